Context: an optimization exercise on an open-source flow, tuned for small area. The choices shown serve that exercise and are no tape-out recipe. At most, simulation tests tie the RTL to the original design; equivalence was not proved. Order is by start time. A run may have started before the one above it ended, and the first run may already hold edits. Some runs may be left out. An edit can pass the tests and still lose a function that they never use. Function not checked in runs 1 and 3 to 5: the RTL went through the layout flow alone. No activity file was given, so power comes from the tool's default toggle rates.

File: design/flow/design.v
`timescale 1ns / 1ps
module svo_axis_pipe #(
	parameter TDATA_WIDTH = 8,
	parameter TUSER_WIDTH = 1
) (
	input clk, resetn,
	input in_axis_tvalid,
	output in_axis_tready,
	input [TDATA_WIDTH-1:0] in_axis_tdata,
	input [TUSER_WIDTH-1:0] in_axis_tuser,
	output out_axis_tvalid,
	input out_axis_tready,
	output [TDATA_WIDTH-1:0] out_axis_tdata,
	output [TUSER_WIDTH-1:0] out_axis_tuser,
	output [TDATA_WIDTH-1:0] pipe_in_tdata,
	input [TDATA_WIDTH-1:0] pipe_out_tdata,
	output [TUSER_WIDTH-1:0] pipe_in_tuser,
	input [TUSER_WIDTH-1:0] pipe_out_tuser,
	output pipe_in_tvalid,
	input pipe_out_tvalid,
	output pipe_enable
);
	reg tvalid_q0, tvalid_q1;
	reg [TDATA_WIDTH-1:0] tdata_q0, tdata_q1;
	reg [TUSER_WIDTH-1:0] tuser_q0, tuser_q1;
	assign in_axis_tready = !tvalid_q1;
	assign out_axis_tvalid = tvalid_q0 || tvalid_q1;
	assign out_axis_tdata = tvalid_q1 ? tdata_q1 : tdata_q0;
	assign out_axis_tuser = tvalid_q1 ? tuser_q1 : tuser_q0;
	assign pipe_enable = in_axis_tvalid && in_axis_tready;
	assign pipe_in_tdata = in_axis_tdata;
	assign pipe_in_tuser = in_axis_tuser;
	assign pipe_in_tvalid = in_axis_tvalid;
	always @(posedge clk) begin
		if (!resetn) begin
			tvalid_q0 <= 0;
			tvalid_q1 <= 0;
		end else begin
			if (pipe_enable) begin
				tdata_q0 <= pipe_out_tdata;
				tdata_q1 <= tdata_q0;
				tuser_q0 <= pipe_out_tuser;
				tuser_q1 <= tuser_q0;
				tvalid_q0 <= pipe_out_tvalid;
				tvalid_q1 <= tvalid_q0 && !out_axis_tready;
			end else if (out_axis_tready) begin
				if (tvalid_q1)
					tvalid_q1 <= 0;
				else
					tvalid_q0 <= 0;
			end
		end
	end
endmodule
module svo_buf #(
	parameter TUSER_WIDTH = 1,
	parameter 
    SVO_MODE             =  "640x480", 
    SVO_FRAMERATE        =  60, 
    SVO_BITS_PER_PIXEL   =  24, 
    SVO_BITS_PER_RED     =   8, 
    SVO_BITS_PER_GREEN   =   8, 
    SVO_BITS_PER_BLUE    =   8, 
    SVO_BITS_PER_ALPHA   =   0
) (
	input clk, resetn,
	input in_axis_tvalid,
	output in_axis_tready,
	input [SVO_BITS_PER_PIXEL-1:0] in_axis_tdata,
	input [TUSER_WIDTH-1:0] in_axis_tuser,
	output out_axis_tvalid,
	input out_axis_tready,
	output [SVO_BITS_PER_PIXEL-1:0] out_axis_tdata,
	output [TUSER_WIDTH-1:0] out_axis_tuser
);
localparam SVO_HOR_PIXELS = 
  SVO_MODE == "640x480V" ? 640 : 
  SVO_MODE == "960x540" ? 960 : 
  SVO_MODE == "768x576" ? 768 : 
  SVO_MODE == "1280x854R" ? 1280 : 
  SVO_MODE == "2560x2048R" ? 2560 : 
  SVO_MODE == "1920x1200" ? 1920 : 
  SVO_MODE == "480x320R" ? 480 : 
  SVO_MODE == "1280x768R" ? 1280 : 
  SVO_MODE == "2560x1440R" ? 2560 : 
  SVO_MODE == "2048x1536" ? 2048 : 
  SVO_MODE == "1024x576" ? 1024 : 
  SVO_MODE == "320x200" ? 320 : 
  SVO_MODE == "384x288R" ? 384 : 
  SVO_MODE == "1280x1024R" ? 1280 : 
  SVO_MODE == "768x576R" ? 768 : 
  SVO_MODE == "2048x1536R" ? 2048 : 
  SVO_MODE == "1024x576R" ? 1024 : 
  SVO_MODE == "1680x1050R" ? 1680 : 
  SVO_MODE == "1280x854" ? 1280 : 
  SVO_MODE == "2560x2048" ? 2560 : 
  SVO_MODE == "1440x900R" ? 1440 : 
  SVO_MODE == "2048x1080" ? 2048 : 
  SVO_MODE == "1152x768R" ? 1152 : 
  SVO_MODE == "4096x2160" ? 4096 : 
  SVO_MODE == "4096x2160R" ? 4096 : 
  SVO_MODE == "800x480" ? 800 : 
  SVO_MODE == "2560x1080R" ? 2560 : 
  SVO_MODE == "1440x1080R" ? 1440 : 
  SVO_MODE == "854x480" ? 854 : 
  SVO_MODE == "640x480" ? 640 : 
  SVO_MODE == "480x320" ? 480 : 
  SVO_MODE == "1920x1200R" ? 1920 : 
  SVO_MODE == "3840x2160" ? 3840 : 
  SVO_MODE == "1400x1050" ? 1400 : 
  SVO_MODE == "854x480R" ? 854 : 
  SVO_MODE == "1680x1050" ? 1680 : 
  SVO_MODE == "320x200R" ? 320 : 
  SVO_MODE == "1920x1080R" ? 1920 : 
  SVO_MODE == "1920x1080" ? 1920 : 
  SVO_MODE == "2560x1440" ? 2560 : 
  SVO_MODE == "1440x900" ? 1440 : 
  SVO_MODE == "1024x600" ? 1024 : 
  SVO_MODE == "1400x1050R" ? 1400 : 
  SVO_MODE == "1366x768" ? 1366 : 
  SVO_MODE == "1440x1080" ? 1440 : 
  SVO_MODE == "1600x900" ? 1600 : 
  SVO_MODE == "64x48T" ? 64 : 
  SVO_MODE == "640x480R" ? 640 : 
  SVO_MODE == "352x288R" ? 352 : 
  SVO_MODE == "1024x768" ? 1024 : 
  SVO_MODE == "800x600" ? 800 : 
  SVO_MODE == "1280x960" ? 1280 : 
  SVO_MODE == "1024x768R" ? 1024 : 
  SVO_MODE == "1280x960R" ? 1280 : 
  SVO_MODE == "1600x900R" ? 1600 : 
  SVO_MODE == "800x600R" ? 800 : 
  SVO_MODE == "1280x800" ? 1280 : 
  SVO_MODE == "384x288" ? 384 : 
  SVO_MODE == "352x288" ? 352 : 
  SVO_MODE == "800x480R" ? 800 : 
  SVO_MODE == "1440x960" ? 1440 : 
  SVO_MODE == "3840x2160R" ? 3840 : 
  SVO_MODE == "2048x1080R" ? 2048 : 
  SVO_MODE == "1280x800R" ? 1280 : 
  SVO_MODE == "1366x768R" ? 1366 : 
  SVO_MODE == "1600x1200R" ? 1600 : 
  SVO_MODE == "2560x1600" ? 2560 : 
  SVO_MODE == "1600x1200" ? 1600 : 
  SVO_MODE == "320x240" ? 320 : 
  SVO_MODE == "1152x864" ? 1152 : 
  SVO_MODE == "1440x960R" ? 1440 : 
  SVO_MODE == "2560x1080" ? 2560 : 
  SVO_MODE == "1152x768" ? 1152 : 
  SVO_MODE == "1280x720" ? 1280 : 
  SVO_MODE == "1152x864R" ? 1152 : 
  SVO_MODE == "1024x600R" ? 1024 : 
  SVO_MODE == "1280x1024" ? 1280 : 
  SVO_MODE == "1280x768" ? 1280 : 
  SVO_MODE == "1280x720R" ? 1280 : 
  SVO_MODE == "2560x1600R" ? 2560 : 
  SVO_MODE == "320x240R" ? 320 : 
  'bx; 
localparam SVO_VER_PIXELS = 
  SVO_MODE == "640x480V" ? 480 : 
  SVO_MODE == "960x540" ? 540 : 
  SVO_MODE == "768x576" ? 576 : 
  SVO_MODE == "1280x854R" ? 854 : 
  SVO_MODE == "2560x2048R" ? 2048 : 
  SVO_MODE == "1920x1200" ? 1200 : 
  SVO_MODE == "480x320R" ? 320 : 
  SVO_MODE == "1280x768R" ? 768 : 
  SVO_MODE == "2560x1440R" ? 1440 : 
  SVO_MODE == "2048x1536" ? 1536 : 
  SVO_MODE == "1024x576" ? 576 : 
  SVO_MODE == "320x200" ? 200 : 
  SVO_MODE == "384x288R" ? 288 : 
  SVO_MODE == "1280x1024R" ? 1024 : 
  SVO_MODE == "768x576R" ? 576 : 
  SVO_MODE == "2048x1536R" ? 1536 : 
  SVO_MODE == "1024x576R" ? 576 : 
  SVO_MODE == "1680x1050R" ? 1050 : 
  SVO_MODE == "1280x854" ? 854 : 
  SVO_MODE == "2560x2048" ? 2048 : 
  SVO_MODE == "1440x900R" ? 900 : 
  SVO_MODE == "2048x1080" ? 1080 : 
  SVO_MODE == "1152x768R" ? 768 : 
  SVO_MODE == "4096x2160" ? 2160 : 
  SVO_MODE == "4096x2160R" ? 2160 : 
  SVO_MODE == "800x480" ? 480 : 
  SVO_MODE == "2560x1080R" ? 1080 : 
  SVO_MODE == "1440x1080R" ? 1080 : 
  SVO_MODE == "854x480" ? 480 : 
  SVO_MODE == "640x480" ? 480 : 
  SVO_MODE == "480x320" ? 320 : 
  SVO_MODE == "1920x1200R" ? 1200 : 
  SVO_MODE == "3840x2160" ? 2160 : 
  SVO_MODE == "1400x1050" ? 1050 : 
  SVO_MODE == "854x480R" ? 480 : 
  SVO_MODE == "1680x1050" ? 1050 : 
  SVO_MODE == "320x200R" ? 200 : 
  SVO_MODE == "1920x1080R" ? 1080 : 
  SVO_MODE == "1920x1080" ? 1080 : 
  SVO_MODE == "2560x1440" ? 1440 : 
  SVO_MODE == "1440x900" ? 900 : 
  SVO_MODE == "1024x600" ? 600 : 
  SVO_MODE == "1400x1050R" ? 1050 : 
  SVO_MODE == "1366x768" ? 768 : 
  SVO_MODE == "1440x1080" ? 1080 : 
  SVO_MODE == "1600x900" ? 900 : 
  SVO_MODE == "64x48T" ? 48 : 
  SVO_MODE == "640x480R" ? 480 : 
  SVO_MODE == "352x288R" ? 288 : 
  SVO_MODE == "1024x768" ? 768 : 
  SVO_MODE == "800x600" ? 600 : 
  SVO_MODE == "1280x960" ? 960 : 
  SVO_MODE == "1024x768R" ? 768 : 
  SVO_MODE == "1280x960R" ? 960 : 
  SVO_MODE == "1600x900R" ? 900 : 
  SVO_MODE == "800x600R" ? 600 : 
  SVO_MODE == "1280x800" ? 800 : 
  SVO_MODE == "384x288" ? 288 : 
  SVO_MODE == "352x288" ? 288 : 
  SVO_MODE == "800x480R" ? 480 : 
  SVO_MODE == "1440x960" ? 960 : 
  SVO_MODE == "3840x2160R" ? 2160 : 
  SVO_MODE == "2048x1080R" ? 1080 : 
  SVO_MODE == "1280x800R" ? 800 : 
  SVO_MODE == "1366x768R" ? 768 : 
  SVO_MODE == "1600x1200R" ? 1200 : 
  SVO_MODE == "2560x1600" ? 1600 : 
  SVO_MODE == "1600x1200" ? 1200 : 
  SVO_MODE == "320x240" ? 240 : 
  SVO_MODE == "1152x864" ? 864 : 
  SVO_MODE == "1440x960R" ? 960 : 
  SVO_MODE == "2560x1080" ? 1080 : 
  SVO_MODE == "1152x768" ? 768 : 
  SVO_MODE == "1280x720" ? 720 : 
  SVO_MODE == "1152x864R" ? 864 : 
  SVO_MODE == "1024x600R" ? 600 : 
  SVO_MODE == "1280x1024" ? 1024 : 
  SVO_MODE == "1280x768" ? 768 : 
  SVO_MODE == "1280x720R" ? 720 : 
  SVO_MODE == "2560x1600R" ? 1600 : 
  SVO_MODE == "320x240R" ? 240 : 
  'bx; 
localparam SVO_HOR_FRONT_PORCH = 
  SVO_MODE == "640x480V" ? 16 : 
  SVO_MODE == "960x540" ? 128 : 
  SVO_MODE == "768x576" ? 32 : 
  SVO_MODE == "1280x854R" ? 48 : 
  SVO_MODE == "2560x2048R" ? 48 : 
  SVO_MODE == "1920x1200" ? 136 : 
  SVO_MODE == "480x320R" ? 48 : 
  SVO_MODE == "1280x768R" ? 48 : 
  SVO_MODE == "2560x1440R" ? 48 : 
  SVO_MODE == "2048x1536" ? 160 : 
  SVO_MODE == "1024x576" ? 40 : 
  SVO_MODE == "320x200" ? 16 : 
  SVO_MODE == "384x288R" ? 48 : 
  SVO_MODE == "1280x1024R" ? 48 : 
  SVO_MODE == "768x576R" ? 48 : 
  SVO_MODE == "2048x1536R" ? 48 : 
  SVO_MODE == "1024x576R" ? 48 : 
  SVO_MODE == "1680x1050R" ? 48 : 
  SVO_MODE == "1280x854" ? 72 : 
  SVO_MODE == "2560x2048" ? 208 : 
  SVO_MODE == "1440x900R" ? 48 : 
  SVO_MODE == "2048x1080" ? 128 : 
  SVO_MODE == "1152x768R" ? 48 : 
  SVO_MODE == "4096x2160" ? 336 : 
  SVO_MODE == "4096x2160R" ? 48 : 
  SVO_MODE == "800x480" ? 24 : 
  SVO_MODE == "2560x1080R" ? 48 : 
  SVO_MODE == "1440x1080R" ? 48 : 
  SVO_MODE == "854x480" ? 24 : 
  SVO_MODE == "640x480" ? 24 : 
  SVO_MODE == "480x320" ? 16 : 
  SVO_MODE == "1920x1200R" ? 48 : 
  SVO_MODE == "3840x2160" ? 320 : 
  SVO_MODE == "1400x1050" ? 88 : 
  SVO_MODE == "854x480R" ? 48 : 
  SVO_MODE == "1680x1050" ? 104 : 
  SVO_MODE == "320x200R" ? 48 : 
  SVO_MODE == "1920x1080R" ? 48 : 
  SVO_MODE == "1920x1080" ? 128 : 
  SVO_MODE == "2560x1440" ? 192 : 
  SVO_MODE == "1440x900" ? 88 : 
  SVO_MODE == "1024x600" ? 48 : 
  SVO_MODE == "1400x1050R" ? 48 : 
  SVO_MODE == "1366x768" ? 72 : 
  SVO_MODE == "1440x1080" ? 88 : 
  SVO_MODE == "1600x900" ? 96 : 
  SVO_MODE == "64x48T" ? 2 : 
  SVO_MODE == "640x480R" ? 48 : 
  SVO_MODE == "352x288R" ? 48 : 
  SVO_MODE == "1024x768" ? 48 : 
  SVO_MODE == "800x600" ? 32 : 
  SVO_MODE == "1280x960" ? 80 : 
  SVO_MODE == "1024x768R" ? 48 : 
  SVO_MODE == "1280x960R" ? 48 : 
  SVO_MODE == "1600x900R" ? 48 : 
  SVO_MODE == "800x600R" ? 48 : 
  SVO_MODE == "1280x800" ? 72 : 
  SVO_MODE == "384x288" ? 16 : 
  SVO_MODE == "352x288" ? 8 : 
  SVO_MODE == "800x480R" ? 48 : 
  SVO_MODE == "1440x960" ? 88 : 
  SVO_MODE == "3840x2160R" ? 48 : 
  SVO_MODE == "2048x1080R" ? 48 : 
  SVO_MODE == "1280x800R" ? 48 : 
  SVO_MODE == "1366x768R" ? 48 : 
  SVO_MODE == "1600x1200R" ? 48 : 
  SVO_MODE == "2560x1600" ? 200 : 
  SVO_MODE == "1600x1200" ? 112 : 
  SVO_MODE == "320x240" ? 16 : 
  SVO_MODE == "1152x864" ? 64 : 
  SVO_MODE == "1440x960R" ? 48 : 
  SVO_MODE == "2560x1080" ? 160 : 
  SVO_MODE == "1152x768" ? 64 : 
  SVO_MODE == "1280x720" ? 64 : 
  SVO_MODE == "1152x864R" ? 48 : 
  SVO_MODE == "1024x600R" ? 48 : 
  SVO_MODE == "1280x1024" ? 88 : 
  SVO_MODE == "1280x768" ? 64 : 
  SVO_MODE == "1280x720R" ? 48 : 
  SVO_MODE == "2560x1600R" ? 48 : 
  SVO_MODE == "320x240R" ? 48 : 
  'bx; 
localparam SVO_HOR_SYNC = 
  SVO_MODE == "640x480V" ? 96 : 
  SVO_MODE == "960x540" ? 112 : 
  SVO_MODE == "768x576" ? 72 : 
  SVO_MODE == "1280x854R" ? 32 : 
  SVO_MODE == "2560x2048R" ? 32 : 
  SVO_MODE == "1920x1200" ? 200 : 
  SVO_MODE == "480x320R" ? 32 : 
  SVO_MODE == "1280x768R" ? 32 : 
  SVO_MODE == "2560x1440R" ? 32 : 
  SVO_MODE == "2048x1536" ? 216 : 
  SVO_MODE == "1024x576" ? 96 : 
  SVO_MODE == "320x200" ? 24 : 
  SVO_MODE == "384x288R" ? 32 : 
  SVO_MODE == "1280x1024R" ? 32 : 
  SVO_MODE == "768x576R" ? 32 : 
  SVO_MODE == "2048x1536R" ? 32 : 
  SVO_MODE == "1024x576R" ? 32 : 
  SVO_MODE == "1680x1050R" ? 32 : 
  SVO_MODE == "1280x854" ? 128 : 
  SVO_MODE == "2560x2048" ? 280 : 
  SVO_MODE == "1440x900R" ? 32 : 
  SVO_MODE == "2048x1080" ? 216 : 
  SVO_MODE == "1152x768R" ? 32 : 
  SVO_MODE == "4096x2160" ? 448 : 
  SVO_MODE == "4096x2160R" ? 32 : 
  SVO_MODE == "800x480" ? 72 : 
  SVO_MODE == "2560x1080R" ? 32 : 
  SVO_MODE == "1440x1080R" ? 32 : 
  SVO_MODE == "854x480" ? 80 : 
  SVO_MODE == "640x480" ? 56 : 
  SVO_MODE == "480x320" ? 40 : 
  SVO_MODE == "1920x1200R" ? 32 : 
  SVO_MODE == "3840x2160" ? 416 : 
  SVO_MODE == "1400x1050" ? 144 : 
  SVO_MODE == "854x480R" ? 32 : 
  SVO_MODE == "1680x1050" ? 176 : 
  SVO_MODE == "320x200R" ? 32 : 
  SVO_MODE == "1920x1080R" ? 32 : 
  SVO_MODE == "1920x1080" ? 200 : 
  SVO_MODE == "2560x1440" ? 272 : 
  SVO_MODE == "1440x900" ? 144 : 
  SVO_MODE == "1024x600" ? 96 : 
  SVO_MODE == "1400x1050R" ? 32 : 
  SVO_MODE == "1366x768" ? 136 : 
  SVO_MODE == "1440x1080" ? 152 : 
  SVO_MODE == "1600x900" ? 160 : 
  SVO_MODE == "64x48T" ? 4 : 
  SVO_MODE == "640x480R" ? 32 : 
  SVO_MODE == "352x288R" ? 32 : 
  SVO_MODE == "1024x768" ? 104 : 
  SVO_MODE == "800x600" ? 80 : 
  SVO_MODE == "1280x960" ? 128 : 
  SVO_MODE == "1024x768R" ? 32 : 
  SVO_MODE == "1280x960R" ? 32 : 
  SVO_MODE == "1600x900R" ? 32 : 
  SVO_MODE == "800x600R" ? 32 : 
  SVO_MODE == "1280x800" ? 128 : 
  SVO_MODE == "384x288" ? 32 : 
  SVO_MODE == "352x288" ? 32 : 
  SVO_MODE == "800x480R" ? 32 : 
  SVO_MODE == "1440x960" ? 144 : 
  SVO_MODE == "3840x2160R" ? 32 : 
  SVO_MODE == "2048x1080R" ? 32 : 
  SVO_MODE == "1280x800R" ? 32 : 
  SVO_MODE == "1366x768R" ? 32 : 
  SVO_MODE == "1600x1200R" ? 32 : 
  SVO_MODE == "2560x1600" ? 272 : 
  SVO_MODE == "1600x1200" ? 168 : 
  SVO_MODE == "320x240" ? 24 : 
  SVO_MODE == "1152x864" ? 120 : 
  SVO_MODE == "1440x960R" ? 32 : 
  SVO_MODE == "2560x1080" ? 272 : 
  SVO_MODE == "1152x768" ? 112 : 
  SVO_MODE == "1280x720" ? 128 : 
  SVO_MODE == "1152x864R" ? 32 : 
  SVO_MODE == "1024x600R" ? 32 : 
  SVO_MODE == "1280x1024" ? 128 : 
  SVO_MODE == "1280x768" ? 128 : 
  SVO_MODE == "1280x720R" ? 32 : 
  SVO_MODE == "2560x1600R" ? 32 : 
  SVO_MODE == "320x240R" ? 32 : 
  'bx; 
localparam SVO_HOR_BACK_PORCH = 
  SVO_MODE == "640x480V" ? 48 : 
  SVO_MODE == "960x540" ? 240 : 
  SVO_MODE == "768x576" ? 104 : 
  SVO_MODE == "1280x854R" ? 80 : 
  SVO_MODE == "2560x2048R" ? 80 : 
  SVO_MODE == "1920x1200" ? 336 : 
  SVO_MODE == "480x320R" ? 80 : 
  SVO_MODE == "1280x768R" ? 80 : 
  SVO_MODE == "2560x1440R" ? 80 : 
  SVO_MODE == "2048x1536" ? 376 : 
  SVO_MODE == "1024x576" ? 136 : 
  SVO_MODE == "320x200" ? 40 : 
  SVO_MODE == "384x288R" ? 80 : 
  SVO_MODE == "1280x1024R" ? 80 : 
  SVO_MODE == "768x576R" ? 80 : 
  SVO_MODE == "2048x1536R" ? 80 : 
  SVO_MODE == "1024x576R" ? 80 : 
  SVO_MODE == "1680x1050R" ? 80 : 
  SVO_MODE == "1280x854" ? 200 : 
  SVO_MODE == "2560x2048" ? 488 : 
  SVO_MODE == "1440x900R" ? 80 : 
  SVO_MODE == "2048x1080" ? 344 : 
  SVO_MODE == "1152x768R" ? 80 : 
  SVO_MODE == "4096x2160" ? 784 : 
  SVO_MODE == "4096x2160R" ? 80 : 
  SVO_MODE == "800x480" ? 96 : 
  SVO_MODE == "2560x1080R" ? 80 : 
  SVO_MODE == "1440x1080R" ? 80 : 
  SVO_MODE == "854x480" ? 104 : 
  SVO_MODE == "640x480" ? 80 : 
  SVO_MODE == "480x320" ? 56 : 
  SVO_MODE == "1920x1200R" ? 80 : 
  SVO_MODE == "3840x2160" ? 736 : 
  SVO_MODE == "1400x1050" ? 232 : 
  SVO_MODE == "854x480R" ? 80 : 
  SVO_MODE == "1680x1050" ? 280 : 
  SVO_MODE == "320x200R" ? 80 : 
  SVO_MODE == "1920x1080R" ? 80 : 
  SVO_MODE == "1920x1080" ? 328 : 
  SVO_MODE == "2560x1440" ? 464 : 
  SVO_MODE == "1440x900" ? 232 : 
  SVO_MODE == "1024x600" ? 144 : 
  SVO_MODE == "1400x1050R" ? 80 : 
  SVO_MODE == "1366x768" ? 208 : 
  SVO_MODE == "1440x1080" ? 240 : 
  SVO_MODE == "1600x900" ? 256 : 
  SVO_MODE == "64x48T" ? 2 : 
  SVO_MODE == "640x480R" ? 80 : 
  SVO_MODE == "352x288R" ? 80 : 
  SVO_MODE == "1024x768" ? 152 : 
  SVO_MODE == "800x600" ? 112 : 
  SVO_MODE == "1280x960" ? 208 : 
  SVO_MODE == "1024x768R" ? 80 : 
  SVO_MODE == "1280x960R" ? 80 : 
  SVO_MODE == "1600x900R" ? 80 : 
  SVO_MODE == "800x600R" ? 80 : 
  SVO_MODE == "1280x800" ? 200 : 
  SVO_MODE == "384x288" ? 48 : 
  SVO_MODE == "352x288" ? 40 : 
  SVO_MODE == "800x480R" ? 80 : 
  SVO_MODE == "1440x960" ? 232 : 
  SVO_MODE == "3840x2160R" ? 80 : 
  SVO_MODE == "2048x1080R" ? 80 : 
  SVO_MODE == "1280x800R" ? 80 : 
  SVO_MODE == "1366x768R" ? 80 : 
  SVO_MODE == "1600x1200R" ? 80 : 
  SVO_MODE == "2560x1600" ? 472 : 
  SVO_MODE == "1600x1200" ? 280 : 
  SVO_MODE == "320x240" ? 40 : 
  SVO_MODE == "1152x864" ? 184 : 
  SVO_MODE == "1440x960R" ? 80 : 
  SVO_MODE == "2560x1080" ? 432 : 
  SVO_MODE == "1152x768" ? 176 : 
  SVO_MODE == "1280x720" ? 192 : 
  SVO_MODE == "1152x864R" ? 80 : 
  SVO_MODE == "1024x600R" ? 80 : 
  SVO_MODE == "1280x1024" ? 216 : 
  SVO_MODE == "1280x768" ? 192 : 
  SVO_MODE == "1280x720R" ? 80 : 
  SVO_MODE == "2560x1600R" ? 80 : 
  SVO_MODE == "320x240R" ? 80 : 
  'bx; 
localparam SVO_VER_FRONT_PORCH = 
  SVO_MODE == "640x480V" ? 10 : 
  SVO_MODE == "960x540" ? 3 : 
  SVO_MODE == "768x576" ? 3 : 
  SVO_MODE == "1280x854R" ? 3 : 
  SVO_MODE == "2560x2048R" ? 3 : 
  SVO_MODE == "1920x1200" ? 3 : 
  SVO_MODE == "480x320R" ? 3 : 
  SVO_MODE == "1280x768R" ? 3 : 
  SVO_MODE == "2560x1440R" ? 3 : 
  SVO_MODE == "2048x1536" ? 3 : 
  SVO_MODE == "1024x576" ? 3 : 
  SVO_MODE == "320x200" ? 3 : 
  SVO_MODE == "384x288R" ? 3 : 
  SVO_MODE == "1280x1024R" ? 3 : 
  SVO_MODE == "768x576R" ? 3 : 
  SVO_MODE == "2048x1536R" ? 3 : 
  SVO_MODE == "1024x576R" ? 3 : 
  SVO_MODE == "1680x1050R" ? 3 : 
  SVO_MODE == "1280x854" ? 3 : 
  SVO_MODE == "2560x2048" ? 3 : 
  SVO_MODE == "1440x900R" ? 3 : 
  SVO_MODE == "2048x1080" ? 3 : 
  SVO_MODE == "1152x768R" ? 3 : 
  SVO_MODE == "4096x2160" ? 3 : 
  SVO_MODE == "4096x2160R" ? 3 : 
  SVO_MODE == "800x480" ? 3 : 
  SVO_MODE == "2560x1080R" ? 3 : 
  SVO_MODE == "1440x1080R" ? 3 : 
  SVO_MODE == "854x480" ? 3 : 
  SVO_MODE == "640x480" ? 3 : 
  SVO_MODE == "480x320" ? 3 : 
  SVO_MODE == "1920x1200R" ? 3 : 
  SVO_MODE == "3840x2160" ? 3 : 
  SVO_MODE == "1400x1050" ? 3 : 
  SVO_MODE == "854x480R" ? 3 : 
  SVO_MODE == "1680x1050" ? 3 : 
  SVO_MODE == "320x200R" ? 3 : 
  SVO_MODE == "1920x1080R" ? 3 : 
  SVO_MODE == "1920x1080" ? 3 : 
  SVO_MODE == "2560x1440" ? 3 : 
  SVO_MODE == "1440x900" ? 3 : 
  SVO_MODE == "1024x600" ? 3 : 
  SVO_MODE == "1400x1050R" ? 3 : 
  SVO_MODE == "1366x768" ? 3 : 
  SVO_MODE == "1440x1080" ? 3 : 
  SVO_MODE == "1600x900" ? 3 : 
  SVO_MODE == "64x48T" ? 1 : 
  SVO_MODE == "640x480R" ? 3 : 
  SVO_MODE == "352x288R" ? 3 : 
  SVO_MODE == "1024x768" ? 3 : 
  SVO_MODE == "800x600" ? 3 : 
  SVO_MODE == "1280x960" ? 3 : 
  SVO_MODE == "1024x768R" ? 3 : 
  SVO_MODE == "1280x960R" ? 3 : 
  SVO_MODE == "1600x900R" ? 3 : 
  SVO_MODE == "800x600R" ? 3 : 
  SVO_MODE == "1280x800" ? 3 : 
  SVO_MODE == "384x288" ? 3 : 
  SVO_MODE == "352x288" ? 3 : 
  SVO_MODE == "800x480R" ? 3 : 
  SVO_MODE == "1440x960" ? 3 : 
  SVO_MODE == "3840x2160R" ? 3 : 
  SVO_MODE == "2048x1080R" ? 3 : 
  SVO_MODE == "1280x800R" ? 3 : 
  SVO_MODE == "1366x768R" ? 3 : 
  SVO_MODE == "1600x1200R" ? 3 : 
  SVO_MODE == "2560x1600" ? 3 : 
  SVO_MODE == "1600x1200" ? 3 : 
  SVO_MODE == "320x240" ? 3 : 
  SVO_MODE == "1152x864" ? 3 : 
  SVO_MODE == "1440x960R" ? 3 : 
  SVO_MODE == "2560x1080" ? 3 : 
  SVO_MODE == "1152x768" ? 3 : 
  SVO_MODE == "1280x720" ? 3 : 
  SVO_MODE == "1152x864R" ? 3 : 
  SVO_MODE == "1024x600R" ? 3 : 
  SVO_MODE == "1280x1024" ? 3 : 
  SVO_MODE == "1280x768" ? 3 : 
  SVO_MODE == "1280x720R" ? 3 : 
  SVO_MODE == "2560x1600R" ? 3 : 
  SVO_MODE == "320x240R" ? 3 : 
  'bx; 
localparam SVO_VER_SYNC = 
  SVO_MODE == "640x480V" ? 2 : 
  SVO_MODE == "960x540" ? 5 : 
  SVO_MODE == "768x576" ? 4 : 
  SVO_MODE == "1280x854R" ? 10 : 
  SVO_MODE == "2560x2048R" ? 7 : 
  SVO_MODE == "1920x1200" ? 6 : 
  SVO_MODE == "480x320R" ? 10 : 
  SVO_MODE == "1280x768R" ? 10 : 
  SVO_MODE == "2560x1440R" ? 5 : 
  SVO_MODE == "2048x1536" ? 4 : 
  SVO_MODE == "1024x576" ? 5 : 
  SVO_MODE == "320x200" ? 6 : 
  SVO_MODE == "384x288R" ? 4 : 
  SVO_MODE == "1280x1024R" ? 7 : 
  SVO_MODE == "768x576R" ? 4 : 
  SVO_MODE == "2048x1536R" ? 4 : 
  SVO_MODE == "1024x576R" ? 5 : 
  SVO_MODE == "1680x1050R" ? 6 : 
  SVO_MODE == "1280x854" ? 10 : 
  SVO_MODE == "2560x2048" ? 7 : 
  SVO_MODE == "1440x900R" ? 6 : 
  SVO_MODE == "2048x1080" ? 10 : 
  SVO_MODE == "1152x768R" ? 10 : 
  SVO_MODE == "4096x2160" ? 10 : 
  SVO_MODE == "4096x2160R" ? 10 : 
  SVO_MODE == "800x480" ? 10 : 
  SVO_MODE == "2560x1080R" ? 10 : 
  SVO_MODE == "1440x1080R" ? 4 : 
  SVO_MODE == "854x480" ? 10 : 
  SVO_MODE == "640x480" ? 4 : 
  SVO_MODE == "480x320" ? 10 : 
  SVO_MODE == "1920x1200R" ? 6 : 
  SVO_MODE == "3840x2160" ? 5 : 
  SVO_MODE == "1400x1050" ? 4 : 
  SVO_MODE == "854x480R" ? 10 : 
  SVO_MODE == "1680x1050" ? 6 : 
  SVO_MODE == "320x200R" ? 6 : 
  SVO_MODE == "1920x1080R" ? 5 : 
  SVO_MODE == "1920x1080" ? 5 : 
  SVO_MODE == "2560x1440" ? 5 : 
  SVO_MODE == "1440x900" ? 6 : 
  SVO_MODE == "1024x600" ? 10 : 
  SVO_MODE == "1400x1050R" ? 4 : 
  SVO_MODE == "1366x768" ? 10 : 
  SVO_MODE == "1440x1080" ? 4 : 
  SVO_MODE == "1600x900" ? 5 : 
  SVO_MODE == "64x48T" ? 2 : 
  SVO_MODE == "640x480R" ? 4 : 
  SVO_MODE == "352x288R" ? 10 : 
  SVO_MODE == "1024x768" ? 4 : 
  SVO_MODE == "800x600" ? 4 : 
  SVO_MODE == "1280x960" ? 4 : 
  SVO_MODE == "1024x768R" ? 4 : 
  SVO_MODE == "1280x960R" ? 4 : 
  SVO_MODE == "1600x900R" ? 5 : 
  SVO_MODE == "800x600R" ? 4 : 
  SVO_MODE == "1280x800" ? 6 : 
  SVO_MODE == "384x288" ? 4 : 
  SVO_MODE == "352x288" ? 10 : 
  SVO_MODE == "800x480R" ? 10 : 
  SVO_MODE == "1440x960" ? 10 : 
  SVO_MODE == "3840x2160R" ? 5 : 
  SVO_MODE == "2048x1080R" ? 10 : 
  SVO_MODE == "1280x800R" ? 6 : 
  SVO_MODE == "1366x768R" ? 10 : 
  SVO_MODE == "1600x1200R" ? 4 : 
  SVO_MODE == "2560x1600" ? 6 : 
  SVO_MODE == "1600x1200" ? 4 : 
  SVO_MODE == "320x240" ? 4 : 
  SVO_MODE == "1152x864" ? 4 : 
  SVO_MODE == "1440x960R" ? 10 : 
  SVO_MODE == "2560x1080" ? 10 : 
  SVO_MODE == "1152x768" ? 10 : 
  SVO_MODE == "1280x720" ? 5 : 
  SVO_MODE == "1152x864R" ? 4 : 
  SVO_MODE == "1024x600R" ? 10 : 
  SVO_MODE == "1280x1024" ? 7 : 
  SVO_MODE == "1280x768" ? 10 : 
  SVO_MODE == "1280x720R" ? 5 : 
  SVO_MODE == "2560x1600R" ? 6 : 
  SVO_MODE == "320x240R" ? 4 : 
  'bx; 
localparam SVO_VER_BACK_PORCH = 
  SVO_MODE == "640x480V" ? 33 : 
  SVO_MODE == "960x540" ? 77 : 
  SVO_MODE == "768x576" ? 16 : 
  SVO_MODE == "1280x854R" ? 12 : 
  SVO_MODE == "2560x2048R" ? 49 : 
  SVO_MODE == "1920x1200" ? 36 : 
  SVO_MODE == "480x320R" ? 6 : 
  SVO_MODE == "1280x768R" ? 9 : 
  SVO_MODE == "2560x1440R" ? 33 : 
  SVO_MODE == "2048x1536" ? 49 : 
  SVO_MODE == "1024x576" ? 15 : 
  SVO_MODE == "320x200" ? 3 : 
  SVO_MODE == "384x288R" ? 6 : 
  SVO_MODE == "1280x1024R" ? 20 : 
  SVO_MODE == "768x576R" ? 10 : 
  SVO_MODE == "2048x1536R" ? 37 : 
  SVO_MODE == "1024x576R" ? 9 : 
  SVO_MODE == "1680x1050R" ? 21 : 
  SVO_MODE == "1280x854" ? 20 : 
  SVO_MODE == "2560x2048" ? 63 : 
  SVO_MODE == "1440x900R" ? 17 : 
  SVO_MODE == "2048x1080" ? 27 : 
  SVO_MODE == "1152x768R" ? 9 : 
  SVO_MODE == "4096x2160" ? 64 : 
  SVO_MODE == "4096x2160R" ? 49 : 
  SVO_MODE == "800x480" ? 7 : 
  SVO_MODE == "2560x1080R" ? 18 : 
  SVO_MODE == "1440x1080R" ? 24 : 
  SVO_MODE == "854x480" ? 7 : 
  SVO_MODE == "640x480" ? 13 : 
  SVO_MODE == "480x320" ? 3 : 
  SVO_MODE == "1920x1200R" ? 26 : 
  SVO_MODE == "3840x2160" ? 69 : 
  SVO_MODE == "1400x1050" ? 32 : 
  SVO_MODE == "854x480R" ? 6 : 
  SVO_MODE == "1680x1050" ? 30 : 
  SVO_MODE == "320x200R" ? 6 : 
  SVO_MODE == "1920x1080R" ? 23 : 
  SVO_MODE == "1920x1080" ? 32 : 
  SVO_MODE == "2560x1440" ? 45 : 
  SVO_MODE == "1440x900" ? 25 : 
  SVO_MODE == "1024x600" ? 11 : 
  SVO_MODE == "1400x1050R" ? 23 : 
  SVO_MODE == "1366x768" ? 17 : 
  SVO_MODE == "1440x1080" ? 33 : 
  SVO_MODE == "1600x900" ? 26 : 
  SVO_MODE == "64x48T" ? 1 : 
  SVO_MODE == "640x480R" ? 7 : 
  SVO_MODE == "352x288R" ? 6 : 
  SVO_MODE == "1024x768" ? 23 : 
  SVO_MODE == "800x600" ? 17 : 
  SVO_MODE == "1280x960" ? 29 : 
  SVO_MODE == "1024x768R" ? 15 : 
  SVO_MODE == "1280x960R" ? 21 : 
  SVO_MODE == "1600x900R" ? 18 : 
  SVO_MODE == "800x600R" ? 11 : 
  SVO_MODE == "1280x800" ? 22 : 
  SVO_MODE == "384x288" ? 6 : 
  SVO_MODE == "352x288" ? 3 : 
  SVO_MODE == "800x480R" ? 6 : 
  SVO_MODE == "1440x960" ? 23 : 
  SVO_MODE == "3840x2160R" ? 54 : 
  SVO_MODE == "2048x1080R" ? 18 : 
  SVO_MODE == "1280x800R" ? 14 : 
  SVO_MODE == "1366x768R" ? 9 : 
  SVO_MODE == "1600x1200R" ? 28 : 
  SVO_MODE == "2560x1600" ? 49 : 
  SVO_MODE == "1600x1200" ? 38 : 
  SVO_MODE == "320x240" ? 5 : 
  SVO_MODE == "1152x864" ? 26 : 
  SVO_MODE == "1440x960R" ? 15 : 
  SVO_MODE == "2560x1080" ? 27 : 
  SVO_MODE == "1152x768" ? 17 : 
  SVO_MODE == "1280x720" ? 20 : 
  SVO_MODE == "1152x864R" ? 18 : 
  SVO_MODE == "1024x600R" ? 6 : 
  SVO_MODE == "1280x1024" ? 29 : 
  SVO_MODE == "1280x768" ? 17 : 
  SVO_MODE == "1280x720R" ? 13 : 
  SVO_MODE == "2560x1600R" ? 37 : 
  SVO_MODE == "320x240R" ? 6 : 
  'bx; 
function integer svo_clog2; 
  input integer v; 
  begin 
    if (v > 0) 
      v = v - 1; 
    svo_clog2 = 0; 
    while (v != 0) begin 
      v = v >> 1; 
      svo_clog2 = svo_clog2 + 1; 
    end 
  end 
endfunction 
function integer svo_max; 
  input integer a, b; 
  begin 
    svo_max = a > b ? a : b; 
  end 
endfunction 
function [SVO_BITS_PER_RED-1:0] svo_r; 
  input [SVO_BITS_PER_PIXEL-1:0] rgba; 
  svo_r = rgba[0 +: SVO_BITS_PER_RED]; 
endfunction 
function [SVO_BITS_PER_RED-1:0] svo_g; 
  input [SVO_BITS_PER_PIXEL-1:0] rgba; 
  svo_g = rgba[SVO_BITS_PER_RED +: SVO_BITS_PER_GREEN]; 
endfunction 
function [SVO_BITS_PER_RED-1:0] svo_b; 
  input [SVO_BITS_PER_PIXEL-1:0] rgba; 
  svo_b = rgba[SVO_BITS_PER_RED + SVO_BITS_PER_GREEN +: SVO_BITS_PER_BLUE]; 
endfunction 
function [SVO_BITS_PER_RED-1:0] svo_a; 
  input [SVO_BITS_PER_PIXEL-1:0] rgba; 
  svo_a = rgba[SVO_BITS_PER_ALPHA ? SVO_BITS_PER_RED + SVO_BITS_PER_GREEN + SVO_BITS_PER_BLUE : 0 +: svo_max(SVO_BITS_PER_ALPHA, 1)]; 
endfunction 
function [SVO_BITS_PER_PIXEL-1:0] svo_rgba; 
  input [SVO_BITS_PER_RED-1:0] r; 
  input [SVO_BITS_PER_GREEN-1:0] g; 
  input [SVO_BITS_PER_BLUE-1:0] b; 
  input [SVO_BITS_PER_ALPHA-1:0] a; 
  svo_rgba = {a, b, g, r}; 
endfunction 
localparam SVO_HOR_TOTAL = SVO_HOR_FRONT_PORCH + SVO_HOR_SYNC + SVO_HOR_BACK_PORCH + SVO_HOR_PIXELS; 
localparam SVO_VER_TOTAL = SVO_VER_FRONT_PORCH + SVO_VER_SYNC + SVO_VER_BACK_PORCH + SVO_VER_PIXELS;
	wire [SVO_BITS_PER_PIXEL-1:0] pipe_in_tdata;
	reg [SVO_BITS_PER_PIXEL-1:0] pipe_out_tdata;
	wire [TUSER_WIDTH-1:0] pipe_in_tuser;
	reg [TUSER_WIDTH-1:0] pipe_out_tuser;
	wire pipe_in_tvalid;
	reg pipe_out_tvalid;
	wire pipe_enable;
	always @(posedge clk) begin
		if (!resetn) begin
			pipe_out_tvalid <= 0;
		end else
		if (pipe_enable) begin
			pipe_out_tdata <= pipe_in_tdata;
			pipe_out_tuser <= pipe_in_tuser;
			pipe_out_tvalid <= pipe_in_tvalid;
		end
	end
	svo_axis_pipe #(
		.TDATA_WIDTH(SVO_BITS_PER_PIXEL),
		.TUSER_WIDTH(TUSER_WIDTH)
	) svo_axis_pipe (
		.clk(clk),
		.resetn(resetn),
		.in_axis_tvalid(in_axis_tvalid),
		.in_axis_tready(in_axis_tready),
		.in_axis_tdata(in_axis_tdata),
		.in_axis_tuser(in_axis_tuser),
		.out_axis_tvalid(out_axis_tvalid),
		.out_axis_tready(out_axis_tready),
		.out_axis_tdata(out_axis_tdata),
		.out_axis_tuser(out_axis_tuser),
		.pipe_in_tdata(pipe_in_tdata),
		.pipe_out_tdata(pipe_out_tdata),
		.pipe_in_tuser(pipe_in_tuser),
		.pipe_out_tuser(pipe_out_tuser),
		.pipe_in_tvalid(pipe_in_tvalid),
		.pipe_out_tvalid(pipe_out_tvalid),
		.pipe_enable(pipe_enable)
	);
endmodule
module svo_dim #( parameter 
    SVO_MODE             =  "640x480", 
    SVO_FRAMERATE        =  60, 
    SVO_BITS_PER_PIXEL   =  24, 
    SVO_BITS_PER_RED     =   8, 
    SVO_BITS_PER_GREEN   =   8, 
    SVO_BITS_PER_BLUE    =   8, 
    SVO_BITS_PER_ALPHA   =   0 ) (
	input clk, resetn, enable,
	input in_axis_tvalid,
	output in_axis_tready,
	input [SVO_BITS_PER_PIXEL-1:0] in_axis_tdata,
	input [0:0] in_axis_tuser,
	output out_axis_tvalid,
	input out_axis_tready,
	output [SVO_BITS_PER_PIXEL-1:0] out_axis_tdata,
	output [0:0] out_axis_tuser
);
localparam SVO_HOR_PIXELS = 
  SVO_MODE == "640x480V" ? 640 : 
  SVO_MODE == "960x540" ? 960 : 
  SVO_MODE == "768x576" ? 768 : 
  SVO_MODE == "1280x854R" ? 1280 : 
  SVO_MODE == "2560x2048R" ? 2560 : 
  SVO_MODE == "1920x1200" ? 1920 : 
  SVO_MODE == "480x320R" ? 480 : 
  SVO_MODE == "1280x768R" ? 1280 : 
  SVO_MODE == "2560x1440R" ? 2560 : 
  SVO_MODE == "2048x1536" ? 2048 : 
  SVO_MODE == "1024x576" ? 1024 : 
  SVO_MODE == "320x200" ? 320 : 
  SVO_MODE == "384x288R" ? 384 : 
  SVO_MODE == "1280x1024R" ? 1280 : 
  SVO_MODE == "768x576R" ? 768 : 
  SVO_MODE == "2048x1536R" ? 2048 : 
  SVO_MODE == "1024x576R" ? 1024 : 
  SVO_MODE == "1680x1050R" ? 1680 : 
  SVO_MODE == "1280x854" ? 1280 : 
  SVO_MODE == "2560x2048" ? 2560 : 
  SVO_MODE == "1440x900R" ? 1440 : 
  SVO_MODE == "2048x1080" ? 2048 : 
  SVO_MODE == "1152x768R" ? 1152 : 
  SVO_MODE == "4096x2160" ? 4096 : 
  SVO_MODE == "4096x2160R" ? 4096 : 
  SVO_MODE == "800x480" ? 800 : 
  SVO_MODE == "2560x1080R" ? 2560 : 
  SVO_MODE == "1440x1080R" ? 1440 : 
  SVO_MODE == "854x480" ? 854 : 
  SVO_MODE == "640x480" ? 640 : 
  SVO_MODE == "480x320" ? 480 : 
  SVO_MODE == "1920x1200R" ? 1920 : 
  SVO_MODE == "3840x2160" ? 3840 : 
  SVO_MODE == "1400x1050" ? 1400 : 
  SVO_MODE == "854x480R" ? 854 : 
  SVO_MODE == "1680x1050" ? 1680 : 
  SVO_MODE == "320x200R" ? 320 : 
  SVO_MODE == "1920x1080R" ? 1920 : 
  SVO_MODE == "1920x1080" ? 1920 : 
  SVO_MODE == "2560x1440" ? 2560 : 
  SVO_MODE == "1440x900" ? 1440 : 
  SVO_MODE == "1024x600" ? 1024 : 
  SVO_MODE == "1400x1050R" ? 1400 : 
  SVO_MODE == "1366x768" ? 1366 : 
  SVO_MODE == "1440x1080" ? 1440 : 
  SVO_MODE == "1600x900" ? 1600 : 
  SVO_MODE == "64x48T" ? 64 : 
  SVO_MODE == "640x480R" ? 640 : 
  SVO_MODE == "352x288R" ? 352 : 
  SVO_MODE == "1024x768" ? 1024 : 
  SVO_MODE == "800x600" ? 800 : 
  SVO_MODE == "1280x960" ? 1280 : 
  SVO_MODE == "1024x768R" ? 1024 : 
  SVO_MODE == "1280x960R" ? 1280 : 
  SVO_MODE == "1600x900R" ? 1600 : 
  SVO_MODE == "800x600R" ? 800 : 
  SVO_MODE == "1280x800" ? 1280 : 
  SVO_MODE == "384x288" ? 384 : 
  SVO_MODE == "352x288" ? 352 : 
  SVO_MODE == "800x480R" ? 800 : 
  SVO_MODE == "1440x960" ? 1440 : 
  SVO_MODE == "3840x2160R" ? 3840 : 
  SVO_MODE == "2048x1080R" ? 2048 : 
  SVO_MODE == "1280x800R" ? 1280 : 
  SVO_MODE == "1366x768R" ? 1366 : 
  SVO_MODE == "1600x1200R" ? 1600 : 
  SVO_MODE == "2560x1600" ? 2560 : 
  SVO_MODE == "1600x1200" ? 1600 : 
  SVO_MODE == "320x240" ? 320 : 
  SVO_MODE == "1152x864" ? 1152 : 
  SVO_MODE == "1440x960R" ? 1440 : 
  SVO_MODE == "2560x1080" ? 2560 : 
  SVO_MODE == "1152x768" ? 1152 : 
  SVO_MODE == "1280x720" ? 1280 : 
  SVO_MODE == "1152x864R" ? 1152 : 
  SVO_MODE == "1024x600R" ? 1024 : 
  SVO_MODE == "1280x1024" ? 1280 : 
  SVO_MODE == "1280x768" ? 1280 : 
  SVO_MODE == "1280x720R" ? 1280 : 
  SVO_MODE == "2560x1600R" ? 2560 : 
  SVO_MODE == "320x240R" ? 320 : 
  'bx; 
localparam SVO_VER_PIXELS = 
  SVO_MODE == "640x480V" ? 480 : 
  SVO_MODE == "960x540" ? 540 : 
  SVO_MODE == "768x576" ? 576 : 
  SVO_MODE == "1280x854R" ? 854 : 
  SVO_MODE == "2560x2048R" ? 2048 : 
  SVO_MODE == "1920x1200" ? 1200 : 
  SVO_MODE == "480x320R" ? 320 : 
  SVO_MODE == "1280x768R" ? 768 : 
  SVO_MODE == "2560x1440R" ? 1440 : 
  SVO_MODE == "2048x1536" ? 1536 : 
  SVO_MODE == "1024x576" ? 576 : 
  SVO_MODE == "320x200" ? 200 : 
  SVO_MODE == "384x288R" ? 288 : 
  SVO_MODE == "1280x1024R" ? 1024 : 
  SVO_MODE == "768x576R" ? 576 : 
  SVO_MODE == "2048x1536R" ? 1536 : 
  SVO_MODE == "1024x576R" ? 576 : 
  SVO_MODE == "1680x1050R" ? 1050 : 
  SVO_MODE == "1280x854" ? 854 : 
  SVO_MODE == "2560x2048" ? 2048 : 
  SVO_MODE == "1440x900R" ? 900 : 
  SVO_MODE == "2048x1080" ? 1080 : 
  SVO_MODE == "1152x768R" ? 768 : 
  SVO_MODE == "4096x2160" ? 2160 : 
  SVO_MODE == "4096x2160R" ? 2160 : 
  SVO_MODE == "800x480" ? 480 : 
  SVO_MODE == "2560x1080R" ? 1080 : 
  SVO_MODE == "1440x1080R" ? 1080 : 
  SVO_MODE == "854x480" ? 480 : 
  SVO_MODE == "640x480" ? 480 : 
  SVO_MODE == "480x320" ? 320 : 
  SVO_MODE == "1920x1200R" ? 1200 : 
  SVO_MODE == "3840x2160" ? 2160 : 
  SVO_MODE == "1400x1050" ? 1050 : 
  SVO_MODE == "854x480R" ? 480 : 
  SVO_MODE == "1680x1050" ? 1050 : 
  SVO_MODE == "320x200R" ? 200 : 
  SVO_MODE == "1920x1080R" ? 1080 : 
  SVO_MODE == "1920x1080" ? 1080 : 
  SVO_MODE == "2560x1440" ? 1440 : 
  SVO_MODE == "1440x900" ? 900 : 
  SVO_MODE == "1024x600" ? 600 : 
  SVO_MODE == "1400x1050R" ? 1050 : 
  SVO_MODE == "1366x768" ? 768 : 
  SVO_MODE == "1440x1080" ? 1080 : 
  SVO_MODE == "1600x900" ? 900 : 
  SVO_MODE == "64x48T" ? 48 : 
  SVO_MODE == "640x480R" ? 480 : 
  SVO_MODE == "352x288R" ? 288 : 
  SVO_MODE == "1024x768" ? 768 : 
  SVO_MODE == "800x600" ? 600 : 
  SVO_MODE == "1280x960" ? 960 : 
  SVO_MODE == "1024x768R" ? 768 : 
  SVO_MODE == "1280x960R" ? 960 : 
  SVO_MODE == "1600x900R" ? 900 : 
  SVO_MODE == "800x600R" ? 600 : 
  SVO_MODE == "1280x800" ? 800 : 
  SVO_MODE == "384x288" ? 288 : 
  SVO_MODE == "352x288" ? 288 : 
  SVO_MODE == "800x480R" ? 480 : 
  SVO_MODE == "1440x960" ? 960 : 
  SVO_MODE == "3840x2160R" ? 2160 : 
  SVO_MODE == "2048x1080R" ? 1080 : 
  SVO_MODE == "1280x800R" ? 800 : 
  SVO_MODE == "1366x768R" ? 768 : 
  SVO_MODE == "1600x1200R" ? 1200 : 
  SVO_MODE == "2560x1600" ? 1600 : 
  SVO_MODE == "1600x1200" ? 1200 : 
  SVO_MODE == "320x240" ? 240 : 
  SVO_MODE == "1152x864" ? 864 : 
  SVO_MODE == "1440x960R" ? 960 : 
  SVO_MODE == "2560x1080" ? 1080 : 
  SVO_MODE == "1152x768" ? 768 : 
  SVO_MODE == "1280x720" ? 720 : 
  SVO_MODE == "1152x864R" ? 864 : 
  SVO_MODE == "1024x600R" ? 600 : 
  SVO_MODE == "1280x1024" ? 1024 : 
  SVO_MODE == "1280x768" ? 768 : 
  SVO_MODE == "1280x720R" ? 720 : 
  SVO_MODE == "2560x1600R" ? 1600 : 
  SVO_MODE == "320x240R" ? 240 : 
  'bx; 
localparam SVO_HOR_FRONT_PORCH = 
  SVO_MODE == "640x480V" ? 16 : 
  SVO_MODE == "960x540" ? 128 : 
  SVO_MODE == "768x576" ? 32 : 
  SVO_MODE == "1280x854R" ? 48 : 
  SVO_MODE == "2560x2048R" ? 48 : 
  SVO_MODE == "1920x1200" ? 136 : 
  SVO_MODE == "480x320R" ? 48 : 
  SVO_MODE == "1280x768R" ? 48 : 
  SVO_MODE == "2560x1440R" ? 48 : 
  SVO_MODE == "2048x1536" ? 160 : 
  SVO_MODE == "1024x576" ? 40 : 
  SVO_MODE == "320x200" ? 16 : 
  SVO_MODE == "384x288R" ? 48 : 
  SVO_MODE == "1280x1024R" ? 48 : 
  SVO_MODE == "768x576R" ? 48 : 
  SVO_MODE == "2048x1536R" ? 48 : 
  SVO_MODE == "1024x576R" ? 48 : 
  SVO_MODE == "1680x1050R" ? 48 : 
  SVO_MODE == "1280x854" ? 72 : 
  SVO_MODE == "2560x2048" ? 208 : 
  SVO_MODE == "1440x900R" ? 48 : 
  SVO_MODE == "2048x1080" ? 128 : 
  SVO_MODE == "1152x768R" ? 48 : 
  SVO_MODE == "4096x2160" ? 336 : 
  SVO_MODE == "4096x2160R" ? 48 : 
  SVO_MODE == "800x480" ? 24 : 
  SVO_MODE == "2560x1080R" ? 48 : 
  SVO_MODE == "1440x1080R" ? 48 : 
  SVO_MODE == "854x480" ? 24 : 
  SVO_MODE == "640x480" ? 24 : 
  SVO_MODE == "480x320" ? 16 : 
  SVO_MODE == "1920x1200R" ? 48 : 
  SVO_MODE == "3840x2160" ? 320 : 
  SVO_MODE == "1400x1050" ? 88 : 
  SVO_MODE == "854x480R" ? 48 : 
  SVO_MODE == "1680x1050" ? 104 : 
  SVO_MODE == "320x200R" ? 48 : 
  SVO_MODE == "1920x1080R" ? 48 : 
  SVO_MODE == "1920x1080" ? 128 : 
  SVO_MODE == "2560x1440" ? 192 : 
  SVO_MODE == "1440x900" ? 88 : 
  SVO_MODE == "1024x600" ? 48 : 
  SVO_MODE == "1400x1050R" ? 48 : 
  SVO_MODE == "1366x768" ? 72 : 
  SVO_MODE == "1440x1080" ? 88 : 
  SVO_MODE == "1600x900" ? 96 : 
  SVO_MODE == "64x48T" ? 2 : 
  SVO_MODE == "640x480R" ? 48 : 
  SVO_MODE == "352x288R" ? 48 : 
  SVO_MODE == "1024x768" ? 48 : 
  SVO_MODE == "800x600" ? 32 : 
  SVO_MODE == "1280x960" ? 80 : 
  SVO_MODE == "1024x768R" ? 48 : 
  SVO_MODE == "1280x960R" ? 48 : 
  SVO_MODE == "1600x900R" ? 48 : 
  SVO_MODE == "800x600R" ? 48 : 
  SVO_MODE == "1280x800" ? 72 : 
  SVO_MODE == "384x288" ? 16 : 
  SVO_MODE == "352x288" ? 8 : 
  SVO_MODE == "800x480R" ? 48 : 
  SVO_MODE == "1440x960" ? 88 : 
  SVO_MODE == "3840x2160R" ? 48 : 
  SVO_MODE == "2048x1080R" ? 48 : 
  SVO_MODE == "1280x800R" ? 48 : 
  SVO_MODE == "1366x768R" ? 48 : 
  SVO_MODE == "1600x1200R" ? 48 : 
  SVO_MODE == "2560x1600" ? 200 : 
  SVO_MODE == "1600x1200" ? 112 : 
  SVO_MODE == "320x240" ? 16 : 
  SVO_MODE == "1152x864" ? 64 : 
  SVO_MODE == "1440x960R" ? 48 : 
  SVO_MODE == "2560x1080" ? 160 : 
  SVO_MODE == "1152x768" ? 64 : 
  SVO_MODE == "1280x720" ? 64 : 
  SVO_MODE == "1152x864R" ? 48 : 
  SVO_MODE == "1024x600R" ? 48 : 
  SVO_MODE == "1280x1024" ? 88 : 
  SVO_MODE == "1280x768" ? 64 : 
  SVO_MODE == "1280x720R" ? 48 : 
  SVO_MODE == "2560x1600R" ? 48 : 
  SVO_MODE == "320x240R" ? 48 : 
  'bx; 
localparam SVO_HOR_SYNC = 
  SVO_MODE == "640x480V" ? 96 : 
  SVO_MODE == "960x540" ? 112 : 
  SVO_MODE == "768x576" ? 72 : 
  SVO_MODE == "1280x854R" ? 32 : 
  SVO_MODE == "2560x2048R" ? 32 : 
  SVO_MODE == "1920x1200" ? 200 : 
  SVO_MODE == "480x320R" ? 32 : 
  SVO_MODE == "1280x768R" ? 32 : 
  SVO_MODE == "2560x1440R" ? 32 : 
  SVO_MODE == "2048x1536" ? 216 : 
  SVO_MODE == "1024x576" ? 96 : 
  SVO_MODE == "320x200" ? 24 : 
  SVO_MODE == "384x288R" ? 32 : 
  SVO_MODE == "1280x1024R" ? 32 : 
  SVO_MODE == "768x576R" ? 32 : 
  SVO_MODE == "2048x1536R" ? 32 : 
  SVO_MODE == "1024x576R" ? 32 : 
  SVO_MODE == "1680x1050R" ? 32 : 
  SVO_MODE == "1280x854" ? 128 : 
  SVO_MODE == "2560x2048" ? 280 : 
  SVO_MODE == "1440x900R" ? 32 : 
  SVO_MODE == "2048x1080" ? 216 : 
  SVO_MODE == "1152x768R" ? 32 : 
  SVO_MODE == "4096x2160" ? 448 : 
  SVO_MODE == "4096x2160R" ? 32 : 
  SVO_MODE == "800x480" ? 72 : 
  SVO_MODE == "2560x1080R" ? 32 : 
  SVO_MODE == "1440x1080R" ? 32 : 
  SVO_MODE == "854x480" ? 80 : 
  SVO_MODE == "640x480" ? 56 : 
  SVO_MODE == "480x320" ? 40 : 
  SVO_MODE == "1920x1200R" ? 32 : 
  SVO_MODE == "3840x2160" ? 416 : 
  SVO_MODE == "1400x1050" ? 144 : 
  SVO_MODE == "854x480R" ? 32 : 
  SVO_MODE == "1680x1050" ? 176 : 
  SVO_MODE == "320x200R" ? 32 : 
  SVO_MODE == "1920x1080R" ? 32 : 
  SVO_MODE == "1920x1080" ? 200 : 
  SVO_MODE == "2560x1440" ? 272 : 
  SVO_MODE == "1440x900" ? 144 : 
  SVO_MODE == "1024x600" ? 96 : 
  SVO_MODE == "1400x1050R" ? 32 : 
  SVO_MODE == "1366x768" ? 136 : 
  SVO_MODE == "1440x1080" ? 152 : 
  SVO_MODE == "1600x900" ? 160 : 
  SVO_MODE == "64x48T" ? 4 : 
  SVO_MODE == "640x480R" ? 32 : 
  SVO_MODE == "352x288R" ? 32 : 
  SVO_MODE == "1024x768" ? 104 : 
  SVO_MODE == "800x600" ? 80 : 
  SVO_MODE == "1280x960" ? 128 : 
  SVO_MODE == "1024x768R" ? 32 : 
  SVO_MODE == "1280x960R" ? 32 : 
  SVO_MODE == "1600x900R" ? 32 : 
  SVO_MODE == "800x600R" ? 32 : 
  SVO_MODE == "1280x800" ? 128 : 
  SVO_MODE == "384x288" ? 32 : 
  SVO_MODE == "352x288" ? 32 : 
  SVO_MODE == "800x480R" ? 32 : 
  SVO_MODE == "1440x960" ? 144 : 
  SVO_MODE == "3840x2160R" ? 32 : 
  SVO_MODE == "2048x1080R" ? 32 : 
  SVO_MODE == "1280x800R" ? 32 : 
  SVO_MODE == "1366x768R" ? 32 : 
  SVO_MODE == "1600x1200R" ? 32 : 
  SVO_MODE == "2560x1600" ? 272 : 
  SVO_MODE == "1600x1200" ? 168 : 
  SVO_MODE == "320x240" ? 24 : 
  SVO_MODE == "1152x864" ? 120 : 
  SVO_MODE == "1440x960R" ? 32 : 
  SVO_MODE == "2560x1080" ? 272 : 
  SVO_MODE == "1152x768" ? 112 : 
  SVO_MODE == "1280x720" ? 128 : 
  SVO_MODE == "1152x864R" ? 32 : 
  SVO_MODE == "1024x600R" ? 32 : 
  SVO_MODE == "1280x1024" ? 128 : 
  SVO_MODE == "1280x768" ? 128 : 
  SVO_MODE == "1280x720R" ? 32 : 
  SVO_MODE == "2560x1600R" ? 32 : 
  SVO_MODE == "320x240R" ? 32 : 
  'bx; 
localparam SVO_HOR_BACK_PORCH = 
  SVO_MODE == "640x480V" ? 48 : 
  SVO_MODE == "960x540" ? 240 : 
  SVO_MODE == "768x576" ? 104 : 
  SVO_MODE == "1280x854R" ? 80 : 
  SVO_MODE == "2560x2048R" ? 80 : 
  SVO_MODE == "1920x1200" ? 336 : 
  SVO_MODE == "480x320R" ? 80 : 
  SVO_MODE == "1280x768R" ? 80 : 
  SVO_MODE == "2560x1440R" ? 80 : 
  SVO_MODE == "2048x1536" ? 376 : 
  SVO_MODE == "1024x576" ? 136 : 
  SVO_MODE == "320x200" ? 40 : 
  SVO_MODE == "384x288R" ? 80 : 
  SVO_MODE == "1280x1024R" ? 80 : 
  SVO_MODE == "768x576R" ? 80 : 
  SVO_MODE == "2048x1536R" ? 80 : 
  SVO_MODE == "1024x576R" ? 80 : 
  SVO_MODE == "1680x1050R" ? 80 : 
  SVO_MODE == "1280x854" ? 200 : 
  SVO_MODE == "2560x2048" ? 488 : 
  SVO_MODE == "1440x900R" ? 80 : 
  SVO_MODE == "2048x1080" ? 344 : 
  SVO_MODE == "1152x768R" ? 80 : 
  SVO_MODE == "4096x2160" ? 784 : 
  SVO_MODE == "4096x2160R" ? 80 : 
  SVO_MODE == "800x480" ? 96 : 
  SVO_MODE == "2560x1080R" ? 80 : 
  SVO_MODE == "1440x1080R" ? 80 : 
  SVO_MODE == "854x480" ? 104 : 
  SVO_MODE == "640x480" ? 80 : 
  SVO_MODE == "480x320" ? 56 : 
  SVO_MODE == "1920x1200R" ? 80 : 
  SVO_MODE == "3840x2160" ? 736 : 
  SVO_MODE == "1400x1050" ? 232 : 
  SVO_MODE == "854x480R" ? 80 : 
  SVO_MODE == "1680x1050" ? 280 : 
  SVO_MODE == "320x200R" ? 80 : 
  SVO_MODE == "1920x1080R" ? 80 : 
  SVO_MODE == "1920x1080" ? 328 : 
  SVO_MODE == "2560x1440" ? 464 : 
  SVO_MODE == "1440x900" ? 232 : 
  SVO_MODE == "1024x600" ? 144 : 
  SVO_MODE == "1400x1050R" ? 80 : 
  SVO_MODE == "1366x768" ? 208 : 
  SVO_MODE == "1440x1080" ? 240 : 
  SVO_MODE == "1600x900" ? 256 : 
  SVO_MODE == "64x48T" ? 2 : 
  SVO_MODE == "640x480R" ? 80 : 
  SVO_MODE == "352x288R" ? 80 : 
  SVO_MODE == "1024x768" ? 152 : 
  SVO_MODE == "800x600" ? 112 : 
  SVO_MODE == "1280x960" ? 208 : 
  SVO_MODE == "1024x768R" ? 80 : 
  SVO_MODE == "1280x960R" ? 80 : 
  SVO_MODE == "1600x900R" ? 80 : 
  SVO_MODE == "800x600R" ? 80 : 
  SVO_MODE == "1280x800" ? 200 : 
  SVO_MODE == "384x288" ? 48 : 
  SVO_MODE == "352x288" ? 40 : 
  SVO_MODE == "800x480R" ? 80 : 
  SVO_MODE == "1440x960" ? 232 : 
  SVO_MODE == "3840x2160R" ? 80 : 
  SVO_MODE == "2048x1080R" ? 80 : 
  SVO_MODE == "1280x800R" ? 80 : 
  SVO_MODE == "1366x768R" ? 80 : 
  SVO_MODE == "1600x1200R" ? 80 : 
  SVO_MODE == "2560x1600" ? 472 : 
  SVO_MODE == "1600x1200" ? 280 : 
  SVO_MODE == "320x240" ? 40 : 
  SVO_MODE == "1152x864" ? 184 : 
  SVO_MODE == "1440x960R" ? 80 : 
  SVO_MODE == "2560x1080" ? 432 : 
  SVO_MODE == "1152x768" ? 176 : 
  SVO_MODE == "1280x720" ? 192 : 
  SVO_MODE == "1152x864R" ? 80 : 
  SVO_MODE == "1024x600R" ? 80 : 
  SVO_MODE == "1280x1024" ? 216 : 
  SVO_MODE == "1280x768" ? 192 : 
  SVO_MODE == "1280x720R" ? 80 : 
  SVO_MODE == "2560x1600R" ? 80 : 
  SVO_MODE == "320x240R" ? 80 : 
  'bx; 
localparam SVO_VER_FRONT_PORCH = 
  SVO_MODE == "640x480V" ? 10 : 
  SVO_MODE == "960x540" ? 3 : 
  SVO_MODE == "768x576" ? 3 : 
  SVO_MODE == "1280x854R" ? 3 : 
  SVO_MODE == "2560x2048R" ? 3 : 
  SVO_MODE == "1920x1200" ? 3 : 
  SVO_MODE == "480x320R" ? 3 : 
  SVO_MODE == "1280x768R" ? 3 : 
  SVO_MODE == "2560x1440R" ? 3 : 
  SVO_MODE == "2048x1536" ? 3 : 
  SVO_MODE == "1024x576" ? 3 : 
  SVO_MODE == "320x200" ? 3 : 
  SVO_MODE == "384x288R" ? 3 : 
  SVO_MODE == "1280x1024R" ? 3 : 
  SVO_MODE == "768x576R" ? 3 : 
  SVO_MODE == "2048x1536R" ? 3 : 
  SVO_MODE == "1024x576R" ? 3 : 
  SVO_MODE == "1680x1050R" ? 3 : 
  SVO_MODE == "1280x854" ? 3 : 
  SVO_MODE == "2560x2048" ? 3 : 
  SVO_MODE == "1440x900R" ? 3 : 
  SVO_MODE == "2048x1080" ? 3 : 
  SVO_MODE == "1152x768R" ? 3 : 
  SVO_MODE == "4096x2160" ? 3 : 
  SVO_MODE == "4096x2160R" ? 3 : 
  SVO_MODE == "800x480" ? 3 : 
  SVO_MODE == "2560x1080R" ? 3 : 
  SVO_MODE == "1440x1080R" ? 3 : 
  SVO_MODE == "854x480" ? 3 : 
  SVO_MODE == "640x480" ? 3 : 
  SVO_MODE == "480x320" ? 3 : 
  SVO_MODE == "1920x1200R" ? 3 : 
  SVO_MODE == "3840x2160" ? 3 : 
  SVO_MODE == "1400x1050" ? 3 : 
  SVO_MODE == "854x480R" ? 3 : 
  SVO_MODE == "1680x1050" ? 3 : 
  SVO_MODE == "320x200R" ? 3 : 
  SVO_MODE == "1920x1080R" ? 3 : 
  SVO_MODE == "1920x1080" ? 3 : 
  SVO_MODE == "2560x1440" ? 3 : 
  SVO_MODE == "1440x900" ? 3 : 
  SVO_MODE == "1024x600" ? 3 : 
  SVO_MODE == "1400x1050R" ? 3 : 
  SVO_MODE == "1366x768" ? 3 : 
  SVO_MODE == "1440x1080" ? 3 : 
  SVO_MODE == "1600x900" ? 3 : 
  SVO_MODE == "64x48T" ? 1 : 
  SVO_MODE == "640x480R" ? 3 : 
  SVO_MODE == "352x288R" ? 3 : 
  SVO_MODE == "1024x768" ? 3 : 
  SVO_MODE == "800x600" ? 3 : 
  SVO_MODE == "1280x960" ? 3 : 
  SVO_MODE == "1024x768R" ? 3 : 
  SVO_MODE == "1280x960R" ? 3 : 
  SVO_MODE == "1600x900R" ? 3 : 
  SVO_MODE == "800x600R" ? 3 : 
  SVO_MODE == "1280x800" ? 3 : 
  SVO_MODE == "384x288" ? 3 : 
  SVO_MODE == "352x288" ? 3 : 
  SVO_MODE == "800x480R" ? 3 : 
  SVO_MODE == "1440x960" ? 3 : 
  SVO_MODE == "3840x2160R" ? 3 : 
  SVO_MODE == "2048x1080R" ? 3 : 
  SVO_MODE == "1280x800R" ? 3 : 
  SVO_MODE == "1366x768R" ? 3 : 
  SVO_MODE == "1600x1200R" ? 3 : 
  SVO_MODE == "2560x1600" ? 3 : 
  SVO_MODE == "1600x1200" ? 3 : 
  SVO_MODE == "320x240" ? 3 : 
  SVO_MODE == "1152x864" ? 3 : 
  SVO_MODE == "1440x960R" ? 3 : 
  SVO_MODE == "2560x1080" ? 3 : 
  SVO_MODE == "1152x768" ? 3 : 
  SVO_MODE == "1280x720" ? 3 : 
  SVO_MODE == "1152x864R" ? 3 : 
  SVO_MODE == "1024x600R" ? 3 : 
  SVO_MODE == "1280x1024" ? 3 : 
  SVO_MODE == "1280x768" ? 3 : 
  SVO_MODE == "1280x720R" ? 3 : 
  SVO_MODE == "2560x1600R" ? 3 : 
  SVO_MODE == "320x240R" ? 3 : 
  'bx; 
localparam SVO_VER_SYNC = 
  SVO_MODE == "640x480V" ? 2 : 
  SVO_MODE == "960x540" ? 5 : 
  SVO_MODE == "768x576" ? 4 : 
  SVO_MODE == "1280x854R" ? 10 : 
  SVO_MODE == "2560x2048R" ? 7 : 
  SVO_MODE == "1920x1200" ? 6 : 
  SVO_MODE == "480x320R" ? 10 : 
  SVO_MODE == "1280x768R" ? 10 : 
  SVO_MODE == "2560x1440R" ? 5 : 
  SVO_MODE == "2048x1536" ? 4 : 
  SVO_MODE == "1024x576" ? 5 : 
  SVO_MODE == "320x200" ? 6 : 
  SVO_MODE == "384x288R" ? 4 : 
  SVO_MODE == "1280x1024R" ? 7 : 
  SVO_MODE == "768x576R" ? 4 : 
  SVO_MODE == "2048x1536R" ? 4 : 
  SVO_MODE == "1024x576R" ? 5 : 
  SVO_MODE == "1680x1050R" ? 6 : 
  SVO_MODE == "1280x854" ? 10 : 
  SVO_MODE == "2560x2048" ? 7 : 
  SVO_MODE == "1440x900R" ? 6 : 
  SVO_MODE == "2048x1080" ? 10 : 
  SVO_MODE == "1152x768R" ? 10 : 
  SVO_MODE == "4096x2160" ? 10 : 
  SVO_MODE == "4096x2160R" ? 10 : 
  SVO_MODE == "800x480" ? 10 : 
  SVO_MODE == "2560x1080R" ? 10 : 
  SVO_MODE == "1440x1080R" ? 4 : 
  SVO_MODE == "854x480" ? 10 : 
  SVO_MODE == "640x480" ? 4 : 
  SVO_MODE == "480x320" ? 10 : 
  SVO_MODE == "1920x1200R" ? 6 : 
  SVO_MODE == "3840x2160" ? 5 : 
  SVO_MODE == "1400x1050" ? 4 : 
  SVO_MODE == "854x480R" ? 10 : 
  SVO_MODE == "1680x1050" ? 6 : 
  SVO_MODE == "320x200R" ? 6 : 
  SVO_MODE == "1920x1080R" ? 5 : 
  SVO_MODE == "1920x1080" ? 5 : 
  SVO_MODE == "2560x1440" ? 5 : 
  SVO_MODE == "1440x900" ? 6 : 
  SVO_MODE == "1024x600" ? 10 : 
  SVO_MODE == "1400x1050R" ? 4 : 
  SVO_MODE == "1366x768" ? 10 : 
  SVO_MODE == "1440x1080" ? 4 : 
  SVO_MODE == "1600x900" ? 5 : 
  SVO_MODE == "64x48T" ? 2 : 
  SVO_MODE == "640x480R" ? 4 : 
  SVO_MODE == "352x288R" ? 10 : 
  SVO_MODE == "1024x768" ? 4 : 
  SVO_MODE == "800x600" ? 4 : 
  SVO_MODE == "1280x960" ? 4 : 
  SVO_MODE == "1024x768R" ? 4 : 
  SVO_MODE == "1280x960R" ? 4 : 
  SVO_MODE == "1600x900R" ? 5 : 
  SVO_MODE == "800x600R" ? 4 : 
  SVO_MODE == "1280x800" ? 6 : 
  SVO_MODE == "384x288" ? 4 : 
  SVO_MODE == "352x288" ? 10 : 
  SVO_MODE == "800x480R" ? 10 : 
  SVO_MODE == "1440x960" ? 10 : 
  SVO_MODE == "3840x2160R" ? 5 : 
  SVO_MODE == "2048x1080R" ? 10 : 
  SVO_MODE == "1280x800R" ? 6 : 
  SVO_MODE == "1366x768R" ? 10 : 
  SVO_MODE == "1600x1200R" ? 4 : 
  SVO_MODE == "2560x1600" ? 6 : 
  SVO_MODE == "1600x1200" ? 4 : 
  SVO_MODE == "320x240" ? 4 : 
  SVO_MODE == "1152x864" ? 4 : 
  SVO_MODE == "1440x960R" ? 10 : 
  SVO_MODE == "2560x1080" ? 10 : 
  SVO_MODE == "1152x768" ? 10 : 
  SVO_MODE == "1280x720" ? 5 : 
  SVO_MODE == "1152x864R" ? 4 : 
  SVO_MODE == "1024x600R" ? 10 : 
  SVO_MODE == "1280x1024" ? 7 : 
  SVO_MODE == "1280x768" ? 10 : 
  SVO_MODE == "1280x720R" ? 5 : 
  SVO_MODE == "2560x1600R" ? 6 : 
  SVO_MODE == "320x240R" ? 4 : 
  'bx; 
localparam SVO_VER_BACK_PORCH = 
  SVO_MODE == "640x480V" ? 33 : 
  SVO_MODE == "960x540" ? 77 : 
  SVO_MODE == "768x576" ? 16 : 
  SVO_MODE == "1280x854R" ? 12 : 
  SVO_MODE == "2560x2048R" ? 49 : 
  SVO_MODE == "1920x1200" ? 36 : 
  SVO_MODE == "480x320R" ? 6 : 
  SVO_MODE == "1280x768R" ? 9 : 
  SVO_MODE == "2560x1440R" ? 33 : 
  SVO_MODE == "2048x1536" ? 49 : 
  SVO_MODE == "1024x576" ? 15 : 
  SVO_MODE == "320x200" ? 3 : 
  SVO_MODE == "384x288R" ? 6 : 
  SVO_MODE == "1280x1024R" ? 20 : 
  SVO_MODE == "768x576R" ? 10 : 
  SVO_MODE == "2048x1536R" ? 37 : 
  SVO_MODE == "1024x576R" ? 9 : 
  SVO_MODE == "1680x1050R" ? 21 : 
  SVO_MODE == "1280x854" ? 20 : 
  SVO_MODE == "2560x2048" ? 63 : 
  SVO_MODE == "1440x900R" ? 17 : 
  SVO_MODE == "2048x1080" ? 27 : 
  SVO_MODE == "1152x768R" ? 9 : 
  SVO_MODE == "4096x2160" ? 64 : 
  SVO_MODE == "4096x2160R" ? 49 : 
  SVO_MODE == "800x480" ? 7 : 
  SVO_MODE == "2560x1080R" ? 18 : 
  SVO_MODE == "1440x1080R" ? 24 : 
  SVO_MODE == "854x480" ? 7 : 
  SVO_MODE == "640x480" ? 13 : 
  SVO_MODE == "480x320" ? 3 : 
  SVO_MODE == "1920x1200R" ? 26 : 
  SVO_MODE == "3840x2160" ? 69 : 
  SVO_MODE == "1400x1050" ? 32 : 
  SVO_MODE == "854x480R" ? 6 : 
  SVO_MODE == "1680x1050" ? 30 : 
  SVO_MODE == "320x200R" ? 6 : 
  SVO_MODE == "1920x1080R" ? 23 : 
  SVO_MODE == "1920x1080" ? 32 : 
  SVO_MODE == "2560x1440" ? 45 : 
  SVO_MODE == "1440x900" ? 25 : 
  SVO_MODE == "1024x600" ? 11 : 
  SVO_MODE == "1400x1050R" ? 23 : 
  SVO_MODE == "1366x768" ? 17 : 
  SVO_MODE == "1440x1080" ? 33 : 
  SVO_MODE == "1600x900" ? 26 : 
  SVO_MODE == "64x48T" ? 1 : 
  SVO_MODE == "640x480R" ? 7 : 
  SVO_MODE == "352x288R" ? 6 : 
  SVO_MODE == "1024x768" ? 23 : 
  SVO_MODE == "800x600" ? 17 : 
  SVO_MODE == "1280x960" ? 29 : 
  SVO_MODE == "1024x768R" ? 15 : 
  SVO_MODE == "1280x960R" ? 21 : 
  SVO_MODE == "1600x900R" ? 18 : 
  SVO_MODE == "800x600R" ? 11 : 
  SVO_MODE == "1280x800" ? 22 : 
  SVO_MODE == "384x288" ? 6 : 
  SVO_MODE == "352x288" ? 3 : 
  SVO_MODE == "800x480R" ? 6 : 
  SVO_MODE == "1440x960" ? 23 : 
  SVO_MODE == "3840x2160R" ? 54 : 
  SVO_MODE == "2048x1080R" ? 18 : 
  SVO_MODE == "1280x800R" ? 14 : 
  SVO_MODE == "1366x768R" ? 9 : 
  SVO_MODE == "1600x1200R" ? 28 : 
  SVO_MODE == "2560x1600" ? 49 : 
  SVO_MODE == "1600x1200" ? 38 : 
  SVO_MODE == "320x240" ? 5 : 
  SVO_MODE == "1152x864" ? 26 : 
  SVO_MODE == "1440x960R" ? 15 : 
  SVO_MODE == "2560x1080" ? 27 : 
  SVO_MODE == "1152x768" ? 17 : 
  SVO_MODE == "1280x720" ? 20 : 
  SVO_MODE == "1152x864R" ? 18 : 
  SVO_MODE == "1024x600R" ? 6 : 
  SVO_MODE == "1280x1024" ? 29 : 
  SVO_MODE == "1280x768" ? 17 : 
  SVO_MODE == "1280x720R" ? 13 : 
  SVO_MODE == "2560x1600R" ? 37 : 
  SVO_MODE == "320x240R" ? 6 : 
  'bx; 
function integer svo_clog2; 
  input integer v; 
  begin 
    if (v > 0) 
      v = v - 1; 
    svo_clog2 = 0; 
    while (v != 0) begin 
      v = v >> 1; 
      svo_clog2 = svo_clog2 + 1; 
    end 
  end 
endfunction 
function integer svo_max; 
  input integer a, b; 
  begin 
    svo_max = a > b ? a : b; 
  end 
endfunction 
function [SVO_BITS_PER_RED-1:0] svo_r; 
  input [SVO_BITS_PER_PIXEL-1:0] rgba; 
  svo_r = rgba[0 +: SVO_BITS_PER_RED]; 
endfunction 
function [SVO_BITS_PER_RED-1:0] svo_g; 
  input [SVO_BITS_PER_PIXEL-1:0] rgba; 
  svo_g = rgba[SVO_BITS_PER_RED +: SVO_BITS_PER_GREEN]; 
endfunction 
function [SVO_BITS_PER_RED-1:0] svo_b; 
  input [SVO_BITS_PER_PIXEL-1:0] rgba; 
  svo_b = rgba[SVO_BITS_PER_RED + SVO_BITS_PER_GREEN +: SVO_BITS_PER_BLUE]; 
endfunction 
function [SVO_BITS_PER_RED-1:0] svo_a; 
  input [SVO_BITS_PER_PIXEL-1:0] rgba; 
  svo_a = rgba[SVO_BITS_PER_ALPHA ? SVO_BITS_PER_RED + SVO_BITS_PER_GREEN + SVO_BITS_PER_BLUE : 0 +: svo_max(SVO_BITS_PER_ALPHA, 1)]; 
endfunction 
function [SVO_BITS_PER_PIXEL-1:0] svo_rgba; 
  input [SVO_BITS_PER_RED-1:0] r; 
  input [SVO_BITS_PER_GREEN-1:0] g; 
  input [SVO_BITS_PER_BLUE-1:0] b; 
  input [SVO_BITS_PER_ALPHA-1:0] a; 
  svo_rgba = {a, b, g, r}; 
endfunction 
localparam SVO_HOR_TOTAL = SVO_HOR_FRONT_PORCH + SVO_HOR_SYNC + SVO_HOR_BACK_PORCH + SVO_HOR_PIXELS; 
localparam SVO_VER_TOTAL = SVO_VER_FRONT_PORCH + SVO_VER_SYNC + SVO_VER_BACK_PORCH + SVO_VER_PIXELS;
	wire [SVO_BITS_PER_PIXEL-1:0] pipe_in_tdata;
	reg [SVO_BITS_PER_PIXEL-1:0] pipe_out_tdata;
	wire pipe_in_tuser;
	reg pipe_out_tuser;
	wire pipe_in_tvalid;
	reg pipe_out_tvalid;
	wire pipe_enable;
	always @(posedge clk) begin
		if (!resetn) begin
			pipe_out_tvalid <= 0;
		end else
		if (pipe_enable) begin
			pipe_out_tdata <= enable ? svo_rgba(svo_r(pipe_in_tdata) >> 1, svo_g(pipe_in_tdata) >> 1, svo_b(pipe_in_tdata) >> 1, svo_a(pipe_in_tdata)) : pipe_in_tdata;
			pipe_out_tuser <= pipe_in_tuser;
			pipe_out_tvalid <= pipe_in_tvalid;
		end
	end
	svo_axis_pipe #(
		.TDATA_WIDTH(SVO_BITS_PER_PIXEL),
		.TUSER_WIDTH(1)
	) svo_axis_pipe (
		.clk(clk),
		.resetn(resetn),
		.in_axis_tvalid(in_axis_tvalid),
		.in_axis_tready(in_axis_tready),
		.in_axis_tdata(in_axis_tdata),
		.in_axis_tuser(in_axis_tuser),
		.out_axis_tvalid(out_axis_tvalid),
		.out_axis_tready(out_axis_tready),
		.out_axis_tdata(out_axis_tdata),
		.out_axis_tuser(out_axis_tuser),
		.pipe_in_tdata(pipe_in_tdata),
		.pipe_out_tdata(pipe_out_tdata),
		.pipe_in_tuser(pipe_in_tuser),
		.pipe_out_tuser(pipe_out_tuser),
		.pipe_in_tvalid(pipe_in_tvalid),
		.pipe_out_tvalid(pipe_out_tvalid),
		.pipe_enable(pipe_enable)
	);
endmodule
module svo_overlay #( parameter 
    SVO_MODE             =  "640x480", 
    SVO_FRAMERATE        =  60, 
    SVO_BITS_PER_PIXEL   =  24, 
    SVO_BITS_PER_RED     =   8, 
    SVO_BITS_PER_GREEN   =   8, 
    SVO_BITS_PER_BLUE    =   8, 
    SVO_BITS_PER_ALPHA   =   0 ) (
	input clk, resetn, enable,
	input in_axis_tvalid,
	output in_axis_tready,
	input [SVO_BITS_PER_PIXEL-1:0] in_axis_tdata,
	input [0:0] in_axis_tuser,
	input over_axis_tvalid,
	output over_axis_tready,
	input [SVO_BITS_PER_PIXEL-1:0] over_axis_tdata,
	input [1:0] over_axis_tuser,
	output out_axis_tvalid,
	input out_axis_tready,
	output [SVO_BITS_PER_PIXEL-1:0] out_axis_tdata,
	output [0:0] out_axis_tuser
);
localparam SVO_HOR_PIXELS = 
  SVO_MODE == "640x480V" ? 640 : 
  SVO_MODE == "960x540" ? 960 : 
  SVO_MODE == "768x576" ? 768 : 
  SVO_MODE == "1280x854R" ? 1280 : 
  SVO_MODE == "2560x2048R" ? 2560 : 
  SVO_MODE == "1920x1200" ? 1920 : 
  SVO_MODE == "480x320R" ? 480 : 
  SVO_MODE == "1280x768R" ? 1280 : 
  SVO_MODE == "2560x1440R" ? 2560 : 
  SVO_MODE == "2048x1536" ? 2048 : 
  SVO_MODE == "1024x576" ? 1024 : 
  SVO_MODE == "320x200" ? 320 : 
  SVO_MODE == "384x288R" ? 384 : 
  SVO_MODE == "1280x1024R" ? 1280 : 
  SVO_MODE == "768x576R" ? 768 : 
  SVO_MODE == "2048x1536R" ? 2048 : 
  SVO_MODE == "1024x576R" ? 1024 : 
  SVO_MODE == "1680x1050R" ? 1680 : 
  SVO_MODE == "1280x854" ? 1280 : 
  SVO_MODE == "2560x2048" ? 2560 : 
  SVO_MODE == "1440x900R" ? 1440 : 
  SVO_MODE == "2048x1080" ? 2048 : 
  SVO_MODE == "1152x768R" ? 1152 : 
  SVO_MODE == "4096x2160" ? 4096 : 
  SVO_MODE == "4096x2160R" ? 4096 : 
  SVO_MODE == "800x480" ? 800 : 
  SVO_MODE == "2560x1080R" ? 2560 : 
  SVO_MODE == "1440x1080R" ? 1440 : 
  SVO_MODE == "854x480" ? 854 : 
  SVO_MODE == "640x480" ? 640 : 
  SVO_MODE == "480x320" ? 480 : 
  SVO_MODE == "1920x1200R" ? 1920 : 
  SVO_MODE == "3840x2160" ? 3840 : 
  SVO_MODE == "1400x1050" ? 1400 : 
  SVO_MODE == "854x480R" ? 854 : 
  SVO_MODE == "1680x1050" ? 1680 : 
  SVO_MODE == "320x200R" ? 320 : 
  SVO_MODE == "1920x1080R" ? 1920 : 
  SVO_MODE == "1920x1080" ? 1920 : 
  SVO_MODE == "2560x1440" ? 2560 : 
  SVO_MODE == "1440x900" ? 1440 : 
  SVO_MODE == "1024x600" ? 1024 : 
  SVO_MODE == "1400x1050R" ? 1400 : 
  SVO_MODE == "1366x768" ? 1366 : 
  SVO_MODE == "1440x1080" ? 1440 : 
  SVO_MODE == "1600x900" ? 1600 : 
  SVO_MODE == "64x48T" ? 64 : 
  SVO_MODE == "640x480R" ? 640 : 
  SVO_MODE == "352x288R" ? 352 : 
  SVO_MODE == "1024x768" ? 1024 : 
  SVO_MODE == "800x600" ? 800 : 
  SVO_MODE == "1280x960" ? 1280 : 
  SVO_MODE == "1024x768R" ? 1024 : 
  SVO_MODE == "1280x960R" ? 1280 : 
  SVO_MODE == "1600x900R" ? 1600 : 
  SVO_MODE == "800x600R" ? 800 : 
  SVO_MODE == "1280x800" ? 1280 : 
  SVO_MODE == "384x288" ? 384 : 
  SVO_MODE == "352x288" ? 352 : 
  SVO_MODE == "800x480R" ? 800 : 
  SVO_MODE == "1440x960" ? 1440 : 
  SVO_MODE == "3840x2160R" ? 3840 : 
  SVO_MODE == "2048x1080R" ? 2048 : 
  SVO_MODE == "1280x800R" ? 1280 : 
  SVO_MODE == "1366x768R" ? 1366 : 
  SVO_MODE == "1600x1200R" ? 1600 : 
  SVO_MODE == "2560x1600" ? 2560 : 
  SVO_MODE == "1600x1200" ? 1600 : 
  SVO_MODE == "320x240" ? 320 : 
  SVO_MODE == "1152x864" ? 1152 : 
  SVO_MODE == "1440x960R" ? 1440 : 
  SVO_MODE == "2560x1080" ? 2560 : 
  SVO_MODE == "1152x768" ? 1152 : 
  SVO_MODE == "1280x720" ? 1280 : 
  SVO_MODE == "1152x864R" ? 1152 : 
  SVO_MODE == "1024x600R" ? 1024 : 
  SVO_MODE == "1280x1024" ? 1280 : 
  SVO_MODE == "1280x768" ? 1280 : 
  SVO_MODE == "1280x720R" ? 1280 : 
  SVO_MODE == "2560x1600R" ? 2560 : 
  SVO_MODE == "320x240R" ? 320 : 
  'bx; 
localparam SVO_VER_PIXELS = 
  SVO_MODE == "640x480V" ? 480 : 
  SVO_MODE == "960x540" ? 540 : 
  SVO_MODE == "768x576" ? 576 : 
  SVO_MODE == "1280x854R" ? 854 : 
  SVO_MODE == "2560x2048R" ? 2048 : 
  SVO_MODE == "1920x1200" ? 1200 : 
  SVO_MODE == "480x320R" ? 320 : 
  SVO_MODE == "1280x768R" ? 768 : 
  SVO_MODE == "2560x1440R" ? 1440 : 
  SVO_MODE == "2048x1536" ? 1536 : 
  SVO_MODE == "1024x576" ? 576 : 
  SVO_MODE == "320x200" ? 200 : 
  SVO_MODE == "384x288R" ? 288 : 
  SVO_MODE == "1280x1024R" ? 1024 : 
  SVO_MODE == "768x576R" ? 576 : 
  SVO_MODE == "2048x1536R" ? 1536 : 
  SVO_MODE == "1024x576R" ? 576 : 
  SVO_MODE == "1680x1050R" ? 1050 : 
  SVO_MODE == "1280x854" ? 854 : 
  SVO_MODE == "2560x2048" ? 2048 : 
  SVO_MODE == "1440x900R" ? 900 : 
  SVO_MODE == "2048x1080" ? 1080 : 
  SVO_MODE == "1152x768R" ? 768 : 
  SVO_MODE == "4096x2160" ? 2160 : 
  SVO_MODE == "4096x2160R" ? 2160 : 
  SVO_MODE == "800x480" ? 480 : 
  SVO_MODE == "2560x1080R" ? 1080 : 
  SVO_MODE == "1440x1080R" ? 1080 : 
  SVO_MODE == "854x480" ? 480 : 
  SVO_MODE == "640x480" ? 480 : 
  SVO_MODE == "480x320" ? 320 : 
  SVO_MODE == "1920x1200R" ? 1200 : 
  SVO_MODE == "3840x2160" ? 2160 : 
  SVO_MODE == "1400x1050" ? 1050 : 
  SVO_MODE == "854x480R" ? 480 : 
  SVO_MODE == "1680x1050" ? 1050 : 
  SVO_MODE == "320x200R" ? 200 : 
  SVO_MODE == "1920x1080R" ? 1080 : 
  SVO_MODE == "1920x1080" ? 1080 : 
  SVO_MODE == "2560x1440" ? 1440 : 
  SVO_MODE == "1440x900" ? 900 : 
  SVO_MODE == "1024x600" ? 600 : 
  SVO_MODE == "1400x1050R" ? 1050 : 
  SVO_MODE == "1366x768" ? 768 : 
  SVO_MODE == "1440x1080" ? 1080 : 
  SVO_MODE == "1600x900" ? 900 : 
  SVO_MODE == "64x48T" ? 48 : 
  SVO_MODE == "640x480R" ? 480 : 
  SVO_MODE == "352x288R" ? 288 : 
  SVO_MODE == "1024x768" ? 768 : 
  SVO_MODE == "800x600" ? 600 : 
  SVO_MODE == "1280x960" ? 960 : 
  SVO_MODE == "1024x768R" ? 768 : 
  SVO_MODE == "1280x960R" ? 960 : 
  SVO_MODE == "1600x900R" ? 900 : 
  SVO_MODE == "800x600R" ? 600 : 
  SVO_MODE == "1280x800" ? 800 : 
  SVO_MODE == "384x288" ? 288 : 
  SVO_MODE == "352x288" ? 288 : 
  SVO_MODE == "800x480R" ? 480 : 
  SVO_MODE == "1440x960" ? 960 : 
  SVO_MODE == "3840x2160R" ? 2160 : 
  SVO_MODE == "2048x1080R" ? 1080 : 
  SVO_MODE == "1280x800R" ? 800 : 
  SVO_MODE == "1366x768R" ? 768 : 
  SVO_MODE == "1600x1200R" ? 1200 : 
  SVO_MODE == "2560x1600" ? 1600 : 
  SVO_MODE == "1600x1200" ? 1200 : 
  SVO_MODE == "320x240" ? 240 : 
  SVO_MODE == "1152x864" ? 864 : 
  SVO_MODE == "1440x960R" ? 960 : 
  SVO_MODE == "2560x1080" ? 1080 : 
  SVO_MODE == "1152x768" ? 768 : 
  SVO_MODE == "1280x720" ? 720 : 
  SVO_MODE == "1152x864R" ? 864 : 
  SVO_MODE == "1024x600R" ? 600 : 
  SVO_MODE == "1280x1024" ? 1024 : 
  SVO_MODE == "1280x768" ? 768 : 
  SVO_MODE == "1280x720R" ? 720 : 
  SVO_MODE == "2560x1600R" ? 1600 : 
  SVO_MODE == "320x240R" ? 240 : 
  'bx; 
localparam SVO_HOR_FRONT_PORCH = 
  SVO_MODE == "640x480V" ? 16 : 
  SVO_MODE == "960x540" ? 128 : 
  SVO_MODE == "768x576" ? 32 : 
  SVO_MODE == "1280x854R" ? 48 : 
  SVO_MODE == "2560x2048R" ? 48 : 
  SVO_MODE == "1920x1200" ? 136 : 
  SVO_MODE == "480x320R" ? 48 : 
  SVO_MODE == "1280x768R" ? 48 : 
  SVO_MODE == "2560x1440R" ? 48 : 
  SVO_MODE == "2048x1536" ? 160 : 
  SVO_MODE == "1024x576" ? 40 : 
  SVO_MODE == "320x200" ? 16 : 
  SVO_MODE == "384x288R" ? 48 : 
  SVO_MODE == "1280x1024R" ? 48 : 
  SVO_MODE == "768x576R" ? 48 : 
  SVO_MODE == "2048x1536R" ? 48 : 
  SVO_MODE == "1024x576R" ? 48 : 
  SVO_MODE == "1680x1050R" ? 48 : 
  SVO_MODE == "1280x854" ? 72 : 
  SVO_MODE == "2560x2048" ? 208 : 
  SVO_MODE == "1440x900R" ? 48 : 
  SVO_MODE == "2048x1080" ? 128 : 
  SVO_MODE == "1152x768R" ? 48 : 
  SVO_MODE == "4096x2160" ? 336 : 
  SVO_MODE == "4096x2160R" ? 48 : 
  SVO_MODE == "800x480" ? 24 : 
  SVO_MODE == "2560x1080R" ? 48 : 
  SVO_MODE == "1440x1080R" ? 48 : 
  SVO_MODE == "854x480" ? 24 : 
  SVO_MODE == "640x480" ? 24 : 
  SVO_MODE == "480x320" ? 16 : 
  SVO_MODE == "1920x1200R" ? 48 : 
  SVO_MODE == "3840x2160" ? 320 : 
  SVO_MODE == "1400x1050" ? 88 : 
  SVO_MODE == "854x480R" ? 48 : 
  SVO_MODE == "1680x1050" ? 104 : 
  SVO_MODE == "320x200R" ? 48 : 
  SVO_MODE == "1920x1080R" ? 48 : 
  SVO_MODE == "1920x1080" ? 128 : 
  SVO_MODE == "2560x1440" ? 192 : 
  SVO_MODE == "1440x900" ? 88 : 
  SVO_MODE == "1024x600" ? 48 : 
  SVO_MODE == "1400x1050R" ? 48 : 
  SVO_MODE == "1366x768" ? 72 : 
  SVO_MODE == "1440x1080" ? 88 : 
  SVO_MODE == "1600x900" ? 96 : 
  SVO_MODE == "64x48T" ? 2 : 
  SVO_MODE == "640x480R" ? 48 : 
  SVO_MODE == "352x288R" ? 48 : 
  SVO_MODE == "1024x768" ? 48 : 
  SVO_MODE == "800x600" ? 32 : 
  SVO_MODE == "1280x960" ? 80 : 
  SVO_MODE == "1024x768R" ? 48 : 
  SVO_MODE == "1280x960R" ? 48 : 
  SVO_MODE == "1600x900R" ? 48 : 
  SVO_MODE == "800x600R" ? 48 : 
  SVO_MODE == "1280x800" ? 72 : 
  SVO_MODE == "384x288" ? 16 : 
  SVO_MODE == "352x288" ? 8 : 
  SVO_MODE == "800x480R" ? 48 : 
  SVO_MODE == "1440x960" ? 88 : 
  SVO_MODE == "3840x2160R" ? 48 : 
  SVO_MODE == "2048x1080R" ? 48 : 
  SVO_MODE == "1280x800R" ? 48 : 
  SVO_MODE == "1366x768R" ? 48 : 
  SVO_MODE == "1600x1200R" ? 48 : 
  SVO_MODE == "2560x1600" ? 200 : 
  SVO_MODE == "1600x1200" ? 112 : 
  SVO_MODE == "320x240" ? 16 : 
  SVO_MODE == "1152x864" ? 64 : 
  SVO_MODE == "1440x960R" ? 48 : 
  SVO_MODE == "2560x1080" ? 160 : 
  SVO_MODE == "1152x768" ? 64 : 
  SVO_MODE == "1280x720" ? 64 : 
  SVO_MODE == "1152x864R" ? 48 : 
  SVO_MODE == "1024x600R" ? 48 : 
  SVO_MODE == "1280x1024" ? 88 : 
  SVO_MODE == "1280x768" ? 64 : 
  SVO_MODE == "1280x720R" ? 48 : 
  SVO_MODE == "2560x1600R" ? 48 : 
  SVO_MODE == "320x240R" ? 48 : 
  'bx; 
localparam SVO_HOR_SYNC = 
  SVO_MODE == "640x480V" ? 96 : 
  SVO_MODE == "960x540" ? 112 : 
  SVO_MODE == "768x576" ? 72 : 
  SVO_MODE == "1280x854R" ? 32 : 
  SVO_MODE == "2560x2048R" ? 32 : 
  SVO_MODE == "1920x1200" ? 200 : 
  SVO_MODE == "480x320R" ? 32 : 
  SVO_MODE == "1280x768R" ? 32 : 
  SVO_MODE == "2560x1440R" ? 32 : 
  SVO_MODE == "2048x1536" ? 216 : 
  SVO_MODE == "1024x576" ? 96 : 
  SVO_MODE == "320x200" ? 24 : 
  SVO_MODE == "384x288R" ? 32 : 
  SVO_MODE == "1280x1024R" ? 32 : 
  SVO_MODE == "768x576R" ? 32 : 
  SVO_MODE == "2048x1536R" ? 32 : 
  SVO_MODE == "1024x576R" ? 32 : 
  SVO_MODE == "1680x1050R" ? 32 : 
  SVO_MODE == "1280x854" ? 128 : 
  SVO_MODE == "2560x2048" ? 280 : 
  SVO_MODE == "1440x900R" ? 32 : 
  SVO_MODE == "2048x1080" ? 216 : 
  SVO_MODE == "1152x768R" ? 32 : 
  SVO_MODE == "4096x2160" ? 448 : 
  SVO_MODE == "4096x2160R" ? 32 : 
  SVO_MODE == "800x480" ? 72 : 
  SVO_MODE == "2560x1080R" ? 32 : 
  SVO_MODE == "1440x1080R" ? 32 : 
  SVO_MODE == "854x480" ? 80 : 
  SVO_MODE == "640x480" ? 56 : 
  SVO_MODE == "480x320" ? 40 : 
  SVO_MODE == "1920x1200R" ? 32 : 
  SVO_MODE == "3840x2160" ? 416 : 
  SVO_MODE == "1400x1050" ? 144 : 
  SVO_MODE == "854x480R" ? 32 : 
  SVO_MODE == "1680x1050" ? 176 : 
  SVO_MODE == "320x200R" ? 32 : 
  SVO_MODE == "1920x1080R" ? 32 : 
  SVO_MODE == "1920x1080" ? 200 : 
  SVO_MODE == "2560x1440" ? 272 : 
  SVO_MODE == "1440x900" ? 144 : 
  SVO_MODE == "1024x600" ? 96 : 
  SVO_MODE == "1400x1050R" ? 32 : 
  SVO_MODE == "1366x768" ? 136 : 
  SVO_MODE == "1440x1080" ? 152 : 
  SVO_MODE == "1600x900" ? 160 : 
  SVO_MODE == "64x48T" ? 4 : 
  SVO_MODE == "640x480R" ? 32 : 
  SVO_MODE == "352x288R" ? 32 : 
  SVO_MODE == "1024x768" ? 104 : 
  SVO_MODE == "800x600" ? 80 : 
  SVO_MODE == "1280x960" ? 128 : 
  SVO_MODE == "1024x768R" ? 32 : 
  SVO_MODE == "1280x960R" ? 32 : 
  SVO_MODE == "1600x900R" ? 32 : 
  SVO_MODE == "800x600R" ? 32 : 
  SVO_MODE == "1280x800" ? 128 : 
  SVO_MODE == "384x288" ? 32 : 
  SVO_MODE == "352x288" ? 32 : 
  SVO_MODE == "800x480R" ? 32 : 
  SVO_MODE == "1440x960" ? 144 : 
  SVO_MODE == "3840x2160R" ? 32 : 
  SVO_MODE == "2048x1080R" ? 32 : 
  SVO_MODE == "1280x800R" ? 32 : 
  SVO_MODE == "1366x768R" ? 32 : 
  SVO_MODE == "1600x1200R" ? 32 : 
  SVO_MODE == "2560x1600" ? 272 : 
  SVO_MODE == "1600x1200" ? 168 : 
  SVO_MODE == "320x240" ? 24 : 
  SVO_MODE == "1152x864" ? 120 : 
  SVO_MODE == "1440x960R" ? 32 : 
  SVO_MODE == "2560x1080" ? 272 : 
  SVO_MODE == "1152x768" ? 112 : 
  SVO_MODE == "1280x720" ? 128 : 
  SVO_MODE == "1152x864R" ? 32 : 
  SVO_MODE == "1024x600R" ? 32 : 
  SVO_MODE == "1280x1024" ? 128 : 
  SVO_MODE == "1280x768" ? 128 : 
  SVO_MODE == "1280x720R" ? 32 : 
  SVO_MODE == "2560x1600R" ? 32 : 
  SVO_MODE == "320x240R" ? 32 : 
  'bx; 
localparam SVO_HOR_BACK_PORCH = 
  SVO_MODE == "640x480V" ? 48 : 
  SVO_MODE == "960x540" ? 240 : 
  SVO_MODE == "768x576" ? 104 : 
  SVO_MODE == "1280x854R" ? 80 : 
  SVO_MODE == "2560x2048R" ? 80 : 
  SVO_MODE == "1920x1200" ? 336 : 
  SVO_MODE == "480x320R" ? 80 : 
  SVO_MODE == "1280x768R" ? 80 : 
  SVO_MODE == "2560x1440R" ? 80 : 
  SVO_MODE == "2048x1536" ? 376 : 
  SVO_MODE == "1024x576" ? 136 : 
  SVO_MODE == "320x200" ? 40 : 
  SVO_MODE == "384x288R" ? 80 : 
  SVO_MODE == "1280x1024R" ? 80 : 
  SVO_MODE == "768x576R" ? 80 : 
  SVO_MODE == "2048x1536R" ? 80 : 
  SVO_MODE == "1024x576R" ? 80 : 
  SVO_MODE == "1680x1050R" ? 80 : 
  SVO_MODE == "1280x854" ? 200 : 
  SVO_MODE == "2560x2048" ? 488 : 
  SVO_MODE == "1440x900R" ? 80 : 
  SVO_MODE == "2048x1080" ? 344 : 
  SVO_MODE == "1152x768R" ? 80 : 
  SVO_MODE == "4096x2160" ? 784 : 
  SVO_MODE == "4096x2160R" ? 80 : 
  SVO_MODE == "800x480" ? 96 : 
  SVO_MODE == "2560x1080R" ? 80 : 
  SVO_MODE == "1440x1080R" ? 80 : 
  SVO_MODE == "854x480" ? 104 : 
  SVO_MODE == "640x480" ? 80 : 
  SVO_MODE == "480x320" ? 56 : 
  SVO_MODE == "1920x1200R" ? 80 : 
  SVO_MODE == "3840x2160" ? 736 : 
  SVO_MODE == "1400x1050" ? 232 : 
  SVO_MODE == "854x480R" ? 80 : 
  SVO_MODE == "1680x1050" ? 280 : 
  SVO_MODE == "320x200R" ? 80 : 
  SVO_MODE == "1920x1080R" ? 80 : 
  SVO_MODE == "1920x1080" ? 328 : 
  SVO_MODE == "2560x1440" ? 464 : 
  SVO_MODE == "1440x900" ? 232 : 
  SVO_MODE == "1024x600" ? 144 : 
  SVO_MODE == "1400x1050R" ? 80 : 
  SVO_MODE == "1366x768" ? 208 : 
  SVO_MODE == "1440x1080" ? 240 : 
  SVO_MODE == "1600x900" ? 256 : 
  SVO_MODE == "64x48T" ? 2 : 
  SVO_MODE == "640x480R" ? 80 : 
  SVO_MODE == "352x288R" ? 80 : 
  SVO_MODE == "1024x768" ? 152 : 
  SVO_MODE == "800x600" ? 112 : 
  SVO_MODE == "1280x960" ? 208 : 
  SVO_MODE == "1024x768R" ? 80 : 
  SVO_MODE == "1280x960R" ? 80 : 
  SVO_MODE == "1600x900R" ? 80 : 
  SVO_MODE == "800x600R" ? 80 : 
  SVO_MODE == "1280x800" ? 200 : 
  SVO_MODE == "384x288" ? 48 : 
  SVO_MODE == "352x288" ? 40 : 
  SVO_MODE == "800x480R" ? 80 : 
  SVO_MODE == "1440x960" ? 232 : 
  SVO_MODE == "3840x2160R" ? 80 : 
  SVO_MODE == "2048x1080R" ? 80 : 
  SVO_MODE == "1280x800R" ? 80 : 
  SVO_MODE == "1366x768R" ? 80 : 
  SVO_MODE == "1600x1200R" ? 80 : 
  SVO_MODE == "2560x1600" ? 472 : 
  SVO_MODE == "1600x1200" ? 280 : 
  SVO_MODE == "320x240" ? 40 : 
  SVO_MODE == "1152x864" ? 184 : 
  SVO_MODE == "1440x960R" ? 80 : 
  SVO_MODE == "2560x1080" ? 432 : 
  SVO_MODE == "1152x768" ? 176 : 
  SVO_MODE == "1280x720" ? 192 : 
  SVO_MODE == "1152x864R" ? 80 : 
  SVO_MODE == "1024x600R" ? 80 : 
  SVO_MODE == "1280x1024" ? 216 : 
  SVO_MODE == "1280x768" ? 192 : 
  SVO_MODE == "1280x720R" ? 80 : 
  SVO_MODE == "2560x1600R" ? 80 : 
  SVO_MODE == "320x240R" ? 80 : 
  'bx; 
localparam SVO_VER_FRONT_PORCH = 
  SVO_MODE == "640x480V" ? 10 : 
  SVO_MODE == "960x540" ? 3 : 
  SVO_MODE == "768x576" ? 3 : 
  SVO_MODE == "1280x854R" ? 3 : 
  SVO_MODE == "2560x2048R" ? 3 : 
  SVO_MODE == "1920x1200" ? 3 : 
  SVO_MODE == "480x320R" ? 3 : 
  SVO_MODE == "1280x768R" ? 3 : 
  SVO_MODE == "2560x1440R" ? 3 : 
  SVO_MODE == "2048x1536" ? 3 : 
  SVO_MODE == "1024x576" ? 3 : 
  SVO_MODE == "320x200" ? 3 : 
  SVO_MODE == "384x288R" ? 3 : 
  SVO_MODE == "1280x1024R" ? 3 : 
  SVO_MODE == "768x576R" ? 3 : 
  SVO_MODE == "2048x1536R" ? 3 : 
  SVO_MODE == "1024x576R" ? 3 : 
  SVO_MODE == "1680x1050R" ? 3 : 
  SVO_MODE == "1280x854" ? 3 : 
  SVO_MODE == "2560x2048" ? 3 : 
  SVO_MODE == "1440x900R" ? 3 : 
  SVO_MODE == "2048x1080" ? 3 : 
  SVO_MODE == "1152x768R" ? 3 : 
  SVO_MODE == "4096x2160" ? 3 : 
  SVO_MODE == "4096x2160R" ? 3 : 
  SVO_MODE == "800x480" ? 3 : 
  SVO_MODE == "2560x1080R" ? 3 : 
  SVO_MODE == "1440x1080R" ? 3 : 
  SVO_MODE == "854x480" ? 3 : 
  SVO_MODE == "640x480" ? 3 : 
  SVO_MODE == "480x320" ? 3 : 
  SVO_MODE == "1920x1200R" ? 3 : 
  SVO_MODE == "3840x2160" ? 3 : 
  SVO_MODE == "1400x1050" ? 3 : 
  SVO_MODE == "854x480R" ? 3 : 
  SVO_MODE == "1680x1050" ? 3 : 
  SVO_MODE == "320x200R" ? 3 : 
  SVO_MODE == "1920x1080R" ? 3 : 
  SVO_MODE == "1920x1080" ? 3 : 
  SVO_MODE == "2560x1440" ? 3 : 
  SVO_MODE == "1440x900" ? 3 : 
  SVO_MODE == "1024x600" ? 3 : 
  SVO_MODE == "1400x1050R" ? 3 : 
  SVO_MODE == "1366x768" ? 3 : 
  SVO_MODE == "1440x1080" ? 3 : 
  SVO_MODE == "1600x900" ? 3 : 
  SVO_MODE == "64x48T" ? 1 : 
  SVO_MODE == "640x480R" ? 3 : 
  SVO_MODE == "352x288R" ? 3 : 
  SVO_MODE == "1024x768" ? 3 : 
  SVO_MODE == "800x600" ? 3 : 
  SVO_MODE == "1280x960" ? 3 : 
  SVO_MODE == "1024x768R" ? 3 : 
  SVO_MODE == "1280x960R" ? 3 : 
  SVO_MODE == "1600x900R" ? 3 : 
  SVO_MODE == "800x600R" ? 3 : 
  SVO_MODE == "1280x800" ? 3 : 
  SVO_MODE == "384x288" ? 3 : 
  SVO_MODE == "352x288" ? 3 : 
  SVO_MODE == "800x480R" ? 3 : 
  SVO_MODE == "1440x960" ? 3 : 
  SVO_MODE == "3840x2160R" ? 3 : 
  SVO_MODE == "2048x1080R" ? 3 : 
  SVO_MODE == "1280x800R" ? 3 : 
  SVO_MODE == "1366x768R" ? 3 : 
  SVO_MODE == "1600x1200R" ? 3 : 
  SVO_MODE == "2560x1600" ? 3 : 
  SVO_MODE == "1600x1200" ? 3 : 
  SVO_MODE == "320x240" ? 3 : 
  SVO_MODE == "1152x864" ? 3 : 
  SVO_MODE == "1440x960R" ? 3 : 
  SVO_MODE == "2560x1080" ? 3 : 
  SVO_MODE == "1152x768" ? 3 : 
  SVO_MODE == "1280x720" ? 3 : 
  SVO_MODE == "1152x864R" ? 3 : 
  SVO_MODE == "1024x600R" ? 3 : 
  SVO_MODE == "1280x1024" ? 3 : 
  SVO_MODE == "1280x768" ? 3 : 
  SVO_MODE == "1280x720R" ? 3 : 
  SVO_MODE == "2560x1600R" ? 3 : 
  SVO_MODE == "320x240R" ? 3 : 
  'bx; 
localparam SVO_VER_SYNC = 
  SVO_MODE == "640x480V" ? 2 : 
  SVO_MODE == "960x540" ? 5 : 
  SVO_MODE == "768x576" ? 4 : 
  SVO_MODE == "1280x854R" ? 10 : 
  SVO_MODE == "2560x2048R" ? 7 : 
  SVO_MODE == "1920x1200" ? 6 : 
  SVO_MODE == "480x320R" ? 10 : 
  SVO_MODE == "1280x768R" ? 10 : 
  SVO_MODE == "2560x1440R" ? 5 : 
  SVO_MODE == "2048x1536" ? 4 : 
  SVO_MODE == "1024x576" ? 5 : 
  SVO_MODE == "320x200" ? 6 : 
  SVO_MODE == "384x288R" ? 4 : 
  SVO_MODE == "1280x1024R" ? 7 : 
  SVO_MODE == "768x576R" ? 4 : 
  SVO_MODE == "2048x1536R" ? 4 : 
  SVO_MODE == "1024x576R" ? 5 : 
  SVO_MODE == "1680x1050R" ? 6 : 
  SVO_MODE == "1280x854" ? 10 : 
  SVO_MODE == "2560x2048" ? 7 : 
  SVO_MODE == "1440x900R" ? 6 : 
  SVO_MODE == "2048x1080" ? 10 : 
  SVO_MODE == "1152x768R" ? 10 : 
  SVO_MODE == "4096x2160" ? 10 : 
  SVO_MODE == "4096x2160R" ? 10 : 
  SVO_MODE == "800x480" ? 10 : 
  SVO_MODE == "2560x1080R" ? 10 : 
  SVO_MODE == "1440x1080R" ? 4 : 
  SVO_MODE == "854x480" ? 10 : 
  SVO_MODE == "640x480" ? 4 : 
  SVO_MODE == "480x320" ? 10 : 
  SVO_MODE == "1920x1200R" ? 6 : 
  SVO_MODE == "3840x2160" ? 5 : 
  SVO_MODE == "1400x1050" ? 4 : 
  SVO_MODE == "854x480R" ? 10 : 
  SVO_MODE == "1680x1050" ? 6 : 
  SVO_MODE == "320x200R" ? 6 : 
  SVO_MODE == "1920x1080R" ? 5 : 
  SVO_MODE == "1920x1080" ? 5 : 
  SVO_MODE == "2560x1440" ? 5 : 
  SVO_MODE == "1440x900" ? 6 : 
  SVO_MODE == "1024x600" ? 10 : 
  SVO_MODE == "1400x1050R" ? 4 : 
  SVO_MODE == "1366x768" ? 10 : 
  SVO_MODE == "1440x1080" ? 4 : 
  SVO_MODE == "1600x900" ? 5 : 
  SVO_MODE == "64x48T" ? 2 : 
  SVO_MODE == "640x480R" ? 4 : 
  SVO_MODE == "352x288R" ? 10 : 
  SVO_MODE == "1024x768" ? 4 : 
  SVO_MODE == "800x600" ? 4 : 
  SVO_MODE == "1280x960" ? 4 : 
  SVO_MODE == "1024x768R" ? 4 : 
  SVO_MODE == "1280x960R" ? 4 : 
  SVO_MODE == "1600x900R" ? 5 : 
  SVO_MODE == "800x600R" ? 4 : 
  SVO_MODE == "1280x800" ? 6 : 
  SVO_MODE == "384x288" ? 4 : 
  SVO_MODE == "352x288" ? 10 : 
  SVO_MODE == "800x480R" ? 10 : 
  SVO_MODE == "1440x960" ? 10 : 
  SVO_MODE == "3840x2160R" ? 5 : 
  SVO_MODE == "2048x1080R" ? 10 : 
  SVO_MODE == "1280x800R" ? 6 : 
  SVO_MODE == "1366x768R" ? 10 : 
  SVO_MODE == "1600x1200R" ? 4 : 
  SVO_MODE == "2560x1600" ? 6 : 
  SVO_MODE == "1600x1200" ? 4 : 
  SVO_MODE == "320x240" ? 4 : 
  SVO_MODE == "1152x864" ? 4 : 
  SVO_MODE == "1440x960R" ? 10 : 
  SVO_MODE == "2560x1080" ? 10 : 
  SVO_MODE == "1152x768" ? 10 : 
  SVO_MODE == "1280x720" ? 5 : 
  SVO_MODE == "1152x864R" ? 4 : 
  SVO_MODE == "1024x600R" ? 10 : 
  SVO_MODE == "1280x1024" ? 7 : 
  SVO_MODE == "1280x768" ? 10 : 
  SVO_MODE == "1280x720R" ? 5 : 
  SVO_MODE == "2560x1600R" ? 6 : 
  SVO_MODE == "320x240R" ? 4 : 
  'bx; 
localparam SVO_VER_BACK_PORCH = 
  SVO_MODE == "640x480V" ? 33 : 
  SVO_MODE == "960x540" ? 77 : 
  SVO_MODE == "768x576" ? 16 : 
  SVO_MODE == "1280x854R" ? 12 : 
  SVO_MODE == "2560x2048R" ? 49 : 
  SVO_MODE == "1920x1200" ? 36 : 
  SVO_MODE == "480x320R" ? 6 : 
  SVO_MODE == "1280x768R" ? 9 : 
  SVO_MODE == "2560x1440R" ? 33 : 
  SVO_MODE == "2048x1536" ? 49 : 
  SVO_MODE == "1024x576" ? 15 : 
  SVO_MODE == "320x200" ? 3 : 
  SVO_MODE == "384x288R" ? 6 : 
  SVO_MODE == "1280x1024R" ? 20 : 
  SVO_MODE == "768x576R" ? 10 : 
  SVO_MODE == "2048x1536R" ? 37 : 
  SVO_MODE == "1024x576R" ? 9 : 
  SVO_MODE == "1680x1050R" ? 21 : 
  SVO_MODE == "1280x854" ? 20 : 
  SVO_MODE == "2560x2048" ? 63 : 
  SVO_MODE == "1440x900R" ? 17 : 
  SVO_MODE == "2048x1080" ? 27 : 
  SVO_MODE == "1152x768R" ? 9 : 
  SVO_MODE == "4096x2160" ? 64 : 
  SVO_MODE == "4096x2160R" ? 49 : 
  SVO_MODE == "800x480" ? 7 : 
  SVO_MODE == "2560x1080R" ? 18 : 
  SVO_MODE == "1440x1080R" ? 24 : 
  SVO_MODE == "854x480" ? 7 : 
  SVO_MODE == "640x480" ? 13 : 
  SVO_MODE == "480x320" ? 3 : 
  SVO_MODE == "1920x1200R" ? 26 : 
  SVO_MODE == "3840x2160" ? 69 : 
  SVO_MODE == "1400x1050" ? 32 : 
  SVO_MODE == "854x480R" ? 6 : 
  SVO_MODE == "1680x1050" ? 30 : 
  SVO_MODE == "320x200R" ? 6 : 
  SVO_MODE == "1920x1080R" ? 23 : 
  SVO_MODE == "1920x1080" ? 32 : 
  SVO_MODE == "2560x1440" ? 45 : 
  SVO_MODE == "1440x900" ? 25 : 
  SVO_MODE == "1024x600" ? 11 : 
  SVO_MODE == "1400x1050R" ? 23 : 
  SVO_MODE == "1366x768" ? 17 : 
  SVO_MODE == "1440x1080" ? 33 : 
  SVO_MODE == "1600x900" ? 26 : 
  SVO_MODE == "64x48T" ? 1 : 
  SVO_MODE == "640x480R" ? 7 : 
  SVO_MODE == "352x288R" ? 6 : 
  SVO_MODE == "1024x768" ? 23 : 
  SVO_MODE == "800x600" ? 17 : 
  SVO_MODE == "1280x960" ? 29 : 
  SVO_MODE == "1024x768R" ? 15 : 
  SVO_MODE == "1280x960R" ? 21 : 
  SVO_MODE == "1600x900R" ? 18 : 
  SVO_MODE == "800x600R" ? 11 : 
  SVO_MODE == "1280x800" ? 22 : 
  SVO_MODE == "384x288" ? 6 : 
  SVO_MODE == "352x288" ? 3 : 
  SVO_MODE == "800x480R" ? 6 : 
  SVO_MODE == "1440x960" ? 23 : 
  SVO_MODE == "3840x2160R" ? 54 : 
  SVO_MODE == "2048x1080R" ? 18 : 
  SVO_MODE == "1280x800R" ? 14 : 
  SVO_MODE == "1366x768R" ? 9 : 
  SVO_MODE == "1600x1200R" ? 28 : 
  SVO_MODE == "2560x1600" ? 49 : 
  SVO_MODE == "1600x1200" ? 38 : 
  SVO_MODE == "320x240" ? 5 : 
  SVO_MODE == "1152x864" ? 26 : 
  SVO_MODE == "1440x960R" ? 15 : 
  SVO_MODE == "2560x1080" ? 27 : 
  SVO_MODE == "1152x768" ? 17 : 
  SVO_MODE == "1280x720" ? 20 : 
  SVO_MODE == "1152x864R" ? 18 : 
  SVO_MODE == "1024x600R" ? 6 : 
  SVO_MODE == "1280x1024" ? 29 : 
  SVO_MODE == "1280x768" ? 17 : 
  SVO_MODE == "1280x720R" ? 13 : 
  SVO_MODE == "2560x1600R" ? 37 : 
  SVO_MODE == "320x240R" ? 6 : 
  'bx; 
function integer svo_clog2; 
  input integer v; 
  begin 
    if (v > 0) 
      v = v - 1; 
    svo_clog2 = 0; 
    while (v != 0) begin 
      v = v >> 1; 
      svo_clog2 = svo_clog2 + 1; 
    end 
  end 
endfunction 
function integer svo_max; 
  input integer a, b; 
  begin 
    svo_max = a > b ? a : b; 
  end 
endfunction 
function [SVO_BITS_PER_RED-1:0] svo_r; 
  input [SVO_BITS_PER_PIXEL-1:0] rgba; 
  svo_r = rgba[0 +: SVO_BITS_PER_RED]; 
endfunction 
function [SVO_BITS_PER_RED-1:0] svo_g; 
  input [SVO_BITS_PER_PIXEL-1:0] rgba; 
  svo_g = rgba[SVO_BITS_PER_RED +: SVO_BITS_PER_GREEN]; 
endfunction 
function [SVO_BITS_PER_RED-1:0] svo_b; 
  input [SVO_BITS_PER_PIXEL-1:0] rgba; 
  svo_b = rgba[SVO_BITS_PER_RED + SVO_BITS_PER_GREEN +: SVO_BITS_PER_BLUE]; 
endfunction 
function [SVO_BITS_PER_RED-1:0] svo_a; 
  input [SVO_BITS_PER_PIXEL-1:0] rgba; 
  svo_a = rgba[SVO_BITS_PER_ALPHA ? SVO_BITS_PER_RED + SVO_BITS_PER_GREEN + SVO_BITS_PER_BLUE : 0 +: svo_max(SVO_BITS_PER_ALPHA, 1)]; 
endfunction 
function [SVO_BITS_PER_PIXEL-1:0] svo_rgba; 
  input [SVO_BITS_PER_RED-1:0] r; 
  input [SVO_BITS_PER_GREEN-1:0] g; 
  input [SVO_BITS_PER_BLUE-1:0] b; 
  input [SVO_BITS_PER_ALPHA-1:0] a; 
  svo_rgba = {a, b, g, r}; 
endfunction 
localparam SVO_HOR_TOTAL = SVO_HOR_FRONT_PORCH + SVO_HOR_SYNC + SVO_HOR_BACK_PORCH + SVO_HOR_PIXELS; 
localparam SVO_VER_TOTAL = SVO_VER_FRONT_PORCH + SVO_VER_SYNC + SVO_VER_BACK_PORCH + SVO_VER_PIXELS;
	wire buf_in_axis_tvalid;
	wire buf_in_axis_tready;
	wire [SVO_BITS_PER_PIXEL-1:0] buf_in_axis_tdata;
	wire [0:0] buf_in_axis_tuser;
	wire buf_over_axis_tvalid;
	wire buf_over_axis_tready;
	wire [SVO_BITS_PER_PIXEL-1:0] buf_over_axis_tdata;
	wire [1:0] buf_over_axis_tuser;
	wire buf_out_axis_tvalid;
	wire buf_out_axis_tready;
	wire [SVO_BITS_PER_PIXEL-1:0] buf_out_axis_tdata;
	wire [0:0] buf_out_axis_tuser;
	wire active = buf_in_axis_tvalid && buf_over_axis_tvalid;
	wire skip_in = !buf_in_axis_tuser[0] && buf_over_axis_tuser[0];
	wire skip_over = buf_in_axis_tuser[0] && !buf_over_axis_tuser[0];
	assign buf_in_axis_tready = active && (skip_in || (!skip_over && buf_out_axis_tready));
	assign buf_over_axis_tready = active && (skip_over || (!skip_in && buf_out_axis_tready));
	assign buf_out_axis_tvalid = active && !skip_in && !skip_over;
	assign buf_out_axis_tdata = enable && buf_over_axis_tuser[1] ? buf_over_axis_tdata : buf_in_axis_tdata;
	assign buf_out_axis_tuser = enable && buf_over_axis_tuser[1] ? buf_over_axis_tuser : buf_in_axis_tuser;
	svo_buf #( 
    .SVO_MODE             (SVO_MODE),           
    .SVO_FRAMERATE        (SVO_FRAMERATE),      
    .SVO_BITS_PER_PIXEL   (SVO_BITS_PER_PIXEL), 
    .SVO_BITS_PER_RED     (SVO_BITS_PER_RED),   
    .SVO_BITS_PER_GREEN   (SVO_BITS_PER_GREEN), 
    .SVO_BITS_PER_BLUE    (SVO_BITS_PER_BLUE),  
    .SVO_BITS_PER_ALPHA   (SVO_BITS_PER_ALPHA) ) svo_buf_in (
		.clk(clk), .resetn(resetn),
		.in_axis_tvalid(in_axis_tvalid),
		.in_axis_tready(in_axis_tready),
		.in_axis_tdata(in_axis_tdata),
		.in_axis_tuser(in_axis_tuser),
		.out_axis_tvalid(buf_in_axis_tvalid),
		.out_axis_tready(buf_in_axis_tready),
		.out_axis_tdata(buf_in_axis_tdata),
		.out_axis_tuser(buf_in_axis_tuser)
	);
	svo_buf #( .TUSER_WIDTH(2), 
    .SVO_MODE             (SVO_MODE),           
    .SVO_FRAMERATE        (SVO_FRAMERATE),      
    .SVO_BITS_PER_PIXEL   (SVO_BITS_PER_PIXEL), 
    .SVO_BITS_PER_RED     (SVO_BITS_PER_RED),   
    .SVO_BITS_PER_GREEN   (SVO_BITS_PER_GREEN), 
    .SVO_BITS_PER_BLUE    (SVO_BITS_PER_BLUE),  
    .SVO_BITS_PER_ALPHA   (SVO_BITS_PER_ALPHA) ) svo_buf_over (
		.clk(clk), .resetn(resetn),
		.in_axis_tvalid(over_axis_tvalid),
		.in_axis_tready(over_axis_tready),
		.in_axis_tdata(over_axis_tdata),
		.in_axis_tuser(over_axis_tuser),
		.out_axis_tvalid(buf_over_axis_tvalid),
		.out_axis_tready(buf_over_axis_tready),
		.out_axis_tdata(buf_over_axis_tdata),
		.out_axis_tuser(buf_over_axis_tuser)
	);
	svo_buf #( 
    .SVO_MODE             (SVO_MODE),           
    .SVO_FRAMERATE        (SVO_FRAMERATE),      
    .SVO_BITS_PER_PIXEL   (SVO_BITS_PER_PIXEL), 
    .SVO_BITS_PER_RED     (SVO_BITS_PER_RED),   
    .SVO_BITS_PER_GREEN   (SVO_BITS_PER_GREEN), 
    .SVO_BITS_PER_BLUE    (SVO_BITS_PER_BLUE),  
    .SVO_BITS_PER_ALPHA   (SVO_BITS_PER_ALPHA) ) svo_buf_out (
		.clk(clk), .resetn(resetn),
		.in_axis_tvalid(buf_out_axis_tvalid),
		.in_axis_tready(buf_out_axis_tready),
		.in_axis_tdata(buf_out_axis_tdata),
		.in_axis_tuser(buf_out_axis_tuser),
		.out_axis_tvalid(out_axis_tvalid),
		.out_axis_tready(out_axis_tready),
		.out_axis_tdata(out_axis_tdata),
		.out_axis_tuser(out_axis_tuser)
	);
endmodule
module svo_rect #( parameter 
    SVO_MODE             =  "640x480", 
    SVO_FRAMERATE        =  60, 
    SVO_BITS_PER_PIXEL   =  24, 
    SVO_BITS_PER_RED     =   8, 
    SVO_BITS_PER_GREEN   =   8, 
    SVO_BITS_PER_BLUE    =   8, 
    SVO_BITS_PER_ALPHA   =   0 ) (
	input clk, resetn,
	input [11:0] x1, y1, x2, y2,
	output reg out_axis_tvalid,
	input out_axis_tready,
	output reg [SVO_BITS_PER_PIXEL-1:0] out_axis_tdata,
	output reg [2:0] out_axis_tuser
);
localparam SVO_HOR_PIXELS = 
  SVO_MODE == "640x480V" ? 640 : 
  SVO_MODE == "960x540" ? 960 : 
  SVO_MODE == "768x576" ? 768 : 
  SVO_MODE == "1280x854R" ? 1280 : 
  SVO_MODE == "2560x2048R" ? 2560 : 
  SVO_MODE == "1920x1200" ? 1920 : 
  SVO_MODE == "480x320R" ? 480 : 
  SVO_MODE == "1280x768R" ? 1280 : 
  SVO_MODE == "2560x1440R" ? 2560 : 
  SVO_MODE == "2048x1536" ? 2048 : 
  SVO_MODE == "1024x576" ? 1024 : 
  SVO_MODE == "320x200" ? 320 : 
  SVO_MODE == "384x288R" ? 384 : 
  SVO_MODE == "1280x1024R" ? 1280 : 
  SVO_MODE == "768x576R" ? 768 : 
  SVO_MODE == "2048x1536R" ? 2048 : 
  SVO_MODE == "1024x576R" ? 1024 : 
  SVO_MODE == "1680x1050R" ? 1680 : 
  SVO_MODE == "1280x854" ? 1280 : 
  SVO_MODE == "2560x2048" ? 2560 : 
  SVO_MODE == "1440x900R" ? 1440 : 
  SVO_MODE == "2048x1080" ? 2048 : 
  SVO_MODE == "1152x768R" ? 1152 : 
  SVO_MODE == "4096x2160" ? 4096 : 
  SVO_MODE == "4096x2160R" ? 4096 : 
  SVO_MODE == "800x480" ? 800 : 
  SVO_MODE == "2560x1080R" ? 2560 : 
  SVO_MODE == "1440x1080R" ? 1440 : 
  SVO_MODE == "854x480" ? 854 : 
  SVO_MODE == "640x480" ? 640 : 
  SVO_MODE == "480x320" ? 480 : 
  SVO_MODE == "1920x1200R" ? 1920 : 
  SVO_MODE == "3840x2160" ? 3840 : 
  SVO_MODE == "1400x1050" ? 1400 : 
  SVO_MODE == "854x480R" ? 854 : 
  SVO_MODE == "1680x1050" ? 1680 : 
  SVO_MODE == "320x200R" ? 320 : 
  SVO_MODE == "1920x1080R" ? 1920 : 
  SVO_MODE == "1920x1080" ? 1920 : 
  SVO_MODE == "2560x1440" ? 2560 : 
  SVO_MODE == "1440x900" ? 1440 : 
  SVO_MODE == "1024x600" ? 1024 : 
  SVO_MODE == "1400x1050R" ? 1400 : 
  SVO_MODE == "1366x768" ? 1366 : 
  SVO_MODE == "1440x1080" ? 1440 : 
  SVO_MODE == "1600x900" ? 1600 : 
  SVO_MODE == "64x48T" ? 64 : 
  SVO_MODE == "640x480R" ? 640 : 
  SVO_MODE == "352x288R" ? 352 : 
  SVO_MODE == "1024x768" ? 1024 : 
  SVO_MODE == "800x600" ? 800 : 
  SVO_MODE == "1280x960" ? 1280 : 
  SVO_MODE == "1024x768R" ? 1024 : 
  SVO_MODE == "1280x960R" ? 1280 : 
  SVO_MODE == "1600x900R" ? 1600 : 
  SVO_MODE == "800x600R" ? 800 : 
  SVO_MODE == "1280x800" ? 1280 : 
  SVO_MODE == "384x288" ? 384 : 
  SVO_MODE == "352x288" ? 352 : 
  SVO_MODE == "800x480R" ? 800 : 
  SVO_MODE == "1440x960" ? 1440 : 
  SVO_MODE == "3840x2160R" ? 3840 : 
  SVO_MODE == "2048x1080R" ? 2048 : 
  SVO_MODE == "1280x800R" ? 1280 : 
  SVO_MODE == "1366x768R" ? 1366 : 
  SVO_MODE == "1600x1200R" ? 1600 : 
  SVO_MODE == "2560x1600" ? 2560 : 
  SVO_MODE == "1600x1200" ? 1600 : 
  SVO_MODE == "320x240" ? 320 : 
  SVO_MODE == "1152x864" ? 1152 : 
  SVO_MODE == "1440x960R" ? 1440 : 
  SVO_MODE == "2560x1080" ? 2560 : 
  SVO_MODE == "1152x768" ? 1152 : 
  SVO_MODE == "1280x720" ? 1280 : 
  SVO_MODE == "1152x864R" ? 1152 : 
  SVO_MODE == "1024x600R" ? 1024 : 
  SVO_MODE == "1280x1024" ? 1280 : 
  SVO_MODE == "1280x768" ? 1280 : 
  SVO_MODE == "1280x720R" ? 1280 : 
  SVO_MODE == "2560x1600R" ? 2560 : 
  SVO_MODE == "320x240R" ? 320 : 
  'bx; 
localparam SVO_VER_PIXELS = 
  SVO_MODE == "640x480V" ? 480 : 
  SVO_MODE == "960x540" ? 540 : 
  SVO_MODE == "768x576" ? 576 : 
  SVO_MODE == "1280x854R" ? 854 : 
  SVO_MODE == "2560x2048R" ? 2048 : 
  SVO_MODE == "1920x1200" ? 1200 : 
  SVO_MODE == "480x320R" ? 320 : 
  SVO_MODE == "1280x768R" ? 768 : 
  SVO_MODE == "2560x1440R" ? 1440 : 
  SVO_MODE == "2048x1536" ? 1536 : 
  SVO_MODE == "1024x576" ? 576 : 
  SVO_MODE == "320x200" ? 200 : 
  SVO_MODE == "384x288R" ? 288 : 
  SVO_MODE == "1280x1024R" ? 1024 : 
  SVO_MODE == "768x576R" ? 576 : 
  SVO_MODE == "2048x1536R" ? 1536 : 
  SVO_MODE == "1024x576R" ? 576 : 
  SVO_MODE == "1680x1050R" ? 1050 : 
  SVO_MODE == "1280x854" ? 854 : 
  SVO_MODE == "2560x2048" ? 2048 : 
  SVO_MODE == "1440x900R" ? 900 : 
  SVO_MODE == "2048x1080" ? 1080 : 
  SVO_MODE == "1152x768R" ? 768 : 
  SVO_MODE == "4096x2160" ? 2160 : 
  SVO_MODE == "4096x2160R" ? 2160 : 
  SVO_MODE == "800x480" ? 480 : 
  SVO_MODE == "2560x1080R" ? 1080 : 
  SVO_MODE == "1440x1080R" ? 1080 : 
  SVO_MODE == "854x480" ? 480 : 
  SVO_MODE == "640x480" ? 480 : 
  SVO_MODE == "480x320" ? 320 : 
  SVO_MODE == "1920x1200R" ? 1200 : 
  SVO_MODE == "3840x2160" ? 2160 : 
  SVO_MODE == "1400x1050" ? 1050 : 
  SVO_MODE == "854x480R" ? 480 : 
  SVO_MODE == "1680x1050" ? 1050 : 
  SVO_MODE == "320x200R" ? 200 : 
  SVO_MODE == "1920x1080R" ? 1080 : 
  SVO_MODE == "1920x1080" ? 1080 : 
  SVO_MODE == "2560x1440" ? 1440 : 
  SVO_MODE == "1440x900" ? 900 : 
  SVO_MODE == "1024x600" ? 600 : 
  SVO_MODE == "1400x1050R" ? 1050 : 
  SVO_MODE == "1366x768" ? 768 : 
  SVO_MODE == "1440x1080" ? 1080 : 
  SVO_MODE == "1600x900" ? 900 : 
  SVO_MODE == "64x48T" ? 48 : 
  SVO_MODE == "640x480R" ? 480 : 
  SVO_MODE == "352x288R" ? 288 : 
  SVO_MODE == "1024x768" ? 768 : 
  SVO_MODE == "800x600" ? 600 : 
  SVO_MODE == "1280x960" ? 960 : 
  SVO_MODE == "1024x768R" ? 768 : 
  SVO_MODE == "1280x960R" ? 960 : 
  SVO_MODE == "1600x900R" ? 900 : 
  SVO_MODE == "800x600R" ? 600 : 
  SVO_MODE == "1280x800" ? 800 : 
  SVO_MODE == "384x288" ? 288 : 
  SVO_MODE == "352x288" ? 288 : 
  SVO_MODE == "800x480R" ? 480 : 
  SVO_MODE == "1440x960" ? 960 : 
  SVO_MODE == "3840x2160R" ? 2160 : 
  SVO_MODE == "2048x1080R" ? 1080 : 
  SVO_MODE == "1280x800R" ? 800 : 
  SVO_MODE == "1366x768R" ? 768 : 
  SVO_MODE == "1600x1200R" ? 1200 : 
  SVO_MODE == "2560x1600" ? 1600 : 
  SVO_MODE == "1600x1200" ? 1200 : 
  SVO_MODE == "320x240" ? 240 : 
  SVO_MODE == "1152x864" ? 864 : 
  SVO_MODE == "1440x960R" ? 960 : 
  SVO_MODE == "2560x1080" ? 1080 : 
  SVO_MODE == "1152x768" ? 768 : 
  SVO_MODE == "1280x720" ? 720 : 
  SVO_MODE == "1152x864R" ? 864 : 
  SVO_MODE == "1024x600R" ? 600 : 
  SVO_MODE == "1280x1024" ? 1024 : 
  SVO_MODE == "1280x768" ? 768 : 
  SVO_MODE == "1280x720R" ? 720 : 
  SVO_MODE == "2560x1600R" ? 1600 : 
  SVO_MODE == "320x240R" ? 240 : 
  'bx; 
localparam SVO_HOR_FRONT_PORCH = 
  SVO_MODE == "640x480V" ? 16 : 
  SVO_MODE == "960x540" ? 128 : 
  SVO_MODE == "768x576" ? 32 : 
  SVO_MODE == "1280x854R" ? 48 : 
  SVO_MODE == "2560x2048R" ? 48 : 
  SVO_MODE == "1920x1200" ? 136 : 
  SVO_MODE == "480x320R" ? 48 : 
  SVO_MODE == "1280x768R" ? 48 : 
  SVO_MODE == "2560x1440R" ? 48 : 
  SVO_MODE == "2048x1536" ? 160 : 
  SVO_MODE == "1024x576" ? 40 : 
  SVO_MODE == "320x200" ? 16 : 
  SVO_MODE == "384x288R" ? 48 : 
  SVO_MODE == "1280x1024R" ? 48 : 
  SVO_MODE == "768x576R" ? 48 : 
  SVO_MODE == "2048x1536R" ? 48 : 
  SVO_MODE == "1024x576R" ? 48 : 
  SVO_MODE == "1680x1050R" ? 48 : 
  SVO_MODE == "1280x854" ? 72 : 
  SVO_MODE == "2560x2048" ? 208 : 
  SVO_MODE == "1440x900R" ? 48 : 
  SVO_MODE == "2048x1080" ? 128 : 
  SVO_MODE == "1152x768R" ? 48 : 
  SVO_MODE == "4096x2160" ? 336 : 
  SVO_MODE == "4096x2160R" ? 48 : 
  SVO_MODE == "800x480" ? 24 : 
  SVO_MODE == "2560x1080R" ? 48 : 
  SVO_MODE == "1440x1080R" ? 48 : 
  SVO_MODE == "854x480" ? 24 : 
  SVO_MODE == "640x480" ? 24 : 
  SVO_MODE == "480x320" ? 16 : 
  SVO_MODE == "1920x1200R" ? 48 : 
  SVO_MODE == "3840x2160" ? 320 : 
  SVO_MODE == "1400x1050" ? 88 : 
  SVO_MODE == "854x480R" ? 48 : 
  SVO_MODE == "1680x1050" ? 104 : 
  SVO_MODE == "320x200R" ? 48 : 
  SVO_MODE == "1920x1080R" ? 48 : 
  SVO_MODE == "1920x1080" ? 128 : 
  SVO_MODE == "2560x1440" ? 192 : 
  SVO_MODE == "1440x900" ? 88 : 
  SVO_MODE == "1024x600" ? 48 : 
  SVO_MODE == "1400x1050R" ? 48 : 
  SVO_MODE == "1366x768" ? 72 : 
  SVO_MODE == "1440x1080" ? 88 : 
  SVO_MODE == "1600x900" ? 96 : 
  SVO_MODE == "64x48T" ? 2 : 
  SVO_MODE == "640x480R" ? 48 : 
  SVO_MODE == "352x288R" ? 48 : 
  SVO_MODE == "1024x768" ? 48 : 
  SVO_MODE == "800x600" ? 32 : 
  SVO_MODE == "1280x960" ? 80 : 
  SVO_MODE == "1024x768R" ? 48 : 
  SVO_MODE == "1280x960R" ? 48 : 
  SVO_MODE == "1600x900R" ? 48 : 
  SVO_MODE == "800x600R" ? 48 : 
  SVO_MODE == "1280x800" ? 72 : 
  SVO_MODE == "384x288" ? 16 : 
  SVO_MODE == "352x288" ? 8 : 
  SVO_MODE == "800x480R" ? 48 : 
  SVO_MODE == "1440x960" ? 88 : 
  SVO_MODE == "3840x2160R" ? 48 : 
  SVO_MODE == "2048x1080R" ? 48 : 
  SVO_MODE == "1280x800R" ? 48 : 
  SVO_MODE == "1366x768R" ? 48 : 
  SVO_MODE == "1600x1200R" ? 48 : 
  SVO_MODE == "2560x1600" ? 200 : 
  SVO_MODE == "1600x1200" ? 112 : 
  SVO_MODE == "320x240" ? 16 : 
  SVO_MODE == "1152x864" ? 64 : 
  SVO_MODE == "1440x960R" ? 48 : 
  SVO_MODE == "2560x1080" ? 160 : 
  SVO_MODE == "1152x768" ? 64 : 
  SVO_MODE == "1280x720" ? 64 : 
  SVO_MODE == "1152x864R" ? 48 : 
  SVO_MODE == "1024x600R" ? 48 : 
  SVO_MODE == "1280x1024" ? 88 : 
  SVO_MODE == "1280x768" ? 64 : 
  SVO_MODE == "1280x720R" ? 48 : 
  SVO_MODE == "2560x1600R" ? 48 : 
  SVO_MODE == "320x240R" ? 48 : 
  'bx; 
localparam SVO_HOR_SYNC = 
  SVO_MODE == "640x480V" ? 96 : 
  SVO_MODE == "960x540" ? 112 : 
  SVO_MODE == "768x576" ? 72 : 
  SVO_MODE == "1280x854R" ? 32 : 
  SVO_MODE == "2560x2048R" ? 32 : 
  SVO_MODE == "1920x1200" ? 200 : 
  SVO_MODE == "480x320R" ? 32 : 
  SVO_MODE == "1280x768R" ? 32 : 
  SVO_MODE == "2560x1440R" ? 32 : 
  SVO_MODE == "2048x1536" ? 216 : 
  SVO_MODE == "1024x576" ? 96 : 
  SVO_MODE == "320x200" ? 24 : 
  SVO_MODE == "384x288R" ? 32 : 
  SVO_MODE == "1280x1024R" ? 32 : 
  SVO_MODE == "768x576R" ? 32 : 
  SVO_MODE == "2048x1536R" ? 32 : 
  SVO_MODE == "1024x576R" ? 32 : 
  SVO_MODE == "1680x1050R" ? 32 : 
  SVO_MODE == "1280x854" ? 128 : 
  SVO_MODE == "2560x2048" ? 280 : 
  SVO_MODE == "1440x900R" ? 32 : 
  SVO_MODE == "2048x1080" ? 216 : 
  SVO_MODE == "1152x768R" ? 32 : 
  SVO_MODE == "4096x2160" ? 448 : 
  SVO_MODE == "4096x2160R" ? 32 : 
  SVO_MODE == "800x480" ? 72 : 
  SVO_MODE == "2560x1080R" ? 32 : 
  SVO_MODE == "1440x1080R" ? 32 : 
  SVO_MODE == "854x480" ? 80 : 
  SVO_MODE == "640x480" ? 56 : 
  SVO_MODE == "480x320" ? 40 : 
  SVO_MODE == "1920x1200R" ? 32 : 
  SVO_MODE == "3840x2160" ? 416 : 
  SVO_MODE == "1400x1050" ? 144 : 
  SVO_MODE == "854x480R" ? 32 : 
  SVO_MODE == "1680x1050" ? 176 : 
  SVO_MODE == "320x200R" ? 32 : 
  SVO_MODE == "1920x1080R" ? 32 : 
  SVO_MODE == "1920x1080" ? 200 : 
  SVO_MODE == "2560x1440" ? 272 : 
  SVO_MODE == "1440x900" ? 144 : 
  SVO_MODE == "1024x600" ? 96 : 
  SVO_MODE == "1400x1050R" ? 32 : 
  SVO_MODE == "1366x768" ? 136 : 
  SVO_MODE == "1440x1080" ? 152 : 
  SVO_MODE == "1600x900" ? 160 : 
  SVO_MODE == "64x48T" ? 4 : 
  SVO_MODE == "640x480R" ? 32 : 
  SVO_MODE == "352x288R" ? 32 : 
  SVO_MODE == "1024x768" ? 104 : 
  SVO_MODE == "800x600" ? 80 : 
  SVO_MODE == "1280x960" ? 128 : 
  SVO_MODE == "1024x768R" ? 32 : 
  SVO_MODE == "1280x960R" ? 32 : 
  SVO_MODE == "1600x900R" ? 32 : 
  SVO_MODE == "800x600R" ? 32 : 
  SVO_MODE == "1280x800" ? 128 : 
  SVO_MODE == "384x288" ? 32 : 
  SVO_MODE == "352x288" ? 32 : 
  SVO_MODE == "800x480R" ? 32 : 
  SVO_MODE == "1440x960" ? 144 : 
  SVO_MODE == "3840x2160R" ? 32 : 
  SVO_MODE == "2048x1080R" ? 32 : 
  SVO_MODE == "1280x800R" ? 32 : 
  SVO_MODE == "1366x768R" ? 32 : 
  SVO_MODE == "1600x1200R" ? 32 : 
  SVO_MODE == "2560x1600" ? 272 : 
  SVO_MODE == "1600x1200" ? 168 : 
  SVO_MODE == "320x240" ? 24 : 
  SVO_MODE == "1152x864" ? 120 : 
  SVO_MODE == "1440x960R" ? 32 : 
  SVO_MODE == "2560x1080" ? 272 : 
  SVO_MODE == "1152x768" ? 112 : 
  SVO_MODE == "1280x720" ? 128 : 
  SVO_MODE == "1152x864R" ? 32 : 
  SVO_MODE == "1024x600R" ? 32 : 
  SVO_MODE == "1280x1024" ? 128 : 
  SVO_MODE == "1280x768" ? 128 : 
  SVO_MODE == "1280x720R" ? 32 : 
  SVO_MODE == "2560x1600R" ? 32 : 
  SVO_MODE == "320x240R" ? 32 : 
  'bx; 
localparam SVO_HOR_BACK_PORCH = 
  SVO_MODE == "640x480V" ? 48 : 
  SVO_MODE == "960x540" ? 240 : 
  SVO_MODE == "768x576" ? 104 : 
  SVO_MODE == "1280x854R" ? 80 : 
  SVO_MODE == "2560x2048R" ? 80 : 
  SVO_MODE == "1920x1200" ? 336 : 
  SVO_MODE == "480x320R" ? 80 : 
  SVO_MODE == "1280x768R" ? 80 : 
  SVO_MODE == "2560x1440R" ? 80 : 
  SVO_MODE == "2048x1536" ? 376 : 
  SVO_MODE == "1024x576" ? 136 : 
  SVO_MODE == "320x200" ? 40 : 
  SVO_MODE == "384x288R" ? 80 : 
  SVO_MODE == "1280x1024R" ? 80 : 
  SVO_MODE == "768x576R" ? 80 : 
  SVO_MODE == "2048x1536R" ? 80 : 
  SVO_MODE == "1024x576R" ? 80 : 
  SVO_MODE == "1680x1050R" ? 80 : 
  SVO_MODE == "1280x854" ? 200 : 
  SVO_MODE == "2560x2048" ? 488 : 
  SVO_MODE == "1440x900R" ? 80 : 
  SVO_MODE == "2048x1080" ? 344 : 
  SVO_MODE == "1152x768R" ? 80 : 
  SVO_MODE == "4096x2160" ? 784 : 
  SVO_MODE == "4096x2160R" ? 80 : 
  SVO_MODE == "800x480" ? 96 : 
  SVO_MODE == "2560x1080R" ? 80 : 
  SVO_MODE == "1440x1080R" ? 80 : 
  SVO_MODE == "854x480" ? 104 : 
  SVO_MODE == "640x480" ? 80 : 
  SVO_MODE == "480x320" ? 56 : 
  SVO_MODE == "1920x1200R" ? 80 : 
  SVO_MODE == "3840x2160" ? 736 : 
  SVO_MODE == "1400x1050" ? 232 : 
  SVO_MODE == "854x480R" ? 80 : 
  SVO_MODE == "1680x1050" ? 280 : 
  SVO_MODE == "320x200R" ? 80 : 
  SVO_MODE == "1920x1080R" ? 80 : 
  SVO_MODE == "1920x1080" ? 328 : 
  SVO_MODE == "2560x1440" ? 464 : 
  SVO_MODE == "1440x900" ? 232 : 
  SVO_MODE == "1024x600" ? 144 : 
  SVO_MODE == "1400x1050R" ? 80 : 
  SVO_MODE == "1366x768" ? 208 : 
  SVO_MODE == "1440x1080" ? 240 : 
  SVO_MODE == "1600x900" ? 256 : 
  SVO_MODE == "64x48T" ? 2 : 
  SVO_MODE == "640x480R" ? 80 : 
  SVO_MODE == "352x288R" ? 80 : 
  SVO_MODE == "1024x768" ? 152 : 
  SVO_MODE == "800x600" ? 112 : 
  SVO_MODE == "1280x960" ? 208 : 
  SVO_MODE == "1024x768R" ? 80 : 
  SVO_MODE == "1280x960R" ? 80 : 
  SVO_MODE == "1600x900R" ? 80 : 
  SVO_MODE == "800x600R" ? 80 : 
  SVO_MODE == "1280x800" ? 200 : 
  SVO_MODE == "384x288" ? 48 : 
  SVO_MODE == "352x288" ? 40 : 
  SVO_MODE == "800x480R" ? 80 : 
  SVO_MODE == "1440x960" ? 232 : 
  SVO_MODE == "3840x2160R" ? 80 : 
  SVO_MODE == "2048x1080R" ? 80 : 
  SVO_MODE == "1280x800R" ? 80 : 
  SVO_MODE == "1366x768R" ? 80 : 
  SVO_MODE == "1600x1200R" ? 80 : 
  SVO_MODE == "2560x1600" ? 472 : 
  SVO_MODE == "1600x1200" ? 280 : 
  SVO_MODE == "320x240" ? 40 : 
  SVO_MODE == "1152x864" ? 184 : 
  SVO_MODE == "1440x960R" ? 80 : 
  SVO_MODE == "2560x1080" ? 432 : 
  SVO_MODE == "1152x768" ? 176 : 
  SVO_MODE == "1280x720" ? 192 : 
  SVO_MODE == "1152x864R" ? 80 : 
  SVO_MODE == "1024x600R" ? 80 : 
  SVO_MODE == "1280x1024" ? 216 : 
  SVO_MODE == "1280x768" ? 192 : 
  SVO_MODE == "1280x720R" ? 80 : 
  SVO_MODE == "2560x1600R" ? 80 : 
  SVO_MODE == "320x240R" ? 80 : 
  'bx; 
localparam SVO_VER_FRONT_PORCH = 
  SVO_MODE == "640x480V" ? 10 : 
  SVO_MODE == "960x540" ? 3 : 
  SVO_MODE == "768x576" ? 3 : 
  SVO_MODE == "1280x854R" ? 3 : 
  SVO_MODE == "2560x2048R" ? 3 : 
  SVO_MODE == "1920x1200" ? 3 : 
  SVO_MODE == "480x320R" ? 3 : 
  SVO_MODE == "1280x768R" ? 3 : 
  SVO_MODE == "2560x1440R" ? 3 : 
  SVO_MODE == "2048x1536" ? 3 : 
  SVO_MODE == "1024x576" ? 3 : 
  SVO_MODE == "320x200" ? 3 : 
  SVO_MODE == "384x288R" ? 3 : 
  SVO_MODE == "1280x1024R" ? 3 : 
  SVO_MODE == "768x576R" ? 3 : 
  SVO_MODE == "2048x1536R" ? 3 : 
  SVO_MODE == "1024x576R" ? 3 : 
  SVO_MODE == "1680x1050R" ? 3 : 
  SVO_MODE == "1280x854" ? 3 : 
  SVO_MODE == "2560x2048" ? 3 : 
  SVO_MODE == "1440x900R" ? 3 : 
  SVO_MODE == "2048x1080" ? 3 : 
  SVO_MODE == "1152x768R" ? 3 : 
  SVO_MODE == "4096x2160" ? 3 : 
  SVO_MODE == "4096x2160R" ? 3 : 
  SVO_MODE == "800x480" ? 3 : 
  SVO_MODE == "2560x1080R" ? 3 : 
  SVO_MODE == "1440x1080R" ? 3 : 
  SVO_MODE == "854x480" ? 3 : 
  SVO_MODE == "640x480" ? 3 : 
  SVO_MODE == "480x320" ? 3 : 
  SVO_MODE == "1920x1200R" ? 3 : 
  SVO_MODE == "3840x2160" ? 3 : 
  SVO_MODE == "1400x1050" ? 3 : 
  SVO_MODE == "854x480R" ? 3 : 
  SVO_MODE == "1680x1050" ? 3 : 
  SVO_MODE == "320x200R" ? 3 : 
  SVO_MODE == "1920x1080R" ? 3 : 
  SVO_MODE == "1920x1080" ? 3 : 
  SVO_MODE == "2560x1440" ? 3 : 
  SVO_MODE == "1440x900" ? 3 : 
  SVO_MODE == "1024x600" ? 3 : 
  SVO_MODE == "1400x1050R" ? 3 : 
  SVO_MODE == "1366x768" ? 3 : 
  SVO_MODE == "1440x1080" ? 3 : 
  SVO_MODE == "1600x900" ? 3 : 
  SVO_MODE == "64x48T" ? 1 : 
  SVO_MODE == "640x480R" ? 3 : 
  SVO_MODE == "352x288R" ? 3 : 
  SVO_MODE == "1024x768" ? 3 : 
  SVO_MODE == "800x600" ? 3 : 
  SVO_MODE == "1280x960" ? 3 : 
  SVO_MODE == "1024x768R" ? 3 : 
  SVO_MODE == "1280x960R" ? 3 : 
  SVO_MODE == "1600x900R" ? 3 : 
  SVO_MODE == "800x600R" ? 3 : 
  SVO_MODE == "1280x800" ? 3 : 
  SVO_MODE == "384x288" ? 3 : 
  SVO_MODE == "352x288" ? 3 : 
  SVO_MODE == "800x480R" ? 3 : 
  SVO_MODE == "1440x960" ? 3 : 
  SVO_MODE == "3840x2160R" ? 3 : 
  SVO_MODE == "2048x1080R" ? 3 : 
  SVO_MODE == "1280x800R" ? 3 : 
  SVO_MODE == "1366x768R" ? 3 : 
  SVO_MODE == "1600x1200R" ? 3 : 
  SVO_MODE == "2560x1600" ? 3 : 
  SVO_MODE == "1600x1200" ? 3 : 
  SVO_MODE == "320x240" ? 3 : 
  SVO_MODE == "1152x864" ? 3 : 
  SVO_MODE == "1440x960R" ? 3 : 
  SVO_MODE == "2560x1080" ? 3 : 
  SVO_MODE == "1152x768" ? 3 : 
  SVO_MODE == "1280x720" ? 3 : 
  SVO_MODE == "1152x864R" ? 3 : 
  SVO_MODE == "1024x600R" ? 3 : 
  SVO_MODE == "1280x1024" ? 3 : 
  SVO_MODE == "1280x768" ? 3 : 
  SVO_MODE == "1280x720R" ? 3 : 
  SVO_MODE == "2560x1600R" ? 3 : 
  SVO_MODE == "320x240R" ? 3 : 
  'bx; 
localparam SVO_VER_SYNC = 
  SVO_MODE == "640x480V" ? 2 : 
  SVO_MODE == "960x540" ? 5 : 
  SVO_MODE == "768x576" ? 4 : 
  SVO_MODE == "1280x854R" ? 10 : 
  SVO_MODE == "2560x2048R" ? 7 : 
  SVO_MODE == "1920x1200" ? 6 : 
  SVO_MODE == "480x320R" ? 10 : 
  SVO_MODE == "1280x768R" ? 10 : 
  SVO_MODE == "2560x1440R" ? 5 : 
  SVO_MODE == "2048x1536" ? 4 : 
  SVO_MODE == "1024x576" ? 5 : 
  SVO_MODE == "320x200" ? 6 : 
  SVO_MODE == "384x288R" ? 4 : 
  SVO_MODE == "1280x1024R" ? 7 : 
  SVO_MODE == "768x576R" ? 4 : 
  SVO_MODE == "2048x1536R" ? 4 : 
  SVO_MODE == "1024x576R" ? 5 : 
  SVO_MODE == "1680x1050R" ? 6 : 
  SVO_MODE == "1280x854" ? 10 : 
  SVO_MODE == "2560x2048" ? 7 : 
  SVO_MODE == "1440x900R" ? 6 : 
  SVO_MODE == "2048x1080" ? 10 : 
  SVO_MODE == "1152x768R" ? 10 : 
  SVO_MODE == "4096x2160" ? 10 : 
  SVO_MODE == "4096x2160R" ? 10 : 
  SVO_MODE == "800x480" ? 10 : 
  SVO_MODE == "2560x1080R" ? 10 : 
  SVO_MODE == "1440x1080R" ? 4 : 
  SVO_MODE == "854x480" ? 10 : 
  SVO_MODE == "640x480" ? 4 : 
  SVO_MODE == "480x320" ? 10 : 
  SVO_MODE == "1920x1200R" ? 6 : 
  SVO_MODE == "3840x2160" ? 5 : 
  SVO_MODE == "1400x1050" ? 4 : 
  SVO_MODE == "854x480R" ? 10 : 
  SVO_MODE == "1680x1050" ? 6 : 
  SVO_MODE == "320x200R" ? 6 : 
  SVO_MODE == "1920x1080R" ? 5 : 
  SVO_MODE == "1920x1080" ? 5 : 
  SVO_MODE == "2560x1440" ? 5 : 
  SVO_MODE == "1440x900" ? 6 : 
  SVO_MODE == "1024x600" ? 10 : 
  SVO_MODE == "1400x1050R" ? 4 : 
  SVO_MODE == "1366x768" ? 10 : 
  SVO_MODE == "1440x1080" ? 4 : 
  SVO_MODE == "1600x900" ? 5 : 
  SVO_MODE == "64x48T" ? 2 : 
  SVO_MODE == "640x480R" ? 4 : 
  SVO_MODE == "352x288R" ? 10 : 
  SVO_MODE == "1024x768" ? 4 : 
  SVO_MODE == "800x600" ? 4 : 
  SVO_MODE == "1280x960" ? 4 : 
  SVO_MODE == "1024x768R" ? 4 : 
  SVO_MODE == "1280x960R" ? 4 : 
  SVO_MODE == "1600x900R" ? 5 : 
  SVO_MODE == "800x600R" ? 4 : 
  SVO_MODE == "1280x800" ? 6 : 
  SVO_MODE == "384x288" ? 4 : 
  SVO_MODE == "352x288" ? 10 : 
  SVO_MODE == "800x480R" ? 10 : 
  SVO_MODE == "1440x960" ? 10 : 
  SVO_MODE == "3840x2160R" ? 5 : 
  SVO_MODE == "2048x1080R" ? 10 : 
  SVO_MODE == "1280x800R" ? 6 : 
  SVO_MODE == "1366x768R" ? 10 : 
  SVO_MODE == "1600x1200R" ? 4 : 
  SVO_MODE == "2560x1600" ? 6 : 
  SVO_MODE == "1600x1200" ? 4 : 
  SVO_MODE == "320x240" ? 4 : 
  SVO_MODE == "1152x864" ? 4 : 
  SVO_MODE == "1440x960R" ? 10 : 
  SVO_MODE == "2560x1080" ? 10 : 
  SVO_MODE == "1152x768" ? 10 : 
  SVO_MODE == "1280x720" ? 5 : 
  SVO_MODE == "1152x864R" ? 4 : 
  SVO_MODE == "1024x600R" ? 10 : 
  SVO_MODE == "1280x1024" ? 7 : 
  SVO_MODE == "1280x768" ? 10 : 
  SVO_MODE == "1280x720R" ? 5 : 
  SVO_MODE == "2560x1600R" ? 6 : 
  SVO_MODE == "320x240R" ? 4 : 
  'bx; 
localparam SVO_VER_BACK_PORCH = 
  SVO_MODE == "640x480V" ? 33 : 
  SVO_MODE == "960x540" ? 77 : 
  SVO_MODE == "768x576" ? 16 : 
  SVO_MODE == "1280x854R" ? 12 : 
  SVO_MODE == "2560x2048R" ? 49 : 
  SVO_MODE == "1920x1200" ? 36 : 
  SVO_MODE == "480x320R" ? 6 : 
  SVO_MODE == "1280x768R" ? 9 : 
  SVO_MODE == "2560x1440R" ? 33 : 
  SVO_MODE == "2048x1536" ? 49 : 
  SVO_MODE == "1024x576" ? 15 : 
  SVO_MODE == "320x200" ? 3 : 
  SVO_MODE == "384x288R" ? 6 : 
  SVO_MODE == "1280x1024R" ? 20 : 
  SVO_MODE == "768x576R" ? 10 : 
  SVO_MODE == "2048x1536R" ? 37 : 
  SVO_MODE == "1024x576R" ? 9 : 
  SVO_MODE == "1680x1050R" ? 21 : 
  SVO_MODE == "1280x854" ? 20 : 
  SVO_MODE == "2560x2048" ? 63 : 
  SVO_MODE == "1440x900R" ? 17 : 
  SVO_MODE == "2048x1080" ? 27 : 
  SVO_MODE == "1152x768R" ? 9 : 
  SVO_MODE == "4096x2160" ? 64 : 
  SVO_MODE == "4096x2160R" ? 49 : 
  SVO_MODE == "800x480" ? 7 : 
  SVO_MODE == "2560x1080R" ? 18 : 
  SVO_MODE == "1440x1080R" ? 24 : 
  SVO_MODE == "854x480" ? 7 : 
  SVO_MODE == "640x480" ? 13 : 
  SVO_MODE == "480x320" ? 3 : 
  SVO_MODE == "1920x1200R" ? 26 : 
  SVO_MODE == "3840x2160" ? 69 : 
  SVO_MODE == "1400x1050" ? 32 : 
  SVO_MODE == "854x480R" ? 6 : 
  SVO_MODE == "1680x1050" ? 30 : 
  SVO_MODE == "320x200R" ? 6 : 
  SVO_MODE == "1920x1080R" ? 23 : 
  SVO_MODE == "1920x1080" ? 32 : 
  SVO_MODE == "2560x1440" ? 45 : 
  SVO_MODE == "1440x900" ? 25 : 
  SVO_MODE == "1024x600" ? 11 : 
  SVO_MODE == "1400x1050R" ? 23 : 
  SVO_MODE == "1366x768" ? 17 : 
  SVO_MODE == "1440x1080" ? 33 : 
  SVO_MODE == "1600x900" ? 26 : 
  SVO_MODE == "64x48T" ? 1 : 
  SVO_MODE == "640x480R" ? 7 : 
  SVO_MODE == "352x288R" ? 6 : 
  SVO_MODE == "1024x768" ? 23 : 
  SVO_MODE == "800x600" ? 17 : 
  SVO_MODE == "1280x960" ? 29 : 
  SVO_MODE == "1024x768R" ? 15 : 
  SVO_MODE == "1280x960R" ? 21 : 
  SVO_MODE == "1600x900R" ? 18 : 
  SVO_MODE == "800x600R" ? 11 : 
  SVO_MODE == "1280x800" ? 22 : 
  SVO_MODE == "384x288" ? 6 : 
  SVO_MODE == "352x288" ? 3 : 
  SVO_MODE == "800x480R" ? 6 : 
  SVO_MODE == "1440x960" ? 23 : 
  SVO_MODE == "3840x2160R" ? 54 : 
  SVO_MODE == "2048x1080R" ? 18 : 
  SVO_MODE == "1280x800R" ? 14 : 
  SVO_MODE == "1366x768R" ? 9 : 
  SVO_MODE == "1600x1200R" ? 28 : 
  SVO_MODE == "2560x1600" ? 49 : 
  SVO_MODE == "1600x1200" ? 38 : 
  SVO_MODE == "320x240" ? 5 : 
  SVO_MODE == "1152x864" ? 26 : 
  SVO_MODE == "1440x960R" ? 15 : 
  SVO_MODE == "2560x1080" ? 27 : 
  SVO_MODE == "1152x768" ? 17 : 
  SVO_MODE == "1280x720" ? 20 : 
  SVO_MODE == "1152x864R" ? 18 : 
  SVO_MODE == "1024x600R" ? 6 : 
  SVO_MODE == "1280x1024" ? 29 : 
  SVO_MODE == "1280x768" ? 17 : 
  SVO_MODE == "1280x720R" ? 13 : 
  SVO_MODE == "2560x1600R" ? 37 : 
  SVO_MODE == "320x240R" ? 6 : 
  'bx; 
function integer svo_clog2; 
  input integer v; 
  begin 
    if (v > 0) 
      v = v - 1; 
    svo_clog2 = 0; 
    while (v != 0) begin 
      v = v >> 1; 
      svo_clog2 = svo_clog2 + 1; 
    end 
  end 
endfunction 
function integer svo_max; 
  input integer a, b; 
  begin 
    svo_max = a > b ? a : b; 
  end 
endfunction 
function [SVO_BITS_PER_RED-1:0] svo_r; 
  input [SVO_BITS_PER_PIXEL-1:0] rgba; 
  svo_r = rgba[0 +: SVO_BITS_PER_RED]; 
endfunction 
function [SVO_BITS_PER_RED-1:0] svo_g; 
  input [SVO_BITS_PER_PIXEL-1:0] rgba; 
  svo_g = rgba[SVO_BITS_PER_RED +: SVO_BITS_PER_GREEN]; 
endfunction 
function [SVO_BITS_PER_RED-1:0] svo_b; 
  input [SVO_BITS_PER_PIXEL-1:0] rgba; 
  svo_b = rgba[SVO_BITS_PER_RED + SVO_BITS_PER_GREEN +: SVO_BITS_PER_BLUE]; 
endfunction 
function [SVO_BITS_PER_RED-1:0] svo_a; 
  input [SVO_BITS_PER_PIXEL-1:0] rgba; 
  svo_a = rgba[SVO_BITS_PER_ALPHA ? SVO_BITS_PER_RED + SVO_BITS_PER_GREEN + SVO_BITS_PER_BLUE : 0 +: svo_max(SVO_BITS_PER_ALPHA, 1)]; 
endfunction 
function [SVO_BITS_PER_PIXEL-1:0] svo_rgba; 
  input [SVO_BITS_PER_RED-1:0] r; 
  input [SVO_BITS_PER_GREEN-1:0] g; 
  input [SVO_BITS_PER_BLUE-1:0] b; 
  input [SVO_BITS_PER_ALPHA-1:0] a; 
  svo_rgba = {a, b, g, r}; 
endfunction 
localparam SVO_HOR_TOTAL = SVO_HOR_FRONT_PORCH + SVO_HOR_SYNC + SVO_HOR_BACK_PORCH + SVO_HOR_PIXELS; 
localparam SVO_VER_TOTAL = SVO_VER_FRONT_PORCH + SVO_VER_SYNC + SVO_VER_BACK_PORCH + SVO_VER_PIXELS;
	reg [14-1:0] x;
	reg [14-1:0] y;
	reg on_x, on_y;
	reg in_x, in_y;
	reg border;
	always @(posedge clk) begin
		if (!resetn) begin
			x = 0;
			y = 0;
			in_x = 0;
			in_y = 0;
		end else begin
			if (out_axis_tvalid && out_axis_tready) begin
				if (x == SVO_HOR_PIXELS-1) begin
					x = 0;
					y = (y == SVO_VER_PIXELS-1) ? 0 : y + 1;
				end else begin
					x = x + 1;
				end
			end
			if (x == x1) in_x = 1;
			if (y == y1) in_y = 1;
			on_x = x == x1 || x == x2;
			on_y = y == y1 || y == y2;
			border =  in_x && in_y && (on_x || on_y);
			out_axis_tvalid <= 1;
			out_axis_tdata <= {SVO_BITS_PER_PIXEL{~border}};
			out_axis_tuser[0] <= !x && !y;
			out_axis_tuser[1] <= in_x && in_y;
			out_axis_tuser[2] <= border;
			if (x == x2) in_x = 0;
			if (y == y2 && x == x2) in_y = 0;
		end
	end
endmodule
`timescale 1ns / 1ps
module svo_tcard #( parameter 
    SVO_MODE             =  "640x480", 
    SVO_FRAMERATE        =  60, 
    SVO_BITS_PER_PIXEL   =  24, 
    SVO_BITS_PER_RED     =   8, 
    SVO_BITS_PER_GREEN   =   8, 
    SVO_BITS_PER_BLUE    =   8, 
    SVO_BITS_PER_ALPHA   =   0 ) (
	input clk, resetn,
	output reg out_axis_tvalid,
	input out_axis_tready,
	output reg [SVO_BITS_PER_PIXEL-1:0] out_axis_tdata,
	output reg [0:0] out_axis_tuser
);
localparam SVO_HOR_PIXELS = 
  SVO_MODE == "640x480V" ? 640 : 
  SVO_MODE == "960x540" ? 960 : 
  SVO_MODE == "768x576" ? 768 : 
  SVO_MODE == "1280x854R" ? 1280 : 
  SVO_MODE == "2560x2048R" ? 2560 : 
  SVO_MODE == "1920x1200" ? 1920 : 
  SVO_MODE == "480x320R" ? 480 : 
  SVO_MODE == "1280x768R" ? 1280 : 
  SVO_MODE == "2560x1440R" ? 2560 : 
  SVO_MODE == "2048x1536" ? 2048 : 
  SVO_MODE == "1024x576" ? 1024 : 
  SVO_MODE == "320x200" ? 320 : 
  SVO_MODE == "384x288R" ? 384 : 
  SVO_MODE == "1280x1024R" ? 1280 : 
  SVO_MODE == "768x576R" ? 768 : 
  SVO_MODE == "2048x1536R" ? 2048 : 
  SVO_MODE == "1024x576R" ? 1024 : 
  SVO_MODE == "1680x1050R" ? 1680 : 
  SVO_MODE == "1280x854" ? 1280 : 
  SVO_MODE == "2560x2048" ? 2560 : 
  SVO_MODE == "1440x900R" ? 1440 : 
  SVO_MODE == "2048x1080" ? 2048 : 
  SVO_MODE == "1152x768R" ? 1152 : 
  SVO_MODE == "4096x2160" ? 4096 : 
  SVO_MODE == "4096x2160R" ? 4096 : 
  SVO_MODE == "800x480" ? 800 : 
  SVO_MODE == "2560x1080R" ? 2560 : 
  SVO_MODE == "1440x1080R" ? 1440 : 
  SVO_MODE == "854x480" ? 854 : 
  SVO_MODE == "640x480" ? 640 : 
  SVO_MODE == "480x320" ? 480 : 
  SVO_MODE == "1920x1200R" ? 1920 : 
  SVO_MODE == "3840x2160" ? 3840 : 
  SVO_MODE == "1400x1050" ? 1400 : 
  SVO_MODE == "854x480R" ? 854 : 
  SVO_MODE == "1680x1050" ? 1680 : 
  SVO_MODE == "320x200R" ? 320 : 
  SVO_MODE == "1920x1080R" ? 1920 : 
  SVO_MODE == "1920x1080" ? 1920 : 
  SVO_MODE == "2560x1440" ? 2560 : 
  SVO_MODE == "1440x900" ? 1440 : 
  SVO_MODE == "1024x600" ? 1024 : 
  SVO_MODE == "1400x1050R" ? 1400 : 
  SVO_MODE == "1366x768" ? 1366 : 
  SVO_MODE == "1440x1080" ? 1440 : 
  SVO_MODE == "1600x900" ? 1600 : 
  SVO_MODE == "64x48T" ? 64 : 
  SVO_MODE == "640x480R" ? 640 : 
  SVO_MODE == "352x288R" ? 352 : 
  SVO_MODE == "1024x768" ? 1024 : 
  SVO_MODE == "800x600" ? 800 : 
  SVO_MODE == "1280x960" ? 1280 : 
  SVO_MODE == "1024x768R" ? 1024 : 
  SVO_MODE == "1280x960R" ? 1280 : 
  SVO_MODE == "1600x900R" ? 1600 : 
  SVO_MODE == "800x600R" ? 800 : 
  SVO_MODE == "1280x800" ? 1280 : 
  SVO_MODE == "384x288" ? 384 : 
  SVO_MODE == "352x288" ? 352 : 
  SVO_MODE == "800x480R" ? 800 : 
  SVO_MODE == "1440x960" ? 1440 : 
  SVO_MODE == "3840x2160R" ? 3840 : 
  SVO_MODE == "2048x1080R" ? 2048 : 
  SVO_MODE == "1280x800R" ? 1280 : 
  SVO_MODE == "1366x768R" ? 1366 : 
  SVO_MODE == "1600x1200R" ? 1600 : 
  SVO_MODE == "2560x1600" ? 2560 : 
  SVO_MODE == "1600x1200" ? 1600 : 
  SVO_MODE == "320x240" ? 320 : 
  SVO_MODE == "1152x864" ? 1152 : 
  SVO_MODE == "1440x960R" ? 1440 : 
  SVO_MODE == "2560x1080" ? 2560 : 
  SVO_MODE == "1152x768" ? 1152 : 
  SVO_MODE == "1280x720" ? 1280 : 
  SVO_MODE == "1152x864R" ? 1152 : 
  SVO_MODE == "1024x600R" ? 1024 : 
  SVO_MODE == "1280x1024" ? 1280 : 
  SVO_MODE == "1280x768" ? 1280 : 
  SVO_MODE == "1280x720R" ? 1280 : 
  SVO_MODE == "2560x1600R" ? 2560 : 
  SVO_MODE == "320x240R" ? 320 : 
  'bx; 
localparam SVO_VER_PIXELS = 
  SVO_MODE == "640x480V" ? 480 : 
  SVO_MODE == "960x540" ? 540 : 
  SVO_MODE == "768x576" ? 576 : 
  SVO_MODE == "1280x854R" ? 854 : 
  SVO_MODE == "2560x2048R" ? 2048 : 
  SVO_MODE == "1920x1200" ? 1200 : 
  SVO_MODE == "480x320R" ? 320 : 
  SVO_MODE == "1280x768R" ? 768 : 
  SVO_MODE == "2560x1440R" ? 1440 : 
  SVO_MODE == "2048x1536" ? 1536 : 
  SVO_MODE == "1024x576" ? 576 : 
  SVO_MODE == "320x200" ? 200 : 
  SVO_MODE == "384x288R" ? 288 : 
  SVO_MODE == "1280x1024R" ? 1024 : 
  SVO_MODE == "768x576R" ? 576 : 
  SVO_MODE == "2048x1536R" ? 1536 : 
  SVO_MODE == "1024x576R" ? 576 : 
  SVO_MODE == "1680x1050R" ? 1050 : 
  SVO_MODE == "1280x854" ? 854 : 
  SVO_MODE == "2560x2048" ? 2048 : 
  SVO_MODE == "1440x900R" ? 900 : 
  SVO_MODE == "2048x1080" ? 1080 : 
  SVO_MODE == "1152x768R" ? 768 : 
  SVO_MODE == "4096x2160" ? 2160 : 
  SVO_MODE == "4096x2160R" ? 2160 : 
  SVO_MODE == "800x480" ? 480 : 
  SVO_MODE == "2560x1080R" ? 1080 : 
  SVO_MODE == "1440x1080R" ? 1080 : 
  SVO_MODE == "854x480" ? 480 : 
  SVO_MODE == "640x480" ? 480 : 
  SVO_MODE == "480x320" ? 320 : 
  SVO_MODE == "1920x1200R" ? 1200 : 
  SVO_MODE == "3840x2160" ? 2160 : 
  SVO_MODE == "1400x1050" ? 1050 : 
  SVO_MODE == "854x480R" ? 480 : 
  SVO_MODE == "1680x1050" ? 1050 : 
  SVO_MODE == "320x200R" ? 200 : 
  SVO_MODE == "1920x1080R" ? 1080 : 
  SVO_MODE == "1920x1080" ? 1080 : 
  SVO_MODE == "2560x1440" ? 1440 : 
  SVO_MODE == "1440x900" ? 900 : 
  SVO_MODE == "1024x600" ? 600 : 
  SVO_MODE == "1400x1050R" ? 1050 : 
  SVO_MODE == "1366x768" ? 768 : 
  SVO_MODE == "1440x1080" ? 1080 : 
  SVO_MODE == "1600x900" ? 900 : 
  SVO_MODE == "64x48T" ? 48 : 
  SVO_MODE == "640x480R" ? 480 : 
  SVO_MODE == "352x288R" ? 288 : 
  SVO_MODE == "1024x768" ? 768 : 
  SVO_MODE == "800x600" ? 600 : 
  SVO_MODE == "1280x960" ? 960 : 
  SVO_MODE == "1024x768R" ? 768 : 
  SVO_MODE == "1280x960R" ? 960 : 
  SVO_MODE == "1600x900R" ? 900 : 
  SVO_MODE == "800x600R" ? 600 : 
  SVO_MODE == "1280x800" ? 800 : 
  SVO_MODE == "384x288" ? 288 : 
  SVO_MODE == "352x288" ? 288 : 
  SVO_MODE == "800x480R" ? 480 : 
  SVO_MODE == "1440x960" ? 960 : 
  SVO_MODE == "3840x2160R" ? 2160 : 
  SVO_MODE == "2048x1080R" ? 1080 : 
  SVO_MODE == "1280x800R" ? 800 : 
  SVO_MODE == "1366x768R" ? 768 : 
  SVO_MODE == "1600x1200R" ? 1200 : 
  SVO_MODE == "2560x1600" ? 1600 : 
  SVO_MODE == "1600x1200" ? 1200 : 
  SVO_MODE == "320x240" ? 240 : 
  SVO_MODE == "1152x864" ? 864 : 
  SVO_MODE == "1440x960R" ? 960 : 
  SVO_MODE == "2560x1080" ? 1080 : 
  SVO_MODE == "1152x768" ? 768 : 
  SVO_MODE == "1280x720" ? 720 : 
  SVO_MODE == "1152x864R" ? 864 : 
  SVO_MODE == "1024x600R" ? 600 : 
  SVO_MODE == "1280x1024" ? 1024 : 
  SVO_MODE == "1280x768" ? 768 : 
  SVO_MODE == "1280x720R" ? 720 : 
  SVO_MODE == "2560x1600R" ? 1600 : 
  SVO_MODE == "320x240R" ? 240 : 
  'bx; 
localparam SVO_HOR_FRONT_PORCH = 
  SVO_MODE == "640x480V" ? 16 : 
  SVO_MODE == "960x540" ? 128 : 
  SVO_MODE == "768x576" ? 32 : 
  SVO_MODE == "1280x854R" ? 48 : 
  SVO_MODE == "2560x2048R" ? 48 : 
  SVO_MODE == "1920x1200" ? 136 : 
  SVO_MODE == "480x320R" ? 48 : 
  SVO_MODE == "1280x768R" ? 48 : 
  SVO_MODE == "2560x1440R" ? 48 : 
  SVO_MODE == "2048x1536" ? 160 : 
  SVO_MODE == "1024x576" ? 40 : 
  SVO_MODE == "320x200" ? 16 : 
  SVO_MODE == "384x288R" ? 48 : 
  SVO_MODE == "1280x1024R" ? 48 : 
  SVO_MODE == "768x576R" ? 48 : 
  SVO_MODE == "2048x1536R" ? 48 : 
  SVO_MODE == "1024x576R" ? 48 : 
  SVO_MODE == "1680x1050R" ? 48 : 
  SVO_MODE == "1280x854" ? 72 : 
  SVO_MODE == "2560x2048" ? 208 : 
  SVO_MODE == "1440x900R" ? 48 : 
  SVO_MODE == "2048x1080" ? 128 : 
  SVO_MODE == "1152x768R" ? 48 : 
  SVO_MODE == "4096x2160" ? 336 : 
  SVO_MODE == "4096x2160R" ? 48 : 
  SVO_MODE == "800x480" ? 24 : 
  SVO_MODE == "2560x1080R" ? 48 : 
  SVO_MODE == "1440x1080R" ? 48 : 
  SVO_MODE == "854x480" ? 24 : 
  SVO_MODE == "640x480" ? 24 : 
  SVO_MODE == "480x320" ? 16 : 
  SVO_MODE == "1920x1200R" ? 48 : 
  SVO_MODE == "3840x2160" ? 320 : 
  SVO_MODE == "1400x1050" ? 88 : 
  SVO_MODE == "854x480R" ? 48 : 
  SVO_MODE == "1680x1050" ? 104 : 
  SVO_MODE == "320x200R" ? 48 : 
  SVO_MODE == "1920x1080R" ? 48 : 
  SVO_MODE == "1920x1080" ? 128 : 
  SVO_MODE == "2560x1440" ? 192 : 
  SVO_MODE == "1440x900" ? 88 : 
  SVO_MODE == "1024x600" ? 48 : 
  SVO_MODE == "1400x1050R" ? 48 : 
  SVO_MODE == "1366x768" ? 72 : 
  SVO_MODE == "1440x1080" ? 88 : 
  SVO_MODE == "1600x900" ? 96 : 
  SVO_MODE == "64x48T" ? 2 : 
  SVO_MODE == "640x480R" ? 48 : 
  SVO_MODE == "352x288R" ? 48 : 
  SVO_MODE == "1024x768" ? 48 : 
  SVO_MODE == "800x600" ? 32 : 
  SVO_MODE == "1280x960" ? 80 : 
  SVO_MODE == "1024x768R" ? 48 : 
  SVO_MODE == "1280x960R" ? 48 : 
  SVO_MODE == "1600x900R" ? 48 : 
  SVO_MODE == "800x600R" ? 48 : 
  SVO_MODE == "1280x800" ? 72 : 
  SVO_MODE == "384x288" ? 16 : 
  SVO_MODE == "352x288" ? 8 : 
  SVO_MODE == "800x480R" ? 48 : 
  SVO_MODE == "1440x960" ? 88 : 
  SVO_MODE == "3840x2160R" ? 48 : 
  SVO_MODE == "2048x1080R" ? 48 : 
  SVO_MODE == "1280x800R" ? 48 : 
  SVO_MODE == "1366x768R" ? 48 : 
  SVO_MODE == "1600x1200R" ? 48 : 
  SVO_MODE == "2560x1600" ? 200 : 
  SVO_MODE == "1600x1200" ? 112 : 
  SVO_MODE == "320x240" ? 16 : 
  SVO_MODE == "1152x864" ? 64 : 
  SVO_MODE == "1440x960R" ? 48 : 
  SVO_MODE == "2560x1080" ? 160 : 
  SVO_MODE == "1152x768" ? 64 : 
  SVO_MODE == "1280x720" ? 64 : 
  SVO_MODE == "1152x864R" ? 48 : 
  SVO_MODE == "1024x600R" ? 48 : 
  SVO_MODE == "1280x1024" ? 88 : 
  SVO_MODE == "1280x768" ? 64 : 
  SVO_MODE == "1280x720R" ? 48 : 
  SVO_MODE == "2560x1600R" ? 48 : 
  SVO_MODE == "320x240R" ? 48 : 
  'bx; 
localparam SVO_HOR_SYNC = 
  SVO_MODE == "640x480V" ? 96 : 
  SVO_MODE == "960x540" ? 112 : 
  SVO_MODE == "768x576" ? 72 : 
  SVO_MODE == "1280x854R" ? 32 : 
  SVO_MODE == "2560x2048R" ? 32 : 
  SVO_MODE == "1920x1200" ? 200 : 
  SVO_MODE == "480x320R" ? 32 : 
  SVO_MODE == "1280x768R" ? 32 : 
  SVO_MODE == "2560x1440R" ? 32 : 
  SVO_MODE == "2048x1536" ? 216 : 
  SVO_MODE == "1024x576" ? 96 : 
  SVO_MODE == "320x200" ? 24 : 
  SVO_MODE == "384x288R" ? 32 : 
  SVO_MODE == "1280x1024R" ? 32 : 
  SVO_MODE == "768x576R" ? 32 : 
  SVO_MODE == "2048x1536R" ? 32 : 
  SVO_MODE == "1024x576R" ? 32 : 
  SVO_MODE == "1680x1050R" ? 32 : 
  SVO_MODE == "1280x854" ? 128 : 
  SVO_MODE == "2560x2048" ? 280 : 
  SVO_MODE == "1440x900R" ? 32 : 
  SVO_MODE == "2048x1080" ? 216 : 
  SVO_MODE == "1152x768R" ? 32 : 
  SVO_MODE == "4096x2160" ? 448 : 
  SVO_MODE == "4096x2160R" ? 32 : 
  SVO_MODE == "800x480" ? 72 : 
  SVO_MODE == "2560x1080R" ? 32 : 
  SVO_MODE == "1440x1080R" ? 32 : 
  SVO_MODE == "854x480" ? 80 : 
  SVO_MODE == "640x480" ? 56 : 
  SVO_MODE == "480x320" ? 40 : 
  SVO_MODE == "1920x1200R" ? 32 : 
  SVO_MODE == "3840x2160" ? 416 : 
  SVO_MODE == "1400x1050" ? 144 : 
  SVO_MODE == "854x480R" ? 32 : 
  SVO_MODE == "1680x1050" ? 176 : 
  SVO_MODE == "320x200R" ? 32 : 
  SVO_MODE == "1920x1080R" ? 32 : 
  SVO_MODE == "1920x1080" ? 200 : 
  SVO_MODE == "2560x1440" ? 272 : 
  SVO_MODE == "1440x900" ? 144 : 
  SVO_MODE == "1024x600" ? 96 : 
  SVO_MODE == "1400x1050R" ? 32 : 
  SVO_MODE == "1366x768" ? 136 : 
  SVO_MODE == "1440x1080" ? 152 : 
  SVO_MODE == "1600x900" ? 160 : 
  SVO_MODE == "64x48T" ? 4 : 
  SVO_MODE == "640x480R" ? 32 : 
  SVO_MODE == "352x288R" ? 32 : 
  SVO_MODE == "1024x768" ? 104 : 
  SVO_MODE == "800x600" ? 80 : 
  SVO_MODE == "1280x960" ? 128 : 
  SVO_MODE == "1024x768R" ? 32 : 
  SVO_MODE == "1280x960R" ? 32 : 
  SVO_MODE == "1600x900R" ? 32 : 
  SVO_MODE == "800x600R" ? 32 : 
  SVO_MODE == "1280x800" ? 128 : 
  SVO_MODE == "384x288" ? 32 : 
  SVO_MODE == "352x288" ? 32 : 
  SVO_MODE == "800x480R" ? 32 : 
  SVO_MODE == "1440x960" ? 144 : 
  SVO_MODE == "3840x2160R" ? 32 : 
  SVO_MODE == "2048x1080R" ? 32 : 
  SVO_MODE == "1280x800R" ? 32 : 
  SVO_MODE == "1366x768R" ? 32 : 
  SVO_MODE == "1600x1200R" ? 32 : 
  SVO_MODE == "2560x1600" ? 272 : 
  SVO_MODE == "1600x1200" ? 168 : 
  SVO_MODE == "320x240" ? 24 : 
  SVO_MODE == "1152x864" ? 120 : 
  SVO_MODE == "1440x960R" ? 32 : 
  SVO_MODE == "2560x1080" ? 272 : 
  SVO_MODE == "1152x768" ? 112 : 
  SVO_MODE == "1280x720" ? 128 : 
  SVO_MODE == "1152x864R" ? 32 : 
  SVO_MODE == "1024x600R" ? 32 : 
  SVO_MODE == "1280x1024" ? 128 : 
  SVO_MODE == "1280x768" ? 128 : 
  SVO_MODE == "1280x720R" ? 32 : 
  SVO_MODE == "2560x1600R" ? 32 : 
  SVO_MODE == "320x240R" ? 32 : 
  'bx; 
localparam SVO_HOR_BACK_PORCH = 
  SVO_MODE == "640x480V" ? 48 : 
  SVO_MODE == "960x540" ? 240 : 
  SVO_MODE == "768x576" ? 104 : 
  SVO_MODE == "1280x854R" ? 80 : 
  SVO_MODE == "2560x2048R" ? 80 : 
  SVO_MODE == "1920x1200" ? 336 : 
  SVO_MODE == "480x320R" ? 80 : 
  SVO_MODE == "1280x768R" ? 80 : 
  SVO_MODE == "2560x1440R" ? 80 : 
  SVO_MODE == "2048x1536" ? 376 : 
  SVO_MODE == "1024x576" ? 136 : 
  SVO_MODE == "320x200" ? 40 : 
  SVO_MODE == "384x288R" ? 80 : 
  SVO_MODE == "1280x1024R" ? 80 : 
  SVO_MODE == "768x576R" ? 80 : 
  SVO_MODE == "2048x1536R" ? 80 : 
  SVO_MODE == "1024x576R" ? 80 : 
  SVO_MODE == "1680x1050R" ? 80 : 
  SVO_MODE == "1280x854" ? 200 : 
  SVO_MODE == "2560x2048" ? 488 : 
  SVO_MODE == "1440x900R" ? 80 : 
  SVO_MODE == "2048x1080" ? 344 : 
  SVO_MODE == "1152x768R" ? 80 : 
  SVO_MODE == "4096x2160" ? 784 : 
  SVO_MODE == "4096x2160R" ? 80 : 
  SVO_MODE == "800x480" ? 96 : 
  SVO_MODE == "2560x1080R" ? 80 : 
  SVO_MODE == "1440x1080R" ? 80 : 
  SVO_MODE == "854x480" ? 104 : 
  SVO_MODE == "640x480" ? 80 : 
  SVO_MODE == "480x320" ? 56 : 
  SVO_MODE == "1920x1200R" ? 80 : 
  SVO_MODE == "3840x2160" ? 736 : 
  SVO_MODE == "1400x1050" ? 232 : 
  SVO_MODE == "854x480R" ? 80 : 
  SVO_MODE == "1680x1050" ? 280 : 
  SVO_MODE == "320x200R" ? 80 : 
  SVO_MODE == "1920x1080R" ? 80 : 
  SVO_MODE == "1920x1080" ? 328 : 
  SVO_MODE == "2560x1440" ? 464 : 
  SVO_MODE == "1440x900" ? 232 : 
  SVO_MODE == "1024x600" ? 144 : 
  SVO_MODE == "1400x1050R" ? 80 : 
  SVO_MODE == "1366x768" ? 208 : 
  SVO_MODE == "1440x1080" ? 240 : 
  SVO_MODE == "1600x900" ? 256 : 
  SVO_MODE == "64x48T" ? 2 : 
  SVO_MODE == "640x480R" ? 80 : 
  SVO_MODE == "352x288R" ? 80 : 
  SVO_MODE == "1024x768" ? 152 : 
  SVO_MODE == "800x600" ? 112 : 
  SVO_MODE == "1280x960" ? 208 : 
  SVO_MODE == "1024x768R" ? 80 : 
  SVO_MODE == "1280x960R" ? 80 : 
  SVO_MODE == "1600x900R" ? 80 : 
  SVO_MODE == "800x600R" ? 80 : 
  SVO_MODE == "1280x800" ? 200 : 
  SVO_MODE == "384x288" ? 48 : 
  SVO_MODE == "352x288" ? 40 : 
  SVO_MODE == "800x480R" ? 80 : 
  SVO_MODE == "1440x960" ? 232 : 
  SVO_MODE == "3840x2160R" ? 80 : 
  SVO_MODE == "2048x1080R" ? 80 : 
  SVO_MODE == "1280x800R" ? 80 : 
  SVO_MODE == "1366x768R" ? 80 : 
  SVO_MODE == "1600x1200R" ? 80 : 
  SVO_MODE == "2560x1600" ? 472 : 
  SVO_MODE == "1600x1200" ? 280 : 
  SVO_MODE == "320x240" ? 40 : 
  SVO_MODE == "1152x864" ? 184 : 
  SVO_MODE == "1440x960R" ? 80 : 
  SVO_MODE == "2560x1080" ? 432 : 
  SVO_MODE == "1152x768" ? 176 : 
  SVO_MODE == "1280x720" ? 192 : 
  SVO_MODE == "1152x864R" ? 80 : 
  SVO_MODE == "1024x600R" ? 80 : 
  SVO_MODE == "1280x1024" ? 216 : 
  SVO_MODE == "1280x768" ? 192 : 
  SVO_MODE == "1280x720R" ? 80 : 
  SVO_MODE == "2560x1600R" ? 80 : 
  SVO_MODE == "320x240R" ? 80 : 
  'bx; 
localparam SVO_VER_FRONT_PORCH = 
  SVO_MODE == "640x480V" ? 10 : 
  SVO_MODE == "960x540" ? 3 : 
  SVO_MODE == "768x576" ? 3 : 
  SVO_MODE == "1280x854R" ? 3 : 
  SVO_MODE == "2560x2048R" ? 3 : 
  SVO_MODE == "1920x1200" ? 3 : 
  SVO_MODE == "480x320R" ? 3 : 
  SVO_MODE == "1280x768R" ? 3 : 
  SVO_MODE == "2560x1440R" ? 3 : 
  SVO_MODE == "2048x1536" ? 3 : 
  SVO_MODE == "1024x576" ? 3 : 
  SVO_MODE == "320x200" ? 3 : 
  SVO_MODE == "384x288R" ? 3 : 
  SVO_MODE == "1280x1024R" ? 3 : 
  SVO_MODE == "768x576R" ? 3 : 
  SVO_MODE == "2048x1536R" ? 3 : 
  SVO_MODE == "1024x576R" ? 3 : 
  SVO_MODE == "1680x1050R" ? 3 : 
  SVO_MODE == "1280x854" ? 3 : 
  SVO_MODE == "2560x2048" ? 3 : 
  SVO_MODE == "1440x900R" ? 3 : 
  SVO_MODE == "2048x1080" ? 3 : 
  SVO_MODE == "1152x768R" ? 3 : 
  SVO_MODE == "4096x2160" ? 3 : 
  SVO_MODE == "4096x2160R" ? 3 : 
  SVO_MODE == "800x480" ? 3 : 
  SVO_MODE == "2560x1080R" ? 3 : 
  SVO_MODE == "1440x1080R" ? 3 : 
  SVO_MODE == "854x480" ? 3 : 
  SVO_MODE == "640x480" ? 3 : 
  SVO_MODE == "480x320" ? 3 : 
  SVO_MODE == "1920x1200R" ? 3 : 
  SVO_MODE == "3840x2160" ? 3 : 
  SVO_MODE == "1400x1050" ? 3 : 
  SVO_MODE == "854x480R" ? 3 : 
  SVO_MODE == "1680x1050" ? 3 : 
  SVO_MODE == "320x200R" ? 3 : 
  SVO_MODE == "1920x1080R" ? 3 : 
  SVO_MODE == "1920x1080" ? 3 : 
  SVO_MODE == "2560x1440" ? 3 : 
  SVO_MODE == "1440x900" ? 3 : 
  SVO_MODE == "1024x600" ? 3 : 
  SVO_MODE == "1400x1050R" ? 3 : 
  SVO_MODE == "1366x768" ? 3 : 
  SVO_MODE == "1440x1080" ? 3 : 
  SVO_MODE == "1600x900" ? 3 : 
  SVO_MODE == "64x48T" ? 1 : 
  SVO_MODE == "640x480R" ? 3 : 
  SVO_MODE == "352x288R" ? 3 : 
  SVO_MODE == "1024x768" ? 3 : 
  SVO_MODE == "800x600" ? 3 : 
  SVO_MODE == "1280x960" ? 3 : 
  SVO_MODE == "1024x768R" ? 3 : 
  SVO_MODE == "1280x960R" ? 3 : 
  SVO_MODE == "1600x900R" ? 3 : 
  SVO_MODE == "800x600R" ? 3 : 
  SVO_MODE == "1280x800" ? 3 : 
  SVO_MODE == "384x288" ? 3 : 
  SVO_MODE == "352x288" ? 3 : 
  SVO_MODE == "800x480R" ? 3 : 
  SVO_MODE == "1440x960" ? 3 : 
  SVO_MODE == "3840x2160R" ? 3 : 
  SVO_MODE == "2048x1080R" ? 3 : 
  SVO_MODE == "1280x800R" ? 3 : 
  SVO_MODE == "1366x768R" ? 3 : 
  SVO_MODE == "1600x1200R" ? 3 : 
  SVO_MODE == "2560x1600" ? 3 : 
  SVO_MODE == "1600x1200" ? 3 : 
  SVO_MODE == "320x240" ? 3 : 
  SVO_MODE == "1152x864" ? 3 : 
  SVO_MODE == "1440x960R" ? 3 : 
  SVO_MODE == "2560x1080" ? 3 : 
  SVO_MODE == "1152x768" ? 3 : 
  SVO_MODE == "1280x720" ? 3 : 
  SVO_MODE == "1152x864R" ? 3 : 
  SVO_MODE == "1024x600R" ? 3 : 
  SVO_MODE == "1280x1024" ? 3 : 
  SVO_MODE == "1280x768" ? 3 : 
  SVO_MODE == "1280x720R" ? 3 : 
  SVO_MODE == "2560x1600R" ? 3 : 
  SVO_MODE == "320x240R" ? 3 : 
  'bx; 
localparam SVO_VER_SYNC = 
  SVO_MODE == "640x480V" ? 2 : 
  SVO_MODE == "960x540" ? 5 : 
  SVO_MODE == "768x576" ? 4 : 
  SVO_MODE == "1280x854R" ? 10 : 
  SVO_MODE == "2560x2048R" ? 7 : 
  SVO_MODE == "1920x1200" ? 6 : 
  SVO_MODE == "480x320R" ? 10 : 
  SVO_MODE == "1280x768R" ? 10 : 
  SVO_MODE == "2560x1440R" ? 5 : 
  SVO_MODE == "2048x1536" ? 4 : 
  SVO_MODE == "1024x576" ? 5 : 
  SVO_MODE == "320x200" ? 6 : 
  SVO_MODE == "384x288R" ? 4 : 
  SVO_MODE == "1280x1024R" ? 7 : 
  SVO_MODE == "768x576R" ? 4 : 
  SVO_MODE == "2048x1536R" ? 4 : 
  SVO_MODE == "1024x576R" ? 5 : 
  SVO_MODE == "1680x1050R" ? 6 : 
  SVO_MODE == "1280x854" ? 10 : 
  SVO_MODE == "2560x2048" ? 7 : 
  SVO_MODE == "1440x900R" ? 6 : 
  SVO_MODE == "2048x1080" ? 10 : 
  SVO_MODE == "1152x768R" ? 10 : 
  SVO_MODE == "4096x2160" ? 10 : 
  SVO_MODE == "4096x2160R" ? 10 : 
  SVO_MODE == "800x480" ? 10 : 
  SVO_MODE == "2560x1080R" ? 10 : 
  SVO_MODE == "1440x1080R" ? 4 : 
  SVO_MODE == "854x480" ? 10 : 
  SVO_MODE == "640x480" ? 4 : 
  SVO_MODE == "480x320" ? 10 : 
  SVO_MODE == "1920x1200R" ? 6 : 
  SVO_MODE == "3840x2160" ? 5 : 
  SVO_MODE == "1400x1050" ? 4 : 
  SVO_MODE == "854x480R" ? 10 : 
  SVO_MODE == "1680x1050" ? 6 : 
  SVO_MODE == "320x200R" ? 6 : 
  SVO_MODE == "1920x1080R" ? 5 : 
  SVO_MODE == "1920x1080" ? 5 : 
  SVO_MODE == "2560x1440" ? 5 : 
  SVO_MODE == "1440x900" ? 6 : 
  SVO_MODE == "1024x600" ? 10 : 
  SVO_MODE == "1400x1050R" ? 4 : 
  SVO_MODE == "1366x768" ? 10 : 
  SVO_MODE == "1440x1080" ? 4 : 
  SVO_MODE == "1600x900" ? 5 : 
  SVO_MODE == "64x48T" ? 2 : 
  SVO_MODE == "640x480R" ? 4 : 
  SVO_MODE == "352x288R" ? 10 : 
  SVO_MODE == "1024x768" ? 4 : 
  SVO_MODE == "800x600" ? 4 : 
  SVO_MODE == "1280x960" ? 4 : 
  SVO_MODE == "1024x768R" ? 4 : 
  SVO_MODE == "1280x960R" ? 4 : 
  SVO_MODE == "1600x900R" ? 5 : 
  SVO_MODE == "800x600R" ? 4 : 
  SVO_MODE == "1280x800" ? 6 : 
  SVO_MODE == "384x288" ? 4 : 
  SVO_MODE == "352x288" ? 10 : 
  SVO_MODE == "800x480R" ? 10 : 
  SVO_MODE == "1440x960" ? 10 : 
  SVO_MODE == "3840x2160R" ? 5 : 
  SVO_MODE == "2048x1080R" ? 10 : 
  SVO_MODE == "1280x800R" ? 6 : 
  SVO_MODE == "1366x768R" ? 10 : 
  SVO_MODE == "1600x1200R" ? 4 : 
  SVO_MODE == "2560x1600" ? 6 : 
  SVO_MODE == "1600x1200" ? 4 : 
  SVO_MODE == "320x240" ? 4 : 
  SVO_MODE == "1152x864" ? 4 : 
  SVO_MODE == "1440x960R" ? 10 : 
  SVO_MODE == "2560x1080" ? 10 : 
  SVO_MODE == "1152x768" ? 10 : 
  SVO_MODE == "1280x720" ? 5 : 
  SVO_MODE == "1152x864R" ? 4 : 
  SVO_MODE == "1024x600R" ? 10 : 
  SVO_MODE == "1280x1024" ? 7 : 
  SVO_MODE == "1280x768" ? 10 : 
  SVO_MODE == "1280x720R" ? 5 : 
  SVO_MODE == "2560x1600R" ? 6 : 
  SVO_MODE == "320x240R" ? 4 : 
  'bx; 
localparam SVO_VER_BACK_PORCH = 
  SVO_MODE == "640x480V" ? 33 : 
  SVO_MODE == "960x540" ? 77 : 
  SVO_MODE == "768x576" ? 16 : 
  SVO_MODE == "1280x854R" ? 12 : 
  SVO_MODE == "2560x2048R" ? 49 : 
  SVO_MODE == "1920x1200" ? 36 : 
  SVO_MODE == "480x320R" ? 6 : 
  SVO_MODE == "1280x768R" ? 9 : 
  SVO_MODE == "2560x1440R" ? 33 : 
  SVO_MODE == "2048x1536" ? 49 : 
  SVO_MODE == "1024x576" ? 15 : 
  SVO_MODE == "320x200" ? 3 : 
  SVO_MODE == "384x288R" ? 6 : 
  SVO_MODE == "1280x1024R" ? 20 : 
  SVO_MODE == "768x576R" ? 10 : 
  SVO_MODE == "2048x1536R" ? 37 : 
  SVO_MODE == "1024x576R" ? 9 : 
  SVO_MODE == "1680x1050R" ? 21 : 
  SVO_MODE == "1280x854" ? 20 : 
  SVO_MODE == "2560x2048" ? 63 : 
  SVO_MODE == "1440x900R" ? 17 : 
  SVO_MODE == "2048x1080" ? 27 : 
  SVO_MODE == "1152x768R" ? 9 : 
  SVO_MODE == "4096x2160" ? 64 : 
  SVO_MODE == "4096x2160R" ? 49 : 
  SVO_MODE == "800x480" ? 7 : 
  SVO_MODE == "2560x1080R" ? 18 : 
  SVO_MODE == "1440x1080R" ? 24 : 
  SVO_MODE == "854x480" ? 7 : 
  SVO_MODE == "640x480" ? 13 : 
  SVO_MODE == "480x320" ? 3 : 
  SVO_MODE == "1920x1200R" ? 26 : 
  SVO_MODE == "3840x2160" ? 69 : 
  SVO_MODE == "1400x1050" ? 32 : 
  SVO_MODE == "854x480R" ? 6 : 
  SVO_MODE == "1680x1050" ? 30 : 
  SVO_MODE == "320x200R" ? 6 : 
  SVO_MODE == "1920x1080R" ? 23 : 
  SVO_MODE == "1920x1080" ? 32 : 
  SVO_MODE == "2560x1440" ? 45 : 
  SVO_MODE == "1440x900" ? 25 : 
  SVO_MODE == "1024x600" ? 11 : 
  SVO_MODE == "1400x1050R" ? 23 : 
  SVO_MODE == "1366x768" ? 17 : 
  SVO_MODE == "1440x1080" ? 33 : 
  SVO_MODE == "1600x900" ? 26 : 
  SVO_MODE == "64x48T" ? 1 : 
  SVO_MODE == "640x480R" ? 7 : 
  SVO_MODE == "352x288R" ? 6 : 
  SVO_MODE == "1024x768" ? 23 : 
  SVO_MODE == "800x600" ? 17 : 
  SVO_MODE == "1280x960" ? 29 : 
  SVO_MODE == "1024x768R" ? 15 : 
  SVO_MODE == "1280x960R" ? 21 : 
  SVO_MODE == "1600x900R" ? 18 : 
  SVO_MODE == "800x600R" ? 11 : 
  SVO_MODE == "1280x800" ? 22 : 
  SVO_MODE == "384x288" ? 6 : 
  SVO_MODE == "352x288" ? 3 : 
  SVO_MODE == "800x480R" ? 6 : 
  SVO_MODE == "1440x960" ? 23 : 
  SVO_MODE == "3840x2160R" ? 54 : 
  SVO_MODE == "2048x1080R" ? 18 : 
  SVO_MODE == "1280x800R" ? 14 : 
  SVO_MODE == "1366x768R" ? 9 : 
  SVO_MODE == "1600x1200R" ? 28 : 
  SVO_MODE == "2560x1600" ? 49 : 
  SVO_MODE == "1600x1200" ? 38 : 
  SVO_MODE == "320x240" ? 5 : 
  SVO_MODE == "1152x864" ? 26 : 
  SVO_MODE == "1440x960R" ? 15 : 
  SVO_MODE == "2560x1080" ? 27 : 
  SVO_MODE == "1152x768" ? 17 : 
  SVO_MODE == "1280x720" ? 20 : 
  SVO_MODE == "1152x864R" ? 18 : 
  SVO_MODE == "1024x600R" ? 6 : 
  SVO_MODE == "1280x1024" ? 29 : 
  SVO_MODE == "1280x768" ? 17 : 
  SVO_MODE == "1280x720R" ? 13 : 
  SVO_MODE == "2560x1600R" ? 37 : 
  SVO_MODE == "320x240R" ? 6 : 
  'bx; 
function integer svo_clog2; 
  input integer v; 
  begin 
    if (v > 0) 
      v = v - 1; 
    svo_clog2 = 0; 
    while (v != 0) begin 
      v = v >> 1; 
      svo_clog2 = svo_clog2 + 1; 
    end 
  end 
endfunction 
function integer svo_max; 
  input integer a, b; 
  begin 
    svo_max = a > b ? a : b; 
  end 
endfunction 
function [SVO_BITS_PER_RED-1:0] svo_r; 
  input [SVO_BITS_PER_PIXEL-1:0] rgba; 
  svo_r = rgba[0 +: SVO_BITS_PER_RED]; 
endfunction 
function [SVO_BITS_PER_RED-1:0] svo_g; 
  input [SVO_BITS_PER_PIXEL-1:0] rgba; 
  svo_g = rgba[SVO_BITS_PER_RED +: SVO_BITS_PER_GREEN]; 
endfunction 
function [SVO_BITS_PER_RED-1:0] svo_b; 
  input [SVO_BITS_PER_PIXEL-1:0] rgba; 
  svo_b = rgba[SVO_BITS_PER_RED + SVO_BITS_PER_GREEN +: SVO_BITS_PER_BLUE]; 
endfunction 
function [SVO_BITS_PER_RED-1:0] svo_a; 
  input [SVO_BITS_PER_PIXEL-1:0] rgba; 
  svo_a = rgba[SVO_BITS_PER_ALPHA ? SVO_BITS_PER_RED + SVO_BITS_PER_GREEN + SVO_BITS_PER_BLUE : 0 +: svo_max(SVO_BITS_PER_ALPHA, 1)]; 
endfunction 
function [SVO_BITS_PER_PIXEL-1:0] svo_rgba; 
  input [SVO_BITS_PER_RED-1:0] r; 
  input [SVO_BITS_PER_GREEN-1:0] g; 
  input [SVO_BITS_PER_BLUE-1:0] b; 
  input [SVO_BITS_PER_ALPHA-1:0] a; 
  svo_rgba = {a, b, g, r}; 
endfunction 
localparam SVO_HOR_TOTAL = SVO_HOR_FRONT_PORCH + SVO_HOR_SYNC + SVO_HOR_BACK_PORCH + SVO_HOR_PIXELS; 
localparam SVO_VER_TOTAL = SVO_VER_FRONT_PORCH + SVO_VER_SYNC + SVO_VER_BACK_PORCH + SVO_VER_PIXELS;
	localparam HOFFSET = ((32 - (SVO_HOR_PIXELS % 32)) % 32) / 2;
	localparam VOFFSET = ((32 - (SVO_VER_PIXELS % 32)) % 32) / 2;
	localparam HOR_CELLS = (SVO_HOR_PIXELS + 31) / 32;
	localparam VER_CELLS = (SVO_VER_PIXELS + 31) / 32;
	localparam BAR_W = (HOR_CELLS - 8 - HOR_CELLS%2) / 2;
	localparam X1 =  2;
	localparam X2 = 2 + BAR_W;
	localparam X3 = HOR_CELLS - 4 - BAR_W;
	localparam X4 = HOR_CELLS - 4;
	function integer best_y_params;
		input integer n, which;
		integer best_y_blk;
		integer best_y_off;
		integer best_y_gap;
		begin
			best_y_blk = 0;
			best_y_gap = 0;
			best_y_off = 0;
			if (SVO_VER_PIXELS == 480) begin
				best_y_blk = 3;
				best_y_gap = 1;
				best_y_off = 1;
			end
			if (SVO_VER_PIXELS == 600) begin
				best_y_blk = 3;
				best_y_gap = 2;
				best_y_off = 2;
			end
			if (SVO_VER_PIXELS == 768) begin
				best_y_blk = 4;
				best_y_gap = 3;
				best_y_off = 2;
			end
			if (SVO_VER_PIXELS == 1080) begin
				best_y_blk = 6;
				best_y_gap = 2;
				best_y_off = 5;
			end
			if (which == 1) best_y_params = best_y_blk;
			if (which == 2) best_y_params = best_y_gap;
			if (which == 3) best_y_params = best_y_off;
		end
	endfunction
	localparam Y_BLK = best_y_params(VER_CELLS, 1);
	localparam Y_GAP = best_y_params(VER_CELLS, 2);
	localparam Y_OFF = best_y_params(VER_CELLS, 3);
	localparam Y1 = 0*Y_BLK + 0*Y_GAP + Y_OFF;
	localparam Y2 = 1*Y_BLK + 0*Y_GAP + Y_OFF;
	localparam Y3 = 1*Y_BLK + 1*Y_GAP + Y_OFF;
	localparam Y4 = 2*Y_BLK + 1*Y_GAP + Y_OFF;
	localparam Y5 = 2*Y_BLK + 2*Y_GAP + Y_OFF;
	localparam Y6 = 3*Y_BLK + 2*Y_GAP + Y_OFF;
	reg [14-1:0] hcursor;
	reg [14-1:0] vcursor;
	reg [14-6:0] x;
	reg [14-6:0] y;
	reg [4:0] xoff, yoff;
	reg [31:0] rng;
	reg [SVO_BITS_PER_RED-1:0] r;
	reg [SVO_BITS_PER_GREEN-1:0] g;
	reg [SVO_BITS_PER_BLUE-1:0] b;
	wire [32*32-1:0] bolt_bitmap = {
		32'b 00000000000000000000000000000000,
		32'b 01111111000000000000000001111111,
		32'b 01111100000000000000000000011111,
		32'b 01110000000000000000000000000111,
		32'b 01100000000000000000000000000011,
		32'b 01100000000000000000000000000011,
		32'b 01000000000000000000000000000001,
		32'b 01000000000000000000000000000001,
		32'b 00000000000000000000000000000000,
		32'b 00000000000000000000000000000000,
		32'b 00000000000000000000000000000000,
		32'b 00000000000000000000000000000000,
		32'b 00000000000000111100000000000000,
		32'b 00000000000001111110000000000000,
		32'b 00000000000011111111000000000000,
		32'b 00000000000011111111000000000000,
		32'b 00000000000011111111000000000000,
		32'b 00000000000011111111000000000000,
		32'b 00000000000001111110000000000000,
		32'b 00000000000000111100000000000000,
		32'b 00000000000000000000000000000000,
		32'b 00000000000000000000000000000000,
		32'b 00000000000000000000000000000000,
		32'b 00000000000000000000000000000000,
		32'b 00000000000000000000000000000000,
		32'b 01000000000000000000000000000001,
		32'b 01000000000000000000000000000001,
		32'b 01100000000000000000000000000011,
		32'b 01100000000000000000000000000011,
		32'b 01110000000000000000000000000111,
		32'b 01111100000000000000000000011111,
		32'b 01111111000000000000000001111111
	};
	always @(posedge clk) begin
		if (!resetn) begin
			hcursor <= 0;
			vcursor <= 0;
			x <= 0;
			y <= 0;
			xoff <= HOFFSET;
			yoff <= VOFFSET;
			out_axis_tvalid <= 0;
			out_axis_tdata <= 0;
			out_axis_tuser <= 0;
		end else
		if (!out_axis_tvalid || out_axis_tready) begin
			if (hcursor == 0)
				rng = y ^ 123456789;
			rng = rng ^ (rng << 13);
			rng = rng ^ (rng >> 17);
			rng = rng ^ (rng <<  5);
			if (!xoff || hcursor == 0) begin
				r = 16 * rng[0] + 16 * rng[1] + 31 * rng[2];
				g = 16 * rng[3] + 16 * rng[4] + 31 * rng[5];
				b = 16 * rng[6] + 16 * rng[7] + 31 * rng[8];
				if ({r, g, b} == 0) begin
					r = 32;
					g = 32;
					b = 32;
				end
			end
			if (&xoff || &yoff) begin
				r = 0;
				g = 0;
				b = 0;
			end
			if (SVO_VER_PIXELS >= 480) begin
				if (X1 < x && x <= X2 && Y1 < y && y <= Y2) begin
					r = 63;
					g = 0;
					b = 0;
				end
				if (X1 < x && x <= X2 && Y3 < y && y <= Y4) begin
					r = 0;
					g = 63;
					b = 0;
				end
				if (X1 < x && x <= X2 && Y5 < y && y <= Y6) begin
					r = 0;
					g = 0;
					b = 63;
				end
				if (X3 < x && x <= X4 && Y1 < y && y <= Y2) begin
					r = 0;
					g = 63;
					b = 63;
				end
				if (X3 < x && x <= X4 && Y3 < y && y <= Y4) begin
					r = 63;
					g = 0;
					b = 63;
				end
				if (X3 < x && x <= X4 && Y5 < y && y <= Y6) begin
					r = 63;
					g = 63;
					b = 0;
				end
				if (&xoff && (x == X2 || x == X4)) begin
					r = 0;
					g = 0;
					b = 0;
				end
				if (&yoff && (y == Y2 || y == Y4 || y == Y6)) begin
					r = 0;
					g = 0;
					b = 0;
				end
			end
			out_axis_tvalid <= 1;
			if ((x == 1 || x == HOR_CELLS-2) && (y == 1 || y == VER_CELLS-2))
				out_axis_tdata <= bolt_bitmap[{yoff,  xoff}] ? ~0 : 0;
			else
				out_axis_tdata <= {b, g, r};
			out_axis_tuser[0] <= !hcursor && !vcursor;
			if (hcursor == SVO_HOR_PIXELS-1) begin
				hcursor <= 0;
				x <= 0;
				xoff <= HOFFSET;
				if (vcursor == SVO_VER_PIXELS-1) begin
					vcursor <= 0;
					y <= 0;
					yoff <= VOFFSET;
				end else begin
					vcursor <= vcursor + 1;
					if (&yoff)
						y <= y + 1;
					yoff <= yoff + 1;
				end
			end else begin
				hcursor <= hcursor + 1;
				if (&xoff)
					x <= x + 1;
				xoff <= xoff + 1;
			end
		end
	end
endmodule
`timescale 1ns / 1ps
module svo_term #(
	parameter 
    SVO_MODE             =  "640x480", 
    SVO_FRAMERATE        =  60, 
    SVO_BITS_PER_PIXEL   =  24, 
    SVO_BITS_PER_RED     =   8, 
    SVO_BITS_PER_GREEN   =   8, 
    SVO_BITS_PER_BLUE    =   8, 
    SVO_BITS_PER_ALPHA   =   0,
	parameter MEM_DEPTH = 2048
) (
	input clk, oclk, resetn,
	input        in_axis_tvalid,
	output       in_axis_tready,
	input  [7:0] in_axis_tdata,
	output       out_axis_tvalid,
	input        out_axis_tready,
	output [1:0] out_axis_tdata,
	output [0:0] out_axis_tuser
);
localparam SVO_HOR_PIXELS = 
  SVO_MODE == "640x480V" ? 640 : 
  SVO_MODE == "960x540" ? 960 : 
  SVO_MODE == "768x576" ? 768 : 
  SVO_MODE == "1280x854R" ? 1280 : 
  SVO_MODE == "2560x2048R" ? 2560 : 
  SVO_MODE == "1920x1200" ? 1920 : 
  SVO_MODE == "480x320R" ? 480 : 
  SVO_MODE == "1280x768R" ? 1280 : 
  SVO_MODE == "2560x1440R" ? 2560 : 
  SVO_MODE == "2048x1536" ? 2048 : 
  SVO_MODE == "1024x576" ? 1024 : 
  SVO_MODE == "320x200" ? 320 : 
  SVO_MODE == "384x288R" ? 384 : 
  SVO_MODE == "1280x1024R" ? 1280 : 
  SVO_MODE == "768x576R" ? 768 : 
  SVO_MODE == "2048x1536R" ? 2048 : 
  SVO_MODE == "1024x576R" ? 1024 : 
  SVO_MODE == "1680x1050R" ? 1680 : 
  SVO_MODE == "1280x854" ? 1280 : 
  SVO_MODE == "2560x2048" ? 2560 : 
  SVO_MODE == "1440x900R" ? 1440 : 
  SVO_MODE == "2048x1080" ? 2048 : 
  SVO_MODE == "1152x768R" ? 1152 : 
  SVO_MODE == "4096x2160" ? 4096 : 
  SVO_MODE == "4096x2160R" ? 4096 : 
  SVO_MODE == "800x480" ? 800 : 
  SVO_MODE == "2560x1080R" ? 2560 : 
  SVO_MODE == "1440x1080R" ? 1440 : 
  SVO_MODE == "854x480" ? 854 : 
  SVO_MODE == "640x480" ? 640 : 
  SVO_MODE == "480x320" ? 480 : 
  SVO_MODE == "1920x1200R" ? 1920 : 
  SVO_MODE == "3840x2160" ? 3840 : 
  SVO_MODE == "1400x1050" ? 1400 : 
  SVO_MODE == "854x480R" ? 854 : 
  SVO_MODE == "1680x1050" ? 1680 : 
  SVO_MODE == "320x200R" ? 320 : 
  SVO_MODE == "1920x1080R" ? 1920 : 
  SVO_MODE == "1920x1080" ? 1920 : 
  SVO_MODE == "2560x1440" ? 2560 : 
  SVO_MODE == "1440x900" ? 1440 : 
  SVO_MODE == "1024x600" ? 1024 : 
  SVO_MODE == "1400x1050R" ? 1400 : 
  SVO_MODE == "1366x768" ? 1366 : 
  SVO_MODE == "1440x1080" ? 1440 : 
  SVO_MODE == "1600x900" ? 1600 : 
  SVO_MODE == "64x48T" ? 64 : 
  SVO_MODE == "640x480R" ? 640 : 
  SVO_MODE == "352x288R" ? 352 : 
  SVO_MODE == "1024x768" ? 1024 : 
  SVO_MODE == "800x600" ? 800 : 
  SVO_MODE == "1280x960" ? 1280 : 
  SVO_MODE == "1024x768R" ? 1024 : 
  SVO_MODE == "1280x960R" ? 1280 : 
  SVO_MODE == "1600x900R" ? 1600 : 
  SVO_MODE == "800x600R" ? 800 : 
  SVO_MODE == "1280x800" ? 1280 : 
  SVO_MODE == "384x288" ? 384 : 
  SVO_MODE == "352x288" ? 352 : 
  SVO_MODE == "800x480R" ? 800 : 
  SVO_MODE == "1440x960" ? 1440 : 
  SVO_MODE == "3840x2160R" ? 3840 : 
  SVO_MODE == "2048x1080R" ? 2048 : 
  SVO_MODE == "1280x800R" ? 1280 : 
  SVO_MODE == "1366x768R" ? 1366 : 
  SVO_MODE == "1600x1200R" ? 1600 : 
  SVO_MODE == "2560x1600" ? 2560 : 
  SVO_MODE == "1600x1200" ? 1600 : 
  SVO_MODE == "320x240" ? 320 : 
  SVO_MODE == "1152x864" ? 1152 : 
  SVO_MODE == "1440x960R" ? 1440 : 
  SVO_MODE == "2560x1080" ? 2560 : 
  SVO_MODE == "1152x768" ? 1152 : 
  SVO_MODE == "1280x720" ? 1280 : 
  SVO_MODE == "1152x864R" ? 1152 : 
  SVO_MODE == "1024x600R" ? 1024 : 
  SVO_MODE == "1280x1024" ? 1280 : 
  SVO_MODE == "1280x768" ? 1280 : 
  SVO_MODE == "1280x720R" ? 1280 : 
  SVO_MODE == "2560x1600R" ? 2560 : 
  SVO_MODE == "320x240R" ? 320 : 
  'bx; 
localparam SVO_VER_PIXELS = 
  SVO_MODE == "640x480V" ? 480 : 
  SVO_MODE == "960x540" ? 540 : 
  SVO_MODE == "768x576" ? 576 : 
  SVO_MODE == "1280x854R" ? 854 : 
  SVO_MODE == "2560x2048R" ? 2048 : 
  SVO_MODE == "1920x1200" ? 1200 : 
  SVO_MODE == "480x320R" ? 320 : 
  SVO_MODE == "1280x768R" ? 768 : 
  SVO_MODE == "2560x1440R" ? 1440 : 
  SVO_MODE == "2048x1536" ? 1536 : 
  SVO_MODE == "1024x576" ? 576 : 
  SVO_MODE == "320x200" ? 200 : 
  SVO_MODE == "384x288R" ? 288 : 
  SVO_MODE == "1280x1024R" ? 1024 : 
  SVO_MODE == "768x576R" ? 576 : 
  SVO_MODE == "2048x1536R" ? 1536 : 
  SVO_MODE == "1024x576R" ? 576 : 
  SVO_MODE == "1680x1050R" ? 1050 : 
  SVO_MODE == "1280x854" ? 854 : 
  SVO_MODE == "2560x2048" ? 2048 : 
  SVO_MODE == "1440x900R" ? 900 : 
  SVO_MODE == "2048x1080" ? 1080 : 
  SVO_MODE == "1152x768R" ? 768 : 
  SVO_MODE == "4096x2160" ? 2160 : 
  SVO_MODE == "4096x2160R" ? 2160 : 
  SVO_MODE == "800x480" ? 480 : 
  SVO_MODE == "2560x1080R" ? 1080 : 
  SVO_MODE == "1440x1080R" ? 1080 : 
  SVO_MODE == "854x480" ? 480 : 
  SVO_MODE == "640x480" ? 480 : 
  SVO_MODE == "480x320" ? 320 : 
  SVO_MODE == "1920x1200R" ? 1200 : 
  SVO_MODE == "3840x2160" ? 2160 : 
  SVO_MODE == "1400x1050" ? 1050 : 
  SVO_MODE == "854x480R" ? 480 : 
  SVO_MODE == "1680x1050" ? 1050 : 
  SVO_MODE == "320x200R" ? 200 : 
  SVO_MODE == "1920x1080R" ? 1080 : 
  SVO_MODE == "1920x1080" ? 1080 : 
  SVO_MODE == "2560x1440" ? 1440 : 
  SVO_MODE == "1440x900" ? 900 : 
  SVO_MODE == "1024x600" ? 600 : 
  SVO_MODE == "1400x1050R" ? 1050 : 
  SVO_MODE == "1366x768" ? 768 : 
  SVO_MODE == "1440x1080" ? 1080 : 
  SVO_MODE == "1600x900" ? 900 : 
  SVO_MODE == "64x48T" ? 48 : 
  SVO_MODE == "640x480R" ? 480 : 
  SVO_MODE == "352x288R" ? 288 : 
  SVO_MODE == "1024x768" ? 768 : 
  SVO_MODE == "800x600" ? 600 : 
  SVO_MODE == "1280x960" ? 960 : 
  SVO_MODE == "1024x768R" ? 768 : 
  SVO_MODE == "1280x960R" ? 960 : 
  SVO_MODE == "1600x900R" ? 900 : 
  SVO_MODE == "800x600R" ? 600 : 
  SVO_MODE == "1280x800" ? 800 : 
  SVO_MODE == "384x288" ? 288 : 
  SVO_MODE == "352x288" ? 288 : 
  SVO_MODE == "800x480R" ? 480 : 
  SVO_MODE == "1440x960" ? 960 : 
  SVO_MODE == "3840x2160R" ? 2160 : 
  SVO_MODE == "2048x1080R" ? 1080 : 
  SVO_MODE == "1280x800R" ? 800 : 
  SVO_MODE == "1366x768R" ? 768 : 
  SVO_MODE == "1600x1200R" ? 1200 : 
  SVO_MODE == "2560x1600" ? 1600 : 
  SVO_MODE == "1600x1200" ? 1200 : 
  SVO_MODE == "320x240" ? 240 : 
  SVO_MODE == "1152x864" ? 864 : 
  SVO_MODE == "1440x960R" ? 960 : 
  SVO_MODE == "2560x1080" ? 1080 : 
  SVO_MODE == "1152x768" ? 768 : 
  SVO_MODE == "1280x720" ? 720 : 
  SVO_MODE == "1152x864R" ? 864 : 
  SVO_MODE == "1024x600R" ? 600 : 
  SVO_MODE == "1280x1024" ? 1024 : 
  SVO_MODE == "1280x768" ? 768 : 
  SVO_MODE == "1280x720R" ? 720 : 
  SVO_MODE == "2560x1600R" ? 1600 : 
  SVO_MODE == "320x240R" ? 240 : 
  'bx; 
localparam SVO_HOR_FRONT_PORCH = 
  SVO_MODE == "640x480V" ? 16 : 
  SVO_MODE == "960x540" ? 128 : 
  SVO_MODE == "768x576" ? 32 : 
  SVO_MODE == "1280x854R" ? 48 : 
  SVO_MODE == "2560x2048R" ? 48 : 
  SVO_MODE == "1920x1200" ? 136 : 
  SVO_MODE == "480x320R" ? 48 : 
  SVO_MODE == "1280x768R" ? 48 : 
  SVO_MODE == "2560x1440R" ? 48 : 
  SVO_MODE == "2048x1536" ? 160 : 
  SVO_MODE == "1024x576" ? 40 : 
  SVO_MODE == "320x200" ? 16 : 
  SVO_MODE == "384x288R" ? 48 : 
  SVO_MODE == "1280x1024R" ? 48 : 
  SVO_MODE == "768x576R" ? 48 : 
  SVO_MODE == "2048x1536R" ? 48 : 
  SVO_MODE == "1024x576R" ? 48 : 
  SVO_MODE == "1680x1050R" ? 48 : 
  SVO_MODE == "1280x854" ? 72 : 
  SVO_MODE == "2560x2048" ? 208 : 
  SVO_MODE == "1440x900R" ? 48 : 
  SVO_MODE == "2048x1080" ? 128 : 
  SVO_MODE == "1152x768R" ? 48 : 
  SVO_MODE == "4096x2160" ? 336 : 
  SVO_MODE == "4096x2160R" ? 48 : 
  SVO_MODE == "800x480" ? 24 : 
  SVO_MODE == "2560x1080R" ? 48 : 
  SVO_MODE == "1440x1080R" ? 48 : 
  SVO_MODE == "854x480" ? 24 : 
  SVO_MODE == "640x480" ? 24 : 
  SVO_MODE == "480x320" ? 16 : 
  SVO_MODE == "1920x1200R" ? 48 : 
  SVO_MODE == "3840x2160" ? 320 : 
  SVO_MODE == "1400x1050" ? 88 : 
  SVO_MODE == "854x480R" ? 48 : 
  SVO_MODE == "1680x1050" ? 104 : 
  SVO_MODE == "320x200R" ? 48 : 
  SVO_MODE == "1920x1080R" ? 48 : 
  SVO_MODE == "1920x1080" ? 128 : 
  SVO_MODE == "2560x1440" ? 192 : 
  SVO_MODE == "1440x900" ? 88 : 
  SVO_MODE == "1024x600" ? 48 : 
  SVO_MODE == "1400x1050R" ? 48 : 
  SVO_MODE == "1366x768" ? 72 : 
  SVO_MODE == "1440x1080" ? 88 : 
  SVO_MODE == "1600x900" ? 96 : 
  SVO_MODE == "64x48T" ? 2 : 
  SVO_MODE == "640x480R" ? 48 : 
  SVO_MODE == "352x288R" ? 48 : 
  SVO_MODE == "1024x768" ? 48 : 
  SVO_MODE == "800x600" ? 32 : 
  SVO_MODE == "1280x960" ? 80 : 
  SVO_MODE == "1024x768R" ? 48 : 
  SVO_MODE == "1280x960R" ? 48 : 
  SVO_MODE == "1600x900R" ? 48 : 
  SVO_MODE == "800x600R" ? 48 : 
  SVO_MODE == "1280x800" ? 72 : 
  SVO_MODE == "384x288" ? 16 : 
  SVO_MODE == "352x288" ? 8 : 
  SVO_MODE == "800x480R" ? 48 : 
  SVO_MODE == "1440x960" ? 88 : 
  SVO_MODE == "3840x2160R" ? 48 : 
  SVO_MODE == "2048x1080R" ? 48 : 
  SVO_MODE == "1280x800R" ? 48 : 
  SVO_MODE == "1366x768R" ? 48 : 
  SVO_MODE == "1600x1200R" ? 48 : 
  SVO_MODE == "2560x1600" ? 200 : 
  SVO_MODE == "1600x1200" ? 112 : 
  SVO_MODE == "320x240" ? 16 : 
  SVO_MODE == "1152x864" ? 64 : 
  SVO_MODE == "1440x960R" ? 48 : 
  SVO_MODE == "2560x1080" ? 160 : 
  SVO_MODE == "1152x768" ? 64 : 
  SVO_MODE == "1280x720" ? 64 : 
  SVO_MODE == "1152x864R" ? 48 : 
  SVO_MODE == "1024x600R" ? 48 : 
  SVO_MODE == "1280x1024" ? 88 : 
  SVO_MODE == "1280x768" ? 64 : 
  SVO_MODE == "1280x720R" ? 48 : 
  SVO_MODE == "2560x1600R" ? 48 : 
  SVO_MODE == "320x240R" ? 48 : 
  'bx; 
localparam SVO_HOR_SYNC = 
  SVO_MODE == "640x480V" ? 96 : 
  SVO_MODE == "960x540" ? 112 : 
  SVO_MODE == "768x576" ? 72 : 
  SVO_MODE == "1280x854R" ? 32 : 
  SVO_MODE == "2560x2048R" ? 32 : 
  SVO_MODE == "1920x1200" ? 200 : 
  SVO_MODE == "480x320R" ? 32 : 
  SVO_MODE == "1280x768R" ? 32 : 
  SVO_MODE == "2560x1440R" ? 32 : 
  SVO_MODE == "2048x1536" ? 216 : 
  SVO_MODE == "1024x576" ? 96 : 
  SVO_MODE == "320x200" ? 24 : 
  SVO_MODE == "384x288R" ? 32 : 
  SVO_MODE == "1280x1024R" ? 32 : 
  SVO_MODE == "768x576R" ? 32 : 
  SVO_MODE == "2048x1536R" ? 32 : 
  SVO_MODE == "1024x576R" ? 32 : 
  SVO_MODE == "1680x1050R" ? 32 : 
  SVO_MODE == "1280x854" ? 128 : 
  SVO_MODE == "2560x2048" ? 280 : 
  SVO_MODE == "1440x900R" ? 32 : 
  SVO_MODE == "2048x1080" ? 216 : 
  SVO_MODE == "1152x768R" ? 32 : 
  SVO_MODE == "4096x2160" ? 448 : 
  SVO_MODE == "4096x2160R" ? 32 : 
  SVO_MODE == "800x480" ? 72 : 
  SVO_MODE == "2560x1080R" ? 32 : 
  SVO_MODE == "1440x1080R" ? 32 : 
  SVO_MODE == "854x480" ? 80 : 
  SVO_MODE == "640x480" ? 56 : 
  SVO_MODE == "480x320" ? 40 : 
  SVO_MODE == "1920x1200R" ? 32 : 
  SVO_MODE == "3840x2160" ? 416 : 
  SVO_MODE == "1400x1050" ? 144 : 
  SVO_MODE == "854x480R" ? 32 : 
  SVO_MODE == "1680x1050" ? 176 : 
  SVO_MODE == "320x200R" ? 32 : 
  SVO_MODE == "1920x1080R" ? 32 : 
  SVO_MODE == "1920x1080" ? 200 : 
  SVO_MODE == "2560x1440" ? 272 : 
  SVO_MODE == "1440x900" ? 144 : 
  SVO_MODE == "1024x600" ? 96 : 
  SVO_MODE == "1400x1050R" ? 32 : 
  SVO_MODE == "1366x768" ? 136 : 
  SVO_MODE == "1440x1080" ? 152 : 
  SVO_MODE == "1600x900" ? 160 : 
  SVO_MODE == "64x48T" ? 4 : 
  SVO_MODE == "640x480R" ? 32 : 
  SVO_MODE == "352x288R" ? 32 : 
  SVO_MODE == "1024x768" ? 104 : 
  SVO_MODE == "800x600" ? 80 : 
  SVO_MODE == "1280x960" ? 128 : 
  SVO_MODE == "1024x768R" ? 32 : 
  SVO_MODE == "1280x960R" ? 32 : 
  SVO_MODE == "1600x900R" ? 32 : 
  SVO_MODE == "800x600R" ? 32 : 
  SVO_MODE == "1280x800" ? 128 : 
  SVO_MODE == "384x288" ? 32 : 
  SVO_MODE == "352x288" ? 32 : 
  SVO_MODE == "800x480R" ? 32 : 
  SVO_MODE == "1440x960" ? 144 : 
  SVO_MODE == "3840x2160R" ? 32 : 
  SVO_MODE == "2048x1080R" ? 32 : 
  SVO_MODE == "1280x800R" ? 32 : 
  SVO_MODE == "1366x768R" ? 32 : 
  SVO_MODE == "1600x1200R" ? 32 : 
  SVO_MODE == "2560x1600" ? 272 : 
  SVO_MODE == "1600x1200" ? 168 : 
  SVO_MODE == "320x240" ? 24 : 
  SVO_MODE == "1152x864" ? 120 : 
  SVO_MODE == "1440x960R" ? 32 : 
  SVO_MODE == "2560x1080" ? 272 : 
  SVO_MODE == "1152x768" ? 112 : 
  SVO_MODE == "1280x720" ? 128 : 
  SVO_MODE == "1152x864R" ? 32 : 
  SVO_MODE == "1024x600R" ? 32 : 
  SVO_MODE == "1280x1024" ? 128 : 
  SVO_MODE == "1280x768" ? 128 : 
  SVO_MODE == "1280x720R" ? 32 : 
  SVO_MODE == "2560x1600R" ? 32 : 
  SVO_MODE == "320x240R" ? 32 : 
  'bx; 
localparam SVO_HOR_BACK_PORCH = 
  SVO_MODE == "640x480V" ? 48 : 
  SVO_MODE == "960x540" ? 240 : 
  SVO_MODE == "768x576" ? 104 : 
  SVO_MODE == "1280x854R" ? 80 : 
  SVO_MODE == "2560x2048R" ? 80 : 
  SVO_MODE == "1920x1200" ? 336 : 
  SVO_MODE == "480x320R" ? 80 : 
  SVO_MODE == "1280x768R" ? 80 : 
  SVO_MODE == "2560x1440R" ? 80 : 
  SVO_MODE == "2048x1536" ? 376 : 
  SVO_MODE == "1024x576" ? 136 : 
  SVO_MODE == "320x200" ? 40 : 
  SVO_MODE == "384x288R" ? 80 : 
  SVO_MODE == "1280x1024R" ? 80 : 
  SVO_MODE == "768x576R" ? 80 : 
  SVO_MODE == "2048x1536R" ? 80 : 
  SVO_MODE == "1024x576R" ? 80 : 
  SVO_MODE == "1680x1050R" ? 80 : 
  SVO_MODE == "1280x854" ? 200 : 
  SVO_MODE == "2560x2048" ? 488 : 
  SVO_MODE == "1440x900R" ? 80 : 
  SVO_MODE == "2048x1080" ? 344 : 
  SVO_MODE == "1152x768R" ? 80 : 
  SVO_MODE == "4096x2160" ? 784 : 
  SVO_MODE == "4096x2160R" ? 80 : 
  SVO_MODE == "800x480" ? 96 : 
  SVO_MODE == "2560x1080R" ? 80 : 
  SVO_MODE == "1440x1080R" ? 80 : 
  SVO_MODE == "854x480" ? 104 : 
  SVO_MODE == "640x480" ? 80 : 
  SVO_MODE == "480x320" ? 56 : 
  SVO_MODE == "1920x1200R" ? 80 : 
  SVO_MODE == "3840x2160" ? 736 : 
  SVO_MODE == "1400x1050" ? 232 : 
  SVO_MODE == "854x480R" ? 80 : 
  SVO_MODE == "1680x1050" ? 280 : 
  SVO_MODE == "320x200R" ? 80 : 
  SVO_MODE == "1920x1080R" ? 80 : 
  SVO_MODE == "1920x1080" ? 328 : 
  SVO_MODE == "2560x1440" ? 464 : 
  SVO_MODE == "1440x900" ? 232 : 
  SVO_MODE == "1024x600" ? 144 : 
  SVO_MODE == "1400x1050R" ? 80 : 
  SVO_MODE == "1366x768" ? 208 : 
  SVO_MODE == "1440x1080" ? 240 : 
  SVO_MODE == "1600x900" ? 256 : 
  SVO_MODE == "64x48T" ? 2 : 
  SVO_MODE == "640x480R" ? 80 : 
  SVO_MODE == "352x288R" ? 80 : 
  SVO_MODE == "1024x768" ? 152 : 
  SVO_MODE == "800x600" ? 112 : 
  SVO_MODE == "1280x960" ? 208 : 
  SVO_MODE == "1024x768R" ? 80 : 
  SVO_MODE == "1280x960R" ? 80 : 
  SVO_MODE == "1600x900R" ? 80 : 
  SVO_MODE == "800x600R" ? 80 : 
  SVO_MODE == "1280x800" ? 200 : 
  SVO_MODE == "384x288" ? 48 : 
  SVO_MODE == "352x288" ? 40 : 
  SVO_MODE == "800x480R" ? 80 : 
  SVO_MODE == "1440x960" ? 232 : 
  SVO_MODE == "3840x2160R" ? 80 : 
  SVO_MODE == "2048x1080R" ? 80 : 
  SVO_MODE == "1280x800R" ? 80 : 
  SVO_MODE == "1366x768R" ? 80 : 
  SVO_MODE == "1600x1200R" ? 80 : 
  SVO_MODE == "2560x1600" ? 472 : 
  SVO_MODE == "1600x1200" ? 280 : 
  SVO_MODE == "320x240" ? 40 : 
  SVO_MODE == "1152x864" ? 184 : 
  SVO_MODE == "1440x960R" ? 80 : 
  SVO_MODE == "2560x1080" ? 432 : 
  SVO_MODE == "1152x768" ? 176 : 
  SVO_MODE == "1280x720" ? 192 : 
  SVO_MODE == "1152x864R" ? 80 : 
  SVO_MODE == "1024x600R" ? 80 : 
  SVO_MODE == "1280x1024" ? 216 : 
  SVO_MODE == "1280x768" ? 192 : 
  SVO_MODE == "1280x720R" ? 80 : 
  SVO_MODE == "2560x1600R" ? 80 : 
  SVO_MODE == "320x240R" ? 80 : 
  'bx; 
localparam SVO_VER_FRONT_PORCH = 
  SVO_MODE == "640x480V" ? 10 : 
  SVO_MODE == "960x540" ? 3 : 
  SVO_MODE == "768x576" ? 3 : 
  SVO_MODE == "1280x854R" ? 3 : 
  SVO_MODE == "2560x2048R" ? 3 : 
  SVO_MODE == "1920x1200" ? 3 : 
  SVO_MODE == "480x320R" ? 3 : 
  SVO_MODE == "1280x768R" ? 3 : 
  SVO_MODE == "2560x1440R" ? 3 : 
  SVO_MODE == "2048x1536" ? 3 : 
  SVO_MODE == "1024x576" ? 3 : 
  SVO_MODE == "320x200" ? 3 : 
  SVO_MODE == "384x288R" ? 3 : 
  SVO_MODE == "1280x1024R" ? 3 : 
  SVO_MODE == "768x576R" ? 3 : 
  SVO_MODE == "2048x1536R" ? 3 : 
  SVO_MODE == "1024x576R" ? 3 : 
  SVO_MODE == "1680x1050R" ? 3 : 
  SVO_MODE == "1280x854" ? 3 : 
  SVO_MODE == "2560x2048" ? 3 : 
  SVO_MODE == "1440x900R" ? 3 : 
  SVO_MODE == "2048x1080" ? 3 : 
  SVO_MODE == "1152x768R" ? 3 : 
  SVO_MODE == "4096x2160" ? 3 : 
  SVO_MODE == "4096x2160R" ? 3 : 
  SVO_MODE == "800x480" ? 3 : 
  SVO_MODE == "2560x1080R" ? 3 : 
  SVO_MODE == "1440x1080R" ? 3 : 
  SVO_MODE == "854x480" ? 3 : 
  SVO_MODE == "640x480" ? 3 : 
  SVO_MODE == "480x320" ? 3 : 
  SVO_MODE == "1920x1200R" ? 3 : 
  SVO_MODE == "3840x2160" ? 3 : 
  SVO_MODE == "1400x1050" ? 3 : 
  SVO_MODE == "854x480R" ? 3 : 
  SVO_MODE == "1680x1050" ? 3 : 
  SVO_MODE == "320x200R" ? 3 : 
  SVO_MODE == "1920x1080R" ? 3 : 
  SVO_MODE == "1920x1080" ? 3 : 
  SVO_MODE == "2560x1440" ? 3 : 
  SVO_MODE == "1440x900" ? 3 : 
  SVO_MODE == "1024x600" ? 3 : 
  SVO_MODE == "1400x1050R" ? 3 : 
  SVO_MODE == "1366x768" ? 3 : 
  SVO_MODE == "1440x1080" ? 3 : 
  SVO_MODE == "1600x900" ? 3 : 
  SVO_MODE == "64x48T" ? 1 : 
  SVO_MODE == "640x480R" ? 3 : 
  SVO_MODE == "352x288R" ? 3 : 
  SVO_MODE == "1024x768" ? 3 : 
  SVO_MODE == "800x600" ? 3 : 
  SVO_MODE == "1280x960" ? 3 : 
  SVO_MODE == "1024x768R" ? 3 : 
  SVO_MODE == "1280x960R" ? 3 : 
  SVO_MODE == "1600x900R" ? 3 : 
  SVO_MODE == "800x600R" ? 3 : 
  SVO_MODE == "1280x800" ? 3 : 
  SVO_MODE == "384x288" ? 3 : 
  SVO_MODE == "352x288" ? 3 : 
  SVO_MODE == "800x480R" ? 3 : 
  SVO_MODE == "1440x960" ? 3 : 
  SVO_MODE == "3840x2160R" ? 3 : 
  SVO_MODE == "2048x1080R" ? 3 : 
  SVO_MODE == "1280x800R" ? 3 : 
  SVO_MODE == "1366x768R" ? 3 : 
  SVO_MODE == "1600x1200R" ? 3 : 
  SVO_MODE == "2560x1600" ? 3 : 
  SVO_MODE == "1600x1200" ? 3 : 
  SVO_MODE == "320x240" ? 3 : 
  SVO_MODE == "1152x864" ? 3 : 
  SVO_MODE == "1440x960R" ? 3 : 
  SVO_MODE == "2560x1080" ? 3 : 
  SVO_MODE == "1152x768" ? 3 : 
  SVO_MODE == "1280x720" ? 3 : 
  SVO_MODE == "1152x864R" ? 3 : 
  SVO_MODE == "1024x600R" ? 3 : 
  SVO_MODE == "1280x1024" ? 3 : 
  SVO_MODE == "1280x768" ? 3 : 
  SVO_MODE == "1280x720R" ? 3 : 
  SVO_MODE == "2560x1600R" ? 3 : 
  SVO_MODE == "320x240R" ? 3 : 
  'bx; 
localparam SVO_VER_SYNC = 
  SVO_MODE == "640x480V" ? 2 : 
  SVO_MODE == "960x540" ? 5 : 
  SVO_MODE == "768x576" ? 4 : 
  SVO_MODE == "1280x854R" ? 10 : 
  SVO_MODE == "2560x2048R" ? 7 : 
  SVO_MODE == "1920x1200" ? 6 : 
  SVO_MODE == "480x320R" ? 10 : 
  SVO_MODE == "1280x768R" ? 10 : 
  SVO_MODE == "2560x1440R" ? 5 : 
  SVO_MODE == "2048x1536" ? 4 : 
  SVO_MODE == "1024x576" ? 5 : 
  SVO_MODE == "320x200" ? 6 : 
  SVO_MODE == "384x288R" ? 4 : 
  SVO_MODE == "1280x1024R" ? 7 : 
  SVO_MODE == "768x576R" ? 4 : 
  SVO_MODE == "2048x1536R" ? 4 : 
  SVO_MODE == "1024x576R" ? 5 : 
  SVO_MODE == "1680x1050R" ? 6 : 
  SVO_MODE == "1280x854" ? 10 : 
  SVO_MODE == "2560x2048" ? 7 : 
  SVO_MODE == "1440x900R" ? 6 : 
  SVO_MODE == "2048x1080" ? 10 : 
  SVO_MODE == "1152x768R" ? 10 : 
  SVO_MODE == "4096x2160" ? 10 : 
  SVO_MODE == "4096x2160R" ? 10 : 
  SVO_MODE == "800x480" ? 10 : 
  SVO_MODE == "2560x1080R" ? 10 : 
  SVO_MODE == "1440x1080R" ? 4 : 
  SVO_MODE == "854x480" ? 10 : 
  SVO_MODE == "640x480" ? 4 : 
  SVO_MODE == "480x320" ? 10 : 
  SVO_MODE == "1920x1200R" ? 6 : 
  SVO_MODE == "3840x2160" ? 5 : 
  SVO_MODE == "1400x1050" ? 4 : 
  SVO_MODE == "854x480R" ? 10 : 
  SVO_MODE == "1680x1050" ? 6 : 
  SVO_MODE == "320x200R" ? 6 : 
  SVO_MODE == "1920x1080R" ? 5 : 
  SVO_MODE == "1920x1080" ? 5 : 
  SVO_MODE == "2560x1440" ? 5 : 
  SVO_MODE == "1440x900" ? 6 : 
  SVO_MODE == "1024x600" ? 10 : 
  SVO_MODE == "1400x1050R" ? 4 : 
  SVO_MODE == "1366x768" ? 10 : 
  SVO_MODE == "1440x1080" ? 4 : 
  SVO_MODE == "1600x900" ? 5 : 
  SVO_MODE == "64x48T" ? 2 : 
  SVO_MODE == "640x480R" ? 4 : 
  SVO_MODE == "352x288R" ? 10 : 
  SVO_MODE == "1024x768" ? 4 : 
  SVO_MODE == "800x600" ? 4 : 
  SVO_MODE == "1280x960" ? 4 : 
  SVO_MODE == "1024x768R" ? 4 : 
  SVO_MODE == "1280x960R" ? 4 : 
  SVO_MODE == "1600x900R" ? 5 : 
  SVO_MODE == "800x600R" ? 4 : 
  SVO_MODE == "1280x800" ? 6 : 
  SVO_MODE == "384x288" ? 4 : 
  SVO_MODE == "352x288" ? 10 : 
  SVO_MODE == "800x480R" ? 10 : 
  SVO_MODE == "1440x960" ? 10 : 
  SVO_MODE == "3840x2160R" ? 5 : 
  SVO_MODE == "2048x1080R" ? 10 : 
  SVO_MODE == "1280x800R" ? 6 : 
  SVO_MODE == "1366x768R" ? 10 : 
  SVO_MODE == "1600x1200R" ? 4 : 
  SVO_MODE == "2560x1600" ? 6 : 
  SVO_MODE == "1600x1200" ? 4 : 
  SVO_MODE == "320x240" ? 4 : 
  SVO_MODE == "1152x864" ? 4 : 
  SVO_MODE == "1440x960R" ? 10 : 
  SVO_MODE == "2560x1080" ? 10 : 
  SVO_MODE == "1152x768" ? 10 : 
  SVO_MODE == "1280x720" ? 5 : 
  SVO_MODE == "1152x864R" ? 4 : 
  SVO_MODE == "1024x600R" ? 10 : 
  SVO_MODE == "1280x1024" ? 7 : 
  SVO_MODE == "1280x768" ? 10 : 
  SVO_MODE == "1280x720R" ? 5 : 
  SVO_MODE == "2560x1600R" ? 6 : 
  SVO_MODE == "320x240R" ? 4 : 
  'bx; 
localparam SVO_VER_BACK_PORCH = 
  SVO_MODE == "640x480V" ? 33 : 
  SVO_MODE == "960x540" ? 77 : 
  SVO_MODE == "768x576" ? 16 : 
  SVO_MODE == "1280x854R" ? 12 : 
  SVO_MODE == "2560x2048R" ? 49 : 
  SVO_MODE == "1920x1200" ? 36 : 
  SVO_MODE == "480x320R" ? 6 : 
  SVO_MODE == "1280x768R" ? 9 : 
  SVO_MODE == "2560x1440R" ? 33 : 
  SVO_MODE == "2048x1536" ? 49 : 
  SVO_MODE == "1024x576" ? 15 : 
  SVO_MODE == "320x200" ? 3 : 
  SVO_MODE == "384x288R" ? 6 : 
  SVO_MODE == "1280x1024R" ? 20 : 
  SVO_MODE == "768x576R" ? 10 : 
  SVO_MODE == "2048x1536R" ? 37 : 
  SVO_MODE == "1024x576R" ? 9 : 
  SVO_MODE == "1680x1050R" ? 21 : 
  SVO_MODE == "1280x854" ? 20 : 
  SVO_MODE == "2560x2048" ? 63 : 
  SVO_MODE == "1440x900R" ? 17 : 
  SVO_MODE == "2048x1080" ? 27 : 
  SVO_MODE == "1152x768R" ? 9 : 
  SVO_MODE == "4096x2160" ? 64 : 
  SVO_MODE == "4096x2160R" ? 49 : 
  SVO_MODE == "800x480" ? 7 : 
  SVO_MODE == "2560x1080R" ? 18 : 
  SVO_MODE == "1440x1080R" ? 24 : 
  SVO_MODE == "854x480" ? 7 : 
  SVO_MODE == "640x480" ? 13 : 
  SVO_MODE == "480x320" ? 3 : 
  SVO_MODE == "1920x1200R" ? 26 : 
  SVO_MODE == "3840x2160" ? 69 : 
  SVO_MODE == "1400x1050" ? 32 : 
  SVO_MODE == "854x480R" ? 6 : 
  SVO_MODE == "1680x1050" ? 30 : 
  SVO_MODE == "320x200R" ? 6 : 
  SVO_MODE == "1920x1080R" ? 23 : 
  SVO_MODE == "1920x1080" ? 32 : 
  SVO_MODE == "2560x1440" ? 45 : 
  SVO_MODE == "1440x900" ? 25 : 
  SVO_MODE == "1024x600" ? 11 : 
  SVO_MODE == "1400x1050R" ? 23 : 
  SVO_MODE == "1366x768" ? 17 : 
  SVO_MODE == "1440x1080" ? 33 : 
  SVO_MODE == "1600x900" ? 26 : 
  SVO_MODE == "64x48T" ? 1 : 
  SVO_MODE == "640x480R" ? 7 : 
  SVO_MODE == "352x288R" ? 6 : 
  SVO_MODE == "1024x768" ? 23 : 
  SVO_MODE == "800x600" ? 17 : 
  SVO_MODE == "1280x960" ? 29 : 
  SVO_MODE == "1024x768R" ? 15 : 
  SVO_MODE == "1280x960R" ? 21 : 
  SVO_MODE == "1600x900R" ? 18 : 
  SVO_MODE == "800x600R" ? 11 : 
  SVO_MODE == "1280x800" ? 22 : 
  SVO_MODE == "384x288" ? 6 : 
  SVO_MODE == "352x288" ? 3 : 
  SVO_MODE == "800x480R" ? 6 : 
  SVO_MODE == "1440x960" ? 23 : 
  SVO_MODE == "3840x2160R" ? 54 : 
  SVO_MODE == "2048x1080R" ? 18 : 
  SVO_MODE == "1280x800R" ? 14 : 
  SVO_MODE == "1366x768R" ? 9 : 
  SVO_MODE == "1600x1200R" ? 28 : 
  SVO_MODE == "2560x1600" ? 49 : 
  SVO_MODE == "1600x1200" ? 38 : 
  SVO_MODE == "320x240" ? 5 : 
  SVO_MODE == "1152x864" ? 26 : 
  SVO_MODE == "1440x960R" ? 15 : 
  SVO_MODE == "2560x1080" ? 27 : 
  SVO_MODE == "1152x768" ? 17 : 
  SVO_MODE == "1280x720" ? 20 : 
  SVO_MODE == "1152x864R" ? 18 : 
  SVO_MODE == "1024x600R" ? 6 : 
  SVO_MODE == "1280x1024" ? 29 : 
  SVO_MODE == "1280x768" ? 17 : 
  SVO_MODE == "1280x720R" ? 13 : 
  SVO_MODE == "2560x1600R" ? 37 : 
  SVO_MODE == "320x240R" ? 6 : 
  'bx; 
function integer svo_clog2; 
  input integer v; 
  begin 
    if (v > 0) 
      v = v - 1; 
    svo_clog2 = 0; 
    while (v != 0) begin 
      v = v >> 1; 
      svo_clog2 = svo_clog2 + 1; 
    end 
  end 
endfunction 
function integer svo_max; 
  input integer a, b; 
  begin 
    svo_max = a > b ? a : b; 
  end 
endfunction 
function [SVO_BITS_PER_RED-1:0] svo_r; 
  input [SVO_BITS_PER_PIXEL-1:0] rgba; 
  svo_r = rgba[0 +: SVO_BITS_PER_RED]; 
endfunction 
function [SVO_BITS_PER_RED-1:0] svo_g; 
  input [SVO_BITS_PER_PIXEL-1:0] rgba; 
  svo_g = rgba[SVO_BITS_PER_RED +: SVO_BITS_PER_GREEN]; 
endfunction 
function [SVO_BITS_PER_RED-1:0] svo_b; 
  input [SVO_BITS_PER_PIXEL-1:0] rgba; 
  svo_b = rgba[SVO_BITS_PER_RED + SVO_BITS_PER_GREEN +: SVO_BITS_PER_BLUE]; 
endfunction 
function [SVO_BITS_PER_RED-1:0] svo_a; 
  input [SVO_BITS_PER_PIXEL-1:0] rgba; 
  svo_a = rgba[SVO_BITS_PER_ALPHA ? SVO_BITS_PER_RED + SVO_BITS_PER_GREEN + SVO_BITS_PER_BLUE : 0 +: svo_max(SVO_BITS_PER_ALPHA, 1)]; 
endfunction 
function [SVO_BITS_PER_PIXEL-1:0] svo_rgba; 
  input [SVO_BITS_PER_RED-1:0] r; 
  input [SVO_BITS_PER_GREEN-1:0] g; 
  input [SVO_BITS_PER_BLUE-1:0] b; 
  input [SVO_BITS_PER_ALPHA-1:0] a; 
  svo_rgba = {a, b, g, r}; 
endfunction 
localparam SVO_HOR_TOTAL = SVO_HOR_FRONT_PORCH + SVO_HOR_SYNC + SVO_HOR_BACK_PORCH + SVO_HOR_PIXELS; 
localparam SVO_VER_TOTAL = SVO_VER_FRONT_PORCH + SVO_VER_SYNC + SVO_VER_BACK_PORCH + SVO_VER_PIXELS;
	wire pipeline_en;
	localparam MEM_ABITS = svo_clog2(MEM_DEPTH);
	reg [7:0] mem [0:MEM_DEPTH-1];
	reg [MEM_ABITS-1:0] mem_start, mem_stop;
	reg [MEM_ABITS-1:0] mem_portA_addr;
	reg [7:0] mem_portA_rdata;
	reg [7:0] mem_portA_wdata;
	reg mem_portA_wen;
	reg [MEM_ABITS-1:0] mem_portB_addr;
	reg [7:0] mem_portB_rdata;
	reg [MEM_ABITS-1:0] mem_start_GR, mem_stop_GR;
	reg [MEM_ABITS-1:0] mem_start_B1, mem_stop_B1;
	reg [MEM_ABITS-1:0] mem_start_B2, mem_stop_B2;
	reg [MEM_ABITS-1:0] mem_start_B3, mem_stop_B3;
	reg [MEM_ABITS-1:0] mem_start_B,  mem_stop_B;
	function [MEM_ABITS-1:0] mem_bin2gray(input [MEM_ABITS-1:0] in);
		integer i;
		reg [MEM_ABITS:0] temp;
		begin
			temp = in;
			for (i=0; i<MEM_ABITS; i=i+1)
				mem_bin2gray[i] = ^temp[i +: 2];
		end
	endfunction
	function [MEM_ABITS-1:0] mem_gray2bin(input [MEM_ABITS-1:0] in);
		integer i;
		begin
			for (i=0; i<MEM_ABITS; i=i+1)
				mem_gray2bin[i] = ^(in >> i);
		end
	endfunction
	always @(posedge clk) begin
		if (mem_portA_wen) begin
			mem_portA_rdata <= 0;
			mem[mem_portA_addr] <= mem_portA_wdata;
		end else begin
			mem_portA_rdata <= mem[mem_portA_addr];
		end
		mem_start_GR <= mem_bin2gray(mem_start);
		mem_stop_GR <= mem_bin2gray(mem_stop);
	end
	always @(posedge oclk) begin
		if (pipeline_en)
			mem_portB_rdata <= mem_portB_addr != mem_stop_B ? mem[mem_portB_addr] : 0;
		mem_start_B1 <= mem_start_GR;
		mem_start_B2 <= mem_start_B1;
		mem_start_B3 <= mem_gray2bin(mem_start_B2);
		mem_stop_B1 <= mem_stop_GR;
		mem_stop_B2 <= mem_stop_B1;
		mem_stop_B3 <= mem_gray2bin(mem_stop_B2);
	end
	reg request_remove_line_oclk;
	reg request_remove_line_syn1;
	reg request_remove_line_syn2;
	reg request_remove_line_syn3;
	reg request_remove_line;
	always @(posedge clk) begin
		request_remove_line_syn1 <= request_remove_line_oclk;
		request_remove_line_syn2 <= request_remove_line_syn1;
		request_remove_line_syn3 <= request_remove_line_syn2;
		request_remove_line <= request_remove_line_syn2 != request_remove_line_syn3;
	end
	reg remove_line;
	wire [MEM_ABITS-1:0] next_mem_start, next_mem_stop;
	assign next_mem_start = mem_start == MEM_DEPTH-1 ? 0 : mem_start + 1;
	assign next_mem_stop = mem_stop == MEM_DEPTH-1 ? 0 : mem_stop + 1;
	assign in_axis_tready = next_mem_stop != mem_start && !remove_line;
	always @(posedge clk) begin
		mem_portA_wen <= 0;
		mem_portA_wdata <= in_axis_tdata;
		mem_portA_addr <= mem_start;
		if (request_remove_line && mem_start != mem_stop) begin
			mem_portA_addr <= next_mem_start;
			mem_start <= next_mem_start;
			remove_line <= 1;
		end
		if (!resetn) begin
			remove_line <= 0;
			mem_start <= 0;
			mem_stop <= 0;
		end else begin
			if (remove_line) begin
				if (mem_portA_rdata == "\n" || mem_start == mem_stop) begin
					remove_line <= 0;
				end else begin
					mem_portA_addr <= next_mem_start;
					mem_start <= next_mem_start;
				end
			end else
			if (next_mem_stop == mem_start) begin
				if (mem_portA_addr == mem_start) begin
					mem_portA_addr <= next_mem_start;
					mem_start <= next_mem_start;
					remove_line <= 1;
				end
			end else
			if (in_axis_tvalid && in_axis_tready) begin
				if (in_axis_tdata >= 32 || in_axis_tdata == "\n") begin
					mem_stop <= next_mem_stop;
					mem_portA_addr <= mem_stop;
					mem_portA_wen <= 1;
				end else
				if (in_axis_tdata == 4) begin
					mem_stop <= mem_start;
				end else
				if (in_axis_tdata == 8) begin
					if (mem_stop != mem_start)
						mem_stop <= mem_stop == 0 ? MEM_DEPTH-1 : mem_stop-1;
				end
			end
		end
	end
	localparam [8191:0] fontmem = {
		8'b00000000, 8'b00000000, 8'b00000000, 8'b00000000, 8'b00000000, 8'b00000000, 8'b00000000, 8'b00000000,
		8'b00000000, 8'b00000000, 8'b00000000, 8'b01100000, 8'b10010010, 8'b00001100, 8'b00000000, 8'b00000000,
		8'b00000000, 8'b00001100, 8'b00010000, 8'b00010000, 8'b00100000, 8'b00010000, 8'b00010000, 8'b00001100,
		8'b00000000, 8'b00010000, 8'b00010000, 8'b00010000, 8'b00010000, 8'b00010000, 8'b00010000, 8'b00010000,
		8'b00000000, 8'b00110000, 8'b00001000, 8'b00001000, 8'b00000100, 8'b00001000, 8'b00001000, 8'b00110000,
		8'b00000000, 8'b00111100, 8'b00001000, 8'b00010000, 8'b00100000, 8'b00111100, 8'b00000000, 8'b00000000,
		8'b00111000, 8'b01000000, 8'b01110000, 8'b01001000, 8'b01001000, 8'b01001000, 8'b00000000, 8'b00000000,
		8'b00000000, 8'b01000100, 8'b00101000, 8'b00010000, 8'b00101000, 8'b01000100, 8'b00000000, 8'b00000000,
		8'b00000000, 8'b01000100, 8'b10101010, 8'b10010010, 8'b10000010, 8'b10000010, 8'b00000000, 8'b00000000,
		8'b00000000, 8'b00010000, 8'b00101000, 8'b01000100, 8'b01000100, 8'b01000100, 8'b00000000, 8'b00000000,
		8'b00000000, 8'b01011000, 8'b00100100, 8'b00100100, 8'b00100100, 8'b00100100, 8'b00000000, 8'b00000000,
		8'b00000000, 8'b00010000, 8'b00010000, 8'b00010000, 8'b00010000, 8'b00111000, 8'b00010000, 8'b00000000,
		8'b00000000, 8'b00011100, 8'b00100000, 8'b00011000, 8'b00000100, 8'b00111000, 8'b00000000, 8'b00000000,
		8'b00000000, 8'b00000100, 8'b00000100, 8'b00000100, 8'b00001100, 8'b00110100, 8'b00000000, 8'b00000000,
		8'b00100000, 8'b00100000, 8'b00111000, 8'b00100100, 8'b00100100, 8'b01011000, 8'b00000000, 8'b00000000,
		8'b00001000, 8'b00001000, 8'b00111000, 8'b01001000, 8'b01001000, 8'b00110100, 8'b00000000, 8'b00000000,
		8'b00000000, 8'b00111000, 8'b01000100, 8'b01000100, 8'b01000100, 8'b00111000, 8'b00000000, 8'b00000000,
		8'b00000000, 8'b01001000, 8'b01001000, 8'b01001000, 8'b01001000, 8'b00110100, 8'b00000000, 8'b00000000,
		8'b00000000, 8'b10000010, 8'b10000010, 8'b10010010, 8'b10010010, 8'b01101101, 8'b00000000, 8'b00000000,
		8'b00000000, 8'b00010000, 8'b00010000, 8'b00010000, 8'b00010000, 8'b00010000, 8'b00010000, 8'b00011000,
		8'b00000000, 8'b00100100, 8'b00010100, 8'b00001100, 8'b00010100, 8'b00100100, 8'b00000100, 8'b00000100,
		8'b00001100, 8'b00010000, 8'b00010000, 8'b00010000, 8'b00010000, 8'b00000000, 8'b00010000, 8'b00000000,
		8'b00000000, 8'b00010000, 8'b00010000, 8'b00010000, 8'b00010000, 8'b00000000, 8'b00010000, 8'b00000000,
		8'b00000000, 8'b01000100, 8'b01000100, 8'b01000100, 8'b01001100, 8'b00110100, 8'b00000100, 8'b00000100,
		8'b00111000, 8'b01000000, 8'b01111000, 8'b01000100, 8'b01000100, 8'b10111000, 8'b00000000, 8'b00000000,
		8'b00000000, 8'b00001000, 8'b00001000, 8'b00001000, 8'b00011100, 8'b00001000, 8'b01001000, 8'b00110000,
		8'b00000000, 8'b00111000, 8'b00000100, 8'b01111100, 8'b01000100, 8'b00111000, 8'b00000000, 8'b00000000,
		8'b00000000, 8'b10110000, 8'b01001000, 8'b01001000, 8'b01001000, 8'b01110000, 8'b01000000, 8'b01000000,
		8'b00000000, 8'b00111000, 8'b00000100, 8'b00000100, 8'b00000100, 8'b00111000, 8'b00000000, 8'b00000000,
		8'b00000000, 8'b00110100, 8'b01001000, 8'b01001000, 8'b01001000, 8'b00111000, 8'b00001000, 8'b00001000,
		8'b00000000, 8'b10111000, 8'b01000100, 8'b01000100, 8'b01111000, 8'b01000000, 8'b00111000, 8'b00000000,
		8'b00000000, 8'b00000000, 8'b00000000, 8'b00000000, 8'b00000000, 8'b00000000, 8'b00010000, 8'b00001000,
		8'b11111110, 8'b00000000, 8'b00000000, 8'b00000000, 8'b00000000, 8'b00000000, 8'b00000000, 8'b00000000,
		8'b00000000, 8'b00000000, 8'b00000000, 8'b00000000, 8'b00000000, 8'b01000100, 8'b00101000, 8'b00010000,
		8'b00000000, 8'b00111000, 8'b00100000, 8'b00100000, 8'b00100000, 8'b00100000, 8'b00100000, 8'b00111000,
		8'b00000000, 8'b10000000, 8'b01000000, 8'b00100000, 8'b00010000, 8'b00001000, 8'b00000100, 8'b00000010,
		8'b00000000, 8'b00111000, 8'b00001000, 8'b00001000, 8'b00001000, 8'b00001000, 8'b00001000, 8'b00111000,
		8'b00000000, 8'b01111100, 8'b00000100, 8'b00001000, 8'b00010000, 8'b00100000, 8'b01000000, 8'b01111100,
		8'b00000000, 8'b00010000, 8'b00010000, 8'b00010000, 8'b00010000, 8'b00101000, 8'b01000100, 8'b01000100,
		8'b00000000, 8'b01000100, 8'b01000100, 8'b00101000, 8'b00010000, 8'b00101000, 8'b01000100, 8'b01000100,
		8'b00000000, 8'b00101000, 8'b00101000, 8'b01010100, 8'b01010100, 8'b10000010, 8'b10000010, 8'b10000010,
		8'b00000000, 8'b00010000, 8'b00010000, 8'b00101000, 8'b00101000, 8'b01000100, 8'b01000100, 8'b01000100,
		8'b00000000, 8'b00111000, 8'b01000100, 8'b01000100, 8'b01000100, 8'b01000100, 8'b01000100, 8'b01000100,
		8'b00000000, 8'b00010000, 8'b00010000, 8'b00010000, 8'b00010000, 8'b00010000, 8'b00010000, 8'b01111100,
		8'b00000000, 8'b00111000, 8'b01000100, 8'b01000000, 8'b00111000, 8'b00000100, 8'b01000100, 8'b00111000,
		8'b00000000, 8'b01000100, 8'b00100100, 8'b00010100, 8'b00111100, 8'b01000100, 8'b01000100, 8'b00111100,
		8'b01100000, 8'b00111000, 8'b01000100, 8'b01000100, 8'b01000100, 8'b01000100, 8'b01000100, 8'b00111000,
		8'b00000000, 8'b00001000, 8'b00001000, 8'b00001000, 8'b00111000, 8'b01001000, 8'b01001000, 8'b00111000,
		8'b00000000, 8'b00111000, 8'b01000100, 8'b01000100, 8'b01000100, 8'b01000100, 8'b01000100, 8'b00111000,
		8'b00000000, 8'b01000100, 8'b01000100, 8'b01100100, 8'b01010100, 8'b01010100, 8'b01001100, 8'b01000100,
		8'b00000000, 8'b10000010, 8'b10000010, 8'b10000010, 8'b10010010, 8'b10101010, 8'b11000110, 8'b10000010,
		8'b00000000, 8'b01111000, 8'b00001000, 8'b00001000, 8'b00001000, 8'b00001000, 8'b00001000, 8'b00001000,
		8'b00000000, 8'b01000100, 8'b01000100, 8'b00100100, 8'b00011100, 8'b00100100, 8'b01000100, 8'b01000100,
		8'b00000000, 8'b00011000, 8'b00100100, 8'b00100100, 8'b00100000, 8'b00100000, 8'b00100000, 8'b01110000,
		8'b00000000, 8'b00111000, 8'b00010000, 8'b00010000, 8'b00010000, 8'b00010000, 8'b00010000, 8'b00111000,
		8'b00000000, 8'b01000100, 8'b01000100, 8'b01000100, 8'b01111100, 8'b01000100, 8'b01000100, 8'b01000100,
		8'b00000000, 8'b00111000, 8'b01000100, 8'b01000100, 8'b01110100, 8'b00000100, 8'b01000100, 8'b00111000,
		8'b00000000, 8'b00000100, 8'b00000100, 8'b00000100, 8'b01111100, 8'b00000100, 8'b00000100, 8'b01111100,
		8'b00000000, 8'b01111100, 8'b00000100, 8'b00000100, 8'b00111100, 8'b00000100, 8'b00000100, 8'b01111100,
		8'b00000000, 8'b00111100, 8'b01000100, 8'b01000100, 8'b01000100, 8'b01000100, 8'b01000100, 8'b00111100,
		8'b00000000, 8'b00111000, 8'b01000100, 8'b00000100, 8'b00000100, 8'b00000100, 8'b01000100, 8'b00111000,
		8'b00000000, 8'b00111100, 8'b01000100, 8'b01000100, 8'b00111100, 8'b01000100, 8'b01000100, 8'b00111100,
		8'b00000000, 8'b01000100, 8'b01000100, 8'b01000100, 8'b01111100, 8'b01000100, 8'b01000100, 8'b00111000,
		8'b00000000, 8'b00111000, 8'b00000100, 8'b01110100, 8'b01010100, 8'b01110100, 8'b01000100, 8'b00111000,
		8'b00000000, 8'b00010000, 8'b00000000, 8'b00010000, 8'b00100000, 8'b01000000, 8'b01000100, 8'b00111000,
		8'b00000000, 8'b00000100, 8'b00001000, 8'b00010000, 8'b00100000, 8'b00010000, 8'b00001000, 8'b00000100,
		8'b00000000, 8'b00000000, 8'b00000000, 8'b11111110, 8'b00000000, 8'b11111110, 8'b00000000, 8'b00000000,
		8'b00000000, 8'b00100000, 8'b00010000, 8'b00001000, 8'b00000100, 8'b00001000, 8'b00010000, 8'b00100000,
		8'b00010000, 8'b00100000, 8'b00110000, 8'b00110000, 8'b00000000, 8'b00110000, 8'b00110000, 8'b00000000,
		8'b00000000, 8'b00000000, 8'b00110000, 8'b00110000, 8'b00000000, 8'b00110000, 8'b00110000, 8'b00000000,
		8'b00000000, 8'b00111000, 8'b01000100, 8'b01000000, 8'b01111000, 8'b01000100, 8'b01000100, 8'b00111000,
		8'b00000000, 8'b00111000, 8'b01000100, 8'b01000100, 8'b00111000, 8'b01000100, 8'b01000100, 8'b00111000,
		8'b00000000, 8'b00001000, 8'b00001000, 8'b00001000, 8'b00010000, 8'b00100000, 8'b01000000, 8'b01111100,
		8'b00000000, 8'b00111000, 8'b01000100, 8'b01000100, 8'b00111100, 8'b00000100, 8'b01000100, 8'b00111000,
		8'b00000000, 8'b00111000, 8'b01000100, 8'b01000000, 8'b00111100, 8'b00000100, 8'b00000100, 8'b01111100,
		8'b00000000, 8'b01110000, 8'b00100000, 8'b00100000, 8'b01111100, 8'b00100100, 8'b00101000, 8'b00110000,
		8'b00000000, 8'b00111000, 8'b01000100, 8'b01000000, 8'b00110000, 8'b01000000, 8'b01000100, 8'b00111000,
		8'b00000000, 8'b01111100, 8'b00001000, 8'b00010000, 8'b00100000, 8'b01000000, 8'b01000100, 8'b00111000,
		8'b00000000, 8'b00111000, 8'b00010000, 8'b00010000, 8'b00010000, 8'b00010000, 8'b00011000, 8'b00010000,
		8'b00000000, 8'b00111000, 8'b01000100, 8'b01000100, 8'b01010100, 8'b01000100, 8'b01000100, 8'b00111000,
		8'b00000000, 8'b00000010, 8'b00000100, 8'b00001000, 8'b00010000, 8'b00100000, 8'b01000000, 8'b10000000,
		8'b00000000, 8'b00110000, 8'b00110000, 8'b00000000, 8'b00000000, 8'b00000000, 8'b00000000, 8'b00000000,
		8'b00000000, 8'b00000000, 8'b00000000, 8'b00000000, 8'b11111110, 8'b00000000, 8'b00000000, 8'b00000000,
		8'b00010000, 8'b00100000, 8'b00110000, 8'b00110000, 8'b00000000, 8'b00000000, 8'b00000000, 8'b00000000,
		8'b00000000, 8'b00010000, 8'b00010000, 8'b00010000, 8'b11111110, 8'b00010000, 8'b00010000, 8'b00010000,
		8'b00000000, 8'b00010000, 8'b10010010, 8'b01010100, 8'b00111000, 8'b01010100, 8'b10010010, 8'b00010000,
		8'b00000000, 8'b00001000, 8'b00010000, 8'b00100000, 8'b00100000, 8'b00100000, 8'b00010000, 8'b00001000,
		8'b00000000, 8'b00100000, 8'b00010000, 8'b00001000, 8'b00001000, 8'b00001000, 8'b00010000, 8'b00100000,
		8'b00000000, 8'b00000000, 8'b00000000, 8'b00000000, 8'b00000000, 8'b00000000, 8'b00010000, 8'b00010000,
		8'b00000000, 8'b01011100, 8'b00100010, 8'b01100010, 8'b00010100, 8'b00001000, 8'b00010100, 8'b00011000,
		8'b00000000, 8'b00000000, 8'b01100100, 8'b01101000, 8'b00010000, 8'b00101100, 8'b01001100, 8'b00000000,
		8'b00000000, 8'b00010000, 8'b00111100, 8'b01010000, 8'b00111000, 8'b00010100, 8'b01111000, 8'b00010000,
		8'b00000000, 8'b00101000, 8'b00101000, 8'b11111110, 8'b00101000, 8'b11111110, 8'b00101000, 8'b00101000,
		8'b00000000, 8'b00000000, 8'b00000000, 8'b00000000, 8'b00000000, 8'b00000000, 8'b00101000, 8'b00101000,
		8'b00000000, 8'b00010000, 8'b00000000, 8'b00010000, 8'b00010000, 8'b00010000, 8'b00010000, 8'b00010000,
		8'b00000000, 8'b00000000, 8'b00000000, 8'b00000000, 8'b00000000, 8'b00000000, 8'b00000000, 8'b00000000,
		8'b00000000, 8'b00000000, 8'b00000000, 8'b00000000, 8'b00000000, 8'b00000000, 8'b00000000, 8'b00000000,
		8'b00000000, 8'b00000000, 8'b00000000, 8'b00000000, 8'b00000000, 8'b00000000, 8'b00000000, 8'b00000000,
		8'b00000000, 8'b00000000, 8'b00000000, 8'b00000000, 8'b00000000, 8'b00000000, 8'b00000000, 8'b00000000,
		8'b00000000, 8'b00000000, 8'b00000000, 8'b00000000, 8'b00000000, 8'b00000000, 8'b00000000, 8'b00000000,
		8'b00000000, 8'b00000000, 8'b00000000, 8'b00000000, 8'b00000000, 8'b00000000, 8'b00000000, 8'b00000000,
		8'b00000000, 8'b00000000, 8'b00000000, 8'b00000000, 8'b00000000, 8'b00000000, 8'b00000000, 8'b00000000,
		8'b00000000, 8'b00000000, 8'b00000000, 8'b00000000, 8'b00000000, 8'b00000000, 8'b00000000, 8'b00000000,
		8'b00000000, 8'b00000000, 8'b00000000, 8'b00000000, 8'b00000000, 8'b00000000, 8'b00000000, 8'b00000000,
		8'b00000000, 8'b00000000, 8'b00000000, 8'b00000000, 8'b00000000, 8'b00000000, 8'b00000000, 8'b00000000,
		8'b00000000, 8'b00000000, 8'b00000000, 8'b00000000, 8'b00000000, 8'b00000000, 8'b00000000, 8'b00000000,
		8'b00000000, 8'b00000000, 8'b00000000, 8'b00000000, 8'b00000000, 8'b00000000, 8'b00000000, 8'b00000000,
		8'b00000000, 8'b00000000, 8'b00000000, 8'b00000000, 8'b00000000, 8'b00000000, 8'b00000000, 8'b00000000,
		8'b00000000, 8'b00000000, 8'b00000000, 8'b00000000, 8'b00000000, 8'b00000000, 8'b00000000, 8'b00000000,
		8'b00000000, 8'b00000000, 8'b00000000, 8'b00000000, 8'b00000000, 8'b00000000, 8'b00000000, 8'b00000000,
		8'b00000000, 8'b00000000, 8'b00000000, 8'b00000000, 8'b00000000, 8'b00000000, 8'b00000000, 8'b00000000,
		8'b00000000, 8'b00000000, 8'b00000000, 8'b00000000, 8'b00000000, 8'b00000000, 8'b00000000, 8'b00000000,
		8'b00000000, 8'b00000000, 8'b00000000, 8'b00000000, 8'b00000000, 8'b00000000, 8'b00000000, 8'b00000000,
		8'b00000000, 8'b00000000, 8'b00000000, 8'b00000000, 8'b00000000, 8'b00000000, 8'b00000000, 8'b00000000,
		8'b00000000, 8'b00000000, 8'b00000000, 8'b00000000, 8'b00000000, 8'b00000000, 8'b00000000, 8'b00000000,
		8'b00000000, 8'b00000000, 8'b00000000, 8'b00000000, 8'b00000000, 8'b00000000, 8'b00000000, 8'b00000000,
		8'b00000000, 8'b00000000, 8'b00000000, 8'b00000000, 8'b00000000, 8'b00000000, 8'b00000000, 8'b00000000,
		8'b00000000, 8'b00000000, 8'b00000000, 8'b00000000, 8'b00000000, 8'b00000000, 8'b00000000, 8'b00000000,
		8'b00000000, 8'b00000000, 8'b00000000, 8'b00000000, 8'b00000000, 8'b00000000, 8'b00000000, 8'b00000000,
		8'b00000000, 8'b00000000, 8'b00000000, 8'b00000000, 8'b00000000, 8'b00000000, 8'b00000000, 8'b00000000,
		8'b00000000, 8'b00000000, 8'b00000000, 8'b00000000, 8'b00000000, 8'b00000000, 8'b00000000, 8'b00000000,
		8'b00000000, 8'b00000000, 8'b00000000, 8'b00000000, 8'b00000000, 8'b00000000, 8'b00000000, 8'b00000000,
		8'b00000000, 8'b00000000, 8'b00000000, 8'b00000000, 8'b00000000, 8'b00000000, 8'b00000000, 8'b00000000,
		8'b00000000, 8'b00000000, 8'b00000000, 8'b00000000, 8'b00000000, 8'b00000000, 8'b00000000, 8'b00000000,
		8'b00000000, 8'b00000000, 8'b00000000, 8'b00000000, 8'b00000000, 8'b00000000, 8'b00000000, 8'b00000000,
		8'b00000000, 8'b00000000, 8'b00000000, 8'b00000000, 8'b00000000, 8'b00000000, 8'b00000000, 8'b00000000,
		8'b00000000, 8'b00000000, 8'b00000000, 8'b00000000, 8'b00000000, 8'b00000000, 8'b00000000, 8'b00000000,
		8'b00000000, 8'b00000000, 8'b00000000, 8'b00000000, 8'b00000000, 8'b00000000, 8'b00000000, 8'b00000000
	};
	function font(input [7:0] c, input [2:0] x, input [2:0] y);
		font = fontmem[{c, y, x}];
	endfunction
	reg [3:0] oresetn_q;
	reg oresetn;
	always @(posedge oclk)
		{oresetn, oresetn_q} <= {oresetn_q, resetn};
	reg p1_start_of_frame;
	reg p1_start_of_line;
	reg p1_valid;
	reg [14-1:0] p1_xpos, p1_ypos;
	always @(posedge oclk) begin
		if (!oresetn) begin
			p1_xpos <= 0;
			p1_ypos <= 0;
			p1_valid <= 0;
		end else
		if (pipeline_en) begin
			p1_valid <= 1;
			p1_start_of_frame <= !p1_xpos && !p1_ypos;
			p1_start_of_line <= !p1_xpos;
			if (p1_xpos == SVO_HOR_PIXELS-1) begin
				p1_xpos <= 0;
				p1_ypos <= p1_ypos == SVO_VER_PIXELS-1 ? 0 : p1_ypos + 1;
			end else begin
				p1_xpos <= p1_xpos + 1;
			end
		end
	end
	reg [2:0] p2_x, p2_y;
	reg p2_start_of_frame;
	reg p2_start_of_line;
	reg p2_valid;
	reg p2_found_end, p2_last_req_remline;
	reg [MEM_ABITS-1:0] p2_line_start_addr;
	wire [MEM_ABITS-1:0] next_mem_portB_addr;
	assign next_mem_portB_addr = mem_portB_addr == MEM_DEPTH-1 ? 0 : mem_portB_addr + 1;
	always @(posedge oclk) begin
		if (!oresetn) begin
			p2_valid <= 0;
			p2_found_end <= 1;
			p2_last_req_remline <= 1;
			request_remove_line_oclk <= 0;
		end else
		if (pipeline_en) begin
			p2_start_of_frame <= p1_start_of_frame;
			p2_start_of_line <= p1_start_of_line;
			p2_valid <= p1_valid;
			if (mem_portB_addr == mem_stop_B)
				p2_found_end <= 1;
			if (p1_start_of_frame) begin
				if (!p2_found_end && !p2_last_req_remline) begin
					request_remove_line_oclk <= ~request_remove_line_oclk;
					p2_last_req_remline <= 1;
				end else
					p2_last_req_remline <= 0;
				mem_stop_B <= mem_stop_B3;
				mem_start_B <= mem_start_B3;
				mem_portB_addr <= mem_start_B3;
				p2_line_start_addr <= mem_start_B3;
				p2_found_end <= 0;
				p2_x <= 0;
				p2_y <= 0;
			end else
			if (p1_start_of_line) begin
				if (p2_y == 7) begin
					if (mem_portB_addr != mem_stop_B) begin
						mem_portB_addr <= next_mem_portB_addr;
						p2_line_start_addr <= next_mem_portB_addr;
					end else begin
						p2_line_start_addr <= mem_stop_B;
					end
				end else begin
					mem_portB_addr <= p2_line_start_addr;
				end
				p2_x <= 0;
				p2_y <= p2_y + 1;
			end else begin
				if (p2_x == 7) begin
					if (mem_portB_addr != mem_stop_B && mem_portB_rdata != "\n")
						mem_portB_addr <= next_mem_portB_addr;
				end
				p2_x <= p2_x + 1;
			end
		end
	end
	reg [2:0] p3_x, p3_y;
	reg p3_start_of_frame;
	reg p3_start_of_line;
	reg p3_valid;
	always @(posedge oclk) begin
		if (!oresetn) begin
			p3_valid <= 0;
		end else
		if (pipeline_en) begin
			p3_x <= p2_x;
			p3_y <= p2_y;
			p3_start_of_frame <= p2_start_of_frame;
			p3_start_of_line <= p2_start_of_line;
			p3_valid <= p2_valid;
		end
	end
	reg [7:0] p4_c;
	reg [2:0] p4_x, p4_y;
	reg p4_start_of_frame;
	reg p4_valid;
	always @(posedge oclk) begin
		if (!oresetn) begin
			p4_valid <= 0;
		end else
		if (pipeline_en) begin
			p4_c <= mem_portB_rdata;
			p4_x <= p3_x;
			p4_y <= p3_y;
			p4_start_of_frame <= p3_start_of_frame;
			p4_valid <= p3_valid;
		end
	end
	reg [1:0] p5_outval;
	reg p5_start_of_frame;
	reg p5_valid;
	always @(posedge oclk) begin
		if (!oresetn) begin
			p5_valid <= 0;
		end else
		if (pipeline_en) begin
			if (32 <= p4_c && p4_c < 128)
				p5_outval <= font(p4_c, p4_x, p4_y) ? 2'b10 : 2'b01;
			else
				p5_outval <= 0;
			p5_start_of_frame <= p4_start_of_frame;
			p5_valid <= p4_valid;
		end
	end
	assign pipeline_en = !p5_valid || out_axis_tready;
	assign out_axis_tvalid = p5_valid;
	assign out_axis_tdata = p5_outval;
	assign out_axis_tuser = p5_start_of_frame;
endmodule
`timescale 1ns / 1ps
module svo_enc #( parameter 
    SVO_MODE             =  "640x480", 
    SVO_FRAMERATE        =  60, 
    SVO_BITS_PER_PIXEL   =  24, 
    SVO_BITS_PER_RED     =   8, 
    SVO_BITS_PER_GREEN   =   8, 
    SVO_BITS_PER_BLUE    =   8, 
    SVO_BITS_PER_ALPHA   =   0 ) (
	input clk, resetn,
	input in_axis_tvalid,
	output reg in_axis_tready,
	input [SVO_BITS_PER_PIXEL-1:0] in_axis_tdata,
	input [0:0] in_axis_tuser,
	output reg out_axis_tvalid,
	input out_axis_tready,
	output reg [SVO_BITS_PER_PIXEL-1:0] out_axis_tdata,
	output reg [3:0] out_axis_tuser
);
localparam SVO_HOR_PIXELS = 
  SVO_MODE == "640x480V" ? 640 : 
  SVO_MODE == "960x540" ? 960 : 
  SVO_MODE == "768x576" ? 768 : 
  SVO_MODE == "1280x854R" ? 1280 : 
  SVO_MODE == "2560x2048R" ? 2560 : 
  SVO_MODE == "1920x1200" ? 1920 : 
  SVO_MODE == "480x320R" ? 480 : 
  SVO_MODE == "1280x768R" ? 1280 : 
  SVO_MODE == "2560x1440R" ? 2560 : 
  SVO_MODE == "2048x1536" ? 2048 : 
  SVO_MODE == "1024x576" ? 1024 : 
  SVO_MODE == "320x200" ? 320 : 
  SVO_MODE == "384x288R" ? 384 : 
  SVO_MODE == "1280x1024R" ? 1280 : 
  SVO_MODE == "768x576R" ? 768 : 
  SVO_MODE == "2048x1536R" ? 2048 : 
  SVO_MODE == "1024x576R" ? 1024 : 
  SVO_MODE == "1680x1050R" ? 1680 : 
  SVO_MODE == "1280x854" ? 1280 : 
  SVO_MODE == "2560x2048" ? 2560 : 
  SVO_MODE == "1440x900R" ? 1440 : 
  SVO_MODE == "2048x1080" ? 2048 : 
  SVO_MODE == "1152x768R" ? 1152 : 
  SVO_MODE == "4096x2160" ? 4096 : 
  SVO_MODE == "4096x2160R" ? 4096 : 
  SVO_MODE == "800x480" ? 800 : 
  SVO_MODE == "2560x1080R" ? 2560 : 
  SVO_MODE == "1440x1080R" ? 1440 : 
  SVO_MODE == "854x480" ? 854 : 
  SVO_MODE == "640x480" ? 640 : 
  SVO_MODE == "480x320" ? 480 : 
  SVO_MODE == "1920x1200R" ? 1920 : 
  SVO_MODE == "3840x2160" ? 3840 : 
  SVO_MODE == "1400x1050" ? 1400 : 
  SVO_MODE == "854x480R" ? 854 : 
  SVO_MODE == "1680x1050" ? 1680 : 
  SVO_MODE == "320x200R" ? 320 : 
  SVO_MODE == "1920x1080R" ? 1920 : 
  SVO_MODE == "1920x1080" ? 1920 : 
  SVO_MODE == "2560x1440" ? 2560 : 
  SVO_MODE == "1440x900" ? 1440 : 
  SVO_MODE == "1024x600" ? 1024 : 
  SVO_MODE == "1400x1050R" ? 1400 : 
  SVO_MODE == "1366x768" ? 1366 : 
  SVO_MODE == "1440x1080" ? 1440 : 
  SVO_MODE == "1600x900" ? 1600 : 
  SVO_MODE == "64x48T" ? 64 : 
  SVO_MODE == "640x480R" ? 640 : 
  SVO_MODE == "352x288R" ? 352 : 
  SVO_MODE == "1024x768" ? 1024 : 
  SVO_MODE == "800x600" ? 800 : 
  SVO_MODE == "1280x960" ? 1280 : 
  SVO_MODE == "1024x768R" ? 1024 : 
  SVO_MODE == "1280x960R" ? 1280 : 
  SVO_MODE == "1600x900R" ? 1600 : 
  SVO_MODE == "800x600R" ? 800 : 
  SVO_MODE == "1280x800" ? 1280 : 
  SVO_MODE == "384x288" ? 384 : 
  SVO_MODE == "352x288" ? 352 : 
  SVO_MODE == "800x480R" ? 800 : 
  SVO_MODE == "1440x960" ? 1440 : 
  SVO_MODE == "3840x2160R" ? 3840 : 
  SVO_MODE == "2048x1080R" ? 2048 : 
  SVO_MODE == "1280x800R" ? 1280 : 
  SVO_MODE == "1366x768R" ? 1366 : 
  SVO_MODE == "1600x1200R" ? 1600 : 
  SVO_MODE == "2560x1600" ? 2560 : 
  SVO_MODE == "1600x1200" ? 1600 : 
  SVO_MODE == "320x240" ? 320 : 
  SVO_MODE == "1152x864" ? 1152 : 
  SVO_MODE == "1440x960R" ? 1440 : 
  SVO_MODE == "2560x1080" ? 2560 : 
  SVO_MODE == "1152x768" ? 1152 : 
  SVO_MODE == "1280x720" ? 1280 : 
  SVO_MODE == "1152x864R" ? 1152 : 
  SVO_MODE == "1024x600R" ? 1024 : 
  SVO_MODE == "1280x1024" ? 1280 : 
  SVO_MODE == "1280x768" ? 1280 : 
  SVO_MODE == "1280x720R" ? 1280 : 
  SVO_MODE == "2560x1600R" ? 2560 : 
  SVO_MODE == "320x240R" ? 320 : 
  'bx; 
localparam SVO_VER_PIXELS = 
  SVO_MODE == "640x480V" ? 480 : 
  SVO_MODE == "960x540" ? 540 : 
  SVO_MODE == "768x576" ? 576 : 
  SVO_MODE == "1280x854R" ? 854 : 
  SVO_MODE == "2560x2048R" ? 2048 : 
  SVO_MODE == "1920x1200" ? 1200 : 
  SVO_MODE == "480x320R" ? 320 : 
  SVO_MODE == "1280x768R" ? 768 : 
  SVO_MODE == "2560x1440R" ? 1440 : 
  SVO_MODE == "2048x1536" ? 1536 : 
  SVO_MODE == "1024x576" ? 576 : 
  SVO_MODE == "320x200" ? 200 : 
  SVO_MODE == "384x288R" ? 288 : 
  SVO_MODE == "1280x1024R" ? 1024 : 
  SVO_MODE == "768x576R" ? 576 : 
  SVO_MODE == "2048x1536R" ? 1536 : 
  SVO_MODE == "1024x576R" ? 576 : 
  SVO_MODE == "1680x1050R" ? 1050 : 
  SVO_MODE == "1280x854" ? 854 : 
  SVO_MODE == "2560x2048" ? 2048 : 
  SVO_MODE == "1440x900R" ? 900 : 
  SVO_MODE == "2048x1080" ? 1080 : 
  SVO_MODE == "1152x768R" ? 768 : 
  SVO_MODE == "4096x2160" ? 2160 : 
  SVO_MODE == "4096x2160R" ? 2160 : 
  SVO_MODE == "800x480" ? 480 : 
  SVO_MODE == "2560x1080R" ? 1080 : 
  SVO_MODE == "1440x1080R" ? 1080 : 
  SVO_MODE == "854x480" ? 480 : 
  SVO_MODE == "640x480" ? 480 : 
  SVO_MODE == "480x320" ? 320 : 
  SVO_MODE == "1920x1200R" ? 1200 : 
  SVO_MODE == "3840x2160" ? 2160 : 
  SVO_MODE == "1400x1050" ? 1050 : 
  SVO_MODE == "854x480R" ? 480 : 
  SVO_MODE == "1680x1050" ? 1050 : 
  SVO_MODE == "320x200R" ? 200 : 
  SVO_MODE == "1920x1080R" ? 1080 : 
  SVO_MODE == "1920x1080" ? 1080 : 
  SVO_MODE == "2560x1440" ? 1440 : 
  SVO_MODE == "1440x900" ? 900 : 
  SVO_MODE == "1024x600" ? 600 : 
  SVO_MODE == "1400x1050R" ? 1050 : 
  SVO_MODE == "1366x768" ? 768 : 
  SVO_MODE == "1440x1080" ? 1080 : 
  SVO_MODE == "1600x900" ? 900 : 
  SVO_MODE == "64x48T" ? 48 : 
  SVO_MODE == "640x480R" ? 480 : 
  SVO_MODE == "352x288R" ? 288 : 
  SVO_MODE == "1024x768" ? 768 : 
  SVO_MODE == "800x600" ? 600 : 
  SVO_MODE == "1280x960" ? 960 : 
  SVO_MODE == "1024x768R" ? 768 : 
  SVO_MODE == "1280x960R" ? 960 : 
  SVO_MODE == "1600x900R" ? 900 : 
  SVO_MODE == "800x600R" ? 600 : 
  SVO_MODE == "1280x800" ? 800 : 
  SVO_MODE == "384x288" ? 288 : 
  SVO_MODE == "352x288" ? 288 : 
  SVO_MODE == "800x480R" ? 480 : 
  SVO_MODE == "1440x960" ? 960 : 
  SVO_MODE == "3840x2160R" ? 2160 : 
  SVO_MODE == "2048x1080R" ? 1080 : 
  SVO_MODE == "1280x800R" ? 800 : 
  SVO_MODE == "1366x768R" ? 768 : 
  SVO_MODE == "1600x1200R" ? 1200 : 
  SVO_MODE == "2560x1600" ? 1600 : 
  SVO_MODE == "1600x1200" ? 1200 : 
  SVO_MODE == "320x240" ? 240 : 
  SVO_MODE == "1152x864" ? 864 : 
  SVO_MODE == "1440x960R" ? 960 : 
  SVO_MODE == "2560x1080" ? 1080 : 
  SVO_MODE == "1152x768" ? 768 : 
  SVO_MODE == "1280x720" ? 720 : 
  SVO_MODE == "1152x864R" ? 864 : 
  SVO_MODE == "1024x600R" ? 600 : 
  SVO_MODE == "1280x1024" ? 1024 : 
  SVO_MODE == "1280x768" ? 768 : 
  SVO_MODE == "1280x720R" ? 720 : 
  SVO_MODE == "2560x1600R" ? 1600 : 
  SVO_MODE == "320x240R" ? 240 : 
  'bx; 
localparam SVO_HOR_FRONT_PORCH = 
  SVO_MODE == "640x480V" ? 16 : 
  SVO_MODE == "960x540" ? 128 : 
  SVO_MODE == "768x576" ? 32 : 
  SVO_MODE == "1280x854R" ? 48 : 
  SVO_MODE == "2560x2048R" ? 48 : 
  SVO_MODE == "1920x1200" ? 136 : 
  SVO_MODE == "480x320R" ? 48 : 
  SVO_MODE == "1280x768R" ? 48 : 
  SVO_MODE == "2560x1440R" ? 48 : 
  SVO_MODE == "2048x1536" ? 160 : 
  SVO_MODE == "1024x576" ? 40 : 
  SVO_MODE == "320x200" ? 16 : 
  SVO_MODE == "384x288R" ? 48 : 
  SVO_MODE == "1280x1024R" ? 48 : 
  SVO_MODE == "768x576R" ? 48 : 
  SVO_MODE == "2048x1536R" ? 48 : 
  SVO_MODE == "1024x576R" ? 48 : 
  SVO_MODE == "1680x1050R" ? 48 : 
  SVO_MODE == "1280x854" ? 72 : 
  SVO_MODE == "2560x2048" ? 208 : 
  SVO_MODE == "1440x900R" ? 48 : 
  SVO_MODE == "2048x1080" ? 128 : 
  SVO_MODE == "1152x768R" ? 48 : 
  SVO_MODE == "4096x2160" ? 336 : 
  SVO_MODE == "4096x2160R" ? 48 : 
  SVO_MODE == "800x480" ? 24 : 
  SVO_MODE == "2560x1080R" ? 48 : 
  SVO_MODE == "1440x1080R" ? 48 : 
  SVO_MODE == "854x480" ? 24 : 
  SVO_MODE == "640x480" ? 24 : 
  SVO_MODE == "480x320" ? 16 : 
  SVO_MODE == "1920x1200R" ? 48 : 
  SVO_MODE == "3840x2160" ? 320 : 
  SVO_MODE == "1400x1050" ? 88 : 
  SVO_MODE == "854x480R" ? 48 : 
  SVO_MODE == "1680x1050" ? 104 : 
  SVO_MODE == "320x200R" ? 48 : 
  SVO_MODE == "1920x1080R" ? 48 : 
  SVO_MODE == "1920x1080" ? 128 : 
  SVO_MODE == "2560x1440" ? 192 : 
  SVO_MODE == "1440x900" ? 88 : 
  SVO_MODE == "1024x600" ? 48 : 
  SVO_MODE == "1400x1050R" ? 48 : 
  SVO_MODE == "1366x768" ? 72 : 
  SVO_MODE == "1440x1080" ? 88 : 
  SVO_MODE == "1600x900" ? 96 : 
  SVO_MODE == "64x48T" ? 2 : 
  SVO_MODE == "640x480R" ? 48 : 
  SVO_MODE == "352x288R" ? 48 : 
  SVO_MODE == "1024x768" ? 48 : 
  SVO_MODE == "800x600" ? 32 : 
  SVO_MODE == "1280x960" ? 80 : 
  SVO_MODE == "1024x768R" ? 48 : 
  SVO_MODE == "1280x960R" ? 48 : 
  SVO_MODE == "1600x900R" ? 48 : 
  SVO_MODE == "800x600R" ? 48 : 
  SVO_MODE == "1280x800" ? 72 : 
  SVO_MODE == "384x288" ? 16 : 
  SVO_MODE == "352x288" ? 8 : 
  SVO_MODE == "800x480R" ? 48 : 
  SVO_MODE == "1440x960" ? 88 : 
  SVO_MODE == "3840x2160R" ? 48 : 
  SVO_MODE == "2048x1080R" ? 48 : 
  SVO_MODE == "1280x800R" ? 48 : 
  SVO_MODE == "1366x768R" ? 48 : 
  SVO_MODE == "1600x1200R" ? 48 : 
  SVO_MODE == "2560x1600" ? 200 : 
  SVO_MODE == "1600x1200" ? 112 : 
  SVO_MODE == "320x240" ? 16 : 
  SVO_MODE == "1152x864" ? 64 : 
  SVO_MODE == "1440x960R" ? 48 : 
  SVO_MODE == "2560x1080" ? 160 : 
  SVO_MODE == "1152x768" ? 64 : 
  SVO_MODE == "1280x720" ? 64 : 
  SVO_MODE == "1152x864R" ? 48 : 
  SVO_MODE == "1024x600R" ? 48 : 
  SVO_MODE == "1280x1024" ? 88 : 
  SVO_MODE == "1280x768" ? 64 : 
  SVO_MODE == "1280x720R" ? 48 : 
  SVO_MODE == "2560x1600R" ? 48 : 
  SVO_MODE == "320x240R" ? 48 : 
  'bx; 
localparam SVO_HOR_SYNC = 
  SVO_MODE == "640x480V" ? 96 : 
  SVO_MODE == "960x540" ? 112 : 
  SVO_MODE == "768x576" ? 72 : 
  SVO_MODE == "1280x854R" ? 32 : 
  SVO_MODE == "2560x2048R" ? 32 : 
  SVO_MODE == "1920x1200" ? 200 : 
  SVO_MODE == "480x320R" ? 32 : 
  SVO_MODE == "1280x768R" ? 32 : 
  SVO_MODE == "2560x1440R" ? 32 : 
  SVO_MODE == "2048x1536" ? 216 : 
  SVO_MODE == "1024x576" ? 96 : 
  SVO_MODE == "320x200" ? 24 : 
  SVO_MODE == "384x288R" ? 32 : 
  SVO_MODE == "1280x1024R" ? 32 : 
  SVO_MODE == "768x576R" ? 32 : 
  SVO_MODE == "2048x1536R" ? 32 : 
  SVO_MODE == "1024x576R" ? 32 : 
  SVO_MODE == "1680x1050R" ? 32 : 
  SVO_MODE == "1280x854" ? 128 : 
  SVO_MODE == "2560x2048" ? 280 : 
  SVO_MODE == "1440x900R" ? 32 : 
  SVO_MODE == "2048x1080" ? 216 : 
  SVO_MODE == "1152x768R" ? 32 : 
  SVO_MODE == "4096x2160" ? 448 : 
  SVO_MODE == "4096x2160R" ? 32 : 
  SVO_MODE == "800x480" ? 72 : 
  SVO_MODE == "2560x1080R" ? 32 : 
  SVO_MODE == "1440x1080R" ? 32 : 
  SVO_MODE == "854x480" ? 80 : 
  SVO_MODE == "640x480" ? 56 : 
  SVO_MODE == "480x320" ? 40 : 
  SVO_MODE == "1920x1200R" ? 32 : 
  SVO_MODE == "3840x2160" ? 416 : 
  SVO_MODE == "1400x1050" ? 144 : 
  SVO_MODE == "854x480R" ? 32 : 
  SVO_MODE == "1680x1050" ? 176 : 
  SVO_MODE == "320x200R" ? 32 : 
  SVO_MODE == "1920x1080R" ? 32 : 
  SVO_MODE == "1920x1080" ? 200 : 
  SVO_MODE == "2560x1440" ? 272 : 
  SVO_MODE == "1440x900" ? 144 : 
  SVO_MODE == "1024x600" ? 96 : 
  SVO_MODE == "1400x1050R" ? 32 : 
  SVO_MODE == "1366x768" ? 136 : 
  SVO_MODE == "1440x1080" ? 152 : 
  SVO_MODE == "1600x900" ? 160 : 
  SVO_MODE == "64x48T" ? 4 : 
  SVO_MODE == "640x480R" ? 32 : 
  SVO_MODE == "352x288R" ? 32 : 
  SVO_MODE == "1024x768" ? 104 : 
  SVO_MODE == "800x600" ? 80 : 
  SVO_MODE == "1280x960" ? 128 : 
  SVO_MODE == "1024x768R" ? 32 : 
  SVO_MODE == "1280x960R" ? 32 : 
  SVO_MODE == "1600x900R" ? 32 : 
  SVO_MODE == "800x600R" ? 32 : 
  SVO_MODE == "1280x800" ? 128 : 
  SVO_MODE == "384x288" ? 32 : 
  SVO_MODE == "352x288" ? 32 : 
  SVO_MODE == "800x480R" ? 32 : 
  SVO_MODE == "1440x960" ? 144 : 
  SVO_MODE == "3840x2160R" ? 32 : 
  SVO_MODE == "2048x1080R" ? 32 : 
  SVO_MODE == "1280x800R" ? 32 : 
  SVO_MODE == "1366x768R" ? 32 : 
  SVO_MODE == "1600x1200R" ? 32 : 
  SVO_MODE == "2560x1600" ? 272 : 
  SVO_MODE == "1600x1200" ? 168 : 
  SVO_MODE == "320x240" ? 24 : 
  SVO_MODE == "1152x864" ? 120 : 
  SVO_MODE == "1440x960R" ? 32 : 
  SVO_MODE == "2560x1080" ? 272 : 
  SVO_MODE == "1152x768" ? 112 : 
  SVO_MODE == "1280x720" ? 128 : 
  SVO_MODE == "1152x864R" ? 32 : 
  SVO_MODE == "1024x600R" ? 32 : 
  SVO_MODE == "1280x1024" ? 128 : 
  SVO_MODE == "1280x768" ? 128 : 
  SVO_MODE == "1280x720R" ? 32 : 
  SVO_MODE == "2560x1600R" ? 32 : 
  SVO_MODE == "320x240R" ? 32 : 
  'bx; 
localparam SVO_HOR_BACK_PORCH = 
  SVO_MODE == "640x480V" ? 48 : 
  SVO_MODE == "960x540" ? 240 : 
  SVO_MODE == "768x576" ? 104 : 
  SVO_MODE == "1280x854R" ? 80 : 
  SVO_MODE == "2560x2048R" ? 80 : 
  SVO_MODE == "1920x1200" ? 336 : 
  SVO_MODE == "480x320R" ? 80 : 
  SVO_MODE == "1280x768R" ? 80 : 
  SVO_MODE == "2560x1440R" ? 80 : 
  SVO_MODE == "2048x1536" ? 376 : 
  SVO_MODE == "1024x576" ? 136 : 
  SVO_MODE == "320x200" ? 40 : 
  SVO_MODE == "384x288R" ? 80 : 
  SVO_MODE == "1280x1024R" ? 80 : 
  SVO_MODE == "768x576R" ? 80 : 
  SVO_MODE == "2048x1536R" ? 80 : 
  SVO_MODE == "1024x576R" ? 80 : 
  SVO_MODE == "1680x1050R" ? 80 : 
  SVO_MODE == "1280x854" ? 200 : 
  SVO_MODE == "2560x2048" ? 488 : 
  SVO_MODE == "1440x900R" ? 80 : 
  SVO_MODE == "2048x1080" ? 344 : 
  SVO_MODE == "1152x768R" ? 80 : 
  SVO_MODE == "4096x2160" ? 784 : 
  SVO_MODE == "4096x2160R" ? 80 : 
  SVO_MODE == "800x480" ? 96 : 
  SVO_MODE == "2560x1080R" ? 80 : 
  SVO_MODE == "1440x1080R" ? 80 : 
  SVO_MODE == "854x480" ? 104 : 
  SVO_MODE == "640x480" ? 80 : 
  SVO_MODE == "480x320" ? 56 : 
  SVO_MODE == "1920x1200R" ? 80 : 
  SVO_MODE == "3840x2160" ? 736 : 
  SVO_MODE == "1400x1050" ? 232 : 
  SVO_MODE == "854x480R" ? 80 : 
  SVO_MODE == "1680x1050" ? 280 : 
  SVO_MODE == "320x200R" ? 80 : 
  SVO_MODE == "1920x1080R" ? 80 : 
  SVO_MODE == "1920x1080" ? 328 : 
  SVO_MODE == "2560x1440" ? 464 : 
  SVO_MODE == "1440x900" ? 232 : 
  SVO_MODE == "1024x600" ? 144 : 
  SVO_MODE == "1400x1050R" ? 80 : 
  SVO_MODE == "1366x768" ? 208 : 
  SVO_MODE == "1440x1080" ? 240 : 
  SVO_MODE == "1600x900" ? 256 : 
  SVO_MODE == "64x48T" ? 2 : 
  SVO_MODE == "640x480R" ? 80 : 
  SVO_MODE == "352x288R" ? 80 : 
  SVO_MODE == "1024x768" ? 152 : 
  SVO_MODE == "800x600" ? 112 : 
  SVO_MODE == "1280x960" ? 208 : 
  SVO_MODE == "1024x768R" ? 80 : 
  SVO_MODE == "1280x960R" ? 80 : 
  SVO_MODE == "1600x900R" ? 80 : 
  SVO_MODE == "800x600R" ? 80 : 
  SVO_MODE == "1280x800" ? 200 : 
  SVO_MODE == "384x288" ? 48 : 
  SVO_MODE == "352x288" ? 40 : 
  SVO_MODE == "800x480R" ? 80 : 
  SVO_MODE == "1440x960" ? 232 : 
  SVO_MODE == "3840x2160R" ? 80 : 
  SVO_MODE == "2048x1080R" ? 80 : 
  SVO_MODE == "1280x800R" ? 80 : 
  SVO_MODE == "1366x768R" ? 80 : 
  SVO_MODE == "1600x1200R" ? 80 : 
  SVO_MODE == "2560x1600" ? 472 : 
  SVO_MODE == "1600x1200" ? 280 : 
  SVO_MODE == "320x240" ? 40 : 
  SVO_MODE == "1152x864" ? 184 : 
  SVO_MODE == "1440x960R" ? 80 : 
  SVO_MODE == "2560x1080" ? 432 : 
  SVO_MODE == "1152x768" ? 176 : 
  SVO_MODE == "1280x720" ? 192 : 
  SVO_MODE == "1152x864R" ? 80 : 
  SVO_MODE == "1024x600R" ? 80 : 
  SVO_MODE == "1280x1024" ? 216 : 
  SVO_MODE == "1280x768" ? 192 : 
  SVO_MODE == "1280x720R" ? 80 : 
  SVO_MODE == "2560x1600R" ? 80 : 
  SVO_MODE == "320x240R" ? 80 : 
  'bx; 
localparam SVO_VER_FRONT_PORCH = 
  SVO_MODE == "640x480V" ? 10 : 
  SVO_MODE == "960x540" ? 3 : 
  SVO_MODE == "768x576" ? 3 : 
  SVO_MODE == "1280x854R" ? 3 : 
  SVO_MODE == "2560x2048R" ? 3 : 
  SVO_MODE == "1920x1200" ? 3 : 
  SVO_MODE == "480x320R" ? 3 : 
  SVO_MODE == "1280x768R" ? 3 : 
  SVO_MODE == "2560x1440R" ? 3 : 
  SVO_MODE == "2048x1536" ? 3 : 
  SVO_MODE == "1024x576" ? 3 : 
  SVO_MODE == "320x200" ? 3 : 
  SVO_MODE == "384x288R" ? 3 : 
  SVO_MODE == "1280x1024R" ? 3 : 
  SVO_MODE == "768x576R" ? 3 : 
  SVO_MODE == "2048x1536R" ? 3 : 
  SVO_MODE == "1024x576R" ? 3 : 
  SVO_MODE == "1680x1050R" ? 3 : 
  SVO_MODE == "1280x854" ? 3 : 
  SVO_MODE == "2560x2048" ? 3 : 
  SVO_MODE == "1440x900R" ? 3 : 
  SVO_MODE == "2048x1080" ? 3 : 
  SVO_MODE == "1152x768R" ? 3 : 
  SVO_MODE == "4096x2160" ? 3 : 
  SVO_MODE == "4096x2160R" ? 3 : 
  SVO_MODE == "800x480" ? 3 : 
  SVO_MODE == "2560x1080R" ? 3 : 
  SVO_MODE == "1440x1080R" ? 3 : 
  SVO_MODE == "854x480" ? 3 : 
  SVO_MODE == "640x480" ? 3 : 
  SVO_MODE == "480x320" ? 3 : 
  SVO_MODE == "1920x1200R" ? 3 : 
  SVO_MODE == "3840x2160" ? 3 : 
  SVO_MODE == "1400x1050" ? 3 : 
  SVO_MODE == "854x480R" ? 3 : 
  SVO_MODE == "1680x1050" ? 3 : 
  SVO_MODE == "320x200R" ? 3 : 
  SVO_MODE == "1920x1080R" ? 3 : 
  SVO_MODE == "1920x1080" ? 3 : 
  SVO_MODE == "2560x1440" ? 3 : 
  SVO_MODE == "1440x900" ? 3 : 
  SVO_MODE == "1024x600" ? 3 : 
  SVO_MODE == "1400x1050R" ? 3 : 
  SVO_MODE == "1366x768" ? 3 : 
  SVO_MODE == "1440x1080" ? 3 : 
  SVO_MODE == "1600x900" ? 3 : 
  SVO_MODE == "64x48T" ? 1 : 
  SVO_MODE == "640x480R" ? 3 : 
  SVO_MODE == "352x288R" ? 3 : 
  SVO_MODE == "1024x768" ? 3 : 
  SVO_MODE == "800x600" ? 3 : 
  SVO_MODE == "1280x960" ? 3 : 
  SVO_MODE == "1024x768R" ? 3 : 
  SVO_MODE == "1280x960R" ? 3 : 
  SVO_MODE == "1600x900R" ? 3 : 
  SVO_MODE == "800x600R" ? 3 : 
  SVO_MODE == "1280x800" ? 3 : 
  SVO_MODE == "384x288" ? 3 : 
  SVO_MODE == "352x288" ? 3 : 
  SVO_MODE == "800x480R" ? 3 : 
  SVO_MODE == "1440x960" ? 3 : 
  SVO_MODE == "3840x2160R" ? 3 : 
  SVO_MODE == "2048x1080R" ? 3 : 
  SVO_MODE == "1280x800R" ? 3 : 
  SVO_MODE == "1366x768R" ? 3 : 
  SVO_MODE == "1600x1200R" ? 3 : 
  SVO_MODE == "2560x1600" ? 3 : 
  SVO_MODE == "1600x1200" ? 3 : 
  SVO_MODE == "320x240" ? 3 : 
  SVO_MODE == "1152x864" ? 3 : 
  SVO_MODE == "1440x960R" ? 3 : 
  SVO_MODE == "2560x1080" ? 3 : 
  SVO_MODE == "1152x768" ? 3 : 
  SVO_MODE == "1280x720" ? 3 : 
  SVO_MODE == "1152x864R" ? 3 : 
  SVO_MODE == "1024x600R" ? 3 : 
  SVO_MODE == "1280x1024" ? 3 : 
  SVO_MODE == "1280x768" ? 3 : 
  SVO_MODE == "1280x720R" ? 3 : 
  SVO_MODE == "2560x1600R" ? 3 : 
  SVO_MODE == "320x240R" ? 3 : 
  'bx; 
localparam SVO_VER_SYNC = 
  SVO_MODE == "640x480V" ? 2 : 
  SVO_MODE == "960x540" ? 5 : 
  SVO_MODE == "768x576" ? 4 : 
  SVO_MODE == "1280x854R" ? 10 : 
  SVO_MODE == "2560x2048R" ? 7 : 
  SVO_MODE == "1920x1200" ? 6 : 
  SVO_MODE == "480x320R" ? 10 : 
  SVO_MODE == "1280x768R" ? 10 : 
  SVO_MODE == "2560x1440R" ? 5 : 
  SVO_MODE == "2048x1536" ? 4 : 
  SVO_MODE == "1024x576" ? 5 : 
  SVO_MODE == "320x200" ? 6 : 
  SVO_MODE == "384x288R" ? 4 : 
  SVO_MODE == "1280x1024R" ? 7 : 
  SVO_MODE == "768x576R" ? 4 : 
  SVO_MODE == "2048x1536R" ? 4 : 
  SVO_MODE == "1024x576R" ? 5 : 
  SVO_MODE == "1680x1050R" ? 6 : 
  SVO_MODE == "1280x854" ? 10 : 
  SVO_MODE == "2560x2048" ? 7 : 
  SVO_MODE == "1440x900R" ? 6 : 
  SVO_MODE == "2048x1080" ? 10 : 
  SVO_MODE == "1152x768R" ? 10 : 
  SVO_MODE == "4096x2160" ? 10 : 
  SVO_MODE == "4096x2160R" ? 10 : 
  SVO_MODE == "800x480" ? 10 : 
  SVO_MODE == "2560x1080R" ? 10 : 
  SVO_MODE == "1440x1080R" ? 4 : 
  SVO_MODE == "854x480" ? 10 : 
  SVO_MODE == "640x480" ? 4 : 
  SVO_MODE == "480x320" ? 10 : 
  SVO_MODE == "1920x1200R" ? 6 : 
  SVO_MODE == "3840x2160" ? 5 : 
  SVO_MODE == "1400x1050" ? 4 : 
  SVO_MODE == "854x480R" ? 10 : 
  SVO_MODE == "1680x1050" ? 6 : 
  SVO_MODE == "320x200R" ? 6 : 
  SVO_MODE == "1920x1080R" ? 5 : 
  SVO_MODE == "1920x1080" ? 5 : 
  SVO_MODE == "2560x1440" ? 5 : 
  SVO_MODE == "1440x900" ? 6 : 
  SVO_MODE == "1024x600" ? 10 : 
  SVO_MODE == "1400x1050R" ? 4 : 
  SVO_MODE == "1366x768" ? 10 : 
  SVO_MODE == "1440x1080" ? 4 : 
  SVO_MODE == "1600x900" ? 5 : 
  SVO_MODE == "64x48T" ? 2 : 
  SVO_MODE == "640x480R" ? 4 : 
  SVO_MODE == "352x288R" ? 10 : 
  SVO_MODE == "1024x768" ? 4 : 
  SVO_MODE == "800x600" ? 4 : 
  SVO_MODE == "1280x960" ? 4 : 
  SVO_MODE == "1024x768R" ? 4 : 
  SVO_MODE == "1280x960R" ? 4 : 
  SVO_MODE == "1600x900R" ? 5 : 
  SVO_MODE == "800x600R" ? 4 : 
  SVO_MODE == "1280x800" ? 6 : 
  SVO_MODE == "384x288" ? 4 : 
  SVO_MODE == "352x288" ? 10 : 
  SVO_MODE == "800x480R" ? 10 : 
  SVO_MODE == "1440x960" ? 10 : 
  SVO_MODE == "3840x2160R" ? 5 : 
  SVO_MODE == "2048x1080R" ? 10 : 
  SVO_MODE == "1280x800R" ? 6 : 
  SVO_MODE == "1366x768R" ? 10 : 
  SVO_MODE == "1600x1200R" ? 4 : 
  SVO_MODE == "2560x1600" ? 6 : 
  SVO_MODE == "1600x1200" ? 4 : 
  SVO_MODE == "320x240" ? 4 : 
  SVO_MODE == "1152x864" ? 4 : 
  SVO_MODE == "1440x960R" ? 10 : 
  SVO_MODE == "2560x1080" ? 10 : 
  SVO_MODE == "1152x768" ? 10 : 
  SVO_MODE == "1280x720" ? 5 : 
  SVO_MODE == "1152x864R" ? 4 : 
  SVO_MODE == "1024x600R" ? 10 : 
  SVO_MODE == "1280x1024" ? 7 : 
  SVO_MODE == "1280x768" ? 10 : 
  SVO_MODE == "1280x720R" ? 5 : 
  SVO_MODE == "2560x1600R" ? 6 : 
  SVO_MODE == "320x240R" ? 4 : 
  'bx; 
localparam SVO_VER_BACK_PORCH = 
  SVO_MODE == "640x480V" ? 33 : 
  SVO_MODE == "960x540" ? 77 : 
  SVO_MODE == "768x576" ? 16 : 
  SVO_MODE == "1280x854R" ? 12 : 
  SVO_MODE == "2560x2048R" ? 49 : 
  SVO_MODE == "1920x1200" ? 36 : 
  SVO_MODE == "480x320R" ? 6 : 
  SVO_MODE == "1280x768R" ? 9 : 
  SVO_MODE == "2560x1440R" ? 33 : 
  SVO_MODE == "2048x1536" ? 49 : 
  SVO_MODE == "1024x576" ? 15 : 
  SVO_MODE == "320x200" ? 3 : 
  SVO_MODE == "384x288R" ? 6 : 
  SVO_MODE == "1280x1024R" ? 20 : 
  SVO_MODE == "768x576R" ? 10 : 
  SVO_MODE == "2048x1536R" ? 37 : 
  SVO_MODE == "1024x576R" ? 9 : 
  SVO_MODE == "1680x1050R" ? 21 : 
  SVO_MODE == "1280x854" ? 20 : 
  SVO_MODE == "2560x2048" ? 63 : 
  SVO_MODE == "1440x900R" ? 17 : 
  SVO_MODE == "2048x1080" ? 27 : 
  SVO_MODE == "1152x768R" ? 9 : 
  SVO_MODE == "4096x2160" ? 64 : 
  SVO_MODE == "4096x2160R" ? 49 : 
  SVO_MODE == "800x480" ? 7 : 
  SVO_MODE == "2560x1080R" ? 18 : 
  SVO_MODE == "1440x1080R" ? 24 : 
  SVO_MODE == "854x480" ? 7 : 
  SVO_MODE == "640x480" ? 13 : 
  SVO_MODE == "480x320" ? 3 : 
  SVO_MODE == "1920x1200R" ? 26 : 
  SVO_MODE == "3840x2160" ? 69 : 
  SVO_MODE == "1400x1050" ? 32 : 
  SVO_MODE == "854x480R" ? 6 : 
  SVO_MODE == "1680x1050" ? 30 : 
  SVO_MODE == "320x200R" ? 6 : 
  SVO_MODE == "1920x1080R" ? 23 : 
  SVO_MODE == "1920x1080" ? 32 : 
  SVO_MODE == "2560x1440" ? 45 : 
  SVO_MODE == "1440x900" ? 25 : 
  SVO_MODE == "1024x600" ? 11 : 
  SVO_MODE == "1400x1050R" ? 23 : 
  SVO_MODE == "1366x768" ? 17 : 
  SVO_MODE == "1440x1080" ? 33 : 
  SVO_MODE == "1600x900" ? 26 : 
  SVO_MODE == "64x48T" ? 1 : 
  SVO_MODE == "640x480R" ? 7 : 
  SVO_MODE == "352x288R" ? 6 : 
  SVO_MODE == "1024x768" ? 23 : 
  SVO_MODE == "800x600" ? 17 : 
  SVO_MODE == "1280x960" ? 29 : 
  SVO_MODE == "1024x768R" ? 15 : 
  SVO_MODE == "1280x960R" ? 21 : 
  SVO_MODE == "1600x900R" ? 18 : 
  SVO_MODE == "800x600R" ? 11 : 
  SVO_MODE == "1280x800" ? 22 : 
  SVO_MODE == "384x288" ? 6 : 
  SVO_MODE == "352x288" ? 3 : 
  SVO_MODE == "800x480R" ? 6 : 
  SVO_MODE == "1440x960" ? 23 : 
  SVO_MODE == "3840x2160R" ? 54 : 
  SVO_MODE == "2048x1080R" ? 18 : 
  SVO_MODE == "1280x800R" ? 14 : 
  SVO_MODE == "1366x768R" ? 9 : 
  SVO_MODE == "1600x1200R" ? 28 : 
  SVO_MODE == "2560x1600" ? 49 : 
  SVO_MODE == "1600x1200" ? 38 : 
  SVO_MODE == "320x240" ? 5 : 
  SVO_MODE == "1152x864" ? 26 : 
  SVO_MODE == "1440x960R" ? 15 : 
  SVO_MODE == "2560x1080" ? 27 : 
  SVO_MODE == "1152x768" ? 17 : 
  SVO_MODE == "1280x720" ? 20 : 
  SVO_MODE == "1152x864R" ? 18 : 
  SVO_MODE == "1024x600R" ? 6 : 
  SVO_MODE == "1280x1024" ? 29 : 
  SVO_MODE == "1280x768" ? 17 : 
  SVO_MODE == "1280x720R" ? 13 : 
  SVO_MODE == "2560x1600R" ? 37 : 
  SVO_MODE == "320x240R" ? 6 : 
  'bx; 
function integer svo_clog2; 
  input integer v; 
  begin 
    if (v > 0) 
      v = v - 1; 
    svo_clog2 = 0; 
    while (v != 0) begin 
      v = v >> 1; 
      svo_clog2 = svo_clog2 + 1; 
    end 
  end 
endfunction 
function integer svo_max; 
  input integer a, b; 
  begin 
    svo_max = a > b ? a : b; 
  end 
endfunction 
function [SVO_BITS_PER_RED-1:0] svo_r; 
  input [SVO_BITS_PER_PIXEL-1:0] rgba; 
  svo_r = rgba[0 +: SVO_BITS_PER_RED]; 
endfunction 
function [SVO_BITS_PER_RED-1:0] svo_g; 
  input [SVO_BITS_PER_PIXEL-1:0] rgba; 
  svo_g = rgba[SVO_BITS_PER_RED +: SVO_BITS_PER_GREEN]; 
endfunction 
function [SVO_BITS_PER_RED-1:0] svo_b; 
  input [SVO_BITS_PER_PIXEL-1:0] rgba; 
  svo_b = rgba[SVO_BITS_PER_RED + SVO_BITS_PER_GREEN +: SVO_BITS_PER_BLUE]; 
endfunction 
function [SVO_BITS_PER_RED-1:0] svo_a; 
  input [SVO_BITS_PER_PIXEL-1:0] rgba; 
  svo_a = rgba[SVO_BITS_PER_ALPHA ? SVO_BITS_PER_RED + SVO_BITS_PER_GREEN + SVO_BITS_PER_BLUE : 0 +: svo_max(SVO_BITS_PER_ALPHA, 1)]; 
endfunction 
function [SVO_BITS_PER_PIXEL-1:0] svo_rgba; 
  input [SVO_BITS_PER_RED-1:0] r; 
  input [SVO_BITS_PER_GREEN-1:0] g; 
  input [SVO_BITS_PER_BLUE-1:0] b; 
  input [SVO_BITS_PER_ALPHA-1:0] a; 
  svo_rgba = {a, b, g, r}; 
endfunction 
localparam SVO_HOR_TOTAL = SVO_HOR_FRONT_PORCH + SVO_HOR_SYNC + SVO_HOR_BACK_PORCH + SVO_HOR_PIXELS; 
localparam SVO_VER_TOTAL = SVO_VER_FRONT_PORCH + SVO_VER_SYNC + SVO_VER_BACK_PORCH + SVO_VER_PIXELS;
	reg [14-1:0] hcursor;
	reg [14-1:0] vcursor;
	reg [3:0] ctrl_fifo [0:3];
	reg [1:0] ctrl_fifo_wraddr, ctrl_fifo_rdaddr;
	reg [SVO_BITS_PER_PIXEL:0] pixel_fifo [0:7];
	reg [2:0] pixel_fifo_wraddr, pixel_fifo_rdaddr;
	reg [SVO_BITS_PER_PIXEL+3:0] out_fifo [0:3];
	reg [1:0] out_fifo_wraddr, out_fifo_rdaddr;
	wire [1:0]  ctrl_fifo_fill =  ctrl_fifo_wraddr -  ctrl_fifo_rdaddr;
	wire [2:0] pixel_fifo_fill = pixel_fifo_wraddr - pixel_fifo_rdaddr;
	wire [1:0]   out_fifo_fill =   out_fifo_wraddr -   out_fifo_rdaddr;
	reg is_hsync, is_vsync, is_blank;
	always @(posedge clk) begin
		if (!resetn) begin
			ctrl_fifo_wraddr <= 0;
			hcursor = 0;
			vcursor = 0;
		end else if (ctrl_fifo_wraddr + 2'd1 != ctrl_fifo_rdaddr) begin
			is_blank = 0;
			is_hsync = 0;
			is_vsync = 0;
			if (hcursor < SVO_HOR_FRONT_PORCH) begin
				is_blank = 1;
			end else if (hcursor < SVO_HOR_FRONT_PORCH + SVO_HOR_SYNC) begin
				is_blank = 1;
				is_hsync = 1;
			end else if (hcursor < SVO_HOR_FRONT_PORCH + SVO_HOR_SYNC + SVO_HOR_BACK_PORCH) begin
				is_blank = 1;
			end
			if (vcursor < SVO_VER_FRONT_PORCH) begin
				is_blank = 1;
			end else if (vcursor < SVO_VER_FRONT_PORCH + SVO_VER_SYNC) begin
				is_blank = 1;
				is_vsync = 1;
			end else if (vcursor < SVO_VER_FRONT_PORCH + SVO_VER_SYNC + SVO_VER_BACK_PORCH) begin
				is_blank = 1;
			end
			ctrl_fifo[ctrl_fifo_wraddr] <= {is_blank, is_vsync, is_hsync, !hcursor && !vcursor};
			ctrl_fifo_wraddr <= ctrl_fifo_wraddr + 1;
			if (hcursor == SVO_HOR_TOTAL-1) begin
				hcursor = 0;
				vcursor = vcursor == SVO_VER_TOTAL-1 ? 0 : vcursor + 1;
			end else begin
				hcursor = hcursor + 1;
			end
		end
	end
	always @(posedge clk) begin
		if (!resetn) begin
			pixel_fifo_wraddr <= 0;
			in_axis_tready <= 0;
		end else begin
			if (in_axis_tvalid && in_axis_tready) begin
				pixel_fifo[pixel_fifo_wraddr] <= {in_axis_tuser, in_axis_tdata};
				pixel_fifo_wraddr <= pixel_fifo_wraddr + 1;
			end
			in_axis_tready <= pixel_fifo_wraddr + 3'd2 != pixel_fifo_rdaddr && pixel_fifo_wraddr + 3'd1 != pixel_fifo_rdaddr;
		end
	end
	always @(posedge clk) begin
		if (!resetn) begin
			ctrl_fifo_rdaddr <= 0;
			pixel_fifo_rdaddr <= 0;
			out_fifo_wraddr <= 0;
		end else begin
			if (ctrl_fifo_rdaddr != ctrl_fifo_wraddr && pixel_fifo_rdaddr != pixel_fifo_wraddr && out_fifo_wraddr + 2'd1 != out_fifo_rdaddr) begin
				if (ctrl_fifo[ctrl_fifo_rdaddr][0] && !pixel_fifo[pixel_fifo_rdaddr][SVO_BITS_PER_PIXEL]) begin
					pixel_fifo_rdaddr <= pixel_fifo_rdaddr + 1;
				end else
				if (ctrl_fifo[ctrl_fifo_rdaddr][3]) begin
					out_fifo[out_fifo_wraddr] <= {ctrl_fifo[ctrl_fifo_rdaddr], {SVO_BITS_PER_PIXEL{1'b0}}};
					out_fifo_wraddr <= out_fifo_wraddr + 1;
					ctrl_fifo_rdaddr <= ctrl_fifo_rdaddr + 1;
				end else begin
					out_fifo[out_fifo_wraddr] <= {ctrl_fifo[ctrl_fifo_rdaddr], pixel_fifo[pixel_fifo_rdaddr][SVO_BITS_PER_PIXEL-1:0]};
					out_fifo_wraddr <= out_fifo_wraddr + 1;
					ctrl_fifo_rdaddr <= ctrl_fifo_rdaddr + 1;
					pixel_fifo_rdaddr <= pixel_fifo_rdaddr + 1;
				end
			end
		end
	end
	reg [1:0] next_out_fifo_rdaddr;
	reg [1:0] wait_for_fifos;
	always @(posedge clk) begin
		if (!resetn) begin
			wait_for_fifos <= 0;
			out_fifo_rdaddr <= 0;
			out_axis_tvalid <= 0;
			out_axis_tdata <= 0;
			out_axis_tuser <= 0;
		end else if (wait_for_fifos < 3 || out_fifo_fill == 0) begin
			if (ctrl_fifo_fill < 3 || pixel_fifo_fill < 6 || out_fifo_fill < 3)
				wait_for_fifos <= 0;
			else
				wait_for_fifos <= wait_for_fifos + 1;
		end else begin
			next_out_fifo_rdaddr = out_fifo_rdaddr;
			if (out_axis_tvalid && out_axis_tready)
				next_out_fifo_rdaddr = next_out_fifo_rdaddr + 1;
			out_axis_tvalid <= next_out_fifo_rdaddr != out_fifo_wraddr;
			{out_axis_tuser, out_axis_tdata} <= out_fifo[next_out_fifo_rdaddr];
			out_fifo_rdaddr <= next_out_fifo_rdaddr;
		end
	end
endmodule
`timescale 1ns / 1ps
module svo_tmds (
	input clk, resetn, de,
	input [1:0] ctrl,
	input [7:0] din,
	output reg [9:0] dout
);
	wire [7:0] D = din;
	function [3:0] N1;
		input [7:0] bits;
		integer i;
		begin
			N1 = 0;
			for (i = 0; i < 8; i = i+1)
				N1 = N1 + bits[i];
		end
	endfunction
	function [3:0] N0;
		input [7:0] bits;
		integer i;
		begin
			N0 = 0;
			for (i = 0; i < 8; i = i+1)
				N0 = N0 + !bits[i];
		end
	endfunction
	reg [9:0] dout_buf2, q_out, q_out_next;
	reg [3:0] N0_q_m, N1_q_m;
	reg signed [7:0] cnt, cnt_next, cnt_tmp;
	reg [8:0] q_m;
	always @(posedge clk) begin
		if (!resetn) begin
			cnt   <= 0;  
			q_out <= 0;
		end else if (!de) begin
			cnt   <= 0;  
			case (ctrl)  
				2'b00: q_out <= 10'b1101010100;
				2'b01: q_out <= 10'b0010101011;
				2'b10: q_out <= 10'b0101010100;
				2'b11: q_out <= 10'b1010101011;
			endcase
		end else begin
			if ((N1(D) > 4) | ((N1(D) == 4) & (D[0] == 0))) begin
				q_m[0] =           D[0];
				q_m[1] = q_m[0] ^~ D[1];
				q_m[2] = q_m[1] ^~ D[2];
				q_m[3] = q_m[2] ^~ D[3];
				q_m[4] = q_m[3] ^~ D[4];
				q_m[5] = q_m[4] ^~ D[5];
				q_m[6] = q_m[5] ^~ D[6];
				q_m[7] = q_m[6] ^~ D[7];
				q_m[8] = 1'b0;
			end
			else begin
				q_m[0] =          D[0];
				q_m[1] = q_m[0] ^ D[1];
				q_m[2] = q_m[1] ^ D[2];
				q_m[3] = q_m[2] ^ D[3];
				q_m[4] = q_m[3] ^ D[4];
				q_m[5] = q_m[4] ^ D[5];
				q_m[6] = q_m[5] ^ D[6];
				q_m[7] = q_m[6] ^ D[7];
				q_m[8] = 1'b1;
			end
			N0_q_m = N0(q_m[7:0]);
			N1_q_m = N1(q_m[7:0]);
			if ((cnt == 0) | (N1_q_m == N0_q_m)) begin
				q_out_next[9]    = ~q_m[8];
				q_out_next[8]    =  q_m[8];
				q_out_next[7:0]  = (q_m[8] ? q_m[7:0] : ~q_m[7:0]);
				if (q_m[8] == 0) begin
					cnt_next = cnt + (N0_q_m - N1_q_m);
				end else begin
					cnt_next = cnt + (N1_q_m - N0_q_m);
				end
			end else if (((cnt > 0) & (N1_q_m > N0_q_m)) | (((cnt < 0) & (N0_q_m > N1_q_m)))) begin
				q_out_next[9]    =  1'b1;
				q_out_next[8]    =  q_m[8];
				q_out_next[7:0]  = ~q_m[7:0];
				cnt_tmp          = cnt + (N0_q_m - N1_q_m);
				if (q_m[8]) begin
					cnt_next = cnt_tmp + 2'h2;
				end else begin
					cnt_next = cnt_tmp;
				end
			end else begin
				q_out_next[9]    =  1'b0;
				q_out_next[8]    =  q_m[8];
				q_out_next[7:0]  =  q_m[7:0];
				cnt_tmp          = cnt + (N1_q_m - N0_q_m);
				if (q_m[8]) begin
					cnt_next = cnt_tmp;
				end else begin
					cnt_next = cnt_tmp - 2'h2;
				end
			end
			cnt   <= cnt_next;
			q_out <= q_out_next;
		end
		dout_buf2 <= q_out;
		dout <= dout_buf2;
	end
endmodule
`timescale 1ns / 1ps
module svo_hdmi_top (
	input clk,
	input resetn,
	input term_in_tvalid,
	output term_in_tready,
	input [7:0] term_in_tdata,
	output [9:0] tmds_ch0,
	output [9:0] tmds_ch1,
	output [9:0] tmds_ch2
);
	parameter SVO_MODE             =   "1280x720";
	parameter SVO_FRAMERATE        =   60;
	parameter SVO_BITS_PER_PIXEL   =   24;
	parameter SVO_BITS_PER_RED     =    8;
	parameter SVO_BITS_PER_GREEN   =    8;
	parameter SVO_BITS_PER_BLUE    =    8;
	parameter SVO_BITS_PER_ALPHA   =    0;
	parameter TERM_MEM_DEPTH       =  256;
	localparam [SVO_BITS_PER_PIXEL-1:0] white_pixval = ~0;
	wire vdma_tvalid;
	wire vdma_tready;
	wire [SVO_BITS_PER_PIXEL-1:0] vdma_tdata;
	wire [0:0] vdma_tuser;
	wire video_tvalid;
	wire video_tready;
	wire [SVO_BITS_PER_PIXEL-1:0] video_tdata;
	wire [0:0] video_tuser;
	wire term_out_tvalid;
	wire term_out_tready;
	wire [1:0] term_out_tdata;
	wire [0:0] term_out_tuser;
	wire video_enc_tvalid, video_enc_tready;
	wire [SVO_BITS_PER_PIXEL-1:0] video_enc_tdata;
	wire [3:0] video_enc_tuser;
	reg [3:0] resetn_clk_pixel_q;
	always @(posedge clk)
		resetn_clk_pixel_q <= {resetn_clk_pixel_q, resetn};
	wire clk_resetn = resetn;
	wire clk_pixel_resetn = resetn_clk_pixel_q[3];
	svo_tcard #( 
    .SVO_MODE             (SVO_MODE),           
    .SVO_FRAMERATE        (SVO_FRAMERATE),      
    .SVO_BITS_PER_PIXEL   (SVO_BITS_PER_PIXEL), 
    .SVO_BITS_PER_RED     (SVO_BITS_PER_RED),   
    .SVO_BITS_PER_GREEN   (SVO_BITS_PER_GREEN), 
    .SVO_BITS_PER_BLUE    (SVO_BITS_PER_BLUE),  
    .SVO_BITS_PER_ALPHA   (SVO_BITS_PER_ALPHA) ) svo_tcard (
		.clk(clk),
		.resetn(resetn),
		.out_axis_tvalid(vdma_tvalid),
		.out_axis_tready(vdma_tready),
		.out_axis_tdata(vdma_tdata),
		.out_axis_tuser(vdma_tuser)
	);
	svo_term #( 
    .SVO_MODE             (SVO_MODE),           
    .SVO_FRAMERATE        (SVO_FRAMERATE),      
    .SVO_BITS_PER_PIXEL   (SVO_BITS_PER_PIXEL), 
    .SVO_BITS_PER_RED     (SVO_BITS_PER_RED),   
    .SVO_BITS_PER_GREEN   (SVO_BITS_PER_GREEN), 
    .SVO_BITS_PER_BLUE    (SVO_BITS_PER_BLUE),  
    .SVO_BITS_PER_ALPHA   (SVO_BITS_PER_ALPHA), .MEM_DEPTH(TERM_MEM_DEPTH) ) svo_term (
		.clk(clk),
		.oclk(clk),
		.resetn(clk_resetn),
		.in_axis_tvalid(term_in_tvalid),
		.in_axis_tready(term_in_tready),
		.in_axis_tdata(term_in_tdata),
		.out_axis_tvalid(term_out_tvalid),
		.out_axis_tready(term_out_tready),
		.out_axis_tdata(term_out_tdata),
		.out_axis_tuser(term_out_tuser)
	);
	svo_overlay #( 
    .SVO_MODE             (SVO_MODE),           
    .SVO_FRAMERATE        (SVO_FRAMERATE),      
    .SVO_BITS_PER_PIXEL   (SVO_BITS_PER_PIXEL), 
    .SVO_BITS_PER_RED     (SVO_BITS_PER_RED),   
    .SVO_BITS_PER_GREEN   (SVO_BITS_PER_GREEN), 
    .SVO_BITS_PER_BLUE    (SVO_BITS_PER_BLUE),  
    .SVO_BITS_PER_ALPHA   (SVO_BITS_PER_ALPHA) ) svo_overlay (
		.clk(clk),
		.resetn(clk_pixel_resetn),
		.enable(1'b1),
		.in_axis_tvalid(vdma_tvalid),
		.in_axis_tready(vdma_tready),
		.in_axis_tdata(vdma_tdata),
		.in_axis_tuser(vdma_tuser),
		.over_axis_tvalid(term_out_tvalid),
		.over_axis_tready(term_out_tready),
		.over_axis_tdata(white_pixval),
		.over_axis_tuser({term_out_tdata == 2'b10, term_out_tuser}),
		.out_axis_tvalid(video_tvalid),
		.out_axis_tready(video_tready),
		.out_axis_tdata(video_tdata),
		.out_axis_tuser(video_tuser)
	);
	svo_enc #( 
    .SVO_MODE             (SVO_MODE),           
    .SVO_FRAMERATE        (SVO_FRAMERATE),      
    .SVO_BITS_PER_PIXEL   (SVO_BITS_PER_PIXEL), 
    .SVO_BITS_PER_RED     (SVO_BITS_PER_RED),   
    .SVO_BITS_PER_GREEN   (SVO_BITS_PER_GREEN), 
    .SVO_BITS_PER_BLUE    (SVO_BITS_PER_BLUE),  
    .SVO_BITS_PER_ALPHA   (SVO_BITS_PER_ALPHA) ) svo_enc (
		.clk(clk),
		.resetn(clk_pixel_resetn),
		.in_axis_tvalid(video_tvalid),
		.in_axis_tready(video_tready),
		.in_axis_tdata(video_tdata),
		.in_axis_tuser(video_tuser),
		.out_axis_tvalid(video_enc_tvalid),
		.out_axis_tready(video_enc_tready),
		.out_axis_tdata(video_enc_tdata),
		.out_axis_tuser(video_enc_tuser)
	);
	assign video_enc_tready = 1;
	svo_tmds svo_tmds_0 (
		.clk(clk),
		.resetn(clk_pixel_resetn),
		.de(!video_enc_tuser[3]),
		.ctrl(video_enc_tuser[2:1]),
		.din(video_enc_tdata[23:16]),
		.dout(tmds_ch0)
	);
	svo_tmds svo_tmds_1 (
		.clk(clk),
		.resetn(clk_pixel_resetn),
		.de(!video_enc_tuser[3]),
		.ctrl(2'b0),
		.din(video_enc_tdata[15:8]),
		.dout(tmds_ch1)
	);
	svo_tmds svo_tmds_2 (
		.clk(clk),
		.resetn(clk_pixel_resetn),
		.de(!video_enc_tuser[3]),
		.ctrl(2'b0),
		.din(video_enc_tdata[7:0]),
		.dout(tmds_ch2)
	);
endmodule
File: design/flow/run.sh
#!/bin/bash
# synth_recipe.tcl (not shown) runs the flow's synth.tcl, then flattens the netlist and writes it again
# the make line also repeats each setting of config.mk as NAME=value (left out here)
make -C /OpenROAD-flow-scripts/flow DESIGN_CONFIG=/design/flow/config.mk WORK_HOME=/design/flow/orfs CLKGATE_MAP_FILE= SYNTH_SCRIPT=/design/flow/synth_recipe.tcl finish
File: design/flow/config.mk
export PLATFORM = sky130hd
export DESIGN_NAME = svo_hdmi_top
export DESIGN_NICKNAME = svo_hdmi_top
export VERILOG_FILES = /design/flow/design.v
export SDC_FILE = /design/flow/constraint.sdc
export NUM_CORES = 4
export LEC_CHECK = 0
export CAP_MARGIN = 20
export CORE_MARGIN = 2
export CORE_UTILIZATION = 40
export SLEW_MARGIN = 20
File: design/flow/constraint.sdc
create_clock -name core_clock -period 13.4 [get_ports {clk}]
set_input_delay 2.6800 -clock core_clock [delete_from_list [all_inputs] [get_ports {clk}]]
set_output_delay 2.6800 -clock core_clock [all_outputs]
set_load 0.01 [all_outputs]
==> impl_metrics.json, run 1 <==
{
  "postCtsSetupRepairBufs": 0,
  "dr.pass1.iters": 6,
  "multi_input_area_um2": 54100,
  "cts_root_buffer": "clkbuf_16",
  "clock.fmax_mhz": 98.7,
  "fillers": 31005,
  "synthesis.area_um2": 146000,
  "clock-sinks": 3084,
  "synth-seq-area-share_pct": 60.6,
  "finish.utilization_pct": 44.8,
  "r2r-start": "svo_enc.out_axis_tdata[16]",
  "ys.flop_type": "edfxtp_1",
  "r2r_slack_ns": 3.27,
  "dr.first_iter.drc_count": 9634,
  "cpMostUsedCell": "fa_1",
  "cts_made_buffers": 333,
  "rows": 221,
  "p_total_w": 0.0276,
  "finalHoldViolations": 0,
  "fin_area_um2": 162000,
  "finalSetupViolCount": 0,
  "grt_max_degree": 212,
  "hp-class": "register to register",
  "cts_htree_levels": 5,
  "start_kind": "register",
  "worst_pin_slew_ns": 1.22,
  "routed-wl-met3_um": 30800,
  "clk_latency_ns": 0.98,
  "numPortBuffers": 41,
  "routed.top_layer": "met5",
  "met1_length_um": 162000,
  "first_global_vias": 84709,
  "die_h_um": 608,
  "antenna_left": 0,
  "wirelength_um": 408000,
  "critPathArrivalTime_ns": 10.84,
  "fp.coreArea_um2": 363000,
  "p_per_area_nw_per_um2": 170,
  "drc_errors": 0,
  "cp_slowest_cell": "a2bb2oi_1",
  "slew_headroom_pct": 18.8,
  "die_area_um2": 369000,
  "holdPathEnd": "svo_term.mem_start_B1[3]",
  "hold_start": "svo_term.mem_start_GR[3]",
  "dr_total_vias": 83753,
  "track_usage_pct": 21.7,
  "area_growth_pct": 11.4,
  "grt_pass1_wl_um": 595000,
  "hpwl_um": 265000,
  "setup_slack_ns": 3.27,
  "fin_skew_ns": 0.121,
  "synth_warnings": 9,
  "gp_congestion": 0.918,
  "path_class": "register to register",
  "r2r-end": "svo_tmds_0.cnt[7]",
  "regArea_um2": 88300,
  "post-place-ws_ns": 3.28,
  "drv_cap": 0,
  "cp-startpoint": "svo_enc.out_axis_tdata[16]",
  "synth_cells": 8763,
  "ys_types": 97,
  "grt_setup_unrepaired": "no",
  "drive_gt1_share_pct": 24.5,
  "worst_setup_hold_path_clk_slew_ns": 0.06,
  "place_area_um2": 151000,
  "r2r_cells": 33,
  "cts_hold_buf": 0,
  "post-route-period-util_pct": 75.6,
  "ys_ff_latch": 3084,
  "synth_edf_count": 2650,
  "outcome": "no timing/DRC/antenna violations",
  "worst_setup_path_end_kind": "register",
  "maxSlewViolCount": 0,
  "cts_tree": "yes",
  "p_leak_nw": 51.4,
  "num_io_pins": 42,
  "synthArstFlopShare_pct": 0,
  "routedWlPerCell_um": 29.5,
  "cts.repair.resized": 0,
  "nets": 8997,
  "critical_path.max_stage_delay_ns": 0.74,
  "antenna_found_initial": 9,
  "clk_path_buf_depth": 4,
  "avgSynthCellArea_um2": 16.6,
  "gr-total-overflow": 0,
  "wl_met2_um": 197000,
  "finalCriticalPeriod_ns": 10.13,
  "holdPathStages": 0,
  "tns_ns": 0,
  "peakVddDrop_v": 0.000122,
  "dieWidth_um": 608,
  "start_util_pct": 40.2,
  "synth_nets": 9030,
  "cp_max_fo": 10,
  "critPathRequiredTime_ns": 14.11,
  "viasPerCell": 6.07
}
-- placed cells by master (no fill, tap or decap), types with 36 or more instances in the layout --
cell and instances:
inv_1 228, and2_1 42, clkinv_1 72, xor2_1 153, nand2b_1 47, nor2_1 649, buf_4 165, dfxtp_1 418
edfxtp_1 2650, a211oi_1 61, nor4_1 39, clkinv_2 53, ha_1 209, mux2i_1 110, nand4_1 52, xnor2_1 195
fa_1 47, and3_1 47, nor3_1 85, nand2_1 375, or3_1 40, clkdlybuf4s50_1 40, nor2b_1 92, mux2_2 47
mux4_2 1387, o211ai_1 41, clkbuf_16 343, o21ai_0 197, nand3_1 123, a21oi_1 277, clkbuf_1 62, o21a_1 36
-- how the worst max path moves through the flow --
stage                     cells past startpoint           endpoint
after floorplan                              33  svo_tmds_0.cnt[7]
after global placement                       33  svo_tmds_0.cnt[7]
after detailed placement                     33  svo_tmds_0.cnt[7]
after CTS                                    33  svo_tmds_0.cnt[7]
after global routing                         33  svo_tmds_0.cnt[7]
final                                        33  svo_tmds_0.cnt[7]
-- where the power goes --
part	internal [W]	leakage [nW]	total (W)	switching, W
sequential	0.0109	27.5	0.0112	0.000357
clock	0.00540	5.37	0.00932	0.00392
combinational	0.00299	18.5	0.00700	0.00401
total	0.0193	51.4	0.0276	0.00828
-- synth_stat cells, drive strengths merged, types with 197 or more instances --
| cell type | instances | area (um^2) |
|---|---|---|
| buf | 233 | 1250 |
| o21ai | 214 | 1070 |
| inv | 232 | 871 |
| dfxtp | 434 | 8690 |
| edfxtp | 2650 | 79600 |
| ha | 209 | 2620 |
| a21oi | 280 | 1420 |
| mux4 | 1387 | 31200 |
| xnor2 | 197 | 1730 |
| nand2 | 378 | 1420 |
| nor2 | 668 | 2510 |
| clkbuf | 357 | 1340 |
-- sequential cells by signal, summed over array words and instances (netlist names), 16 cells and up, named ones only --
register                                        count
svo_enc.ctrl_fifo                                  16
svo_enc.out_axis_tdata                             24
svo_enc.out_fifo                                  108
svo_enc.pixel_fifo                                200
svo_overlay.svo_buf_in.pipe_out_tdata              24
svo_overlay.svo_buf_in.svo_axis_pipe.tdata_q0      24
svo_overlay.svo_buf_in.svo_axis_pipe.tdata_q1      24
svo_overlay.svo_buf_out.pipe_out_tdata             24
svo_overlay.svo_buf_out.svo_axis_pipe.tdata_q0     24
svo_overlay.svo_buf_out.svo_axis_pipe.tdata_q1     24
svo_tcard.out_axis_tdata                           24
svo_tcard.rng                                      32
svo_term.mem                                     2048
-- critical path: cells and delay by family, from the launching register on --
family,cells,cell delay (ns)
xor+xnor,2,0.41
flops,1,0.37
fa+ha+maj,13,5.54
compound gates,7,2.45
buf+inv,6,0.41
simple gates,5,0.79
-- kinds of logic after synthesis --
| kind of cell | Yosys count | share of synthesized area (%) |
|---|---|---|
| compound gates | 982 | 4.41 |
| simple gates | 1714 | 5.49 |
| xor+xnor | 354 | 2.16 |
| fa+ha+maj | 256 | 2.44 |
| buf+inv | 828 | 2.39 |
| mux | 1545 | 22.6 |
| flops | 3084 | 60.6 |
-- through the flow --
stage	hold slack [ns]	cells
4_1_cts	0.318	13797
3_3_place_gp	0.311	13187
5_1_grt	0.322	13800
2_1_floorplan	0.310	8763
3_5_place_dp	0.312	13188
6_report	0.314	13805
-- final cells by class --
class / instances / share of cell area (%)
clock buffers: 418 / 5.54
multi-input cells: 4851 / 33.3
inverters: 238 / 0.550
flip-flops and latches: 3084 / 54.4
clock inverters: 191 / 1.24
repair buffers: 222 / 1.22
well taps: 4794 / 3.70
diodes: 7 / 0.0108
-- routing by layer --
layer | global-route usage, % | vias to the layer above
li1 | - | 35247
met1 | 28.8 | 44199
met2 | 35.5 | 3483
met3 | 3.77 | 820
met4 | 8.81 | 4
met5 | 0 | -
==> run 2: changes to the inputs <==
==> design/flow/design.v (replaced) <==
`timescale 1ns / 1ps
module svo_term #(parameter FGN = 14, parameter FGTAP = 14) (
	input clk, resetn, pe,
	input        in_axis_tvalid,
	output       in_axis_tready,
	input  [7:0] in_axis_tdata,
	output fg
);
	reg [6:0] mem [0:255];
	reg [7:0] mem_start, mem_stop;
	reg [7:0] mem_portA_addr;
	reg [6:0] mem_portA_rdata;
	reg [6:0] mem_portA_wdata;
	reg mem_portA_wen;
	reg [7:0] mem_portB_addr;
	reg [6:0] mem_portB_rdata;
	reg [7:0] mem_start_B1, mem_stop_B1;
	reg [7:0] mem_start_B2, mem_stop_B2;
	reg [7:0] mem_start_B3, mem_stop_B3;
	reg [7:0] mem_start_B4, mem_stop_B4;
	reg [7:0] mem_stop_B;
	wire portA_nl = &mem_portA_rdata[6:5];
	wire portB_nl = &mem_portB_rdata[6:5];
	wire [6:0] in_code = in_axis_tdata[7] ? 7'd0 :
	                     in_axis_tdata == 8'd10 ? 7'b1100000 : in_axis_tdata[6:0] - 7'd32;
	always @(posedge clk) begin
		if (mem_portA_wen) begin
			mem_portA_rdata <= 0;
			mem[mem_portA_addr] <= mem_portA_wdata;
		end else begin
			mem_portA_rdata <= mem[mem_portA_addr];
		end
		if (pe)
			mem_portB_rdata <= mem_portB_addr != mem_stop_B ? mem[mem_portB_addr] : 7'd0;
		mem_start_B1 <= mem_start;
		mem_start_B2 <= mem_start_B1;
		mem_start_B3 <= mem_start_B2;
		mem_start_B4 <= mem_start_B3;
		mem_stop_B1 <= mem_stop;
		mem_stop_B2 <= mem_stop_B1;
		mem_stop_B3 <= mem_stop_B2;
		mem_stop_B4 <= mem_stop_B3;
	end
	reg request_remove_line_oclk;
	reg request_remove_line_syn1;
	reg request_remove_line_syn2;
	reg request_remove_line_syn3;
	reg request_remove_line;
	always @(posedge clk) begin
		request_remove_line_syn1 <= request_remove_line_oclk;
		request_remove_line_syn2 <= request_remove_line_syn1;
		request_remove_line_syn3 <= request_remove_line_syn2;
		request_remove_line <= request_remove_line_syn2 != request_remove_line_syn3;
	end
	reg remove_line;
	wire [7:0] next_mem_start = mem_start + 8'd1;
	wire [7:0] next_mem_stop = mem_stop + 8'd1;
	assign in_axis_tready = next_mem_stop != mem_start && !remove_line;
	always @(posedge clk) begin
		mem_portA_wen <= 0;
		mem_portA_wdata <= in_code;
		mem_portA_addr <= mem_start;
		if (request_remove_line && mem_start != mem_stop) begin
			mem_portA_addr <= next_mem_start;
			mem_start <= next_mem_start;
			remove_line <= 1;
		end
		if (!resetn) begin
			remove_line <= 0;
			mem_start <= 0;
			mem_stop <= 0;
		end else begin
			if (remove_line) begin
				if (portA_nl || mem_start == mem_stop) begin
					remove_line <= 0;
				end else begin
					mem_portA_addr <= next_mem_start;
					mem_start <= next_mem_start;
				end
			end else
			if (next_mem_stop == mem_start) begin
				if (mem_portA_addr == mem_start) begin
					mem_portA_addr <= next_mem_start;
					mem_start <= next_mem_start;
					remove_line <= 1;
				end
			end else
			if (in_axis_tvalid && in_axis_tready) begin
				if (in_axis_tdata >= 32 || in_axis_tdata == 8'd10) begin
					mem_stop <= next_mem_stop;
					mem_portA_addr <= mem_stop;
					mem_portA_wen <= 1;
				end else
				if (in_axis_tdata == 4) begin
					mem_stop <= mem_start;
				end else
				if (in_axis_tdata == 8) begin
					if (mem_stop != mem_start)
						mem_stop <= mem_stop - 8'd1;
				end
			end
		end
	end
	localparam [8191:0] fontmem = {
		8'b00000000, 8'b00000000, 8'b00000000, 8'b00000000, 8'b00000000, 8'b00000000, 8'b00000000, 8'b00000000,
		8'b00000000, 8'b00000000, 8'b00000000, 8'b01100000, 8'b10010010, 8'b00001100, 8'b00000000, 8'b00000000,
		8'b00000000, 8'b00001100, 8'b00010000, 8'b00010000, 8'b00100000, 8'b00010000, 8'b00010000, 8'b00001100,
		8'b00000000, 8'b00010000, 8'b00010000, 8'b00010000, 8'b00010000, 8'b00010000, 8'b00010000, 8'b00010000,
		8'b00000000, 8'b00110000, 8'b00001000, 8'b00001000, 8'b00000100, 8'b00001000, 8'b00001000, 8'b00110000,
		8'b00000000, 8'b00111100, 8'b00001000, 8'b00010000, 8'b00100000, 8'b00111100, 8'b00000000, 8'b00000000,
		8'b00111000, 8'b01000000, 8'b01110000, 8'b01001000, 8'b01001000, 8'b01001000, 8'b00000000, 8'b00000000,
		8'b00000000, 8'b01000100, 8'b00101000, 8'b00010000, 8'b00101000, 8'b01000100, 8'b00000000, 8'b00000000,
		8'b00000000, 8'b01000100, 8'b10101010, 8'b10010010, 8'b10000010, 8'b10000010, 8'b00000000, 8'b00000000,
		8'b00000000, 8'b00010000, 8'b00101000, 8'b01000100, 8'b01000100, 8'b01000100, 8'b00000000, 8'b00000000,
		8'b00000000, 8'b01011000, 8'b00100100, 8'b00100100, 8'b00100100, 8'b00100100, 8'b00000000, 8'b00000000,
		8'b00000000, 8'b00010000, 8'b00010000, 8'b00010000, 8'b00010000, 8'b00111000, 8'b00010000, 8'b00000000,
		8'b00000000, 8'b00011100, 8'b00100000, 8'b00011000, 8'b00000100, 8'b00111000, 8'b00000000, 8'b00000000,
		8'b00000000, 8'b00000100, 8'b00000100, 8'b00000100, 8'b00001100, 8'b00110100, 8'b00000000, 8'b00000000,
		8'b00100000, 8'b00100000, 8'b00111000, 8'b00100100, 8'b00100100, 8'b01011000, 8'b00000000, 8'b00000000,
		8'b00001000, 8'b00001000, 8'b00111000, 8'b01001000, 8'b01001000, 8'b00110100, 8'b00000000, 8'b00000000,
		8'b00000000, 8'b00111000, 8'b01000100, 8'b01000100, 8'b01000100, 8'b00111000, 8'b00000000, 8'b00000000,
		8'b00000000, 8'b01001000, 8'b01001000, 8'b01001000, 8'b01001000, 8'b00110100, 8'b00000000, 8'b00000000,
		8'b00000000, 8'b10000010, 8'b10000010, 8'b10010010, 8'b10010010, 8'b01101101, 8'b00000000, 8'b00000000,
		8'b00000000, 8'b00010000, 8'b00010000, 8'b00010000, 8'b00010000, 8'b00010000, 8'b00010000, 8'b00011000,
		8'b00000000, 8'b00100100, 8'b00010100, 8'b00001100, 8'b00010100, 8'b00100100, 8'b00000100, 8'b00000100,
		8'b00001100, 8'b00010000, 8'b00010000, 8'b00010000, 8'b00010000, 8'b00000000, 8'b00010000, 8'b00000000,
		8'b00000000, 8'b00010000, 8'b00010000, 8'b00010000, 8'b00010000, 8'b00000000, 8'b00010000, 8'b00000000,
		8'b00000000, 8'b01000100, 8'b01000100, 8'b01000100, 8'b01001100, 8'b00110100, 8'b00000100, 8'b00000100,
		8'b00111000, 8'b01000000, 8'b01111000, 8'b01000100, 8'b01000100, 8'b10111000, 8'b00000000, 8'b00000000,
		8'b00000000, 8'b00001000, 8'b00001000, 8'b00001000, 8'b00011100, 8'b00001000, 8'b01001000, 8'b00110000,
		8'b00000000, 8'b00111000, 8'b00000100, 8'b01111100, 8'b01000100, 8'b00111000, 8'b00000000, 8'b00000000,
		8'b00000000, 8'b10110000, 8'b01001000, 8'b01001000, 8'b01001000, 8'b01110000, 8'b01000000, 8'b01000000,
		8'b00000000, 8'b00111000, 8'b00000100, 8'b00000100, 8'b00000100, 8'b00111000, 8'b00000000, 8'b00000000,
		8'b00000000, 8'b00110100, 8'b01001000, 8'b01001000, 8'b01001000, 8'b00111000, 8'b00001000, 8'b00001000,
		8'b00000000, 8'b10111000, 8'b01000100, 8'b01000100, 8'b01111000, 8'b01000000, 8'b00111000, 8'b00000000,
		8'b00000000, 8'b00000000, 8'b00000000, 8'b00000000, 8'b00000000, 8'b00000000, 8'b00010000, 8'b00001000,
		8'b11111110, 8'b00000000, 8'b00000000, 8'b00000000, 8'b00000000, 8'b00000000, 8'b00000000, 8'b00000000,
		8'b00000000, 8'b00000000, 8'b00000000, 8'b00000000, 8'b00000000, 8'b01000100, 8'b00101000, 8'b00010000,
		8'b00000000, 8'b00111000, 8'b00100000, 8'b00100000, 8'b00100000, 8'b00100000, 8'b00100000, 8'b00111000,
		8'b00000000, 8'b10000000, 8'b01000000, 8'b00100000, 8'b00010000, 8'b00001000, 8'b00000100, 8'b00000010,
		8'b00000000, 8'b00111000, 8'b00001000, 8'b00001000, 8'b00001000, 8'b00001000, 8'b00001000, 8'b00111000,
		8'b00000000, 8'b01111100, 8'b00000100, 8'b00001000, 8'b00010000, 8'b00100000, 8'b01000000, 8'b01111100,
		8'b00000000, 8'b00010000, 8'b00010000, 8'b00010000, 8'b00010000, 8'b00101000, 8'b01000100, 8'b01000100,
		8'b00000000, 8'b01000100, 8'b01000100, 8'b00101000, 8'b00010000, 8'b00101000, 8'b01000100, 8'b01000100,
		8'b00000000, 8'b00101000, 8'b00101000, 8'b01010100, 8'b01010100, 8'b10000010, 8'b10000010, 8'b10000010,
		8'b00000000, 8'b00010000, 8'b00010000, 8'b00101000, 8'b00101000, 8'b01000100, 8'b01000100, 8'b01000100,
		8'b00000000, 8'b00111000, 8'b01000100, 8'b01000100, 8'b01000100, 8'b01000100, 8'b01000100, 8'b01000100,
		8'b00000000, 8'b00010000, 8'b00010000, 8'b00010000, 8'b00010000, 8'b00010000, 8'b00010000, 8'b01111100,
		8'b00000000, 8'b00111000, 8'b01000100, 8'b01000000, 8'b00111000, 8'b00000100, 8'b01000100, 8'b00111000,
		8'b00000000, 8'b01000100, 8'b00100100, 8'b00010100, 8'b00111100, 8'b01000100, 8'b01000100, 8'b00111100,
		8'b01100000, 8'b00111000, 8'b01000100, 8'b01000100, 8'b01000100, 8'b01000100, 8'b01000100, 8'b00111000,
		8'b00000000, 8'b00001000, 8'b00001000, 8'b00001000, 8'b00111000, 8'b01001000, 8'b01001000, 8'b00111000,
		8'b00000000, 8'b00111000, 8'b01000100, 8'b01000100, 8'b01000100, 8'b01000100, 8'b01000100, 8'b00111000,
		8'b00000000, 8'b01000100, 8'b01000100, 8'b01100100, 8'b01010100, 8'b01010100, 8'b01001100, 8'b01000100,
		8'b00000000, 8'b10000010, 8'b10000010, 8'b10000010, 8'b10010010, 8'b10101010, 8'b11000110, 8'b10000010,
		8'b00000000, 8'b01111000, 8'b00001000, 8'b00001000, 8'b00001000, 8'b00001000, 8'b00001000, 8'b00001000,
		8'b00000000, 8'b01000100, 8'b01000100, 8'b00100100, 8'b00011100, 8'b00100100, 8'b01000100, 8'b01000100,
		8'b00000000, 8'b00011000, 8'b00100100, 8'b00100100, 8'b00100000, 8'b00100000, 8'b00100000, 8'b01110000,
		8'b00000000, 8'b00111000, 8'b00010000, 8'b00010000, 8'b00010000, 8'b00010000, 8'b00010000, 8'b00111000,
		8'b00000000, 8'b01000100, 8'b01000100, 8'b01000100, 8'b01111100, 8'b01000100, 8'b01000100, 8'b01000100,
		8'b00000000, 8'b00111000, 8'b01000100, 8'b01000100, 8'b01110100, 8'b00000100, 8'b01000100, 8'b00111000,
		8'b00000000, 8'b00000100, 8'b00000100, 8'b00000100, 8'b01111100, 8'b00000100, 8'b00000100, 8'b01111100,
		8'b00000000, 8'b01111100, 8'b00000100, 8'b00000100, 8'b00111100, 8'b00000100, 8'b00000100, 8'b01111100,
		8'b00000000, 8'b00111100, 8'b01000100, 8'b01000100, 8'b01000100, 8'b01000100, 8'b01000100, 8'b00111100,
		8'b00000000, 8'b00111000, 8'b01000100, 8'b00000100, 8'b00000100, 8'b00000100, 8'b01000100, 8'b00111000,
		8'b00000000, 8'b00111100, 8'b01000100, 8'b01000100, 8'b00111100, 8'b01000100, 8'b01000100, 8'b00111100,
		8'b00000000, 8'b01000100, 8'b01000100, 8'b01000100, 8'b01111100, 8'b01000100, 8'b01000100, 8'b00111000,
		8'b00000000, 8'b00111000, 8'b00000100, 8'b01110100, 8'b01010100, 8'b01110100, 8'b01000100, 8'b00111000,
		8'b00000000, 8'b00010000, 8'b00000000, 8'b00010000, 8'b00100000, 8'b01000000, 8'b01000100, 8'b00111000,
		8'b00000000, 8'b00000100, 8'b00001000, 8'b00010000, 8'b00100000, 8'b00010000, 8'b00001000, 8'b00000100,
		8'b00000000, 8'b00000000, 8'b00000000, 8'b11111110, 8'b00000000, 8'b11111110, 8'b00000000, 8'b00000000,
		8'b00000000, 8'b00100000, 8'b00010000, 8'b00001000, 8'b00000100, 8'b00001000, 8'b00010000, 8'b00100000,
		8'b00010000, 8'b00100000, 8'b00110000, 8'b00110000, 8'b00000000, 8'b00110000, 8'b00110000, 8'b00000000,
		8'b00000000, 8'b00000000, 8'b00110000, 8'b00110000, 8'b00000000, 8'b00110000, 8'b00110000, 8'b00000000,
		8'b00000000, 8'b00111000, 8'b01000100, 8'b01000000, 8'b01111000, 8'b01000100, 8'b01000100, 8'b00111000,
		8'b00000000, 8'b00111000, 8'b01000100, 8'b01000100, 8'b00111000, 8'b01000100, 8'b01000100, 8'b00111000,
		8'b00000000, 8'b00001000, 8'b00001000, 8'b00001000, 8'b00010000, 8'b00100000, 8'b01000000, 8'b01111100,
		8'b00000000, 8'b00111000, 8'b01000100, 8'b01000100, 8'b00111100, 8'b00000100, 8'b01000100, 8'b00111000,
		8'b00000000, 8'b00111000, 8'b01000100, 8'b01000000, 8'b00111100, 8'b00000100, 8'b00000100, 8'b01111100,
		8'b00000000, 8'b01110000, 8'b00100000, 8'b00100000, 8'b01111100, 8'b00100100, 8'b00101000, 8'b00110000,
		8'b00000000, 8'b00111000, 8'b01000100, 8'b01000000, 8'b00110000, 8'b01000000, 8'b01000100, 8'b00111000,
		8'b00000000, 8'b01111100, 8'b00001000, 8'b00010000, 8'b00100000, 8'b01000000, 8'b01000100, 8'b00111000,
		8'b00000000, 8'b00111000, 8'b00010000, 8'b00010000, 8'b00010000, 8'b00010000, 8'b00011000, 8'b00010000,
		8'b00000000, 8'b00111000, 8'b01000100, 8'b01000100, 8'b01010100, 8'b01000100, 8'b01000100, 8'b00111000,
		8'b00000000, 8'b00000010, 8'b00000100, 8'b00001000, 8'b00010000, 8'b00100000, 8'b01000000, 8'b10000000,
		8'b00000000, 8'b00110000, 8'b00110000, 8'b00000000, 8'b00000000, 8'b00000000, 8'b00000000, 8'b00000000,
		8'b00000000, 8'b00000000, 8'b00000000, 8'b00000000, 8'b11111110, 8'b00000000, 8'b00000000, 8'b00000000,
		8'b00010000, 8'b00100000, 8'b00110000, 8'b00110000, 8'b00000000, 8'b00000000, 8'b00000000, 8'b00000000,
		8'b00000000, 8'b00010000, 8'b00010000, 8'b00010000, 8'b11111110, 8'b00010000, 8'b00010000, 8'b00010000,
		8'b00000000, 8'b00010000, 8'b10010010, 8'b01010100, 8'b00111000, 8'b01010100, 8'b10010010, 8'b00010000,
		8'b00000000, 8'b00001000, 8'b00010000, 8'b00100000, 8'b00100000, 8'b00100000, 8'b00010000, 8'b00001000,
		8'b00000000, 8'b00100000, 8'b00010000, 8'b00001000, 8'b00001000, 8'b00001000, 8'b00010000, 8'b00100000,
		8'b00000000, 8'b00000000, 8'b00000000, 8'b00000000, 8'b00000000, 8'b00000000, 8'b00010000, 8'b00010000,
		8'b00000000, 8'b01011100, 8'b00100010, 8'b01100010, 8'b00010100, 8'b00001000, 8'b00010100, 8'b00011000,
		8'b00000000, 8'b00000000, 8'b01100100, 8'b01101000, 8'b00010000, 8'b00101100, 8'b01001100, 8'b00000000,
		8'b00000000, 8'b00010000, 8'b00111100, 8'b01010000, 8'b00111000, 8'b00010100, 8'b01111000, 8'b00010000,
		8'b00000000, 8'b00101000, 8'b00101000, 8'b11111110, 8'b00101000, 8'b11111110, 8'b00101000, 8'b00101000,
		8'b00000000, 8'b00000000, 8'b00000000, 8'b00000000, 8'b00000000, 8'b00000000, 8'b00101000, 8'b00101000,
		8'b00000000, 8'b00010000, 8'b00000000, 8'b00010000, 8'b00010000, 8'b00010000, 8'b00010000, 8'b00010000,
		8'b00000000, 8'b00000000, 8'b00000000, 8'b00000000, 8'b00000000, 8'b00000000, 8'b00000000, 8'b00000000,
		8'b00000000, 8'b00000000, 8'b00000000, 8'b00000000, 8'b00000000, 8'b00000000, 8'b00000000, 8'b00000000,
		8'b00000000, 8'b00000000, 8'b00000000, 8'b00000000, 8'b00000000, 8'b00000000, 8'b00000000, 8'b00000000,
		8'b00000000, 8'b00000000, 8'b00000000, 8'b00000000, 8'b00000000, 8'b00000000, 8'b00000000, 8'b00000000,
		8'b00000000, 8'b00000000, 8'b00000000, 8'b00000000, 8'b00000000, 8'b00000000, 8'b00000000, 8'b00000000,
		8'b00000000, 8'b00000000, 8'b00000000, 8'b00000000, 8'b00000000, 8'b00000000, 8'b00000000, 8'b00000000,
		8'b00000000, 8'b00000000, 8'b00000000, 8'b00000000, 8'b00000000, 8'b00000000, 8'b00000000, 8'b00000000,
		8'b00000000, 8'b00000000, 8'b00000000, 8'b00000000, 8'b00000000, 8'b00000000, 8'b00000000, 8'b00000000,
		8'b00000000, 8'b00000000, 8'b00000000, 8'b00000000, 8'b00000000, 8'b00000000, 8'b00000000, 8'b00000000,
		8'b00000000, 8'b00000000, 8'b00000000, 8'b00000000, 8'b00000000, 8'b00000000, 8'b00000000, 8'b00000000,
		8'b00000000, 8'b00000000, 8'b00000000, 8'b00000000, 8'b00000000, 8'b00000000, 8'b00000000, 8'b00000000,
		8'b00000000, 8'b00000000, 8'b00000000, 8'b00000000, 8'b00000000, 8'b00000000, 8'b00000000, 8'b00000000,
		8'b00000000, 8'b00000000, 8'b00000000, 8'b00000000, 8'b00000000, 8'b00000000, 8'b00000000, 8'b00000000,
		8'b00000000, 8'b00000000, 8'b00000000, 8'b00000000, 8'b00000000, 8'b00000000, 8'b00000000, 8'b00000000,
		8'b00000000, 8'b00000000, 8'b00000000, 8'b00000000, 8'b00000000, 8'b00000000, 8'b00000000, 8'b00000000,
		8'b00000000, 8'b00000000, 8'b00000000, 8'b00000000, 8'b00000000, 8'b00000000, 8'b00000000, 8'b00000000,
		8'b00000000, 8'b00000000, 8'b00000000, 8'b00000000, 8'b00000000, 8'b00000000, 8'b00000000, 8'b00000000,
		8'b00000000, 8'b00000000, 8'b00000000, 8'b00000000, 8'b00000000, 8'b00000000, 8'b00000000, 8'b00000000,
		8'b00000000, 8'b00000000, 8'b00000000, 8'b00000000, 8'b00000000, 8'b00000000, 8'b00000000, 8'b00000000,
		8'b00000000, 8'b00000000, 8'b00000000, 8'b00000000, 8'b00000000, 8'b00000000, 8'b00000000, 8'b00000000,
		8'b00000000, 8'b00000000, 8'b00000000, 8'b00000000, 8'b00000000, 8'b00000000, 8'b00000000, 8'b00000000,
		8'b00000000, 8'b00000000, 8'b00000000, 8'b00000000, 8'b00000000, 8'b00000000, 8'b00000000, 8'b00000000,
		8'b00000000, 8'b00000000, 8'b00000000, 8'b00000000, 8'b00000000, 8'b00000000, 8'b00000000, 8'b00000000,
		8'b00000000, 8'b00000000, 8'b00000000, 8'b00000000, 8'b00000000, 8'b00000000, 8'b00000000, 8'b00000000,
		8'b00000000, 8'b00000000, 8'b00000000, 8'b00000000, 8'b00000000, 8'b00000000, 8'b00000000, 8'b00000000,
		8'b00000000, 8'b00000000, 8'b00000000, 8'b00000000, 8'b00000000, 8'b00000000, 8'b00000000, 8'b00000000,
		8'b00000000, 8'b00000000, 8'b00000000, 8'b00000000, 8'b00000000, 8'b00000000, 8'b00000000, 8'b00000000,
		8'b00000000, 8'b00000000, 8'b00000000, 8'b00000000, 8'b00000000, 8'b00000000, 8'b00000000, 8'b00000000,
		8'b00000000, 8'b00000000, 8'b00000000, 8'b00000000, 8'b00000000, 8'b00000000, 8'b00000000, 8'b00000000,
		8'b00000000, 8'b00000000, 8'b00000000, 8'b00000000, 8'b00000000, 8'b00000000, 8'b00000000, 8'b00000000,
		8'b00000000, 8'b00000000, 8'b00000000, 8'b00000000, 8'b00000000, 8'b00000000, 8'b00000000, 8'b00000000,
		8'b00000000, 8'b00000000, 8'b00000000, 8'b00000000, 8'b00000000, 8'b00000000, 8'b00000000, 8'b00000000,
		8'b00000000, 8'b00000000, 8'b00000000, 8'b00000000, 8'b00000000, 8'b00000000, 8'b00000000, 8'b00000000
	};
	localparam [8191:0] fontmem2 = fontmem >> 2048;
	reg [4:0] oresetn_q;
	always @(posedge clk)
		oresetn_q <= {oresetn_q[3:0], resetn};
	wire oresetn = oresetn_q[4];
	wire adv = oresetn && pe;
	reg p1_start_of_frame;
	reg p1_start_of_line;
	reg [10:0] p1_xpos;
	reg [9:0] p1_ypos;
	always @(posedge clk) begin
		if (!oresetn) begin
			p1_xpos <= 0;
			p1_ypos <= 0;
		end else
		if (pe) begin
			p1_start_of_frame <= !p1_xpos && !p1_ypos;
			p1_start_of_line <= !p1_xpos;
			if (p1_xpos == 1279) begin
				p1_xpos <= 0;
				p1_ypos <= p1_ypos == 719 ? 10'd0 : p1_ypos + 10'd1;
			end else begin
				p1_xpos <= p1_xpos + 11'd1;
			end
		end
	end
	reg [2:0] p2_x, p2_y;
	reg p2_found_end, p2_last_req_remline;
	reg [7:0] p2_line_start_addr;
	wire [7:0] next_mem_portB_addr = mem_portB_addr + 8'd1;
	always @(posedge clk) begin
		if (!oresetn) begin
			p2_found_end <= 1;
			p2_last_req_remline <= 1;
			request_remove_line_oclk <= 0;
		end else
		if (pe) begin
			if (mem_portB_addr == mem_stop_B)
				p2_found_end <= 1;
			if (p1_start_of_frame) begin
				if (!p2_found_end && !p2_last_req_remline) begin
					request_remove_line_oclk <= ~request_remove_line_oclk;
					p2_last_req_remline <= 1;
				end else
					p2_last_req_remline <= 0;
				mem_stop_B <= mem_stop_B4;
				mem_portB_addr <= mem_start_B4;
				p2_line_start_addr <= mem_start_B4;
				p2_found_end <= 0;
				p2_x <= 0;
				p2_y <= 0;
			end else
			if (p1_start_of_line) begin
				if (p2_y == 7) begin
					if (mem_portB_addr != mem_stop_B) begin
						mem_portB_addr <= next_mem_portB_addr;
						p2_line_start_addr <= next_mem_portB_addr;
					end else begin
						p2_line_start_addr <= mem_stop_B;
					end
				end else begin
					mem_portB_addr <= p2_line_start_addr;
				end
				p2_x <= 0;
				p2_y <= p2_y + 3'd1;
			end else begin
				if (p2_x == 7) begin
					if (mem_portB_addr != mem_stop_B && !portB_nl)
						mem_portB_addr <= next_mem_portB_addr;
				end
				p2_x <= p2_x + 3'd1;
			end
		end
	end
	reg [2:0] p3_x, p3_y, p4_x, p4_y;
	reg [6:0] p4_c;
	reg [FGN:1] fgq;
	always @(posedge clk) begin
		if (oresetn && pe) begin
			p3_x <= p2_x;
			p3_y <= p2_y;
			p4_c <= mem_portB_rdata;
			p4_x <= p3_x;
			p4_y <= p3_y;
			fgq <= {fgq[FGN-1:1], fontmem2[{p4_c, p4_y, p4_x}]};
		end
	end
	assign fg = fgq[FGTAP];
endmodule
`timescale 1ns / 1ps
module svo_tmds #(parameter CH0 = 0) (
	input clk, zero, dead, blank, hsync, vsync,
	input white, black, gray,
	input [2:0] c,
	output reg [9:0] dout
);
	reg signed [3:0] cnt;    
	reg [2:0] k;
	always @* begin
		if (dead || black) k = 3'd0;
		else if (white) k = 3'd6;
		else if (gray) k = 3'd3;
		else case (c)
			3'b000: k = 3'd0;
			3'b001, 3'b010: k = 3'd1;
			3'b011: k = 3'd3;
			3'b100: k = 3'd2;
			3'b101, 3'b110: k = 3'd4;
			default: k = 3'd5;
		endcase
	end
	wire neg = cnt[3];
	reg [9:0] sym;
	reg signed [3:0] step;
	always @* begin
		case ({k, neg})
			{3'd0, 1'b1}: begin sym = 10'h3ff; step =  4'sd5; end
			{3'd0, 1'b0}: begin sym = 10'h100; step = -4'sd4; end
			{3'd1, 1'b1}: begin sym = 10'h1f0; step =  4'sd0; end
			{3'd1, 1'b0}: begin sym = 10'h1f0; step =  4'sd0; end
			{3'd2, 1'b1}: begin sym = 10'h05f; step =  4'sd1; end
			{3'd2, 1'b0}: begin sym = 10'h2a0; step = -4'sd2; end
			{3'd3, 1'b1}: begin sym = 10'h31f; step =  4'sd2; end
			{3'd3, 1'b0}: begin sym = 10'h1e0; step = -4'sd1; end
			{3'd4, 1'b1}: begin sym = 10'h04f; step =  4'sd0; end
			{3'd4, 1'b0}: begin sym = 10'h2b0; step = -4'sd1; end
			{3'd5, 1'b1}: begin sym = 10'h0bf; step =  4'sd2; end
			{3'd5, 1'b0}: begin sym = 10'h240; step = -4'sd3; end
			{3'd6, 1'b1}: begin sym = 10'h0ff; step =  4'sd3; end
			default:      begin sym = 10'h200; step = -4'sd4; end
		endcase
	end
	always @* begin
		if (zero)
			dout = 10'd0;
		else if (blank && !dead)
			case (CH0 ? {vsync, hsync} : 2'b00)
				2'b00: dout = 10'b1101010100;
				2'b01: dout = 10'b0010101011;
				2'b10: dout = 10'b0101010100;
				default: dout = 10'b1010101011;
			endcase
		else
			dout = sym;
	end
	always @(posedge clk) begin
		if (zero || (blank && !dead))
			cnt <= 0;
		else
			cnt <= cnt + step;
	end
endmodule
`timescale 1ns / 1ps
module svo_hdmi_top (
	input clk,
	input resetn,
	input term_in_tvalid,
	output term_in_tready,
	input [7:0] term_in_tdata,
	output [9:0] tmds_ch0,
	output [9:0] tmds_ch1,
	output [9:0] tmds_ch2
);
	reg [10:0] hh;
	reg [9:0] vw;
	reg dead;
	wire h_last = hh == 11'd1663;
	wire h_eol = hh == 11'd1279;
	always @(posedge clk) begin
		if (!resetn) begin
			hh <= 11'd1512;
			vw <= 10'd174;
			dead <= 1;
		end else begin
			hh <= h_last ? 11'd0 : hh + 11'd1;
			if (h_eol) begin
				vw <= vw == 10'd747 ? 10'd0 : vw + 10'd1;
				if (vw == 10'd727)
					dead <= 0;
			end
		end
	end
	wire h_act = hh < 11'd1280;
	wire v_act = vw >= 10'd8 && vw < 10'd728;
	wire hsync = hh >= 11'd1344 && hh < 11'd1472;
	wire vsync = vw >= 10'd731 && vw < 10'd736;
	wire blank = !(h_act && v_act);
	wire zero = dead && vw == 10'd174 && hh >= 11'd1512 && hh < 11'd1519;
	wire win1 = vw == 10'd174 && hh >= 11'd1512 && hh <= 11'd1524;
	wire win2 = vw == 10'd727 && hh >= 11'd1266 && hh <= 11'd1275;
	wire pe = dead ? (win1 || win2) : !blank;
	wire fg;
	svo_term svo_term (
		.clk(clk),
		.resetn(resetn),
		.pe(pe),
		.in_axis_tvalid(term_in_tvalid),
		.in_axis_tready(term_in_tready),
		.in_axis_tdata(term_in_tdata),
		.fg(fg)
	);
	wire [32*32-1:0] bolt_bitmap = {
		32'b 00000000000000000000000000000000,
		32'b 01111111000000000000000001111111,
		32'b 01111100000000000000000000011111,
		32'b 01110000000000000000000000000111,
		32'b 01100000000000000000000000000011,
		32'b 01100000000000000000000000000011,
		32'b 01000000000000000000000000000001,
		32'b 01000000000000000000000000000001,
		32'b 00000000000000000000000000000000,
		32'b 00000000000000000000000000000000,
		32'b 00000000000000000000000000000000,
		32'b 00000000000000000000000000000000,
		32'b 00000000000000111100000000000000,
		32'b 00000000000001111110000000000000,
		32'b 00000000000011111111000000000000,
		32'b 00000000000011111111000000000000,
		32'b 00000000000011111111000000000000,
		32'b 00000000000011111111000000000000,
		32'b 00000000000001111110000000000000,
		32'b 00000000000000111100000000000000,
		32'b 00000000000000000000000000000000,
		32'b 00000000000000000000000000000000,
		32'b 00000000000000000000000000000000,
		32'b 00000000000000000000000000000000,
		32'b 00000000000000000000000000000000,
		32'b 01000000000000000000000000000001,
		32'b 01000000000000000000000000000001,
		32'b 01100000000000000000000000000011,
		32'b 01100000000000000000000000000011,
		32'b 01110000000000000000000000000111,
		32'b 01111100000000000000000000011111,
		32'b 01111111000000000000000001111111
	};
	function [31:0] xorshift(input [31:0] s);
		reg [31:0] t;
		begin
			t = s ^ (s << 13);
			t = t ^ (t >> 17);
			xorshift = t ^ (t << 5);
		end
	endfunction
	reg [31:0] rng;
	reg [8:0] col;
	wire [31:0] rng_next = xorshift(h_last ? {27'd0, vw[9:5]} ^ 32'd123456789 : rng);
	always @(posedge clk) begin
		rng <= rng_next;
		if (&hh[4:0])
			col <= rng_next[8:0];
	end
	wire [5:0] cx = hh[10:5];
	wire [4:0] cy = vw[9:5];
	wire bolt_cell = (cx == 6'd1 || cx == 6'd38) && (cy == 5'd1 || cy == 5'd21);
	wire bolt_on = bolt_bitmap[{vw[4:0], hh[4:0]}];
	wire grid = &hh[4:0] || &vw[4:0];
	wire white = fg || (bolt_cell && bolt_on);
	wire black = !white && (bolt_cell || grid);
	wire gray = col == 9'd0;
	svo_tmds #(.CH0(1)) svo_tmds_0 (
		.clk(clk), .zero(zero), .dead(dead), .blank(blank), .hsync(hsync), .vsync(vsync),
		.white(white), .black(black), .gray(gray), .c(col[8:6]), .dout(tmds_ch0));
	svo_tmds #(.CH0(0)) svo_tmds_1 (
		.clk(clk), .zero(zero), .dead(dead), .blank(blank), .hsync(1'b0), .vsync(1'b0),
		.white(white), .black(black), .gray(gray), .c(col[5:3]), .dout(tmds_ch1));
	svo_tmds #(.CH0(0)) svo_tmds_2 (
		.clk(clk), .zero(zero), .dead(dead), .blank(blank), .hsync(1'b0), .vsync(1'b0),
		.white(white), .black(black), .gray(gray), .c(col[2:0]), .dout(tmds_ch2));
endmodule
==> impl_metrics.json, run 2 <==
{
  "synth_top_area_share_pct": 62.4,
  "ys_ff_latch": 2071,
  "path_class": "register to output port",
  "grt_pass1_wl_um": 343000,
  "finish.utilization_pct": 44.9,
  "dr_total_vias": 48967,
  "r2r_slack_ns": 7.86,
  "clk_latency_ns": 0.87,
  "finalHoldViolations": 0,
  "synthesis.area_um2": 90100,
  "gp_congestion": 0.938,
  "synth.most_common_cell": "edfxtp_1",
  "cts_root_buffer": "clkbuf_16",
  "start_kind": "register",
  "peakVddDrop_v": 0.000137,
  "place_area_um2": 93600,
  "power_frac_seq_pct": 44.7,
  "post-route-period-util_pct": 61.3,
  "hpwl_um": 143000,
  "power_frac_comb_pct": 19.2,
  "postCtsSetupRepairBufs": 0,
  "synth_cells": 5069,
  "area_growth_pct": 11.8,
  "num_io_pins": 42,
  "setup_slack_ns": 5.19,
  "synth_area_leaders": "edfxtp_1, mux4_2, dfxtp_1, nor2_1, clkbuf_1",
  "worst_pin_slew_ns": 1.15,
  "intPower_w": 0.0119,
  "rows": 174,
  "worst_setup_hold_path_clk_slew_ns": 0.06,
  "drv_cap": 0,
  "critPathRequiredTime_ns": 10.72,
  "cts.repair.resized": 0,
  "power_frac_clock_pct": 36.1,
  "largest_register": "svo_term.mem",
  "post-place-ws_ns": 6.09,
  "die_h_um": 479,
  "worst_setup_path_end_kind": "output port",
  "drive_gt1_share_pct": 23.3,
  "gr-total-overflow": 0,
  "final_common_cell": "edfxtp_1",
  "grt_max_degree": 257,
  "largest_reg_flops": 1792,
  "synthArstFlopShare_pct": 0,
  "track_usage_pct": 20.2,
  "first_global_vias": 48794,
  "synth_nets": 5137,
  "holdPathEnd": "svo_term.oresetn_q[2]",
  "slew_headroom_pct": 22.8,
  "avgSynthCellArea_um2": 17.8,
  "viasPerCell": 5.95,
  "clk_path_buf_depth": 3,
  "nets": 5114,
  "r2r_cells": 8,
  "ys_types": 94,
  "synth_warnings": 4,
  "mostFrequentLayoutCells": "edfxtp_1, mux4_2, nor2_1",
  "clock-sinks": 2071,
  "dr.first_iter.drc_count": 6454,
  "antenna_left": 0,
  "start_util_pct": 40.2,
  "cp_max_fo": 37,
  "tns_ns": 0,
  "critPathArrivalTime_ns": 5.53,
  "p_per_area_nw_per_um2": 164,
  "r2r-start": "svo_term.mem_portB_addr[0]",
  "hold_start": "svo_term.oresetn_q[1]",
  "fin_area_um2": 101000,
  "cts_hold_buf": 0,
  "hp-class": "register to register",
  "cts_made_buffers": 213,
  "routedWlPerCell_um": 28.3,
  "dieWidth_um": 479,
  "fp.coreArea_um2": 224000,
  "cts_tree": "yes",
  "antenna_found_initial": 4,
  "cts_htree_levels": 4,
  "p_leak_nw": 31.4,
  "outcome": "no timing/DRC/antenna violations",
  "drc_errors": 0,
  "die_area_um2": 229000,
  "power.switching_w": 0.00458,
  "r2r-end": "svo_term.mem_portB_rdata[3]",
  "wirelength_um": 233000,
  "holdPathStages": 0,
  "synth_edf_count": 1873,
  "synth-seq-area-share_pct": 66.9,
  "grt_setup_unrepaired": "no",
  "dr.pass1.iters": 6,
  "reg.largest.list": "svo_term.mem: 1792 flops, rng: 32 flops, svo_term.fgq: 14 flops",
  "finalSetupViolCount": 0,
  "finalCriticalPeriod_ns": 8.21,
  "ys.flop_type": "edfxtp_1",
  "numPortBuffers": 41,
  "synthTopCellsByCount": "edfxtp_1, mux4_2, nor2_1",
  "synth_top_area_cell": "edfxtp_1",
  "maxSlewViolCount": 0,
  "clock.fmax_mhz": 122,
  "fin_skew_ns": 0.0509,
  "p_sw_share_pct": 27.8
}
## run 2: cell count changes after synthesis, moves of 175 or more
cell / previous run / this run
edfxtp_1: 2650 / 1873
mux4_2: 1387 / 757
nor2_1: 668 / 418
dfxtp_1: 434 / 198
nand2_1: 378 / 166
inv_1: 229 / 54
## run 2: through the flow
stage	std cells	power, W	hold slack (ns)
finish	8228	0.0165	0.318
global placement	7820	0.0107	0.313
CTS	8222	0.0166	0.308
detailed placement	7820	0.0107	0.312
global route	8226	0.0170	0.320
floorplan	5069	0.00955	0.310
## run 2: how the worst max path moves through the flow
stage           from     endpoint  slack, ns  cells after the start
3_5_place_dp   hh[1]  tmds_ch1[9]       6.09                     15
3_3_place_gp   hh[1]  tmds_ch1[9]       6.16                     15
6_report       hh[2]  tmds_ch1[9]       5.19                     14
5_1_grt        hh[2]  tmds_ch1[9]       4.93                     14
4_1_cts        hh[1]  tmds_ch1[9]       5.15                     15
2_1_floorplan  hh[2]  tmds_ch1[9]       7.06                     14
## run 2: layout make-up
type,instances,area [um^2]
flip-flops and latches,2071,60200
clock inverters,138,1460
well taps,2992,3740
fillers,19193,124000
multi-input cells,2572,28200
clock buffers,264,5580
inverters,58,218
repair buffers,130,1250
diodes,3,7.51
## run 2: worst max-delay path, stage by stage, from the launching register on
cell and delay [ns]:
dfxtp_1 0.67, inv_1 0.18, ha_1 0.26, nand3b_1 0.11, a211oi_1 0.09, nor3_1 0.51, o311ai_4 0.22, o211ai_4 0.10
buf_4 0.39, o211ai_1 0.28, ha_1 0.39, and4_4 0.18, or4_1 0.53, a21oi_1 0.20, clkdlybuf4s50_1 0.56
## run 2: layer usage
metal / share of wire [%] / GRT usage [%] / vias to the layer above
met5: 0 / 0 / -
met4: 2.4 / 5.25 / 0
met3: 7.9 / 3.77 / 354
met2: 47 / 31.5 / 2131
met1: 43 / 29.2 / 25775
li1: - / - / 20707
## run 2: power by group through the flow
stage	combinational (W)	sequential, W	clock (W)
detailed placement	0.00317	0.00751	0
global placement	0.00316	0.00751	0
finish	0.00317	0.00737	0.00595
floorplan	0.00215	0.00740	0
global route	0.00332	0.00739	0.00632
CTS	0.00318	0.00737	0.00605
## run 2: kinds of logic (layout without fill, tap and decap cells)
kind of cell | after synthesis | count (layout) | share of synthesized area, %
compound gates | 583 | 583 | 4.35
xor+xnor | 157 | 157 | 1.54
fa+ha+maj | 59 | 59 | 0.839
buf+inv | 426 | 590 | 1.92
flops | 2071 | 2071 | 66.9
mux | 798 | 798 | 19.4
other cells | 0 | 3 | 0
simple gates | 975 | 975 | 5.10
==> run 3: changes to the inputs <==
--- a/design/flow/design.v
+++ b/design/flow/design.v
@@ -1,45 +1,69 @@
 `timescale 1ns / 1ps
 module svo_term #(parameter FGN = 14, parameter FGTAP = 14) (
-	input clk, resetn, pe,
+	input clk, resetn, pe, sof, sol, cap,
 	input        in_axis_tvalid,
 	output       in_axis_tready,
 	input  [7:0] in_axis_tdata,
 	output fg
 );
-	reg [6:0] mem [0:255];
 	reg [7:0] mem_start, mem_stop;
 	reg [7:0] mem_portA_addr;
-	reg [6:0] mem_portA_rdata;
 	reg [6:0] mem_portA_wdata;
 	reg mem_portA_wen;
 	reg [7:0] mem_portB_addr;
 	reg [6:0] mem_portB_rdata;
-	reg [7:0] mem_start_B1, mem_stop_B1;
-	reg [7:0] mem_start_B2, mem_stop_B2;
-	reg [7:0] mem_start_B3, mem_stop_B3;
-	reg [7:0] mem_start_B4, mem_stop_B4;
+	reg [7:0] mem_start_C, mem_stop_C;
 	reg [7:0] mem_stop_B;
-	wire portA_nl = &mem_portA_rdata[6:5];
 	wire portB_nl = &mem_portB_rdata[6:5];
 	wire [6:0] in_code = in_axis_tdata[7] ? 7'd0 :
 	                     in_axis_tdata == 8'd10 ? 7'b1100000 : in_axis_tdata[6:0] - 7'd32;
-	always @(posedge clk) begin
-		if (mem_portA_wen) begin
-			mem_portA_rdata <= 0;
-			mem[mem_portA_addr] <= mem_portA_wdata;
-		end else begin
-			mem_portA_rdata <= mem[mem_portA_addr];
+	wire [15:0] a_lo, a_hi, b_lo, b_hi;
+	genvar gi;
+	generate for (gi = 0; gi < 16; gi = gi + 1) begin : predec
+		assign a_lo[gi] = mem_portA_addr[3:0] == gi;
+		assign a_hi[gi] = mem_portA_addr[7:4] == gi;
+		assign b_lo[gi] = mem_portB_addr[3:0] == gi;
+		assign b_hi[gi] = mem_portB_addr[7:4] == gi;
+	end endgenerate
+	wire [255:0] nl_flags;
+	wire [7*256-1:0] ents;
+	generate for (gi = 0; gi < 256; gi = gi + 1) begin : ent
+		reg [6:0] q;
+		always @(posedge clk)
+			if (mem_portA_wen && a_hi[gi / 16] && a_lo[gi % 16])
+				q <= mem_portA_wdata;
+		assign nl_flags[gi] = &q[6:5];
+		assign ents[7*gi +: 7] = q;
+	end endgenerate
+	reg rdA;
+	reg [15:0] rowA;
+	reg [6:0] rdB, colB [0:15];
+	integer i, j;
+	always @* begin
+		rdA = 0;
+		for (j = 0; j < 16; j = j + 1) begin
+			rowA[j] = 0;
+			for (i = 0; i < 16; i = i + 1)
+				rowA[j] = rowA[j] | (nl_flags[16*j+i] & a_lo[i]);
+			rdA = rdA | (rowA[j] & a_hi[j]);
+		end
+		rdB = 0;
+		for (j = 0; j < 16; j = j + 1) begin
+			colB[j] = 0;
+			for (i = 0; i < 16; i = i + 1)
+				colB[j] = colB[j] | (ents[7*(16*j+i) +: 7] & {7{b_lo[i]}});
+			rdB = rdB | (colB[j] & {7{b_hi[j]}});
 		end
+	end
+	reg portA_nl;
+	always @(posedge clk) begin
+		portA_nl <= !mem_portA_wen && rdA;
 		if (pe)
-			mem_portB_rdata <= mem_portB_addr != mem_stop_B ? mem[mem_portB_addr] : 7'd0;
-		mem_start_B1 <= mem_start;
-		mem_start_B2 <= mem_start_B1;
-		mem_start_B3 <= mem_start_B2;
-		mem_start_B4 <= mem_start_B3;
-		mem_stop_B1 <= mem_stop;
-		mem_stop_B2 <= mem_stop_B1;
-		mem_stop_B3 <= mem_stop_B2;
-		mem_stop_B4 <= mem_stop_B3;
+			mem_portB_rdata <= mem_portB_addr != mem_stop_B ? rdB : 7'd0;
+		if (cap) begin
+			mem_start_C <= mem_start;
+			mem_stop_C <= mem_stop;
+		end
 	end
 	reg request_remove_line_oclk;
 	reg request_remove_line_syn1;
@@ -232,37 +256,15 @@
 		8'b00000000, 8'b00000000, 8'b00000000, 8'b00000000, 8'b00000000, 8'b00000000, 8'b00000000, 8'b00000000
 	};
 	localparam [8191:0] fontmem2 = fontmem >> 2048;
-	reg [4:0] oresetn_q;
-	always @(posedge clk)
-		oresetn_q <= {oresetn_q[3:0], resetn};
-	wire oresetn = oresetn_q[4];
-	wire adv = oresetn && pe;
-	reg p1_start_of_frame;
-	reg p1_start_of_line;
-	reg [10:0] p1_xpos;
-	reg [9:0] p1_ypos;
-	always @(posedge clk) begin
-		if (!oresetn) begin
-			p1_xpos <= 0;
-			p1_ypos <= 0;
-		end else
-		if (pe) begin
-			p1_start_of_frame <= !p1_xpos && !p1_ypos;
-			p1_start_of_line <= !p1_xpos;
-			if (p1_xpos == 1279) begin
-				p1_xpos <= 0;
-				p1_ypos <= p1_ypos == 719 ? 10'd0 : p1_ypos + 10'd1;
-			end else begin
-				p1_xpos <= p1_xpos + 11'd1;
-			end
-		end
-	end
+	wire adv = pe;
+	wire p1_start_of_frame = sof;
+	wire p1_start_of_line = sol;
 	reg [2:0] p2_x, p2_y;
 	reg p2_found_end, p2_last_req_remline;
 	reg [7:0] p2_line_start_addr;
 	wire [7:0] next_mem_portB_addr = mem_portB_addr + 8'd1;
 	always @(posedge clk) begin
-		if (!oresetn) begin
+		if (!resetn) begin
 			p2_found_end <= 1;
 			p2_last_req_remline <= 1;
 			request_remove_line_oclk <= 0;
@@ -276,9 +278,9 @@
 					p2_last_req_remline <= 1;
 				end else
 					p2_last_req_remline <= 0;
-				mem_stop_B <= mem_stop_B4;
-				mem_portB_addr <= mem_start_B4;
-				p2_line_start_addr <= mem_start_B4;
+				mem_stop_B <= mem_stop_C;
+				mem_portB_addr <= mem_start_C;
+				p2_line_start_addr <= mem_start_C;
 				p2_found_end <= 0;
 				p2_x <= 0;
 				p2_y <= 0;
@@ -309,7 +311,7 @@
 	reg [6:0] p4_c;
 	reg [FGN:1] fgq;
 	always @(posedge clk) begin
-		if (oresetn && pe) begin
+		if (pe) begin
 			p3_x <= p2_x;
 			p3_y <= p2_y;
 			p4_c <= mem_portB_rdata;
@@ -419,14 +421,18 @@
 	wire vsync = vw >= 10'd731 && vw < 10'd736;
 	wire blank = !(h_act && v_act);
 	wire zero = dead && vw == 10'd174 && hh >= 11'd1512 && hh < 11'd1519;
-	wire win1 = vw == 10'd174 && hh >= 11'd1512 && hh <= 11'd1524;
+	wire win1 = vw == 10'd174 && hh >= 11'd1517 && hh <= 11'd1524;
 	wire win2 = vw == 10'd727 && hh >= 11'd1266 && hh <= 11'd1275;
 	wire pe = dead ? (win1 || win2) : !blank;
+	wire first = vw == 10'd174 && hh == 11'd1518;
+	wire sof = dead ? first : vw == 10'd727 && hh == 11'd1263;
+	wire sol = dead ? first : hh == 11'd1263;
+	wire cap = dead ? vw == 10'd174 && hh == 11'd1514 : vw == 10'd727 && hh == 11'd1259;
 	wire fg;
 	svo_term svo_term (
 		.clk(clk),
 		.resetn(resetn),
-		.pe(pe),
+		.pe(pe), .sof(sof), .sol(sol), .cap(cap),
 		.in_axis_tvalid(term_in_tvalid),
 		.in_axis_tready(term_in_tready),
 		.in_axis_tdata(term_in_tdata),
--- a/design/flow/config.mk
+++ b/design/flow/config.mk
@@ -7,5 +7,7 @@
 export LEC_CHECK = 0
 export CAP_MARGIN = 20
 export CORE_MARGIN = 2
-export CORE_UTILIZATION = 40
+export CORE_UTILIZATION = 60
+export CTS_BUF_LIST = sky130_fd_sc_hd__clkbuf_8
+export CTS_CLUSTER_SIZE = 30
 export SLEW_MARGIN = 20
==> impl_metrics.json, run 3 <==
{
  "synth.most_common_cell": "edfxtp_1",
  "r2r_cells": 9,
  "grt_max_degree": 184,
  "rows": 136,
  "finalCriticalPeriod_ns": 8.18,
  "critPathArrivalTime_ns": 5.50,
  "r2r-end": "svo_term.mem_portB_rdata[6]",
  "r2r_slack_ns": 8.20,
  "holdPathEnd": "svo_term.request_remove_line_syn2",
  "die_h_um": 375,
  "dieWidth_um": 375,
  "fin_skew_ns": 0.0911,
  "routedWlPerCell_um": 34.6,
  "synth_top_area_share_pct": 68.6,
  "synth_warnings": 5,
  "hold_start": "svo_term.request_remove_line_syn1",
  "finalHoldViolations": 0,
  "p_leak_nw": 29.1,
  "worst_pin_slew_ns": 1.28,
  "synth_nets": 5892,
  "antenna_found_initial": 7,
  "ys.flop_type": "edfxtp_1",
  "drc_errors": 0,
  "postCtsSetupRepairBufs": 0,
  "synthArstFlopShare_pct": 0,
  "first_global_vias": 54860,
  "gp_congestion": 1.00,
  "hp-class": "register to register",
  "fillers": 9896,
  "cts_root_buffer": "clkbuf_8",
  "synth_top_area_cell": "edfxtp_1",
  "cts_tree": "yes",
  "p_per_area_nw_per_um2": 138,
  "setup_slack_ns": 5.22,
  "holdPathStages": 0,
  "clk_latency_ns": 1.03,
  "nets": 5987,
  "clk_path_buf_depth": 4,
  "viasPerCell": 7.21,
  "gr-total-overflow": 0,
  "r2r-start": "svo_term.mem_portB_addr[3]",
  "cts_htree_levels": 5,
  "path_class": "register to output port",
  "final_common_cell": "edfxtp_1",
  "hold_slack_ns": 0.336,
  "hpwl_um": 166000,
  "largest_register": "svo_term.ent.q",
  "power_frac_seq_pct": 55.0,
  "p_sw_share_pct": 23.7,
  "fp.coreArea_um2": 137000,
  "drive_gt1_share_pct": 10.5,
  "largest_reg_flops": 1792,
  "maxSlewViolCount": 0,
  "synthTopCellsByCount": "edfxtp_1, nor2_1, a22oi_1",
  "cp_max_fo": 12,
  "clock-sinks": 1994,
  "start_kind": "register",
  "reg.largest.list": "svo_term.ent.q: 1792 flops, rng: 32 flops, svo_term.fgq: 14 flops",
  "dr_total_vias": 57353,
  "worst_setup_path_end_kind": "output port",
  "drv_cap": 0,
  "die_area_um2": 141000,
  "tns_ns": 0,
  "antenna_left": 0,
  "synth_cells": 5827,
  "fin_area_um2": 90700,
  "mostFrequentLayoutCells": "edfxtp_1, a22oi_1, nor2_1",
  "synth_area_leaders": "edfxtp_1, a22oi_1, dfxtp_1, nand3_1, nor2_1",
  "post-route-period-util_pct": 61.1,
  "numPortBuffers": 41,
  "finalSetupViolCount": 0,
  "synthesis.area_um2": 82600,
  "clock.fmax_mhz": 122,
  "outcome": "no timing/DRC/antenna violations",
  "avgSynthCellArea_um2": 14.2,
  "synth-seq-area-share_pct": 71.2,
  "critPathRequiredTime_ns": 10.72,
  "ys_ff_latch": 1994,
  "cts_made_buffers": 329,
  "dr.first_iter.drc_count": 9218,
  "start_util_pct": 60.3,
  "track_usage_pct": 38.6,
  "cts.repair.resized": 0,
  "peakVddDrop_v": 0.000133,
  "power_frac_clock_pct": 39.6,
  "wirelength_um": 276000,
  "worst_setup_hold_path_clk_slew_ns": 0.06,
  "power_frac_comb_pct": 5.4,
  "ys_types": 115,
  "cts_hold_buf": 0,
  "grt_setup_unrepaired": "no",
  "slew_headroom_pct": 14.8,
  "p_total_w": 0.0126,
  "grt_pass1_wl_um": 390000,
  "post-place-ws_ns": 6.19,
  "intPower_w": 0.00958,
  "place_area_um2": 84700,
  "power.switching_w": 0.00298,
  "num_io_pins": 42,
  "area_growth_pct": 9.84,
  "dr.pass1.iters": 13,
  "synth_edf_count": 1887
}
-- run 3: final cells by class --
type | count | area, um^2 | area share, %
well taps | 1794 | 2240 | 2.47
clock inverters | 226 | 1230 | 1.36
inverters | 50 | 188 | 0.207
repair buffers | 164 | 1470 | 1.62
clock buffers | 343 | 4720 | 5.20
diodes | 3 | 7.51 | 0.00827
multi-input cells | 3383 | 22000 | 24.3
flip-flops and latches | 1994 | 58800 | 64.8
-- run 3: stage by stage --
step	instances	util, %
after floorplan	5827	-
after global placement	7383	61.9
after detailed placement	7383	61.9
after CTS	7952	66.2
after global routing	7956	66.2
final	7957	66.2
-- run 3: worst max-delay path by stage --
stage / startpoint / to / slack (ns)
after floorplan: hh[0] / tmds_ch0[7] / 7.41
after global placement: hh[1] / tmds_ch0[6] / 6.08
after detailed placement: hh[1] / tmds_ch0[7] / 6.19
after CTS: hh[1] / tmds_ch0[7] / 5.14
after global routing: hh[1] / tmds_ch0[6] / 4.70
final: hh[1] / tmds_ch1[9] / 5.22
-- run 3: power by group through the flow --
stage               registers (W)  clock network, W  logic [W]
floorplan                 0.00706                 0   0.000301
global placement          0.00703                 0   0.000630
detailed placement        0.00703                 0   0.000633
CTS                       0.00690           0.00500   0.000634
global route              0.00691           0.00525   0.000686
finish                    0.00691           0.00498   0.000674
-- run 3: layer usage --
metal / global-route usage (%) / part of all wire, %
met3: 12.3 / 14
met4: 16.8 / 4.9
met5: 0 / 0.0098
met1: 53.4 / 37
met2: 56.7 / 43
-- run 3: kinds of logic after synthesis --
kind of cell / count (synthesis) / share of synthesized area (%)
flops: 1994 / 71.2
xor+xnor: 141 / 1.49
compound gates: 1539 / 13.9
mux: 36 / 0.460
fa+ha+maj: 54 / 0.845
simple gates: 1613 / 9.66
buf+inv: 450 / 2.41
-- run 3: worst max-delay path, stage by stage, from the launching register on --
cell,delay (ns)
dfxtp_1,0.44
ha_1,0.34
inv_1,0.14
nor2_1,0.06
ha_1,0.33
or3_1,0.59
nor3_1,0.56
o21ai_0,0.40
ha_1,0.41
inv_1,0.17
o32ai_1,0.11
a221oi_1,0.29
o31a_1,0.16
clkdlybuf4s50_1,0.53
==> run 4: changes to the inputs <==
--- a/design/flow/design.v
+++ b/design/flow/design.v
@@ -44,7 +44,7 @@
 		for (j = 0; j < 16; j = j + 1) begin
 			rowA[j] = 0;
 			for (i = 0; i < 16; i = i + 1)
-				rowA[j] = rowA[j] | (nl_flags[16*j+i] & a_lo[i]);
+				rowA[j] = rowA[j] | (ents[7*(16*j+i)+6] & ents[7*(16*j+i)+5] & a_lo[i]);
 			rdA = rdA | (rowA[j] & a_hi[j]);
 		end
 		rdB = 0;
==> design/flow/flow/run.sh (new file) <==
#!/bin/bash
# Standard layout; only the clock tree is built differently: larger sink
# clusters and no dummy loads, so it needs far fewer clock buffers.
set -euo pipefail
export CTS_ARGS="-sink_clustering_enable -repair_clock_nets -dont_use_dummy_load -sink_clustering_size 25 -sink_clustering_max_diameter 80"
bash standard.sh finish > standard.log 2>&1
==> design/flow/standard.sh (new file) <==
#!/bin/bash
# synth_recipe.tcl (not shown) runs the flow's synth.tcl, then flattens the netlist and writes it again
# the make line also repeats each setting of config.mk as NAME=value (left out here)
make -C /OpenROAD-flow-scripts/flow DESIGN_CONFIG=/design/flow/config.mk WORK_HOME=/design/flow/orfs CLKGATE_MAP_FILE= SYNTH_SCRIPT=/design/flow/synth_recipe.tcl "${@:-finish}"
--- a/design/flow/config.mk
+++ b/design/flow/config.mk
@@ -8,6 +8,4 @@
 export CAP_MARGIN = 20
 export CORE_MARGIN = 2
 export CORE_UTILIZATION = 60
-export CTS_BUF_LIST = sky130_fd_sc_hd__clkbuf_8
-export CTS_CLUSTER_SIZE = 30
 export SLEW_MARGIN = 20
removed: design/flow/run.sh
==> impl_metrics.json, run 4 <==
{
  "outcome": "no timing/DRC/antenna violations",
  "first_global_vias": 51847,
  "finalCriticalPeriod_ns": 7.38,
  "antenna_left": 0,
  "synth_top_area_cell": "edfxtp_1",
  "gp_congestion": 1.01,
  "viasPerCell": 7.47,
  "critPathArrivalTime_ns": 4.70,
  "cts_htree_levels": 3,
  "dr.first_iter.drc_count": 9210,
  "synth_nets": 5858,
  "synth_top_family_by_area": "compound AO/OA/AOI/OAI gates",
  "cts.repair.resized": 0,
  "cp_max_fo": 12,
  "worst_setup_path_end_kind": "output port",
  "clk_latency_ns": 0.78,
  "peakVddDrop_v": 0.000151,
  "largest_reg_flops": 1792,
  "fin_area_um2": 86900,
  "cts_hold_buf": 0,
  "p_leak_nw": 26.6,
  "instances_no_fill": 7433,
  "hpwl_um": 164000,
  "cts_root_buffer": "clkbuf_16",
  "worst-path-buf-inv": 2,
  "nets": 5714,
  "routedWlPerCell_um": 36.1,
  "reg.largest.list": "svo_term.ent.q: 1792 flops, rng: 32 flops, svo_term.fgq: 14 flops",
  "post-route-period-util_pct": 55.1,
  "slew_headroom_pct": 13.9,
  "synth_cells": 5792,
  "rows": 135,
  "dieWidth_um": 374,
  "cts_tree": "yes",
  "final_common_cell": "edfxtp_1",
  "cpLargestDelayFamily": "simple AND/OR/NAND/NOR gates",
  "finalSetupViolCount": 0,
  "track_usage_pct": 37.8,
  "drive_gt1_share_pct": 5.72,
  "synthXorXnorAreaFrac_pct": 1.47,
  "die_area_um2": 140000,
  "fp.coreArea_um2": 136000,
  "synth_area_leaders": "edfxtp_1, a22oi_1, a221oi_1, dfxtp_1, a22o_1",
  "place_area_um2": 84400,
  "postCtsSetupRepairBufs": 0,
  "synthMuxAreaShare_pct": 0.407,
  "synthArstFlopShare_pct": 0,
  "synthTopCellsByCount": "edfxtp_1, nor2_1, a22oi_1",
  "multi_input_area_um2": 21700,
  "synth_compound_area_share_pct": 14.1,
  "hp-class": "register to register",
  "cpMostUsedCell": "nor2_1",
  "post-place-cells": 7327,
  "grt_pass1_wl_um": 380000,
  "synth_top_area_share_pct": 69.0,
  "regArea_um2": 58800,
  "largest_register": "svo_term.ent.q",
  "tns_ns": 0,
  "p_per_area_nw_per_um2": 123,
  "ys_ff_latch": 1994,
  "grt_max_degree": 105,
  "antenna_found_initial": 13,
  "critPathRequiredTime_ns": 10.72,
  "clock-sinks": 1994,
  "finalHoldViolations": 0,
  "clk_path_buf_depth": 3,
  "cts_made_buffers": 98,
  "wirelength_um": 269000,
  "synthesis.area_um2": 82100,
  "mostFrequentLayoutCells": "edfxtp_1, nor2_1, a22oi_1",
  "fin_skew_ns": 0.111,
  "cp_cell_sequence": "ha_1, and3_1, ha_1, nor3_1, nand2_1, nor2_1, o21ai_0, ha_1, inv_1, nor2_1, a21oi_1, nor2_1, a21oi_1, nor2_1, clkdlybuf4s50_1",
  "ys_types": 104,
  "synth-simple-area-share_pct": 9.24,
  "worst_pin_slew_ns": 1.29,
  "gr-total-overflow": 0,
  "fillers": 9925,
  "start_util_pct": 60.5,
  "drv_cap": 0,
  "clock.fmax_mhz": 135,
  "drc_errors": 0,
  "path_class": "register to output port",
  "start_kind": "register",
  "maxSlewViolCount": 0,
  "critical_path.max_stage_delay_ns": 0.49,
  "avgSynthCellArea_um2": 14.2,
  "hold_slack_ns": 0.335,
  "dr_total_vias": 55496,
  "worst_setup_hold_path_clk_slew_ns": 0.08,
  "cp_slowest_cell": "clkdlybuf4s50_1",
  "synth-seq-area-share_pct": 71.6,
  "area_growth_pct": 5.81,
  "dr.pass1.iters": 9,
  "synth.most_common_cell": "edfxtp_1",
  "synth_edf_count": 1887,
  "ys.flop_type": "edfxtp_1",
  "grt_setup_unrepaired": "no",
  "numPortBuffers": 41,
  "synthAdderAreaFrac_pct": 0.890,
  "synth_warnings": 5,
  "die_h_um": 374,
  "num_io_pins": 42
}
## run 4: cell count changes after synthesis, moves of 23 or more
cell,before,now
nor2_1,503,539
a22o_1,211,234
buf_2,116,57
a221oi_1,212,246
a22oi_1,496,444
nand3_1,408,342
a31oi_1,65,88
clkbuf_1,199,277
## run 4: cell families (layout without fill, tap and decap cells)
kind of cell | after synthesis | count (layout)
flops | 1994 | 1994
compound gates | 1561 | 1561
simple gates | 1561 | 1561
buf+inv | 450 | 304
xor+xnor | 138 | 138
fa+ha+maj | 57 | 57
mux | 31 | 31
other cells | 0 | 6
## run 4: path summary, 6_finish.rpt
check | from | endpoint | slack (ns) | cells past startpoint
worst min-delay path | svo_term.request_remove_line_syn1 | svo_term.request_remove_line_syn2 | 0.33 | 0
worst max register to register | svo_term.mem_portB_addr[2] | svo_term.mem_portB_rdata[3] | 8.59 | 10
worst max-delay path | hh[1] | tmds_ch1[7] | 6.02 | 15
worst min register to register | svo_term.request_remove_line_syn1 | svo_term.request_remove_line_syn2 | 0.33 | 0
## run 4: metal layers
layer / share of wire (%) / vias up / global-route usage, % / routed length [um]
met5: 0.035 / - / 0.103 / 94
met4: 5.8 / 16 / 19.2 / 15700
met3: 13 / 804 / 8.43 / 33600
met2: 45 / 4309 / 56.7 / 120000
met1: 37 / 27586 / 52.5 / 99100
li1: - / 22781 / - / -
## run 4: through the flow
stage / power [W] / util [%] / setup WS [ns]
6_report: 0.0107 / 64.0 / 6.02
5_1_grt: 0.0109 / 64.0 / 5.56
4_1_cts: 0.0107 / 64.0 / 5.98
3_3_place_gp: 0.00765 / 62.2 / 6.79
3_5_place_dp: 0.00766 / 62.2 / 6.71
2_1_floorplan: 0.00738 / - / 7.69
## run 4: power by group
part           switching (W)  leakage (nW)  internal (W)  total (W)
Clock                0.00184          1.21       0.00130    0.00314
Sequential         0.0000644          18.1       0.00684    0.00690
Combinational       0.000494          7.33      0.000158   0.000651
## run 4: final cells by class
| class | instances | share of cell area, % |
|---|---|---|
| clock buffer | 98 | 2.82 |
| tap | 1781 | 2.57 |
| inverter | 45 | 0.194 |
| timing repair buffer | 161 | 1.67 |
| sequential | 1994 | 67.7 |
| multi-input combinational | 3348 | 25.0 |
| antenna | 6 | 0.0173 |
## run 4: worst reg2reg max path, delay by kind of cell, from the launching register on
kind | cells | cell delay (ns)
flip-flops | 1 | 0.71
AO/OA/AOI/OAI | 3 | 1.29
buffers and inverters | 2 | 1.24
AND/OR/NAND/NOR | 5 | 1.35
==> run 5: changes to the inputs <==
--- a/design/flow/design.v
+++ b/design/flow/design.v
@@ -307,17 +307,13 @@
 			end
 		end
 	end
-	reg [2:0] p3_x, p3_y, p4_x, p4_y;
-	reg [6:0] p4_c;
-	reg [FGN:1] fgq;
+	reg [2:0] p3_x, p3_y;
+	reg [FGN:0] fgq;
 	always @(posedge clk) begin
 		if (pe) begin
 			p3_x <= p2_x;
 			p3_y <= p2_y;
-			p4_c <= mem_portB_rdata;
-			p4_x <= p3_x;
-			p4_y <= p3_y;
-			fgq <= {fgq[FGN-1:1], fontmem2[{p4_c, p4_y, p4_x}]};
+			fgq <= {fgq[FGN-1:0], fontmem2[{mem_portB_rdata, p3_y, p3_x}]};
 		end
 	end
 	assign fg = fgq[FGTAP];
==> design/flow/flow/run.sh (replaced) <==
#!/bin/bash
# The standard layout with two changes:
#  - synthesis: the standard flow's synthesis script, except that ABC maps the logic with
#    flow/abc_area_nf.script (area-oriented) instead of ORFS's speed script.
#    Flip-flops are mapped before ABC runs, so the registers (names, count,
#    cell types) are exactly the standard synthesis's.
#  - clock tree: larger sink clusters and no dummy loads.
set -euo pipefail
W=$(pwd)
export CTS_ARGS="-sink_clustering_enable -repair_clock_nets -dont_use_dummy_load -sink_clustering_size 25 -sink_clustering_max_diameter 80"

sed "s|log_cmd abc {\*}\$abc_args|log_cmd abc -script $W/flow/abc_area_nf.script {*}[lrange \$abc_args 2 end]|" \
	"$FLOW_HOME/scripts/synth.tcl" > "$W/own_synth.tcl"
grep -q "abc_area_nf.script" "$W/own_synth.tcl"
sed "s|source \$::env(SCRIPTS_DIR)/synth.tcl|source $W/own_synth.tcl|" "$W/synth_recipe.tcl" > "$W/own_synth_recipe.tcl"
grep -q "own_synth.tcl" "$W/own_synth_recipe.tcl"
sed "s|SYNTH_SCRIPT=[^ ]*|SYNTH_SCRIPT=$W/own_synth_recipe.tcl|" "$W/standard.sh" > "$W/own_standard.sh"
grep -q "own_synth_recipe.tcl" "$W/own_standard.sh"

bash "$W/own_standard.sh" synth > "$W/synth.log" 2>&1
bash "$W/standard.sh" finish > "$W/standard.log" 2>&1
==> design/flow/flow/abc_area_nf.script (new file) <==
&get -n
&st
&dc2
&dch
&nf -R 1000
&st
&dc2
&dch
&nf -R 1000
&put
==> impl_metrics.json, run 5 <==
{
  "synth_warnings": 5,
  "dr_total_vias": 54467,
  "drc_errors": 0,
  "critPathRequiredTime_ns": 10.72,
  "holdPathStages": 0,
  "reg.largest.list": "svo_term.ent.q: 1792 flops, rng: 32 flops, svo_term.fgq: 15 flops",
  "viasPerCell": 7.64,
  "ys.flop_type": "edfxtp_1",
  "path_class": "register to output port",
  "fillers": 9302,
  "die_h_um": 365,
  "synth.most_common_cell": "edfxtp_1",
  "clk_path_buf_depth": 3,
  "fin_area_um2": 84500,
  "outcome": "no timing/DRC/antenna violations",
  "dr.pass1.iters": 11,
  "start_util_pct": 60.4,
  "p_total_w": 0.0103,
  "worst_pin_slew_ns": 1.33,
  "ys_types": 62,
  "postCtsSetupRepairBufs": 0,
  "rows": 132,
  "area_growth_pct": 8.04,
  "clk_latency_ns": 0.77,
  "cts_tree": "yes",
  "wirelength_um": 267000,
  "ys_ff_latch": 1982,
  "critPathArrivalTime_ns": 6.00,
  "clock.fmax_mhz": 115,
  "numPortBuffers": 41,
  "dr.first_iter.drc_count": 11830,
  "multi_input_area_um2": 19800,
  "maxSlewViolCount": 0,
  "avgSynthCellArea_um2": 15.3,
  "synth_nets": 5186,
  "regArea_um2": 58500,
  "antenna_left": 0,
  "cts_root_buffer": "clkbuf_16",
  "finalCriticalPeriod_ns": 8.68,
  "peakVddDrop_v": 0.000160,
  "num_io_pins": 42,
  "first_global_vias": 50789,
  "synthTopCellsByCount": "edfxtp_1, nor2_1, a222oi_1",
  "slew_headroom_pct": 10.6,
  "p_per_area_nw_per_um2": 122,
  "p_leak_nw": 25.9,
  "largest_register": "svo_term.ent.q",
  "cts_made_buffers": 96,
  "drive_gt1_share_pct": 5.31,
  "worst_setup_path_end_kind": "output port",
  "track_usage_pct": 39.6,
  "gr-total-overflow": 0,
  "r2r_cells": 21,
  "final_common_cell": "edfxtp_1",
  "synth-seq-area-share_pct": 74.8,
  "grt_setup_unrepaired": "no",
  "clock-sinks": 1982,
  "synth_area_leaders": "edfxtp_1, a222oi_1, dfxtp_1, a22oi_1, nor2_1",
  "gp_congestion": 1.03,
  "synth_cells": 5121,
  "synthesis.area_um2": 78200,
  "place_area_um2": 82000,
  "grt_max_degree": 103,
  "finalHoldViolations": 0,
  "worst_setup_hold_path_clk_slew_ns": 0.08,
  "drv_cap": 0,
  "synth_top_area_share_pct": 72.0,
  "cts_hold_buf": 0,
  "finalSetupViolCount": 0,
  "synthArstFlopShare_pct": 0,
  "cts_htree_levels": 3,
  "nets": 5449,
  "grt_pass1_wl_um": 373000,
  "synth_top_area_cell": "edfxtp_1",
  "hp-class": "register to register",
  "die_area_um2": 133000,
  "post-route-period-util_pct": 64.8,
  "tns_ns": 0,
  "antenna_found_initial": 14,
  "routedWlPerCell_um": 37.4,
  "hpwl_um": 166000,
  "mostFrequentLayoutCells": "edfxtp_1, nor2_1, a222oi_1",
  "fin_skew_ns": 0.130,
  "largest_reg_flops": 1792,
  "synth_edf_count": 1875,
  "dieWidth_um": 365,
  "start_kind": "register",
  "fp.coreArea_um2": 129000,
  "cp_max_fo": 11,
  "cts.repair.resized": 0
}
run 5: per-stage QoR:
stage          util, %  cells  hold WS (ns)  setup slack (ns)
2_1_floorplan        -   5121         0.310              6.69
3_3_place_gp      63.3   7027         0.327              5.41
3_5_place_dp      63.4   7028         0.324              5.28
4_1_cts           65.2   7124         0.344              4.58
5_1_grt           65.2   7124         0.354              4.12
6_report          65.2   7132         0.337              4.72
run 5: cell type report:
cell class	count	area share [%]
multi-input combinational	3093	23.4
tap	1742	2.58
antenna	8	0.0237
timing repair buffer	174	1.74
clock buffer	96	2.84
sequential	1982	69.2
inverter	37	0.164
run 5: kinds of logic (layout without fill, tap and decap cells):
group	Yosys count	in the layout	synth area share, %
AOI/OAI and AO/OA	1393	1393	13.4
xor gates and xnor gates	122	122	1.37
adders and majority gates	54	54	0.893
buffers and inverters	46	307	0.264
DFF	1982	1982	74.8
muxes	10	10	0.130
other	0	8	0
and+or+nand+nor	1514	1514	9.22
run 5: worst max-delay path, stage by stage, from the launching register on:
cell and delay (ns):
dfxtp_1 0.48, ha_1 0.33, clkinv_1 0.13, ha_1 0.18, and3_1 0.20, a2111oi_0 0.45, nor4_1 0.10, a41oi_1 0.19
o21ai_0 0.11, a31oi_1 0.66, nand2_1 0.24, o21ai_0 0.79, o21ai_0 0.33, a21o_1 0.27, o31ai_1 0.09, and2_0 0.24
clkdlybuf4s50_1 0.56
run 5: final timing paths:
path	from	end	slack, ns
worst min-delay path	svo_term.request_remove_line_syn1	svo_term.request_remove_line_syn2	0.34
worst max-delay path	hh[1]	tmds_ch1[1]	4.72
worst max register to register	hh[1]	svo_tmds_2.cnt[3]	7.59
worst min register to register	svo_term.request_remove_line_syn1	svo_term.request_remove_line_syn2	0.34
run 5: metal layers:
layer | up-vias | track usage (%) | wire length [um] | part of all wire [%]
li1 | 21991 | - | - | -
met1 | 26736 | 53.3 | 92200 | 35
met2 | 4777 | 59.0 | 117000 | 44
met3 | 947 | 10.7 | 38800 | 15
met4 | 16 | 22.2 | 18600 | 7.0
met5 | - | 0 | 117 | 0.044
run 5: power breakdown:
group	total [W]	switching, W	internal [W]
Clock	0.00310	0.00183	0.00128
Combinational	0.000328	0.000258	0.0000701
Sequential	0.00683	0.0000473	0.00679
==> run 6: changes to the inputs <==
--- a/design/flow/design.v
+++ b/design/flow/design.v
@@ -1,6 +1,7 @@
 `timescale 1ns / 1ps
 module svo_term #(parameter FGN = 14, parameter FGTAP = 14) (
 	input clk, resetn, pe, sof, sol, cap,
+	input [2:0] p2_x, p2_y, p3_x, p3_y,
 	input        in_axis_tvalid,
 	output       in_axis_tready,
 	input  [7:0] in_axis_tdata,
@@ -259,7 +260,6 @@
 	wire adv = pe;
 	wire p1_start_of_frame = sof;
 	wire p1_start_of_line = sol;
-	reg [2:0] p2_x, p2_y;
 	reg p2_found_end, p2_last_req_remline;
 	reg [7:0] p2_line_start_addr;
 	wire [7:0] next_mem_portB_addr = mem_portB_addr + 8'd1;
@@ -282,8 +282,6 @@
 				mem_portB_addr <= mem_start_C;
 				p2_line_start_addr <= mem_start_C;
 				p2_found_end <= 0;
-				p2_x <= 0;
-				p2_y <= 0;
 			end else
 			if (p1_start_of_line) begin
 				if (p2_y == 7) begin
@@ -296,23 +294,17 @@
 				end else begin
 					mem_portB_addr <= p2_line_start_addr;
 				end
-				p2_x <= 0;
-				p2_y <= p2_y + 3'd1;
 			end else begin
 				if (p2_x == 7) begin
 					if (mem_portB_addr != mem_stop_B && !portB_nl)
 						mem_portB_addr <= next_mem_portB_addr;
 				end
-				p2_x <= p2_x + 3'd1;
 			end
 		end
 	end
-	reg [2:0] p3_x, p3_y;
 	reg [FGN:0] fgq;
 	always @(posedge clk) begin
 		if (pe) begin
-			p3_x <= p2_x;
-			p3_y <= p2_y;
 			fgq <= {fgq[FGN-1:0], fontmem2[{mem_portB_rdata, p3_y, p3_x}]};
 		end
 	end
@@ -423,12 +415,17 @@
 	wire first = vw == 10'd174 && hh == 11'd1518;
 	wire sof = dead ? first : vw == 10'd727 && hh == 11'd1263;
 	wire sol = dead ? first : hh == 11'd1263;
+	wire [2:0] p2_x = hh[2:0] + (dead ? (vw == 10'd174 ? 3'd1 : 3'd4) : 3'd0);
+	wire [2:0] p3_x = hh[2:0] + (dead ? (vw == 10'd174 ? 3'd0 : 3'd3) : 3'd7);
+	wire [2:0] p2_y = dead ? 3'd0 : vw[2:0] + (hh >= 11'd1264 ? 3'd1 : 3'd0);
+	wire [2:0] p3_y = dead ? 3'd0 : vw[2:0] + (hh >= 11'd1265 ? 3'd1 : 3'd0);
 	wire cap = dead ? vw == 10'd174 && hh == 11'd1514 : vw == 10'd727 && hh == 11'd1259;
 	wire fg;
 	svo_term svo_term (
 		.clk(clk),
 		.resetn(resetn),
 		.pe(pe), .sof(sof), .sol(sol), .cap(cap),
+		.p2_x(p2_x), .p2_y(p2_y), .p3_x(p3_x), .p3_y(p3_y),
 		.in_axis_tvalid(term_in_tvalid),
 		.in_axis_tready(term_in_tready),
 		.in_axis_tdata(term_in_tdata),
==> impl_metrics.json, run 6 <==
{
  "outcome": "no timing/DRC/antenna violations",
  "gr-total-overflow": 0,
  "wirelength_um": 265000,
  "cp_max_fo": 10,
  "ys.flop_type": "edfxtp_1",
  "synth-seq-area-share_pct": 74.3,
  "instances_no_fill": 7220,
  "worst_setup_path_end_kind": "output port",
  "synth.most_common_cell": "edfxtp_1",
  "gp_congestion": 1.01,
  "ys_types": 64,
  "die_h_um": 365,
  "hpwl_um": 161000,
  "viasPerCell": 7.54,
  "start_kind": "register",
  "reg.largest.list": "svo_term.ent.q: 1792 flops, rng: 32 flops, svo_term.fgq: 15 flops",
  "p_total_w": 0.0103,
  "synthesis.area_um2": 78200,
  "cts_root_buffer": "clkbuf_16",
  "worst_setup_hold_path_clk_slew_ns": 0.08,
  "maxSlewViolCount": 0,
  "finalCriticalPeriod_ns": 9.00,
  "worst_pin_slew_ns": 1.30,
  "clock-sinks": 1970,
  "worst-path-buf-inv": 2,
  "postCtsSetupRepairBufs": 0,
  "synth_area_leaders": "edfxtp_1, a222oi_1, dfxtp_1, a22oi_1, nor2_1",
  "synth_warnings": 5,
  "finalSetupViolCount": 0,
  "peakVddDrop_v": 0.000127,
  "drc_errors": 0,
  "tns_ns": 0,
  "routedWlPerCell_um": 36.7,
  "dr.pass1.iters": 13,
  "synthArstFlopShare_pct": 0,
  "hp-class": "register to register",
  "dieWidth_um": 365,
  "synth_cells": 5216,
  "cpMostUsedCell": "nor2_1",
  "grt_max_degree": 179,
  "synthTopCellsByCount": "edfxtp_1, nor2_1, nand2_1",
  "start_util_pct": 60.4,
  "p_per_area_nw_per_um2": 122,
  "clock.fmax_mhz": 111,
  "grt_pass1_wl_um": 373000,
  "antenna_found_initial": 18,
  "finalHoldViolations": 0,
  "area_growth_pct": 8.06,
  "post-place-cells": 7110,
  "cts_htree_levels": 3,
  "nets": 5535,
  "critical_path.max_stage_delay_ns": 0.74,
  "fin_skew_ns": 0.132,
  "rows": 132,
  "post-route-period-util_pct": 67.2,
  "cts_tree": "yes",
  "largest_reg_flops": 1792,
  "p_leak_nw": 26.2,
  "clk_latency_ns": 0.79,
  "first_global_vias": 51178,
  "fillers": 9429,
  "largest_register": "svo_term.ent.q",
  "drv_cap": 0,
  "cts_made_buffers": 97,
  "ys_ff_latch": 1970,
  "num_io_pins": 42,
  "cts_hold_buf": 0,
  "dr.first_iter.drc_count": 11320,
  "synth_edf_count": 1863,
  "grt_setup_unrepaired": "no",
  "slew_headroom_pct": 13.0,
  "critPathArrivalTime_ns": 6.32,
  "mostFrequentLayoutCells": "edfxtp_1, nor2_1, nand2_1",
  "path_class": "register to output port",
  "synth_nets": 5282,
  "die_area_um2": 133000,
  "synth_top_area_cell": "edfxtp_1",
  "dr_total_vias": 54424,
  "hold_slack_ns": 0.363,
  "clk_path_buf_depth": 3,
  "cp_slowest_cell": "a31oi_1",
  "avgSynthCellArea_um2": 15.0,
  "cts.repair.resized": 0,
  "fp.coreArea_um2": 129000,
  "cp_cell_sequence": "clkinv_1, ha_1, and3_1, a31oi_1, nor2_1, a2111oi_0, o41ai_1, a31oi_1, a21oi_1, o211ai_1, ha_1, nor2_1, nor2b_1, a21boi_0, a21oi_1, nor2b_1, nor2_1, clkdlybuf4s50_1",
  "synth_top_area_share_pct": 71.5,
  "final_common_cell": "edfxtp_1",
  "numPortBuffers": 41,
  "track_usage_pct": 39.6,
  "antenna_left": 0,
  "cpLargestDelayFamily": "compound AO/OA/AOI/OAI gates",
  "critPathRequiredTime_ns": 10.72,
  "drive_gt1_share_pct": 5.14
}
-- run 6: cell type report --
| cell class | instances | area [um^2] | area share [%] |
|---|---|---|---|
| inverter | 40 | 150 | 0.178 |
| multi-input combinational | 3197 | 20200 | 23.9 |
| clock buffer | 97 | 2430 | 2.87 |
| timing repair buffer | 163 | 1430 | 1.70 |
| sequential | 1970 | 58100 | 68.8 |
| antenna | 11 | 27.5 | 0.0326 |
| tap | 1742 | 2180 | 2.58 |
-- run 6: report_power, final --
group,internal (W),switching [W],total [W]
Sequential,0.00675,0.0000497,0.00680
Clock,0.00129,0.00183,0.00312
Combinational,0.0000917,0.000298,0.000390
-- run 6: metrics by stage --
step	utilization [%]	instance area, um^2	setup slack [ns]
floorplan	-	78200	6.64
global placement	63.3	82000	5.25
global route	65.2	84500	3.84
CTS	65.2	84400	4.36
finish	65.3	84500	4.40
detailed placement	63.3	82000	5.11
-- run 6: worst paths after layout --
kind	from	to	slack [ns]	cells after the start
setup / recovery	hh[1]	tmds_ch2[2]	4.40	18
hold / removal	svo_term.request_remove_line_syn1	svo_term.request_remove_line_syn2	0.36	0
setup reg to reg	vw[0]	svo_term.fgq[0]	6.54	22
hold reg to reg	svo_term.request_remove_line_syn1	svo_term.request_remove_line_syn2	0.36	0
-- run 6: routing by layer --
metal | share of wire (%) | GRT usage [%] | vias to the layer above | wire length, um
li1 | - | - | 22180 | -
met1 | 35 | 53.3 | 26778 | 93500
met2 | 45 | 59.2 | 4577 | 118000
met3 | 14 | 11.6 | 871 | 37600
met4 | 6.0 | 20.1 | 18 | 15900
met5 | 0.059 | 0 | - | 157
-- run 6: cell families after synthesis --
group	share of synthesized area (%)
AO/OA/AOI/OAI	13.4
XOR/XNOR	1.33
adder cells (fa/ha/maj)	0.918
buffers and inverters	0.278
flip-flops	74.3
multiplexers	0.120
AND/OR/NAND/NOR	9.69
==> run 7: changes to the inputs <==
--- a/design/flow/flow/run.sh
+++ b/design/flow/flow/run.sh
@@ -5,8 +5,10 @@
 #    Flip-flops are mapped before ABC runs, so the registers (names, count,
 #    cell types) are exactly the standard synthesis's.
 #  - clock tree: larger sink clusters and no dummy loads.
+#  - port buffers: every input and output still gets its buffer, a buf_1.
 set -euo pipefail
 W=$(pwd)
+export BUFFER_PORTS_ARGS="-buffer_cell sky130_fd_sc_hd__buf_1"
 export CTS_ARGS="-sink_clustering_enable -repair_clock_nets -dont_use_dummy_load -sink_clustering_size 25 -sink_clustering_max_diameter 80"
 
 sed "s|log_cmd abc {\*}\$abc_args|log_cmd abc -script $W/flow/abc_area_nf.script {*}[lrange \$abc_args 2 end]|" \
==> design/flow/flow/abc_area_nf.script (replaced) <==
&get -n
&st
&dc2
&dch
&nf -R 1000
&st
&dc2
&dch
&nf -R 1000
&st
&dc2
&dch
&nf -R 1000
&put
--- a/design/flow/config.mk
+++ b/design/flow/config.mk
@@ -7,5 +7,5 @@
 export LEC_CHECK = 0
 export CAP_MARGIN = 20
 export CORE_MARGIN = 2
-export CORE_UTILIZATION = 60
+export CORE_UTILIZATION = 70
 export SLEW_MARGIN = 20
==> impl_metrics.json, run 7 <==
{
  "viasPerCell": 8.14,
  "fillers": 6503,
  "start_kind": "register",
  "worst_pin_slew_ns": 1.31,
  "antenna_left": 0,
  "nets": 5482,
  "largest_register": "svo_term.ent.q",
  "synth_nets": 5249,
  "grt_max_degree": 257,
  "antenna_found_initial": 16,
  "clk_latency_ns": 0.76,
  "synthMuxAreaShare_pct": 0.197,
  "intPower_w": 0.00813,
  "power_frac_seq_pct": 64.8,
  "peakVddDrop_v": 0.000147,
  "first_global_vias": 52492,
  "synth_warnings": 5,
  "ys_ff_latch": 1970,
  "cp_max_fo": 10,
  "drv_cap": 0,
  "num_io_pins": 42,
  "fin_skew_ns": 0.0870,
  "fin_area_um2": 83500,
  "synth_compound_area_share_pct": 13.2,
  "outcome": "no timing/DRC/antenna violations",
  "synthAdderAreaFrac_pct": 0.920,
  "largest_reg_flops": 1792,
  "gr-total-overflow": 0,
  "path_class": "register to output port",
  "ys_types": 65,
  "p_sw_share_pct": 22.8,
  "critPathRequiredTime_ns": 10.72,
  "cts_hold_buf": 0,
  "power.switching_w": 0.00241,
  "dr.first_iter.drc_count": 13903,
  "use_met2_pct": 66.3,
  "grt_setup_unrepaired": "no",
  "mostFrequentLayoutCells": "edfxtp_1, nor2_1, nand2_1",
  "synthArstFlopShare_pct": 0,
  "r2r_slack_ns": 6.74,
  "synth-seq-area-share_pct": 74.4,
  "clock-sinks": 1970,
  "p_leak_nw": 25.8,
  "synth_cells": 5183,
  "synth_top_area_cell": "edfxtp_1",
  "dr.pass1.iters": 13,
  "met3_usage_pct": 15.4,
  "place_area_um2": 81200,
  "synth.most_common_cell": "edfxtp_1",
  "synthesis.area_um2": 78100,
  "start_util_pct": 70.5,
  "hp-class": "register to register",
  "gp_congestion": 1.03,
  "power_frac_comb_pct": 6.8,
  "fp.coreArea_um2": 111000,
  "clk_path_buf_depth": 3,
  "die_h_um": 338,
  "met1_usage_pct": 60.3,
  "wirelength_um": 261000,
  "reg.largest.list": "svo_term.ent.q: 1792 flops, rng: 32 flops, svo_term.fgq: 15 flops",
  "drive_gt1_share_pct": 4.71,
  "ys.flop_type": "edfxtp_1",
  "rows": 122,
  "finalSetupViolCount": 0,
  "top_usage_layer": "met2",
  "synth-simple-area-share_pct": 9.69,
  "cts_made_buffers": 90,
  "avgSynthCellArea_um2": 15.1,
  "die_area_um2": 114000,
  "maxSlewViolCount": 0,
  "cts_root_buffer": "clkbuf_16",
  "drc_errors": 0,
  "synth_edf_count": 1863,
  "critPathArrivalTime_ns": 5.70,
  "cts.repair.resized": 0,
  "synthXorXnorAreaFrac_pct": 1.30,
  "synth_top_family_by_area": "compound AO/OA/AOI/OAI gates",
  "clock.fmax_mhz": 119,
  "worst_setup_path_end_kind": "output port",
  "synth_top_area_share_pct": 71.7,
  "track_usage_pct": 45.5,
  "area_growth_pct": 7.03,
  "synth_area_leaders": "edfxtp_1, a222oi_1, dfxtp_1, nor2_1, a22oi_1",
  "postCtsSetupRepairBufs": 0,
  "post-route-period-util_pct": 62.5,
  "tns_ns": 0,
  "finalCriticalPeriod_ns": 8.38,
  "hpwl_um": 157000,
  "dr_total_vias": 56261,
  "slew_headroom_pct": 12.5,
  "routedWlPerCell_um": 37.7,
  "cts_htree_levels": 3,
  "final_common_cell": "edfxtp_1",
  "finalHoldViolations": 0,
  "dieWidth_um": 338,
  "numPortBuffers": 41,
  "p_per_area_nw_per_um2": 126,
  "synthTopCellsByCount": "edfxtp_1, nor2_1, nand2_1",
  "worst_setup_hold_path_clk_slew_ns": 0.09,
  "cts_tree": "yes",
  "grt_pass1_wl_um": 367000,
  "power_frac_clock_pct": 28.3
}
## run 7: cell count changes in the layout (fill, tap and decap cells not counted), moves of 19 or more
cell,previous run,this run
and3_1,81,62
nand3_1,279,318
clkdlybuf4s50_1,40,0
nand2_1,372,351
a22oi_1,267,246
buf_1,0,41
## run 7: through the flow
stage	setup slack (ns)	power [W]	util, %	instances	hold WS, ns
2_1_floorplan	6.58	0.00730	-	5183	0.310
3_5_place_dp	5.86	0.00763	73.3	6809	0.319
4_1_cts	5.10	0.0104	75.4	6899	0.338
6_report	5.02	0.0105	75.5	6911	0.334
3_3_place_gp	5.90	0.00762	73.3	6809	0.324
5_1_grt	4.40	0.0107	75.5	6905	0.347
## run 7: cell type report
| type | instances | area (um^2) | share of cell area (%) |
|---|---|---|---|
| Tap cell | 1488 | 1860 | 2.23 |
| Multi-Input combinational cell | 3162 | 20000 | 23.9 |
| Antenna cell | 9 | 22.5 | 0.0270 |
| Sequential cell | 1970 | 58100 | 69.6 |
| Inverter | 42 | 158 | 0.189 |
| Clock buffer | 90 | 2250 | 2.70 |
| Timing Repair Buffer | 150 | 1140 | 1.36 |
## run 7: logic make-up after synthesis
kind of cell	count (synthesis)
AO/OA/AOI/OAI	1363
multiplexers	15
XOR/XNOR	116
adder cells (fa/ha/maj)	55
flip-flops	1970
buffers and inverters	51
AND/OR/NAND/NOR	1613
## run 7: layer usage
layer | wire [um] | vias up | part of all wire (%)
met5 | 139 | - | 0.053
met4 | 19600 | 20 | 7.5
met3 | 46100 | 1313 | 18
met2 | 113000 | 6257 | 43
met1 | 82200 | 26620 | 32
li1 | - | 22051 | -
## run 7: path summary, 6_finish.rpt
check                                    start  cells past startpoint                                 to
max                                      hh[1]                     21                        tmds_ch1[1]
min          svo_term.request_remove_line_syn1                      0  svo_term.request_remove_line_syn2
max reg2reg                              vw[0]                     21                    svo_term.fgq[0]
min reg2reg  svo_term.request_remove_line_syn1                      0  svo_term.request_remove_line_syn2
## run 7: power groups by stage
stage	sequential, W	clock, W	combinational [W]
2_1_floorplan	0.00701	0	0.000295
3_3_place_gp	0.00697	0	0.000653
3_5_place_dp	0.00697	0	0.000659
4_1_cts	0.00683	0.00294	0.000662
5_1_grt	0.00684	0.00313	0.000723
6_report	0.00684	0.00299	0.000718
## run 7: critical path: stages, from the launching register on
cell,delay (ns)
dfxtp_1,0.54
clkinv_1,0.26
ha_1,0.28
and3_1,0.17
a31oi_1,0.18
nor2_1,0.05
a2111oi_0,0.45
nor3_1,0.10
nand2_1,0.09
nand2_1,0.05
a31oi_1,0.34
buf_4,0.24
clkinv_1,0.09
o21bai_1,0.49
nor2_1,0.15
nand2_1,0.20
ha_1,0.25
o21ai_0,0.18
a21oi_1,0.37
a21oi_1,0.10
nor2_1,0.22
buf_1,0.23
==> run 8: changes to the inputs <==
--- a/design/flow/design.v
+++ b/design/flow/design.v
@@ -1,7 +1,7 @@
 `timescale 1ns / 1ps
-module svo_term #(parameter FGN = 14, parameter FGTAP = 14) (
+module svo_term #(parameter FGN = 15, parameter FGTAP = 15) (
 	input clk, resetn, pe, sof, sol, cap,
-	input [2:0] p2_x, p2_y, p3_x, p3_y,
+	input [2:0] p2_x, p2_y,
 	input        in_axis_tvalid,
 	output       in_axis_tready,
 	input  [7:0] in_axis_tdata,
@@ -12,10 +12,9 @@
 	reg [6:0] mem_portA_wdata;
 	reg mem_portA_wen;
 	reg [7:0] mem_portB_addr;
-	reg [6:0] mem_portB_rdata;
+	reg portB_nl;
 	reg [7:0] mem_start_C, mem_stop_C;
 	reg [7:0] mem_stop_B;
-	wire portB_nl = &mem_portB_rdata[6:5];
 	wire [6:0] in_code = in_axis_tdata[7] ? 7'd0 :
 	                     in_axis_tdata == 8'd10 ? 7'b1100000 : in_axis_tdata[6:0] - 7'd32;
 	wire [15:0] a_lo, a_hi, b_lo, b_hi;
@@ -26,14 +25,12 @@
 		assign b_lo[gi] = mem_portB_addr[3:0] == gi;
 		assign b_hi[gi] = mem_portB_addr[7:4] == gi;
 	end endgenerate
-	wire [255:0] nl_flags;
 	wire [7*256-1:0] ents;
 	generate for (gi = 0; gi < 256; gi = gi + 1) begin : ent
 		reg [6:0] q;
 		always @(posedge clk)
 			if (mem_portA_wen && a_hi[gi / 16] && a_lo[gi % 16])
 				q <= mem_portA_wdata;
-		assign nl_flags[gi] = &q[6:5];
 		assign ents[7*gi +: 7] = q;
 	end endgenerate
 	reg rdA;
@@ -60,7 +57,7 @@
 	always @(posedge clk) begin
 		portA_nl <= !mem_portA_wen && rdA;
 		if (pe)
-			mem_portB_rdata <= mem_portB_addr != mem_stop_B ? rdB : 7'd0;
+			portB_nl <= mem_portB_addr != mem_stop_B && &rdB[6:5];
 		if (cap) begin
 			mem_start_C <= mem_start;
 			mem_stop_C <= mem_stop;
@@ -257,7 +254,6 @@
 		8'b00000000, 8'b00000000, 8'b00000000, 8'b00000000, 8'b00000000, 8'b00000000, 8'b00000000, 8'b00000000
 	};
 	localparam [8191:0] fontmem2 = fontmem >> 2048;
-	wire adv = pe;
 	wire p1_start_of_frame = sof;
 	wire p1_start_of_line = sol;
 	reg p2_found_end, p2_last_req_remline;
@@ -304,9 +300,8 @@
 	end
 	reg [FGN:0] fgq;
 	always @(posedge clk) begin
-		if (pe) begin
-			fgq <= {fgq[FGN-1:0], fontmem2[{mem_portB_rdata, p3_y, p3_x}]};
-		end
+		if (pe)
+			fgq <= {fgq[FGN-1:0], mem_portB_addr != mem_stop_B && fontmem2[{rdB, p2_y, p2_x}]};
 	end
 	assign fg = fgq[FGTAP];
 endmodule
@@ -416,16 +411,14 @@
 	wire sof = dead ? first : vw == 10'd727 && hh == 11'd1263;
 	wire sol = dead ? first : hh == 11'd1263;
 	wire [2:0] p2_x = hh[2:0] + (dead ? (vw == 10'd174 ? 3'd1 : 3'd4) : 3'd0);
-	wire [2:0] p3_x = hh[2:0] + (dead ? (vw == 10'd174 ? 3'd0 : 3'd3) : 3'd7);
 	wire [2:0] p2_y = dead ? 3'd0 : vw[2:0] + (hh >= 11'd1264 ? 3'd1 : 3'd0);
-	wire [2:0] p3_y = dead ? 3'd0 : vw[2:0] + (hh >= 11'd1265 ? 3'd1 : 3'd0);
 	wire cap = dead ? vw == 10'd174 && hh == 11'd1514 : vw == 10'd727 && hh == 11'd1259;
 	wire fg;
 	svo_term svo_term (
 		.clk(clk),
 		.resetn(resetn),
 		.pe(pe), .sof(sof), .sol(sol), .cap(cap),
-		.p2_x(p2_x), .p2_y(p2_y), .p3_x(p3_x), .p3_y(p3_y),
+		.p2_x(p2_x), .p2_y(p2_y),
 		.in_axis_tvalid(term_in_tvalid),
 		.in_axis_tready(term_in_tready),
 		.in_axis_tdata(term_in_tdata),
==> impl_metrics.json, run 8 <==
{
  "hold_start": "svo_term.request_remove_line_syn1",
  "post-place-cells": 6818,
  "outcome": "no timing/DRC/antenna violations",
  "mostFrequentLayoutCells": "edfxtp_1, nor2_1, nand2_1",
  "synth.most_common_cell": "edfxtp_1",
  "num_io_pins": 42,
  "synth_top_area_cell": "edfxtp_1",
  "postCtsSetupRepairBufs": 0,
  "antenna_found_initial": 11,
  "cts_hold_buf": 0,
  "synth_area_leaders": "edfxtp_1, a222oi_1, a22oi_1, dfxtp_1, nor2_1",
  "r2r_cells": 19,
  "viasPerCell": 8.08,
  "r2r-end": "svo_term.fgq[0]",
  "r2r-start": "svo_term.mem_portB_addr[0]",
  "power.switching_w": 0.00225,
  "cts_root_buffer": "clkbuf_16",
  "p_sw_share_pct": 21.8,
  "cts_tree": "yes",
  "dr_total_vias": 56058,
  "nets": 5492,
  "drv_cap": 0,
  "fin_skew_ns": 0.102,
  "area_growth_pct": 7.22,
  "hpwl_um": 156000,
  "slew_headroom_pct": 12.5,
  "largest_reg_flops": 1792,
  "critical_path.max_stage_delay_ns": 0.50,
  "ys.flop_type": "edfxtp_1",
  "fp.coreArea_um2": 111000,
  "tns_ns": 0,
  "antenna_left": 0,
  "cts_htree_levels": 3,
  "dieWidth_um": 338,
  "cpLargestDelayFamily": "compound AO/OA/AOI/OAI gates",
  "synthTopCellsByCount": "edfxtp_1, nor2_1, nand2_1",
  "finalCriticalPeriod_ns": 7.98,
  "drc_errors": 0,
  "grt_pass1_wl_um": 365000,
  "clock.fmax_mhz": 125,
  "drive_gt1_share_pct": 4.92,
  "power_frac_clock_pct": 29.4,
  "post-route-period-util_pct": 59.6,
  "synth-seq-area-share_pct": 74.4,
  "cp-startpoint": "hh[0]",
  "die_area_um2": 114000,
  "worst_setup_path_end_kind": "output port",
  "cts_made_buffers": 92,
  "clk_latency_ns": 0.76,
  "synthArstFlopShare_pct": 0,
  "cp_cell_sequence": "ha_1, clkinv_1, ha_1, a221o_1, a21oi_1, nor4_1, o21ai_0, nand2b_1, a41oi_1, a21oi_1, and2_0, o21ai_0, ha_1, o21ai_0, a21oi_1, a21oi_1, nor2_1, buf_1",
  "critPathRequiredTime_ns": 10.72,
  "synth_edf_count": 1858,
  "synthesis.area_um2": 77900,
  "first_global_vias": 52599,
  "finalSetupViolCount": 0,
  "setup.worst_path.end": "tmds_ch2[1]",
  "numPortBuffers": 41,
  "synth_nets": 5251,
  "clk_path_buf_depth": 3,
  "avgSynthCellArea_um2": 15.0,
  "dr.pass1.iters": 11,
  "worst-path-buf-inv": 2,
  "routedWlPerCell_um": 37.1,
  "power_frac_comb_pct": 4.7,
  "grt_max_degree": 115,
  "final_common_cell": "edfxtp_1",
  "cp_slowest_cell": "a41oi_1",
  "rows": 122,
  "intPower_w": 0.00807,
  "path_class": "register to output port",
  "synth_top_area_share_pct": 71.6,
  "power_frac_seq_pct": 65.9,
  "routed.top_layer": "met5",
  "cp_max_fo": 10,
  "dr.first_iter.drc_count": 12940,
  "p_per_area_nw_per_um2": 124,
  "hp-class": "register to register",
  "cp.depth": 18,
  "gr-total-overflow": 0,
  "largest_register": "svo_term.ent.q",
  "wl_met2_um": 111000,
  "clock-sinks": 1965,
  "start_util_pct": 70.5,
  "gp_congestion": 0.986,
  "worst_setup_hold_path_clk_slew_ns": 0.09,
  "synth_cells": 5187,
  "p_leak_nw": 25.8,
  "finalHoldViolations": 0,
  "start_kind": "register",
  "peakVddDrop_v": 0.000181,
  "die_h_um": 338,
  "track_usage_pct": 45.1,
  "instances_no_fill": 6938,
  "ys_types": 64,
  "critPathArrivalTime_ns": 5.30,
  "worst_pin_slew_ns": 1.31,
  "hold_slack_ns": 0.352,
  "wirelength_um": 258000,
  "r2r_slack_ns": 6.29,
  "synth_warnings": 5,
  "cts.repair.resized": 0,
  "reg.largest.list": "svo_term.ent.q: 1792 flops, rng: 32 flops, svo_term.fgq: 16 flops",
  "grt_setup_unrepaired": "no",
  "met1_length_um": 84100,
  "cpMostUsedCell": "a21oi_1",
  "routed-wl-met3_um": 44500,
  "finish.utilization_pct": 75.6,
  "maxSlewViolCount": 0,
  "ys_ff_latch": 1965
}
[run 8: cell count changes after synthesis, sizes merged, moves of 29 or more]
cell and change:
a222oi -54, a22oi +90, nand3 -33, nand4 +29
[run 8: cell type report]
class | count | area, um^2
Sequential cell | 1965 | 58000
Fill cell | 6686 | 27000
Multi-Input combinational cell | 3175 | 20000
Clock buffer | 92 | 2300
Tap cell | 1488 | 1860
Timing Repair Buffer | 156 | 1180
Inverter | 38 | 143
Antenna cell | 24 | 60.1
[run 8: logic make-up after synthesis]
logic type	count (synthesis)	share of synthesized area [%]
AND/OR/NAND/NOR	1590	9.60
buffers and inverters	47	0.270
XOR/XNOR	112	1.26
flip-flops	1965	74.4
adder cells (fa/ha/maj)	53	0.881
multiplexers	9	0.117
AO/OA/AOI/OAI	1411	13.5
[run 8: how the worst min path moves through the flow]
stage	end	slack [ns]	cells past startpoint
after floorplan	svo_term.request_remove_line_syn2	0.31	0
after global placement	svo_term.request_remove_line_syn2	0.32	0
after detailed placement	svo_term.request_remove_line_syn2	0.32	0
after CTS	svo_term.request_remove_line_syn2	0.36	0
after global routing	svo_term.request_remove_line_syn2	0.37	0
final	svo_term.request_remove_line_syn2	0.35	0
[run 8: routing by layer]
metal | track usage, % | up-vias
li1 | - | 22075
met1 | 60.2 | 26688
met2 | 64.1 | 6057
met3 | 16.3 | 1226
met4 | 27.0 | 12
met5 | 0.213 | -
[run 8: worst register-to-register path, delay by kind of cell (launching register included)]
kind / cells / cell delay, ns
and+or+nand+nor: 6 / 2.21
buffers and inverters: 3 / 1.26
AOI/OAI and AO/OA: 9 / 2.64
adders and majority gates: 1 / 0.34
DFF: 1 / 0.53
[run 8: power by group through the flow]
stage	clock network [W]	logic, W	registers, W
after global routing	0.00318	0.000491	0.00680
after CTS	0.00298	0.000445	0.00680
final	0.00303	0.000482	0.00680
after global placement	0	0.000441	0.00694
after detailed placement	0	0.000443	0.00694
after floorplan	0	0.000207	0.00696
[run 8: stage by stage]
stage,worst slack [ns],power (W),area [um^2]
6_report,5.42,0.0103,83500
5_1_grt,4.90,0.0105,83400
4_1_cts,5.43,0.0102,83300
3_5_place_dp,6.20,0.00738,81000
3_3_place_gp,6.38,0.00738,81000
2_1_floorplan,6.27,0.00717,77900

-- separate check: timing with driven ports --
No port has a modelled driver above. Below, the same layouts with a new extraction and two added sets of constraints.
Step 1: set_driving_cell puts a clkbuf_16 on clk and a buf_2 on each other input, an assumption about the parent block.
Step 2 adds t to the input delays and takes it off the output delays; t is the mean of the earliest and latest rising clock arrival at the registers after step 1. Input paths then give back, and output paths get back, about the clock's delay inside the block.
a / b / c = ideal / step 1 / step 2; a / b = the first two.
| run | shift t [ns] | slack for setup (ns) | worst setup path at the end | slew at the worst register clock pin (ns) | worst slew at a driven data input, ns |
|---|---|---|---|---|---|
| run 1 | 1.023 | 3.270 / 3.270 / 3.270 | register to register | 0.07 / 0.07 | 0.14 |
| run 2 | 0.943 | 5.188 / 5.091 / 6.034 | register to output | 0.07 / 0.07 | 0.08 |
| run 3 | 1.063 | 5.215 / 5.133 / 6.196 | register to output | 0.09 / 0.09 | 0.04 |
| run 4 | 0.793 | 6.016 / 5.930 / 6.723 | register to output | 0.11 / 0.11 | 0.06 |
| run 5 | 0.794 | 4.718 / 4.637 / 5.431 | register to output | 0.10 / 0.10 | 0.07 |
| run 6 | 0.812 | 4.399 / 4.310 / 5.123 | register to output | 0.11 / 0.11 | 0.06 |
| run 7 | 0.775 | 5.024 / 4.947 / 5.722 | register to output | 0.11 / 0.11 | 0.10 |
| run 8 | 0.790 | 5.419 / 5.342 / 6.132 | register to output | 0.12 / 0.12 | 0.04 |
After both steps setup and hold are still met in every run listed.
